What follows belongs to an exercise in optimizing a design on an open flow for small area, a short achievable clock period and few clock cycles; a production flow would make more cautious choices.
Where RTL was checked, it was by simulation tests only, not by an equivalence proof against the original.
Runs are listed by start time; runs that overlapped did not see each other's results, and the first one shown may already differ from the original design.
Not every run is shown, and edits may drop behaviour that the tests do not exercise.
The RTL of runs 3 to 12, 20, 24, 25, 37 and 39 was laid out without a check of its function.

### flow/design.v
module huffman(clk, reset, gray_valid, CNT_valid,  gray_data, CNT1, CNT2, CNT3, CNT4, CNT5, CNT6,
    code_valid, HC1, HC2, HC3, HC4, HC5, HC6, M1, M2, M3, M4, M5, M6);
input clk;
input reset;
input gray_valid;
input [7:0] gray_data;
output reg CNT_valid;
output reg [7:0] CNT1, CNT2, CNT3, CNT4, CNT5, CNT6;
output reg code_valid;
output reg [7:0] HC1, HC2, HC3, HC4, HC5, HC6;
output reg [7:0] M1, M2, M3, M4, M5, M6;
reg [7:0] SET[0:5];
reg [5:0] SET_flag[0:5];
reg [2:0] num;
reg [2:0] times;
reg [2:0] count;
reg [6:0] amount; 
reg [2:0] endpoint;
reg [2:0] bitpos[0:5];
reg [2:0] state;
reg [2:0] nextstate;
parameter Initialization = 3'd0;
parameter OutputCNT = 3'd1;
parameter Sort = 3'd2;
parameter Encode = 3'd3;
parameter FinalStage = 3'd4;
parameter Finish = 3'd5;
always@(posedge clk) begin
	if(reset) state <= Initialization;
	else state <= nextstate;
end
always@(*) begin
	case(state)
		Initialization: begin
			if(amount==7'd100) nextstate = OutputCNT;
			else nextstate = Initialization;
		end
		OutputCNT: nextstate = Sort;
		Sort: begin
			if(times==3'd7) nextstate = Encode;
			else nextstate = Sort;
		end
		Encode: begin
			if(endpoint==3'd1) nextstate = FinalStage;
			else nextstate = Sort;
		end
		FinalStage: nextstate = Finish;
		default: nextstate = Finish;
	endcase
end
always@(posedge clk) begin
	if(reset) begin
		CNT1 <= 8'd0;
		CNT2 <= 8'd0;
		CNT3 <= 8'd0;
		CNT4 <= 8'd0;
		CNT5 <= 8'd0;
		CNT6 <= 8'd0;
		CNT_valid <= 0;
		amount <= 7'd0;
		count <= 3'd0;
		num <= 3'd0;
		times <= 3'd0;
		SET[0] <= 8'd0;
		SET[1] <= 8'd0;
		SET[2] <= 8'd0;
		SET[3] <= 8'd0;
		SET[4] <= 8'd0;
		SET[5] <= 8'd0;
		SET_flag[0] <= 6'b000001;
		SET_flag[1] <= 6'b000010;
		SET_flag[2] <= 6'b000100;
		SET_flag[3] <= 6'b001000;
		SET_flag[4] <= 6'b010000;
		SET_flag[5] <= 6'b100000;
		endpoint <= 3'd5;
		HC1 <= 8'd0;
		HC2 <= 8'd0;
		HC3 <= 8'd0;
		HC4 <= 8'd0;
		HC5 <= 8'd0;
		HC6 <= 8'd0;
		M1 <= 8'd0;
		M2 <= 8'd0;
		M3 <= 8'd0;
		M4 <= 8'd0;
		M5 <= 8'd0;
		M6 <= 8'd0;
		bitpos[0] <= 3'd0;
		bitpos[1] <= 3'd0;
		bitpos[2] <= 3'd0;
		bitpos[3] <= 3'd0;
		bitpos[4] <= 3'd0;
		bitpos[5] <= 3'd0;
		code_valid <= 0;
	end
	else begin
		case(state)
			Initialization: begin
				if(gray_valid) begin
					case(gray_data)
						8'h01: CNT1 <= CNT1 + 8'd1;
						8'h02: CNT2 <= CNT2 + 8'd1;
						8'h03: CNT3 <= CNT3 + 8'd1;
						8'h04: CNT4 <= CNT4 + 8'd1;
						8'h05: CNT5 <= CNT5 + 8'd1;
						8'h06: CNT6 <= CNT6 + 8'd1;
					endcase
					amount <= amount + 7'd1;
				end
			end
			OutputCNT: begin
				count <= 3'd0;
				num <= 3'd1;
				times <= 3'd2;
				CNT_valid <= 1;
				SET[0] <= CNT1;
				SET[1] <= CNT2;
				SET[2] <= CNT3;
				SET[3] <= CNT4;
				SET[4] <= CNT5;
				SET[5] <= CNT6;			
			end
			Sort: begin
				CNT_valid <= 0;
				if(times!=7) begin
					if(SET[num] > SET[count]) begin
						SET[num] <= SET[count];
						SET[count] <= SET[num];
						SET_flag[num] <= SET_flag[count];
						SET_flag[count] <= SET_flag[num];
						if(count!=0) num <= num - 3'd1;
					end
					if(count==3'd0) begin
						num <= times;
						times <= times + 3'd1;
						count <= times - 3'd1;
					end
					else begin
						count <= count - 3'd1;
					end
				end
			end
			Encode: begin
				endpoint <= endpoint - 3'd1;
				if(SET_flag[endpoint][0]) begin
					M1[bitpos[0]] <= 1;
					HC1[bitpos[0]] <= 1;
					bitpos[0] <= bitpos[0] + 3'd1;
				end
				if(SET_flag[endpoint][1]) begin
					M2[bitpos[1]] <= 1;
					HC2[bitpos[1]] <= 1;
					bitpos[1] <= bitpos[1] + 3'd1;
				end
				if(SET_flag[endpoint][2]) begin
					M3[bitpos[2]] <= 1;
					HC3[bitpos[2]] <= 1;
					bitpos[2] <= bitpos[2] + 3'd1;
				end
				if(SET_flag[endpoint][3]) begin
					M4[bitpos[3]] <= 1;
					HC4[bitpos[3]] <= 1;
					bitpos[3] <= bitpos[3] + 3'd1;
				end
				if(SET_flag[endpoint][4]) begin
					M5[bitpos[4]] <= 1;
					HC5[bitpos[4]] <= 1;
					bitpos[4] <= bitpos[4] + 3'd1;
				end
				if(SET_flag[endpoint][5]) begin
					M6[bitpos[5]] <= 1;
					HC6[bitpos[5]] <= 1;
					bitpos[5] <= bitpos[5] + 3'd1;
				end
				if(SET_flag[endpoint-3'd1][0]) begin
					M1[bitpos[0]] <= 1;
					HC1[bitpos[0]] <= 0;
					bitpos[0] <= bitpos[0] + 3'd1;
				end
				if(SET_flag[endpoint-3'd1][1]) begin
					M2[bitpos[1]] <= 1;
					HC2[bitpos[1]] <= 0;
					bitpos[1] <= bitpos[1] + 3'd1;
				end
				if(SET_flag[endpoint-3'd1][2]) begin
					M3[bitpos[2]] <= 1;
					HC3[bitpos[2]] <= 0;
					bitpos[2] <= bitpos[2] + 3'd1;
				end
				if(SET_flag[endpoint-3'd1][3]) begin
					M4[bitpos[3]] <= 1;
					HC4[bitpos[3]] <= 0;
					bitpos[3] <= bitpos[3] + 3'd1;
				end
				if(SET_flag[endpoint-3'd1][4]) begin
					M5[bitpos[4]] <= 1;
					HC5[bitpos[4]] <= 0;
					bitpos[4] <= bitpos[4] + 3'd1;
				end
				if(SET_flag[endpoint-3'd1][5]) begin
					M6[bitpos[5]] <= 1;
					HC6[bitpos[5]] <= 0;
					bitpos[5] <= bitpos[5] + 3'd1;
				end
				SET[endpoint] <= 8'd0;
				SET_flag[endpoint] <= 6'b000000;
				SET[endpoint-3'd1] <= SET[endpoint] + SET[endpoint-3'd1];
				SET_flag[endpoint-3'd1] <= SET_flag[endpoint] | SET_flag[endpoint-3'd1];
				count <= 3'd0;
				num <= 3'd1;
				times <= 3'd2;
			end
			FinalStage: code_valid <= 1;
			Finish: code_valid <= 0;
		endcase
	end
end
endmodule
### flow/run.sh
#!/bin/bash
# synth_recipe.tcl (not shown) runs the flow's synth.tcl, then flattens the netlist and writes it again
# the make line also repeats each setting of config.mk as NAME=value (left out here)
make -C /OpenROAD-flow-scripts/flow DESIGN_CONFIG=/design/flow/config.mk WORK_HOME=/design/flow/orfs CLKGATE_MAP_FILE= SYNTH_SCRIPT=/design/flow/synth_recipe.tcl finish
### flow/config.mk
export PLATFORM = sky130hd
export DESIGN_NAME = huffman
export DESIGN_NICKNAME = huffman
export VERILOG_FILES = /design/flow/design.v
export SDC_FILE = /design/flow/constraint.sdc
export NUM_CORES = 4
export LEC_CHECK = 0
export CAP_MARGIN = 20
export CORE_MARGIN = 2
export CORE_UTILIZATION = 40
export PLACE_DENSITY = 0.6
export SLEW_MARGIN = 20
### flow/constraint.sdc
create_clock -name core_clock -period 4.5 [get_ports {clk}]
set_input_delay 0.9000 -clock core_clock [delete_from_list [all_inputs] [get_ports {clk}]]
set_output_delay 0.9000 -clock core_clock [all_outputs]
set_load 0.01 [all_outputs]
==> results of run 1 <==
[per-layer routing]
| layer | global-route usage, % | wire, µm | part of all wire (%) |
|---|---|---|---|
| met5 | 0 | 0 | 0 |
| met4 | 8.41 | 1850 | 3.3 |
| met3 | 5.95 | 5710 | 10 |
| met2 | 36.6 | 24600 | 44 |
| met1 | 32.8 | 23700 | 42 |
[worst min-delay path by stage]
stage                                 from                     end  slack, ns
CTS                     M4[3]$_SDFFE_PP0P_      M4[3]$_SDFFE_PP0P_       0.47
finish                  M3[7]$_SDFFE_PP0P_      M3[7]$_SDFFE_PP0P_       0.46
detailed placement      M4[3]$_SDFFE_PP0P_      M4[3]$_SDFFE_PP0P_       0.46
global placement        M5[6]$_SDFFE_PP0P_      M5[6]$_SDFFE_PP0P_       0.45
global route            M3[7]$_SDFFE_PP0P_      M3[7]$_SDFFE_PP0P_       0.48
floorplan           amount[0]$_SDFFE_PP0P_  amount[0]$_SDFFE_PP0P_       0.45
[critical path, stage by stage (launching register included)]
cell,delay [ns]
dfxtp_2,0.35
buf_12,0.25
mux4_2,0.54
mux2i_1,0.24
inv_1,0.07
ha_1,0.31
and4_1,0.24
nand2b_1,0.11
nand3_1,0.38
and3_1,0.37
or4_4,0.68
nand2_1,0.34
[stage by stage]
step | utilization (%) | area (µm²) | std cells
after floorplan | - | 17900 | 1754
after global placement | 45.7 | 20200 | 2436
after detailed placement | 45.7 | 20200 | 2436
after CTS | 48.6 | 21500 | 2506
after global routing | 48.7 | 21500 | 2506
final | 48.7 | 21500 | 2506
[kinds of logic after synthesis]
group           count (synthesis)
simple gates                  549
mux                           197
xor+xnor                       70
flops                         307
compound gates                412
buf+inv                       163
fa+ha+maj                      56
[layout by cell type, fill, tap and decap left out, drive strengths merged, types with 5 or more instances in the layout]
master         count
and4               7
nand3b             9
nor2             224
mux2              32
and3              12
a22oi             13
inv               42
edfxtp           112
buf               60
a32oi             13
mux2i             53
clkinv            11
xor2              39
and2              27
a221oi            21
clkbuf            50
o21ai             40
nor4               7
a31o               6
a21oi            173
a31oi             36
a311oi             9
or3               16
dfxtp            195
nor3              23
xnor2             31
nand2b             9
nor2b             14
mux4             112
or4b               5
clkdlybuf4s50    155
nand3             36
a211oi            49
ha                55
nand4             16
o31ai             23
nand2            126
a211o              6
[area by class of cell]
class                      count  area (µm²)
fill                        4100       22700
multi-input combinational   1284        9990
sequential                   307        7270
timing repair buffer         215        2020
clock buffer                  50        1050
tap                          592         741
clock inverter                20         254
inverter                      38         143
[what timing repair did]
item                                    in CTS  in global routing
endpoints found under the setup margin       0                 32
gates resized for setup                      0                  3
setup buffers                                0                  0
hold endpoints to repair                     0                  0
==> flow_metrics.tcl, run 1 <==
set metrics [dict create \
    combinational_family_with_the_most_area_after_synthesis "multiplexers" \
    timing_worst_slew_pin_value_ns 1.24 \
    clockBufferDepth 3 \
    drt-initial-drc-count 1803 \
    min_period_over_period_pct 94.4 \
    r2r_cells 11 \
    post_route_cells_drive_above_1_share_pct 15.0 \
    remaining_drc_errors 0 \
    avgRoutedWirePerCell_um 22.3 \
    outcome "complete, no violations" \
    synth-main-ff-cell "dfxtp_1" \
    reg.largest.list "SET: 64 flops, SET_flag: 48 flops, bitpos: 18 flops" \
    synth_fa_ha_area_share_pct 3.96 \
    synthTopCellsByArea "dfxtp_1, edfxtp_1, mux4_2" \
    largest_reg_flops 64 \
    setup_total_negative_slack_ns 0 \
    timing_max_transition_violations_final 0 \
    vias 14900 \
    syn-mean-instance-area_um2 10.2 \
    via_per_inst 5.94 \
    layout-area-overhead-vs-synth_pct 20.0 \
    coreArea_mm2 0.0441 \
    hold_slack_ns 0.461 \
    grt_pass1_vias 14500 \
    floorplan.die.width_um 215 \
    post_synth_and_or_nand_nor_area_fraction_pct 14.5 \
    fmax_mhz 235 \
    ant_nets 0 \
    start_util_pct 40.5 \
    largest-register "SET" \
    drt-pass1-iter-count 5 \
    finalHoldViolCount 0 \
    place_congestion 0.969 \
    synth_cell_types 71 \
    final-setup-viol-count 0 \
    cts_tree "built" \
    ys_async_sr_fraction_pct 0 \
    numClockSinks 307 \
    worst-r2r-setup-slack_ns 0.25 \
    yosys-mux-area-fraction_pct 19.1 \
    synth_top_cell_area_share_pct 21.8 \
    globalRoute.totalOverflow 0 \
    timing.final.ws_setup_ns 0.252 \
    post_synth_instance_area_mm2 0.0179 \
    worst-setup-path-type "reg2reg" \
    synth_edf_count 112 \
    cp.arrival_ns 4.48 \
    cts.root.buffer_cell "clkbuf_16" \
    grt_start_max_net_pins 92 \
    synth.ff_latch_count 307 \
    max-slew-margin-rel_pct 16.9 \
    commonest_cells_in_the_synthesized_netlist "nor2_1, dfxtp_1, a21oi_1" \
    skew_ns 0.0183 \
    clk-insertion-delay-late_ns 0.57 \
    path_clk_slew_ns 0.06 \
    critPathCapture "SET[6][3]$_DFFE_PP_" \
    clock_tree.htree_level_count 2 \
    place_ws_ns 0.273 \
    cts_hold_buf 0 \
    num_antenna_cells 0 \
    die_y_um 215 \
    critPathMaxFanout 28 \
    synth_area_leader_cell "dfxtp_1" \
    antenna_found_initial 0 \
    num_rows 77 \
    worstHoldPathType "reg2reg" \
    compound_gate_fraction_of_synth_area_pct 14.7 \
    xor_xnor_portion_of_the_synthesized_cell_area_pct 3.43 \
    period_minus_slack_ns 4.25 \
    yosys.cell_count.top_type "nor2_1" \
    critical_path.reg2reg.endpoint "SET[6][3]$_DFFE_PP_" \
    hold-path-cell-count 2 \
    grt_pass1_wl_mm 86.1 \
    start_kind "flip-flop" \
    synth.yosys.seq_area_share_pct 40.6 \
    dp.final_hpwl_mm 40.9 \
    syn-instance-count 1754 \
    dieArea_mm2 0.0464 \
    cts_buffers 38 \
    critPathRequiredTime_ns 4.73 \
    drv_cap 0 \
    ys.warnings.count 2 \
    kind_of_capture_point_of_the_worst_setup_path "flip-flop" \
    portBuffers 156 \
    grtUsageTotal_pct 23.9 \
    rsz_0062_raised_after_global_routing "no" \
    wirelength_mm 55.8 \
    design.final.nets 1951 \
    ioPinCount 157 \
]
Testbench counts, summed over its fixed seeds: cycles 60,480.
Power of run 1 is not shown: the default activity estimate is doubtful for this run.
==> run 2: changes to the inputs <==
==> flow/design.v (replaced) <==
module huffman(clk, reset, gray_valid, CNT_valid,  gray_data, CNT1, CNT2, CNT3, CNT4, CNT5, CNT6,
    code_valid, HC1, HC2, HC3, HC4, HC5, HC6, M1, M2, M3, M4, M5, M6);
input clk;
input reset;
input gray_valid;
input [7:0] gray_data;
output reg CNT_valid;
output [7:0] CNT1, CNT2, CNT3, CNT4, CNT5, CNT6;
output reg code_valid;
output [7:0] HC1, HC2, HC3, HC4, HC5, HC6;
output [7:0] M1, M2, M3, M4, M5, M6;
reg [6:0] W1, W2, W3, W4, W5;
reg [6:0] V;
reg [6:0] amount;    
reg [2:0] ptr [0:5];
reg [4:0] hc [0:5];
reg [4:0] m [0:5];
assign CNT1 = {1'b0, W5};
assign CNT2 = {1'b0, V};
assign CNT3 = {1'b0, W1};
assign CNT4 = {1'b0, W2};
assign CNT5 = {1'b0, W3};
assign CNT6 = {1'b0, W4};
assign HC1 = {3'b0, hc[0]};
assign HC2 = {3'b0, hc[1]};
assign HC3 = {3'b0, hc[2]};
assign HC4 = {3'b0, hc[3]};
assign HC5 = {3'b0, hc[4]};
assign HC6 = {3'b0, hc[5]};
assign M1 = {3'b0, m[0]};
assign M2 = {3'b0, m[1]};
assign M3 = {3'b0, m[2]};
assign M4 = {3'b0, m[3]};
assign M5 = {3'b0, m[4]};
assign M6 = {3'b0, m[5]};
wire counting = (amount < 7'd100);
wire sorting  = (amount >= 7'd100) && (amount <= 7'd104);
wire merging  = (amount >= 7'd105) && (amount <= 7'd109);
wire last_sort = (amount == 7'd104);
wire last_merge = (amount == 7'd109);
wire [5:1] U = {1'b0,
                amount == 7'd100,
                amount <= 7'd101,
                amount <= 7'd102,
                amount <= 7'd103};
wire [6:0] D = 7'd127;    
wire lt1 = W1 < V;
wire lt2 = W2 < V;
wire lt3 = W3 < V;
wire lt4 = W4 < V;
wire lt5 = W5 < V;
wire [6:1] T;
assign T[1] = merging ? lt2 : (lt1 | U[1]);
assign T[2] = merging ? lt3 : (lt2 | U[2]);
assign T[3] = merging ? lt4 : (lt3 | U[3]);
assign T[4] = merging ? lt5 : (lt4 | U[4]);
assign T[5] = merging ? 1'b0 : lt5;
assign T[6] = 1'b0;
wire [2:0] p = T[1] + T[2] + T[3] + T[4] + T[5];
wire [6:0] Wa1 = merging ? W3 : W2;
wire [6:0] Wa2 = merging ? W4 : W3;
wire [6:0] Wa3 = merging ? W5 : W4;
wire [6:0] Wa4 = merging ? D  : W5;
wire [6:0] Wa5 = D;
wire [6:0] Wb1 = merging ? W2 : W1;
wire [6:0] Wb2 = merging ? W3 : W2;
wire [6:0] Wb3 = merging ? W4 : W3;
wire [6:0] Wb4 = merging ? W5 : W4;
wire [6:0] Wb5 = merging ? D  : W5;
wire step = sorting | merging;
function [6:0] pick;
    input up, here;
    input [6:0] a, v, b;
    pick = up ? a : here ? v : b;
endfunction
wire [2:0] sym = gray_data[2:0];
wire take = counting & gray_valid;
wire [6:0] s1 = W2 + (merging ? W3 : W1);
wire [6:0] s2 = V + (merging ? W2 : W1);
wire sel1 = T[2];
always @(posedge clk) begin
    if (reset) begin
        amount <= 7'd0;
        CNT_valid <= 1'b0;
        code_valid <= 1'b0;
        V <= 7'd0;
        W1 <= 7'd0; W2 <= 7'd0; W3 <= 7'd0; W4 <= 7'd0; W5 <= 7'd0;
    end else begin
        CNT_valid <= take && amount == 7'd99;
        code_valid <= last_merge;
        if (take || (!counting && amount != 7'd110))
            amount <= amount + 7'd1;
        if (take) begin
            if (sym == 3'd1) W5 <= W5 + 7'd1;
            if (sym == 3'd2) V  <= V  + 7'd1;
            if (sym == 3'd3) W1 <= W1 + 7'd1;
            if (sym == 3'd4) W2 <= W2 + 7'd1;
            if (sym == 3'd5) W3 <= W3 + 7'd1;
            if (sym == 3'd6) W4 <= W4 + 7'd1;
        end
        if (step) begin
            W1 <= pick(T[2], T[1],          Wa1, V, Wb1);
            W2 <= pick(T[3], T[2] & !T[3],  Wa2, V, Wb2);
            W3 <= pick(T[4], T[3] & !T[4],  Wa3, V, Wb3);
            W4 <= pick(T[5], T[4] & !T[5],  Wa4, V, Wb4);
            W5 <= pick(1'b0, T[5],          Wa5, V, Wb5);
            if (sorting && !last_sort) V <= W1;
            else V <= sel1 ? s1 : s2;
        end
    end
end
integer s;
reg [2:0] j;
always @(posedge clk) begin
    if (reset) begin
        ptr[0] <= 3'd5;
        ptr[1] <= 3'd0;
        ptr[2] <= 3'd1;
        ptr[3] <= 3'd2;
        ptr[4] <= 3'd3;
        ptr[5] <= 3'd4;
    end else if (step) begin
        for (s = 0; s < 6; s = s + 1) begin
            j = ptr[s];
            if (sorting) begin
                if (j == 3'd0) ptr[s] <= p;
                else ptr[s] <= j - {2'b0, T[j]};
            end else begin
                if (j <= 3'd1) ptr[s] <= p;
                else ptr[s] <= j - 3'd1 - {2'b0, T[j-3'd1]};
            end
        end
    end
end
always @(posedge clk) begin
    if (reset) begin
        for (s = 0; s < 6; s = s + 1) begin
            hc[s] <= 5'd0;
            m[s] <= 5'd0;
        end
    end else if (merging) begin
        for (s = 0; s < 6; s = s + 1) begin
            if (ptr[s] <= 3'd1) begin
                m[s] <= {m[s][3:0], 1'b1};
                hc[s] <= hc[s] | (({m[s][3:0], 1'b1} & ~m[s]) & {5{ptr[s] == 3'd0}});
            end
        end
    end
end
endmodule
==> run 2 against run 1 <==
Effect of this change: sequential share of layout area decreased by 13 points; core utilization about the same; clock-buffer cell count is 33 lower; worst hold slack better by 0.012 ns; design area decreased by 43%; die area down 42%; via count fell by 32%; synthesized area is 43% lower; worst setup slack better by 0.067 ns; largest cell class unchanged; wire length is 43% lower.
==> flow_metrics.tcl, run 2 <==
set metrics [dict create \
    outcome "complete, no violations" \
    design.final.nets 1571 \
    syn-instance-count 1357 \
    setup_total_negative_slack_ns 0 \
    synthTopCellsByArea "dfxtp_1, ha_1, a21oi_1" \
    final-setup-viol-count 0 \
    skew_ns 0.00876 \
    cts.root.buffer_cell "clkbuf_16" \
    ys_async_sr_fraction_pct 0 \
    kind_of_capture_point_of_the_worst_setup_path "flip-flop" \
    grt_pass1_wl_mm 50.9 \
    vias 10100 \
    cts_hold_buf 0 \
    synth.ff_latch_count 129 \
    ys.warnings.count 4 \
    ioPinCount 157 \
    worstHoldPathType "reg2reg" \
    grt_pass1_vias 9277 \
    floorplan.die.width_um 164 \
    die_y_um 164 \
    antenna_found_initial 0 \
    min_period_over_period_pct 92.9 \
    synth_cell_types 72 \
    max-slew-margin-rel_pct 45.6 \
    reg.largest.list "hc: 30 flops, m: 30 flops, ptr: 18 flops" \
    layout-area-overhead-vs-synth_pct 19.6 \
    compound_gate_fraction_of_synth_area_pct 24.9 \
    rsz_0062_raised_after_global_routing "no" \
    path_clk_slew_ns 0.07 \
    place_congestion 0.879 \
    cts_buffers 17 \
    post_synth_instance_area_mm2 0.0102 \
    drt-initial-drc-count 814 \
    layout.cells.most_common "nor2_1" \
    post_cts_buffers 0 \
    clockBufferDepth 2 \
    timing_max_transition_violations_final 0 \
    num_antenna_cells 0 \
    yosys-mux-area-fraction_pct 3.36 \
    post_route_cells_drive_above_1_share_pct 8.09 \
    avgRoutedWirePerCell_um 17.6 \
    period_minus_slack_ns 4.18 \
    fmax_mhz 239 \
    finalHoldViolCount 0 \
    worst-setup-path-type "reg2reg" \
    grt_start_max_net_pins 76 \
    ant_nets 0 \
    coreArea_mm2 0.0251 \
    synth-main-ff-cell "dfxtp_1" \
    drv_cap 0 \
    commonest_cells_in_the_synthesized_netlist "nor2_1, a21oi_1, dfxtp_1" \
    start_util_pct 40.6 \
    synth_area_leader_cell "dfxtp_1" \
    combinational_family_with_the_most_area_after_synthesis "compound AO/OA/AOI/OAI gates" \
    post_synth_and_or_nand_nor_area_fraction_pct 19.8 \
    globalRoute.totalOverflow 0 \
    commonest_cells_after_routing_fill_and_taps_aside "nor2_1, a21oi_1, dfxtp_1, nand2_1, clkdlybuf4s50_1" \
    clk-insertion-delay-late_ns 0.42 \
    timing_worst_slew_pin_value_ns 0.814 \
    synth_edf_count 0 \
    num_rows 58 \
    drt-pass1-iter-count 5 \
    dp.final_hpwl_mm 22.4 \
    xor_xnor_portion_of_the_synthesized_cell_area_pct 4.72 \
    wirelength_mm 31.8 \
    cp.arrival_ns 4.46 \
    yosys.cell_count.top_type "nor2_1" \
    dieArea_mm2 0.0268 \
    ctsResizeCount 0 \
    syn-mean-instance-area_um2 7.52 \
    critPathRequiredTime_ns 4.78 \
    layout.filler_cells 2543 \
    portBuffers 109 \
    grtUsageTotal_pct 24.0 \
    clock_tree.htree_level_count 4 \
    cts_tree "built" \
    via_per_inst 5.61 \
    remaining_drc_errors 0 \
    synth_top_cell_area_share_pct 25.3 \
    start_kind "flip-flop" \
    synth.yosys.seq_area_share_pct 25.3 \
    synth_fa_ha_area_share_pct 12.8 \
    numClockSinks 129 \
    critPathMaxFanout 17 \
]
## run 2: cell count changes in the layout (fill, tap and decap cells not counted), sizes merged, moves of 38 or more
cell	change
inv	+39
edfxtp	-112
mux4	-112
a21oi	-38
dfxtp	-66
nor2	-49
clkdlybuf4s50	-47
conb	+42
ha	+43
## run 2: cell type report
cell class              count  area, µm²  share of cell area (%)
multi-input cells        1078       6880                    56.3
flip-flops and latches    129       2580                    21.2
repair buffers            162       1490                    12.2
clock buffers              17        425                    3.49
well taps                 330        413                    3.38
clock inverters            15        159                    1.30
inverters                  70        263                    2.15
## run 2: cell families after synthesis
group                      after synthesis
xor gates and xnor gates                55
DFF                                    129
other                                    1
buffers and inverters                  191
muxes                                   33
AOI/OAI and AO/OA                      398
and+or+nand+nor                        448
adders and majority gates              102
## run 2: worst paths after layout
check	depth (start not counted)	slack, ns	startpoint	to
max	21	0.32	V[2]$_SDFFE_PP0P_	ptr[4][2]$_SDFFE_PP0N_
min	2	0.47	ptr[0][1]$_SDFFE_PP0N_	ptr[0][1]$_SDFFE_PP0N_
max reg2reg	21	0.32	V[2]$_SDFFE_PP0P_	ptr[4][2]$_SDFFE_PP0N_
min reg2reg	2	0.47	ptr[0][1]$_SDFFE_PP0N_	ptr[0][1]$_SDFFE_PP0N_
## run 2: routing by layer
metal / share of wire (%) / global-route usage, %
met5: 0 / 0
met4: 2.8 / 8.29
met3: 7.9 / 5.33
met2: 43 / 36.5
met1: 46 / 33.3
## run 2: through the flow
step	hold slack (ns)	instances	worst slack (ns)	util (%)	area, µm²
floorplan	0.446	1398	0.0199	-	10400
global placement	0.447	1769	0.436	46.3	11600
detailed placement	0.457	1769	0.420	46.3	11600
CTS	0.480	1801	0.363	48.6	12200
global route	0.506	1801	0.00473	48.6	12200
finish	0.473	1801	0.319	48.6	12200
## run 2: critical path, cell delays in order, from the launching register on
cell      delay (ns)
dfxtp_1         0.33
inv_1           0.17
ha_1            0.36
nand2_1         0.04
o21ai_0         0.36
a41oi_1         0.22
or2_2           0.38
o21a_2          0.29
inv_2           0.08
buf_4           0.25
nor2_1          0.06
a21oi_1         0.11
o21ai_0         0.09
a21boi_0        0.14
ha_1            0.21
ha_1            0.18
xnor2_1         0.15
nor2_1          0.05
a211oi_1        0.30
nor3_1          0.08
a21oi_1         0.12
nor2_1          0.05
Testbench counts for the RTL of run 2, summed over its fixed seeds: cycles 35,520.
Power of run 2 is not shown: the default activity estimate is doubtful for this run.
==> run 3: changes to the inputs <==
--- a/flow/design.v
+++ b/flow/design.v
@@ -56,7 +56,7 @@
 assign T[4] = merging ? lt5 : (lt4 | U[4]);
 assign T[5] = merging ? 1'b0 : lt5;
 assign T[6] = 1'b0;
-wire [2:0] p = T[1] + T[2] + T[3] + T[4] + T[5];
+wire [2:0] p = {T[4], T[2] & !T[4], (T[1] & !T[2]) | (T[3] & !T[4]) | T[5]};
 wire [6:0] Wa1 = merging ? W3 : W2;
 wire [6:0] Wa2 = merging ? W4 : W3;
 wire [6:0] Wa3 = merging ? W5 : W4;
@@ -109,8 +109,25 @@
         end
     end
 end
+wire [2:0] dst0 = p;
+wire [2:0] dst1 = merging ? p : (T[1] ? 3'd0 : 3'd1);
+wire [2:0] dst2 = merging ? (T[1] ? 3'd0 : 3'd1) : (T[2] ? 3'd1 : 3'd2);
+wire [2:0] dst3 = merging ? (T[2] ? 3'd1 : 3'd2) : (T[3] ? 3'd2 : 3'd3);
+wire [2:0] dst4 = merging ? (T[3] ? 3'd2 : 3'd3) : (T[4] ? 3'd3 : 3'd4);
+wire [2:0] dst5 = merging ? (T[4] ? 3'd3 : 3'd4) : (T[5] ? 3'd4 : 3'd5);
+function [2:0] dst;
+    input [2:0] j;
+    input [2:0] d0, d1, d2, d3, d4, d5;
+    case (j)
+        3'd0: dst = d0;
+        3'd1: dst = d1;
+        3'd2: dst = d2;
+        3'd3: dst = d3;
+        3'd4: dst = d4;
+        default: dst = d5;
+    endcase
+endfunction
 integer s;
-reg [2:0] j;
 always @(posedge clk) begin
     if (reset) begin
         ptr[0] <= 3'd5;
@@ -120,16 +137,8 @@
         ptr[4] <= 3'd3;
         ptr[5] <= 3'd4;
     end else if (step) begin
-        for (s = 0; s < 6; s = s + 1) begin
-            j = ptr[s];
-            if (sorting) begin
-                if (j == 3'd0) ptr[s] <= p;
-                else ptr[s] <= j - {2'b0, T[j]};
-            end else begin
-                if (j <= 3'd1) ptr[s] <= p;
-                else ptr[s] <= j - 3'd1 - {2'b0, T[j-3'd1]};
-            end
-        end
+        for (s = 0; s < 6; s = s + 1)
+            ptr[s] <= dst(ptr[s], dst0, dst1, dst2, dst3, dst4, dst5);
     end
 end
 always @(posedge clk) begin
--- a/flow/config.mk
+++ b/flow/config.mk
@@ -9,4 +9,5 @@
 export CORE_MARGIN = 2
 export CORE_UTILIZATION = 40
 export PLACE_DENSITY = 0.6
+export SETUP_SLACK_MARGIN = 1.5
 export SLEW_MARGIN = 20
==> run 3 against run 2 <==
Effect of this change: still clean on timing, DRC and antenna; synthesized area decreased by 11%; core utilization up 1.6 points; first-iteration DRC count fell by 4.3%; worst setup slack improved by 1.2 ns; worst hold slack got worse by 0.0047 ns; die area shrank 10%; fmax up 38%; sequential cell count unchanged; critical path depth is 5 lower; design area shrank 7.4%.
==> flow_metrics.tcl, run 3 <==
set metrics [dict create \
    outcome "complete, no violations" \
    synthTopCellsByArea "dfxtp_1, ha_1, nor2_1" \
    place_ws_ns 1.03 \
    finalHoldViolCount 0 \
    globalRoute.totalOverflow 0 \
    cts.root.buffer_cell "clkbuf_16" \
    portBuffers 109 \
    period_minus_slack_ns 3.03 \
    timing.final.ws_setup_ns 1.47 \
    num_rows 55 \
    crit_buf_inv 1 \
    clockBufferDepth 2 \
    worst-r2r-setup-slack_ns 1.47 \
    vias 9167 \
    timing_worst_slew_pin_value_ns 1.00 \
    remaining_drc_errors 0 \
    synth_area_leader_cell "dfxtp_1" \
    numClockSinks 129 \
    floorplan.die.width_um 155 \
    post_route_cells_drive_above_1_share_pct 11.2 \
    rsz_0062_raised_after_global_routing "yes" \
    start_kind "flip-flop" \
    drv_cap 0 \
    worst_path_dominant_cell_family "simple AND/OR/NAND/NOR gates" \
    cp.arrival_ns 3.38 \
    clock_tree.htree_level_count 4 \
    synth.yosys.seq_area_share_pct 28.4 \
    cts_tree "built" \
    r2r_cells 16 \
    cts_buffers 17 \
    grt_start_max_net_pins 65 \
    design.final.nets 1373 \
    worst_path_max_delay_cell "or3_4" \
    worstPathCellList "or3_4, a21o_4, nand2_4, nand2_2, nand2_1, ha_2, inv_2, fa_2, nor2b_2, o21ai_2, nand2b_1, a31oi_2, xor2_1, mux2i_1, nand3_1, a21oi_2" \
    setup_total_negative_slack_ns 0 \
    path_clk_slew_ns 0.06 \
    ant_nets 0 \
    grt_pass1_wl_mm 45.7 \
    reg.largest.list "hc: 30 flops, m: 30 flops, ptr: 18 flops" \
    die_y_um 155 \
    grtUsageTotal_pct 23.7 \
    worst-setup-path-type "reg2reg" \
    layout.filler_cells 2150 \
    post_synth_instance_area_mm2 0.00911 \
    ys_async_sr_fraction_pct 0 \
    syn-mean-instance-area_um2 7.55 \
    place_congestion 0.880 \
    synth_cell_types 77 \
    synth_top_cell_area_share_pct 28.4 \
    kind_of_capture_point_of_the_worst_setup_path "flip-flop" \
    hold-path-cell-count 2 \
    max_stage_delay_ns 0.41 \
    placed_area_mm2 0.0103 \
    rr_startpoint "amount[1]$_SDFFE_PP0P_" \
    critPathMaxFanout 6 \
    max-slew-margin-rel_pct 32.4 \
    timing.hold.worst.start "hc[5][0]$_SDFFE_PP0P_" \
    critical_path.reg2reg.endpoint "V[6]$_SDFFE_PP0P_" \
    grt_pass1_vias 8528 \
    num_antenna_cells 0 \
    commonest_cells_after_routing_fill_and_taps_aside "nor2_1, dfxtp_1, clkdlybuf4s50_1, a21oi_1, nand2_1" \
    critPathRequiredTime_ns 4.86 \
    coreArea_mm2 0.0225 \
    synth.ff_latch_count 129 \
    synth_edf_count 0 \
    avgRoutedWirePerCell_um 18.0 \
    final-setup-viol-count 0 \
    wirelength_mm 28.8 \
    drt-pass1-iter-count 6 \
    dieArea_mm2 0.0240 \
    via_per_inst 5.72 \
    antenna_found_initial 0 \
    min_period_over_period_pct 67.2 \
    commonest_cells_in_the_synthesized_netlist "nor2_1, dfxtp_1, a21oi_1" \
    clk-insertion-delay-late_ns 0.43 \
    ioPinCount 157 \
    skew_ns 0.00984 \
    synth-main-ff-cell "dfxtp_1" \
    drt-initial-drc-count 779 \
    cts_hold_buf 0 \
    place_inst 1540 \
    fmax_mhz 331 \
    start_util_pct 40.5 \
    yosys.cell_count.top_type "nor2_1" \
    layout.cells.most_common "nor2_1" \
    worstHoldPathType "reg2reg" \
    layout-area-overhead-vs-synth_pct 24.0 \
    timing.hold.worst_endpoint "hc[5][0]$_SDFFE_PP0P_" \
    worstSetupStartpoint "amount[1]$_SDFFE_PP0P_" \
    syn-instance-count 1207 \
    ys.warnings.count 4 \
    stdcell_count 1603 \
    post-route-cell-area_mm2 0.0113 \
    timing_max_transition_violations_final 0 \
    dp.final_hpwl_mm 19.3 \
]
==> run 3: cell count changes after synthesis, sizes merged, moves of 12 or more <==
cell / before / now
nand2: 128 / 90
a221oi: 13 / 1
inv: 70 / 55
a211oi: 41 / 28
xor2: 29 / 11
a21oi: 135 / 94
ha: 98 / 55
mux2i: 23 / 48
clkbuf: 48 / 64
==> run 3: cell families (layout without fill, tap and decap cells) <==
| kind of cell | Yosys count | in the layout | share of synthesized area, % |
|---|---|---|---|
| buffers and inverters | 183 | 251 | 9.73 |
| xor gates and xnor gates | 28 | 28 | 2.69 |
| and+or+nand+nor | 406 | 407 | 20.3 |
| adders and majority gates | 57 | 57 | 7.99 |
| other | 1 | 42 | 0.0412 |
| DFF | 129 | 129 | 28.4 |
| muxes | 52 | 52 | 5.77 |
| AOI/OAI and AO/OA | 351 | 352 | 25.1 |
==> run 3: how the worst max path moves through the flow <==
stage | slack [ns] | end | cells after the start
floorplan | 1.47 | V[6]$_SDFFE_PP0P_ | 19
global placement | 1.06 | V[6]$_SDFFE_PP0P_ | 16
detailed placement | 1.03 | V[6]$_SDFFE_PP0P_ | 16
CTS | 1.44 | V[6]$_SDFFE_PP0P_ | 16
global route | 1.34 | V[6]$_SDFFE_PP0P_ | 16
finish | 1.47 | V[6]$_SDFFE_PP0P_ | 16
==> run 3: through the flow <==
step	util [%]	hold WS, ns
global placement	45.7	0.447
CTS	49.0	0.473
global route	50.2	0.478
finish	50.2	0.468
floorplan	-	0.502
detailed placement	45.7	0.453
==> run 3: per-layer routing <==
| metal | global-route usage [%] | vias up | share of wire, % |
|---|---|---|---|
| li1 | - | 4440 | - |
| met1 | 32.0 | 4323 | 45 |
| met2 | 38.5 | 355 | 46 |
| met3 | 5.15 | 49 | 7.1 |
| met4 | 6.48 | 0 | 1.8 |
| met5 | 0 | - | 0 |
==> run 3: tightest hold or removal path: stages (launching register included) <==
cell and delay (ns):
dfxtp_1 0.32, a21oi_1 0.04, nor2_1 0.07
==> run 3: area by class of cell <==
type	instances	area [µm²]	share of cell area, %
multi-input cells	938	6030	53.3
flip-flops and latches	129	2590	23.0
repair buffers	163	1500	13.3
clock buffers	17	425	3.77
well taps	285	357	3.16
inverters	56	213	1.88
clock inverters	15	184	1.63
==> run 3: repair_timing <==
item,4_1_cts,5_1_grt
buffers inserted,10,19
gates resized for setup,20,33
cloned,1,1
pin swaps,5,15
setup endpoints to repair,34,37
hold endpoints to repair,0,0
Power of run 3 is not shown: the default activity estimate is doubtful for this run.
==> run 4: changes to the inputs <==
--- a/flow/config.mk
+++ b/flow/config.mk
@@ -5,9 +5,10 @@
 export SDC_FILE = /design/flow/constraint.sdc
 export NUM_CORES = 4
 export LEC_CHECK = 0
+export ABC_CLOCK_PERIOD_IN_PS = 2000
 export CAP_MARGIN = 20
 export CORE_MARGIN = 2
 export CORE_UTILIZATION = 40
 export PLACE_DENSITY = 0.6
-export SETUP_SLACK_MARGIN = 1.5
+export SETUP_SLACK_MARGIN = 2.5
 export SLEW_MARGIN = 20
==> run 4 against run 3 <==
Effect of this change: fmax is 1.8% higher; wire length is 20% higher; non-clock buffer count is 113 higher; cell count is 7.2% higher; register-to-register slack better by 0.05 ns; design area is 18% higher; highest routed layer unchanged.
==> flow_metrics.tcl, run 4 <==
set metrics [dict create \
    clockBufferDepth 2 \
    clk-insertion-delay-late_ns 0.44 \
    kind_of_capture_point_of_the_worst_setup_path "flip-flop" \
    commonest_cells_after_routing_fill_and_taps_aside "nor2_1, buf_4, nand2_1, a21oi_1, dfxtp_1" \
    post_route_cells_drive_above_1_share_pct 33.1 \
    finalHoldViolCount 0 \
    ant_nets 0 \
    synth.ff_latch_count 129 \
    critPathRequiredTime_ns 4.86 \
    num_antenna_cells 0 \
    synth_top_cell_area_share_pct 28.4 \
    num_rows 55 \
    grt_pass1_wl_mm 51.3 \
    synth_edf_count 0 \
    max-slew-margin-rel_pct 29.4 \
    drv_cap 0 \
    timing_worst_slew_pin_value_ns 1.06 \
    ys_async_sr_fraction_pct 0 \
    worstHoldPathType "reg2reg" \
    outcome "complete, no violations" \
    start_kind "flip-flop" \
    syn-instance-count 1207 \
    cts.root.buffer_cell "clkbuf_16" \
    path_clk_slew_ns 0.07 \
    fmax_mhz 336 \
    synth.yosys.seq_area_share_pct 28.4 \
    avgRoutedWirePerCell_um 20.0 \
    ys.warnings.count 4 \
    synth_cell_types 77 \
    cts_tree "built" \
    clock_tree.htree_level_count 4 \
    layout.cells.most_common "nor2_1" \
    start_util_pct 40.5 \
    commonest_cells_in_the_synthesized_netlist "nor2_1, dfxtp_1, a21oi_1" \
    dieArea_mm2 0.0240 \
    grtUsageTotal_pct 26.7 \
    grt_start_max_net_pins 74 \
    post_synth_instance_area_mm2 0.00911 \
    die_y_um 155 \
    rsz_0062_raised_after_global_routing "yes" \
    via_per_inst 5.94 \
    floorplan.die.width_um 155 \
    numClockSinks 129 \
    coreArea_mm2 0.0225 \
    min_period_over_period_pct 66.1 \
    portBuffers 109 \
    place_congestion 0.887 \
    timing_max_transition_violations_final 0 \
    synth_area_leader_cell "dfxtp_1" \
    antenna_found_initial 0 \
    globalRoute.totalOverflow 0 \
    ioPinCount 157 \
    dp.final_hpwl_mm 19.3 \
    yosys.cell_count.top_type "nor2_1" \
    setup_total_negative_slack_ns 0 \
    skew_ns 0.00965 \
    drt-initial-drc-count 1068 \
    layout-area-overhead-vs-synth_pct 46.2 \
    vias 10200 \
    reg.largest.list "hc: 30 flops, m: 30 flops, ptr: 18 flops" \
    synthTopCellsByArea "dfxtp_1, ha_1, nor2_1" \
    period_minus_slack_ns 2.97 \
    wirelength_mm 34.5 \
    cts_hold_buf 0 \
    remaining_drc_errors 0 \
    worst-setup-path-type "reg2reg" \
    syn-mean-instance-area_um2 7.55 \
    critPathMaxFanout 6 \
    synth-main-ff-cell "dfxtp_1" \
    grt_pass1_vias 9236 \
    cp.arrival_ns 3.33 \
    cts_buffers 17 \
    drt-pass1-iter-count 6 \
    final-setup-viol-count 0 \
    design.final.nets 1489 \
]
run 4: cell counts after synthesis:
No cell type changed its count.
run 4: repair_timing:
item | CTS | global route
pin swaps | 69 | 57
resized for setup | 458 | 152
setup endpoints to repair | 230 | 191
buffers inserted | 88 | 46
gates cloned | 9 | 3
run 4: area by class of cell:
class                   instances  area [µm²]
clock buffers                  17         425
fillers                      1970        9180
repair buffers                276        2560
multi-input cells             941        6810
well taps                     285         357
clock inverters                15         185
inverters                      56         223
flip-flops and latches        129        2760
run 4: final timing paths:
kind | from | end | slack (ns) | cells past startpoint
setup / recovery | amount[2]$_SDFFE_PP0P_ | V[6]$_SDFFE_PP0P_ | 1.53 | 16
hold / removal | hc[1][4]$_SDFFE_PP0P_ | hc[1][4]$_SDFFE_PP0P_ | 0.47 | 2
setup reg to reg | amount[2]$_SDFFE_PP0P_ | V[6]$_SDFFE_PP0P_ | 1.53 | 16
hold reg to reg | hc[1][4]$_SDFFE_PP0P_ | hc[1][4]$_SDFFE_PP0P_ | 0.47 | 2
run 4: metrics by stage:
step	utilization [%]	setup slack, ns	hold slack [ns]	area, µm²	std cells
global route	59.2	1.43	0.495	13300	1719
floorplan	-	1.56	0.502	9420	1248
detailed placement	46.1	0.965	0.457	10400	1541
finish	59.2	1.53	0.466	13300	1719
global placement	46.1	0.936	0.445	10400	1541
CTS	56.0	1.64	0.468	12600	1670
run 4: cell families (layout without fill, tap and decap cells):
group | after synthesis | after routing | synth area share (%)
flip-flops | 129 | 129 | 28.4
XOR/XNOR | 28 | 28 | 2.69
buffers and inverters | 183 | 364 | 9.73
multiplexers | 52 | 52 | 5.77
adder cells (fa/ha/maj) | 57 | 57 | 7.99
AO/OA/AOI/OAI | 351 | 355 | 25.1
AND/OR/NAND/NOR | 406 | 407 | 20.3
other | 1 | 42 | 0.0412
run 4: critical path: stages, from the launching register on:
cell	delay, ns
dfxtp_4	0.35
or3_4	0.41
a21o_4	0.24
nand2_8	0.09
nand2_4	0.06
nand2_4	0.07
ha_4	0.12
inv_2	0.03
fa_2	0.35
nor2b_2	0.13
o21ai_1	0.08
nand2b_1	0.15
a31oi_2	0.13
xor2_1	0.18
mux2i_1	0.18
nand3_1	0.10
a21oi_1	0.20
run 4: layer usage:
metal | routed length, µm | up-vias | part of all wire [%] | track usage (%)
li1 | - | 4687 | - | -
met1 | 13900 | 4839 | 40 | 35.0
met2 | 15900 | 534 | 46 | 42.6
met3 | 3120 | 145 | 9.0 | 5.52
met4 | 1540 | 0 | 4.5 | 11.4
met5 | 0 | - | 0 | 0
Power of run 4 is not shown: the default activity estimate is doubtful for this run.
==> run 5: changes to the inputs <==
--- a/flow/design.v
+++ b/flow/design.v
@@ -33,16 +33,10 @@
 assign M4 = {3'b0, m[3]};
 assign M5 = {3'b0, m[4]};
 assign M6 = {3'b0, m[5]};
-wire counting = (amount < 7'd100);
-wire sorting  = (amount >= 7'd100) && (amount <= 7'd104);
-wire merging  = (amount >= 7'd105) && (amount <= 7'd109);
-wire last_sort = (amount == 7'd104);
-wire last_merge = (amount == 7'd109);
-wire [5:1] U = {1'b0,
-                amount == 7'd100,
-                amount <= 7'd101,
-                amount <= 7'd102,
-                amount <= 7'd103};
+reg counting, sorting, merging;
+reg [4:1] U;
+wire last_sort = sorting & !U[1];
+wire last_merge = merging & !U[1];
 wire [6:0] D = 7'd127;    
 wire lt1 = W1 < V;
 wire lt2 = W2 < V;
@@ -81,6 +75,10 @@
 always @(posedge clk) begin
     if (reset) begin
         amount <= 7'd0;
+        counting <= 1'b1;
+        sorting <= 1'b0;
+        merging <= 1'b0;
+        U <= 4'b1111;
         CNT_valid <= 1'b0;
         code_valid <= 1'b0;
         V <= 7'd0;
@@ -88,8 +86,17 @@
     end else begin
         CNT_valid <= take && amount == 7'd99;
         code_valid <= last_merge;
-        if (take || (!counting && amount != 7'd110))
-            amount <= amount + 7'd1;
+        if (take) amount <= amount + 7'd1;
+        if (take && amount == 7'd99) begin
+            counting <= 1'b0;
+            sorting <= 1'b1;
+        end
+        if (last_sort) begin
+            sorting <= 1'b0;
+            merging <= 1'b1;
+        end
+        if (last_merge) merging <= 1'b0;
+        if (step) U <= last_sort ? 4'b1111 : {1'b0, U[4:2]};
         if (take) begin
             if (sym == 3'd1) W5 <= W5 + 7'd1;
             if (sym == 3'd2) V  <= V  + 7'd1;
==> flow/config.mk (replaced) <==
export PLATFORM = sky130hd
export DESIGN_NAME = huffman
export DESIGN_NICKNAME = huffman
export VERILOG_FILES = /design/flow/design.v
export SDC_FILE = /design/flow/constraint.sdc
export NUM_CORES = 4
export LEC_CHECK = 0
export CAP_MARGIN = 20
export CORE_MARGIN = 2
export CORE_UTILIZATION = 40
export PLACE_DENSITY = 0.6
export SETUP_SLACK_MARGIN = 1.5
export SLEW_MARGIN = 20
==> run 5 against run 4 <==
Effect of this change: clock-buffer cell count is the same; via count shrank 10%; register-to-register slack gained 0.07 ns; clock skew grew 0.00065 ns; sequential cell count grew 7; core utilization shrank 9.3 points; critical path type unchanged; highest routed layer unchanged.
==> flow_metrics.tcl, run 5 <==
set metrics [dict create \
    critPathMaxFanout 8 \
    ioPinCount 157 \
    antenna_found_initial 0 \
    cts_hold_buf 0 \
    grt_pass1_wl_mm 45.1 \
    ys_async_sr_fraction_pct 0 \
    r2r_cells 11 \
    synth_cell_types 74 \
    post_route_cells_drive_above_1_share_pct 9.79 \
    path_clk_slew_ns 0.07 \
    post_synth_instance_area_mm2 0.00928 \
    num_rows 55 \
    synth-main-ff-cell "dfxtp_1" \
    min_period_over_period_pct 64.6 \
    synth.ff_latch_count 136 \
    fmax_mhz 344 \
    placed_area_mm2 0.0105 \
    wirelength_mm 28.7 \
    drv_cap 0 \
    clockBufferDepth 2 \
    syn-mean-instance-area_um2 7.71 \
    globalRoute.totalOverflow 0 \
    skew_ns 0.0103 \
    ys.warnings.count 4 \
    final-setup-viol-count 0 \
    dp.final_hpwl_mm 19.7 \
    clk-insertion-delay-late_ns 0.43 \
    timing.final.ws_setup_ns 1.59 \
    most_used_cell_along_the_critical_path "buf_4" \
    synthTopCellsByArea "dfxtp_1, nor2_1, ha_1" \
    layout.filler_cells 2242 \
    synth_edf_count 0 \
    yosys.cell_count.top_type "nor2_1" \
    hold-path-cell-count 2 \
    m1WireLength_mm 13.4 \
    sequential_cell_area_mm2 0.00273 \
    dieArea_mm2 0.0244 \
    synth_top_cell_area_share_pct 29.3 \
    grt_pass1_vias 8237 \
    start_util_pct 40.9 \
    commonest_cells_in_the_synthesized_netlist "nor2_1, dfxtp_1, a21oi_1, nand2_1, o21ai_0" \
    die_y_um 156 \
    worst_path_max_delay_cell "a221o_1" \
    num_antenna_cells 0 \
    clock_tree.htree_level_count 4 \
    numClockSinks 136 \
    commonest_cells_after_routing_fill_and_taps_aside "nor2_1, dfxtp_1, clkdlybuf4s50_1, nand2_1, a21oi_1" \
    grt_start_max_net_pins 58 \
    cts_buffers 17 \
    rsz_0062_raised_after_global_routing "no" \
    synth.yosys.seq_area_share_pct 29.3 \
    multiInputGateArea_mm2 0.00600 \
    syn-instance-count 1203 \
    portBuffers 109 \
    route.met2.wl_mm 13.0 \
    setup_total_negative_slack_ns 0 \
    met3_wirelength_mm 1.88 \
    ant_nets 0 \
    coreArea_mm2 0.0227 \
    worstPathCellList "clkinvlp_4, ha_4, and2_1, a221o_1, a31oi_4, buf_4, o22ai_4, buf_4, mux2i_1, a211oi_2, a211oi_1" \
    floorplan.die.width_um 156 \
    post-route-cell-area_mm2 0.0113 \
    finalHoldViolCount 0 \
    grtUsageTotal_pct 23.2 \
    drt-initial-drc-count 667 \
    start_kind "flip-flop" \
    place_ws_ns 1.33 \
    drt-pass1-iter-count 7 \
    layout-area-overhead-vs-synth_pct 22.2 \
    remaining_drc_errors 0 \
    design.final.nets 1358 \
    worst-setup-path-type "reg2reg" \
    outcome "complete, no violations" \
    via_per_inst 5.73 \
    top_layer_used "met4" \
    period_minus_slack_ns 2.91 \
    timing_max_transition_violations_final 0 \
    cp.arrival_ns 3.19 \
    timing_worst_slew_pin_value_ns 0.986 \
    kind_of_capture_point_of_the_worst_setup_path "flip-flop" \
    worstHoldPathType "reg2reg" \
    avgRoutedWirePerCell_um 18.0 \
    layout.cells.most_common "nor2_1" \
    reg.largest.list "hc: 30 flops, m: 30 flops, ptr: 18 flops" \
    critPathRequiredTime_ns 4.78 \
    place_congestion 0.880 \
    synth_area_leader_cell "dfxtp_1" \
    cts_tree "built" \
    cts.root.buffer_cell "clkbuf_16" \
    max-slew-margin-rel_pct 33.7 \
    vias 9135 \
    max_stage_delay_ns 0.40 \
]
[run 5: cell types whose count changed after synthesis, sizes merged, moves of 8 or more]
| cell | before | now |
|---|---|---|
| clkbuf | 64 | 50 |
| nand4 | 9 | 17 |
| nor2 | 183 | 167 |
| xnor2 | 17 | 29 |
| mux2i | 48 | 33 |
| mux2 | 4 | 13 |
| a31oi | 46 | 32 |
| xor2 | 11 | 21 |
| nand3 | 33 | 24 |
[run 5: final timing paths]
kind / startpoint / slack (ns) / endpoint
setup reg to reg: V[6]$_SDFFE_PP0P_ / 1.59 / W3[3]$_SDFFE_PP0P_
hold / removal: hc[3][0]$_SDFFE_PP0P_ / 0.47 / hc[3][0]$_SDFFE_PP0P_
hold reg to reg: hc[3][0]$_SDFFE_PP0P_ / 0.47 / hc[3][0]$_SDFFE_PP0P_
setup / recovery: V[6]$_SDFFE_PP0P_ / 1.59 / W3[3]$_SDFFE_PP0P_
[run 5: per-stage QoR]
stage	hold WS, ns	util (%)	instances
floorplan	0.433	-	1244
global placement	0.446	46.0	1544
detailed placement	0.459	46.0	1544
CTS	0.475	48.8	1575
global route	0.501	49.9	1593
finish	0.467	49.9	1593
[run 5: timing repair]
action                                  CTS  global route
endpoints found under the setup margin    8            40
buffers inserted                          0            17
pin swaps                                 0             3
gates resized for setup                   4            20
cloned                                    0             1
[run 5: metal layers]
layer	track usage [%]	vias to the layer above
li1	-	4436
met1	32.6	4318
met2	36.6	345
met3	4.43	36
met4	5.77	0
met5	0	-
[run 5: worst max-delay path, delay by kind of cell, from the launching register on]
| family | cells | cell delay, ns |
|---|---|---|
| AO/OA/AOI/OAI | 5 | 1.16 |
| AND/OR/NAND/NOR | 1 | 0.19 |
| adder cells (fa/ha/maj) | 1 | 0.31 |
| buffers and inverters | 3 | 0.62 |
| flip-flops | 1 | 0.37 |
| multiplexers | 1 | 0.12 |
[run 5: final cells by class]
type	instances	share of cell area (%)
repair buffers	152	12.5
well taps	285	3.14
multi-input cells	932	52.9
clock inverters	14	1.68
clock buffers	17	3.75
inverters	57	1.95
flip-flops and latches	136	24.1
[run 5: cells by family after synthesis]
family | synth area share, %
fa+ha+maj | 7.04
simple gates | 18.5
compound gates | 25.9
mux | 5.27
buf+inv | 9.21
xor+xnor | 4.72
flops | 29.3
other cells | 0.0404
Power of run 5 is not shown: the default activity estimate is doubtful for this run.
==> run 6: changes to the inputs <==
--- a/flow/design.v
+++ b/flow/design.v
@@ -38,11 +38,21 @@
 wire last_sort = sorting & !U[1];
 wire last_merge = merging & !U[1];
 wire [6:0] D = 7'd127;    
-wire lt1 = W1 < V;
-wire lt2 = W2 < V;
-wire lt3 = W3 < V;
-wire lt4 = W4 < V;
-wire lt5 = W5 < V;
+function lt7;
+    input [6:0] a, b;
+    reg [6:0] l, e;
+    begin
+        l = ~a & b;
+        e = ~(a ^ b);
+        lt7 = l[6] | e[6] & (l[5] | e[5] & (l[4] | e[4] & (l[3] | e[3] &
+              (l[2] | e[2] & (l[1] | e[1] & l[0])))));
+    end
+endfunction
+wire lt1 = lt7(W1, V);
+wire lt2 = lt7(W2, V);
+wire lt3 = lt7(W3, V);
+wire lt4 = lt7(W4, V);
+wire lt5 = lt7(W5, V);
 wire [6:1] T;
 assign T[1] = merging ? lt2 : (lt1 | U[1]);
 assign T[2] = merging ? lt3 : (lt2 | U[2]);
==> run 6 against run 5 <==
Effect of this change: critical path depth decreased by 2; first-iteration DRC count increased by 13%; sequential share of layout area increased by 0.65 points; non-clock buffer count decreased by 16; highest routed layer unchanged; cell count increased by 1.1%; synthesized cell count increased by 2.8%; die area increased by 0.16%; via count about the same; worst hold slack got worse by 0.00098 ns; wire length increased by 0.82%; sequential cell count unchanged; largest cell class unchanged.
==> flow_metrics.tcl, run 6 <==
set metrics [dict create \
    dieArea_mm2 0.0245 \
    period_minus_slack_ns 2.90 \
    outcome "complete, no violations" \
    cp.arrival_ns 3.24 \
    dp.final_hpwl_mm 20.1 \
    syn-instance-count 1237 \
    vias 9131 \
    wirelength_mm 28.9 \
    worstHoldPathType "reg2reg" \
    coreArea_mm2 0.0227 \
    ys.warnings.count 4 \
    syn-mean-instance-area_um2 7.51 \
    synth_edf_count 0 \
    groute.layer.met3.usage_pct 3.49 \
    hold_slack_ns 0.466 \
    critPathRequiredTime_ns 4.84 \
    setup_total_negative_slack_ns 0 \
    final-setup-viol-count 0 \
    clock_tree.htree_level_count 4 \
    grt.met1_usage_pct 33.1 \
    layout-area-overhead-vs-synth_pct 18.9 \
    antenna_found_initial 0 \
    synth_cell_types 88 \
    num_antenna_cells 0 \
    die_y_um 156 \
    num_rows 55 \
    synth-main-ff-cell "dfxtp_1" \
    start_kind "flip-flop" \
    commonest_cells_in_the_synthesized_netlist "nor2_1, dfxtp_1, nand2_1" \
    grtUsageTotal_pct 23.5 \
    synth.ff_latch_count 136 \
    globalRoute.totalOverflow 0 \
    commonest_cells_after_routing_fill_and_taps_aside "nor2_1, dfxtp_1, clkdlybuf4s50_1, nand2_1, a21oi_1" \
    yosys.cell_count.top_type "nor2_1" \
    max-slew-margin-rel_pct 29.7 \
    remaining_drc_errors 0 \
    cts_tree "built" \
    kind_of_capture_point_of_the_worst_setup_path "flip-flop" \
    critical_path.reg2reg.endpoint "ptr[3][0]$_SDFFE_PP0N_" \
    numClockSinks 136 \
    floorplan.die.width_um 156 \
    path_clk_slew_ns 0.06 \
    hold-path-cell-count 2 \
    r2r_cells 9 \
    min_period_over_period_pct 64.5 \
    drt-initial-drc-count 756 \
    drv_cap 0 \
    ioPinCount 157 \
    timing.final.ws_setup_ns 1.60 \
    reg.largest.list "hc: 30 flops, m: 30 flops, ptr: 18 flops" \
    fmax_mhz 345 \
    critPathMaxFanout 10 \
    place_ws_ns 1.34 \
    grt_pass1_vias 8234 \
    grt-busiest-layer "met2" \
    start_util_pct 40.9 \
    ys_async_sr_fraction_pct 0 \
    cts_buffers 17 \
    via_per_inst 5.67 \
    rsz_0062_raised_after_global_routing "no" \
    globalRouteMet2Util_pct 38.2 \
    multiInputGateArea_mm2 0.00581 \
    worst-r2r-setup-slack_ns 1.60 \
    skew_ns 0.0127 \
    portBuffers 109 \
    ant_nets 0 \
    layout.cells.most_common "nor2_1" \
    worst-setup-path-type "reg2reg" \
    synth_area_leader_cell "dfxtp_1" \
    post_synth_instance_area_mm2 0.00930 \
    timing_max_transition_violations_final 0 \
    avgRoutedWirePerCell_um 18.0 \
    clockBufferDepth 2 \
    grt_start_max_net_pins 74 \
    grt_pass1_wl_mm 45.5 \
    post_route_cells_drive_above_1_share_pct 8.30 \
    place_congestion 0.854 \
    timing_worst_slew_pin_value_ns 1.05 \
    timing.hold.worst.start "hc[4][3]$_SDFFE_PP0P_" \
    design.final.nets 1374 \
    rr_startpoint "W5[5]$_SDFFE_PP0P_" \
    clk-insertion-delay-late_ns 0.42 \
    cts.root.buffer_cell "clkbuf_16" \
    drt-pass1-iter-count 7 \
    timing.hold.worst_endpoint "hc[4][3]$_SDFFE_PP0P_" \
    synth_top_cell_area_share_pct 29.3 \
    finalHoldViolCount 0 \
    sequential_cell_area_mm2 0.00273 \
    synthTopCellsByArea "dfxtp_1, nor2_1, ha_1" \
    layout.filler_cells 2263 \
    synth.yosys.seq_area_share_pct 29.3 \
]
run 6: cell families (layout without fill, tap and decap cells):
kind of cell | after synthesis | count (layout) | synth area share, %
buffers and inverters | 202 | 249 | 10.5
adder cells (fa/ha/maj) | 51 | 51 | 7.03
XOR/XNOR | 45 | 45 | 4.24
multiplexers | 28 | 28 | 3.12
AO/OA/AOI/OAI | 342 | 342 | 24.1
AND/OR/NAND/NOR | 432 | 432 | 21.8
other | 1 | 42 | 0.0403
flip-flops | 136 | 136 | 29.3
run 6: worst max-delay path by stage:
stage	start	end	slack (ns)	cells past startpoint
2_1_floorplan	merging$_SDFFE_PP0P_	V[6]$_SDFFE_PP0P_	1.61	14
3_3_place_gp	gray_valid	W4[6]$_SDFFE_PP0P_	1.36	8
3_5_place_dp	gray_data[0]	W1[6]$_SDFFE_PP0P_	1.34	6
4_1_cts	W4[2]$_SDFFE_PP0P_	ptr[1][0]$_SDFFE_PP0N_	1.49	9
5_1_grt	W5[5]$_SDFFE_PP0P_	ptr[3][0]$_SDFFE_PP0N_	1.47	9
6_report	W5[5]$_SDFFE_PP0P_	ptr[3][0]$_SDFFE_PP0N_	1.60	9
run 6: final cells by class:
cell class,instances,share of cell area (%)
flip-flops and latches,136,24.7
clock buffers,19,4.01
inverters,81,2.75
repair buffers,136,11.7
well taps,285,3.23
clock inverters,13,1.10
multi-input cells,940,52.5
run 6: what timing repair did:
action,CTS,global route
setup buffers,0,4
pin swaps,0,1
endpoints found under the setup margin,13,30
gates resized for setup,3,10
hold buffers,0,0
hold endpoints to repair,0,0
cloned,0,0
run 6: critical path: stages (launching register included):
cell and delay, ns:
dfxtp_1 0.58, inv_1 0.09, ha_1 0.35, a21oi_1 0.30, nand3b_1 0.24, o211ai_2 0.33
and2_2 0.39, o211ai_1 0.17, a31o_2 0.29, o211ai_1 0.07
run 6: routing by layer:
| metal | up-vias | share of wire [%] | wire (µm) |
|---|---|---|---|
| li1 | 4467 | - | - |
| met1 | 4330 | 47 | 13600 |
| met2 | 311 | 46 | 13300 |
| met3 | 23 | 6.1 | 1780 |
| met4 | 0 | 0.95 | 274 |
| met5 | - | 0 | 0 |
run 6: per-stage QoR:
| stage | instance area (µm²) | std cells | util (%) |
|---|---|---|---|
| detailed placement | 10400 | 1574 | 45.9 |
| finish | 11100 | 1610 | 48.7 |
| global route | 11100 | 1610 | 48.7 |
| CTS | 11000 | 1606 | 48.4 |
| floorplan | 9450 | 1278 | - |
| global placement | 10400 | 1574 | 45.9 |
Power of run 6 is not shown: the default activity estimate is doubtful for this run.
==> run 7: changes to the inputs <==
--- a/flow/config.mk
+++ b/flow/config.mk
@@ -9,5 +9,5 @@
 export CORE_MARGIN = 2
 export CORE_UTILIZATION = 40
 export PLACE_DENSITY = 0.6
-export SETUP_SLACK_MARGIN = 1.5
+export SETUP_SLACK_MARGIN = 2.5
 export SLEW_MARGIN = 20
==> run 7 against run 6 <==
Effect of this change: still clean; non-clock buffer count grew 126; clock skew is 0.0047 ns lower; die area unchanged; critical path depth up 1; worst hold slack got worse by 0.0062 ns; fmax rose by 16%; core utilization increased by 11 points; via count up 12%; clock-buffer cell count is 2 lower.
==> flow_metrics.tcl, run 7 <==
set metrics [dict create \
    start_util_pct 40.9 \
    r2r_cells 10 \
    min_period_over_period_pct 55.7 \
    synth.ff_latch_count 136 \
    worst-r2r-setup-slack_ns 1.99 \
    coreArea_mm2 0.0227 \
    critPathRequiredTime_ns 4.80 \
    cts.root.buffer_cell "clkbuf_16" \
    portBuffers 109 \
    kind_of_capture_point_of_the_worst_setup_path "flip-flop" \
    timing_max_transition_violations_final 0 \
    worstHoldPathType "reg2reg" \
    num_antenna_cells 0 \
    yosys.cell_count.top_type "nor2_1" \
    cts_hold_buf 0 \
    outcome "complete, no violations" \
    clockBufferDepth 2 \
    combinational_family_with_the_most_area_after_synthesis "compound AO/OA/AOI/OAI gates" \
    rsz_0062_raised_after_global_routing "yes" \
    wirelength_mm 34.9 \
    setup_total_negative_slack_ns 0 \
    antenna_found_initial 0 \
    finalHoldViolCount 0 \
    worstPathCellList "ha_4, a21oi_4, nand3_2, or4_4, buf_12, buf_6, and2_4, o22a_1, o21ai_1, o211ai_1" \
    cts_tree "built" \
    globalRoute.totalOverflow 0 \
    post_synth_instance_area_mm2 0.00930 \
    ioPinCount 157 \
    fmax_mhz 399 \
    via_per_inst 5.87 \
    period_minus_slack_ns 2.51 \
    timing.critical_path.depth 10 \
    synth_fa_ha_area_share_pct 7.03 \
    clock_tree.htree_level_count 4 \
    layout.cells.most_common "nor2_1" \
    post_synth_and_or_nand_nor_area_fraction_pct 21.8 \
    path_clk_slew_ns 0.07 \
    worst_path_dominant_cell_family "simple AND/OR/NAND/NOR gates" \
    synth_area_leader_cell "dfxtp_1" \
    critPathMaxFanout 6 \
    grt_start_max_net_pins 69 \
    vias 10200 \
    critPathCapture "ptr[1][0]$_SDFFE_PP0N_" \
    grt_pass1_wl_mm 51.6 \
    commonest_cells_in_the_synthesized_netlist "nor2_1, dfxtp_1, nand2_1" \
    synth.yosys.seq_area_share_pct 29.3 \
    dp.final_hpwl_mm 19.9 \
    layout-area-overhead-vs-synth_pct 46.8 \
    grt_pass1_vias 9216 \
    critical_path.reg2reg.endpoint "ptr[1][0]$_SDFFE_PP0N_" \
    synthTopCellsByArea "dfxtp_1, nor2_1, ha_1" \
    drt-initial-drc-count 1092 \
    grtUsageTotal_pct 26.9 \
    ys_async_sr_fraction_pct 0 \
    dieArea_mm2 0.0245 \
    die_y_um 156 \
    worst_path_max_delay_cell "or4_4" \
    worst-setup-path-type "reg2reg" \
    yosys-mux-area-fraction_pct 3.12 \
    compound_gate_fraction_of_synth_area_pct 24.1 \
    worstSetupStartpoint "V[6]$_SDFFE_PP0P_" \
    synth_cell_types 88 \
    place_congestion 0.848 \
    syn-mean-instance-area_um2 7.51 \
    xor_xnor_portion_of_the_synthesized_cell_area_pct 4.24 \
    skew_ns 0.00804 \
    numClockSinks 136 \
    layout.filler_cells 1960 \
    reg.largest.list "hc: 30 flops, m: 30 flops, ptr: 18 flops" \
    num_rows 55 \
    commonest_cells_after_routing_fill_and_taps_aside "nor2_1, nand2_1, buf_4, a21oi_1, dfxtp_1" \
    design.final.nets 1503 \
    synth_edf_count 0 \
    rr_startpoint "V[6]$_SDFFE_PP0P_" \
    synth_top_cell_area_share_pct 29.3 \
    syn-instance-count 1237 \
    ys.warnings.count 4 \
    start_kind "flip-flop" \
    clk-insertion-delay-late_ns 0.43 \
    final-setup-viol-count 0 \
    max-slew-margin-rel_pct 36.2 \
    post_route_cells_drive_above_1_share_pct 34.2 \
    ant_nets 0 \
    avgRoutedWirePerCell_um 20.1 \
    synth-main-ff-cell "dfxtp_1" \
    hold_slack_ns 0.460 \
    drt-pass1-iter-count 6 \
    floorplan.die.width_um 156 \
    timing_worst_slew_pin_value_ns 0.955 \
    max_stage_delay_ns 0.58 \
    crit_buf_inv 2 \
    cp.arrival_ns 2.81 \
    drv_cap 0 \
    cts_buffers 17 \
    remaining_drc_errors 0 \
]
==> run 7: cell count changes in the layout (fill, tap and decap cells not counted), moves of 17 or more <==
cell             before  now
dfxtp_1             132   74
a21oi_4               1   18
dlygate4sd2_1         0   44
dfxtp_2               3   25
o21ai_0              55   36
ha_1                 49   30
buf_4                28   95
clkdlybuf4s15_1       0   28
ha_4                  0   18
clkdlybuf4s50_1     108    0
dfxtp_4               1   37
buf_6                 0   41
a21oi_1              97   75
==> run 7: what timing repair did <==
action	CTS	global route
gates resized for setup	343	160
gates cloned	4	2
endpoints found under the setup margin	206	157
pin swaps	71	76
endpoints found under the hold margin	0	0
setup buffers	96	44
==> run 7: metal layers <==
metal / wire length [µm] / up-vias / track usage (%)
met1: 14900 / 4785 / 36.2
met4: 1270 / 0 / 10.7
li1: - / 4754 / -
met5: 0 / - / 0
met2: 15800 / 548 / 42.2
met3: 2960 / 120 / 5.32
==> run 7: logic make-up after synthesis <==
family	count (synthesis)
flops	136
fa+ha+maj	51
mux	28
simple gates	432
compound gates	342
xor+xnor	45
other cells	1
buf+inv	202
==> run 7: per-stage QoR <==
stage | instances | util, % | setup WS (ns) | area, µm²
final | 1739 | 60.1 | 1.99 | 13600
after global routing | 1739 | 60.1 | 1.94 | 13600
after CTS | 1693 | 56.5 | 2.08 | 12800
after detailed placement | 1561 | 47.6 | 1.28 | 10800
after global placement | 1561 | 47.6 | 1.34 | 10800
after floorplan | 1278 | - | 2.06 | 10000
==> run 7: cell type report <==
cell class	count	area [µm²]	area share, %
sequential	136	2890	21.2
inverter	81	314	2.30
multi-input combinational	943	7060	51.7
timing repair buffer	262	2460	18.1
clock inverter	15	131	0.963
tap	285	357	2.61
clock buffer	17	425	3.12
==> run 7: worst min-delay path by stage <==
stage,from,endpoint,slack [ns],cells past startpoint
floorplan,amount[1]$_SDFFE_PP0P_,amount[1]$_SDFFE_PP0P_,0.45,2
finish,hc[2][4]$_SDFFE_PP0P_,hc[2][4]$_SDFFE_PP0P_,0.46,2
global route,hc[2][0]$_SDFFE_PP0P_,hc[2][0]$_SDFFE_PP0P_,0.48,2
CTS,hc[2][0]$_SDFFE_PP0P_,hc[2][0]$_SDFFE_PP0P_,0.47,2
detailed placement,hc[2][0]$_SDFFE_PP0P_,hc[2][0]$_SDFFE_PP0P_,0.45,2
global placement,hc[3][2]$_SDFFE_PP0P_,hc[3][2]$_SDFFE_PP0P_,0.45,2
==> run 7: tightest hold or removal path, stage by stage (launching register included) <==
cell and delay, ns:
dfxtp_1 0.32, a31oi_1 0.04, nor2_1 0.07
Power of run 7 is not shown: the default activity estimate is doubtful for this run.
==> run 8: changes to the inputs <==
--- a/flow/design.v
+++ b/flow/design.v
@@ -27,25 +27,25 @@
 assign HC4 = {3'b0, hc[3]};
 assign HC5 = {3'b0, hc[4]};
 assign HC6 = {3'b0, hc[5]};
-assign M1 = {3'b0, m[0]};
-assign M2 = {3'b0, m[1]};
-assign M3 = {3'b0, m[2]};
-assign M4 = {3'b0, m[3]};
-assign M5 = {3'b0, m[4]};
-assign M6 = {3'b0, m[5]};
+assign M1 = {3'b0, m[0][4:1], 1'b1};
+assign M2 = {3'b0, m[1][4:1], 1'b1};
+assign M3 = {3'b0, m[2][4:1], 1'b1};
+assign M4 = {3'b0, m[3][4:1], 1'b1};
+assign M5 = {3'b0, m[4][4:1], 1'b1};
+assign M6 = {3'b0, m[5][4:1], 1'b1};
 reg counting, sorting, merging;
 reg [4:1] U;
 wire last_sort = sorting & !U[1];
 wire last_merge = merging & !U[1];
-wire [6:0] D = 7'd127;    
+wire step = sorting | merging;
 function lt7;
     input [6:0] a, b;
-    reg [6:0] l, e;
+    reg [6:0] l, g;
     begin
         l = ~a & b;
-        e = ~(a ^ b);
-        lt7 = l[6] | e[6] & (l[5] | e[5] & (l[4] | e[4] & (l[3] | e[3] &
-              (l[2] | e[2] & (l[1] | e[1] & l[0])))));
+        g = a & ~b;
+        lt7 = l[6] | ~g[6] & (l[5] | ~g[5] & (l[4] | ~g[4] & (l[3] | ~g[3] &
+              (l[2] | ~g[2] & (l[1] | ~g[1] & l[0])))));
     end
 endfunction
 wire lt1 = lt7(W1, V);
@@ -58,30 +58,19 @@
 assign T[2] = merging ? lt3 : (lt2 | U[2]);
 assign T[3] = merging ? lt4 : (lt3 | U[3]);
 assign T[4] = merging ? lt5 : (lt4 | U[4]);
-assign T[5] = merging ? 1'b0 : lt5;
+assign T[5] = !merging & lt5;
 assign T[6] = 1'b0;
 wire [2:0] p = {T[4], T[2] & !T[4], (T[1] & !T[2]) | (T[3] & !T[4]) | T[5]};
-wire [6:0] Wa1 = merging ? W3 : W2;
-wire [6:0] Wa2 = merging ? W4 : W3;
-wire [6:0] Wa3 = merging ? W5 : W4;
-wire [6:0] Wa4 = merging ? D  : W5;
-wire [6:0] Wa5 = D;
-wire [6:0] Wb1 = merging ? W2 : W1;
-wire [6:0] Wb2 = merging ? W3 : W2;
-wire [6:0] Wb3 = merging ? W4 : W3;
-wire [6:0] Wb4 = merging ? W5 : W4;
-wire [6:0] Wb5 = merging ? D  : W5;
-wire step = sorting | merging;
+wire [6:0] D = 7'd127;    
 function [6:0] pick;
-    input up, here;
-    input [6:0] a, v, b;
-    pick = up ? a : here ? v : b;
+    input mrg, up, here;
+    input [6:0] w2, w1, w0, v;
+    pick = here ? v : up ? (mrg ? w2 : w1) : (mrg ? w1 : w0);
 endfunction
 wire [2:0] sym = gray_data[2:0];
 wire take = counting & gray_valid;
 wire [6:0] s1 = W2 + (merging ? W3 : W1);
 wire [6:0] s2 = V + (merging ? W2 : W1);
-wire sel1 = T[2];
 always @(posedge clk) begin
     if (reset) begin
         amount <= 7'd0;
@@ -116,13 +105,13 @@
             if (sym == 3'd6) W4 <= W4 + 7'd1;
         end
         if (step) begin
-            W1 <= pick(T[2], T[1],          Wa1, V, Wb1);
-            W2 <= pick(T[3], T[2] & !T[3],  Wa2, V, Wb2);
-            W3 <= pick(T[4], T[3] & !T[4],  Wa3, V, Wb3);
-            W4 <= pick(T[5], T[4] & !T[5],  Wa4, V, Wb4);
-            W5 <= pick(1'b0, T[5],          Wa5, V, Wb5);
+            W1 <= pick(merging, T[2], T[1] & !T[2], W3, W2, W1, V);
+            W2 <= pick(merging, T[3], T[2] & !T[3], W4, W3, W2, V);
+            W3 <= pick(merging, T[4], T[3] & !T[4], W5, W4, W3, V);
+            W4 <= pick(merging, T[5], T[4] & !T[5], D,  W5, W4, V);
+            W5 <= pick(merging, 1'b0, T[5],         D,  D,  W5, V);
             if (sorting && !last_sort) V <= W1;
-            else V <= sel1 ? s1 : s2;
+            else V <= T[2] ? s1 : s2;
         end
     end
 end
--- a/flow/config.mk
+++ b/flow/config.mk
@@ -9,5 +9,5 @@
 export CORE_MARGIN = 2
 export CORE_UTILIZATION = 40
 export PLACE_DENSITY = 0.6
-export SETUP_SLACK_MARGIN = 2.5
+export SETUP_SLACK_MARGIN = 1.5
 export SLEW_MARGIN = 20
==> run 8 against run 7 <==
Effect of this change: design area down 19%; die area up 2.3%; critical endpoint is now ptr[4][0]$_SDFFE_PP1N_; synthesized cell count up 3.9%; register-to-register slack worse by 0.35 ns; synthesized area up 2.4%; highest routed layer unchanged; wire length down 15%; largest cell class unchanged.
==> flow_metrics.tcl, run 8 <==
set metrics [dict create \
    groute.layer.met3.usage_pct 4.27 \
    cts_tree "built" \
    num_rows 56 \
    synth_cell_types 85 \
    fmax_mhz 350 \
    die_y_um 158 \
    max-slew-margin-rel_pct 33.6 \
    critPathMaxFanout 11 \
    min_period_over_period_pct 63.5 \
    ys_async_sr_fraction_pct 0 \
    post_synth_instance_area_mm2 0.00952 \
    layout-area-overhead-vs-synth_pct 15.8 \
    start_util_pct 40.7 \
    outcome "complete, no violations" \
    cts.root.buffer_cell "clkbuf_16" \
    timing.final.ws_setup_ns 1.64 \
    synth_area_leader_cell "dfxtp_1" \
    period_minus_slack_ns 2.86 \
    numClockSinks 136 \
    avgRoutedWirePerCell_um 17.9 \
    coreArea_mm2 0.0234 \
    vias 9399 \
    grt.met1_usage_pct 32.4 \
    globalRoute.totalOverflow 0 \
    globalRouteMet2Util_pct 37.2 \
    timing_worst_slew_pin_value_ns 0.989 \
    post_route_cells_drive_above_1_share_pct 8.70 \
    drt-initial-drc-count 839 \
    antenna_found_initial 0 \
    place_ws_ns 1.11 \
    setup_total_negative_slack_ns 0 \
    ioPinCount 157 \
    place_congestion 0.900 \
    grt_pass1_vias 8461 \
    drv_cap 0 \
    synth_edf_count 0 \
    synth_top_cell_area_share_pct 28.6 \
    start_kind "flip-flop" \
    critPathRequiredTime_ns 4.87 \
    clk-insertion-delay-late_ns 0.43 \
    syn-mean-instance-area_um2 7.40 \
    ant_nets 0 \
    skew_ns 0.00862 \
    timing_max_transition_violations_final 0 \
    grtUsageTotal_pct 23.4 \
    via_per_inst 5.69 \
    final-setup-viol-count 0 \
    layout.filler_cells 2389 \
    wirelength_mm 29.5 \
    grt_start_max_net_pins 68 \
    kind_of_capture_point_of_the_worst_setup_path "flip-flop" \
    commonest_cells_after_routing_fill_and_taps_aside "nor2_1, dfxtp_1, nand2_1, a21oi_1, clkdlybuf4s50_1" \
    portBuffers 103 \
    synth-main-ff-cell "dfxtp_1" \
    grt_pass1_wl_mm 46.1 \
    cp.arrival_ns 3.23 \
    drt-pass1-iter-count 6 \
    ys.warnings.count 4 \
    num_antenna_cells 0 \
    worst-setup-path-type "reg2reg" \
    cts_buffers 17 \
    rr_startpoint "W5[4]$_SDFFE_PP0P_" \
    worstHoldPathType "reg2reg" \
    clock_tree.htree_level_count 4 \
    synthTopCellsByArea "dfxtp_1, nor2_1, buf_4" \
    floorplan.die.width_um 158 \
    remaining_drc_errors 0 \
    path_clk_slew_ns 0.07 \
    finalHoldViolCount 0 \
    grt-busiest-layer "met2" \
    rsz_0062_raised_after_global_routing "yes" \
    syn-instance-count 1285 \
    reg.largest.list "hc: 30 flops, m: 30 flops, ptr: 18 flops" \
    synth.yosys.seq_area_share_pct 28.6 \
    clockBufferDepth 2 \
    place_inst 1619 \
    yosys.cell_count.top_type "nor2_1" \
    stdcell_count 1653 \
    cts_hold_buf 0 \
    dieArea_mm2 0.0250 \
    design.final.nets 1354 \
    worstSetupStartpoint "W5[4]$_SDFFE_PP0P_" \
    timing.hold.worst.start "hc[4][2]$_SDFFE_PP0P_" \
    dp.final_hpwl_mm 20.4 \
    synth.ff_latch_count 136 \
    commonest_cells_in_the_synthesized_netlist "nor2_1, dfxtp_1, nand2_1" \
    layout.cells.most_common "nor2_1" \
]
[run 8: changes by cell type after synthesis, moves of 10 or more]
cell / before / now
nand3_1: 35 / 24
inv_1: 79 / 60
nand2_1: 106 / 119
nor2b_1: 5 / 17
nor2_1: 168 / 158
nand2b_1: 4 / 24
buf_4: 45 / 75
mux2_2: 8 / 18
o22ai_1: 25 / 14
ha_1: 49 / 19
[run 8: critical path, cell delays in order, from the launching register on]
cell      delay [ns]
dfxtp_1         0.56
nand2b_1        0.13
o21ai_1         0.27
a21oi_1         0.18
and2_2          0.31
xnor2_1         0.65
o41ai_1         0.18
o311ai_0        0.35
a22o_1          0.17
[run 8: final cells by class]
class | count | area, µm² | share of cell area, %
timing repair buffer | 128 | 1220 | 11.0
multi-input combinational | 972 | 5850 | 53.1
clock buffer | 17 | 425 | 3.86
sequential | 136 | 2740 | 24.8
clock inverter | 14 | 140 | 1.27
inverter | 67 | 251 | 2.28
tap | 319 | 399 | 3.62
[run 8: cell families (layout without fill, tap and decap cells)]
kind of cell               Yosys count  after routing  share of synthesized area (%)
xor gates and xnor gates            46             46                           4.23
AOI/OAI and AO/OA                  373            374                           26.0
other                                2             48                         0.0789
buffers and inverters              224            226                           12.2
muxes                               36             36                           4.02
DFF                                136            136                           28.6
and+or+nand+nor                    445            445                           21.7
adders and majority gates           23             23                           3.14
[run 8: path summary, 6_finish.rpt]
kind	to	slack, ns	depth (start not counted)
max	ptr[4][0]$_SDFFE_PP1N_	1.64	8
min	hc[4][2]$_SDFFE_PP0P_	0.47	2
max reg2reg	ptr[4][0]$_SDFFE_PP1N_	1.64	8
min reg2reg	hc[4][2]$_SDFFE_PP0P_	0.47	2
[run 8: metrics by stage]
step / util (%) / area [µm²] / hold slack (ns)
2_1_floorplan: - / 9690 / 0.431
3_3_place_gp: 44.4 / 10400 / 0.448
3_5_place_dp: 44.4 / 10400 / 0.456
4_1_cts: 46.9 / 11000 / 0.472
5_1_grt: 47.1 / 11000 / 0.479
6_report: 47.1 / 11000 / 0.466
[run 8: repair_timing]
| item | CTS | global route |
|---|---|---|
| pin swaps | 0 | 3 |
| setup buffers | 0 | 2 |
| cloned | 0 | 1 |
| resized for setup | 10 | 10 |
| setup endpoints to repair | 38 | 31 |
[run 8: metal layers]
metal / vias up / part of all wire [%]
met1: 4442 / 46
met2: 363 / 45
met5: - / 0
li1: 4545 / -
met3: 49 / 7.1
met4: 0 / 2.0
Power of run 8 is not shown: the default activity estimate is doubtful for this run.
==> run 9: changes to the inputs <==
==> flow/design.v: back to that of run 6 <==
==> flow/flow/run.sh (new file) <==
#!/bin/bash
# Standard layout, but with the smallest buffer on the ports.
set -euo pipefail
sed 's|"\${@:-finish}"|BUFFER_PORTS_ARGS="-buffer_cell sky130_fd_sc_hd__buf_1" "${@:-finish}"|' standard.sh > my_standard.sh
bash my_standard.sh > flow.log 2>&1
==> flow/standard.sh (new file) <==
#!/bin/bash
# synth_recipe.tcl (not shown) runs the flow's synth.tcl, then flattens the netlist and writes it again
# the make line also repeats each setting of config.mk as NAME=value (left out here)
make -C /OpenROAD-flow-scripts/flow DESIGN_CONFIG=/design/flow/config.mk WORK_HOME=/design/flow/orfs CLKGATE_MAP_FILE= SYNTH_SCRIPT=/design/flow/synth_recipe.tcl "${@:-finish}"
--- a/flow/config.mk
+++ b/flow/config.mk
@@ -8,6 +8,7 @@
 export CAP_MARGIN = 20
 export CORE_MARGIN = 2
 export CORE_UTILIZATION = 40
+export CTS_BUF_LIST = sky130_fd_sc_hd__clkbuf_8
 export PLACE_DENSITY = 0.6
 export SETUP_SLACK_MARGIN = 1.5
 export SLEW_MARGIN = 20
removed: flow/run.sh
==> run 9 against run 8 <==
Effect of this change: wire length decreased by 4.0%; design area decreased by 7.4%; global-route usage decreased by 0.29 points; core utilization shrank 2.2 points; register-to-register slack lost 0.02 ns; die area fell by 2.3%; clock skew increased by 0.0046 ns; synthesized area fell by 2.3%; still clean; sequential cell count is the same; cell count down 2.8%; critical path depth is 1 higher; fmax is 0.57% lower.
==> flow_metrics.tcl, run 9 <==
set metrics [dict create \
    critPathRequiredTime_ns 4.88 \
    portBuffers 109 \
    drv_cap 0 \
    fmax_mhz 348 \
    timing_max_transition_violations_final 0 \
    critPathCapture "W2[6]$_SDFFE_PP0P_" \
    cts_buffers 17 \
    groute.layer.met3.usage_pct 4.02 \
    post_route_cells_drive_above_1_share_pct 8.02 \
    place_congestion 0.854 \
    cts.root.buffer_cell "clkbuf_8" \
    syn-mean-instance-area_um2 7.51 \
    synth_area_leader_cell "dfxtp_1" \
    start_kind "flip-flop" \
    ant_nets 0 \
    numClockSinks 136 \
    design.final.nets 1371 \
    place_ws_ns 1.44 \
    worst-r2r-setup-slack_ns 1.63 \
    clk-insertion-delay-late_ns 0.46 \
    outcome "complete, no violations" \
    skew_ns 0.0132 \
    synth-main-ff-cell "dfxtp_1" \
    rsz_0062_raised_after_global_routing "yes" \
    critPathMaxFanout 18 \
    via_per_inst 5.70 \
    layout.cells.most_common "nor2_1" \
    synth_edf_count 0 \
    clock_tree.htree_level_count 4 \
    rr_startpoint "V[2]$_SDFFE_PP0P_" \
    layout-area-overhead-vs-synth_pct 9.79 \
    floorplan.die.width_um 156 \
    grt_pass1_vias 8176 \
    syn-instance-count 1237 \
    final-setup-viol-count 0 \
    drt-initial-drc-count 771 \
    ioPinCount 157 \
    synthTopCellsByArea "dfxtp_1, nor2_1, ha_1" \
    yosys.cell_count.top_type "nor2_1" \
    grt-busiest-layer "met2" \
    path_clk_slew_ns 0.09 \
    dp.final_hpwl_mm 20.1 \
    reg.largest.list "hc: 30 flops, m: 30 flops, ptr: 18 flops" \
    synth_cell_types 88 \
    setup_total_negative_slack_ns 0 \
    timing.final.ws_setup_ns 1.63 \
    clockBufferDepth 2 \
    drt-pass1-iter-count 5 \
    cp.arrival_ns 3.26 \
    dieArea_mm2 0.0245 \
    ys.warnings.count 4 \
    stdcell_count 1607 \
    avgRoutedWirePerCell_um 17.7 \
    grtUsageTotal_pct 23.1 \
    place_inst 1571 \
    num_rows 55 \
    period_minus_slack_ns 2.87 \
    commonest_cells_after_routing_fill_and_taps_aside "nor2_1, dfxtp_1, buf_1, nand2_1, a21oi_1" \
    start_util_pct 40.9 \
    globalRoute.totalOverflow 0 \
    grt.met1_usage_pct 32.3 \
    remaining_drc_errors 0 \
    critical_path.reg2reg.endpoint "W2[6]$_SDFFE_PP0P_" \
    finalHoldViolCount 0 \
    die_y_um 156 \
    timing_worst_slew_pin_value_ns 1.11 \
    post_synth_instance_area_mm2 0.00930 \
    cts_tree "built" \
    synth.ff_latch_count 136 \
    worst-setup-path-type "reg2reg" \
    synth_top_cell_area_share_pct 29.3 \
    ys_async_sr_fraction_pct 0 \
    vias 9158 \
    grt_pass1_wl_mm 44.8 \
    grt_start_max_net_pins 59 \
    coreArea_mm2 0.0227 \
    num_antenna_cells 0 \
    kind_of_capture_point_of_the_worst_setup_path "flip-flop" \
    worstSetupStartpoint "V[2]$_SDFFE_PP0P_" \
    cts_hold_buf 0 \
    min_period_over_period_pct 63.9 \
    worstHoldPathType "reg2reg" \
    max-slew-margin-rel_pct 25.5 \
    antenna_found_initial 0 \
    globalRouteMet2Util_pct 36.1 \
    commonest_cells_in_the_synthesized_netlist "nor2_1, dfxtp_1, nand2_1" \
    r2r_cells 9 \
    wirelength_mm 28.4 \
    synth.yosys.seq_area_share_pct 29.3 \
]
==> run 9: cell type report <==
cell class / instances / area, µm²
clock buffer: 19 / 262
clock inverter: 13 / 153
fill: 2323 / 12500
inverter: 81 / 307
multi-input combinational: 940 / 5810
sequential: 136 / 2730
tap: 285 / 357
timing repair buffer: 133 / 593
==> run 9: worst min path at each step <==
stage / from / depth (start not counted) / slack [ns] / to
floorplan: counting$_SDFFE_PP1P_ / 2 / 0.44 / counting$_SDFFE_PP1P_
global placement: hc[3][3]$_SDFFE_PP0P_ / 2 / 0.44 / hc[3][3]$_SDFFE_PP0P_
detailed placement: hc[4][4]$_SDFFE_PP0P_ / 2 / 0.46 / hc[4][4]$_SDFFE_PP0P_
CTS: hc[4][4]$_SDFFE_PP0P_ / 2 / 0.47 / hc[4][4]$_SDFFE_PP0P_
global route: hc[0][4]$_SDFFE_PP0P_ / 2 / 0.49 / hc[0][4]$_SDFFE_PP0P_
finish: hc[4][4]$_SDFFE_PP0P_ / 2 / 0.47 / hc[4][4]$_SDFFE_PP0P_
==> run 9: cell families after synthesis <==
kind of cell	Yosys count	share of synthesized area, %
XOR/XNOR	45	4.24
flip-flops	136	29.3
AO/OA/AOI/OAI	342	24.1
buffers and inverters	202	10.5
other	1	0.0403
multiplexers	28	3.12
adder cells (fa/ha/maj)	51	7.03
AND/OR/NAND/NOR	432	21.8
==> run 9: critical path: stages (launching register included) <==
cell and delay, ns:
dfxtp_2 0.46, buf_4 0.26, ha_1 0.27, a21oi_1 0.19, a21oi_2 0.12, or4_4 0.59
nand2_4 0.25, nor2_1 0.07, o311a_1 0.39, a211oi_2 0.20
==> run 9: per-stage QoR <==
step | util [%] | hold WS [ns] | instance area (µm²)
floorplan | - | 0.444 | 9450
CTS | 44.7 | 0.475 | 10200
detailed placement | 42.8 | 0.456 | 9720
finish | 44.9 | 0.469 | 10200
global placement | 42.8 | 0.445 | 9720
global route | 44.9 | 0.494 | 10200
==> run 9: what timing repair did <==
action / CTS / global route
pin swaps: 1 / 1
endpoints found under the setup margin: 20 / 26
buffers inserted: 1 / 3
resized for setup: 6 / 7
cloned: 0 / 0
==> run 9: metal layers <==
metal	wire, µm	part of all wire (%)
met5	0	0
met4	588	2.1
met3	1900	6.7
met2	12600	45
met1	13200	47
Power of run 9 is not shown: the default activity estimate is doubtful for this run.
==> run 10: changes to the inputs <==
--- a/flow/design.v
+++ b/flow/design.v
@@ -27,25 +27,28 @@
 assign HC4 = {3'b0, hc[3]};
 assign HC5 = {3'b0, hc[4]};
 assign HC6 = {3'b0, hc[5]};
-assign M1 = {3'b0, m[0]};
-assign M2 = {3'b0, m[1]};
-assign M3 = {3'b0, m[2]};
-assign M4 = {3'b0, m[3]};
-assign M5 = {3'b0, m[4]};
-assign M6 = {3'b0, m[5]};
+assign M1 = {3'b0, m[0][4:1], 1'b1};
+assign M2 = {3'b0, m[1][4:1], 1'b1};
+assign M3 = {3'b0, m[2][4:1], 1'b1};
+assign M4 = {3'b0, m[3][4:1], 1'b1};
+assign M5 = {3'b0, m[4][4:1], 1'b1};
+assign M6 = {3'b0, m[5][4:1], 1'b1};
 reg counting, sorting, merging;
 reg [4:1] U;
 wire last_sort = sorting & !U[1];
 wire last_merge = merging & !U[1];
-wire [6:0] D = 7'd127;    
+reg ph;              
+reg [5:1] Tr;
+wire step = (sorting | merging) & (ph | last_merge);
+wire cmp_cycle = (sorting | merging) & !ph & !last_merge;
 function lt7;
     input [6:0] a, b;
-    reg [6:0] l, e;
+    reg [6:0] l, g;
     begin
         l = ~a & b;
-        e = ~(a ^ b);
-        lt7 = l[6] | e[6] & (l[5] | e[5] & (l[4] | e[4] & (l[3] | e[3] &
-              (l[2] | e[2] & (l[1] | e[1] & l[0])))));
+        g = a & ~b;
+        lt7 = l[6] | ~g[6] & (l[5] | ~g[5] & (l[4] | ~g[4] & (l[3] | ~g[3] &
+              (l[2] | ~g[2] & (l[1] | ~g[1] & l[0])))));
     end
 endfunction
 wire lt1 = lt7(W1, V);
@@ -53,35 +56,24 @@
 wire lt3 = lt7(W3, V);
 wire lt4 = lt7(W4, V);
 wire lt5 = lt7(W5, V);
-wire [6:1] T;
-assign T[1] = merging ? lt2 : (lt1 | U[1]);
-assign T[2] = merging ? lt3 : (lt2 | U[2]);
-assign T[3] = merging ? lt4 : (lt3 | U[3]);
-assign T[4] = merging ? lt5 : (lt4 | U[4]);
-assign T[5] = merging ? 1'b0 : lt5;
-assign T[6] = 1'b0;
+wire [5:1] Tc;
+assign Tc[1] = merging ? lt2 : (lt1 | U[1]);
+assign Tc[2] = merging ? lt3 : (lt2 | U[2]);
+assign Tc[3] = merging ? lt4 : (lt3 | U[3]);
+assign Tc[4] = merging ? lt5 : (lt4 | U[4]);
+assign Tc[5] = !merging & lt5;
+wire [6:1] T = {1'b0, Tr};
 wire [2:0] p = {T[4], T[2] & !T[4], (T[1] & !T[2]) | (T[3] & !T[4]) | T[5]};
-wire [6:0] Wa1 = merging ? W3 : W2;
-wire [6:0] Wa2 = merging ? W4 : W3;
-wire [6:0] Wa3 = merging ? W5 : W4;
-wire [6:0] Wa4 = merging ? D  : W5;
-wire [6:0] Wa5 = D;
-wire [6:0] Wb1 = merging ? W2 : W1;
-wire [6:0] Wb2 = merging ? W3 : W2;
-wire [6:0] Wb3 = merging ? W4 : W3;
-wire [6:0] Wb4 = merging ? W5 : W4;
-wire [6:0] Wb5 = merging ? D  : W5;
-wire step = sorting | merging;
+wire [6:0] D = 7'd127;    
 function [6:0] pick;
-    input up, here;
-    input [6:0] a, v, b;
-    pick = up ? a : here ? v : b;
+    input mrg, up, here;
+    input [6:0] w2, w1, w0, v;
+    pick = here ? v : up ? (mrg ? w2 : w1) : (mrg ? w1 : w0);
 endfunction
 wire [2:0] sym = gray_data[2:0];
 wire take = counting & gray_valid;
 wire [6:0] s1 = W2 + (merging ? W3 : W1);
 wire [6:0] s2 = V + (merging ? W2 : W1);
-wire sel1 = T[2];
 always @(posedge clk) begin
     if (reset) begin
         amount <= 7'd0;
@@ -89,6 +81,8 @@
         sorting <= 1'b0;
         merging <= 1'b0;
         U <= 4'b1111;
+        ph <= 1'b0;
+        Tr <= 5'd0;
         CNT_valid <= 1'b0;
         code_valid <= 1'b0;
         V <= 7'd0;
@@ -101,11 +95,14 @@
             counting <= 1'b0;
             sorting <= 1'b1;
         end
-        if (last_sort) begin
+        if (step & last_sort) begin
             sorting <= 1'b0;
             merging <= 1'b1;
         end
         if (last_merge) merging <= 1'b0;
+        if (cmp_cycle) Tr <= Tc;
+        if (cmp_cycle) ph <= 1'b1;
+        if (step) ph <= 1'b0;
         if (step) U <= last_sort ? 4'b1111 : {1'b0, U[4:2]};
         if (take) begin
             if (sym == 3'd1) W5 <= W5 + 7'd1;
@@ -116,13 +113,13 @@
             if (sym == 3'd6) W4 <= W4 + 7'd1;
         end
         if (step) begin
-            W1 <= pick(T[2], T[1],          Wa1, V, Wb1);
-            W2 <= pick(T[3], T[2] & !T[3],  Wa2, V, Wb2);
-            W3 <= pick(T[4], T[3] & !T[4],  Wa3, V, Wb3);
-            W4 <= pick(T[5], T[4] & !T[5],  Wa4, V, Wb4);
-            W5 <= pick(1'b0, T[5],          Wa5, V, Wb5);
+            W1 <= pick(merging, T[2], T[1] & !T[2], W3, W2, W1, V);
+            W2 <= pick(merging, T[3], T[2] & !T[3], W4, W3, W2, V);
+            W3 <= pick(merging, T[4], T[3] & !T[4], W5, W4, W3, V);
+            W4 <= pick(merging, T[5], T[4] & !T[5], D,  W5, W4, V);
+            W5 <= pick(merging, 1'b0, T[5],         D,  D,  W5, V);
             if (sorting && !last_sort) V <= W1;
-            else V <= sel1 ? s1 : s2;
+            else V <= T[2] ? s1 : s2;
         end
     end
 end
@@ -164,7 +161,7 @@
             hc[s] <= 5'd0;
             m[s] <= 5'd0;
         end
-    end else if (merging) begin
+    end else if (merging & step) begin
         for (s = 0; s < 6; s = s + 1) begin
             if (ptr[s] <= 3'd1) begin
                 m[s] <= {m[s][3:0], 1'b1};
==> flow/run.sh (new file) <==
#!/bin/bash
# synth_recipe.tcl (not shown) runs the flow's synth.tcl, then flattens the netlist and writes it again
# the make line also repeats each setting of config.mk as NAME=value (left out here)
make -C /OpenROAD-flow-scripts/flow DESIGN_CONFIG=/design/flow/config.mk WORK_HOME=/design/flow/orfs CLKGATE_MAP_FILE= SYNTH_SCRIPT=/design/flow/synth_recipe.tcl finish
--- a/flow/config.mk
+++ b/flow/config.mk
@@ -8,7 +8,6 @@
 export CAP_MARGIN = 20
 export CORE_MARGIN = 2
 export CORE_UTILIZATION = 40
-export CTS_BUF_LIST = sky130_fd_sc_hd__clkbuf_8
 export PLACE_DENSITY = 0.6
-export SETUP_SLACK_MARGIN = 1.5
+export SETUP_SLACK_MARGIN = 2.5
 export SLEW_MARGIN = 20
removed: flow/flow/run.sh
removed: flow/standard.sh
==> run 10 against run 9 <==
Effect of this change: synthesized area about the same; fmax up 23%; sequential cell count up 6; worst setup slack better by 0.54 ns; critical path depth up 2; synthesized cell count up 0.97%; critical path type unchanged; first-iteration DRC count down 18%; cell count up 0.87%; highest routed layer unchanged.
==> flow_metrics.tcl, run 10 <==
set metrics [dict create \
    place_ws_ns 1.62 \
    synth_edf_count 0 \
    max_stage_delay_ns 0.41 \
    stdcell_count 1621 \
    reg.largest.list "hc: 30 flops, m: 30 flops, ptr: 18 flops" \
    start_kind "flip-flop" \
    worstHoldPathType "reg2reg" \
    place_congestion 0.844 \
    synth.ff_latch_count 142 \
    worstPathCellList "or2b_1, o21ai_4, ha_4, inv_2, fa_2, nor2b_4, o31a_1, o21ai_2, a21oi_1, nor3b_1, o32ai_1" \
    avgRoutedWirePerCell_um 17.1 \
    start_util_pct 40.9 \
    layout.filler_cells 2264 \
    antenna_found_initial 0 \
    synth_top_cell_area_share_pct 30.6 \
    ioPinCount 157 \
    skew_ns 0.0131 \
    grt_start_max_net_pins 87 \
    globalRoute.totalOverflow 0 \
    crit_buf_inv 1 \
    grt_pass1_vias 8207 \
    rsz_0062_raised_after_global_routing "yes" \
    worst-setup-path-type "reg2reg" \
    worst_path_dominant_cell_family "compound AO/OA/AOI/OAI gates" \
    ys.warnings.count 4 \
    cts_hold_buf 0 \
    clk-insertion-delay-late_ns 0.43 \
    floorplan.die.width_um 156 \
    synth.yosys.seq_area_share_pct 30.6 \
    path_clk_slew_ns 0.06 \
    yosys.cell_count.top_type "nor2_1" \
    wirelength_mm 27.8 \
    max-slew-margin-rel_pct 43.3 \
    sequential_cell_area_mm2 0.00302 \
    syn-instance-count 1249 \
    commonest_cells_in_the_synthesized_netlist "nor2_1, dfxtp_1, a21oi_1" \
    critPathRequiredTime_ns 4.83 \
    synth-main-ff-cell "dfxtp_1" \
    clock_tree.htree_level_count 4 \
    layout-area-overhead-vs-synth_pct 23.2 \
    drt-initial-drc-count 635 \
    worst-r2r-setup-slack_ns 2.17 \
    route.met2.wl_mm 13.2 \
    min_period_over_period_pct 51.8 \
    portBuffers 103 \
    dp.final_hpwl_mm 17.8 \
    timing.final.ws_setup_ns 2.17 \
    final-setup-viol-count 0 \
    finalHoldViolCount 0 \
    cp.arrival_ns 2.66 \
    multiInputGateArea_mm2 0.00576 \
    setup_total_negative_slack_ns 0 \
    timing_max_transition_violations_final 0 \
    period_minus_slack_ns 2.33 \
    via_per_inst 5.60 \
    vias 9085 \
    cts_tree "built" \
    syn-mean-instance-area_um2 7.44 \
    ys_async_sr_fraction_pct 0 \
    post_route_cells_drive_above_1_share_pct 22.2 \
    drt-pass1-iter-count 5 \
    cts_buffers 17 \
    commonest_cells_after_routing_fill_and_taps_aside "nor2_1, a21oi_1, nand2_1, dfxtp_1, inv_1" \
    synth_area_leader_cell "dfxtp_1" \
    worst_path_max_delay_cell "dfxtp_4" \
    clockBufferDepth 2 \
    place_inst 1530 \
    num_antenna_cells 0 \
    remaining_drc_errors 0 \
    drv_cap 0 \
    dieArea_mm2 0.0245 \
    grtUsageTotal_pct 22.6 \
    fmax_mhz 429 \
    synth_cell_types 67 \
    m1WireLength_mm 12.2 \
    met3_wirelength_mm 1.83 \
    cts.root.buffer_cell "clkbuf_16" \
    numClockSinks 142 \
    synthTopCellsByArea "dfxtp_1, nor2_1, buf_4" \
    outcome "complete, no violations" \
    post_synth_instance_area_mm2 0.00930 \
    coreArea_mm2 0.0227 \
    die_y_um 156 \
    top_layer_used "met4" \
    ant_nets 0 \
    critPathMaxFanout 7 \
    num_rows 55 \
    timing_worst_slew_pin_value_ns 0.850 \
    kind_of_capture_point_of_the_worst_setup_path "flip-flop" \
    layout.cells.most_common "nor2_1" \
    design.final.nets 1355 \
    grt_pass1_wl_mm 43.9 \
]
run 10: cell types whose count changed in the layout (fill, tap and decap cells not counted), moves of 18 or more:
cell	previous run	this run
buf_4	24	53
ha_1	49	18
clkbuf_8	19	1
nand2_1	106	86
nand3_1	35	13
dfxtp_4	1	40
dfxtp_1	133	84
clkdlybuf4s15_1	0	25
buf_1	108	0
clkbuf_2	0	25
dlygate4sd2_1	0	35
a211oi_1	20	42
run 10: per-layer routing:
layer | up-vias | global-route usage [%]
met3 | 38 | 3.77
li1 | 4397 | -
met2 | 350 | 37.3
met1 | 4300 | 29.7
met5 | - | 0
met4 | 0 | 8.13
run 10: worst paths after layout:
check | startpoint | endpoint | depth (start not counted)
min reg2reg | hc[5][2]$_SDFFE_PP0P_ | hc[5][2]$_SDFFE_PP0P_ | 2
max | merging$_SDFFE_PP0P_ | V[6]$_SDFFE_PP0P_ | 11
max reg2reg | merging$_SDFFE_PP0P_ | V[6]$_SDFFE_PP0P_ | 11
min | hc[5][2]$_SDFFE_PP0P_ | hc[5][2]$_SDFFE_PP0P_ | 2
run 10: kinds of logic after synthesis:
| logic type | share of synthesized area, % |
|---|---|
| and+or+nand+nor | 19.6 |
| AOI/OAI and AO/OA | 23.6 |
| buffers and inverters | 13.3 |
| DFF | 30.6 |
| xor gates and xnor gates | 3.96 |
| adders and majority gates | 5.17 |
| muxes | 3.80 |
| other | 0.0808 |
run 10: worst reg2reg max path, stage by stage, from the launching register on:
cell and delay (ns):
dfxtp_4 0.41, or2b_1 0.29, o21ai_4 0.09, ha_4 0.16
inv_2 0.03, fa_2 0.37, nor2b_4 0.15, o31a_1 0.20
o21ai_2 0.08, a21oi_1 0.13, nor3b_1 0.06, o32ai_1 0.25
run 10: stage by stage:
step | util (%) | hold WS (ns) | instance area, µm²
6_report | 50.4 | 0.459 | 11500
5_1_grt | 50.4 | 0.486 | 11500
4_1_cts | 49.4 | 0.468 | 11200
3_5_place_dp | 44.3 | 0.457 | 10100
3_3_place_gp | 44.3 | 0.446 | 10100
2_1_floorplan | - | 0.436 | 9580
run 10: final cells by class:
class | count | share of cell area (%)
Clock buffer | 18 | 3.83
Clock inverter | 14 | 1.11
Inverter | 78 | 2.69
Multi-Input combinational cell | 916 | 50.3
Sequential cell | 142 | 26.3
Tap cell | 285 | 3.11
Timing Repair Buffer | 168 | 12.7
run 10: timing repair:
item	in CTS	in global routing
buffers inserted	30	26
endpoints found under the setup margin	236	126
resized for setup	293	89
cloned	3	0
pin swaps	23	18
Power of run 10 is not shown: the default activity estimate is doubtful for this run.
==> run 11: changes to the inputs <==
--- a/flow/design.v
+++ b/flow/design.v
@@ -35,12 +35,13 @@
 assign M6 = {3'b0, m[5][4:1], 1'b1};
 reg counting, sorting, merging;
 reg [4:1] U;
+reg ph;              
+reg [5:1] Tr;
 wire last_sort = sorting & !U[1];
 wire last_merge = merging & !U[1];
-reg ph;              
-reg [5:1] Tr;
-wire step = (sorting | merging) & (ph | last_merge);
-wire cmp_cycle = (sorting | merging) & !ph & !last_merge;
+wire cmp_cycle = (sorting | merging) & !ph;
+wire ins_cycle = (sorting | merging) & ph;
+wire drop = merging & cmp_cycle;
 function lt7;
     input [6:0] a, b;
     reg [6:0] l, g;
@@ -66,14 +67,28 @@
 wire [2:0] p = {T[4], T[2] & !T[4], (T[1] & !T[2]) | (T[3] & !T[4]) | T[5]};
 wire [6:0] D = 7'd127;    
 function [6:0] pick;
-    input mrg, up, here;
-    input [6:0] w2, w1, w0, v;
-    pick = here ? v : up ? (mrg ? w2 : w1) : (mrg ? w1 : w0);
+    input up, here;
+    input [6:0] w1, w0, v;
+    pick = here ? v : up ? w1 : w0;
 endfunction
 wire [2:0] sym = gray_data[2:0];
 wire take = counting & gray_valid;
-wire [6:0] s1 = W2 + (merging ? W3 : W1);
-wire [6:0] s2 = V + (merging ? W2 : W1);
+function [6:0] add7;
+    input [6:0] a, b;
+    reg [6:0] g, t, x, g1, t1, g2, t2, g3;
+    begin
+        g = a & b;
+        t = a | b;
+        x = a ^ b;
+        g1 = g | (t & {g[5:0], 1'b0});
+        t1 = t & {t[5:0], 1'b0};
+        g2 = g1 | (t1 & {g1[4:0], 2'b0});
+        t2 = t1 & {t1[4:0], 2'b0};
+        g3 = g2 | (t2 & {g2[2:0], 4'b0});
+        add7 = x ^ {g3[5:0], 1'b0};
+    end
+endfunction
+wire [6:0] vsum = add7(W1, T[2] ? W2 : V);
 always @(posedge clk) begin
     if (reset) begin
         amount <= 7'd0;
@@ -82,7 +97,6 @@
         merging <= 1'b0;
         U <= 4'b1111;
         ph <= 1'b0;
-        Tr <= 5'd0;
         CNT_valid <= 1'b0;
         code_valid <= 1'b0;
         V <= 7'd0;
@@ -95,15 +109,13 @@
             counting <= 1'b0;
             sorting <= 1'b1;
         end
-        if (step & last_sort) begin
+        if (ins_cycle & last_sort) begin
             sorting <= 1'b0;
             merging <= 1'b1;
         end
         if (last_merge) merging <= 1'b0;
-        if (cmp_cycle) Tr <= Tc;
-        if (cmp_cycle) ph <= 1'b1;
-        if (step) ph <= 1'b0;
-        if (step) U <= last_sort ? 4'b1111 : {1'b0, U[4:2]};
+        ph <= cmp_cycle & !last_merge;
+        if (ins_cycle) U <= last_sort ? 4'b1111 : {1'b0, U[4:2]};
         if (take) begin
             if (sym == 3'd1) W5 <= W5 + 7'd1;
             if (sym == 3'd2) V  <= V  + 7'd1;
@@ -112,23 +124,28 @@
             if (sym == 3'd5) W3 <= W3 + 7'd1;
             if (sym == 3'd6) W4 <= W4 + 7'd1;
         end
-        if (step) begin
-            W1 <= pick(merging, T[2], T[1] & !T[2], W3, W2, W1, V);
-            W2 <= pick(merging, T[3], T[2] & !T[3], W4, W3, W2, V);
-            W3 <= pick(merging, T[4], T[3] & !T[4], W5, W4, W3, V);
-            W4 <= pick(merging, T[5], T[4] & !T[5], D,  W5, W4, V);
-            W5 <= pick(merging, 1'b0, T[5],         D,  D,  W5, V);
+        if (drop) begin
+            W1 <= W2; W2 <= W3; W3 <= W4; W4 <= W5; W5 <= D;
+        end
+        if (ins_cycle) begin
+            W1 <= pick(T[2], T[1] & !T[2], W2, W1, V);
+            W2 <= pick(T[3], T[2] & !T[3], W3, W2, V);
+            W3 <= pick(T[4], T[3] & !T[4], W4, W3, V);
+            W4 <= pick(T[5], T[4] & !T[5], W5, W4, V);
+            W5 <= pick(1'b0, T[5],         D,  W5, V);
             if (sorting && !last_sort) V <= W1;
-            else V <= T[2] ? s1 : s2;
+            else V <= vsum;
         end
     end
 end
+always @(posedge clk)
+    if (cmp_cycle) Tr <= Tc;
 wire [2:0] dst0 = p;
-wire [2:0] dst1 = merging ? p : (T[1] ? 3'd0 : 3'd1);
-wire [2:0] dst2 = merging ? (T[1] ? 3'd0 : 3'd1) : (T[2] ? 3'd1 : 3'd2);
-wire [2:0] dst3 = merging ? (T[2] ? 3'd1 : 3'd2) : (T[3] ? 3'd2 : 3'd3);
-wire [2:0] dst4 = merging ? (T[3] ? 3'd2 : 3'd3) : (T[4] ? 3'd3 : 3'd4);
-wire [2:0] dst5 = merging ? (T[4] ? 3'd3 : 3'd4) : (T[5] ? 3'd4 : 3'd5);
+wire [2:0] dst1 = T[1] ? 3'd0 : 3'd1;
+wire [2:0] dst2 = T[2] ? 3'd1 : 3'd2;
+wire [2:0] dst3 = T[3] ? 3'd2 : 3'd3;
+wire [2:0] dst4 = T[4] ? 3'd3 : 3'd4;
+wire [2:0] dst5 = T[5] ? 3'd4 : 3'd5;
 function [2:0] dst;
     input [2:0] j;
     input [2:0] d0, d1, d2, d3, d4, d5;
@@ -150,7 +167,10 @@
         ptr[3] <= 3'd2;
         ptr[4] <= 3'd3;
         ptr[5] <= 3'd4;
-    end else if (step) begin
+    end else if (drop) begin
+        for (s = 0; s < 6; s = s + 1)
+            if (ptr[s] != 3'd0) ptr[s] <= ptr[s] - 3'd1;
+    end else if (ins_cycle) begin
         for (s = 0; s < 6; s = s + 1)
             ptr[s] <= dst(ptr[s], dst0, dst1, dst2, dst3, dst4, dst5);
     end
@@ -161,7 +181,7 @@
             hc[s] <= 5'd0;
             m[s] <= 5'd0;
         end
-    end else if (merging & step) begin
+    end else if (drop) begin
         for (s = 0; s < 6; s = s + 1) begin
             if (ptr[s] <= 3'd1) begin
                 m[s] <= {m[s][3:0], 1'b1};
==> flow/flow/run.sh (new file) <==
#!/bin/bash
# Standard layout, but with the smallest buffer on the ports.
set -euo pipefail
sed 's|"\${@:-finish}"|BUFFER_PORTS_ARGS="-buffer_cell sky130_fd_sc_hd__buf_1" "${@:-finish}"|' standard.sh > my_standard.sh
bash my_standard.sh > flow.log 2>&1
==> flow/standard.sh (new file) <==
#!/bin/bash
# synth_recipe.tcl (not shown) runs the flow's synth.tcl, then flattens the netlist and writes it again
# the make line also repeats each setting of config.mk as NAME=value (left out here)
make -C /OpenROAD-flow-scripts/flow DESIGN_CONFIG=/design/flow/config.mk WORK_HOME=/design/flow/orfs CLKGATE_MAP_FILE= SYNTH_SCRIPT=/design/flow/synth_recipe.tcl "${@:-finish}"
--- a/flow/config.mk
+++ b/flow/config.mk
@@ -8,6 +8,7 @@
 export CAP_MARGIN = 20
 export CORE_MARGIN = 2
 export CORE_UTILIZATION = 40
+export CTS_BUF_LIST = sky130_fd_sc_hd__clkbuf_8
 export PLACE_DENSITY = 0.6
 export SETUP_SLACK_MARGIN = 2.5
 export SLEW_MARGIN = 20
removed: flow/run.sh
==> run 11 against run 10 <==
Effect of this change: wire length fell by 0.48%; highest routed layer unchanged; design area down 4.1%; sequential cell count stayed put; synthesized area increased by 0.69%; clock skew increased by 0.0038 ns; global-route usage fell by 0.47 points; critical endpoint unchanged; largest cell class unchanged.
==> flow_metrics.tcl, run 11 <==
set metrics [dict create \
    outcome "complete, no violations" \
    coreArea_mm2 0.0228 \
    drt-initial-drc-count 839 \
    rsz_0062_raised_after_global_routing "yes" \
    post_synth_instance_area_mm2 0.00936 \
    critPathRequiredTime_ns 4.87 \
    period_minus_slack_ns 2.49 \
    worst-setup-path-type "reg2reg" \
    dieArea_mm2 0.0246 \
    max-slew-margin-rel_pct 41.8 \
    cp.arrival_ns 2.86 \
    globalRoute.totalOverflow 0 \
    ys.warnings.count 4 \
    wirelength_mm 27.7 \
    path_clk_slew_ns 0.11 \
    synth-main-ff-cell "dfxtp_1" \
    vias 8924 \
    numClockSinks 142 \
    cts_hold_buf 0 \
    place_congestion 0.863 \
    final-setup-viol-count 0 \
    timing_worst_slew_pin_value_ns 0.863 \
    synth_cell_types 73 \
    min_period_over_period_pct 55.3 \
    reg.largest.list "hc: 30 flops, m: 30 flops, ptr: 18 flops" \
    avgRoutedWirePerCell_um 17.4 \
    yosys.cell_count.top_type "dfxtp_1" \
    layout.cells.most_common "nor2_1" \
    antenna_found_initial 0 \
    num_antenna_cells 0 \
    remaining_drc_errors 0 \
    start_kind "flip-flop" \
    fmax_mhz 402 \
    die_y_um 157 \
    portBuffers 103 \
    design.final.nets 1332 \
    clk-insertion-delay-late_ns 0.49 \
    dp.final_hpwl_mm 17.8 \
    grtUsageTotal_pct 22.1 \
    grt_pass1_vias 7988 \
    kind_of_capture_point_of_the_worst_setup_path "flip-flop" \
    floorplan.die.width_um 157 \
    num_rows 55 \
    post_route_cells_drive_above_1_share_pct 19.2 \
    synth_top_cell_area_share_pct 29.3 \
    layout-area-overhead-vs-synth_pct 17.4 \
    drt-pass1-iter-count 5 \
    via_per_inst 5.61 \
    grt_start_max_net_pins 67 \
    synth_area_leader_cell "dfxtp_1" \
    synth_edf_count 5 \
    clockBufferDepth 2 \
    cts.root.buffer_cell "clkbuf_8" \
    critPathMaxFanout 6 \
    synthTopCellsByArea "dfxtp_1, ha_1, buf_4" \
    skew_ns 0.0169 \
    finalHoldViolCount 0 \
    commonest_cells_in_the_synthesized_netlist "dfxtp_1, nor2_1, inv_1" \
    commonest_cells_after_routing_fill_and_taps_aside "nor2_1, buf_1, inv_1, dfxtp_1, a21oi_1" \
    start_util_pct 41.1 \
    cts_tree "built" \
    worstHoldPathType "reg2reg" \
    cts_buffers 17 \
    timing_max_transition_violations_final 0 \
    setup_total_negative_slack_ns 0 \
    ys_async_sr_fraction_pct 0 \
    grt_pass1_wl_mm 43.2 \
    clock_tree.htree_level_count 4 \
    syn-instance-count 1187 \
    synth.ff_latch_count 142 \
    syn-mean-instance-area_um2 7.89 \
    drv_cap 0 \
    ioPinCount 157 \
    synth.yosys.seq_area_share_pct 30.9 \
    ant_nets 0 \
]
[run 11: what timing repair did]
item | in CTS | in global routing
endpoints found under the setup margin | 176 | 76
pin swaps | 13 | 16
resized for setup | 128 | 72
gates cloned | 2 | 1
buffers inserted | 34 | 11
[run 11: per-layer routing]
layer / routed length (µm) / GRT usage (%) / share of wire, %
met1: 12400 / 30.0 / 45
met2: 12700 / 34.9 / 46
met3: 1930 / 4.30 / 7.0
met4: 614 / 8.21 / 2.2
met5: 0 / 0 / 0
[run 11: logic make-up after synthesis]
family,count (synthesis),synth area share [%]
compound gates,329,23.8
xor+xnor,26,2.43
fa+ha+maj,65,8.50
buf+inv,238,12.8
flops,142,30.9
mux,32,3.45
other cells,2,0.0802
simple gates,353,18.1
[run 11: layout make-up]
type / instances / area [µm²]
Inverter: 91 / 355
Tap cell: 313 / 392
Sequential cell: 142 / 3050
Fill cell: 2245 / 11800
Clock inverter: 15 / 189
Multi-Input combinational cell: 854 / 5850
Timing Repair Buffer: 160 / 917
Clock buffer: 17 / 234
[run 11: critical path, cell delays in order, from the launching register on]
cell and delay [ns]:
edfxtp_1 0.51, clkinvlp_4 0.27, a21boi_2 0.19, inv_1 0.06, ha_2 0.18, or4_4 0.50, mux2_4 0.28, and3_4 0.16
o31a_1 0.22
[run 11: metrics by stage]
stage          std cells  instance area (µm²)  util, %  setup slack [ns]  hold slack (ns)
3_5_place_dp        1512                 9610     42.2              1.60            0.454
6_report            1592                11000     48.2              2.01            0.473
2_1_floorplan       1233                 9630        -              2.09            0.453
5_1_grt             1592                11000     48.2              1.92            0.495
4_1_cts             1580                10700     46.9              2.05            0.477
3_3_place_gp        1512                 9610     42.2              1.57            0.449
[run 11: path summary, 6_finish.rpt]
kind                                             from                     to  slack, ns  cells after the start
worst min register to register  hc[0][2]$_SDFFE_PP0P_  hc[0][2]$_SDFFE_PP0P_       0.47                      2
worst min-delay path            hc[0][2]$_SDFFE_PP0P_  hc[0][2]$_SDFFE_PP0P_       0.47                      2
worst max register to register        Tr[2]$_DFFE_PP_      V[6]$_SDFFE_PP0P_       2.01                      8
worst max-delay path                  Tr[2]$_DFFE_PP_      V[6]$_SDFFE_PP0P_       2.01                      8
Power of run 11 is not shown: the default activity estimate is doubtful for this run.
==> run 12: changes to the inputs <==
--- a/flow/design.v
+++ b/flow/design.v
@@ -88,7 +88,11 @@
         add7 = x ^ {g3[5:0], 1'b0};
     end
 endfunction
-wire [6:0] vsum = add7(W1, T[2] ? W2 : V);
+reg [6:0] S;
+wire [6:0] sa = merging ? W2 : W1;
+wire [6:0] sb = merging ? W3 : W2;
+wire [6:0] sum_ab = add7(sa, sb);
+wire [6:0] sum_va = add7(V, sa);
 always @(posedge clk) begin
     if (reset) begin
         amount <= 7'd0;
@@ -134,12 +138,15 @@
             W4 <= pick(T[5], T[4] & !T[5], W5, W4, V);
             W5 <= pick(1'b0, T[5],         D,  W5, V);
             if (sorting && !last_sort) V <= W1;
-            else V <= vsum;
+            else V <= S;
         end
     end
 end
 always @(posedge clk)
-    if (cmp_cycle) Tr <= Tc;
+    if (cmp_cycle) begin
+        Tr <= Tc;
+        S <= Tc[2] ? sum_ab : sum_va;
+    end
 wire [2:0] dst0 = p;
 wire [2:0] dst1 = T[1] ? 3'd0 : 3'd1;
 wire [2:0] dst2 = T[2] ? 3'd1 : 3'd2;
==> run 12 against run 11 <==
Effect of this change: critical path depth increased by 1; wire length increased by 5.6%; clock skew decreased by 0.0046 ns; register-to-register slack improved by 0.17 ns; global-route usage decreased by 0.23 points; via count increased by 4.1%; critical path type unchanged; highest routed layer unchanged.
==> flow_metrics.tcl, run 12 <==
set metrics [dict create \
    outcome "complete, no violations" \
    synth_fa_ha_area_share_pct 9.37 \
    place_ws_ns 1.46 \
    cts_buffers 17 \
    grt_pass1_vias 8410 \
    timing_worst_slew_pin_value_ns 0.671 \
    setup_total_negative_slack_ns 0 \
    design.final.nets 1397 \
    ioPinCount 157 \
    cts_tree "built" \
    synth_cell_types 81 \
    clock_tree.htree_level_count 4 \
    start_kind "flip-flop" \
    post-route-cell-area_mm2 0.0116 \
    crit_buf_inv 2 \
    floorplan.die.width_um 161 \
    cts.root.buffer_cell "clkbuf_8" \
    post_synth_and_or_nand_nor_area_fraction_pct 16.1 \
    worstHoldPathType "reg2reg" \
    timing_max_transition_violations_final 0 \
    synth-main-ff-cell "dfxtp_1" \
    grt_start_max_net_pins 58 \
    worst_path_max_delay_cell "fa_2" \
    reg.largest.list "hc: 30 flops, m: 30 flops, ptr: 18 flops" \
    drt-pass1-iter-count 5 \
    ys.warnings.count 4 \
    die_y_um 161 \
    commonest_cells_in_the_synthesized_netlist "nor2_1, dfxtp_1, inv_1" \
    xor_xnor_portion_of_the_synthesized_cell_area_pct 2.92 \
    globalRoute.totalOverflow 0 \
    max_stage_delay_ns 0.42 \
    vias 9288 \
    syn-mean-instance-area_um2 8.09 \
    coreArea_mm2 0.0243 \
    finalHoldViolCount 0 \
    clk-insertion-delay-late_ns 0.48 \
    numClockSinks 149 \
    timing.hold.worst.start "hc[5][2]$_SDFFE_PP0P_" \
    worst_path_dominant_cell_family "adder cells" \
    timing.hold.worst_endpoint "hc[5][2]$_SDFFE_PP0P_" \
    ys_async_sr_fraction_pct 0 \
    skew_ns 0.0123 \
    fmax_mhz 431 \
    critPathRequiredTime_ns 4.74 \
    post_route_cells_drive_above_1_share_pct 21.0 \
    r2r_cells 9 \
    via_per_inst 5.61 \
    portBuffers 103 \
    avgRoutedWirePerCell_um 17.6 \
    min_period_over_period_pct 51.5 \
    synth_top_cell_area_share_pct 27.7 \
    combinational_family_with_the_most_area_after_synthesis "compound AO/OA/AOI/OAI gates" \
    syn-instance-count 1223 \
    synth_area_leader_cell "dfxtp_1" \
    path_clk_slew_ns 0.10 \
    placed_area_mm2 0.0102 \
    place_congestion 0.840 \
    worstPathCellList "buf_12, mux2_4, ha_4, fa_2, inv_2, o311a_4, o31ai_4, xnor2_2, mux2i_1" \
    rsz_0062_raised_after_global_routing "yes" \
    ant_nets 0 \
    compound_gate_fraction_of_synth_area_pct 21.9 \
    critPathMaxFanout 6 \
    timing.final.ws_setup_ns 2.18 \
    rr_startpoint "merging$_SDFFE_PP0P_" \
    post_synth_instance_area_mm2 0.00989 \
    grtUsageTotal_pct 21.9 \
    grt_pass1_wl_mm 45.7 \
    yosys-mux-area-fraction_pct 5.49 \
    max-slew-margin-rel_pct 55.2 \
    period_minus_slack_ns 2.32 \
    layout.cells.most_common "nor2_1" \
    start_util_pct 40.7 \
    hold-path-cell-count 2 \
    layout-area-overhead-vs-synth_pct 17.8 \
    remaining_drc_errors 0 \
    antenna_found_initial 0 \
    dieArea_mm2 0.0260 \
    cp.arrival_ns 2.55 \
    num_rows 57 \
    worst-r2r-setup-slack_ns 2.18 \
    dp.final_hpwl_mm 18.7 \
    commonest_cells_after_routing_fill_and_taps_aside "nor2_1, inv_1, a21oi_1, buf_1, dfxtp_1" \
    clockBufferDepth 2 \
    drv_cap 0 \
    synth_edf_count 12 \
    synth.yosys.seq_area_share_pct 31.4 \
    wirelength_mm 29.2 \
    critical_path.reg2reg.endpoint "S[6]$_DFFE_PP_" \
    yosys.cell_count.top_type "nor2_1" \
    worst-setup-path-type "reg2reg" \
    kind_of_capture_point_of_the_worst_setup_path "flip-flop" \
    synth.ff_latch_count 149 \
    drt-initial-drc-count 858 \
    sequential_cell_area_mm2 0.00327 \
    multiInputGateArea_mm2 0.00612 \
    num_antenna_cells 0 \
    synthTopCellsByArea "dfxtp_1, ha_1, buf_4" \
    layout.filler_cells 2370 \
    final-setup-viol-count 0 \
]
run 12: metal layers:
| metal | track usage (%) | wire, µm | vias up |
|---|---|---|---|
| met5 | 0 | 0 | - |
| met4 | 7.14 | 772 | 0 |
| met3 | 4.21 | 1920 | 52 |
| met2 | 36.1 | 13700 | 346 |
| met1 | 28.9 | 12800 | 4475 |
| li1 | - | - | 4415 |
run 12: cell families after synthesis:
kind of cell    count (synthesis)
mux                            53
other cells                     2
buf+inv                       250
fa+ha+maj                      74
flops                         149
simple gates                  334
compound gates                328
xor+xnor                       33
run 12: worst min-delay path: stages (launching register included):
cell and delay (ns):
dfxtp_1 0.34, a31oi_1 0.04, nor2_1 0.07
run 12: what timing repair did:
action                     CTS  global route
buffers inserted            36            23
setup endpoints to repair  174           133
cloned                       2             1
gates resized for setup    105            99
hold buffers                 0             0
pin swaps                   10            18
run 12: cell type report:
type | instances | area share [%]
Tap cell | 324 | 3.48
Clock inverter | 15 | 1.35
Multi-Input combinational cell | 873 | 52.5
Timing Repair Buffer | 173 | 9.01
Inverter | 105 | 3.54
Clock buffer | 17 | 2.01
Sequential cell | 149 | 28.1
run 12: worst max-delay path by stage:
stage	startpoint	to	cells past startpoint
3_5_place_dp	merging$_SDFFE_PP0P_	S[5]$_DFFE_PP_	8
5_1_grt	merging$_SDFFE_PP0P_	S[6]$_DFFE_PP_	9
6_report	merging$_SDFFE_PP0P_	S[6]$_DFFE_PP_	9
3_3_place_gp	merging$_SDFFE_PP0P_	S[5]$_DFFE_PP_	8
4_1_cts	merging$_SDFFE_PP0P_	S[6]$_DFFE_PP_	9
2_1_floorplan	merging$_SDFFE_PP0P_	S[6]$_DFFE_PP_	10
run 12: stage by stage:
stage,hold slack (ns),util (%),instances
floorplan,0.453,-,1269
global placement,0.447,42.0,1562
detailed placement,0.452,42.0,1562
CTS,0.480,46.0,1632
global route,0.498,47.9,1656
finish,0.474,47.9,1656
Power of run 12 is not shown: the default activity estimate is doubtful for this run.
==> run 13: changes to the inputs <==
--- a/flow/design.v
+++ b/flow/design.v
@@ -73,26 +73,8 @@
 endfunction
 wire [2:0] sym = gray_data[2:0];
 wire take = counting & gray_valid;
-function [6:0] add7;
-    input [6:0] a, b;
-    reg [6:0] g, t, x, g1, t1, g2, t2, g3;
-    begin
-        g = a & b;
-        t = a | b;
-        x = a ^ b;
-        g1 = g | (t & {g[5:0], 1'b0});
-        t1 = t & {t[5:0], 1'b0};
-        g2 = g1 | (t1 & {g1[4:0], 2'b0});
-        t2 = t1 & {t1[4:0], 2'b0};
-        g3 = g2 | (t2 & {g2[2:0], 4'b0});
-        add7 = x ^ {g3[5:0], 1'b0};
-    end
-endfunction
-reg [6:0] S;
-wire [6:0] sa = merging ? W2 : W1;
-wire [6:0] sb = merging ? W3 : W2;
-wire [6:0] sum_ab = add7(sa, sb);
-wire [6:0] sum_va = add7(V, sa);
+wire [6:0] s1 = W1 + W2;
+wire [6:0] s2 = V + W1;
 always @(posedge clk) begin
     if (reset) begin
         amount <= 7'd0;
@@ -138,15 +120,12 @@
             W4 <= pick(T[5], T[4] & !T[5], W5, W4, V);
             W5 <= pick(1'b0, T[5],         D,  W5, V);
             if (sorting && !last_sort) V <= W1;
-            else V <= S;
+            else V <= T[2] ? s1 : s2;
         end
     end
 end
 always @(posedge clk)
-    if (cmp_cycle) begin
-        Tr <= Tc;
-        S <= Tc[2] ? sum_ab : sum_va;
-    end
+    if (cmp_cycle) Tr <= Tc;
 wire [2:0] dst0 = p;
 wire [2:0] dst1 = T[1] ? 3'd0 : 3'd1;
 wire [2:0] dst2 = T[2] ? 3'd1 : 3'd2;
==> run 13 against run 12 <==
Effect of this change: core utilization grew 1.1 points; worst hold slack about the same; critical path depth rose by 3; fmax is 2.1% lower; sequential share of layout area rose by 0.22 points; synthesized cell count shrank 6.2%; clock skew increased by 0.0098 ns; design area fell by 7.6%; first-iteration DRC count decreased by 6.8%.
==> flow_metrics.tcl, run 13 <==
set metrics [dict create \
    ant_nets 0 \
    clk-insertion-delay-late_ns 0.48 \
    worstHoldPathType "reg2reg" \
    dp.final_hpwl_mm 17.6 \
    layout.cells.most_common "nor2_1" \
    placed_area_mm2 0.00930 \
    min_period_over_period_pct 52.6 \
    fmax_mhz 422 \
    drt-initial-drc-count 800 \
    dieArea_mm2 0.0238 \
    grt_start_max_net_pins 71 \
    worstPathCellList "buf_6, buf_12, buf_4, nand2_1, o21ai_1, ha_1, o211ai_1, a21oi_2, a211oi_2, xor2_1, a41o_1, nor3_2" \
    critPathRequiredTime_ns 4.86 \
    remaining_drc_errors 0 \
    syn-mean-instance-area_um2 7.87 \
    worst-setup-path-type "reg2reg" \
    max-slew-margin-rel_pct 54.0 \
    worst-r2r-setup-slack_ns 2.13 \
    grtUsageTotal_pct 22.2 \
    timing.hold.worst_endpoint "hc[5][0]$_SDFFE_PP0P_" \
    portBuffers 103 \
    die_y_um 154 \
    reg.largest.list "hc: 30 flops, m: 30 flops, ptr: 18 flops" \
    hold-path-cell-count 2 \
    timing.critical_path.depth 12 \
    outcome "complete, no violations" \
    synth_edf_count 5 \
    layout.filler_cells 2088 \
    drv_cap 0 \
    ys.warnings.count 4 \
    commonest_cells_after_routing_fill_and_taps_aside "nor2_1, buf_1, a21oi_1, inv_1, dfxtp_1" \
    avgRoutedWirePerCell_um 17.6 \
    rr_startpoint "Tr[2]$_DFFE_PP_" \
    start_util_pct 41.1 \
    cp.arrival_ns 2.73 \
    path_clk_slew_ns 0.09 \
    synth.ff_latch_count 142 \
    commonest_cells_in_the_synthesized_netlist "nor2_1, dfxtp_1, a21oi_1" \
    worstSetupStartpoint "Tr[2]$_DFFE_PP_" \
    cts_hold_buf 0 \
    kind_of_capture_point_of_the_worst_setup_path "flip-flop" \
    critPathMaxFanout 6 \
    timing_max_transition_violations_final 0 \
    num_antenna_cells 0 \
    ys_async_sr_fraction_pct 0 \
    layout-area-overhead-vs-synth_pct 19.2 \
    floorplan.die.width_um 154 \
    yosys.cell_count.top_type "nor2_1" \
    vias 8709 \
    skew_ns 0.0220 \
    place_congestion 0.892 \
    finalHoldViolCount 0 \
    worst_path_max_delay_cell "edfxtp_1" \
    timing.hold.worst.start "hc[5][0]$_SDFFE_PP0P_" \
    antenna_found_initial 0 \
    synth_cell_types 78 \
    start_kind "flip-flop" \
    cts_buffers 17 \
    cts_tree "built" \
    grt_pass1_wl_mm 42.5 \
    num_rows 54 \
    setup_total_negative_slack_ns 0 \
    synth_top_cell_area_share_pct 30.4 \
    grt_pass1_vias 7919 \
    wirelength_mm 27.0 \
    syn-instance-count 1147 \
    post_route_cells_drive_above_1_share_pct 20.9 \
    numClockSinks 142 \
    post_synth_instance_area_mm2 0.00903 \
    drt-pass1-iter-count 8 \
    coreArea_mm2 0.0220 \
    clockBufferDepth 2 \
    synthTopCellsByArea "dfxtp_1, ha_1, buf_4" \
    clock_tree.htree_level_count 4 \
    period_minus_slack_ns 2.37 \
    rsz_0062_raised_after_global_routing "yes" \
    synth.yosys.seq_area_share_pct 32.0 \
    max_stage_delay_ns 0.42 \
    worst_path_dominant_cell_family "compound AO/OA/AOI/OAI gates" \
    final-setup-viol-count 0 \
    critical_path.reg2reg.endpoint "V[6]$_SDFFE_PP0P_" \
    via_per_inst 5.68 \
    cts.root.buffer_cell "clkbuf_8" \
    r2r_cells 12 \
    timing_worst_slew_pin_value_ns 0.690 \
    design.final.nets 1300 \
    synth_area_leader_cell "dfxtp_1" \
    post-route-cell-area_mm2 0.0108 \
    ioPinCount 157 \
    globalRoute.totalOverflow 0 \
    crit_buf_inv 3 \
    synth-main-ff-cell "dfxtp_1" \
]
==> run 13: changes by cell type in the layout (fill, tap and decap cells not counted), sizes merged, moves of 6 or more <==
cell	previous run	this run
o32ai	6	0
clkbuf	33	22
a221oi	7	19
nand2	60	73
ha	65	49
inv	113	88
edfxtp	12	5
mux2i	49	31
nand2b	18	10
nor3	25	33
==> run 13: cell families (layout without fill, tap and decap cells) <==
logic type,Yosys count,after routing,synth area share (%)
xor+xnor,24,24,2.33
compound gates,328,329,24.2
other cells,2,48,0.0832
buf+inv,221,279,12.5
flops,142,142,32.0
simple gates,342,342,17.6
mux,32,32,3.56
fa+ha+maj,56,56,7.71
==> run 13: what timing repair did <==
item                                    CTS  global route
cloned                                    2             0
pin swaps                                12            35
setup buffers                            30            15
gates resized for setup                 107           116
endpoints found under the setup margin  172           157
==> run 13: metal layers <==
layer  track usage [%]  vias up  wire [µm]
met1              29.8     4133      11800
met4              7.39        0        593
li1                  -     4177          -
met3              4.31       43       1940
met2              35.8      356      12600
met5                 0        -          0
==> run 13: worst register-to-register path: stages (launching register included) <==
cell and delay [ns]:
edfxtp_1 0.42, buf_6 0.14, buf_12 0.13, buf_4 0.16, nand2_1 0.06, o21ai_1 0.07, ha_1 0.34, o211ai_1 0.13
a21oi_2 0.06, a211oi_2 0.25, xor2_1 0.25, a41o_1 0.22, nor3_2 0.04
==> run 13: area by class of cell <==
type / count / area, µm² / area share (%)
Sequential cell: 142 / 3050 / 28.3
Multi-Input combinational cell: 831 / 5610 / 52.1
Inverter: 83 / 323 / 3.00
Timing Repair Buffer: 164 / 1010 / 9.37
Clock buffer: 17 / 234 / 2.17
Clock inverter: 15 / 191 / 1.78
Tap cell: 280 / 350 / 3.26
==> run 13: worst max-delay path by stage <==
stage / end / slack [ns]
2_1_floorplan: V[6]$_SDFFE_PP0P_ / 2.13
3_3_place_gp: hc[4][4]$_SDFFE_PP0P_ / 1.81
3_5_place_dp: W1[4]$_SDFFE_PP0P_ / 1.81
4_1_cts: V[6]$_SDFFE_PP0P_ / 2.25
5_1_grt: V[6]$_SDFFE_PP0P_ / 2.08
6_report: V[6]$_SDFFE_PP0P_ / 2.13
==> run 13: per-stage QoR <==
| stage | hold slack, ns | setup slack, ns | cells | utilization [%] |
|---|---|---|---|---|
| finish | 0.474 | 2.13 | 1532 | 49.0 |
| global route | 0.497 | 2.08 | 1532 | 49.0 |
| CTS | 0.480 | 2.25 | 1517 | 46.8 |
| detailed placement | 0.453 | 1.81 | 1453 | 42.3 |
| global placement | 0.447 | 1.81 | 1453 | 42.3 |
| floorplan | 0.445 | 2.13 | 1193 | - |
Testbench counts for the RTL of run 13, summed over its fixed seeds: cycles 38,400.
Power of run 13 is not shown: the default activity estimate is doubtful for this run.
==> run 14: changes to the inputs <==
--- a/flow/config.mk
+++ b/flow/config.mk
@@ -10,5 +10,5 @@
 export CORE_UTILIZATION = 40
 export CTS_BUF_LIST = sky130_fd_sc_hd__clkbuf_8
 export PLACE_DENSITY = 0.6
-export SETUP_SLACK_MARGIN = 2.5
+export SETUP_SLACK_MARGIN = 2.9
 export SLEW_MARGIN = 20
==> run 14 against run 13 <==
Effect of this change: critical path depth down 1; register-to-register slack better by 0.05 ns; via count up 14%; clock-buffer cell count up 1; still clean; wire length up 22%; die area unchanged; cell count up 11%; synthesized cell count unchanged; design area up 31%; non-clock buffer count up 165; fmax up 2.1%.
==> flow_metrics.tcl, run 14 <==
set metrics [dict create \
    clk-insertion-delay-late_ns 0.49 \
    portBuffers 103 \
    worst_path_dominant_cell_family "adder cells" \
    num_antenna_cells 0 \
    vias 9911 \
    dp.final_hpwl_mm 17.3 \
    worst-setup-path-type "reg2reg" \
    critPathMaxFanout 12 \
    max-slew-margin-rel_pct 48.8 \
    worst_path_max_delay_cell "edfxtp_1" \
    path_clk_slew_ns 0.09 \
    skew_ns 0.0208 \
    cts.root.buffer_cell "clkbuf_8" \
    cts_tree "built" \
    num_rows 54 \
    synth_cell_types 78 \
    commonest_cells_in_the_synthesized_netlist "nor2_1, dfxtp_1, a21oi_1" \
    critPathRequiredTime_ns 4.91 \
    yosys.cell_count.top_type "nor2_1" \
    commonest_cells_after_routing_fill_and_taps_aside "buf_4, buf_6, nor2_1, dfxtp_2, inv_1" \
    worstPathCellList "buf_12, o21ai_2, ha_2, inv_2, fa_2, nand2b_4, a21oi_2, a211oi_1, xor2_1, a41o_1, nor3_1" \
    rr_startpoint "Tr[2]$_DFFE_PP_" \
    start_util_pct 41.1 \
    worst-r2r-setup-slack_ns 2.18 \
    drt-pass1-iter-count 8 \
    ys.warnings.count 4 \
    floorplan.die.width_um 154 \
    cp.arrival_ns 2.73 \
    wirelength_mm 32.9 \
    synth.ff_latch_count 142 \
    design.final.nets 1467 \
    via_per_inst 5.83 \
    antenna_found_initial 0 \
    grt_pass1_vias 9129 \
    critical_path.reg2reg.endpoint "V[6]$_SDFFE_PP0P_" \
    drt-initial-drc-count 942 \
    combinational_family_with_the_most_area_after_synthesis "compound AO/OA/AOI/OAI gates" \
    timing.hold.worst.start "hc[2][4]$_SDFFE_PP0P_" \
    ys_async_sr_fraction_pct 0 \
    cts_buffers 17 \
    synthTopCellsByArea "dfxtp_1, ha_1, buf_4" \
    layout-area-overhead-vs-synth_pct 56.1 \
    dieArea_mm2 0.0238 \
    stdcell_count 1699 \
    kind_of_capture_point_of_the_worst_setup_path "flip-flop" \
    yosys-mux-area-fraction_pct 3.56 \
    crit_buf_inv 2 \
    timing_max_transition_violations_final 0 \
    start_kind "flip-flop" \
    post_synth_instance_area_mm2 0.00903 \
    xor_xnor_portion_of_the_synthesized_cell_area_pct 2.33 \
    layout.cells.most_common "buf_4" \
    setup_total_negative_slack_ns 0 \
    clock_tree.htree_level_count 4 \
    min_period_over_period_pct 51.5 \
    die_y_um 154 \
    finalHoldViolCount 0 \
    synth.yosys.seq_area_share_pct 32.0 \
    timing_worst_slew_pin_value_ns 0.765 \
    outcome "complete, no violations" \
    post_route_cells_drive_above_1_share_pct 48.9 \
    post_synth_and_or_nand_nor_area_fraction_pct 17.6 \
    ioPinCount 157 \
    synth-main-ff-cell "dfxtp_1" \
    ant_nets 0 \
    fmax_mhz 431 \
    period_minus_slack_ns 2.32 \
    multiInputGateArea_mm2 0.00646 \
    numClockSinks 142 \
    grt_start_max_net_pins 72 \
    syn-mean-instance-area_um2 7.87 \
    grt_pass1_wl_mm 49.3 \
    synth_area_leader_cell "dfxtp_1" \
    place_inst 1448 \
    final-setup-viol-count 0 \
    hold-path-cell-count 2 \
    clockBufferDepth 2 \
    compound_gate_fraction_of_synth_area_pct 24.2 \
    globalRoute.totalOverflow 0 \
    place_congestion 0.860 \
    max_stage_delay_ns 0.47 \
    rsz_0062_raised_after_global_routing "yes" \
    synth_fa_ha_area_share_pct 7.71 \
    reg.largest.list "hc: 30 flops, m: 30 flops, ptr: 18 flops" \
    synth_edf_count 5 \
    synth_top_cell_area_share_pct 30.4 \
    avgRoutedWirePerCell_um 19.4 \
    drv_cap 0 \
    coreArea_mm2 0.0220 \
    hold_slack_ns 0.477 \
    layout.filler_cells 1775 \
    syn-instance-count 1147 \
    r2r_cells 11 \
    worstHoldPathType "reg2reg" \
    timing.hold.worst_endpoint "hc[2][4]$_SDFFE_PP0P_" \
    sequential_cell_area_mm2 0.00317 \
    remaining_drc_errors 0 \
    grtUsageTotal_pct 25.8 \
]
[run 14: cell count changes in the layout (fill, tap and decap cells not counted), sizes merged]
| cell | previous run | this run |
|---|---|---|
| clkinv | 8 | 2 |
| o22a | 6 | 7 |
| inv | 88 | 87 |
| o31a | 3 | 4 |
| buf | 159 | 321 |
| a21o | 7 | 6 |
| clkbuf | 22 | 25 |
| bufinv | 0 | 1 |
| nand2 | 73 | 74 |
| clkinvlp | 2 | 7 |
| bufbuf | 0 | 1 |
[run 14: worst register-to-register path: cells and delay by family, from the launching register on]
kind	cells	cell delay, ns
simple gates	2	0.28
flops	1	0.47
compound gates	4	0.52
buf+inv	2	0.22
xor+xnor	1	0.17
fa+ha+maj	2	0.59
[run 14: cell families (layout without fill, tap and decap cells)]
family,after synthesis,count (layout)
simple gates,342,343
compound gates,328,330
buf+inv,221,444
flops,142,142
fa+ha+maj,56,56
mux,32,32
xor+xnor,24,24
other cells,2,48
[run 14: how the worst max path moves through the flow]
stage / start / end / slack (ns) / depth (start not counted)
2_1_floorplan: Tr[2]$_DFFE_PP_ / V[6]$_SDFFE_PP0P_ / 2.13 / 13
3_3_place_gp: merging$_SDFFE_PP0P_ / hc[0][3]$_SDFFE_PP0P_ / 1.65 / 5
3_5_place_dp: merging$_SDFFE_PP0P_ / hc[0][3]$_SDFFE_PP0P_ / 1.66 / 5
4_1_cts: Tr[2]$_DFFE_PP_ / V[6]$_SDFFE_PP0P_ / 2.20 / 11
5_1_grt: Tr[2]$_DFFE_PP_ / V[5]$_SDFFE_PP0P_ / 2.01 / 11
6_report: Tr[2]$_DFFE_PP_ / V[6]$_SDFFE_PP0P_ / 2.18 / 11
[run 14: layout make-up]
type	instances	area share (%)
Clock buffer	18	1.76
Clock inverter	14	1.03
Inverter	83	2.43
Multi-Input combinational cell	833	45.9
Sequential cell	142	22.5
Tap cell	280	2.49
Timing Repair Buffer	329	23.9
[run 14: what timing repair did]
item / 4_1_cts / 5_1_grt
hold buffers: 0 / 0
setup endpoints to repair: 235 / 225
gates cloned: 8 / 3
gates resized for setup: 546 / 138
endpoints found under the hold margin: 0 / 0
setup buffers: 158 / 50
pin swaps: 50 / 83
[run 14: per-layer routing]
metal  vias to the layer above  global-route usage [%]  part of all wire [%]
met1                      4745                    33.4                    40
met2                       524                    42.7                    49
met4                         0                    10.0                   3.4
met5                         -                       0                     0
li1                       4531                       -                     -
met3                       111                    4.79                   8.2
[run 14: stage by stage]
step | instance area [µm²] | setup slack, ns | util [%]
4_1_cts | 13000 | 2.20 | 59.3
3_3_place_gp | 9430 | 1.65 | 43.0
3_5_place_dp | 9430 | 1.66 | 43.0
5_1_grt | 14100 | 2.01 | 64.2
6_report | 14100 | 2.18 | 64.2
2_1_floorplan | 9530 | 2.13 | -
Power of run 14 is not shown: the default activity estimate is doubtful for this run.
==> run 15: changes to the inputs <==
--- a/flow/config.mk
+++ b/flow/config.mk
@@ -10,5 +10,5 @@
 export CORE_UTILIZATION = 40
 export CTS_BUF_LIST = sky130_fd_sc_hd__clkbuf_8
 export PLACE_DENSITY = 0.6
-export SETUP_SLACK_MARGIN = 2.9
+export SETUP_SLACK_MARGIN = 2.0
 export SLEW_MARGIN = 20
==> run 15 against run 14 <==
Effect of this change: cell count is 12% lower; via count is 14% lower; largest cell class unchanged; critical endpoint is now W3[4]$_SDFFE_PP0P_; global-route usage is 4.2 points lower; critical path type unchanged; sequential cell count stayed put; clock skew is 0.0035 ns lower.
==> flow_metrics.tcl, run 15 <==
set metrics [dict create \
    grt_start_max_net_pins 81 \
    synth_edf_count 5 \
    grt-busiest-layer "met2" \
    outcome "complete, no violations" \
    period_minus_slack_ns 2.47 \
    worstSetupStartpoint "sorting$_SDFFE_PP0P_" \
    max-slew-margin-rel_pct 33.5 \
    post_synth_instance_area_mm2 0.00903 \
    worst-setup-path-type "reg2reg" \
    vias 8493 \
    r2r_cells 7 \
    critPathCapture "W3[4]$_SDFFE_PP0P_" \
    synth-main-ff-cell "dfxtp_1" \
    start_kind "flip-flop" \
    clockBufferDepth 2 \
    floorplan.die.width_um 154 \
    timing_max_transition_violations_final 0 \
    die_y_um 154 \
    ioPinCount 157 \
    path_clk_slew_ns 0.10 \
    drt-pass1-iter-count 8 \
    cts.root.buffer_cell "clkbuf_8" \
    globalRouteMet2Util_pct 35.4 \
    dieArea_mm2 0.0238 \
    final_core_util_pct 44.7 \
    layout-area-overhead-vs-synth_pct 8.65 \
    cts_hold_buf 0 \
    synth_area_leader_cell "dfxtp_1" \
    globalRoute.totalOverflow 0 \
    cts_tree "built" \
    drv_cap 0 \
    drt-initial-drc-count 892 \
    portBuffers 103 \
    synth.yosys.seq_area_share_pct 32.0 \
    fmax_mhz 405 \
    synth.ff_latch_count 142 \
    via_per_inst 5.70 \
    grt_pass1_vias 7780 \
    rsz_0062_raised_after_global_routing "yes" \
    antenna_found_initial 0 \
    num_rows 54 \
    reg.largest.list "hc: 30 flops, m: 30 flops, ptr: 18 flops" \
    syn-instance-count 1147 \
    num_antenna_cells 0 \
    wirelength_mm 26.0 \
    ys_async_sr_fraction_pct 0 \
    yosys.cell_count.top_type "nor2_1" \
    worstHoldPathType "reg2reg" \
    groute.layer.met3.usage_pct 3.73 \
    grtUsageTotal_pct 21.6 \
    avgRoutedWirePerCell_um 17.5 \
    critPathMaxFanout 19 \
    worst-r2r-setup-slack_ns 2.03 \
    kind_of_capture_point_of_the_worst_setup_path "flip-flop" \
    design.final.nets 1259 \
    final-setup-viol-count 0 \
    commonest_cells_in_the_synthesized_netlist "nor2_1, dfxtp_1, a21oi_1" \
    synth_cell_types 78 \
    dp.final_hpwl_mm 17.9 \
    cts_buffers 17 \
    clk-insertion-delay-late_ns 0.47 \
    layout.cells.most_common "nor2_1" \
    grt_pass1_wl_mm 41.6 \
    coreArea_mm2 0.0220 \
    setup_total_negative_slack_ns 0 \
    synth_top_cell_area_share_pct 30.4 \
    commonest_cells_after_routing_fill_and_taps_aside "nor2_1, dfxtp_1, buf_1, a21oi_1, inv_1" \
    cp.arrival_ns 2.83 \
    clock_tree.htree_level_count 4 \
    synthTopCellsByArea "dfxtp_1, ha_1, buf_4" \
    ys.warnings.count 4 \
    skew_ns 0.0172 \
    rr_startpoint "sorting$_SDFFE_PP0P_" \
    remaining_drc_errors 0 \
    place_congestion 0.886 \
    min_period_over_period_pct 54.9 \
    ant_nets 0 \
    post_route_cells_drive_above_1_share_pct 8.26 \
    syn-mean-instance-area_um2 7.87 \
    timing_worst_slew_pin_value_ns 0.998 \
    start_util_pct 41.1 \
    numClockSinks 142 \
    grt.met1_usage_pct 29.1 \
    critical_path.reg2reg.endpoint "W3[4]$_SDFFE_PP0P_" \
    critPathRequiredTime_ns 4.86 \
    finalHoldViolCount 0 \
]
-- run 15: stage by stage --
stage	hold WS (ns)	worst slack [ns]	area, µm²	instances
detailed placement	0.452	1.40	9250	1454
global placement	0.446	1.45	9250	1454
floorplan	0.440	2.01	9210	1193
CTS	0.478	1.94	9700	1487
global route	0.509	1.95	9810	1491
finish	0.475	2.03	9810	1491
-- run 15: cell families after synthesis --
| kind of cell | count (synthesis) | synth area share (%) |
|---|---|---|
| xor gates and xnor gates | 24 | 2.33 |
| DFF | 142 | 32.0 |
| muxes | 32 | 3.56 |
| and+or+nand+nor | 342 | 17.6 |
| other | 2 | 0.0832 |
| adders and majority gates | 56 | 7.71 |
| AOI/OAI and AO/OA | 328 | 24.2 |
| buffers and inverters | 221 | 12.5 |
-- run 15: critical path, stage by stage (launching register included) --
cell	delay (ns)
dfxtp_1	0.80
o21ai_4	0.26
buf_4	0.28
nor2_1	0.49
a21oi_1	0.14
nor2_1	0.11
nor2_1	0.05
o31a_1	0.24
-- run 15: worst min-delay path by stage --
stage | startpoint | to | slack (ns) | depth (start not counted)
after global placement | hc[1][2]$_SDFFE_PP0P_ | hc[1][2]$_SDFFE_PP0P_ | 0.45 | 2
after CTS | counting$_SDFFE_PP1P_ | counting$_SDFFE_PP1P_ | 0.48 | 2
final | hc[1][2]$_SDFFE_PP0P_ | hc[1][2]$_SDFFE_PP0P_ | 0.48 | 2
after floorplan | counting$_SDFFE_PP1P_ | counting$_SDFFE_PP1P_ | 0.44 | 2
after detailed placement | hc[1][2]$_SDFFE_PP0P_ | hc[1][2]$_SDFFE_PP0P_ | 0.45 | 2
after global routing | hc[2][1]$_SDFFE_PP0P_ | hc[2][1]$_SDFFE_PP0P_ | 0.51 | 2
-- run 15: layout make-up --
type | count | area, µm²
inverter | 83 | 322
tap | 280 | 350
clock buffer | 17 | 234
fill | 2246 | 12200
timing repair buffer | 124 | 556
multi-input combinational | 830 | 5260
clock inverter | 15 | 189
sequential | 142 | 2900
-- run 15: repair_timing --
item / 4_1_cts / 5_1_grt
pin swaps: 0 / 1
gates resized for setup: 5 / 21
cloned: 0 / 0
endpoints found under the setup margin: 26 / 39
buffers inserted: 1 / 4
-- run 15: metal layers --
layer	vias to the layer above	share of wire (%)
met5	-	0
met1	4032	45
met4	0	1.8
met2	327	47
li1	4092	-
met3	42	6.7
Power of run 15 is not shown: the default activity estimate is doubtful for this run.
==> run 16: changes to the inputs <==
--- a/flow/config.mk
+++ b/flow/config.mk
@@ -7,8 +7,8 @@
 export LEC_CHECK = 0
 export CAP_MARGIN = 20
 export CORE_MARGIN = 2
-export CORE_UTILIZATION = 40
+export CORE_UTILIZATION = 60
 export CTS_BUF_LIST = sky130_fd_sc_hd__clkbuf_8
-export PLACE_DENSITY = 0.6
-export SETUP_SLACK_MARGIN = 2.0
+export PLACE_DENSITY = 0.75
+export SETUP_SLACK_MARGIN = 2.5
 export SLEW_MARGIN = 20
==> run 16 against run 15 <==
Effect of this change: cell count fell by 5.0%; sequential cell count is the same; worst hold slack lost 0.0014 ns.
==> flow_metrics.tcl, run 16 <==
set metrics [dict create \
    outcome "complete, no violations" \
    antenna_found_initial 0 \
    skew_ns 0.0176 \
    place_congestion 0.896 \
    synth_area_leader_cell "dfxtp_1" \
    clock_tree.htree_level_count 4 \
    ioPinCount 157 \
    syn-mean-instance-area_um2 7.87 \
    hold-path-cell-count 2 \
    worst_path_max_delay_cell "edfxtp_1" \
    yosys.cell_count.top_type "nor2_1" \
    crit_buf_inv 2 \
    portBuffers 103 \
    clk-insertion-delay-late_ns 0.46 \
    drt-pass1-iter-count 6 \
    worstPathCellList "buf_12, buf_4, o21ai_0, ha_1, o211ai_1, a21oi_2, a211oi_2, xor2_1, a41o_1, nor3_2" \
    timing.hold.worst_endpoint "hc[1][4]$_SDFFE_PP0P_" \
    layout-area-overhead-vs-synth_pct 14.7 \
    final-setup-viol-count 0 \
    period_minus_slack_ns 2.43 \
    kind_of_capture_point_of_the_worst_setup_path "flip-flop" \
    num_antenna_cells 0 \
    post_synth_instance_area_mm2 0.00903 \
    cts_tree "built" \
    synth_cell_types 78 \
    start_util_pct 61.6 \
    rsz_0062_raised_after_global_routing "yes" \
    dieArea_mm2 0.0160 \
    worst-setup-path-type "reg2reg" \
    layout.cells.most_common "nor2_1" \
    timing_max_transition_violations_final 0 \
    globalRoute.totalOverflow 0 \
    synth-main-ff-cell "dfxtp_1" \
    grt_start_max_net_pins 78 \
    syn-instance-count 1147 \
    worstHoldPathType "reg2reg" \
    grtUsageTotal_pct 29.5 \
    critPathMaxFanout 6 \
    ant_nets 0 \
    synthTopCellsByArea "dfxtp_1, ha_1, buf_4" \
    avgRoutedWirePerCell_um 17.5 \
    floorplan.die.width_um 127 \
    max_stage_delay_ns 0.53 \
    numClockSinks 142 \
    critical_path.reg2reg.endpoint "V[6]$_SDFFE_PP0P_" \
    wirelength_mm 24.8 \
    worst_path_dominant_cell_family "compound AO/OA/AOI/OAI gates" \
    synth_edf_count 5 \
    setup_total_negative_slack_ns 0 \
    design.final.nets 1281 \
    commonest_cells_in_the_synthesized_netlist "nor2_1, dfxtp_1, a21oi_1" \
    grt_pass1_wl_mm 38.5 \
    finalHoldViolCount 0 \
    worst-r2r-setup-slack_ns 2.07 \
    drv_cap 0 \
    post_route_cells_drive_above_1_share_pct 17.7 \
    timing.hold.worst.start "hc[1][4]$_SDFFE_PP0P_" \
    rr_startpoint "Tr[2]$_DFFE_PP_" \
    place_inst 1352 \
    reg.largest.list "hc: 30 flops, m: 30 flops, ptr: 18 flops" \
    cts.root.buffer_cell "clkbuf_8" \
    r2r_cells 10 \
    commonest_cells_after_routing_fill_and_taps_aside "nor2_1, buf_1, dfxtp_1, a21oi_1, inv_1" \
    drt-initial-drc-count 1028 \
    remaining_drc_errors 0 \
    fmax_mhz 411 \
    synth_top_cell_area_share_pct 30.4 \
    cts_hold_buf 0 \
    cts_buffers 17 \
    dp.final_hpwl_mm 15.7 \
    grt_pass1_vias 7503 \
    min_period_over_period_pct 54.1 \
    critPathRequiredTime_ns 4.86 \
    vias 8755 \
    timing_worst_slew_pin_value_ns 0.758 \
    die_y_um 127 \
    synth.yosys.seq_area_share_pct 32.0 \
    max-slew-margin-rel_pct 49.3 \
    start_kind "flip-flop" \
    path_clk_slew_ns 0.10 \
    ys.warnings.count 4 \
    coreArea_mm2 0.0146 \
    clockBufferDepth 2 \
    worstSetupStartpoint "Tr[2]$_DFFE_PP_" \
    final_core_util_pct 70.7 \
    placed_area_mm2 0.00914 \
    num_rows 44 \
    stdcell_count 1417 \
    ys_async_sr_fraction_pct 0 \
    synth.ff_latch_count 142 \
    post-route-cell-area_mm2 0.0104 \
    via_per_inst 6.18 \
    cp.arrival_ns 2.80 \
]
[run 16: cell counts after synthesis]
Identical to the previous run, type by type.
[run 16: metrics by stage]
stage          setup slack (ns)  hold WS (ns)
3_5_place_dp               1.57         0.456
6_report                   2.07         0.474
3_3_place_gp               1.62         0.447
2_1_floorplan              2.13         0.445
5_1_grt                    1.97         0.501
4_1_cts                    2.22         0.478
[run 16: final cells by class]
type,instances,area [µm²]
Multi-Input combinational cell,832,5580
Tap cell,184,230
Inverter,83,323
Sequential cell,142,3000
Timing Repair Buffer,144,847
Clock buffer,17,234
Fill cell,1210,4290
Clock inverter,15,148
[run 16: worst max path at each step]
| stage | end | slack (ns) | cells past startpoint |
|---|---|---|---|
| final | V[6]$_SDFFE_PP0P_ | 2.07 | 10 |
| after global routing | V[6]$_SDFFE_PP0P_ | 1.97 | 10 |
| after CTS | V[6]$_SDFFE_PP0P_ | 2.22 | 11 |
| after detailed placement | hc[2][2]$_SDFFE_PP0P_ | 1.57 | 5 |
| after global placement | hc[2][3]$_SDFFE_PP0P_ | 1.62 | 5 |
| after floorplan | V[6]$_SDFFE_PP0P_ | 2.13 | 13 |
[run 16: routing by layer]
layer	wire length (µm)	vias to the layer above	track usage (%)
li1	-	4141	-
met5	0	-	0
met3	2200	45	5.78
met1	10700	4120	42.3
met2	11400	449	44.8
met4	476	0	9.44
[run 16: worst register-to-register path: cells and delay by family (launching register included)]
family          cells  cell delay (ns)
xor+xnor            1             0.26
simple gates        1             0.04
flops               1             0.53
compound gates      5             0.85
buf+inv             2             0.33
fa+ha+maj           1             0.33
[run 16: repair_timing]
item                       in CTS  in global routing
hold endpoints to repair        0                  0
cloned                          2                  3
buffers inserted               18                 10
pin swaps                       6                 23
gates resized for setup        84                 86
setup endpoints to repair     170                 99
[run 16: cell families (layout without fill, tap and decap cells)]
group / count (synthesis) / after routing / synth area share [%]
adders and majority gates: 56 / 56 / 7.71
buffers and inverters: 221 / 259 / 12.5
xor gates and xnor gates: 24 / 24 / 2.33
muxes: 32 / 32 / 3.56
AOI/OAI and AO/OA: 328 / 330 / 24.2
DFF: 142 / 142 / 32.0
and+or+nand+nor: 342 / 342 / 17.6
other: 2 / 48 / 0.0832
Power of run 16 is not shown: the default activity estimate is doubtful for this run.
==> run 17: changes to the inputs <==
--- a/flow/config.mk
+++ b/flow/config.mk
@@ -10,5 +10,5 @@
 export CORE_UTILIZATION = 60
 export CTS_BUF_LIST = sky130_fd_sc_hd__clkbuf_8
 export PLACE_DENSITY = 0.75
-export SETUP_SLACK_MARGIN = 2.5
+export SETUP_SLACK_MARGIN = 2.0
 export SLEW_MARGIN = 20
==> run 17 against run 16 <==
Effect of this change: still clean on timing, DRC and antenna; wire length is 5.2% lower; clock-buffer cell count grew 3; die area did not move; synthesized area unchanged; global-route usage fell by 0.80 points; register-to-register slack about the same; sequential share of layout area increased by 1.0 points; design area shrank 6.2%; worst setup slack better by 0.0048 ns; synthesized cell count unchanged; non-clock buffer count decreased by 16; critical path type unchanged; largest cell class unchanged.
==> flow_metrics.tcl, run 17 <==
set metrics [dict create \
    min_period_over_period_pct 54.0 \
    via_per_inst 6.12 \
    critical_path.reg2reg.endpoint "V[4]$_SDFFE_PP0P_" \
    grt_start_max_net_pins 73 \
    post_route_cells_drive_above_1_share_pct 8.64 \
    setup_total_negative_slack_ns 0 \
    commonest_cells_after_routing_fill_and_taps_aside "nor2_1, dfxtp_1, buf_1, a21oi_1, inv_1" \
    reg.largest.list "hc: 30 flops, m: 30 flops, ptr: 18 flops" \
    critPathMaxFanout 16 \
    globalRoute.totalOverflow 0 \
    dieArea_mm2 0.0160 \
    commonest_cells_in_the_synthesized_netlist "nor2_1, dfxtp_1, a21oi_1" \
    grt_pass1_wl_mm 37.7 \
    finalHoldViolCount 0 \
    post-route-cell-area_mm2 0.00972 \
    skew_ns 0.00854 \
    ys_async_sr_fraction_pct 0 \
    r2r_cells 6 \
    timing.hold.worst_endpoint "hc[5][0]$_SDFFE_PP0P_" \
    wirelength_mm 23.5 \
    clk-insertion-delay-late_ns 0.48 \
    cts_hold_buf 0 \
    placed_area_mm2 0.00911 \
    rsz_0062_raised_after_global_routing "yes" \
    max-slew-margin-rel_pct 37.2 \
    hold-path-cell-count 2 \
    crit_buf_inv 0 \
    worstHoldPathType "reg2reg" \
    place_inst 1355 \
    synth_area_leader_cell "dfxtp_1" \
    synth_edf_count 5 \
    max_stage_delay_ns 0.52 \
    num_antenna_cells 0 \
    place_congestion 0.880 \
    rr_startpoint "V[1]$_SDFFE_PP0P_" \
    clock_tree.htree_level_count 4 \
    floorplan.die.width_um 127 \
    timing.hold.worst.start "hc[5][0]$_SDFFE_PP0P_" \
    synth.yosys.seq_area_share_pct 32.0 \
    start_util_pct 61.6 \
    num_rows 44 \
    vias 8557 \
    path_clk_slew_ns 0.09 \
    kind_of_capture_point_of_the_worst_setup_path "flip-flop" \
    synthTopCellsByArea "dfxtp_1, ha_1, buf_4" \
    synth-main-ff-cell "dfxtp_1" \
    cts_tree "built" \
    syn-instance-count 1147 \
    ioPinCount 157 \
    cts_buffers 17 \
    drt-initial-drc-count 931 \
    portBuffers 103 \
    yosys.cell_count.top_type "nor2_1" \
    clockBufferDepth 2 \
    worst-setup-path-type "reg2reg" \
    grtUsageTotal_pct 28.7 \
    syn-mean-instance-area_um2 7.87 \
    start_kind "flip-flop" \
    post_synth_instance_area_mm2 0.00903 \
    dp.final_hpwl_mm 15.7 \
    period_minus_slack_ns 2.43 \
    layout.filler_cells 1335 \
    final_core_util_pct 66.3 \
    layout-area-overhead-vs-synth_pct 7.62 \
    grt_pass1_vias 7466 \
    outcome "complete, no violations" \
    worstPathCellList "ha_1, or3b_2, or4_1, xnor2_1, nor2_1, a311oi_1" \
    remaining_drc_errors 0 \
    synth_top_cell_area_share_pct 30.4 \
    fmax_mhz 412 \
    critPathRequiredTime_ns 4.88 \
    stdcell_count 1399 \
    die_y_um 127 \
    ant_nets 0 \
    drv_cap 0 \
    worst-r2r-setup-slack_ns 2.07 \
    avgRoutedWirePerCell_um 16.8 \
    numClockSinks 142 \
    design.final.nets 1263 \
    cp.arrival_ns 2.80 \
    ys.warnings.count 4 \
    antenna_found_initial 0 \
    timing_worst_slew_pin_value_ns 0.942 \
    synth_cell_types 78 \
    worst_path_max_delay_cell "or4_1" \
    timing.critical_path.depth 6 \
    worst_path_dominant_cell_family "simple AND/OR/NAND/NOR gates" \
    synth.ff_latch_count 142 \
    final-setup-viol-count 0 \
    layout.cells.most_common "nor2_1" \
    timing_max_transition_violations_final 0 \
    drt-pass1-iter-count 6 \
    coreArea_mm2 0.0146 \
    cts.root.buffer_cell "clkbuf_8" \
]
-- run 17: logic make-up (layout without fill, tap and decap cells) --
logic type	after synthesis	in the layout	share of synthesized area, %
simple gates	342	342	17.6
compound gates	328	328	24.2
buf+inv	221	243	12.5
flops	142	142	32.0
fa+ha+maj	56	56	7.71
mux	32	32	3.56
xor+xnor	24	24	2.33
other cells	2	48	0.0832
-- run 17: cell type report --
| class | count | area [µm²] | area share [%] |
|---|---|---|---|
| multi-input combinational | 830 | 5250 | 54.0 |
| sequential | 142 | 2910 | 30.0 |
| timing repair buffer | 128 | 608 | 6.26 |
| inverter | 83 | 319 | 3.28 |
| clock buffer | 20 | 275 | 2.83 |
| tap | 184 | 230 | 2.37 |
| clock inverter | 12 | 124 | 1.27 |
-- run 17: per-layer routing --
layer / share of wire [%] / GRT usage, % / routed length, µm / up-vias
li1: - / - / - / 4087
met1: 44 / 40.3 / 10400 / 4008
met2: 44 / 44.3 / 10400 / 415
met3: 9.1 / 6.79 / 2140 / 47
met4: 2.1 / 8.21 / 493 / 0
met5: 0 / 0 / 0 / -
-- run 17: worst max-delay path by stage --
stage                          to                  from
6_report        V[4]$_SDFFE_PP0P_     V[1]$_SDFFE_PP0P_
3_3_place_gp   W1[0]$_SDFFE_PP0P_         ph$_SDFF_PP0_
5_1_grt        W1[4]$_SDFFE_PP0P_            gray_valid
2_1_floorplan   V[6]$_SDFFE_PP0P_       Tr[2]$_DFFE_PP_
4_1_cts        W1[4]$_SDFFE_PP0P_  sorting$_SDFFE_PP0P_
3_5_place_dp   W1[4]$_SDFFE_PP0P_            gray_valid
-- run 17: worst register-to-register path, delay by kind of cell, from the launching register on --
kind,cells,cell delay (ns)
fa+ha+maj,1,0.29
xor+xnor,1,0.23
simple gates,3,1.04
flops,1,0.49
compound gates,1,0.28
-- run 17: timing repair --
item                                    CTS  global route
pin swaps                                 0             6
cloned                                    0             1
endpoints found under the setup margin  103            65
resized for setup                        11            20
setup buffers                             1            10
-- run 17: stage by stage --
step | setup slack, ns | hold slack [ns]
6_report | 2.07 | 0.471
5_1_grt | 1.99 | 0.502
4_1_cts | 1.88 | 0.478
3_5_place_dp | 1.54 | 0.457
3_3_place_gp | 1.56 | 0.446
2_1_floorplan | 2.01 | 0.440
Power of run 17 is not shown: the default activity estimate is doubtful for this run.
==> run 18: changes to the inputs <==
--- a/flow/design.v
+++ b/flow/design.v
@@ -73,8 +73,8 @@
 endfunction
 wire [2:0] sym = gray_data[2:0];
 wire take = counting & gray_valid;
-wire [6:0] s1 = W1 + W2;
-wire [6:0] s2 = V + W1;
+reg selw2, selv;
+wire [6:0] vnext = W1 + (({7{selw2}} & W2) | ({7{selv}} & V));
 always @(posedge clk) begin
     if (reset) begin
         amount <= 7'd0;
@@ -119,13 +119,16 @@
             W3 <= pick(T[4], T[3] & !T[4], W4, W3, V);
             W4 <= pick(T[5], T[4] & !T[5], W5, W4, V);
             W5 <= pick(1'b0, T[5],         D,  W5, V);
-            if (sorting && !last_sort) V <= W1;
-            else V <= T[2] ? s1 : s2;
+            V <= vnext;
         end
     end
 end
-always @(posedge clk)
-    if (cmp_cycle) Tr <= Tc;
+wire sum_next = merging | last_sort;
+always @(posedge clk) begin
+    Tr <= Tc;
+    selw2 <= sum_next & Tc[2];
+    selv <= sum_next & !Tc[2];
+end
 wire [2:0] dst0 = p;
 wire [2:0] dst1 = T[1] ? 3'd0 : 3'd1;
 wire [2:0] dst2 = T[2] ? 3'd1 : 3'd2;
--- a/flow/config.mk
+++ b/flow/config.mk
@@ -7,8 +7,8 @@
 export LEC_CHECK = 0
 export CAP_MARGIN = 20
 export CORE_MARGIN = 2
-export CORE_UTILIZATION = 60
+export CORE_UTILIZATION = 40
 export CTS_BUF_LIST = sky130_fd_sc_hd__clkbuf_8
-export PLACE_DENSITY = 0.75
+export PLACE_DENSITY = 0.6
 export SETUP_SLACK_MARGIN = 2.0
 export SLEW_MARGIN = 20
==> run 18 against run 17 <==
Effect of this change: cell count is 3.4% higher; core utilization shrank 23 points; via count down 6.4%; synthesized cell count fell by 3.7%; sequential cell count is 2 higher; non-clock buffer count decreased by 14.
==> flow_metrics.tcl, run 18 <==
set metrics [dict create \
    path_clk_slew_ns 0.09 \
    commonest_cells_after_routing_fill_and_taps_aside "nor2_1, dfxtp_1, buf_1, inv_1, a21oi_1" \
    skew_ns 0.0120 \
    grtUsageTotal_pct 20.2 \
    clockBufferDepth 2 \
    ys_async_sr_fraction_pct 0 \
    ys.warnings.count 4 \
    cts_tree "built" \
    remaining_drc_errors 0 \
    synth_edf_count 0 \
    antenna_found_initial 0 \
    numClockSinks 144 \
    num_antenna_cells 0 \
    hold_slack_ns 0.455 \
    clock_tree.htree_level_count 4 \
    drt-pass1-iter-count 5 \
    post-route-cell-area_mm2 0.00949 \
    num_rows 54 \
    layout.cells.most_common "nor2_1" \
    globalRoute.totalOverflow 0 \
    synth_area_leader_cell "dfxtp_1" \
    design.final.nets 1214 \
    commonest_cells_in_the_synthesized_netlist "nor2_1, dfxtp_1, a21oi_1" \
    outcome "complete, no violations" \
    cts.root.buffer_cell "clkbuf_8" \
    final-setup-viol-count 0 \
    synth.ff_latch_count 144 \
    dieArea_mm2 0.0233 \
    placed_area_mm2 0.00906 \
    dp.final_hpwl_mm 16.5 \
    ant_nets 0 \
    post_synth_instance_area_mm2 0.00883 \
    final_core_util_pct 43.6 \
    drv_cap 0 \
    vias 8012 \
    yosys.cell_count.top_type "nor2_1" \
    timing.hold.worst.start "counting$_SDFFE_PP1P_" \
    drt-initial-drc-count 564 \
    timing_max_transition_violations_final 0 \
    avgRoutedWirePerCell_um 16.4 \
    synth_top_cell_area_share_pct 32.6 \
    via_per_inst 5.54 \
    synth.yosys.seq_area_share_pct 32.6 \
    place_congestion 0.847 \
    synthTopCellsByArea "dfxtp_1, ha_1, nor2_1" \
    critPathMaxFanout 7 \
    timing.hold.worst_endpoint "counting$_SDFFE_PP1P_" \
    rr_startpoint "selw2$_DFF_P_" \
    kind_of_capture_point_of_the_worst_setup_path "flip-flop" \
    floorplan.die.width_um 153 \
    worstSetupStartpoint "selw2$_DFF_P_" \
    min_period_over_period_pct 53.4 \
    layout-area-overhead-vs-synth_pct 7.41 \
    worstHoldPathType "reg2reg" \
    grt_pass1_vias 7310 \
    worst-setup-path-type "reg2reg" \
    syn-mean-instance-area_um2 7.99 \
    finalHoldViolCount 0 \
    wirelength_mm 23.7 \
    syn-instance-count 1105 \
    portBuffers 103 \
    hold-path-cell-count 2 \
    sequential_cell_area_mm2 0.00289 \
    rsz_0062_raised_after_global_routing "yes" \
    critPathRequiredTime_ns 4.87 \
    reg.largest.list "hc: 30 flops, m: 30 flops, ptr: 18 flops" \
    worst-r2r-setup-slack_ns 2.10 \
    grt_start_max_net_pins 59 \
    coreArea_mm2 0.0218 \
    ioPinCount 157 \
    synth_cell_types 70 \
    synth-main-ff-cell "dfxtp_1" \
    cp.arrival_ns 2.77 \
    timing_worst_slew_pin_value_ns 0.898 \
    grt_pass1_wl_mm 39.0 \
    die_y_um 153 \
    clk-insertion-delay-late_ns 0.46 \
    period_minus_slack_ns 2.40 \
    multiInputGateArea_mm2 0.00507 \
    r2r_cells 9 \
    start_kind "flip-flop" \
    post_route_cells_drive_above_1_share_pct 5.92 \
    max-slew-margin-rel_pct 39.6 \
    cts_buffers 17 \
    critical_path.reg2reg.endpoint "V[6]$_SDFFE_PP0P_" \
    setup_total_negative_slack_ns 0 \
    start_util_pct 40.6 \
    layout.filler_cells 2251 \
    fmax_mhz 416 \
]
[run 18: cell types whose count changed after synthesis, sizes merged, moves of 9 or more]
cell and delta:
nand2 -21, mux2i +9, a221oi -9, o21ai -27
a211oi +15, o22ai +12
[run 18: cell families after synthesis]
| group | share of synthesized area, % |
|---|---|
| AO/OA/AOI/OAI | 23.5 |
| XOR/XNOR | 2.28 |
| adder cells (fa/ha/maj) | 7.85 |
| buffers and inverters | 12.4 |
| flip-flops | 32.6 |
| multiplexers | 4.53 |
| other | 0.0850 |
| AND/OR/NAND/NOR | 16.6 |
[run 18: timing repair]
action | in CTS | in global routing
resized for setup | 2 | 12
buffers inserted | 0 | 0
hold buffers | 0 | 0
endpoints found under the hold margin | 0 | 0
setup endpoints to repair | 4 | 39
[run 18: critical path, cell delays in order (launching register included)]
cell and delay, ns:
dfxtp_1 0.40, a22o_1 0.26, ha_1 0.20, fa_1 0.40, a21o_1 0.21, a21oi_2 0.19
o21bai_1 0.08, a21oi_1 0.21, xnor2_1 0.11, a211oi_1 0.24
[run 18: cell type report]
cell class	count	area share, %
clock inverters	14	1.45
multi-input cells	793	53.5
inverters	83	3.28
clock buffers	18	2.61
repair buffers	114	4.99
well taps	280	3.69
flip-flops and latches	144	30.5
[run 18: stage by stage]
| stage | setup slack, ns | instances |
|---|---|---|
| floorplan | 2.19 | 1151 |
| global placement | 1.74 | 1414 |
| detailed placement | 1.72 | 1414 |
| CTS | 2.00 | 1446 |
| global route | 1.98 | 1446 |
| finish | 2.10 | 1446 |
[run 18: worst max-delay path by stage]
| stage | endpoint | slack, ns |
|---|---|---|
| 2_1_floorplan | V[6]$_SDFFE_PP0P_ | 2.19 |
| 3_3_place_gp | V[6]$_SDFFE_PP0P_ | 1.74 |
| 4_1_cts | W4[3]$_SDFFE_PP0P_ | 2.00 |
| 6_report | V[6]$_SDFFE_PP0P_ | 2.10 |
| 3_5_place_dp | V[6]$_SDFFE_PP0P_ | 1.72 |
| 5_1_grt | W1[3]$_SDFFE_PP0P_ | 1.98 |
[run 18: layer usage]
| metal | track usage [%] | routed length, µm | vias up |
|---|---|---|---|
| met5 | 0 | 0 | - |
| met4 | 4.54 | 195 | 0 |
| met3 | 3.78 | 1500 | 19 |
| met2 | 32.3 | 10900 | 267 |
| met1 | 28.5 | 11100 | 3796 |
| li1 | - | - | 3930 |
Testbench counts for the RTL of run 18, summed over its fixed seeds: cycles 38,400.
Power of run 18 is not shown: the default activity estimate is doubtful for this run.
==> run 19: changes to the inputs <==
--- a/flow/config.mk
+++ b/flow/config.mk
@@ -10,5 +10,5 @@
 export CORE_UTILIZATION = 40
 export CTS_BUF_LIST = sky130_fd_sc_hd__clkbuf_8
 export PLACE_DENSITY = 0.6
-export SETUP_SLACK_MARGIN = 2.0
+export SETUP_SLACK_MARGIN = 1.7
 export SLEW_MARGIN = 20
==> run 19 against run 18 <==
Effect of this change: largest cell class unchanged; global-route usage did not move; via count fell by 0.31%; clock skew fell by 0.00051 ns; wire length fell by 0.30%; core utilization fell by 0.20 points; die area did not move; sequential cell count did not move.
==> flow_metrics.tcl, run 19 <==
set metrics [dict create \
    outcome "complete, no violations" \
    numClockSinks 144 \
    portBuffers 103 \
    wirelength_mm 23.6 \
    clk-insertion-delay-late_ns 0.46 \
    dp.final_hpwl_mm 16.5 \
    layout.cells.most_common "nor2_1" \
    period_minus_slack_ns 2.61 \
    ys_async_sr_fraction_pct 0 \
    cts.root.buffer_cell "clkbuf_8" \
    synth-main-ff-cell "dfxtp_1" \
    grt_start_max_net_pins 59 \
    cp.arrival_ns 2.98 \
    reg.largest.list "hc: 30 flops, m: 30 flops, ptr: 18 flops" \
    via_per_inst 5.52 \
    ioPinCount 157 \
    vias 7987 \
    finalHoldViolCount 0 \
    min_period_over_period_pct 57.9 \
    hold-path-cell-count 2 \
    drt-pass1-iter-count 5 \
    clock_tree.htree_level_count 4 \
    final_core_util_pct 43.4 \
    dieArea_mm2 0.0233 \
    synth_area_leader_cell "dfxtp_1" \
    critPathMaxFanout 16 \
    num_rows 54 \
    antenna_found_initial 0 \
    cts_buffers 17 \
    hold_slack_ns 0.454 \
    fmax_mhz 384 \
    max-slew-margin-rel_pct 37.9 \
    skew_ns 0.0115 \
    critPathRequiredTime_ns 4.87 \
    coreArea_mm2 0.0218 \
    start_kind "flip-flop" \
    syn-instance-count 1105 \
    ant_nets 0 \
    commonest_cells_after_routing_fill_and_taps_aside "nor2_1, dfxtp_1, buf_1, a21oi_1, inv_1" \
    synth_cell_types 70 \
    place_congestion 0.847 \
    r2r_cells 9 \
    worst-setup-path-type "reg2reg" \
    timing.final.ws_setup_ns 1.89 \
    worst-r2r-setup-slack_ns 1.89 \
    synth_top_cell_area_share_pct 32.6 \
    final-setup-viol-count 0 \
    timing_max_transition_violations_final 0 \
    grt-busiest-layer "met2" \
    cts_tree "built" \
    worstSetupStartpoint "V[0]$_SDFFE_PP0P_" \
    drt-initial-drc-count 502 \
    setup_total_negative_slack_ns 0 \
    grt_pass1_vias 7310 \
    critical_path.reg2reg.endpoint "V[6]$_SDFFE_PP0P_" \
    place_ws_ns 1.72 \
    globalRouteMet2Util_pct 32.3 \
    syn-mean-instance-area_um2 7.99 \
    ys.warnings.count 4 \
    die_y_um 153 \
    rsz_0062_raised_after_global_routing "no" \
    post_synth_instance_area_mm2 0.00883 \
    synth.ff_latch_count 144 \
    synthTopCellsByArea "dfxtp_1, ha_1, nor2_1" \
    kind_of_capture_point_of_the_worst_setup_path "flip-flop" \
    clockBufferDepth 2 \
    groute.layer.met3.usage_pct 3.78 \
    commonest_cells_in_the_synthesized_netlist "nor2_1, dfxtp_1, a21oi_1" \
    timing_worst_slew_pin_value_ns 0.923 \
    path_clk_slew_ns 0.09 \
    remaining_drc_errors 0 \
    synth.yosys.seq_area_share_pct 32.6 \
    critPathCapture "V[6]$_SDFFE_PP0P_" \
    grt.met1_usage_pct 28.5 \
    layout-area-overhead-vs-synth_pct 6.93 \
    design.final.nets 1214 \
    globalRoute.totalOverflow 0 \
    avgRoutedWirePerCell_um 16.3 \
    grtUsageTotal_pct 20.2 \
    drv_cap 0 \
    rr_startpoint "V[0]$_SDFFE_PP0P_" \
    synth_edf_count 0 \
    num_antenna_cells 0 \
    start_util_pct 40.6 \
    worstHoldPathType "reg2reg" \
    post_route_cells_drive_above_1_share_pct 5.15 \
    floorplan.die.width_um 153 \
    yosys.cell_count.top_type "nor2_1" \
    grt_pass1_wl_mm 39.0 \
]
-- run 19: cell counts after synthesis --
Identical to the previous run, type by type.
-- run 19: layer usage --
layer	wire, µm	part of all wire (%)
met5	0	0
met4	248	1.1
met3	1490	6.3
met2	10800	46
met1	11100	47
-- run 19: critical path: stages, from the launching register on --
cell and delay, ns:
dfxtp_1 0.55, a22o_1 0.31, ha_1 0.20, fa_1 0.40, a21o_1 0.20, a21oi_1 0.22
o21bai_1 0.09, a21oi_1 0.21, xnor2_1 0.10, a211oi_1 0.23
-- run 19: cell type report --
| class | instances | area [µm²] |
|---|---|---|
| fill | 2253 | 12300 |
| multi-input combinational | 793 | 5040 |
| sequential | 144 | 2880 |
| timing repair buffer | 114 | 473 |
| tap | 280 | 350 |
| inverter | 83 | 312 |
| clock buffer | 18 | 248 |
| clock inverter | 14 | 138 |
-- run 19: worst min-delay path by stage --
stage / start / endpoint / slack, ns
global placement: counting$_SDFFE_PP1P_ / counting$_SDFFE_PP1P_ / 0.45
CTS: counting$_SDFFE_PP1P_ / counting$_SDFFE_PP1P_ / 0.46
finish: counting$_SDFFE_PP1P_ / counting$_SDFFE_PP1P_ / 0.45
detailed placement: counting$_SDFFE_PP1P_ / counting$_SDFFE_PP1P_ / 0.44
floorplan: counting$_SDFFE_PP1P_ / counting$_SDFFE_PP1P_ / 0.43
global route: counting$_SDFFE_PP1P_ / counting$_SDFFE_PP1P_ / 0.50
-- run 19: timing repair --
action | CTS | global route
resized for setup | 0 | 1
setup endpoints to repair | 0 | 2
hold endpoints to repair | 0 | 0
setup buffers | 0 | 0
hold buffers | 0 | 0
-- run 19: cells by family (layout without fill, tap and decap cells) --
logic type,Yosys count,count (layout),synth area share [%]
AO/OA/AOI/OAI,310,310,23.5
XOR/XNOR,23,23,2.28
adder cells (fa/ha/maj),56,56,7.85
buffers and inverters,214,229,12.4
flip-flops,144,144,32.6
multiplexers,40,40,4.53
other,2,48,0.0850
AND/OR/NAND/NOR,316,316,16.6
-- run 19: through the flow --
stage	instance area, µm²	cells
global route	9440	1446
CTS	9440	1446
detailed placement	9060	1414
finish	9440	1446
global placement	9060	1414
floorplan	9000	1151
Power of run 19 is not shown: the default activity estimate is doubtful for this run.
==> run 20: changes to the inputs <==
--- a/flow/design.v
+++ b/flow/design.v
@@ -38,7 +38,7 @@
 reg ph;              
 reg [5:1] Tr;
 wire last_sort = sorting & !U[1];
-wire last_merge = merging & !U[1];
+wire last_merge = merging & !U[2];
 wire cmp_cycle = (sorting | merging) & !ph;
 wire ins_cycle = (sorting | merging) & ph;
 wire drop = merging & cmp_cycle;
@@ -89,7 +89,7 @@
         W1 <= 7'd0; W2 <= 7'd0; W3 <= 7'd0; W4 <= 7'd0; W5 <= 7'd0;
     end else begin
         CNT_valid <= take && amount == 7'd99;
-        code_valid <= last_merge;
+        code_valid <= last_merge & ins_cycle;
         if (take) amount <= amount + 7'd1;
         if (take && amount == 7'd99) begin
             counting <= 1'b0;
@@ -99,8 +99,8 @@
             sorting <= 1'b0;
             merging <= 1'b1;
         end
-        if (last_merge) merging <= 1'b0;
-        ph <= cmp_cycle & !last_merge;
+        if (last_merge & ins_cycle) merging <= 1'b0;
+        ph <= cmp_cycle;
         if (ins_cycle) U <= last_sort ? 4'b1111 : {1'b0, U[4:2]};
         if (take) begin
             if (sym == 3'd1) W5 <= W5 + 7'd1;
@@ -164,17 +164,20 @@
             ptr[s] <= dst(ptr[s], dst0, dst1, dst2, dst3, dst4, dst5);
     end
 end
+reg part, bit1;
 always @(posedge clk) begin
     if (reset) begin
         for (s = 0; s < 6; s = s + 1) begin
             hc[s] <= 5'd0;
             m[s] <= 5'd0;
         end
-    end else if (drop) begin
+    end else if (drop | (last_merge & ins_cycle)) begin
         for (s = 0; s < 6; s = s + 1) begin
-            if (ptr[s] <= 3'd1) begin
+            part = drop ? (ptr[s] <= 3'd1) : 1'b1;
+            bit1 = drop ? (ptr[s] == 3'd0) : ((ptr[s] == 3'd0) ^ T[1]);
+            if (part) begin
                 m[s] <= {m[s][3:0], 1'b1};
-                hc[s] <= hc[s] | (({m[s][3:0], 1'b1} & ~m[s]) & {5{ptr[s] == 3'd0}});
+                hc[s] <= hc[s] | (({m[s][3:0], 1'b1} & ~m[s]) & {5{bit1}});
             end
         end
     end
--- a/flow/config.mk
+++ b/flow/config.mk
@@ -10,5 +10,5 @@
 export CORE_UTILIZATION = 40
 export CTS_BUF_LIST = sky130_fd_sc_hd__clkbuf_8
 export PLACE_DENSITY = 0.6
-export SETUP_SLACK_MARGIN = 1.7
+export SETUP_SLACK_MARGIN = 2.0
 export SLEW_MARGIN = 20
==> run 20 against run 19 <==
Effect of this change: critical path type is now reg2out; register-to-register slack improved by 0.25 ns; sequential share of layout area fell by 1.6 points; core utilization fell by 0.67 points; highest routed layer unchanged; fmax rose by 7.9%; synthesized area rose by 7.0%; worst setup slack improved by 0.19 ns; first-iteration DRC count rose by 48%; worst hold slack improved by 0.0087 ns.
==> flow_metrics.tcl, run 20 <==
set metrics [dict create \
    grt_start_max_net_pins 69 \
    synth_edf_count 0 \
    ant_nets 0 \
    combinational_family_with_the_most_area_after_synthesis "compound AO/OA/AOI/OAI gates" \
    commonest_cells_after_routing_fill_and_taps_aside "dfxtp_1, buf_1, nor2_1, a21oi_1, nand2_1" \
    clk-insertion-delay-late_ns 0.48 \
    worst-setup-path-type "reg2out" \
    place_ws_ns 1.72 \
    synth_top_cell_area_share_pct 30.5 \
    post_route_cells_drive_above_1_share_pct 6.93 \
    start_util_pct 40.5 \
    coreArea_mm2 0.0233 \
    design.final.nets 1245 \
    min_period_over_period_pct 53.6 \
    period_minus_slack_ns 2.41 \
    vias 8521 \
    dieArea_mm2 0.0249 \
    critPathRequiredTime_ns 3.60 \
    globalRoute.totalOverflow 0 \
    outcome "complete, no violations" \
    grt_pass1_vias 7807 \
    rr_startpoint "V[1]$_SDFFE_PP0P_" \
    wirelength_mm 26.7 \
    num_rows 56 \
    ioPinCount 157 \
    compound_gate_fraction_of_synth_area_pct 27.1 \
    synth_area_leader_cell "dfxtp_1" \
    timing.final.ws_setup_ns 2.09 \
    worst-r2r-setup-slack_ns 2.14 \
    clock_tree.htree_level_count 4 \
    crit_buf_inv 1 \
    ys.warnings.count 4 \
    yosys.cell_count.top_type "dfxtp_1" \
    drt-pass1-iter-count 7 \
    ys_async_sr_fraction_pct 0 \
    timing_worst_slew_pin_value_ns 0.943 \
    fmax_mhz 414 \
    max-slew-margin-rel_pct 37.0 \
    layout.cells.most_common "dfxtp_1" \
    synth_fa_ha_area_share_pct 7.02 \
    remaining_drc_errors 0 \
    layout-area-overhead-vs-synth_pct 5.54 \
    timing.hold.worst_endpoint "hc[2][4]$_SDFFE_PP0P_" \
    post_synth_instance_area_mm2 0.00945 \
    final_core_util_pct 42.7 \
    max_stage_delay_ns 0.82 \
    finalHoldViolCount 0 \
    portBuffers 103 \
    synth.yosys.seq_area_share_pct 30.5 \
    worstPathCellList "buf_1" \
    kind_of_capture_point_of_the_worst_setup_path "output pin" \
    grt_pass1_wl_mm 42.5 \
    via_per_inst 5.61 \
    critPathMaxFanout 21 \
    path_clk_slew_ns 0.09 \
    timing_max_transition_violations_final 0 \
    final-setup-viol-count 0 \
    reg.largest.list "hc: 30 flops, m: 30 flops, ptr: 18 flops" \
    clockBufferDepth 2 \
    drt-initial-drc-count 744 \
    skew_ns 0.0166 \
    worstHoldPathType "reg2reg" \
    synth.ff_latch_count 144 \
    xor_xnor_portion_of_the_synthesized_cell_area_pct 2.97 \
    commonest_cells_in_the_synthesized_netlist "dfxtp_1, nor2_1, buf_4" \
    rsz_0062_raised_after_global_routing "no" \
    cts.root.buffer_cell "clkbuf_8" \
    synth-main-ff-cell "dfxtp_1" \
    syn-mean-instance-area_um2 8.22 \
    worst_path_max_delay_cell "dfxtp_1" \
    place_inst 1483 \
    start_kind "flip-flop" \
    place_congestion 0.851 \
    avgRoutedWirePerCell_um 17.6 \
    setup_total_negative_slack_ns 0 \
    timing.hold.worst.start "hc[2][4]$_SDFFE_PP0P_" \
    synthTopCellsByArea "dfxtp_1, buf_4, ha_1" \
    syn-instance-count 1150 \
    yosys-mux-area-fraction_pct 3.24 \
    numClockSinks 144 \
    floorplan.die.width_um 158 \
    drv_cap 0 \
    hold-path-cell-count 2 \
    cts_tree "built" \
    grtUsageTotal_pct 21.5 \
    stdcell_count 1519 \
    die_y_um 158 \
    worst_path_dominant_cell_family "flip-flops" \
    post_synth_and_or_nand_nor_area_fraction_pct 16.5 \
    synth_cell_types 79 \
    dp.final_hpwl_mm 18.3 \
    antenna_found_initial 3 \
    cts_buffers 17 \
    cp.arrival_ns 1.51 \
    r2r_cells 7 \
    critical_path.reg2reg.endpoint "V[6]$_SDFFE_PP0P_" \
]
run 20: metrics by stage:
stage | hold slack, ns | instance area (µm²)
2_1_floorplan | 0.425 | 9620
5_1_grt | 0.473 | 9970
3_3_place_gp | 0.444 | 9580
6_report | 0.463 | 9970
3_5_place_dp | 0.445 | 9580
4_1_cts | 0.465 | 9950
run 20: cell type report:
type,count,area [µm²]
fill,2415,13400
multi-input combinational,835,5580
sequential,144,2890
timing repair buffer,112,458
tap,319,399
inverter,74,278
clock buffer,19,262
clock inverter,13,104
antenna,3,7.51
run 20: cell families after synthesis:
kind of cell | Yosys count
flip-flops | 144
other | 2
multiplexers | 30
AO/OA/AOI/OAI | 353
AND/OR/NAND/NOR | 318
buffers and inverters | 218
adder cells (fa/ha/maj) | 53
XOR/XNOR | 32
run 20: worst max-delay path by stage:
stage / from / end / slack [ns] / depth (start not counted)
floorplan: V[0]$_SDFFE_PP0P_ / V[6]$_SDFFE_PP0P_ / 2.33 / 9
global placement: ph$_SDFF_PP0_ / W2[4]$_SDFFE_PP0P_ / 1.75 / 4
detailed placement: ph$_SDFF_PP0_ / hc[3][2]$_SDFFE_PP0P_ / 1.72 / 5
CTS: ph$_SDFF_PP0_ / W2[4]$_SDFFE_PP0P_ / 2.02 / 4
global route: ph$_SDFF_PP0_ / W1[3]$_SDFFE_PP0P_ / 2.01 / 6
finish: V[5]$_SDFFE_PP0P_ / CNT2[5] / 2.09 / 1
run 20: what timing repair did:
item	CTS	global route
setup buffers	0	0
endpoints found under the hold margin	0	0
pin swaps	0	1
gates cloned	0	1
hold buffers	0	0
endpoints found under the setup margin	62	24
gates resized for setup	2	3
run 20: routing by layer:
metal	global-route usage (%)	vias up	part of all wire [%]
met2	33.6	320	45
met1	29.2	4031	46
met4	8.61	0	2.4
li1	-	4122	-
met3	3.91	48	6.3
met5	0	-	0
Power of run 20 is not shown: the default activity estimate is doubtful for this run.
==> run 21: changes to the inputs <==
--- a/flow/design.v
+++ b/flow/design.v
@@ -38,7 +38,7 @@
 reg ph;              
 reg [5:1] Tr;
 wire last_sort = sorting & !U[1];
-wire last_merge = merging & !U[2];
+wire last_merge = merging & !U[1];
 wire cmp_cycle = (sorting | merging) & !ph;
 wire ins_cycle = (sorting | merging) & ph;
 wire drop = merging & cmp_cycle;
@@ -89,7 +89,7 @@
         W1 <= 7'd0; W2 <= 7'd0; W3 <= 7'd0; W4 <= 7'd0; W5 <= 7'd0;
     end else begin
         CNT_valid <= take && amount == 7'd99;
-        code_valid <= last_merge & ins_cycle;
+        code_valid <= last_merge;
         if (take) amount <= amount + 7'd1;
         if (take && amount == 7'd99) begin
             counting <= 1'b0;
@@ -99,8 +99,8 @@
             sorting <= 1'b0;
             merging <= 1'b1;
         end
-        if (last_merge & ins_cycle) merging <= 1'b0;
-        ph <= cmp_cycle;
+        if (last_merge) merging <= 1'b0;
+        ph <= cmp_cycle & !last_merge;
         if (ins_cycle) U <= last_sort ? 4'b1111 : {1'b0, U[4:2]};
         if (take) begin
             if (sym == 3'd1) W5 <= W5 + 7'd1;
@@ -164,20 +164,17 @@
             ptr[s] <= dst(ptr[s], dst0, dst1, dst2, dst3, dst4, dst5);
     end
 end
-reg part, bit1;
 always @(posedge clk) begin
     if (reset) begin
         for (s = 0; s < 6; s = s + 1) begin
             hc[s] <= 5'd0;
             m[s] <= 5'd0;
         end
-    end else if (drop | (last_merge & ins_cycle)) begin
+    end else if (drop) begin
         for (s = 0; s < 6; s = s + 1) begin
-            part = drop ? (ptr[s] <= 3'd1) : 1'b1;
-            bit1 = drop ? (ptr[s] == 3'd0) : ((ptr[s] == 3'd0) ^ T[1]);
-            if (part) begin
+            if (ptr[s] <= 3'd1) begin
                 m[s] <= {m[s][3:0], 1'b1};
-                hc[s] <= hc[s] | (({m[s][3:0], 1'b1} & ~m[s]) & {5{bit1}});
+                hc[s] <= hc[s] | (({m[s][3:0], 1'b1} & ~m[s]) & {5{ptr[s] == 3'd0}});
             end
         end
     end
--- a/flow/config.mk
+++ b/flow/config.mk
@@ -10,5 +10,5 @@
 export CORE_UTILIZATION = 40
 export CTS_BUF_LIST = sky130_fd_sc_hd__clkbuf_8
 export PLACE_DENSITY = 0.6
-export SETUP_SLACK_MARGIN = 2.0
+export SETUP_SLACK_MARGIN = 2.6
 export SLEW_MARGIN = 20
==> run 21 against run 20 <==
Effect of this change: design area grew 14%; fmax grew 14%; sequential cell count is the same; via count grew 0.65%; worst setup slack gained 0.31 ns; register-to-register slack gained 0.25 ns; worst hold slack is essentially flat; die area shrank 6.4%; critical path type unchanged; largest cell class unchanged.
==> flow_metrics.tcl, run 21 <==
set metrics [dict create \
    syn-mean-instance-area_um2 7.99 \
    cts_tree "built" \
    top_layer_used "met4" \
    max-slew-margin-rel_pct 56.7 \
    portBuffers 103 \
    grtUsageTotal_pct 21.2 \
    yosys.cell_count.top_type "nor2_1" \
    avgRoutedWirePerCell_um 17.0 \
    ys.warnings.count 4 \
    drt-initial-drc-count 614 \
    skew_ns 0.0132 \
    start_kind "flip-flop" \
    synthTopCellsByArea "dfxtp_1, ha_1, nor2_1" \
    synth.ff_latch_count 144 \
    crit_buf_inv 1 \
    final-setup-viol-count 0 \
    synth_cell_types 70 \
    worst_path_dominant_cell_family "flip-flops" \
    worst-setup-path-type "reg2out" \
    floorplan.die.width_um 153 \
    num_antenna_cells 0 \
    ioPinCount 157 \
    cts_hold_buf 0 \
    wirelength_mm 26.3 \
    grt_pass1_wl_mm 40.6 \
    numClockSinks 144 \
    coreArea_mm2 0.0218 \
    fmax_mhz 474 \
    clockBufferDepth 2 \
    antenna_found_initial 0 \
    synth_edf_count 0 \
    route.met2.wl_mm 12.2 \
    synth_top_cell_area_share_pct 32.6 \
    worst_path_max_delay_cell "dfxtp_2" \
    worstPathCellList "buf_1" \
    met3_wirelength_mm 1.64 \
    layout-area-overhead-vs-synth_pct 28.3 \
    max_stage_delay_ns 0.55 \
    outcome "complete, no violations" \
    remaining_drc_errors 0 \
    path_clk_slew_ns 0.09 \
    worst-r2r-setup-slack_ns 2.39 \
    critPathMaxFanout 11 \
    timing_max_transition_violations_final 0 \
    worstHoldPathType "reg2reg" \
    commonest_cells_after_routing_fill_and_taps_aside "nor2_1, buf_4, inv_1, a21oi_1, dfxtp_1" \
    m1WireLength_mm 12.0 \
    ant_nets 0 \
    dp.final_hpwl_mm 16.1 \
    cp.arrival_ns 1.21 \
    drt-pass1-iter-count 8 \
    place_congestion 0.833 \
    grt_pass1_vias 7715 \
    via_per_inst 5.54 \
    commonest_cells_in_the_synthesized_netlist "nor2_1, dfxtp_1, a21oi_1" \
    drv_cap 0 \
    ys_async_sr_fraction_pct 0 \
    post_synth_instance_area_mm2 0.00883 \
    synth_area_leader_cell "dfxtp_1" \
    globalRoute.totalOverflow 0 \
    cts_buffers 17 \
    syn-instance-count 1105 \
    start_util_pct 40.6 \
    critPathRequiredTime_ns 3.60 \
    dieArea_mm2 0.0233 \
    synth.yosys.seq_area_share_pct 32.6 \
    num_rows 54 \
    synth-main-ff-cell "dfxtp_1" \
    layout.cells.most_common "nor2_1" \
    rsz_0062_raised_after_global_routing "yes" \
    kind_of_capture_point_of_the_worst_setup_path "output pin" \
    period_minus_slack_ns 2.11 \
    reg.largest.list "hc: 30 flops, m: 30 flops, ptr: 18 flops" \
    design.final.nets 1316 \
    clk-insertion-delay-late_ns 0.46 \
    finalHoldViolCount 0 \
    die_y_um 153 \
    post_route_cells_drive_above_1_share_pct 33.2 \
    timing_worst_slew_pin_value_ns 0.648 \
    clock_tree.htree_level_count 4 \
    vias 8576 \
    cts.root.buffer_cell "clkbuf_8" \
    min_period_over_period_pct 46.9 \
    setup_total_negative_slack_ns 0 \
    grt_start_max_net_pins 69 \
]
==> run 21: cells by family (layout without fill, tap and decap cells) <==
| kind of cell | count (synthesis) | after routing | synth area share, % |
|---|---|---|---|
| AOI/OAI and AO/OA | 310 | 311 | 23.5 |
| xor gates and xnor gates | 23 | 23 | 2.28 |
| adders and majority gates | 56 | 56 | 7.85 |
| buffers and inverters | 214 | 330 | 12.4 |
| DFF | 144 | 144 | 32.6 |
| muxes | 40 | 40 | 4.53 |
| other | 2 | 48 | 0.0850 |
| and+or+nand+nor | 316 | 316 | 16.6 |
==> run 21: repair_timing <==
| action | in CTS | in global routing |
|---|---|---|
| endpoints found under the setup margin | 192 | 143 |
| resized for setup | 224 | 145 |
| pin swaps | 23 | 38 |
| cloned | 0 | 2 |
| setup buffers | 62 | 39 |
==> run 21: path summary, 6_finish.rpt <==
path,from,end,depth (start not counted)
hold reg to reg,counting$_SDFFE_PP1P_,counting$_SDFFE_PP1P_,2
setup / recovery,V[2]$_SDFFE_PP0P_,CNT2[2],1
hold / removal,counting$_SDFFE_PP1P_,counting$_SDFFE_PP1P_,2
setup reg to reg,W2[0]$_SDFFE_PP0P_,V[6]$_SDFFE_PP0P_,9
==> run 21: through the flow <==
stage	cells	cell area, µm²	hold WS (ns)	util [%]	worst slack, ns
2_1_floorplan	1151	9070	0.436	-	2.41
3_3_place_gp	1413	9100	0.448	41.8	1.61
3_5_place_dp	1413	9100	0.453	41.8	1.55
4_1_cts	1507	10500	0.468	48.1	2.42
5_1_grt	1548	11300	0.486	52.1	2.27
6_report	1548	11300	0.463	52.1	2.39
==> run 21: routing by layer <==
metal  vias to the layer above  global-route usage, %
met5                         -                      0
met4                         0                   6.79
met3                        46                   3.41
met2                       317                   34.0
met1                      4067                   29.1
li1                       4146                      -
==> run 21: area by class of cell <==
class | instances | area, µm²
flip-flops and latches | 144 | 3130
clock inverters | 14 | 179
inverters | 83 | 330
well taps | 280 | 350
multi-input cells | 794 | 5610
clock buffers | 18 | 248
fillers | 2105 | 10400
repair buffers | 215 | 1480
Testbench counts for the RTL of run 21, summed over its fixed seeds: cycles 38,400.
Power of run 21 is not shown: the default activity estimate is doubtful for this run.
==> run 22: changes to the inputs <==
--- a/flow/config.mk
+++ b/flow/config.mk
@@ -10,5 +10,5 @@
 export CORE_UTILIZATION = 40
 export CTS_BUF_LIST = sky130_fd_sc_hd__clkbuf_8
 export PLACE_DENSITY = 0.6
-export SETUP_SLACK_MARGIN = 2.6
+export SETUP_SLACK_MARGIN = 2.3
 export SLEW_MARGIN = 20
==> run 22 against run 21 <==
Effect of this change: still clean; cell count decreased by 5.9%; critical path depth rose by 8; wire length shrank 7.7%; register-to-register slack worse by 0.04 ns; global-route usage decreased by 1.1 points; design area shrank 15%; synthesized area unchanged; worst hold slack better by 0.0070 ns; core utilization is 7.6 points lower; synthesized cell count unchanged; clock-buffer cell count unchanged; largest cell class unchanged; highest routed layer unchanged.
==> flow_metrics.tcl, run 22 <==
set metrics [dict create \
    outcome "complete, no violations" \
    max-slew-margin-rel_pct 55.5 \
    floorplan.die.width_um 153 \
    dieArea_mm2 0.0233 \
    syn-mean-instance-area_um2 7.99 \
    cts_hold_buf 0 \
    synth_area_leader_cell "dfxtp_1" \
    dp.final_hpwl_mm 16.5 \
    via_per_inst 5.59 \
    worst-setup-path-type "reg2reg" \
    setup_total_negative_slack_ns 0 \
    num_rows 54 \
    syn-instance-count 1105 \
    post_synth_instance_area_mm2 0.00883 \
    commonest_cells_after_routing_fill_and_taps_aside "nor2_1, dfxtp_1, buf_1, inv_1, a21oi_1" \
    synth_cell_types 70 \
    synthTopCellsByArea "dfxtp_1, ha_1, nor2_1" \
    timing.final.ws_setup_ns 2.36 \
    portBuffers 103 \
    period_minus_slack_ns 2.14 \
    synth.ff_latch_count 144 \
    kind_of_capture_point_of_the_worst_setup_path "flip-flop" \
    wirelength_mm 24.3 \
    drt-initial-drc-count 654 \
    final-setup-viol-count 0 \
    drt-pass1-iter-count 6 \
    remaining_drc_errors 0 \
    critPathMaxFanout 7 \
    min_period_over_period_pct 47.6 \
    die_y_um 153 \
    post_route_cells_drive_above_1_share_pct 8.58 \
    skew_ns 0.0140 \
    synth_top_cell_area_share_pct 32.6 \
    place_ws_ns 1.51 \
    grtUsageTotal_pct 20.1 \
    layout.cells.most_common "nor2_1" \
    vias 8147 \
    grt_pass1_wl_mm 38.8 \
    timing_worst_slew_pin_value_ns 0.668 \
    multiInputGateArea_mm2 0.00514 \
    layout-area-overhead-vs-synth_pct 9.52 \
    fmax_mhz 466 \
    synth-main-ff-cell "dfxtp_1" \
    grt_start_max_net_pins 56 \
    reg.largest.list "hc: 30 flops, m: 30 flops, ptr: 18 flops" \
    timing_max_transition_violations_final 0 \
    commonest_cells_in_the_synthesized_netlist "nor2_1, dfxtp_1, a21oi_1" \
    hold_slack_ns 0.470 \
    layout.filler_cells 2260 \
    finalHoldViolCount 0 \
    cts_buffers 17 \
    antenna_found_initial 0 \
    numClockSinks 144 \
    ys.warnings.count 4 \
    clock_tree.htree_level_count 4 \
    start_kind "flip-flop" \
    design.final.nets 1225 \
    num_antenna_cells 0 \
    ant_nets 0 \
    critPathRequiredTime_ns 4.84 \
    ys_async_sr_fraction_pct 0 \
    sequential_cell_area_mm2 0.00292 \
    ioPinCount 157 \
    cp.arrival_ns 2.49 \
    cts_tree "built" \
    drv_cap 0 \
    start_util_pct 40.6 \
    place_congestion 0.846 \
    worstHoldPathType "reg2reg" \
    synth_edf_count 0 \
    clk-insertion-delay-late_ns 0.45 \
    path_clk_slew_ns 0.08 \
    grt_pass1_vias 7378 \
    rsz_0062_raised_after_global_routing "yes" \
    coreArea_mm2 0.0218 \
    clockBufferDepth 2 \
    synth.yosys.seq_area_share_pct 32.6 \
    globalRoute.totalOverflow 0 \
    avgRoutedWirePerCell_um 16.6 \
    cts.root.buffer_cell "clkbuf_8" \
    yosys.cell_count.top_type "nor2_1" \
]
run 22: cell counts after synthesis:
No cell type changed its count.
run 22: worst paths after layout:
check                           slack [ns]             startpoint                    end  depth (start not counted)
worst max-delay path                  2.36          selw2$_DFF_P_      V[6]$_SDFFE_PP0P_                          9
worst min-delay path                  0.47  hc[1][0]$_SDFFE_PP0P_  hc[1][0]$_SDFFE_PP0P_                          2
worst max register to register        2.36          selw2$_DFF_P_      V[6]$_SDFFE_PP0P_                          9
worst min register to register        0.47  hc[1][0]$_SDFFE_PP0P_  hc[1][0]$_SDFFE_PP0P_                          2
run 22: worst max-delay path, cell delays in order, from the launching register on:
cell      delay [ns]
dfxtp_4         0.38
a22o_1          0.25
ha_4            0.17
fa_2            0.36
a21o_1          0.18
a21oi_2         0.16
o21bai_1        0.10
a21oi_1         0.17
xnor2_1         0.09
a211oi_1        0.19
run 22: layer usage:
layer	GRT usage (%)	share of wire (%)
met5	0	0
met1	27.5	47
met4	6.17	1.6
met2	32.1	46
met3	3.70	5.8
run 22: final cells by class:
type / count / area share [%]
Timing Repair Buffer: 125 / 5.74
Sequential cell: 144 / 30.2
Multi-Input combinational cell: 793 / 53.2
Clock buffer: 18 / 2.56
Tap cell: 280 / 3.62
Clock inverter: 14 / 1.46
Inverter: 83 / 3.26
run 22: per-stage QoR:
stage | instances | area (µm²) | util [%]
finish | 1457 | 9670 | 44.5
global route | 1457 | 9670 | 44.5
CTS | 1451 | 9580 | 44.0
detailed placement | 1414 | 9060 | 41.7
global placement | 1414 | 9060 | 41.7
floorplan | 1151 | 9020 | -
run 22: repair_timing:
item                       CTS  global route
buffers inserted             5             6
resized for setup           28            18
pin swaps                    2             8
cloned                       0             0
setup endpoints to repair  116            71
run 22: cells by family (layout without fill, tap and decap cells):
kind of cell    count (synthesis)  count (layout)  synth area share [%]
compound gates                310             310                  23.5
xor+xnor                       23              23                  2.28
fa+ha+maj                      56              56                  7.85
buf+inv                       214             240                  12.4
flops                         144             144                  32.6
mux                            40              40                  4.53
other cells                     2              48                0.0850
simple gates                  316             316                  16.6
Power of run 22 is not shown: the default activity estimate is doubtful for this run.
==> run 23: changes to the inputs <==
--- a/flow/config.mk
+++ b/flow/config.mk
@@ -7,8 +7,8 @@
 export LEC_CHECK = 0
 export CAP_MARGIN = 20
 export CORE_MARGIN = 2
-export CORE_UTILIZATION = 40
+export CORE_UTILIZATION = 70
 export CTS_BUF_LIST = sky130_fd_sc_hd__clkbuf_8
-export PLACE_DENSITY = 0.6
+export PLACE_DENSITY = 0.8
 export SETUP_SLACK_MARGIN = 2.3
 export SLEW_MARGIN = 20
==> run 23 against run 22 <==
Effect of this change: worst setup slack lost 0.026 ns; fmax shrank 1.2%; via count grew 1.1%; non-clock buffer count shrank 7; cell count fell by 8.0%; wire length down 9.9%; sequential share of layout area increased by 0.66 points; core utilization increased by 31 points; design area decreased by 2.1%; die area fell by 42%; largest cell class unchanged.
==> flow_metrics.tcl, run 23 <==
set metrics [dict create \
    synth-main-ff-cell "dfxtp_1" \
    worst_path_dominant_cell_family "compound AO/OA/AOI/OAI gates" \
    floorplan.die.width_um 116 \
    max_stage_delay_ns 0.36 \
    ant_nets 0 \
    worstHoldPathType "reg2reg" \
    synthTopCellsByArea "dfxtp_1, ha_1, nor2_1" \
    numClockSinks 144 \
    antenna_found_initial 0 \
    drt-initial-drc-count 841 \
    grt_pass1_wl_mm 34.5 \
    synth_edf_count 0 \
    period_minus_slack_ns 2.17 \
    dp.final_hpwl_mm 14.7 \
    timing_max_transition_violations_final 0 \
    clockBufferDepth 2 \
    cts_buffers 17 \
    ioPinCount 157 \
    synth.yosys.seq_area_share_pct 32.6 \
    cts_tree "built" \
    yosys.cell_count.top_type "nor2_1" \
    post_synth_instance_area_mm2 0.00883 \
    crit_buf_inv 0 \
    design.final.nets 1218 \
    syn-mean-instance-area_um2 7.99 \
    timing_worst_slew_pin_value_ns 0.644 \
    grt_pass1_vias 7119 \
    start_kind "flip-flop" \
    clk-insertion-delay-late_ns 0.48 \
    wirelength_mm 21.8 \
    synth_top_cell_area_share_pct 32.6 \
    vias 8240 \
    critPathMaxFanout 7 \
    fmax_mhz 461 \
    path_clk_slew_ns 0.08 \
    avgRoutedWirePerCell_um 16.3 \
    setup_total_negative_slack_ns 0 \
    dieArea_mm2 0.0135 \
    final-setup-viol-count 0 \
    layout.cells.most_common "nor2_1" \
    layout.filler_cells 998 \
    synth_cell_types 70 \
    kind_of_capture_point_of_the_worst_setup_path "flip-flop" \
    grt_start_max_net_pins 53 \
    place_ws_ns 1.64 \
    max-slew-margin-rel_pct 56.9 \
    finalHoldViolCount 0 \
    reg.largest.list "hc: 30 flops, m: 30 flops, ptr: 18 flops" \
    num_rows 41 \
    synth_area_leader_cell "dfxtp_1" \
    syn-instance-count 1105 \
    cts.root.buffer_cell "clkbuf_8" \
    post_route_cells_drive_above_1_share_pct 8.38 \
    commonest_cells_in_the_synthesized_netlist "nor2_1, dfxtp_1, a21oi_1" \
    drt-pass1-iter-count 6 \
    timing.final.ws_setup_ns 2.33 \
    skew_ns 0.0123 \
    layout-area-overhead-vs-synth_pct 7.21 \
    grtUsageTotal_pct 31.8 \
    ys_async_sr_fraction_pct 0 \
    commonest_cells_after_routing_fill_and_taps_aside "nor2_1, dfxtp_1, buf_1, inv_1, a21oi_1" \
    start_util_pct 70.8 \
    remaining_drc_errors 0 \
    drv_cap 0 \
    min_period_over_period_pct 48.2 \
    synth.ff_latch_count 144 \
    place_congestion 0.915 \
    portBuffers 103 \
    worst-setup-path-type "reg2reg" \
    globalRoute.totalOverflow 0 \
    worst_path_max_delay_cell "dfxtp_2" \
    clock_tree.htree_level_count 4 \
    die_y_um 116 \
    ys.warnings.count 4 \
    outcome "complete, no violations" \
    worstPathCellList "a22o_1, ha_1, fa_2, a21o_1, a21oi_2, o21bai_1, a21oi_1, xnor2_1, a211oi_1" \
    rsz_0062_raised_after_global_routing "yes" \
    via_per_inst 6.14 \
    num_antenna_cells 0 \
    critPathRequiredTime_ns 4.88 \
    coreArea_mm2 0.0125 \
    cp.arrival_ns 2.55 \
]
run 23: cell counts after synthesis:
Identical to the previous run, type by type.
run 23: worst min-delay path: cells and delay by family (launching register included):
family	cells	cell delay, ns
AOI/OAI and AO/OA	1	0.04
and+or+nand+nor	1	0.07
DFF	1	0.33
run 23: what timing repair did:
action                                 CTS  global route
endpoints found under the hold margin    0             0
buffers inserted                         3             4
resized for setup                       21            28
setup endpoints to repair              116            72
hold buffers                             0             0
gates cloned                             0             0
pin swaps                                1             2
run 23: logic make-up (layout without fill, tap and decap cells):
group           after synthesis  count (layout)  synth area share [%]
compound gates              310             310                  23.5
mux                          40              40                  4.53
simple gates                316             316                  16.6
xor+xnor                     23              23                  2.28
flops                       144             144                  32.6
other cells                   2              48                0.0850
fa+ha+maj                    56              56                  7.85
buf+inv                     214             232                  12.4
run 23: layer usage:
layer | routed length, µm | GRT usage, % | share of wire (%)
met4 | 614 | 13.0 | 2.8
met2 | 9710 | 48.7 | 44
met5 | 0 | 0 | 0
met3 | 1980 | 6.54 | 9.1
met1 | 9540 | 44.1 | 44
run 23: area by class of cell:
type	count	area, µm²	area share, %
Clock buffer	18	248	2.62
Inverter	83	324	3.42
Multi-Input combinational cell	793	5140	54.3
Sequential cell	144	2920	30.8
Timing Repair Buffer	118	503	5.31
Clock inverter	13	116	1.23
Tap cell	172	215	2.27
run 23: worst paths after layout:
path	depth (start not counted)	startpoint	slack, ns	to
worst max-delay path	9	selw2$_DFF_P_	2.33	V[6]$_SDFFE_PP0P_
worst min-delay path	2	hc[2][4]$_SDFFE_PP0P_	0.47	hc[2][4]$_SDFFE_PP0P_
worst max register to register	9	selw2$_DFF_P_	2.33	V[6]$_SDFFE_PP0P_
worst min register to register	2	hc[2][4]$_SDFFE_PP0P_	0.47	hc[2][4]$_SDFFE_PP0P_
run 23: metrics by stage:
step | utilization, % | instances | hold WS, ns | instance area, µm²
after global routing | 76.0 | 1341 | 0.498 | 9470
after detailed placement | 71.4 | 1303 | 0.455 | 8900
after global placement | 71.4 | 1303 | 0.444 | 8900
after floorplan | - | 1151 | 0.431 | 9020
final | 76.0 | 1341 | 0.467 | 9470
after CTS | 74.9 | 1337 | 0.474 | 9340
Power of run 23 is not shown: the default activity estimate is doubtful for this run.
==> run 24: changes to the inputs <==
--- a/flow/design.v
+++ b/flow/design.v
@@ -52,11 +52,13 @@
               (l[2] | ~g[2] & (l[1] | ~g[1] & l[0])))));
     end
 endfunction
-wire lt1 = lt7(W1, V);
-wire lt2 = lt7(W2, V);
-wire lt3 = lt7(W3, V);
-wire lt4 = lt7(W4, V);
-wire lt5 = lt7(W5, V);
+wire fly = sorting & ph;
+wire [6:0] R = fly ? W1 : V;
+wire lt1 = lt7(fly ? V : W1, R);
+wire lt2 = lt7(W2, R);
+wire lt3 = lt7(W3, R);
+wire lt4 = lt7(W4, R);
+wire lt5 = lt7(W5, R);
 wire [5:1] Tc;
 assign Tc[1] = merging ? lt2 : (lt1 | U[1]);
 assign Tc[2] = merging ? lt3 : (lt2 | U[2]);
@@ -64,6 +66,12 @@
 assign Tc[4] = merging ? lt5 : (lt4 | U[4]);
 assign Tc[5] = !merging & lt5;
 wire [6:1] T = {1'b0, Tr};
+wire [5:1] Tn;
+assign Tn[1] = U[2] | (T[1] & !T[2] ? lt1 : T[2] ? lt2 : 1'b0);
+assign Tn[2] = U[3] | (T[2] & !T[3] ? lt1 : T[3] ? lt3 : lt2);
+assign Tn[3] = U[4] | (T[3] & !T[4] ? lt1 : T[4] ? lt4 : lt3);
+assign Tn[4] =        (T[4] & !T[5] ? lt1 : T[5] ? lt5 : lt4);
+assign Tn[5] =        (T[5]         ? lt1 : lt5);
 wire [2:0] p = {T[4], T[2] & !T[4], (T[1] & !T[2]) | (T[3] & !T[4]) | T[5]};
 wire [6:0] D = 7'd127;    
 function [6:0] pick;
@@ -100,7 +108,7 @@
             merging <= 1'b1;
         end
         if (last_merge) merging <= 1'b0;
-        ph <= cmp_cycle & !last_merge;
+        ph <= cmp_cycle ? !last_merge : (fly & !last_sort);
         if (ins_cycle) U <= last_sort ? 4'b1111 : {1'b0, U[4:2]};
         if (take) begin
             if (sym == 3'd1) W5 <= W5 + 7'd1;
@@ -123,11 +131,12 @@
         end
     end
 end
-wire sum_next = merging | last_sort;
+wire sum_next = cmp_cycle ? merging : !U[2];
+wire [5:1] Tnext = fly ? Tn : Tc;
 always @(posedge clk) begin
-    Tr <= Tc;
-    selw2 <= sum_next & Tc[2];
-    selv <= sum_next & !Tc[2];
+    Tr <= Tnext;
+    selw2 <= sum_next & Tnext[2];
+    selv <= sum_next & !Tnext[2];
 end
 wire [2:0] dst0 = p;
 wire [2:0] dst1 = T[1] ? 3'd0 : 3'd1;
--- a/flow/config.mk
+++ b/flow/config.mk
@@ -7,8 +7,8 @@
 export LEC_CHECK = 0
 export CAP_MARGIN = 20
 export CORE_MARGIN = 2
-export CORE_UTILIZATION = 70
+export CORE_UTILIZATION = 40
 export CTS_BUF_LIST = sky130_fd_sc_hd__clkbuf_8
-export PLACE_DENSITY = 0.8
-export SETUP_SLACK_MARGIN = 2.3
+export PLACE_DENSITY = 0.6
+export SETUP_SLACK_MARGIN = 2.0
 export SLEW_MARGIN = 20
==> run 24 against run 23 <==
Effect of this change: design area grew 11%; non-clock buffer count grew 31; global-route usage shrank 10 points; critical path depth is the same; still clean on timing, DRC and antenna; synthesized cell count grew 11%; worst setup slack lost 0.43 ns; critical path type unchanged; die area grew 82%; highest routed layer unchanged; via count grew 7.9%; fmax shrank 16%; critical endpoint is now selv$_DFF_P_; core utilization shrank 31 points.
==> flow_metrics.tcl, run 24 <==
set metrics [dict create \
    period_minus_slack_ns 2.60 \
    groute.layer.met3.usage_pct 4.05 \
    grt_start_max_net_pins 51 \
    synth.yosys.seq_area_share_pct 30.8 \
    coreArea_mm2 0.0233 \
    wirelength_mm 26.6 \
    hold-path-cell-count 2 \
    worst_path_max_delay_cell "dfxtp_4" \
    design.final.nets 1352 \
    yosys.cell_count.top_type "nor2_1" \
    dieArea_mm2 0.0247 \
    synthTopCellsByArea "dfxtp_1, nor2_1, ha_1" \
    kind_of_capture_point_of_the_worst_setup_path "flip-flop" \
    worst-r2r-setup-slack_ns 1.90 \
    max_stage_delay_ns 0.37 \
    portBuffers 103 \
    r2r_cells 9 \
    synth_top_cell_area_share_pct 30.8 \
    setup_total_negative_slack_ns 0 \
    critPathMaxFanout 4 \
    synth_area_leader_cell "dfxtp_1" \
    synth.ff_latch_count 144 \
    dp.final_hpwl_mm 17.8 \
    start_util_pct 40.3 \
    max-slew-margin-rel_pct 34.1 \
    grt-busiest-layer "met2" \
    cts.root.buffer_cell "clkbuf_8" \
    ioPinCount 157 \
    yosys-mux-area-fraction_pct 3.35 \
    finalHoldViolCount 0 \
    ant_nets 0 \
    clockBufferDepth 2 \
    rr_startpoint "W1[1]$_SDFFE_PP0P_" \
    vias 8889 \
    post_route_cells_drive_above_1_share_pct 11.3 \
    cp.arrival_ns 2.95 \
    num_antenna_cells 0 \
    syn-mean-instance-area_um2 7.66 \
    cts_buffers 17 \
    cts_tree "built" \
    critPathRequiredTime_ns 4.85 \
    skew_ns 0.0123 \
    floorplan.die.width_um 157 \
    worst-setup-path-type "reg2reg" \
    timing_worst_slew_pin_value_ns 0.979 \
    clock_tree.htree_level_count 4 \
    drt-initial-drc-count 815 \
    grtUsageTotal_pct 21.5 \
    commonest_cells_in_the_synthesized_netlist "nor2_1, dfxtp_1, a21oi_1" \
    avgRoutedWirePerCell_um 16.4 \
    timing.hold.worst_endpoint "hc[0][4]$_SDFFE_PP0P_" \
    min_period_over_period_pct 57.7 \
    num_rows 56 \
    start_kind "flip-flop" \
    globalRoute.totalOverflow 0 \
    globalRouteMet2Util_pct 32.5 \
    grt_pass1_vias 7986 \
    reg.largest.list "hc: 30 flops, m: 30 flops, ptr: 18 flops" \
    commonest_cells_after_routing_fill_and_taps_aside "nor2_1, dfxtp_1, buf_1, a21oi_1, inv_1" \
    die_y_um 157 \
    timing_max_transition_violations_final 0 \
    fmax_mhz 385 \
    synth_cell_types 76 \
    rsz_0062_raised_after_global_routing "yes" \
    antenna_found_initial 0 \
    grt_pass1_wl_mm 42.3 \
    compound_gate_fraction_of_synth_area_pct 25.1 \
    synth_fa_ha_area_share_pct 7.33 \
    path_clk_slew_ns 0.10 \
    drv_cap 0 \
    timing.hold.worst.start "hc[0][4]$_SDFFE_PP0P_" \
    ys.warnings.count 4 \
    worstHoldPathType "reg2reg" \
    layout.cells.most_common "nor2_1" \
    synth-main-ff-cell "dfxtp_1" \
    post_synth_instance_area_mm2 0.00937 \
    numClockSinks 144 \
    xor_xnor_portion_of_the_synthesized_cell_area_pct 1.96 \
    final-setup-viol-count 0 \
    ys_async_sr_fraction_pct 0 \
    layout-area-overhead-vs-synth_pct 12.3 \
    via_per_inst 5.48 \
    grt.met1_usage_pct 30.6 \
    layout.filler_cells 2422 \
    drt-pass1-iter-count 6 \
    combinational_family_with_the_most_area_after_synthesis "compound AO/OA/AOI/OAI gates" \
    place_congestion 0.908 \
    synth_edf_count 0 \
    remaining_drc_errors 0 \
    critical_path.reg2reg.endpoint "selv$_DFF_P_" \
    worstPathCellList "nor2b_4, o311a_4, o21ai_2, a31oi_2, o32ai_2, o311ai_2, or2_1, maj3_2, o311a_1" \
    post_synth_and_or_nand_nor_area_fraction_pct 19.2 \
    clk-insertion-delay-late_ns 0.47 \
    outcome "complete, no violations" \
    syn-instance-count 1223 \
]
run 24: stage by stage:
stage / instances / hold WS (ns) / utilization (%) / setup WS [ns] / instance area [µm²]
after detailed placement: 1562 / 0.454 / 41.4 / 1.39 / 9640
after global routing: 1623 / 0.501 / 45.3 / 1.80 / 10500
final: 1623 / 0.473 / 45.3 / 1.90 / 10500
after floorplan: 1269 / 0.454 / - / 2.02 / 9550
after global placement: 1562 / 0.446 / 41.4 / 1.42 / 9640
after CTS: 1608 / 0.477 / 44.0 / 1.88 / 10200
run 24: timing repair:
| action | CTS | global route |
|---|---|---|
| buffers inserted | 12 | 15 |
| hold buffers | 0 | 0 |
| endpoints found under the setup margin | 21 | 42 |
| pin swaps | 6 | 11 |
| cloned | 2 | 0 |
| gates resized for setup | 29 | 41 |
run 24: area by class of cell:
class | instances | area [µm²] | share of cell area (%)
multi-input combinational | 903 | 5770 | 54.8
sequential | 144 | 2910 | 27.7
timing repair buffer | 149 | 757 | 7.19
tap | 319 | 399 | 3.79
inverter | 76 | 300 | 2.85
clock buffer | 18 | 248 | 2.35
clock inverter | 14 | 144 | 1.37
run 24: worst max-delay path: cells and delay by family (launching register included):
kind / cells / cell delay (ns)
adders and majority gates: 1 / 0.34
DFF: 1 / 0.37
AOI/OAI and AO/OA: 6 / 1.38
and+or+nand+nor: 2 / 0.40
run 24: logic make-up (layout without fill, tap and decap cells):
logic type	count (synthesis)	in the layout
compound gates	349	350
xor+xnor	21	21
fa+ha+maj	55	55
buf+inv	224	257
flops	144	144
mux	31	31
other cells	2	48
simple gates	397	398
run 24: per-layer routing:
layer | wire (µm) | vias to the layer above | share of wire (%)
li1 | - | 4378 | -
met5 | 0 | - | 0
met3 | 2040 | 36 | 7.7
met2 | 11900 | 358 | 45
met1 | 12300 | 4117 | 46
met4 | 425 | 0 | 1.6
run 24: worst max-delay path by stage:
stage,from,endpoint,slack [ns],cells past startpoint
2_1_floorplan,W1[1]$_SDFFE_PP0P_,selv$_DFF_P_,2.02,9
4_1_cts,W1[1]$_SDFFE_PP0P_,selv$_DFF_P_,1.88,9
6_report,W1[1]$_SDFFE_PP0P_,selv$_DFF_P_,1.90,9
3_3_place_gp,sorting$_SDFFE_PP0P_,selv$_DFF_P_,1.42,8
3_5_place_dp,sorting$_SDFFE_PP0P_,selv$_DFF_P_,1.39,8
5_1_grt,W1[1]$_SDFFE_PP0P_,selv$_DFF_P_,1.80,9
Power of run 24 is not shown: the default activity estimate is doubtful for this run.
==> run 25: changes to the inputs <==
--- a/flow/config.mk
+++ b/flow/config.mk
@@ -10,5 +10,5 @@
 export CORE_UTILIZATION = 40
 export CTS_BUF_LIST = sky130_fd_sc_hd__clkbuf_8
 export PLACE_DENSITY = 0.6
-export SETUP_SLACK_MARGIN = 2.0
+export SETUP_SLACK_MARGIN = 2.3
 export SLEW_MARGIN = 20
==> run 25 against run 24 <==
Effect of this change: non-clock buffer count grew 5; register-to-register slack better by 0.04 ns; fmax is 1.7% higher; wire length is 2.6% higher; cell count up 0.25%; first-iteration DRC count grew 28%; sequential cell count unchanged; largest cell class unchanged; clock skew up 0.011 ns; via count up 2.1%; die area unchanged; synthesized area unchanged; global-route usage grew 0.18 points.
==> flow_metrics.tcl, run 25 <==
set metrics [dict create \
    syn-instance-count 1223 \
    reg.largest.list "hc: 30 flops, m: 30 flops, ptr: 18 flops" \
    synthTopCellsByArea "dfxtp_1, nor2_1, ha_1" \
    max_stage_delay_ns 0.36 \
    worst-setup-path-type "reg2reg" \
    floorplan.die.width_um 157 \
    cts_tree "built" \
    worstPathCellList "nor2b_4, o311a_4, o21ai_2, a31oi_4, o32ai_4, o311ai_2, or2_1, maj3_2, o311a_1" \
    commonest_cells_after_routing_fill_and_taps_aside "nor2_1, dfxtp_1, buf_1, a21oi_1, inv_1" \
    post_synth_instance_area_mm2 0.00937 \
    outcome "complete, no violations" \
    via_per_inst 5.58 \
    path_clk_slew_ns 0.11 \
    worstHoldPathType "reg2reg" \
    synth-main-ff-cell "dfxtp_1" \
    cts.root.buffer_cell "clkbuf_8" \
    critPathRequiredTime_ns 4.85 \
    post_route_cells_drive_above_1_share_pct 13.5 \
    ioPinCount 157 \
    layout.cells.most_common "nor2_1" \
    timing_max_transition_violations_final 0 \
    synth.ff_latch_count 144 \
    portBuffers 103 \
    start_kind "flip-flop" \
    clockBufferDepth 2 \
    clock_tree.htree_level_count 4 \
    worst_path_max_delay_cell "dfxtp_4" \
    critPathMaxFanout 3 \
    commonest_cells_in_the_synthesized_netlist "nor2_1, dfxtp_1, a21oi_1" \
    grtUsageTotal_pct 21.7 \
    layout-area-overhead-vs-synth_pct 15.5 \
    grt_start_max_net_pins 84 \
    cp.arrival_ns 2.90 \
    synth_edf_count 0 \
    ant_nets 0 \
    yosys.cell_count.top_type "nor2_1" \
    numClockSinks 144 \
    wirelength_mm 27.3 \
    vias 9078 \
    timing_worst_slew_pin_value_ns 0.920 \
    num_antenna_cells 0 \
    clk-insertion-delay-late_ns 0.47 \
    cts_hold_buf 0 \
    ys.warnings.count 4 \
    finalHoldViolCount 0 \
    kind_of_capture_point_of_the_worst_setup_path "flip-flop" \
    skew_ns 0.0228 \
    avgRoutedWirePerCell_um 16.8 \
    design.final.nets 1356 \
    dp.final_hpwl_mm 17.6 \
    drv_cap 0 \
    cts_buffers 17 \
    start_util_pct 40.3 \
    num_rows 56 \
    drt-pass1-iter-count 6 \
    synth_area_leader_cell "dfxtp_1" \
    max-slew-margin-rel_pct 38.7 \
    coreArea_mm2 0.0233 \
    setup_total_negative_slack_ns 0 \
    period_minus_slack_ns 2.55 \
    dieArea_mm2 0.0247 \
    synth.yosys.seq_area_share_pct 30.8 \
    min_period_over_period_pct 56.8 \
    grt_pass1_vias 8013 \
    syn-mean-instance-area_um2 7.66 \
    globalRoute.totalOverflow 0 \
    final-setup-viol-count 0 \
    antenna_found_initial 0 \
    drt-initial-drc-count 1042 \
    die_y_um 157 \
    synth_cell_types 76 \
    rsz_0062_raised_after_global_routing "yes" \
    grt_pass1_wl_mm 42.6 \
    remaining_drc_errors 0 \
    synth_top_cell_area_share_pct 30.8 \
    fmax_mhz 392 \
    ys_async_sr_fraction_pct 0 \
    place_congestion 0.886 \
]
run 25: logic make-up (layout without fill, tap and decap cells):
kind of cell	Yosys count	count (layout)	share of synthesized area, %
fa+ha+maj	55	55	7.33
xor+xnor	21	21	1.96
buf+inv	224	262	12.2
flops	144	144	30.8
mux	31	31	3.35
simple gates	397	398	19.2
other cells	2	48	0.0801
compound gates	349	349	25.1
run 25: what timing repair did:
item	CTS	global route
cloned	1	0
endpoints found under the setup margin	132	66
resized for setup	68	48
pin swaps	22	18
setup buffers	23	12
run 25: final timing paths:
check / startpoint / to / slack [ns] / cells past startpoint
max: W1[1]$_SDFFE_PP0P_ / selv$_DFF_P_ / 1.95 / 9
min: hc[0][2]$_SDFFE_PP0P_ / hc[0][2]$_SDFFE_PP0P_ / 0.47 / 2
max reg2reg: W1[1]$_SDFFE_PP0P_ / selv$_DFF_P_ / 1.95 / 9
min reg2reg: hc[0][2]$_SDFFE_PP0P_ / hc[0][2]$_SDFFE_PP0P_ / 0.47 / 2
run 25: cell type report:
| cell class | count | area, µm² |
|---|---|---|
| clock buffer | 17 | 234 |
| clock inverter | 15 | 210 |
| fill | 2381 | 12400 |
| multi-input combinational | 902 | 5890 |
| timing repair buffer | 154 | 853 |
| inverter | 76 | 304 |
| tap | 319 | 399 |
| sequential | 144 | 2930 |
run 25: per-stage QoR:
stage	util, %	cell area, µm²	hold WS [ns]	std cells	setup slack [ns]
after global routing	46.5	10800	0.507	1627	1.85
after global placement	41.4	9640	0.447	1559	1.32
after CTS	45.3	10500	0.478	1615	1.91
after floorplan	-	9600	0.454	1269	2.10
after detailed placement	41.4	9640	0.453	1559	1.28
final	46.5	10800	0.474	1627	1.95
run 25: metal layers:
| metal | vias to the layer above | share of wire (%) | track usage [%] |
|---|---|---|---|
| met5 | - | 0 | 0 |
| met4 | 0 | 1.9 | 7.06 |
| met2 | 363 | 46 | 34.2 |
| met3 | 39 | 7.5 | 3.85 |
| met1 | 4283 | 45 | 30.0 |
| li1 | 4393 | - | - |
run 25: critical path: cells and delay by family, from the launching register on:
kind,cells,cell delay (ns)
AO/OA/AOI/OAI,6,1.36
adder cells (fa/ha/maj),1,0.31
flip-flops,1,0.36
AND/OR/NAND/NOR,2,0.39
Power of run 25 is not shown: the default activity estimate is doubtful for this run.
==> run 26: changes to the inputs <==
--- a/flow/design.v
+++ b/flow/design.v
@@ -52,13 +52,11 @@
               (l[2] | ~g[2] & (l[1] | ~g[1] & l[0])))));
     end
 endfunction
-wire fly = sorting & ph;
-wire [6:0] R = fly ? W1 : V;
-wire lt1 = lt7(fly ? V : W1, R);
-wire lt2 = lt7(W2, R);
-wire lt3 = lt7(W3, R);
-wire lt4 = lt7(W4, R);
-wire lt5 = lt7(W5, R);
+wire lt1 = lt7(W1, V);
+wire lt2 = lt7(W2, V);
+wire lt3 = lt7(W3, V);
+wire lt4 = lt7(W4, V);
+wire lt5 = lt7(W5, V);
 wire [5:1] Tc;
 assign Tc[1] = merging ? lt2 : (lt1 | U[1]);
 assign Tc[2] = merging ? lt3 : (lt2 | U[2]);
@@ -66,12 +64,6 @@
 assign Tc[4] = merging ? lt5 : (lt4 | U[4]);
 assign Tc[5] = !merging & lt5;
 wire [6:1] T = {1'b0, Tr};
-wire [5:1] Tn;
-assign Tn[1] = U[2] | (T[1] & !T[2] ? lt1 : T[2] ? lt2 : 1'b0);
-assign Tn[2] = U[3] | (T[2] & !T[3] ? lt1 : T[3] ? lt3 : lt2);
-assign Tn[3] = U[4] | (T[3] & !T[4] ? lt1 : T[4] ? lt4 : lt3);
-assign Tn[4] =        (T[4] & !T[5] ? lt1 : T[5] ? lt5 : lt4);
-assign Tn[5] =        (T[5]         ? lt1 : lt5);
 wire [2:0] p = {T[4], T[2] & !T[4], (T[1] & !T[2]) | (T[3] & !T[4]) | T[5]};
 wire [6:0] D = 7'd127;    
 function [6:0] pick;
@@ -108,7 +100,7 @@
             merging <= 1'b1;
         end
         if (last_merge) merging <= 1'b0;
-        ph <= cmp_cycle ? !last_merge : (fly & !last_sort);
+        ph <= cmp_cycle & !last_merge;
         if (ins_cycle) U <= last_sort ? 4'b1111 : {1'b0, U[4:2]};
         if (take) begin
             if (sym == 3'd1) W5 <= W5 + 7'd1;
@@ -131,12 +123,11 @@
         end
     end
 end
-wire sum_next = cmp_cycle ? merging : !U[2];
-wire [5:1] Tnext = fly ? Tn : Tc;
+wire sum_next = merging | last_sort;
 always @(posedge clk) begin
-    Tr <= Tnext;
-    selw2 <= sum_next & Tnext[2];
-    selv <= sum_next & !Tnext[2];
+    Tr <= Tc;
+    selw2 <= sum_next & Tc[2];
+    selv <= sum_next & !Tc[2];
 end
 wire [2:0] dst0 = p;
 wire [2:0] dst1 = T[1] ? 3'd0 : 3'd1;
--- a/flow/config.mk
+++ b/flow/config.mk
@@ -9,6 +9,8 @@
 export CORE_MARGIN = 2
 export CORE_UTILIZATION = 40
 export CTS_BUF_LIST = sky130_fd_sc_hd__clkbuf_8
+export CTS_CLUSTER_DIAMETER = 60
+export CTS_CLUSTER_SIZE = 30
 export PLACE_DENSITY = 0.6
 export SETUP_SLACK_MARGIN = 2.3
 export SLEW_MARGIN = 20
==> run 26 against run 25 <==
Effect of this change: still clean on timing, DRC and antenna; synthesized cell count is 9.6% lower; sequential cell count stayed put; synthesized area is 5.8% lower; core utilization is 2.1 points lower; global-route usage is 1.6 points lower; first-iteration DRC count is 37% lower; critical path depth stayed put; register-to-register slack better by 0.41 ns; clock skew is 0.0089 ns lower; wire length is 11% lower; via count is 10% lower; fmax is 19% higher; critical path type unchanged.
==> flow_metrics.tcl, run 26 <==
set metrics [dict create \
    grtUsageTotal_pct 20.1 \
    synth_cell_types 70 \
    synth.yosys.seq_area_share_pct 32.6 \
    synth-main-ff-cell "dfxtp_1" \
    min_period_over_period_pct 47.6 \
    hold-path-cell-count 2 \
    dieArea_mm2 0.0233 \
    layout.filler_cells 2260 \
    setup_total_negative_slack_ns 0 \
    dp.final_hpwl_mm 16.5 \
    drt-initial-drc-count 654 \
    worstPathCellList "a22o_1, ha_4, fa_2, a21o_1, a21oi_2, o21bai_1, a21oi_1, xnor2_1, a211oi_1" \
    cts.root.buffer_cell "clkbuf_8" \
    cp.arrival_ns 2.49 \
    num_antenna_cells 0 \
    synth.ff_latch_count 144 \
    timing.hold.worst.start "hc[1][0]$_SDFFE_PP0P_" \
    post_route_cells_drive_above_1_share_pct 8.58 \
    reg.largest.list "hc: 30 flops, m: 30 flops, ptr: 18 flops" \
    yosys.cell_count.top_type "nor2_1" \
    drt-pass1-iter-count 6 \
    max_stage_delay_ns 0.38 \
    layout-area-overhead-vs-synth_pct 9.52 \
    syn-mean-instance-area_um2 7.99 \
    numClockSinks 144 \
    skew_ns 0.0140 \
    globalRoute.totalOverflow 0 \
    timing.hold.worst_endpoint "hc[1][0]$_SDFFE_PP0P_" \
    portBuffers 103 \
    commonest_cells_after_routing_fill_and_taps_aside "nor2_1, dfxtp_1, buf_1, inv_1, a21oi_1" \
    coreArea_mm2 0.0218 \
    grt_pass1_vias 7378 \
    floorplan.die.width_um 153 \
    fmax_mhz 466 \
    worst-r2r-setup-slack_ns 2.36 \
    synth_top_cell_area_share_pct 32.6 \
    synthTopCellsByArea "dfxtp_1, ha_1, nor2_1" \
    max-slew-margin-rel_pct 55.5 \
    synth_edf_count 0 \
    grt_pass1_wl_mm 38.8 \
    vias 8147 \
    synth_area_leader_cell "dfxtp_1" \
    clock_tree.htree_level_count 4 \
    place_congestion 0.846 \
    worstHoldPathType "reg2reg" \
    syn-instance-count 1105 \
    antenna_found_initial 0 \
    timing_worst_slew_pin_value_ns 0.668 \
    worst-setup-path-type "reg2reg" \
    design.final.nets 1225 \
    start_kind "flip-flop" \
    via_per_inst 5.59 \
    die_y_um 153 \
    drv_cap 0 \
    wirelength_mm 24.3 \
    ys_async_sr_fraction_pct 0 \
    kind_of_capture_point_of_the_worst_setup_path "flip-flop" \
    ioPinCount 157 \
    period_minus_slack_ns 2.14 \
    critPathRequiredTime_ns 4.84 \
    post_synth_instance_area_mm2 0.00883 \
    outcome "complete, no violations" \
    num_rows 54 \
    ys.warnings.count 4 \
    rsz_0062_raised_after_global_routing "yes" \
    ant_nets 0 \
    timing_max_transition_violations_final 0 \
    cts_tree "built" \
    final-setup-viol-count 0 \
    worst_path_max_delay_cell "dfxtp_4" \
    layout.cells.most_common "nor2_1" \
    grt_start_max_net_pins 56 \
    critical_path.reg2reg.endpoint "V[6]$_SDFFE_PP0P_" \
    commonest_cells_in_the_synthesized_netlist "nor2_1, dfxtp_1, a21oi_1" \
    finalHoldViolCount 0 \
    clockBufferDepth 2 \
    critPathMaxFanout 7 \
    remaining_drc_errors 0 \
    rr_startpoint "selw2$_DFF_P_" \
    start_util_pct 40.6 \
    clk-insertion-delay-late_ns 0.45 \
    avgRoutedWirePerCell_um 16.6 \
    cts_buffers 17 \
    r2r_cells 9 \
    path_clk_slew_ns 0.08 \
]
==> run 26: cell types whose count changed after synthesis, sizes merged, moves of 9 or more <==
cell    before  now
o21ai       63   37
nor2       189  149
and3        15    2
nand4        4   15
mux2i       31   40
nor3        53   27
clkbuf      60   38
a21oi       90   81
a211oi      22   34
==> run 26: critical path: cells and delay by family (launching register included) <==
kind,cells,cell delay [ns]
flip-flops,1,0.38
AO/OA/AOI/OAI,6,1.05
XOR/XNOR,1,0.09
adder cells (fa/ha/maj),2,0.53
==> run 26: how the worst max path moves through the flow <==
| stage | from | endpoint | slack, ns | depth (start not counted) |
|---|---|---|---|---|
| after global placement | merging$_SDFFE_PP0P_ | W4[2]$_SDFFE_PP0P_ | 1.60 | 5 |
| after global routing | W2[0]$_SDFFE_PP0P_ | V[6]$_SDFFE_PP0P_ | 2.27 | 9 |
| after detailed placement | merging$_SDFFE_PP0P_ | W4[5]$_SDFFE_PP0P_ | 1.51 | 5 |
| after CTS | gray_valid | V[5]$_SDFFE_PP0P_ | 2.30 | 8 |
| after floorplan | gray_valid | V[6]$_SDFFE_PP0P_ | 2.33 | 8 |
| final | selw2$_DFF_P_ | V[6]$_SDFFE_PP0P_ | 2.36 | 9 |
==> run 26: routing by layer <==
metal / track usage [%] / share of wire [%]
met1: 27.5 / 47
met2: 32.1 / 46
met3: 3.70 / 5.8
met4: 6.17 / 1.6
met5: 0 / 0
==> run 26: stage by stage <==
stage / std cells / setup slack [ns] / util (%) / hold WS, ns / instance area [µm²]
after detailed placement: 1414 / 1.51 / 41.7 / 0.448 / 9060
after CTS: 1451 / 2.30 / 44.0 / 0.464 / 9580
after global placement: 1414 / 1.60 / 41.7 / 0.446 / 9060
after global routing: 1457 / 2.27 / 44.5 / 0.500 / 9670
final: 1457 / 2.36 / 44.5 / 0.470 / 9670
after floorplan: 1151 / 2.33 / - / 0.431 / 9020
==> run 26: timing repair <==
action / in CTS / in global routing
buffers inserted: 5 / 6
pin swaps: 2 / 8
gates resized for setup: 28 / 18
hold buffers: 0 / 0
endpoints found under the hold margin: 0 / 0
endpoints found under the setup margin: 116 / 71
==> run 26: area by class of cell <==
type | count | area (µm²) | area share, %
timing repair buffer | 125 | 556 | 5.74
clock inverter | 14 | 141 | 1.46
multi-input combinational | 793 | 5140 | 53.2
sequential | 144 | 2920 | 30.2
clock buffer | 18 | 248 | 2.56
inverter | 83 | 315 | 3.26
tap | 280 | 350 | 3.62
==> run 26: logic make-up after synthesis <==
logic type	share of synthesized area (%)
AO/OA/AOI/OAI	23.5
flip-flops	32.6
other	0.0850
XOR/XNOR	2.28
buffers and inverters	12.4
AND/OR/NAND/NOR	16.6
adder cells (fa/ha/maj)	7.85
multiplexers	4.53
Testbench counts for the RTL of run 26, summed over its fixed seeds: cycles 38,400.
Power of run 26 is not shown: the default activity estimate is doubtful for this run.
==> run 27: changes to the inputs <==
--- a/flow/config.mk
+++ b/flow/config.mk
@@ -9,8 +9,8 @@
 export CORE_MARGIN = 2
 export CORE_UTILIZATION = 40
 export CTS_BUF_LIST = sky130_fd_sc_hd__clkbuf_8
-export CTS_CLUSTER_DIAMETER = 60
-export CTS_CLUSTER_SIZE = 30
+export CTS_CLUSTER_DIAMETER = 120
+export CTS_CLUSTER_SIZE = 50
 export PLACE_DENSITY = 0.6
 export SETUP_SLACK_MARGIN = 2.3
 export SLEW_MARGIN = 20
==> run 27 against run 26 <==
Effect of this change: still clean; sequential share of layout area unchanged; sequential cell count did not move; design area unchanged; global-route usage is the same; register-to-register slack barely moved; non-clock buffer count unchanged; clock-buffer cell count did not move; cell count did not move; via count did not move; critical path type unchanged; largest cell class unchanged.
==> flow_metrics.tcl, run 27 <==
set metrics [dict create \
    globalRoute.totalOverflow 0 \
    outcome "complete, no violations" \
    vias 8147 \
    timing.hold.worst.start "hc[1][0]$_SDFFE_PP0P_" \
    layout-area-overhead-vs-synth_pct 9.52 \
    finalHoldViolCount 0 \
    post_route_cells_drive_above_1_share_pct 8.58 \
    max-slew-margin-rel_pct 55.5 \
    path_clk_slew_ns 0.08 \
    fmax_mhz 466 \
    ys.warnings.count 4 \
    dp.final_hpwl_mm 16.5 \
    worstHoldPathType "reg2reg" \
    floorplan.die.width_um 153 \
    post_synth_instance_area_mm2 0.00883 \
    timing_max_transition_violations_final 0 \
    setup_total_negative_slack_ns 0 \
    sequential_cell_area_mm2 0.00292 \
    synth-main-ff-cell "dfxtp_1" \
    grt_start_max_net_pins 56 \
    coreArea_mm2 0.0218 \
    multiInputGateArea_mm2 0.00514 \
    start_util_pct 40.6 \
    commonest_cells_after_routing_fill_and_taps_aside "nor2_1, dfxtp_1, buf_1, inv_1, a21oi_1" \
    drt-initial-drc-count 654 \
    worst-r2r-setup-slack_ns 2.36 \
    worst_path_dominant_cell_family "compound AO/OA/AOI/OAI gates" \
    synth.yosys.seq_area_share_pct 32.6 \
    layout.filler_cells 2260 \
    wirelength_mm 24.3 \
    worst_path_max_delay_cell "dfxtp_4" \
    remaining_drc_errors 0 \
    worst-setup-path-type "reg2reg" \
    cts.root.buffer_cell "clkbuf_8" \
    design.final.nets 1225 \
    final_core_util_pct 44.5 \
    timing.hold.worst_endpoint "hc[1][0]$_SDFFE_PP0P_" \
    reg.largest.list "hc: 30 flops, m: 30 flops, ptr: 18 flops" \
    antenna_found_initial 0 \
    start_kind "flip-flop" \
    rsz_0062_raised_after_global_routing "yes" \
    yosys.cell_count.top_type "nor2_1" \
    skew_ns 0.0140 \
    synth.ff_latch_count 144 \
    synth_cell_types 70 \
    grt_pass1_wl_mm 38.8 \
    avgRoutedWirePerCell_um 16.6 \
    post-route-cell-area_mm2 0.00967 \
    worstPathCellList "a22o_1, ha_4, fa_2, a21o_1, a21oi_2, o21bai_1, a21oi_1, xnor2_1, a211oi_1" \
    critPathRequiredTime_ns 4.84 \
    ys_async_sr_fraction_pct 0 \
    place_congestion 0.846 \
    timing_worst_slew_pin_value_ns 0.668 \
    r2r_cells 9 \
    critical_path.reg2reg.endpoint "V[6]$_SDFFE_PP0P_" \
    syn-mean-instance-area_um2 7.99 \
    die_y_um 153 \
    via_per_inst 5.59 \
    synthTopCellsByArea "dfxtp_1, ha_1, nor2_1" \
    grt_pass1_vias 7378 \
    cp.arrival_ns 2.49 \
    num_rows 54 \
    cts_hold_buf 0 \
    clk-insertion-delay-late_ns 0.45 \
    max_stage_delay_ns 0.38 \
    critPathMaxFanout 7 \
    portBuffers 103 \
    syn-instance-count 1105 \
    dieArea_mm2 0.0233 \
    placed_area_mm2 0.00906 \
    clock_tree.htree_level_count 4 \
    synth_area_leader_cell "dfxtp_1" \
    min_period_over_period_pct 47.6 \
    place_inst 1414 \
    synth_edf_count 0 \
    cts_buffers 17 \
    crit_buf_inv 0 \
    drv_cap 0 \
    cts_tree "built" \
    ioPinCount 157 \
    num_antenna_cells 0 \
    ant_nets 0 \
    rr_startpoint "selw2$_DFF_P_" \
    commonest_cells_in_the_synthesized_netlist "nor2_1, dfxtp_1, a21oi_1" \
    numClockSinks 144 \
    hold-path-cell-count 2 \
    kind_of_capture_point_of_the_worst_setup_path "flip-flop" \
    clockBufferDepth 2 \
    grtUsageTotal_pct 20.1 \
    period_minus_slack_ns 2.14 \
    synth_top_cell_area_share_pct 32.6 \
    stdcell_count 1457 \
    layout.cells.most_common "nor2_1" \
    drt-pass1-iter-count 6 \
    final-setup-viol-count 0 \
]
-- run 27: cell counts after synthesis --
No cell type changed its count.
-- run 27: cells by family after synthesis --
logic type / synth area share [%]
buffers and inverters: 12.4
DFF: 32.6
other: 0.0850
adders and majority gates: 7.85
AOI/OAI and AO/OA: 23.5
muxes: 4.53
and+or+nand+nor: 16.6
xor gates and xnor gates: 2.28
-- run 27: what timing repair did --
| item | in CTS | in global routing |
|---|---|---|
| resized for setup | 28 | 18 |
| setup buffers | 5 | 6 |
| gates cloned | 0 | 0 |
| pin swaps | 2 | 8 |
| endpoints found under the setup margin | 116 | 71 |
-- run 27: worst reg2reg max path: stages (launching register included) --
cell,delay (ns)
dfxtp_4,0.38
a22o_1,0.25
ha_4,0.17
fa_2,0.36
a21o_1,0.18
a21oi_2,0.16
o21bai_1,0.10
a21oi_1,0.17
xnor2_1,0.09
a211oi_1,0.19
-- run 27: worst max path at each step --
stage,start,endpoint,depth (start not counted)
final,selw2$_DFF_P_,V[6]$_SDFFE_PP0P_,9
after global routing,W2[0]$_SDFFE_PP0P_,V[6]$_SDFFE_PP0P_,9
after CTS,gray_valid,V[5]$_SDFFE_PP0P_,8
after detailed placement,merging$_SDFFE_PP0P_,W4[5]$_SDFFE_PP0P_,5
after global placement,merging$_SDFFE_PP0P_,W4[2]$_SDFFE_PP0P_,5
after floorplan,gray_valid,V[6]$_SDFFE_PP0P_,8
-- run 27: metrics by stage --
step	hold WS [ns]	worst slack (ns)
3_3_place_gp	0.446	1.60
3_5_place_dp	0.448	1.51
4_1_cts	0.464	2.30
6_report	0.470	2.36
2_1_floorplan	0.431	2.33
5_1_grt	0.500	2.27
-- run 27: area by class of cell --
class / instances / area share [%]
clock buffers: 18 / 2.56
clock inverters: 14 / 1.46
multi-input cells: 793 / 53.2
well taps: 280 / 3.62
flip-flops and latches: 144 / 30.2
inverters: 83 / 3.26
repair buffers: 125 / 5.74
-- run 27: routing by layer --
layer  part of all wire, %  up-vias  track usage, %
li1                      -     3962               -
met1                    47     3864            27.5
met2                    46      289            32.1
met3                   5.8       32            3.70
met4                   1.6        0            6.17
met5                     0        -               0
Power of run 27 is not shown: the default activity estimate is doubtful for this run.
==> run 28: changes to the inputs <==
--- a/flow/config.mk
+++ b/flow/config.mk
@@ -9,8 +9,6 @@
 export CORE_MARGIN = 2
 export CORE_UTILIZATION = 40
 export CTS_BUF_LIST = sky130_fd_sc_hd__clkbuf_8
-export CTS_CLUSTER_DIAMETER = 120
-export CTS_CLUSTER_SIZE = 50
 export PLACE_DENSITY = 0.6
-export SETUP_SLACK_MARGIN = 2.3
+export SETUP_SLACK_MARGIN = 2.4
 export SLEW_MARGIN = 20
==> run 28 against run 27 <==
Effect of this change: fmax is 0.31% higher; cell count is 0.21% higher; sequential share of layout area rose by 0.17 points; critical path depth is the same; non-clock buffer count grew 2; sequential cell count unchanged; via count is 0.75% lower; synthesized area did not move; critical path type unchanged; critical endpoint unchanged.
==> flow_metrics.tcl, run 28 <==
set metrics [dict create \
    antenna_found_initial 0 \
    cts_buffers 17 \
    post_route_cells_drive_above_1_share_pct 11.9 \
    num_antenna_cells 0 \
    grt_pass1_wl_mm 39.0 \
    compound_gate_fraction_of_synth_area_pct 23.5 \
    final-setup-viol-count 0 \
    grtUsageTotal_pct 20.2 \
    layout-area-overhead-vs-synth_pct 10.7 \
    outcome "complete, no violations" \
    remaining_drc_errors 0 \
    coreArea_mm2 0.0218 \
    timing_max_transition_violations_final 0 \
    ant_nets 0 \
    synth_fa_ha_area_share_pct 7.85 \
    post_synth_instance_area_mm2 0.00883 \
    combinational_family_with_the_most_area_after_synthesis "compound AO/OA/AOI/OAI gates" \
    globalRoute.totalOverflow 0 \
    worstPathCellList "a22o_1, ha_2, fa_2, a21o_1, a21oi_2, o21bai_1, a21oi_2, xnor2_1, a211oi_2" \
    portBuffers 103 \
    layout.cells.most_common "nor2_1" \
    numClockSinks 144 \
    wirelength_mm 24.1 \
    ioPinCount 157 \
    ys.warnings.count 4 \
    xor_xnor_portion_of_the_synthesized_cell_area_pct 2.28 \
    drt-initial-drc-count 548 \
    setup_total_negative_slack_ns 0 \
    synth.yosys.seq_area_share_pct 32.6 \
    ys_async_sr_fraction_pct 0 \
    synth.ff_latch_count 144 \
    yosys.cell_count.top_type "nor2_1" \
    skew_ns 0.0160 \
    synthTopCellsByArea "dfxtp_1, ha_1, nor2_1" \
    layout.filler_cells 2192 \
    critPathMaxFanout 2 \
    worst_path_max_delay_cell "fa_2" \
    kind_of_capture_point_of_the_worst_setup_path "flip-flop" \
    grt_start_max_net_pins 57 \
    final_core_util_pct 44.9 \
    dp.final_hpwl_mm 16.3 \
    min_period_over_period_pct 47.5 \
    max_stage_delay_ns 0.36 \
    synth_top_cell_area_share_pct 32.6 \
    dieArea_mm2 0.0233 \
    avgRoutedWirePerCell_um 16.5 \
    period_minus_slack_ns 2.14 \
    synth_edf_count 0 \
    cp.arrival_ns 2.45 \
    reg.largest.list "hc: 30 flops, m: 30 flops, ptr: 18 flops" \
    most_used_cell_along_the_critical_path "a21oi_2" \
    yosys-mux-area-fraction_pct 4.53 \
    start_kind "flip-flop" \
    vias 8086 \
    clockBufferDepth 2 \
    clk-insertion-delay-late_ns 0.46 \
    commonest_cells_in_the_synthesized_netlist "nor2_1, dfxtp_1, a21oi_1" \
    synth_cell_types 70 \
    place_congestion 0.873 \
    die_y_um 153 \
    syn-mean-instance-area_um2 7.99 \
    synth_area_leader_cell "dfxtp_1" \
    clock_tree.htree_level_count 4 \
    path_clk_slew_ns 0.09 \
    cts_hold_buf 0 \
    grt_pass1_vias 7413 \
    finalHoldViolCount 0 \
    max-slew-margin-rel_pct 52.7 \
    drt-pass1-iter-count 5 \
    commonest_cells_after_routing_fill_and_taps_aside "nor2_1, dfxtp_1, buf_1, inv_1, a21oi_1" \
    num_rows 54 \
    synth-main-ff-cell "dfxtp_1" \
    post_synth_and_or_nand_nor_area_fraction_pct 16.6 \
    fmax_mhz 468 \
    start_util_pct 40.6 \
    worst-r2r-setup-slack_ns 2.36 \
    worstHoldPathType "reg2reg" \
    design.final.nets 1228 \
    worst-setup-path-type "reg2reg" \
    via_per_inst 5.54 \
    drv_cap 0 \
    critPathRequiredTime_ns 4.81 \
    cts.root.buffer_cell "clkbuf_8" \
    timing_worst_slew_pin_value_ns 0.710 \
    syn-instance-count 1105 \
    rsz_0062_raised_after_global_routing "yes" \
    cts_tree "built" \
    floorplan.die.width_um 153 \
]
## run 28: cell count changes in the layout (fill, tap and decap cells not counted), moves of 3 or more
cell	before	now
a21oi_1	76	72
a21oi_2	4	9
dfxtp_1	127	103
dfxtp_2	11	28
dfxtp_4	6	13
inv_8	0	3
o21ai_0	33	30
o21ai_1	3	6
## run 28: path summary, 6_finish.rpt
path / to / from / depth (start not counted)
setup reg to reg: V[6]$_SDFFE_PP0P_ / W2[0]$_SDFFE_PP0P_ / 9
hold reg to reg: hc[0][2]$_SDFFE_PP0P_ / hc[0][2]$_SDFFE_PP0P_ / 2
hold / removal: hc[0][2]$_SDFFE_PP0P_ / hc[0][2]$_SDFFE_PP0P_ / 2
setup / recovery: V[6]$_SDFFE_PP0P_ / W2[0]$_SDFFE_PP0P_ / 9
## run 28: cell families (layout without fill, tap and decap cells)
group	Yosys count	after routing
buffers and inverters	214	242
AND/OR/NAND/NOR	316	316
multiplexers	40	40
XOR/XNOR	23	23
flip-flops	144	144
adder cells (fa/ha/maj)	56	56
other	2	48
AO/OA/AOI/OAI	310	311
## run 28: critical path, delay by kind of cell (launching register included)
kind	cells	cell delay (ns)
flip-flops	1	0.35
adder cells (fa/ha/maj)	2	0.54
XOR/XNOR	1	0.16
AO/OA/AOI/OAI	6	0.94
## run 28: stage by stage
stage | instance area (µm²) | hold slack, ns | setup slack [ns] | instances
after CTS | 9640 | 0.478 | 2.35 | 1456
after global placement | 9070 | 0.442 | 1.62 | 1413
after floorplan | 9030 | 0.431 | 2.38 | 1151
after global routing | 9770 | 0.503 | 2.27 | 1460
after detailed placement | 9070 | 0.455 | 1.61 | 1413
final | 9770 | 0.475 | 2.36 | 1460
## run 28: final cells by class
| type | count | area (µm²) | area share (%) |
|---|---|---|---|
| Clock buffer | 17 | 234 | 2.39 |
| Clock inverter | 15 | 128 | 1.31 |
| Inverter | 83 | 315 | 3.23 |
| Multi-Input combinational cell | 794 | 5210 | 53.3 |
| Sequential cell | 144 | 2970 | 30.4 |
| Tap cell | 280 | 350 | 3.58 |
| Timing Repair Buffer | 127 | 571 | 5.84 |
## run 28: per-layer routing
metal / part of all wire, % / track usage [%] / up-vias
met5: 0 / 0 / -
met4: 1.5 / 5.56 / 0
met3: 6.9 / 3.98 / 28
met2: 46 / 32.5 / 295
met1: 46 / 27.5 / 3803
li1: - / - / 3960
## run 28: what timing repair did
action,in CTS,in global routing
pin swaps,8,6
resized for setup,53,37
gates cloned,0,1
setup endpoints to repair,142,65
buffers inserted,11,3
Power of run 28 is not shown: the default activity estimate is doubtful for this run.
==> run 29: changes to the inputs <==
--- a/flow/config.mk
+++ b/flow/config.mk
@@ -10,5 +10,5 @@
 export CORE_UTILIZATION = 40
 export CTS_BUF_LIST = sky130_fd_sc_hd__clkbuf_8
 export PLACE_DENSITY = 0.6
-export SETUP_SLACK_MARGIN = 2.4
+export SETUP_SLACK_MARGIN = 2.2
 export SLEW_MARGIN = 20
==> run 29 against run 28 <==
Effect of this change: register-to-register slack worse by 0.07 ns; core utilization down 0.82 points; non-clock buffer count down 10; highest routed layer unchanged; synthesized area unchanged; sequential share of layout area about the same; wire length down 0.34%; via count about the same; die area unchanged; sequential cell count unchanged; fmax down 3.2%.
==> flow_metrics.tcl, run 29 <==
set metrics [dict create \
    layout.cells.most_common "nor2_1" \
    commonest_cells_after_routing_fill_and_taps_aside "nor2_1, dfxtp_1, buf_1, inv_1, a21oi_1" \
    timing_max_transition_violations_final 0 \
    synth.yosys.seq_area_share_pct 32.6 \
    critPathMaxFanout 7 \
    vias 8088 \
    avgRoutedWirePerCell_um 16.6 \
    antenna_found_initial 0 \
    outcome "complete, no violations" \
    floorplan.die.width_um 153 \
    syn-instance-count 1105 \
    num_antenna_cells 0 \
    rsz_0062_raised_after_global_routing "no" \
    drt-initial-drc-count 544 \
    start_util_pct 40.6 \
    max-slew-margin-rel_pct 50.4 \
    remaining_drc_errors 0 \
    coreArea_mm2 0.0218 \
    cts.root.buffer_cell "clkbuf_8" \
    ant_nets 0 \
    path_clk_slew_ns 0.09 \
    clockBufferDepth 2 \
    syn-mean-instance-area_um2 7.99 \
    post_synth_instance_area_mm2 0.00883 \
    design.final.nets 1217 \
    min_period_over_period_pct 49.1 \
    grt_start_max_net_pins 58 \
    cts_tree "built" \
    via_per_inst 5.58 \
    finalHoldViolCount 0 \
    wirelength_mm 24.0 \
    ys.warnings.count 4 \
    yosys.cell_count.top_type "nor2_1" \
    timing_worst_slew_pin_value_ns 0.744 \
    synthTopCellsByArea "dfxtp_1, ha_1, nor2_1" \
    drt-pass1-iter-count 5 \
    reg.largest.list "hc: 30 flops, m: 30 flops, ptr: 18 flops" \
    skew_ns 0.0148 \
    final-setup-viol-count 0 \
    die_y_um 153 \
    dp.final_hpwl_mm 16.2 \
    kind_of_capture_point_of_the_worst_setup_path "flip-flop" \
    synth_area_leader_cell "dfxtp_1" \
    setup_total_negative_slack_ns 0 \
    drv_cap 0 \
    fmax_mhz 453 \
    ioPinCount 157 \
    cp.arrival_ns 2.56 \
    portBuffers 103 \
    grt_pass1_wl_mm 38.6 \
    worst-setup-path-type "reg2reg" \
    start_kind "flip-flop" \
    synth_top_cell_area_share_pct 32.6 \
    place_congestion 0.863 \
    worstHoldPathType "reg2reg" \
    period_minus_slack_ns 2.21 \
    cts_buffers 17 \
    critPathRequiredTime_ns 4.85 \
    globalRoute.totalOverflow 0 \
    num_rows 54 \
    layout.filler_cells 2226 \
    synth_cell_types 70 \
    synth-main-ff-cell "dfxtp_1" \
    clk-insertion-delay-late_ns 0.46 \
    ys_async_sr_fraction_pct 0 \
    layout-area-overhead-vs-synth_pct 8.66 \
    synth.ff_latch_count 144 \
    synth_edf_count 0 \
    post_route_cells_drive_above_1_share_pct 8.21 \
    numClockSinks 144 \
    commonest_cells_in_the_synthesized_netlist "nor2_1, dfxtp_1, a21oi_1" \
    grtUsageTotal_pct 20.0 \
    grt_pass1_vias 7153 \
    clock_tree.htree_level_count 4 \
    dieArea_mm2 0.0233 \
]
run 29: cell counts after synthesis:
Identical to the previous run, type by type.
run 29: cells by family (layout without fill, tap and decap cells):
logic type | count (synthesis) | count (layout) | synth area share (%)
compound gates | 310 | 310 | 23.5
xor+xnor | 23 | 23 | 2.28
fa+ha+maj | 56 | 56 | 7.85
buf+inv | 214 | 232 | 12.4
flops | 144 | 144 | 32.6
mux | 40 | 40 | 4.53
other cells | 2 | 48 | 0.0850
simple gates | 316 | 316 | 16.6
run 29: what timing repair did:
item                                    CTS  global route
buffers inserted                          3             1
pin swaps                                 1             2
endpoints found under the setup margin  104            77
hold buffers                              0             0
resized for setup                        21            25
run 29: per-stage QoR:
stage | instance area [µm²] | std cells | hold slack, ns | setup WS (ns) | util (%)
final | 9600 | 1449 | 0.458 | 2.29 | 44.1
after detailed placement | 9050 | 1413 | 0.449 | 1.63 | 41.6
after global routing | 9600 | 1449 | 0.499 | 2.20 | 44.1
after CTS | 9520 | 1448 | 0.463 | 2.19 | 43.8
after global placement | 9050 | 1413 | 0.445 | 1.64 | 41.6
after floorplan | 9010 | 1151 | 0.431 | 2.22 | -
run 29: path summary, 6_finish.rpt:
path	start	endpoint	slack [ns]	cells after the start
hold / removal	counting$_SDFFE_PP1P_	counting$_SDFFE_PP1P_	0.46	2
setup reg to reg	selw2$_DFF_P_	V[6]$_SDFFE_PP0P_	2.29	9
setup / recovery	selw2$_DFF_P_	V[6]$_SDFFE_PP0P_	2.29	9
hold reg to reg	counting$_SDFFE_PP1P_	counting$_SDFFE_PP1P_	0.46	2
run 29: per-layer routing:
| layer | part of all wire, % | GRT usage, % |
|---|---|---|
| met3 | 6.7 | 3.41 |
| met1 | 46 | 28.1 |
| met4 | 0.84 | 4.28 |
| met2 | 46 | 32.1 |
| met5 | 0 | 0 |
run 29: area by class of cell:
| type | instances | area, µm² | share of cell area (%) |
|---|---|---|---|
| Clock buffer | 17 | 234 | 2.44 |
| Clock inverter | 15 | 141 | 1.47 |
| Inverter | 83 | 315 | 3.29 |
| Multi-Input combinational cell | 793 | 5140 | 53.6 |
| Sequential cell | 144 | 2910 | 30.4 |
| Tap cell | 280 | 350 | 3.65 |
| Timing Repair Buffer | 117 | 499 | 5.20 |
run 29: worst max-delay path, stage by stage, from the launching register on:
cell      delay (ns)
dfxtp_4         0.38
a22o_1          0.23
ha_1            0.20
fa_2            0.35
a21o_1          0.19
a21oi_2         0.17
o21bai_1        0.10
a21oi_2         0.17
xnor2_1         0.09
a211oi_1        0.21
Power of run 29 is not shown: the default activity estimate is doubtful for this run.
==> run 30: changes to the inputs <==
--- a/flow/design.v
+++ b/flow/design.v
@@ -149,7 +149,7 @@
 endfunction
 integer s;
 always @(posedge clk) begin
-    if (reset) begin
+    if (counting) begin
         ptr[0] <= 3'd5;
         ptr[1] <= 3'd0;
         ptr[2] <= 3'd1;
@@ -165,7 +165,7 @@
     end
 end
 always @(posedge clk) begin
-    if (reset) begin
+    if (counting) begin
         for (s = 0; s < 6; s = s + 1) begin
             hc[s] <= 5'd0;
             m[s] <= 5'd0;
--- a/flow/config.mk
+++ b/flow/config.mk
@@ -10,5 +10,5 @@
 export CORE_UTILIZATION = 40
 export CTS_BUF_LIST = sky130_fd_sc_hd__clkbuf_8
 export PLACE_DENSITY = 0.6
-export SETUP_SLACK_MARGIN = 2.2
+export SETUP_SLACK_MARGIN = 2.3
 export SLEW_MARGIN = 20
==> run 30 against run 29 <==
Effect of this change: still clean on timing, DRC and antenna; fmax rose by 4.7%; global-route usage is 1.0 points lower; critical path depth shrank 8; cell count decreased by 0.35%; clock skew is 0.0023 ns higher; worst hold slack improved by 0.011 ns; critical endpoint is now CNT6[5]; critical path type is now reg2out; via count is 1.8% lower; highest routed layer unchanged; core utilization up 0.22 points; synthesized cell count is 0.45% lower; design area rose by 0.81%; wire length shrank 5.2%.
==> flow_metrics.tcl, run 30 <==
set metrics [dict create \
    outcome "complete, no violations" \
    max_stage_delay_ns 0.56 \
    antenna_found_initial 0 \
    yosys.cell_count.top_type "dfxtp_1" \
    synth_cell_types 65 \
    path_clk_slew_ns 0.09 \
    finalHoldViolCount 0 \
    ys.warnings.count 4 \
    rsz_0062_raised_after_global_routing "yes" \
    start_util_pct 40.7 \
    timing.hold.worst.start "hc[3][0]$_SDFFE_PP0P_" \
    setup_total_negative_slack_ns 0 \
    design.final.nets 1212 \
    synth_top_cell_area_share_pct 32.4 \
    critPathMaxFanout 8 \
    reg.largest.list "hc: 30 flops, m: 30 flops, ptr: 18 flops" \
    synth.yosys.seq_area_share_pct 32.4 \
    timing.hold.worst_endpoint "hc[3][0]$_SDFFE_PP0P_" \
    wirelength_mm 22.8 \
    syn-instance-count 1100 \
    globalRoute.totalOverflow 0 \
    cts_buffers 17 \
    layout.cells.most_common "nor2_1" \
    dp.final_hpwl_mm 15.5 \
    vias 7942 \
    post_synth_instance_area_mm2 0.00889 \
    critical_path.reg2reg.endpoint "ptr[4][1]$_SDFFE_PP1P_" \
    cts_hold_buf 0 \
    min_period_over_period_pct 46.9 \
    worst_path_dominant_cell_family "flip-flops" \
    worst-setup-path-type "reg2out" \
    place_congestion 0.844 \
    drv_cap 0 \
    die_y_um 153 \
    clockBufferDepth 2 \
    worstHoldPathType "reg2reg" \
    timing_worst_slew_pin_value_ns 0.800 \
    num_rows 54 \
    commonest_cells_in_the_synthesized_netlist "dfxtp_1, nor2_1, a21oi_1" \
    cp.arrival_ns 1.21 \
    layout-area-overhead-vs-synth_pct 8.80 \
    grt_pass1_vias 6973 \
    hold-path-cell-count 2 \
    commonest_cells_after_routing_fill_and_taps_aside "nor2_1, dfxtp_1, buf_1, inv_1, a21oi_1" \
    worstPathCellList "buf_1" \
    coreArea_mm2 0.0218 \
    clock_tree.htree_level_count 4 \
    period_minus_slack_ns 2.11 \
    clk-insertion-delay-late_ns 0.46 \
    fmax_mhz 474 \
    grt_start_max_net_pins 79 \
    ys_async_sr_fraction_pct 0 \
    synth-main-ff-cell "dfxtp_1" \
    grtUsageTotal_pct 18.9 \
    synth.ff_latch_count 144 \
    final-setup-viol-count 0 \
    kind_of_capture_point_of_the_worst_setup_path "output pin" \
    grt_pass1_wl_mm 36.8 \
    critPathRequiredTime_ns 3.60 \
    ioPinCount 157 \
    worst_path_max_delay_cell "dfxtp_1" \
    via_per_inst 5.50 \
    num_antenna_cells 0 \
    max-slew-margin-rel_pct 46.6 \
    syn-mean-instance-area_um2 8.08 \
    worst-r2r-setup-slack_ns 2.40 \
    remaining_drc_errors 0 \
    dieArea_mm2 0.0234 \
    synth_area_leader_cell "dfxtp_1" \
    synthTopCellsByArea "dfxtp_1, ha_1, buf_4" \
    crit_buf_inv 1 \
    timing_max_transition_violations_final 0 \
    synth_edf_count 0 \
    ant_nets 0 \
    post_route_cells_drive_above_1_share_pct 8.51 \
    rr_startpoint "ptr[4][0]$_SDFFE_PP1P_" \
    numClockSinks 144 \
    r2r_cells 7 \
    start_kind "flip-flop" \
    floorplan.die.width_um 153 \
    avgRoutedWirePerCell_um 15.8 \
    cts_tree "built" \
    drt-pass1-iter-count 6 \
    cts.root.buffer_cell "clkbuf_8" \
    drt-initial-drc-count 571 \
    portBuffers 103 \
    skew_ns 0.0171 \
]
## run 30: per-stage QoR
step	std cells	area (µm²)	hold WS, ns	util [%]	setup slack, ns
floorplan	1146	9070	0.454	-	2.33
global placement	1403	9050	0.443	41.5	1.74
detailed placement	1403	9050	0.451	41.5	1.74
CTS	1438	9560	0.476	43.8	2.30
global route	1444	9670	0.502	44.3	2.23
finish	1444	9670	0.469	44.3	2.39
## run 30: layout make-up
class | instances | area, µm²
fillers | 2262 | 12200
clock buffers | 17 | 234
clock inverters | 15 | 210
well taps | 280 | 350
flip-flops and latches | 144 | 2920
multi-input cells | 785 | 5120
inverters | 84 | 315
repair buffers | 119 | 520
## run 30: cells by family after synthesis
kind of cell               synth area share, %
AOI/OAI and AO/OA                         23.3
xor gates and xnor gates                  2.36
adders and majority gates                 7.68
buffers and inverters                     12.7
DFF                                       32.4
muxes                                     4.62
other                                   0.0845
and+or+nand+nor                           16.8
## run 30: routing by layer
| layer | up-vias | track usage (%) | wire (µm) |
|---|---|---|---|
| li1 | 3921 | - | - |
| met5 | - | 0 | 0 |
| met2 | 247 | 31.0 | 10800 |
| met3 | 21 | 3.77 | 1350 |
| met1 | 3753 | 25.8 | 10400 |
| met4 | 0 | 4.28 | 236 |
## run 30: worst max path at each step
stage               cells past startpoint                      to  slack [ns]                  from
global route                            6      W5[2]$_SDFFE_PP0P_        2.23  merging$_SDFFE_PP0P_
detailed placement                      6  ptr[1][0]$_SDFFE_PP0P_        1.74         Tr[4]$_DFF_P_
global placement                        6  ptr[1][0]$_SDFFE_PP0P_        1.74         Tr[4]$_DFF_P_
CTS                                     1                 CNT2[2]        2.30     V[2]$_SDFFE_PP0P_
floorplan                              10       V[6]$_SDFFE_PP0P_        2.33     V[0]$_SDFFE_PP0P_
finish                                  1                 CNT6[5]        2.39    W4[5]$_SDFFE_PP0P_
## run 30: what timing repair did
item                       CTS  global route
pin swaps                    0            10
setup endpoints to repair   49            48
gates cloned                 0             0
resized for setup           17            20
buffers inserted             3             6
Testbench counts for the RTL of run 30, summed over its fixed seeds: cycles 38,400.
Power of run 30 is not shown: the default activity estimate is doubtful for this run.
==> run 31: changes to the inputs <==
--- a/flow/config.mk
+++ b/flow/config.mk
@@ -10,5 +10,5 @@
 export CORE_UTILIZATION = 40
 export CTS_BUF_LIST = sky130_fd_sc_hd__clkbuf_8
 export PLACE_DENSITY = 0.6
-export SETUP_SLACK_MARGIN = 2.3
+export SETUP_SLACK_MARGIN = 2.4
 export SLEW_MARGIN = 20
==> run 31 against run 30 <==
Effect of this change: still clean on timing, DRC and antenna; global-route usage is 0.096 points higher; critical path depth is 8 higher; worst hold slack hardly changed.
==> flow_metrics.tcl, run 31 <==
set metrics [dict create \
    synth_cell_types 65 \
    post_route_cells_drive_above_1_share_pct 12.0 \
    synth_top_cell_area_share_pct 32.4 \
    num_antenna_cells 0 \
    critPathMaxFanout 2 \
    layout.cells.most_common "nor2_1" \
    synthTopCellsByArea "dfxtp_1, ha_1, buf_4" \
    design.final.nets 1225 \
    commonest_cells_after_routing_fill_and_taps_aside "nor2_1, dfxtp_1, buf_1, inv_1, a21oi_1" \
    ys.warnings.count 4 \
    syn-instance-count 1100 \
    reg.largest.list "hc: 30 flops, m: 30 flops, ptr: 18 flops" \
    hold_slack_ns 0.469 \
    yosys.cell_count.top_type "dfxtp_1" \
    cts.root.buffer_cell "clkbuf_8" \
    layout.filler_cells 2200 \
    coreArea_mm2 0.0218 \
    finalHoldViolCount 0 \
    via_per_inst 5.43 \
    drt-initial-drc-count 665 \
    max_stage_delay_ns 0.36 \
    drt-pass1-iter-count 7 \
    antenna_found_initial 0 \
    floorplan.die.width_um 153 \
    worst_path_max_delay_cell "dfxtp_4" \
    min_period_over_period_pct 47.7 \
    rsz_0062_raised_after_global_routing "yes" \
    start_kind "flip-flop" \
    timing_max_transition_violations_final 0 \
    kind_of_capture_point_of_the_worst_setup_path "flip-flop" \
    syn-mean-instance-area_um2 8.08 \
    drv_cap 0 \
    cts_tree "built" \
    cp.arrival_ns 2.46 \
    num_rows 54 \
    clockBufferDepth 2 \
    skew_ns 0.0111 \
    layout-area-overhead-vs-synth_pct 11.3 \
    avgRoutedWirePerCell_um 15.7 \
    synth_edf_count 0 \
    timing_worst_slew_pin_value_ns 0.815 \
    ioPinCount 157 \
    synth-main-ff-cell "dfxtp_1" \
    clk-insertion-delay-late_ns 0.46 \
    grt_start_max_net_pins 79 \
    remaining_drc_errors 0 \
    multiInputGateArea_mm2 0.00522 \
    dieArea_mm2 0.0234 \
    numClockSinks 144 \
    synth.yosys.seq_area_share_pct 32.4 \
    crit_buf_inv 0 \
    place_congestion 0.824 \
    portBuffers 103 \
    final-setup-viol-count 0 \
    grt_pass1_vias 7086 \
    worstPathCellList "a22o_1, ha_4, fa_2, a21o_1, a21oi_2, o21bai_1, a21oi_1, xnor2_1, a211oi_1" \
    ys_async_sr_fraction_pct 0 \
    path_clk_slew_ns 0.09 \
    grt_pass1_wl_mm 36.9 \
    outcome "complete, no violations" \
    dp.final_hpwl_mm 15.2 \
    worst_path_dominant_cell_family "compound AO/OA/AOI/OAI gates" \
    setup_total_negative_slack_ns 0 \
    grtUsageTotal_pct 19.0 \
    period_minus_slack_ns 2.15 \
    clock_tree.htree_level_count 4 \
    fmax_mhz 466 \
    synth_area_leader_cell "dfxtp_1" \
    critPathRequiredTime_ns 4.81 \
    vias 7912 \
    start_util_pct 40.7 \
    worst-setup-path-type "reg2reg" \
    max-slew-margin-rel_pct 45.6 \
    cts_buffers 17 \
    wirelength_mm 22.9 \
    worstHoldPathType "reg2reg" \
    commonest_cells_in_the_synthesized_netlist "dfxtp_1, nor2_1, a21oi_1" \
    ant_nets 0 \
    sequential_cell_area_mm2 0.00297 \
    die_y_um 153 \
    synth.ff_latch_count 144 \
    globalRoute.totalOverflow 0 \
    post_synth_instance_area_mm2 0.00889 \
]
-- run 31: cell type report --
cell class                 count  share of cell area [%]
multi-input combinational    786                    52.7
sequential                   144                    30.0
timing repair buffer         131                    6.32
tap                          280                    3.54
inverter                      84                    3.19
clock buffer                  17                    2.36
clock inverter                15                    1.87
-- run 31: routing by layer --
layer | GRT usage [%] | vias to the layer above | routed length [µm]
li1 | - | 3939 | -
met1 | 25.2 | 3697 | 10400
met2 | 31.2 | 266 | 10900
met3 | 4.37 | 10 | 1430
met4 | 5.07 | 0 | 167
met5 | 0 | - | 0
-- run 31: final timing paths --
kind                                end  slack, ns  cells past startpoint                   from
setup reg to reg      V[6]$_SDFFE_PP0P_       2.35                      9          selw2$_DFF_P_
setup / recovery      V[6]$_SDFFE_PP0P_       2.35                      9          selw2$_DFF_P_
hold reg to reg   hc[5][4]$_SDFFE_PP0P_       0.47                      2  hc[5][4]$_SDFFE_PP0P_
hold / removal    hc[5][4]$_SDFFE_PP0P_       0.47                      2  hc[5][4]$_SDFFE_PP0P_
-- run 31: stage by stage --
step                setup WS (ns)  utilization, %  area, µm²  cells
floorplan                    2.42               -       9080   1146
global placement             1.75            41.5       9050   1403
detailed placement           1.72            41.5       9050   1403
CTS                          2.32            44.2       9640   1445
global route                 2.28            45.4       9900   1457
finish                       2.35            45.4       9900   1457
-- run 31: what timing repair did --
action,4_1_cts,5_1_grt
hold buffers,0,0
gates resized for setup,34,51
endpoints found under the setup margin,73,89
cloned,0,1
pin swaps,7,14
buffers inserted,10,11
-- run 31: worst register-to-register path, delay by kind of cell, from the launching register on --
| kind | cells | cell delay, ns |
|---|---|---|
| compound gates | 6 | 0.97 |
| fa+ha+maj | 2 | 0.53 |
| flops | 1 | 0.36 |
| xor+xnor | 1 | 0.14 |
-- run 31: cells by family (layout without fill, tap and decap cells) --
logic type,after synthesis,after routing,synth area share [%]
compound gates,306,307,23.3
mux,41,41,4.62
fa+ha+maj,55,55,7.68
buf+inv,217,247,12.7
xor+xnor,24,24,2.36
flops,144,144,32.4
simple gates,311,311,16.8
other cells,2,48,0.0845
Power of run 31 is not shown: the default activity estimate is doubtful for this run.
==> run 32: changes to the inputs <==
--- a/flow/config.mk
+++ b/flow/config.mk
@@ -9,6 +9,7 @@
 export CORE_MARGIN = 2
 export CORE_UTILIZATION = 40
 export CTS_BUF_LIST = sky130_fd_sc_hd__clkbuf_8
+export GPL_ROUTABILITY_DRIVEN = 0
 export PLACE_DENSITY = 0.6
-export SETUP_SLACK_MARGIN = 2.4
+export SETUP_SLACK_MARGIN = 2.3
 export SLEW_MARGIN = 20
==> run 32 against run 31 <==
Effect of this change: global-route usage shrank 0.096 points; highest routed layer unchanged; design area shrank 2.3%; wire length shrank 0.39%; worst setup slack gained 0.038 ns; sequential cell count is the same.
==> flow_metrics.tcl, run 32 <==
set metrics [dict create \
    outcome "complete, no violations" \
    critPathMaxFanout 8 \
    cp.arrival_ns 1.21 \
    r2r_cells 7 \
    ant_nets 0 \
    start_util_pct 40.7 \
    dp.final_hpwl_mm 15.5 \
    timing.critical_path.depth 1 \
    stdcell_count 1444 \
    reg.largest.list "hc: 30 flops, m: 30 flops, ptr: 18 flops" \
    max-slew-margin-rel_pct 46.6 \
    syn-mean-instance-area_um2 8.08 \
    remaining_drc_errors 0 \
    rr_startpoint "ptr[4][0]$_SDFFE_PP1P_" \
    clock_tree.htree_level_count 4 \
    start_kind "flip-flop" \
    skew_ns 0.0171 \
    avgRoutedWirePerCell_um 15.8 \
    critPathCapture "CNT6[5]" \
    clk-insertion-delay-late_ns 0.46 \
    worst_path_max_delay_cell "dfxtp_1" \
    finalHoldViolCount 0 \
    timing_max_transition_violations_final 0 \
    ioPinCount 157 \
    path_clk_slew_ns 0.09 \
    commonest_cells_after_routing_fill_and_taps_aside "nor2_1, dfxtp_1, buf_1, inv_1, a21oi_1" \
    rsz_0062_raised_after_global_routing "yes" \
    fmax_mhz 474 \
    critPathRequiredTime_ns 3.60 \
    clockBufferDepth 2 \
    ys_async_sr_fraction_pct 0 \
    num_rows 54 \
    setup_total_negative_slack_ns 0 \
    portBuffers 103 \
    synth.ff_latch_count 144 \
    via_per_inst 5.50 \
    num_antenna_cells 0 \
    worstPathCellList "buf_1" \
    timing_worst_slew_pin_value_ns 0.800 \
    post-route-cell-area_mm2 0.00967 \
    synth_edf_count 0 \
    grt_pass1_vias 6973 \
    worst-setup-path-type "reg2out" \
    floorplan.die.width_um 153 \
    dieArea_mm2 0.0234 \
    cts_tree "built" \
    period_minus_slack_ns 2.11 \
    synth_cell_types 65 \
    grt_pass1_wl_mm 36.8 \
    worst_path_dominant_cell_family "flip-flops" \
    synth-main-ff-cell "dfxtp_1" \
    layout-area-overhead-vs-synth_pct 8.80 \
    placed_area_mm2 0.00905 \
    synth.yosys.seq_area_share_pct 32.4 \
    critical_path.reg2reg.endpoint "ptr[4][1]$_SDFFE_PP1P_" \
    post_synth_instance_area_mm2 0.00889 \
    worst-r2r-setup-slack_ns 2.40 \
    vias 7942 \
    drv_cap 0 \
    hold_slack_ns 0.469 \
    commonest_cells_in_the_synthesized_netlist "dfxtp_1, nor2_1, a21oi_1" \
    ys.warnings.count 4 \
    min_period_over_period_pct 46.9 \
    sequential_cell_area_mm2 0.00292 \
    globalRoute.totalOverflow 0 \
    layout.filler_cells 2262 \
    worstSetupStartpoint "W4[5]$_SDFFE_PP0P_" \
    kind_of_capture_point_of_the_worst_setup_path "output pin" \
    grt_start_max_net_pins 79 \
    grtUsageTotal_pct 18.9 \
    design.final.nets 1212 \
    coreArea_mm2 0.0218 \
    worstHoldPathType "reg2reg" \
    synthTopCellsByArea "dfxtp_1, ha_1, buf_4" \
    place_inst 1403 \
    max_stage_delay_ns 0.56 \
    cts.root.buffer_cell "clkbuf_8" \
    syn-instance-count 1100 \
    final-setup-viol-count 0 \
    post_route_cells_drive_above_1_share_pct 8.51 \
    wirelength_mm 22.8 \
    synth_area_leader_cell "dfxtp_1" \
    cts_buffers 17 \
    layout.cells.most_common "nor2_1" \
    synth_top_cell_area_share_pct 32.4 \
    antenna_found_initial 0 \
    multiInputGateArea_mm2 0.00512 \
    drt-pass1-iter-count 6 \
    crit_buf_inv 1 \
    drt-initial-drc-count 571 \
    numClockSinks 144 \
    yosys.cell_count.top_type "dfxtp_1" \
    die_y_um 153 \
]
==> run 32: cell types whose count changed in the layout (fill, tap and decap cells not counted), moves of 2 or more <==
cell	delta
inv_6	-2
nor4_2	+2
dfxtp_2	-15
buf_4	-9
dfxtp_1	+23
dfxtp_4	-8
nor4_4	-2
buf_6	-2
a21oi_1	+3
a21oi_2	-2
==> run 32: worst min-delay path by stage <==
| stage | cells past startpoint | from | endpoint |
|---|---|---|---|
| after CTS | 2 | hc[3][0]$_SDFFE_PP0P_ | hc[3][0]$_SDFFE_PP0P_ |
| after global routing | 2 | hc[5][2]$_SDFFE_PP0P_ | hc[5][2]$_SDFFE_PP0P_ |
| after floorplan | 2 | amount[1]$_SDFFE_PP0P_ | amount[1]$_SDFFE_PP0P_ |
| after detailed placement | 2 | hc[3][0]$_SDFFE_PP0P_ | hc[3][0]$_SDFFE_PP0P_ |
| final | 2 | hc[3][0]$_SDFFE_PP0P_ | hc[3][0]$_SDFFE_PP0P_ |
| after global placement | 2 | hc[2][4]$_SDFFE_PP0P_ | hc[2][4]$_SDFFE_PP0P_ |
==> run 32: per-stage QoR <==
stage	setup slack, ns	util [%]
floorplan	2.33	-
global placement	1.74	41.5
detailed placement	1.74	41.5
CTS	2.30	43.8
global route	2.23	44.3
finish	2.39	44.3
==> run 32: cell type report <==
cell class	instances	share of cell area, %
flip-flops and latches	144	30.2
clock buffers	17	2.42
repair buffers	119	5.38
inverters	84	3.26
multi-input cells	785	53.0
clock inverters	15	2.17
well taps	280	3.62
==> run 32: cell families after synthesis <==
kind of cell | share of synthesized area, %
compound gates | 23.3
xor+xnor | 2.36
fa+ha+maj | 7.68
buf+inv | 12.7
flops | 32.4
mux | 4.62
other cells | 0.0845
simple gates | 16.8
==> run 32: what timing repair did <==
item,4_1_cts,5_1_grt
resized for setup,17,20
hold buffers,0,0
setup endpoints to repair,49,48
setup buffers,3,6
pin swaps,0,10
==> run 32: per-layer routing <==
metal / GRT usage (%) / share of wire [%] / up-vias / routed length (µm)
met5: 0 / 0 / - / 0
met4: 4.28 / 1.0 / 0 / 236
met3: 3.77 / 5.9 / 21 / 1350
met2: 31.0 / 47 / 247 / 10800
met1: 25.8 / 46 / 3753 / 10400
li1: - / - / 3921 / -
Power of run 32 is not shown: the default activity estimate is doubtful for this run.
==> run 33: changes to the inputs <==
==> flow/flow/run.sh (replaced) <==
#!/bin/bash
# Standard layout, but with the smallest buffer on the ports and, after global
# routing, non-critical cells sized down again (RECOVER_POWER).
set -euo pipefail
sed 's|"\${@:-finish}"|BUFFER_PORTS_ARGS="-buffer_cell sky130_fd_sc_hd__buf_1" RECOVER_POWER=100 "${@:-finish}"|' standard.sh > my_standard.sh
bash my_standard.sh > flow.log 2>&1
--- a/flow/config.mk
+++ b/flow/config.mk
@@ -9,7 +9,6 @@
 export CORE_MARGIN = 2
 export CORE_UTILIZATION = 40
 export CTS_BUF_LIST = sky130_fd_sc_hd__clkbuf_8
-export GPL_ROUTABILITY_DRIVEN = 0
 export PLACE_DENSITY = 0.6
 export SETUP_SLACK_MARGIN = 2.3
 export SLEW_MARGIN = 20
==> run 33 against run 32 <==
Effect of this change: the layout now fails its checks (capacitance limit, slew limit); via count shrank 0.40%; synthesized cell count is the same; cell count is the same; worst hold slack gained 0.00067 ns; worst setup slack lost 0.99 ns; wire length grew 0.26%; critical endpoint is now W3[3]$_SDFFE_PP0P_; design area shrank 1.2%; clock skew is essentially flat; clock-buffer cell count is the same; fmax shrank 32%; non-clock buffer count is the same; largest cell class unchanged; first-iteration DRC count grew 0.18%; highest routed layer unchanged.
==> flow_metrics.tcl, run 33 <==
set metrics [dict create \
    portBuffers 103 \
    grt_start_max_net_pins 79 \
    num_rows 54 \
    synth.ff_latch_count 144 \
    ys.warnings.count 4 \
    commonest_cells_after_routing_fill_and_taps_aside "nor2_1, dfxtp_1, buf_1, inv_1, a21oi_1" \
    cts.root.buffer_cell "clkbuf_8" \
    synthTopCellsByArea "dfxtp_1, ha_1, buf_4" \
    via_per_inst 5.48 \
    period_minus_slack_ns 3.09 \
    drt-pass1-iter-count 5 \
    rsz_0062_raised_after_global_routing "yes" \
    path_clk_slew_ns 0.09 \
    timing_max_transition_violations_final 60 \
    ant_nets 0 \
    outcome "complete, but fails checks" \
    floorplan.die.width_um 153 \
    worst_path_dominant_cell_family "buffers and inverters" \
    start_kind "flip-flop" \
    max-slew-margin-rel_pct -89.6 \
    worstPathCellList "nand2b_1, clkbuf_1, nand2_4, o32ai_1, buf_12, a21oi_1, o22ai_1, nor2_1" \
    reg.largest.list "hc: 30 flops, m: 30 flops, ptr: 18 flops" \
    vias 7910 \
    synth_top_cell_area_share_pct 32.4 \
    setup_total_negative_slack_ns 0 \
    drv_cap 1 \
    coreArea_mm2 0.0218 \
    synth_edf_count 0 \
    grt_pass1_wl_mm 36.8 \
    critPathRequiredTime_ns 4.75 \
    timing_worst_slew_pin_value_ns 2.84 \
    grt_pass1_vias 6973 \
    syn-instance-count 1100 \
    worst-setup-path-type "reg2reg" \
    remaining_drc_errors 0 \
    num_antenna_cells 0 \
    min_period_over_period_pct 68.8 \
    start_util_pct 40.7 \
    yosys.cell_count.top_type "dfxtp_1" \
    crit_buf_inv 2 \
    critPathMaxFanout 26 \
    wirelength_mm 22.9 \
    cp.arrival_ns 3.34 \
    synth_cell_types 65 \
    design.final.nets 1212 \
    dp.final_hpwl_mm 15.5 \
    place_congestion 0.844 \
    numClockSinks 144 \
    globalRoute.totalOverflow 0 \
    avgRoutedWirePerCell_um 15.8 \
    check_failures "capacitance limit, slew limit" \
    clk-insertion-delay-late_ns 0.46 \
    synth-main-ff-cell "dfxtp_1" \
    max_stage_delay_ns 0.88 \
    fmax_mhz 323 \
    cts_hold_buf 0 \
    drt-initial-drc-count 572 \
    kind_of_capture_point_of_the_worst_setup_path "flip-flop" \
    ys_async_sr_fraction_pct 0 \
    antenna_found_initial 0 \
    worstHoldPathType "reg2reg" \
    skew_ns 0.0167 \
    cts_buffers 17 \
    synth_area_leader_cell "dfxtp_1" \
    ioPinCount 157 \
    worst_path_max_delay_cell "clkbuf_1" \
    synth.yosys.seq_area_share_pct 32.4 \
    clock_tree.htree_level_count 4 \
    post_synth_instance_area_mm2 0.00889 \
    layout.cells.most_common "nor2_1" \
    final-setup-viol-count 0 \
    cts_tree "built" \
    finalHoldViolCount 0 \
    grtUsageTotal_pct 18.9 \
    layout-area-overhead-vs-synth_pct 7.53 \
    die_y_um 153 \
    commonest_cells_in_the_synthesized_netlist "dfxtp_1, nor2_1, a21oi_1" \
    clockBufferDepth 2 \
    post_route_cells_drive_above_1_share_pct 6.19 \
    dieArea_mm2 0.0234 \
    syn-mean-instance-area_um2 8.08 \
]
run 33: cell type report:
class / instances / area [µm²]
Tap cell: 280 / 350
Fill cell: 2278 / 12300
Multi-Input combinational cell: 785 / 5040
Inverter: 84 / 315
Clock inverter: 15 / 210
Timing Repair Buffer: 119 / 509
Clock buffer: 17 / 234
Sequential cell: 144 / 2900
run 33: per-layer routing:
layer | track usage (%) | vias to the layer above | routed length (µm)
li1 | - | 3913 | -
met4 | 4.28 | 0 | 202
met2 | 31.0 | 264 | 10800
met1 | 25.8 | 3715 | 10500
met5 | 0 | - | 0
met3 | 3.77 | 18 | 1340
run 33: timing repair:
action | 4_1_cts | 5_1_grt
resized for setup | 17 | 20
pin swaps | 0 | 10
buffers inserted | 3 | 6
endpoints found under the setup margin | 49 | 48
run 33: path summary, 6_finish.rpt:
check,slack [ns],depth (start not counted),to,start
worst max register to register,1.41,8,W3[3]$_SDFFE_PP0P_,merging$_SDFFE_PP0P_
worst max-delay path,1.41,8,W3[3]$_SDFFE_PP0P_,merging$_SDFFE_PP0P_
worst min-delay path,0.47,2,hc[3][0]$_SDFFE_PP0P_,hc[3][0]$_SDFFE_PP0P_
worst min register to register,0.47,2,hc[3][0]$_SDFFE_PP0P_,hc[3][0]$_SDFFE_PP0P_
run 33: worst min-delay path, cell delays in order, from the launching register on:
cell and delay, ns:
dfxtp_1 0.33, a21oi_1 0.04, nor2_1 0.07
run 33: cells by family (layout without fill, tap and decap cells):
kind of cell | after synthesis | count (layout) | synth area share [%]
muxes | 41 | 41 | 4.62
and+or+nand+nor | 311 | 311 | 16.8
other | 2 | 48 | 0.0845
adders and majority gates | 55 | 55 | 7.68
xor gates and xnor gates | 24 | 24 | 2.36
DFF | 144 | 144 | 32.4
AOI/OAI and AO/OA | 306 | 306 | 23.3
buffers and inverters | 217 | 235 | 12.7
run 33: through the flow:
| step | setup WS, ns | util, % | hold slack (ns) | cell area [µm²] | std cells |
|---|---|---|---|---|---|
| 5_1_grt | 1.19 | 43.8 | 0.502 | 9560 | 1444 |
| 2_1_floorplan | 2.33 | - | 0.454 | 9070 | 1146 |
| 3_3_place_gp | 1.74 | 41.5 | 0.443 | 9050 | 1403 |
| 6_report | 1.41 | 43.8 | 0.470 | 9560 | 1444 |
| 3_5_place_dp | 1.74 | 41.5 | 0.451 | 9050 | 1403 |
| 4_1_cts | 2.30 | 43.8 | 0.476 | 9560 | 1438 |
Power of run 33 is not shown: the default activity estimate is doubtful for this run.
==> run 34: changes to the inputs <==
==> flow/flow/run.sh (replaced) <==
#!/bin/bash
# Standard layout, but with the smallest buffer on the ports.
set -euo pipefail
sed 's|"\${@:-finish}"|BUFFER_PORTS_ARGS="-buffer_cell sky130_fd_sc_hd__buf_1" "${@:-finish}"|' standard.sh > my_standard.sh
bash my_standard.sh > flow.log 2>&1
--- a/flow/config.mk
+++ b/flow/config.mk
@@ -7,8 +7,8 @@
 export LEC_CHECK = 0
 export CAP_MARGIN = 20
 export CORE_MARGIN = 2
-export CORE_UTILIZATION = 40
+export CORE_UTILIZATION = 70
 export CTS_BUF_LIST = sky130_fd_sc_hd__clkbuf_8
-export PLACE_DENSITY = 0.6
-export SETUP_SLACK_MARGIN = 2.3
+export PLACE_DENSITY = 0.8
+export SETUP_SLACK_MARGIN = 2.4
 export SLEW_MARGIN = 20
==> run 34 against run 33 <==
Effect of this change: the run now finishes clean; via count rose by 2.8%; design area rose by 1.1%; synthesized cell count did not move; sequential share of layout area barely moved; clock-buffer cell count rose by 1; sequential cell count did not move; die area fell by 42%; critical path depth rose by 1; global-route usage rose by 12 points.
==> flow_metrics.tcl, run 34 <==
set metrics [dict create \
    drv_cap 0 \
    dp.final_hpwl_mm 14.1 \
    max-slew-margin-rel_pct 48.4 \
    synth-main-ff-cell "dfxtp_1" \
    reg.largest.list "hc: 30 flops, m: 30 flops, ptr: 18 flops" \
    cts_buffers 17 \
    cp.arrival_ns 2.42 \
    grt_pass1_wl_mm 33.6 \
    grt.met1_usage_pct 38.3 \
    post_synth_instance_area_mm2 0.00889 \
    grt_pass1_vias 6991 \
    placed_area_mm2 0.00892 \
    commonest_cells_in_the_synthesized_netlist "dfxtp_1, nor2_1, a21oi_1" \
    kind_of_capture_point_of_the_worst_setup_path "flip-flop" \
    timing_worst_slew_pin_value_ns 0.774 \
    finalHoldViolCount 0 \
    cts.root.buffer_cell "clkbuf_8" \
    synth_area_leader_cell "dfxtp_1" \
    ioPinCount 157 \
    fmax_mhz 475 \
    min_period_over_period_pct 46.7 \
    ys.warnings.count 4 \
    portBuffers 103 \
    num_rows 41 \
    crit_buf_inv 0 \
    synth_cell_types 65 \
    numClockSinks 144 \
    dieArea_mm2 0.0136 \
    critPathMaxFanout 3 \
    layout-area-overhead-vs-synth_pct 8.67 \
    yosys.cell_count.top_type "dfxtp_1" \
    worst_path_dominant_cell_family "compound AO/OA/AOI/OAI gates" \
    final-setup-viol-count 0 \
    remaining_drc_errors 0 \
    synth_edf_count 0 \
    start_kind "flip-flop" \
    cts_tree "built" \
    vias 8133 \
    max_stage_delay_ns 0.37 \
    grtUsageTotal_pct 30.8 \
    synth.yosys.seq_area_share_pct 32.4 \
    die_y_um 117 \
    globalRouteMet2Util_pct 51.5 \
    synthTopCellsByArea "dfxtp_1, ha_1, buf_4" \
    outcome "complete, no violations" \
    syn-instance-count 1100 \
    grt-busiest-layer "met2" \
    period_minus_slack_ns 2.10 \
    timing_max_transition_violations_final 0 \
    start_util_pct 71.0 \
    grt_start_max_net_pins 79 \
    place_congestion 0.909 \
    layout.cells.most_common "nor2_1" \
    clock_tree.htree_level_count 4 \
    synth.ff_latch_count 144 \
    post-route-cell-area_mm2 0.00966 \
    antenna_found_initial 0 \
    groute.layer.met3.usage_pct 5.60 \
    ant_nets 0 \
    design.final.nets 1217 \
    drt-initial-drc-count 679 \
    worst-setup-path-type "reg2reg" \
    clk-insertion-delay-late_ns 0.46 \
    worstHoldPathType "reg2reg" \
    drt-pass1-iter-count 8 \
    worstPathCellList "a22o_1, ha_2, fa_2, a21o_1, a21oi_2, o21bai_1, a21oi_1, xnor2_1, a211oi_1" \
    ys_async_sr_fraction_pct 0 \
    syn-mean-instance-area_um2 8.08 \
    worst_path_max_delay_cell "dfxtp_4" \
    synth_top_cell_area_share_pct 32.4 \
    worst-r2r-setup-slack_ns 2.40 \
    post_route_cells_drive_above_1_share_pct 10.5 \
    globalRoute.totalOverflow 0 \
    num_antenna_cells 0 \
    cts_hold_buf 0 \
    commonest_cells_after_routing_fill_and_taps_aside "nor2_1, dfxtp_1, buf_1, inv_1, a21oi_1" \
    coreArea_mm2 0.0125 \
    floorplan.die.width_um 117 \
    wirelength_mm 21.4 \
    clockBufferDepth 2 \
    avgRoutedWirePerCell_um 16.0 \
    skew_ns 0.0100 \
    via_per_inst 6.06 \
    setup_total_negative_slack_ns 0 \
    rsz_0062_raised_after_global_routing "yes" \
    critPathRequiredTime_ns 4.81 \
    path_clk_slew_ns 0.08 \
]
## run 34: cell counts after synthesis
Identical to the previous run, type by type.
## run 34: metal layers
| layer | routed length, µm | vias up |
|---|---|---|
| li1 | - | 3929 |
| met1 | 9030 | 3793 |
| met2 | 10300 | 340 |
| met3 | 1290 | 71 |
| met4 | 775 | 0 |
| met5 | 0 | - |
## run 34: kinds of logic (layout without fill, tap and decap cells)
kind of cell	Yosys count	after routing	synth area share (%)
AOI/OAI and AO/OA	306	306	23.3
xor gates and xnor gates	24	24	2.36
muxes	41	41	4.62
buffers and inverters	217	240	12.7
adders and majority gates	55	55	7.68
other	2	48	0.0845
DFF	144	144	32.4
and+or+nand+nor	311	311	16.8
## run 34: final cells by class
| cell class | instances | area (µm²) |
|---|---|---|
| multi-input cells | 785 | 5200 |
| flip-flops and latches | 144 | 2930 |
| fillers | 975 | 2860 |
| repair buffers | 124 | 576 |
| inverters | 84 | 315 |
| clock buffers | 18 | 248 |
| well taps | 172 | 215 |
| clock inverters | 14 | 180 |
## run 34: final timing paths
check | from | end | depth (start not counted)
max | selw2$_DFF_P_ | V[6]$_SDFFE_PP0P_ | 9
min | hc[2][2]$_SDFFE_PP0P_ | hc[2][2]$_SDFFE_PP0P_ | 2
max reg2reg | selw2$_DFF_P_ | V[6]$_SDFFE_PP0P_ | 9
min reg2reg | hc[2][2]$_SDFFE_PP0P_ | hc[2][2]$_SDFFE_PP0P_ | 2
## run 34: repair_timing
action                                  4_1_cts  5_1_grt
pin swaps                                     6       15
setup buffers                                 7        7
endpoints found under the setup margin       71       61
gates resized for setup                      28       35
## run 34: per-stage QoR
stage	util, %	std cells	setup WS (ns)	hold slack, ns
after floorplan	-	1146	2.42	0.454
after global placement	71.3	1295	1.80	0.443
after detailed placement	71.3	1295	1.82	0.453
after CTS	75.6	1334	2.36	0.473
after global routing	77.2	1341	2.26	0.488
final	77.2	1341	2.40	0.469
## run 34: tightest hold or removal path: cells and delay by family (launching register included)
family | cells | cell delay, ns
AO/OA/AOI/OAI | 1 | 0.04
flip-flops | 1 | 0.33
AND/OR/NAND/NOR | 1 | 0.07
Power of run 34 is not shown: the default activity estimate is doubtful for this run.
==> run 35: changes to the inputs <==
--- a/flow/config.mk
+++ b/flow/config.mk
@@ -5,10 +5,11 @@
 export SDC_FILE = /design/flow/constraint.sdc
 export NUM_CORES = 4
 export LEC_CHECK = 0
+export ABC_AREA = 1
 export CAP_MARGIN = 20
 export CORE_MARGIN = 2
 export CORE_UTILIZATION = 70
 export CTS_BUF_LIST = sky130_fd_sc_hd__clkbuf_8
 export PLACE_DENSITY = 0.8
-export SETUP_SLACK_MARGIN = 2.4
+export SETUP_SLACK_MARGIN = 2.3
 export SLEW_MARGIN = 20
==> run 35 against run 34 <==
Effect of this change: design area grew 2.9%; core utilization shrank 1.2 points; clock-buffer cell count grew 1; register-to-register slack lost 0.06 ns; via count grew 14%; critical endpoint is now CNT5[2]; still clean; critical path depth shrank 8; clock skew grew 0.0019 ns.
==> flow_metrics.tcl, run 35 <==
set metrics [dict create \
    max_stage_delay_ns 0.54 \
    synth-main-ff-cell "dfxtp_1" \
    post_synth_and_or_nand_nor_area_fraction_pct 19.5 \
    worst-r2r-setup-slack_ns 2.34 \
    setup_total_negative_slack_ns 0 \
    drt-pass1-iter-count 6 \
    design.final.nets 1470 \
    worstPathCellList "buf_1" \
    synth.ff_latch_count 144 \
    xor_xnor_portion_of_the_synthesized_cell_area_pct 1.79 \
    syn-mean-instance-area_um2 6.88 \
    ys.warnings.count 4 \
    grt_pass1_wl_mm 38.6 \
    cp.arrival_ns 1.26 \
    critPathRequiredTime_ns 3.60 \
    crit_buf_inv 1 \
    globalRoute.totalOverflow 0 \
    synth_edf_count 0 \
    antenna_found_initial 0 \
    num_antenna_cells 0 \
    timing_max_transition_violations_final 0 \
    rsz_0062_raised_after_global_routing "yes" \
    numClockSinks 144 \
    synth_area_leader_cell "dfxtp_1" \
    critPathMaxFanout 10 \
    path_clk_slew_ns 0.08 \
    cts_hold_buf 0 \
    fmax_mhz 462 \
    post_synth_instance_area_mm2 0.00929 \
    clk-insertion-delay-late_ns 0.47 \
    commonest_cells_in_the_synthesized_netlist "nand2_1, inv_1, a21oi_1" \
    outcome "complete, no violations" \
    layout.filler_cells 1084 \
    syn-instance-count 1349 \
    timing_worst_slew_pin_value_ns 0.704 \
    cts.root.buffer_cell "clkbuf_8" \
    kind_of_capture_point_of_the_worst_setup_path "output pin" \
    cts_buffers 17 \
    place_congestion 0.935 \
    ioPinCount 157 \
    grt_start_max_net_pins 48 \
    layout-area-overhead-vs-synth_pct 7.11 \
    wirelength_mm 24.3 \
    reg.largest.list "hc: 30 flops, m: 30 flops, ptr: 18 flops" \
    synth_cell_types 47 \
    synth_fa_ha_area_share_pct 6.82 \
    worst-setup-path-type "reg2out" \
    worstHoldPathType "reg2reg" \
    yosys.cell_count.top_type "nand2_1" \
    sequential_cell_area_mm2 0.00289 \
    vias 9257 \
    skew_ns 0.0120 \
    worst_path_dominant_cell_family "flip-flops" \
    dp.final_hpwl_mm 15.9 \
    yosys-mux-area-fraction_pct 0 \
    via_per_inst 5.80 \
    synth_top_cell_area_share_pct 31.0 \
    start_kind "flip-flop" \
    min_period_over_period_pct 48.1 \
    synth.yosys.seq_area_share_pct 31.0 \
    ant_nets 0 \
    post_route_cells_drive_above_1_share_pct 7.32 \
    start_util_pct 71.0 \
    dieArea_mm2 0.0142 \
    finalHoldViolCount 0 \
    drv_cap 0 \
    worst_path_max_delay_cell "dfxtp_1" \
    combinational_family_with_the_most_area_after_synthesis "compound AO/OA/AOI/OAI gates" \
    clock_tree.htree_level_count 4 \
    cts_tree "built" \
    avgRoutedWirePerCell_um 15.2 \
    max-slew-margin-rel_pct 53.1 \
    remaining_drc_errors 0 \
    commonest_cells_after_routing_fill_and_taps_aside "nand2_1, inv_1, a21oi_1, dfxtp_1, o21ai_0" \
    grtUsageTotal_pct 33.6 \
    multiInputGateArea_mm2 0.00516 \
    final-setup-viol-count 0 \
    num_rows 42 \
    ys_async_sr_fraction_pct 0 \
    drt-initial-drc-count 976 \
    synthTopCellsByArea "dfxtp_1, nand2_1, a21oi_1" \
    portBuffers 103 \
    compound_gate_fraction_of_synth_area_pct 24.9 \
    grt_pass1_vias 7957 \
    clockBufferDepth 2 \
    die_y_um 119 \
    coreArea_mm2 0.0131 \
    floorplan.die.width_um 119 \
    layout.cells.most_common "nand2_1" \
    period_minus_slack_ns 2.16 \
]
## run 35: cell type report
class	count	share of cell area (%)
timing repair buffer	123	5.47
clock buffer	19	2.63
sequential	144	29.1
clock inverter	12	1.84
tap	176	2.21
multi-input combinational	946	51.9
inverter	177	6.89
## run 35: cell families after synthesis
family,count (synthesis)
buf+inv,308
simple gates,421
compound gates,405
flops,144
xor+xnor,19
other cells,2
fa+ha+maj,50
## run 35: worst reg2reg max path, stage by stage, from the launching register on
cell	delay (ns)
dfxtp_2	0.50
clkinvlp_4	0.14
buf_4	0.19
o22ai_1	0.18
ha_1	0.29
a21oi_1	0.15
a21boi_0	0.27
nand2_1	0.08
nand3_1	0.08
nand3_1	0.08
a21oi_1	0.14
## run 35: per-layer routing
| layer | share of wire (%) | GRT usage, % | vias to the layer above |
|---|---|---|---|
| met2 | 45 | 55.0 | 487 |
| met1 | 42 | 42.3 | 4140 |
| met5 | 0 | 0 | - |
| met3 | 9.5 | 6.23 | 81 |
| li1 | - | - | 4549 |
| met4 | 3.6 | 16.8 | 0 |
## run 35: what timing repair did
| item | 4_1_cts | 5_1_grt |
|---|---|---|
| cloned | 1 | 2 |
| pin swaps | 2 | 3 |
| endpoints found under the setup margin | 75 | 83 |
| resized for setup | 6 | 13 |
| setup buffers | 2 | 11 |
## run 35: final timing paths
| kind | startpoint | end | depth (start not counted) |
|---|---|---|---|
| worst min register to register | hc[2][4]$_SDFFE_PP0P_ | hc[2][4]$_SDFFE_PP0P_ | 2 |
| worst max register to register | V[5]$_SDFFE_PP0P_ | V[6]$_SDFFE_PP0P_ | 10 |
| worst max-delay path | W3[2]$_SDFFE_PP0P_ | CNT5[2] | 1 |
| worst min-delay path | hc[2][4]$_SDFFE_PP0P_ | hc[2][4]$_SDFFE_PP0P_ | 2 |
## run 35: through the flow
| stage | std cells | cell area (µm²) | worst slack, ns | utilization [%] | hold slack [ns] |
|---|---|---|---|---|---|
| after floorplan | 1395 | 9460 | 2.41 | - | 0.445 |
| after global placement | 1550 | 9320 | 1.93 | 71.2 | 0.435 |
| after detailed placement | 1550 | 9320 | 1.88 | 71.2 | 0.439 |
| after CTS | 1584 | 9800 | 2.10 | 74.9 | 0.451 |
| after global routing | 1597 | 9950 | 2.15 | 76.0 | 0.467 |
| final | 1597 | 9950 | 2.34 | 76.0 | 0.449 |
Power of run 35 is not shown: the default activity estimate is doubtful for this run.
==> run 36: changes to the inputs <==
--- a/flow/config.mk
+++ b/flow/config.mk
@@ -5,7 +5,6 @@
 export SDC_FILE = /design/flow/constraint.sdc
 export NUM_CORES = 4
 export LEC_CHECK = 0
-export ABC_AREA = 1
 export CAP_MARGIN = 20
 export CORE_MARGIN = 2
 export CORE_UTILIZATION = 70
==> run 36 against run 35 <==
Effect of this change: synthesized area fell by 4.2%; sequential share of layout area rose by 1.7 points; clock-buffer cell count up 2.
==> flow_metrics.tcl, run 36 <==
set metrics [dict create \
    outcome "complete, no violations" \
    ys_async_sr_fraction_pct 0 \
    post_synth_instance_area_mm2 0.00889 \
    worstSetupStartpoint "V[4]$_SDFFE_PP0P_" \
    r2r_cells 9 \
    critPathMaxFanout 10 \
    period_minus_slack_ns 2.17 \
    min_period_over_period_pct 48.1 \
    cts.root.buffer_cell "clkbuf_8" \
    finalHoldViolCount 0 \
    post_route_cells_drive_above_1_share_pct 8.10 \
    fmax_mhz 462 \
    coreArea_mm2 0.0125 \
    layout.filler_cells 1007 \
    multiInputGateArea_mm2 0.00511 \
    cts_tree "built" \
    grt_start_max_net_pins 79 \
    path_clk_slew_ns 0.07 \
    synthTopCellsByArea "dfxtp_1, ha_1, buf_4" \
    cts_hold_buf 0 \
    ioPinCount 157 \
    grt_pass1_wl_mm 32.7 \
    skew_ns 0.0124 \
    num_rows 41 \
    clk-insertion-delay-late_ns 0.46 \
    final-setup-viol-count 0 \
    drv_cap 0 \
    clock_tree.htree_level_count 4 \
    num_antenna_cells 0 \
    remaining_drc_errors 0 \
    portBuffers 103 \
    worst_path_dominant_cell_family "flip-flops" \
    setup_total_negative_slack_ns 0 \
    synth_edf_count 0 \
    worst_path_max_delay_cell "dfxtp_1" \
    critPathRequiredTime_ns 3.60 \
    timing_worst_slew_pin_value_ns 0.773 \
    rr_startpoint "selw2$_DFF_P_" \
    dp.final_hpwl_mm 14.1 \
    synth_cell_types 65 \
    clockBufferDepth 2 \
    wirelength_mm 20.8 \
    timing_max_transition_violations_final 0 \
    antenna_found_initial 0 \
    cts_buffers 17 \
    worstHoldPathType "reg2reg" \
    place_congestion 0.914 \
    commonest_cells_in_the_synthesized_netlist "dfxtp_1, nor2_1, a21oi_1" \
    avgRoutedWirePerCell_um 15.6 \
    synth.ff_latch_count 144 \
    yosys.cell_count.top_type "dfxtp_1" \
    layout.cells.most_common "nor2_1" \
    synth.yosys.seq_area_share_pct 32.4 \
    place_inst 1295 \
    commonest_cells_after_routing_fill_and_taps_aside "nor2_1, dfxtp_1, buf_1, inv_1, a21oi_1" \
    drt-initial-drc-count 596 \
    reg.largest.list "hc: 30 flops, m: 30 flops, ptr: 18 flops" \
    floorplan.die.width_um 117 \
    globalRoute.totalOverflow 0 \
    via_per_inst 5.98 \
    synth-main-ff-cell "dfxtp_1" \
    critical_path.reg2reg.endpoint "V[6]$_SDFFE_PP0P_" \
    cp.arrival_ns 1.27 \
    critPathCapture "CNT2[4]" \
    layout-area-overhead-vs-synth_pct 6.25 \
    die_y_um 117 \
    worstPathCellList "buf_1" \
    ys.warnings.count 4 \
    numClockSinks 144 \
    syn-mean-instance-area_um2 8.08 \
    rsz_0062_raised_after_global_routing "yes" \
    stdcell_count 1333 \
    ant_nets 0 \
    grt_pass1_vias 6780 \
    crit_buf_inv 1 \
    max_stage_delay_ns 0.61 \
    sequential_cell_area_mm2 0.00291 \
    timing.critical_path.depth 1 \
    worst-setup-path-type "reg2out" \
    kind_of_capture_point_of_the_worst_setup_path "output pin" \
    dieArea_mm2 0.0136 \
    vias 7970 \
    synth_top_cell_area_share_pct 32.4 \
    start_kind "flip-flop" \
    grtUsageTotal_pct 30.1 \
    worst-r2r-setup-slack_ns 2.42 \
    synth_area_leader_cell "dfxtp_1" \
    start_util_pct 71.0 \
    drt-pass1-iter-count 5 \
    design.final.nets 1210 \
    syn-instance-count 1100 \
    max-slew-margin-rel_pct 48.5 \
]
==> run 36: cell count changes in the layout (fill, tap and decap cells not counted), sizes merged, moves of 12 or more <==
cell,previous run,this run
o21ai,156,32
nand3,64,13
a211oi,9,34
nand2,228,50
nor3,16,34
inv,175,81
nand2b,0,17
nor2,87,139
mux2i,0,41
a221oi,0,12
a21oi,152,85
nor2b,0,18
==> run 36: worst min path at each step <==
stage / startpoint / to / slack, ns / depth (start not counted)
after floorplan: amount[1]$_SDFFE_PP0P_ / amount[1]$_SDFFE_PP0P_ / 0.45 / 2
after detailed placement: hc[2][4]$_SDFFE_PP0P_ / hc[2][4]$_SDFFE_PP0P_ / 0.45 / 2
final: hc[2][4]$_SDFFE_PP0P_ / hc[2][4]$_SDFFE_PP0P_ / 0.47 / 2
after global placement: hc[3][2]$_SDFFE_PP0P_ / hc[3][2]$_SDFFE_PP0P_ / 0.44 / 2
after global routing: hc[1][3]$_SDFFE_PP0P_ / hc[1][3]$_SDFFE_PP0P_ / 0.49 / 2
after CTS: hc[2][4]$_SDFFE_PP0P_ / hc[2][4]$_SDFFE_PP0P_ / 0.47 / 2
==> run 36: metal layers <==
| metal | vias to the layer above | part of all wire, % | track usage [%] |
|---|---|---|---|
| met5 | - | 0 | 0 |
| met4 | 0 | 1.7 | 12.2 |
| met3 | 31 | 6.6 | 5.19 |
| met2 | 330 | 48 | 50.0 |
| met1 | 3689 | 43 | 38.8 |
| li1 | 3920 | - | - |
==> run 36: area by class of cell <==
type / instances / area share, %
multi-input combinational: 785 / 54.1
sequential: 144 / 30.8
timing repair buffer: 117 / 5.46
inverter: 84 / 3.42
clock buffer: 21 / 3.06
tap: 172 / 2.28
clock inverter: 10 / 0.927
==> run 36: metrics by stage <==
stage | util, % | cell area, µm² | setup WS, ns | hold slack (ns)
final | 75.5 | 9450 | 2.33 | 0.466
after global routing | 75.5 | 9450 | 2.26 | 0.488
after CTS | 74.5 | 9330 | 2.27 | 0.472
after detailed placement | 71.2 | 8920 | 1.79 | 0.454
after global placement | 71.2 | 8920 | 1.83 | 0.444
after floorplan | - | 9070 | 2.33 | 0.454
==> run 36: cells by family after synthesis <==
| kind of cell | after synthesis | share of synthesized area (%) |
|---|---|---|
| compound gates | 306 | 23.3 |
| xor+xnor | 24 | 2.36 |
| fa+ha+maj | 55 | 7.68 |
| buf+inv | 217 | 12.7 |
| flops | 144 | 32.4 |
| mux | 41 | 4.62 |
| other cells | 2 | 0.0845 |
| simple gates | 311 | 16.8 |
==> run 36: timing repair <==
item                       4_1_cts  5_1_grt
buffers inserted                 0        7
pin swaps                        0        6
resized for setup               15       18
setup endpoints to repair       50       38
Power of run 36 is not shown: the default activity estimate is doubtful for this run.
==> run 37: changes to the inputs <==
--- a/flow/design.v
+++ b/flow/design.v
@@ -74,7 +74,22 @@
 wire [2:0] sym = gray_data[2:0];
 wire take = counting & gray_valid;
 reg selw2, selv;
-wire [6:0] vnext = W1 + (({7{selw2}} & W2) | ({7{selv}} & V));
+function [6:0] add7;
+    input [6:0] a, b;
+    reg [6:0] g, t, x, g1, t1, g2, t2, g3;
+    begin
+        g = a & b;
+        t = a | b;
+        x = a ^ b;
+        g1 = g | (t & {g[5:0], 1'b0});
+        t1 = t & {t[5:0], 1'b0};
+        g2 = g1 | (t1 & {g1[4:0], 2'b0});
+        t2 = t1 & {t1[4:0], 2'b0};
+        g3 = g2 | (t2 & {g2[2:0], 4'b0});
+        add7 = x ^ {g3[5:0], 1'b0};
+    end
+endfunction
+wire [6:0] vnext = add7(W1, ({7{selw2}} & W2) | ({7{selv}} & V));
 always @(posedge clk) begin
     if (reset) begin
         amount <= 7'd0;
==> run 37 against run 36 <==
Effect of this change: still clean; worst setup slack improved by 0.020 ns; global-route usage increased by 3.2 points; critical path depth unchanged; core utilization increased by 2.4 points; synthesized area increased by 0.17%; non-clock buffer count increased by 11; critical path type unchanged; critical endpoint is now CNT4[5]; highest routed layer unchanged.
==> flow_metrics.tcl, run 37 <==
set metrics [dict create \
    outcome "complete, no violations" \
    commonest_cells_after_routing_fill_and_taps_aside "nor2_1, dfxtp_1, buf_1, inv_1, a21oi_1" \
    ys_async_sr_fraction_pct 0 \
    num_rows 41 \
    timing_worst_slew_pin_value_ns 0.674 \
    commonest_cells_in_the_synthesized_netlist "nor2_1, dfxtp_1, inv_1" \
    clockBufferDepth 2 \
    grt_pass1_wl_mm 36.0 \
    min_period_over_period_pct 47.7 \
    critPathMaxFanout 8 \
    synth-main-ff-cell "dfxtp_1" \
    critical_path.reg2reg.endpoint "hc[5][3]$_SDFFE_PP0P_" \
    drt-pass1-iter-count 8 \
    design.final.nets 1260 \
    grt.met1_usage_pct 42.7 \
    ant_nets 0 \
    reg.largest.list "hc: 30 flops, m: 30 flops, ptr: 18 flops" \
    synth_top_cell_area_share_pct 32.4 \
    cp.arrival_ns 1.25 \
    start_util_pct 71.2 \
    finalHoldViolCount 0 \
    period_minus_slack_ns 2.15 \
    synth_edf_count 0 \
    critPathRequiredTime_ns 3.60 \
    wirelength_mm 23.2 \
    grtUsageTotal_pct 33.3 \
    portBuffers 103 \
    drt-initial-drc-count 926 \
    rsz_0062_raised_after_global_routing "yes" \
    final-setup-viol-count 0 \
    place_congestion 0.895 \
    numClockSinks 144 \
    remaining_drc_errors 0 \
    syn-mean-instance-area_um2 7.87 \
    synth_cell_types 64 \
    die_y_um 117 \
    grt_pass1_vias 7333 \
    rr_startpoint "ptr[5][0]$_SDFFE_PP0P_" \
    cts_tree "built" \
    crit_buf_inv 1 \
    globalRoute.totalOverflow 0 \
    worst_path_max_delay_cell "dfxtp_1" \
    max-slew-margin-rel_pct 55.1 \
    fmax_mhz 466 \
    via_per_inst 6.10 \
    worst-r2r-setup-slack_ns 2.39 \
    dp.final_hpwl_mm 15.4 \
    synth.yosys.seq_area_share_pct 32.4 \
    worstHoldPathType "reg2reg" \
    cts_buffers 17 \
    clk-insertion-delay-late_ns 0.47 \
    ioPinCount 157 \
    avgRoutedWirePerCell_um 16.8 \
    globalRouteMet2Util_pct 55.9 \
    antenna_found_initial 0 \
    synth_area_leader_cell "dfxtp_1" \
    layout.cells.most_common "nor2_1" \
    timing.hold.worst.start "hc[4][0]$_SDFFE_PP0P_" \
    timing_max_transition_violations_final 0 \
    path_clk_slew_ns 0.08 \
    ys.warnings.count 4 \
    worstPathCellList "buf_1" \
    hold-path-cell-count 2 \
    synth.ff_latch_count 144 \
    dieArea_mm2 0.0136 \
    drv_cap 0 \
    post_route_cells_drive_above_1_share_pct 8.95 \
    syn-instance-count 1132 \
    skew_ns 0.0106 \
    cts.root.buffer_cell "clkbuf_8" \
    worst_path_dominant_cell_family "flip-flops" \
    start_kind "flip-flop" \
    post_synth_instance_area_mm2 0.00891 \
    max_stage_delay_ns 0.58 \
    num_antenna_cells 0 \
    yosys.cell_count.top_type "nor2_1" \
    groute.layer.met3.usage_pct 6.18 \
    setup_total_negative_slack_ns 0 \
    layout-area-overhead-vs-synth_pct 9.48 \
    synthTopCellsByArea "dfxtp_1, ha_1, nor2_1" \
    vias 8410 \
    worst-setup-path-type "reg2out" \
    r2r_cells 7 \
    cts_hold_buf 0 \
    floorplan.die.width_um 117 \
    grt_start_max_net_pins 54 \
    kind_of_capture_point_of_the_worst_setup_path "output pin" \
    grt-busiest-layer "met2" \
    coreArea_mm2 0.0125 \
    timing.hold.worst_endpoint "hc[4][0]$_SDFFE_PP0P_" \
    clock_tree.htree_level_count 4 \
]
==> run 37: changes by cell type in the layout (fill, tap and decap cells not counted), sizes merged, moves of 6 or more <==
cell   previous run  this run
inv              81        95
o22ai            21        38
o21ai            32        26
nand2            50        36
buf             115       127
mux2i            41        29
nand3            13        25
nor2            139       172
a21o              8         2
xnor2            12        18
==> run 37: per-stage QoR <==
| stage | hold WS, ns | setup slack, ns | cell area (µm²) | util, % | std cells |
|---|---|---|---|---|---|
| after detailed placement | 0.452 | 1.81 | 9010 | 72.0 | 1335 |
| after CTS | 0.477 | 2.27 | 9580 | 76.5 | 1370 |
| after global routing | 0.498 | 2.26 | 9750 | 77.9 | 1379 |
| after floorplan | 0.468 | 2.31 | 9080 | - | 1178 |
| after global placement | 0.447 | 1.81 | 9010 | 72.0 | 1335 |
| final | 0.470 | 2.35 | 9750 | 77.9 | 1379 |
==> run 37: layout make-up <==
cell class                 instances  area, µm²
fill                             969       2770
sequential                       144       2920
clock inverter                    15        233
tap                              172        215
inverter                          92        349
timing repair buffer             128        592
multi-input combinational        811       5210
clock buffer                      17        234
==> run 37: kinds of logic (layout without fill, tap and decap cells) <==
| family | count (synthesis) | count (layout) | synth area share, % |
|---|---|---|---|
| xor gates and xnor gates | 30 | 30 | 2.95 |
| AOI/OAI and AO/OA | 299 | 299 | 22.2 |
| buffers and inverters | 223 | 252 | 12.6 |
| DFF | 144 | 144 | 32.4 |
| other | 2 | 48 | 0.0843 |
| muxes | 29 | 29 | 3.26 |
| adders and majority gates | 62 | 62 | 8.61 |
| and+or+nand+nor | 343 | 343 | 17.9 |
==> run 37: how the worst max path moves through the flow <==
stage | startpoint | to | cells past startpoint
global placement | gray_valid | W5[2]$_SDFFE_PP0P_ | 7
CTS | merging$_SDFFE_PP0P_ | hc[0][4]$_SDFFE_PP0P_ | 7
finish | W2[5]$_SDFFE_PP0P_ | CNT4[5] | 1
detailed placement | gray_valid | W5[2]$_SDFFE_PP0P_ | 7
floorplan | V[0]$_SDFFE_PP0P_ | V[6]$_SDFFE_PP0P_ | 11
global route | selv$_DFF_P_ | V[6]$_SDFFE_PP0P_ | 10
==> run 37: routing by layer <==
layer | share of wire [%] | vias up
met5 | 0 | -
met4 | 2.3 | 0
met3 | 7.9 | 55
met2 | 48 | 400
met1 | 41 | 3942
li1 | - | 4013
==> run 37: what timing repair did <==
item                                    CTS  global route
resized for setup                        26            30
endpoints found under the setup margin  105            49
pin swaps                                 0             9
buffers inserted                          3             9
Power of run 37 is not shown: the default activity estimate is doubtful for this run.
==> run 38: changes to the inputs <==
--- a/flow/design.v
+++ b/flow/design.v
@@ -74,22 +74,7 @@
 wire [2:0] sym = gray_data[2:0];
 wire take = counting & gray_valid;
 reg selw2, selv;
-function [6:0] add7;
-    input [6:0] a, b;
-    reg [6:0] g, t, x, g1, t1, g2, t2, g3;
-    begin
-        g = a & b;
-        t = a | b;
-        x = a ^ b;
-        g1 = g | (t & {g[5:0], 1'b0});
-        t1 = t & {t[5:0], 1'b0};
-        g2 = g1 | (t1 & {g1[4:0], 2'b0});
-        t2 = t1 & {t1[4:0], 2'b0};
-        g3 = g2 | (t2 & {g2[2:0], 4'b0});
-        add7 = x ^ {g3[5:0], 1'b0};
-    end
-endfunction
-wire [6:0] vnext = add7(W1, ({7{selw2}} & W2) | ({7{selv}} & V));
+wire [6:0] vnext = W1 + (({7{selw2}} & W2) | ({7{selv}} & V));
 always @(posedge clk) begin
     if (reset) begin
         amount <= 7'd0;
--- a/flow/config.mk
+++ b/flow/config.mk
@@ -7,8 +7,8 @@
 export LEC_CHECK = 0
 export CAP_MARGIN = 20
 export CORE_MARGIN = 2
-export CORE_UTILIZATION = 70
+export CORE_UTILIZATION = 80
 export CTS_BUF_LIST = sky130_fd_sc_hd__clkbuf_8
-export PLACE_DENSITY = 0.8
+export PLACE_DENSITY = 0.88
 export SETUP_SLACK_MARGIN = 2.3
 export SLEW_MARGIN = 20
==> run 38 against run 37 <==
Effect of this change: still clean; worst hold slack barely moved; design area down 2.6%; sequential share of layout area grew 0.69 points; first-iteration DRC count decreased by 5.4%; cell count fell by 5.8%; sequential cell count unchanged; clock-buffer cell count up 4; fmax is 4.8% lower; clock skew rose by 0.0020 ns; critical endpoint is now W5[6]$_SDFFE_PP0P_.
==> flow_metrics.tcl, run 38 <==
set metrics [dict create \
    die_y_um 109 \
    clk-insertion-delay-late_ns 0.47 \
    floorplan.die.width_um 109 \
    place_congestion 0.902 \
    skew_ns 0.0127 \
    min_period_over_period_pct 50.1 \
    remaining_drc_errors 0 \
    ys.warnings.count 4 \
    synth_area_leader_cell "dfxtp_1" \
    layout-area-overhead-vs-synth_pct 6.77 \
    reg.largest.list "hc: 30 flops, m: 30 flops, ptr: 18 flops" \
    commonest_cells_in_the_synthesized_netlist "dfxtp_1, nor2_1, a21oi_1" \
    commonest_cells_after_routing_fill_and_taps_aside "nor2_1, dfxtp_1, buf_1, inv_1, a21oi_1" \
    via_per_inst 6.47 \
    vias 8404 \
    drt-initial-drc-count 876 \
    design.final.nets 1207 \
    coreArea_mm2 0.0108 \
    avgRoutedWirePerCell_um 17.4 \
    synth_edf_count 0 \
    kind_of_capture_point_of_the_worst_setup_path "flip-flop" \
    drv_cap 0 \
    dp.final_hpwl_mm 14.4 \
    antenna_found_initial 0 \
    cts_buffers 17 \
    layout.cells.most_common "nor2_1" \
    synth.ff_latch_count 144 \
    syn-instance-count 1100 \
    clock_tree.htree_level_count 4 \
    sequential_cell_area_mm2 0.00291 \
    synth.yosys.seq_area_share_pct 32.4 \
    grt_pass1_wl_mm 34.8 \
    grt_start_max_net_pins 79 \
    path_clk_slew_ns 0.08 \
    grtUsageTotal_pct 36.7 \
    cp.arrival_ns 2.57 \
    cts_hold_buf 0 \
    cts.root.buffer_cell "clkbuf_8" \
    ys_async_sr_fraction_pct 0 \
    ioPinCount 157 \
    post_route_cells_drive_above_1_share_pct 7.94 \
    rsz_0062_raised_after_global_routing "yes" \
    yosys.cell_count.top_type "dfxtp_1" \
    start_kind "flip-flop" \
    syn-mean-instance-area_um2 8.08 \
    start_util_pct 82.0 \
    portBuffers 103 \
    finalHoldViolCount 0 \
    cts_tree "built" \
    num_antenna_cells 0 \
    critPathMaxFanout 26 \
    setup_total_negative_slack_ns 0 \
    synthTopCellsByArea "dfxtp_1, ha_1, buf_4" \
    globalRoute.totalOverflow 0 \
    wirelength_mm 22.7 \
    clockBufferDepth 2 \
    numClockSinks 144 \
    dieArea_mm2 0.0120 \
    outcome "complete, no violations" \
    timing_worst_slew_pin_value_ns 0.765 \
    final-setup-viol-count 0 \
    ant_nets 0 \
    period_minus_slack_ns 2.25 \
    fmax_mhz 444 \
    grt_pass1_vias 7383 \
    multiInputGateArea_mm2 0.00511 \
    synth-main-ff-cell "dfxtp_1" \
    worstPathCellList "nand2b_1, buf_4, nand2_4, o22a_2, a21oi_1, a211oi_1" \
    synth_cell_types 65 \
    synth_top_cell_area_share_pct 32.4 \
    worst-r2r-setup-slack_ns 2.25 \
    timing_max_transition_violations_final 0 \
    worstHoldPathType "reg2reg" \
    critPathRequiredTime_ns 4.82 \
    max-slew-margin-rel_pct 49.0 \
    worst_path_max_delay_cell "dfxtp_2" \
    worst-setup-path-type "reg2reg" \
    post_synth_instance_area_mm2 0.00889 \
    max_stage_delay_ns 0.58 \
    num_rows 38 \
    layout.filler_cells 619 \
    drt-pass1-iter-count 6 \
]
[run 38: changes by cell type after synthesis, moves of 9 or more]
| cell | previous run | this run |
|---|---|---|
| nand3_1 | 25 | 13 |
| mux2i_1 | 29 | 41 |
| nor2_1 | 172 | 139 |
| buf_2 | 11 | 20 |
| clkbuf_1 | 42 | 32 |
| nand2_1 | 36 | 49 |
| inv_1 | 90 | 79 |
| o22ai_1 | 38 | 21 |
[run 38: final timing paths]
check | from | end | depth (start not counted)
hold / removal | hc[3][1]$_SDFFE_PP0P_ | hc[3][1]$_SDFFE_PP0P_ | 2
setup / recovery | ph$_SDFF_PP0_ | W5[6]$_SDFFE_PP0P_ | 6
setup reg to reg | ph$_SDFF_PP0_ | W5[6]$_SDFFE_PP0P_ | 6
hold reg to reg | hc[3][1]$_SDFFE_PP0P_ | hc[3][1]$_SDFFE_PP0P_ | 2
[run 38: per-layer routing]
layer  vias up  part of all wire (%)  routed length (µm)  global-route usage, %
met5         -                     0                   0                      0
met4         0                   5.2                1170                   18.6
met3       122                   8.7                1980                   8.60
met2       536                    49               11000                   63.2
met1      3843                    37                8470                   42.3
li1       3903                     -                   -                      -
[run 38: per-stage QoR]
| stage | cells | hold WS, ns | worst slack, ns | instance area [µm²] | util [%] |
|---|---|---|---|---|---|
| 2_1_floorplan | 1146 | 0.454 | 2.33 | 9070 | - |
| 3_3_place_gp | 1264 | 0.444 | 1.88 | 8880 | 81.9 |
| 3_5_place_dp | 1264 | 0.458 | 1.80 | 8880 | 81.9 |
| 4_1_cts | 1298 | 0.476 | 2.30 | 9430 | 87.0 |
| 5_1_grt | 1299 | 0.499 | 2.23 | 9490 | 87.6 |
| 6_report | 1299 | 0.470 | 2.25 | 9490 | 87.6 |
[run 38: area by class of cell]
class	count	share of cell area (%)
Tap cell	140	1.85
Sequential cell	144	30.6
Timing Repair Buffer	114	5.09
Multi-Input combinational cell	785	53.8
Clock buffer	21	3.04
Inverter	84	3.36
Clock inverter	11	2.20
[run 38: cells by family (layout without fill, tap and decap cells)]
family                     after synthesis  count (layout)  share of synthesized area (%)
buffers and inverters                  217             230                           12.7
adders and majority gates               55              55                           7.68
DFF                                    144             144                           32.4
other                                    2              48                         0.0845
and+or+nand+nor                        311             311                           16.8
muxes                                   41              41                           4.62
AOI/OAI and AO/OA                      306             306                           23.3
xor gates and xnor gates                24              24                           2.36
[run 38: repair_timing]
action                                  4_1_cts  5_1_grt
buffers inserted                              2        1
resized for setup                            13       20
pin swaps                                     0        9
endpoints found under the setup margin       44       34
gates cloned                                  0        0
[run 38: worst max-delay path: cells and delay by family, from the launching register on]
kind                   cells  cell delay (ns)
AND/OR/NAND/NOR            2             0.46
buffers and inverters      1             0.34
flip-flops                 1             0.58
AO/OA/AOI/OAI              3             0.72
Testbench counts for the RTL of run 38, summed over its fixed seeds: cycles 38,400.
Power of run 38 is not shown: the default activity estimate is doubtful for this run.
==> run 39: changes to the inputs <==
--- a/flow/design.v
+++ b/flow/design.v
@@ -38,7 +38,7 @@
 reg ph;              
 reg [5:1] Tr;
 wire last_sort = sorting & !U[1];
-wire last_merge = merging & !U[1];
+wire last_merge = merging & !U[2];
 wire cmp_cycle = (sorting | merging) & !ph;
 wire ins_cycle = (sorting | merging) & ph;
 wire drop = merging & cmp_cycle;
@@ -89,7 +89,7 @@
         W1 <= 7'd0; W2 <= 7'd0; W3 <= 7'd0; W4 <= 7'd0; W5 <= 7'd0;
     end else begin
         CNT_valid <= take && amount == 7'd99;
-        code_valid <= last_merge;
+        code_valid <= last_merge & ins_cycle;
         if (take) amount <= amount + 7'd1;
         if (take && amount == 7'd99) begin
             counting <= 1'b0;
@@ -99,8 +99,8 @@
             sorting <= 1'b0;
             merging <= 1'b1;
         end
-        if (last_merge) merging <= 1'b0;
-        ph <= cmp_cycle & !last_merge;
+        if (last_merge & ins_cycle) merging <= 1'b0;
+        ph <= cmp_cycle;
         if (ins_cycle) U <= last_sort ? 4'b1111 : {1'b0, U[4:2]};
         if (take) begin
             if (sym == 3'd1) W5 <= W5 + 7'd1;
@@ -164,17 +164,20 @@
             ptr[s] <= dst(ptr[s], dst0, dst1, dst2, dst3, dst4, dst5);
     end
 end
+reg part, bit1;
 always @(posedge clk) begin
     if (counting) begin
         for (s = 0; s < 6; s = s + 1) begin
             hc[s] <= 5'd0;
             m[s] <= 5'd0;
         end
-    end else if (drop) begin
+    end else if (drop | (last_merge & ins_cycle)) begin
         for (s = 0; s < 6; s = s + 1) begin
-            if (ptr[s] <= 3'd1) begin
+            part = drop ? (ptr[s] <= 3'd1) : 1'b1;
+            bit1 = drop ? (ptr[s] == 3'd0) : ((ptr[s] == 3'd0) ^ T[1]);
+            if (part) begin
                 m[s] <= {m[s][3:0], 1'b1};
-                hc[s] <= hc[s] | (({m[s][3:0], 1'b1} & ~m[s]) & {5{ptr[s] == 3'd0}});
+                hc[s] <= hc[s] | (({m[s][3:0], 1'b1} & ~m[s]) & {5{bit1}});
             end
         end
     end
--- a/flow/config.mk
+++ b/flow/config.mk
@@ -7,8 +7,8 @@
 export LEC_CHECK = 0
 export CAP_MARGIN = 20
 export CORE_MARGIN = 2
-export CORE_UTILIZATION = 80
+export CORE_UTILIZATION = 70
 export CTS_BUF_LIST = sky130_fd_sc_hd__clkbuf_8
-export PLACE_DENSITY = 0.88
+export PLACE_DENSITY = 0.8
 export SETUP_SLACK_MARGIN = 2.3
 export SLEW_MARGIN = 20
==> run 39 against run 38 <==
Effect of this change: highest routed layer unchanged; wire length up 8.1%; sequential cell count unchanged; worst hold slack lost 0.0071 ns; clock skew barely moved; cell count increased by 6.9%; core utilization shrank 11 points; critical path depth down 5; global-route usage fell by 3.0 points; synthesized area increased by 5.0%; still clean on timing, DRC and antenna; register-to-register slack better by 0.12 ns; critical path type is now reg2out; synthesized cell count rose by 3.8%.
==> flow_metrics.tcl, run 39 <==
set metrics [dict create \
    outcome "complete, no violations" \
    hold-path-cell-count 1 \
    fmax_mhz 460 \
    timing.critical_path.depth 1 \
    worst-r2r-setup-slack_ns 2.37 \
    floorplan.die.width_um 120 \
    yosys.cell_count.top_type "dfxtp_1" \
    die_y_um 120 \
    critical_path.reg2reg.endpoint "Tr[4]$_DFF_P_" \
    dp.final_hpwl_mm 16.1 \
    clk-insertion-delay-late_ns 0.48 \
    path_clk_slew_ns 0.10 \
    vias 8868 \
    ys_async_sr_fraction_pct 0 \
    met3_wirelength_mm 2.40 \
    setup_total_negative_slack_ns 0 \
    cts.root.buffer_cell "clkbuf_8" \
    drt-pass1-iter-count 12 \
    antenna_found_initial 0 \
    rr_startpoint "V[2]$_SDFFE_PP0P_" \
    max-slew-margin-rel_pct 40.5 \
    layout.cells.most_common "dfxtp_1" \
    critPathCapture "CNT2[5]" \
    post_synth_instance_area_mm2 0.00934 \
    coreArea_mm2 0.0131 \
    drv_cap 0 \
    portBuffers 103 \
    wirelength_mm 24.5 \
    cp.arrival_ns 1.27 \
    worstHoldPathType "reg2reg" \
    synth.yosys.seq_area_share_pct 30.9 \
    m1WireLength_mm 10.5 \
    start_util_pct 71.1 \
    num_rows 42 \
    design.final.nets 1261 \
    synth-main-ff-cell "dfxtp_1" \
    cts_hold_buf 0 \
    ys.warnings.count 4 \
    post-route-cell-area_mm2 0.0100 \
    r2r_cells 5 \
    timing_max_transition_violations_final 0 \
    reg.largest.list "hc: 30 flops, m: 30 flops, ptr: 18 flops" \
    worstPathCellList "buf_1" \
    worst_path_dominant_cell_family "flip-flops" \
    layout.filler_cells 1090 \
    clock_tree.htree_level_count 4 \
    worstSetupStartpoint "V[5]$_SDFFE_PP0P_" \
    post_route_cells_drive_above_1_share_pct 9.40 \
    worst_path_max_delay_cell "dfxtp_2" \
    grt_pass1_vias 7955 \
    numClockSinks 144 \
    via_per_inst 6.38 \
    rsz_0062_raised_after_global_routing "yes" \
    final_core_util_pct 76.4 \
    ioPinCount 157 \
    layout-area-overhead-vs-synth_pct 7.54 \
    period_minus_slack_ns 2.17 \
    placed_area_mm2 0.00936 \
    syn-instance-count 1142 \
    place_congestion 0.951 \
    synth_edf_count 0 \
    final-setup-viol-count 0 \
    worst-setup-path-type "reg2out" \
    timing_worst_slew_pin_value_ns 0.893 \
    synth_cell_types 79 \
    skew_ns 0.0123 \
    hold_slack_ns 0.463 \
    grt_start_max_net_pins 45 \
    grt_pass1_wl_mm 39.2 \
    dieArea_mm2 0.0143 \
    remaining_drc_errors 0 \
    drt-initial-drc-count 1107 \
    top_layer_used "met4" \
    critPathRequiredTime_ns 3.60 \
    synth_top_cell_area_share_pct 30.9 \
    cts_tree "built" \
    globalRoute.totalOverflow 0 \
    route.met2.wl_mm 10.9 \
    syn-mean-instance-area_um2 8.18 \
    synth.ff_latch_count 144 \
    max_stage_delay_ns 0.59 \
    synth_area_leader_cell "dfxtp_1" \
    start_kind "flip-flop" \
    cts_buffers 17 \
    synthTopCellsByArea "dfxtp_1, ha_1, buf_4" \
    grtUsageTotal_pct 33.7 \
    kind_of_capture_point_of_the_worst_setup_path "output pin" \
    finalHoldViolCount 0 \
    crit_buf_inv 1 \
    commonest_cells_after_routing_fill_and_taps_aside "dfxtp_1, buf_1, nor2_1, inv_1" \
    critPathMaxFanout 19 \
    clockBufferDepth 2 \
    ant_nets 0 \
    commonest_cells_in_the_synthesized_netlist "dfxtp_1, nor2_1, buf_4" \
    avgRoutedWirePerCell_um 17.6 \
    min_period_over_period_pct 48.3 \
    num_antenna_cells 0 \
]
==> run 39: per-layer routing <==
layer	vias up	global-route usage (%)
li1	4156	-
met2	510	51.8
met3	63	6.51
met1	4139	47.1
met5	-	0
met4	0	12.3
==> run 39: how the worst min path moves through the flow <==
stage | start | to
floorplan | m[5][0]$_SDFFE_PP0P_ | hc[5][0]$_SDFFE_PP0P_
global placement | hc[4][4]$_SDFFE_PP0P_ | hc[4][4]$_SDFFE_PP0P_
detailed placement | hc[5][4]$_SDFFE_PP0P_ | hc[5][4]$_SDFFE_PP0P_
CTS | m[4][0]$_SDFFE_PP0P_ | hc[4][0]$_SDFFE_PP0P_
global route | hc[0][1]$_SDFFE_PP0P_ | hc[0][1]$_SDFFE_PP0P_
finish | m[4][0]$_SDFFE_PP0P_ | hc[4][0]$_SDFFE_PP0P_
==> run 39: kinds of logic after synthesis <==
group	after synthesis	share of synthesized area (%)
adders and majority gates	53	7.11
other	2	0.0804
and+or+nand+nor	320	16.6
xor gates and xnor gates	24	2.25
buffers and inverters	214	12.1
muxes	28	3.01
AOI/OAI and AO/OA	357	27.9
DFF	144	30.9
==> run 39: timing repair <==
action                                 in CTS  in global routing
gates resized for setup                    18                 28
endpoints found under the hold margin       0                  0
pin swaps                                   4                  8
cloned                                      1                  0
setup endpoints to repair                 116                 56
buffers inserted                            6                  9
==> run 39: layout make-up <==
class	count	area [µm²]	share of cell area [%]
clock buffers	17	234	2.33
clock inverters	15	184	1.83
inverters	78	293	2.92
multi-input cells	831	5600	55.7
flip-flops and latches	144	2920	29.1
well taps	176	220	2.19
repair buffers	128	596	5.93
==> run 39: per-stage QoR <==
| stage | setup WS [ns] | cells |
|---|---|---|
| after floorplan | 2.35 | 1188 |
| after global placement | 1.75 | 1341 |
| after detailed placement | 1.70 | 1341 |
| after CTS | 2.31 | 1380 |
| after global routing | 2.30 | 1389 |
| final | 2.33 | 1389 |
Power of run 39 is not shown: the default activity estimate is doubtful for this run.
==> run 40: changes to the inputs <==
--- a/flow/design.v
+++ b/flow/design.v
@@ -38,7 +38,7 @@
 reg ph;              
 reg [5:1] Tr;
 wire last_sort = sorting & !U[1];
-wire last_merge = merging & !U[2];
+wire last_merge = merging & !U[1];
 wire cmp_cycle = (sorting | merging) & !ph;
 wire ins_cycle = (sorting | merging) & ph;
 wire drop = merging & cmp_cycle;
@@ -89,7 +89,7 @@
         W1 <= 7'd0; W2 <= 7'd0; W3 <= 7'd0; W4 <= 7'd0; W5 <= 7'd0;
     end else begin
         CNT_valid <= take && amount == 7'd99;
-        code_valid <= last_merge & ins_cycle;
+        code_valid <= last_merge;
         if (take) amount <= amount + 7'd1;
         if (take && amount == 7'd99) begin
             counting <= 1'b0;
@@ -99,8 +99,8 @@
             sorting <= 1'b0;
             merging <= 1'b1;
         end
-        if (last_merge & ins_cycle) merging <= 1'b0;
-        ph <= cmp_cycle;
+        if (last_merge) merging <= 1'b0;
+        ph <= cmp_cycle & !last_merge;
         if (ins_cycle) U <= last_sort ? 4'b1111 : {1'b0, U[4:2]};
         if (take) begin
             if (sym == 3'd1) W5 <= W5 + 7'd1;
@@ -164,20 +164,17 @@
             ptr[s] <= dst(ptr[s], dst0, dst1, dst2, dst3, dst4, dst5);
     end
 end
-reg part, bit1;
 always @(posedge clk) begin
     if (counting) begin
         for (s = 0; s < 6; s = s + 1) begin
             hc[s] <= 5'd0;
             m[s] <= 5'd0;
         end
-    end else if (drop | (last_merge & ins_cycle)) begin
+    end else if (drop) begin
         for (s = 0; s < 6; s = s + 1) begin
-            part = drop ? (ptr[s] <= 3'd1) : 1'b1;
-            bit1 = drop ? (ptr[s] == 3'd0) : ((ptr[s] == 3'd0) ^ T[1]);
-            if (part) begin
+            if (ptr[s] <= 3'd1) begin
                 m[s] <= {m[s][3:0], 1'b1};
-                hc[s] <= hc[s] | (({m[s][3:0], 1'b1} & ~m[s]) & {5{bit1}});
+                hc[s] <= hc[s] | (({m[s][3:0], 1'b1} & ~m[s]) & {5{ptr[s] == 3'd0}});
             end
         end
     end
--- a/flow/config.mk
+++ b/flow/config.mk
@@ -10,5 +10,5 @@
 export CORE_UTILIZATION = 70
 export CTS_BUF_LIST = sky130_fd_sc_hd__clkbuf_8
 export PLACE_DENSITY = 0.8
-export SETUP_SLACK_MARGIN = 2.3
+export SETUP_SLACK_MARGIN = 2.35
 export SLEW_MARGIN = 20
==> run 40 against run 39 <==
Effect of this change: still clean on timing, DRC and antenna; worst hold slack improved by 0.0023 ns; clock-buffer cell count increased by 2; via count decreased by 10%; register-to-register slack improved by 0.02 ns; wire length decreased by 12%; core utilization decreased by 0.39 points; fmax increased by 3.1%; sequential share of layout area increased by 1.6 points; first-iteration DRC count decreased by 47%; sequential cell count unchanged; critical path type is now reg2reg.
==> flow_metrics.tcl, run 40 <==
set metrics [dict create \
    synth.ff_latch_count 144 \
    cp.arrival_ns 2.42 \
    drv_cap 0 \
    numClockSinks 144 \
    coreArea_mm2 0.0125 \
    synth.yosys.seq_area_share_pct 32.4 \
    drt-initial-drc-count 582 \
    commonest_cells_in_the_synthesized_netlist "dfxtp_1, nor2_1, a21oi_1" \
    synthTopCellsByArea "dfxtp_1, ha_1, buf_4" \
    clk-insertion-delay-late_ns 0.46 \
    antenna_found_initial 0 \
    kind_of_capture_point_of_the_worst_setup_path "flip-flop" \
    layout-area-overhead-vs-synth_pct 7.08 \
    clock_tree.htree_level_count 4 \
    ioPinCount 157 \
    sequential_cell_area_mm2 0.00292 \
    worstSetupStartpoint "W2[0]$_SDFFE_PP0P_" \
    synth_area_leader_cell "dfxtp_1" \
    post-route-cell-area_mm2 0.00952 \
    via_per_inst 5.97 \
    synth_edf_count 0 \
    syn-instance-count 1100 \
    die_y_um 117 \
    worstHoldPathType "reg2reg" \
    layout.cells.most_common "nor2_1" \
    synth_cell_types 65 \
    worst-setup-path-type "reg2reg" \
    yosys.cell_count.top_type "dfxtp_1" \
    remaining_drc_errors 0 \
    grt_pass1_wl_mm 33.3 \
    dieArea_mm2 0.0136 \
    clockBufferDepth 2 \
    fmax_mhz 474 \
    layout.filler_cells 972 \
    final-setup-viol-count 0 \
    ys_async_sr_fraction_pct 0 \
    critPathMaxFanout 5 \
    outcome "complete, no violations" \
    num_antenna_cells 0 \
    cts_tree "built" \
    post_route_cells_drive_above_1_share_pct 9.10 \
    dp.final_hpwl_mm 14.2 \
    grtUsageTotal_pct 30.7 \
    design.final.nets 1214 \
    cts_buffers 17 \
    vias 7982 \
    synth_top_cell_area_share_pct 32.4 \
    grt_pass1_vias 6854 \
    ys.warnings.count 4 \
    timing_worst_slew_pin_value_ns 0.780 \
    commonest_cells_after_routing_fill_and_taps_aside "nor2_1, dfxtp_1, buf_1, inv_1, a21oi_1" \
    period_minus_slack_ns 2.11 \
    start_kind "flip-flop" \
    min_period_over_period_pct 46.8 \
    wirelength_mm 21.6 \
    ant_nets 0 \
    multiInputGateArea_mm2 0.00513 \
    critPathRequiredTime_ns 4.81 \
    skew_ns 0.0117 \
    worst-r2r-setup-slack_ns 2.39 \
    critical_path.reg2reg.endpoint "V[6]$_SDFFE_PP0P_" \
    finalHoldViolCount 0 \
    path_clk_slew_ns 0.08 \
    portBuffers 103 \
    max-slew-margin-rel_pct 48.0 \
    cts.root.buffer_cell "clkbuf_8" \
    critPathCapture "V[6]$_SDFFE_PP0P_" \
    setup_total_negative_slack_ns 0 \
    avgRoutedWirePerCell_um 16.1 \
    num_rows 41 \
    rr_startpoint "W2[0]$_SDFFE_PP0P_" \
    synth-main-ff-cell "dfxtp_1" \
    reg.largest.list "hc: 30 flops, m: 30 flops, ptr: 18 flops" \
    syn-mean-instance-area_um2 8.08 \
    drt-pass1-iter-count 5 \
    globalRoute.totalOverflow 0 \
    grt_start_max_net_pins 79 \
    start_util_pct 71.0 \
    r2r_cells 9 \
    floorplan.die.width_um 117 \
    post_synth_instance_area_mm2 0.00889 \
    rsz_0062_raised_after_global_routing "yes" \
    placed_area_mm2 0.00892 \
    place_congestion 0.918 \
    timing_max_transition_violations_final 0 \
]
run 40: cell count changes after synthesis, sizes merged, moves of 16 or more:
cell | before | now
nand2 | 71 | 50
nor2 | 94 | 139
nor3 | 18 | 34
nand3 | 29 | 13
o21ai | 59 | 32
a31oi | 13 | 30
run 40: stage by stage:
step                hold WS (ns)  instances  util, %  setup WS, ns
floorplan                  0.454       1146        -          2.35
global placement           0.443       1295     71.2          1.84
detailed placement         0.456       1295     71.2          1.69
global route               0.491       1337     76.1          2.27
finish                     0.465       1337     76.1          2.39
CTS                        0.473       1331     75.2          2.30
run 40: cell type report:
class / count / share of cell area [%]
Inverter: 84 / 3.35
Multi-Input combinational cell: 785 / 53.9
Sequential cell: 144 / 30.7
Tap cell: 172 / 2.26
Timing Repair Buffer: 121 / 5.60
Clock inverter: 12 / 1.51
Clock buffer: 19 / 2.75
run 40: worst min path at each step:
| stage | start | end | cells past startpoint |
|---|---|---|---|
| 2_1_floorplan | amount[1]$_SDFFE_PP0P_ | amount[1]$_SDFFE_PP0P_ | 2 |
| 3_3_place_gp | hc[5][4]$_SDFFE_PP0P_ | hc[5][4]$_SDFFE_PP0P_ | 2 |
| 3_5_place_dp | hc[5][2]$_SDFFE_PP0P_ | hc[5][2]$_SDFFE_PP0P_ | 2 |
| 4_1_cts | hc[4][1]$_SDFFE_PP0P_ | hc[4][1]$_SDFFE_PP0P_ | 2 |
| 5_1_grt | hc[1][2]$_SDFFE_PP0P_ | hc[1][2]$_SDFFE_PP0P_ | 2 |
| 6_report | hc[5][2]$_SDFFE_PP0P_ | hc[5][2]$_SDFFE_PP0P_ | 2 |
run 40: cell families (layout without fill, tap and decap cells):
logic type                 count (synthesis)  count (layout)  synth area share (%)
AOI/OAI and AO/OA                        306             306                  23.3
xor gates and xnor gates                  24              24                  2.36
adders and majority gates                 55              55                  7.68
buffers and inverters                    217             236                  12.7
DFF                                      144             144                  32.4
muxes                                     41              41                  4.62
other                                      2              48                0.0845
and+or+nand+nor                          311             311                  16.8
run 40: metal layers:
metal | track usage (%) | vias up | wire length, µm
li1 | - | 3912 | -
met1 | 39.0 | 3719 | 9440
met4 | 14.4 | 0 | 669
met2 | 50.9 | 303 | 10300
met3 | 5.29 | 48 | 1190
met5 | 0 | - | 0
run 40: worst max-delay path, cell delays in order, from the launching register on:
cell and delay (ns):
dfxtp_4 0.37, a22o_1 0.24, ha_2 0.19, fa_2 0.37
a21o_1 0.18, a21oi_2 0.15, o21bai_1 0.08, a21oi_1 0.16
xnor2_1 0.14, a211oi_1 0.08
run 40: timing repair:
item / CTS / global route
pin swaps: 2 / 9
gates resized for setup: 22 / 24
buffers inserted: 5 / 6
hold buffers: 0 / 0
endpoints found under the setup margin: 63 / 67
Testbench counts for the RTL of run 40, summed over its fixed seeds: cycles 38,400.
Power of run 40 is not shown: the default activity estimate is doubtful for this run.
==> run 41: changes to the inputs <==
--- a/flow/design.v
+++ b/flow/design.v
@@ -12,7 +12,7 @@
 reg [6:0] W1, W2, W3, W4, W5;
 reg [6:0] V;
 reg [6:0] amount;    
-reg [2:0] ptr [0:5];
+reg [5:1] ptr [0:5];
 reg [4:0] hc [0:5];
 reg [4:0] m [0:5];
 assign CNT1 = {1'b0, W5};
@@ -64,7 +64,6 @@
 assign Tc[4] = merging ? lt5 : (lt4 | U[4]);
 assign Tc[5] = !merging & lt5;
 wire [6:1] T = {1'b0, Tr};
-wire [2:0] p = {T[4], T[2] & !T[4], (T[1] & !T[2]) | (T[3] & !T[4]) | T[5]};
 wire [6:0] D = 7'd127;    
 function [6:0] pick;
     input up, here;
@@ -129,39 +128,21 @@
     selw2 <= sum_next & Tc[2];
     selv <= sum_next & !Tc[2];
 end
-wire [2:0] dst0 = p;
-wire [2:0] dst1 = T[1] ? 3'd0 : 3'd1;
-wire [2:0] dst2 = T[2] ? 3'd1 : 3'd2;
-wire [2:0] dst3 = T[3] ? 3'd2 : 3'd3;
-wire [2:0] dst4 = T[4] ? 3'd3 : 3'd4;
-wire [2:0] dst5 = T[5] ? 3'd4 : 3'd5;
-function [2:0] dst;
-    input [2:0] j;
-    input [2:0] d0, d1, d2, d3, d4, d5;
-    case (j)
-        3'd0: dst = d0;
-        3'd1: dst = d1;
-        3'd2: dst = d2;
-        3'd3: dst = d3;
-        3'd4: dst = d4;
-        default: dst = d5;
-    endcase
-endfunction
 integer s;
 always @(posedge clk) begin
     if (counting) begin
-        ptr[0] <= 3'd5;
-        ptr[1] <= 3'd0;
-        ptr[2] <= 3'd1;
-        ptr[3] <= 3'd2;
-        ptr[4] <= 3'd3;
-        ptr[5] <= 3'd4;
+        ptr[0] <= 5'b11111;
+        ptr[1] <= 5'b00000;
+        ptr[2] <= 5'b00001;
+        ptr[3] <= 5'b00011;
+        ptr[4] <= 5'b00111;
+        ptr[5] <= 5'b01111;
     end else if (drop) begin
         for (s = 0; s < 6; s = s + 1)
-            if (ptr[s] != 3'd0) ptr[s] <= ptr[s] - 3'd1;
+            ptr[s] <= {1'b0, ptr[s][5:2]};
     end else if (ins_cycle) begin
         for (s = 0; s < 6; s = s + 1)
-            ptr[s] <= dst(ptr[s], dst0, dst1, dst2, dst3, dst4, dst5);
+            ptr[s] <= !ptr[s][1] ? T[5:1] : ptr[s] & ({1'b0, ptr[s][5:2]} | ~T[5:1]);
     end
 end
 always @(posedge clk) begin
@@ -172,9 +153,9 @@
         end
     end else if (drop) begin
         for (s = 0; s < 6; s = s + 1) begin
-            if (ptr[s] <= 3'd1) begin
+            if (!ptr[s][2]) begin
                 m[s] <= {m[s][3:0], 1'b1};
-                hc[s] <= hc[s] | (({m[s][3:0], 1'b1} & ~m[s]) & {5{ptr[s] == 3'd0}});
+                hc[s] <= hc[s] | (({m[s][3:0], 1'b1} & ~m[s]) & {5{!ptr[s][1]}});
             end
         end
     end
--- a/flow/config.mk
+++ b/flow/config.mk
@@ -10,5 +10,5 @@
 export CORE_UTILIZATION = 70
 export CTS_BUF_LIST = sky130_fd_sc_hd__clkbuf_8
 export PLACE_DENSITY = 0.8
-export SETUP_SLACK_MARGIN = 2.35
+export SETUP_SLACK_MARGIN = 2.3
 export SLEW_MARGIN = 20
==> run 41 against run 40 <==
Effect of this change: still clean; clock-buffer cell count did not move; worst hold slack improved by 0.0032 ns; clock skew fell by 0.0024 ns; sequential cell count rose by 12; cell count fell by 2.8%.
==> flow_metrics.tcl, run 41 <==
set metrics [dict create \
    outcome "complete, no violations" \
    max_stage_delay_ns 0.61 \
    start_util_pct 71.5 \
    synth.ff_latch_count 156 \
    cts_buffers 17 \
    grt_pass1_vias 6745 \
    post_synth_and_or_nand_nor_area_fraction_pct 16.9 \
    kind_of_capture_point_of_the_worst_setup_path "output pin" \
    finalHoldViolCount 0 \
    synthTopCellsByArea "dfxtp_1, buf_4, a21oi_1" \
    synth_top_cell_area_share_pct 36.5 \
    skew_ns 0.00932 \
    synth_cell_types 70 \
    synth-main-ff-cell "dfxtp_1" \
    setup_total_negative_slack_ns 0 \
    place_congestion 0.945 \
    min_period_over_period_pct 48.2 \
    drt-initial-drc-count 932 \
    post_synth_instance_area_mm2 0.00855 \
    cp.arrival_ns 1.27 \
    critPathRequiredTime_ns 3.60 \
    dieArea_mm2 0.0131 \
    design.final.nets 1165 \
    synth_area_leader_cell "dfxtp_1" \
    wirelength_mm 21.1 \
    worst_path_max_delay_cell "dfxtp_1" \
    yosys.cell_count.top_type "dfxtp_1" \
    final-setup-viol-count 0 \
    floorplan.die.width_um 115 \
    ioPinCount 157 \
    final_core_util_pct 75.6 \
    ys.warnings.count 4 \
    reg.largest.list "hc: 30 flops, m: 30 flops, ptr: 30 flops" \
    syn-instance-count 1102 \
    drv_cap 0 \
    worst-r2r-setup-slack_ns 2.38 \
    grtUsageTotal_pct 31.5 \
    rsz_0062_raised_after_global_routing "yes" \
    num_rows 40 \
    period_minus_slack_ns 2.17 \
    ys_async_sr_fraction_pct 0 \
    timing.final.ws_setup_ns 2.33 \
    layout.cells.most_common "dfxtp_1" \
    max-slew-margin-rel_pct 43.5 \
    syn-mean-instance-area_um2 7.76 \
    dp.final_hpwl_mm 14.0 \
    commonest_cells_after_routing_fill_and_taps_aside "dfxtp_1, nor2_1, buf_1, a21oi_1, nand2_1" \
    place_ws_ns 1.79 \
    combinational_family_with_the_most_area_after_synthesis "compound AO/OA/AOI/OAI gates" \
    xor_xnor_portion_of_the_synthesized_cell_area_pct 2.25 \
    grt_pass1_wl_mm 33.3 \
    cts_tree "built" \
    layout.filler_cells 970 \
    commonest_cells_in_the_synthesized_netlist "dfxtp_1, nor2_1, a21oi_1" \
    synth.yosys.seq_area_share_pct 36.5 \
    worst_path_dominant_cell_family "flip-flops" \
    crit_buf_inv 1 \
    post_route_cells_drive_above_1_share_pct 7.46 \
    cts.root.buffer_cell "clkbuf_8" \
    clockBufferDepth 2 \
    portBuffers 103 \
    die_y_um 115 \
    path_clk_slew_ns 0.09 \
    synth_edf_count 0 \
    globalRoute.totalOverflow 0 \
    worstHoldPathType "reg2reg" \
    num_antenna_cells 0 \
    yosys-mux-area-fraction_pct 0.234 \
    vias 8091 \
    avgRoutedWirePerCell_um 16.2 \
    grt_start_max_net_pins 87 \
    antenna_found_initial 0 \
    remaining_drc_errors 0 \
    timing_max_transition_violations_final 0 \
    fmax_mhz 461 \
    via_per_inst 6.22 \
    coreArea_mm2 0.0120 \
    timing_worst_slew_pin_value_ns 0.847 \
    start_kind "flip-flop" \
    layout-area-overhead-vs-synth_pct 5.84 \
    critPathMaxFanout 11 \
    ant_nets 0 \
    synth_fa_ha_area_share_pct 2.25 \
    worst-setup-path-type "reg2out" \
    worstPathCellList "buf_1" \
    drt-pass1-iter-count 5 \
    clock_tree.htree_level_count 4 \
    numClockSinks 156 \
    clk-insertion-delay-late_ns 0.47 \
    compound_gate_fraction_of_synth_area_pct 29.1 \
]
==> run 41: metrics by stage <==
stage | hold slack, ns | instances | instance area, µm²
CTS | 0.474 | 1300 | 8970
floorplan | 0.458 | 1148 | 8730
global route | 0.491 | 1300 | 9050
global placement | 0.444 | 1266 | 8550
detailed placement | 0.453 | 1266 | 8550
finish | 0.468 | 1300 | 9050
==> run 41: cell type report <==
type / instances / area [µm²] / area share [%]
Timing Repair Buffer: 116 / 490 / 5.42
Clock inverter: 13 / 108 / 1.19
Inverter: 63 / 241 / 2.67
Clock buffer: 19 / 262 / 2.89
Sequential cell: 156 / 3140 / 34.7
Tap cell: 147 / 184 / 2.03
Multi-Input combinational cell: 786 / 4620 / 51.1
==> run 41: worst paths after layout <==
kind              cells after the start                  start                     to
setup / recovery                      1     W2[2]$_SDFFE_PP0P_                CNT4[2]
hold / removal                        2  hc[0][1]$_SDFFE_PP0P_  hc[0][1]$_SDFFE_PP0P_
setup reg to reg                      9      V[0]$_SDFFE_PP0P_      V[6]$_SDFFE_PP0P_
hold reg to reg                       2  hc[0][1]$_SDFFE_PP0P_  hc[0][1]$_SDFFE_PP0P_
==> run 41: logic make-up (layout without fill, tap and decap cells) <==
logic type,count (synthesis),after routing
AOI/OAI and AO/OA,385,386
xor gates and xnor gates,22,22
adders and majority gates,15,15
buffers and inverters,207,211
DFF,156,156
muxes,2,2
other,2,48
and+or+nand+nor,313,313
==> run 41: per-layer routing <==
metal	global-route usage, %	part of all wire, %	vias up
met3	6.67	8.5	47
met4	13.1	2.2	0
li1	-	-	3895
met2	51.2	47	440
met1	40.7	42	3709
met5	0	0	-
==> run 41: timing repair <==
item / in CTS / in global routing
cloned: 1 / 0
hold buffers: 0 / 0
endpoints found under the setup margin: 104 / 40
pin swaps: 2 / 6
setup buffers: 1 / 0
resized for setup: 14 / 20
Testbench counts for the RTL of run 41, summed over its fixed seeds: cycles 38,400.
Power of run 41 is not shown: the default activity estimate is doubtful for this run.
==> run 42: changes to the inputs <==
--- a/flow/config.mk
+++ b/flow/config.mk
@@ -10,5 +10,5 @@
 export CORE_UTILIZATION = 70
 export CTS_BUF_LIST = sky130_fd_sc_hd__clkbuf_8
 export PLACE_DENSITY = 0.8
-export SETUP_SLACK_MARGIN = 2.3
+export SETUP_SLACK_MARGIN = 2.4
 export SLEW_MARGIN = 20
==> run 42 against run 41 <==
Effect of this change: wire length grew 3.5%; core utilization rose by 1.3 points; worst hold slack got worse by 0.0013 ns; worst setup slack improved by 0.083 ns; sequential cell count unchanged; critical path type is now reg2reg.
==> flow_metrics.tcl, run 42 <==
set metrics [dict create \
    num_rows 40 \
    globalRoute.totalOverflow 0 \
    coreArea_mm2 0.0120 \
    die_y_um 115 \
    hold-path-cell-count 2 \
    via_per_inst 6.25 \
    dieArea_mm2 0.0131 \
    wirelength_mm 21.9 \
    rsz_0062_raised_after_global_routing "yes" \
    commonest_cells_after_routing_fill_and_taps_aside "dfxtp_1, nor2_1, buf_1, a21oi_1, nand2_1" \
    synth.yosys.seq_area_share_pct 36.5 \
    drv_cap 0 \
    numClockSinks 156 \
    ys_async_sr_fraction_pct 0 \
    start_kind "flip-flop" \
    worst-r2r-setup-slack_ns 2.41 \
    cts.root.buffer_cell "clkbuf_8" \
    grtUsageTotal_pct 32.8 \
    reg.largest.list "hc: 30 flops, m: 30 flops, ptr: 30 flops" \
    outcome "complete, no violations" \
    synth.ff_latch_count 156 \
    path_clk_slew_ns 0.09 \
    place_ws_ns 1.78 \
    cts_tree "built" \
    timing.hold.worst_endpoint "hc[5][1]$_SDFFE_PP0P_" \
    yosys.cell_count.top_type "dfxtp_1" \
    antenna_found_initial 0 \
    remaining_drc_errors 0 \
    setup_total_negative_slack_ns 0 \
    min_period_over_period_pct 46.4 \
    multiInputGateArea_mm2 0.00464 \
    syn-instance-count 1102 \
    final_core_util_pct 77.0 \
    grt_pass1_wl_mm 34.9 \
    cp.arrival_ns 2.45 \
    final-setup-viol-count 0 \
    synthTopCellsByArea "dfxtp_1, buf_4, a21oi_1" \
    grt_pass1_vias 7225 \
    drt-initial-drc-count 900 \
    floorplan.die.width_um 115 \
    fmax_mhz 479 \
    timing.final.ws_setup_ns 2.41 \
    synth_cell_types 70 \
    rr_startpoint "V[0]$_SDFFE_PP0P_" \
    finalHoldViolCount 0 \
    layout.cells.most_common "dfxtp_1" \
    kind_of_capture_point_of_the_worst_setup_path "flip-flop" \
    critPathMaxFanout 4 \
    ys.warnings.count 4 \
    clock_tree.htree_level_count 4 \
    design.final.nets 1172 \
    ioPinCount 157 \
    layout.filler_cells 919 \
    synth_edf_count 0 \
    post_synth_instance_area_mm2 0.00855 \
    worstHoldPathType "reg2reg" \
    clockBufferDepth 2 \
    avgRoutedWirePerCell_um 16.8 \
    ant_nets 0 \
    period_minus_slack_ns 2.09 \
    critical_path.reg2reg.endpoint "V[6]$_SDFFE_PP0P_" \
    syn-mean-instance-area_um2 7.76 \
    cts_buffers 17 \
    commonest_cells_in_the_synthesized_netlist "dfxtp_1, nor2_1, a21oi_1" \
    post_route_cells_drive_above_1_share_pct 9.50 \
    synth-main-ff-cell "dfxtp_1" \
    vias 8154 \
    timing.hold.worst.start "hc[5][1]$_SDFFE_PP0P_" \
    clk-insertion-delay-late_ns 0.45 \
    skew_ns 0.0116 \
    synth_area_leader_cell "dfxtp_1" \
    place_inst 1264 \
    r2r_cells 9 \
    stdcell_count 1305 \
    cts_hold_buf 0 \
    place_congestion 0.929 \
    max-slew-margin-rel_pct 40.4 \
    critPathRequiredTime_ns 4.86 \
    synth_top_cell_area_share_pct 36.5 \
    worst-setup-path-type "reg2reg" \
    dp.final_hpwl_mm 13.9 \
    start_util_pct 71.5 \
    num_antenna_cells 0 \
    timing_worst_slew_pin_value_ns 0.893 \
    grt_start_max_net_pins 87 \
    sequential_cell_area_mm2 0.00317 \
    timing_max_transition_violations_final 0 \
    drt-pass1-iter-count 6 \
    layout-area-overhead-vs-synth_pct 7.73 \
    portBuffers 103 \
]
[run 42: cell count changes in the layout (fill, tap and decap cells not counted), sizes merged]
cell and change:
bufinv +4, clkinvlp -2, buf +6, inv -4, clkinv +1
[run 42: kinds of logic after synthesis]
family	Yosys count	share of synthesized area (%)
AO/OA/AOI/OAI	385	29.1
AND/OR/NAND/NOR	313	16.9
buffers and inverters	207	12.7
flip-flops	156	36.5
XOR/XNOR	22	2.25
adder cells (fa/ha/maj)	15	2.25
other	2	0.0878
multiplexers	2	0.234
[run 42: per-layer routing]
| layer | global-route usage (%) | share of wire, % | vias to the layer above |
|---|---|---|---|
| li1 | - | - | 3924 |
| met1 | 43.1 | 43 | 3804 |
| met2 | 53.1 | 47 | 377 |
| met3 | 5.56 | 7.4 | 49 |
| met4 | 14.3 | 2.6 | 0 |
| met5 | 0 | 0 | - |
[run 42: metrics by stage]
| step | hold slack [ns] | instance area (µm²) |
|---|---|---|
| after floorplan | 0.458 | 8740 |
| after global placement | 0.445 | 8540 |
| after detailed placement | 0.452 | 8540 |
| after CTS | 0.471 | 9100 |
| after global routing | 0.491 | 9210 |
| final | 0.467 | 9210 |
[run 42: timing repair]
item | CTS | global route
gates resized for setup | 29 | 32
pin swaps | 8 | 4
cloned | 1 | 0
endpoints found under the hold margin | 0 | 0
setup buffers | 8 | 2
setup endpoints to repair | 149 | 82
[run 42: layout make-up]
| cell class | count | share of cell area (%) |
|---|---|---|
| tap | 147 | 2.00 |
| sequential | 156 | 34.4 |
| clock buffer | 18 | 2.69 |
| inverter | 63 | 2.59 |
| timing repair buffer | 123 | 6.09 |
| multi-input combinational | 786 | 50.4 |
| clock inverter | 12 | 1.87 |
[run 42: worst max path at each step]
stage | from | end | slack (ns)
after floorplan | gray_data[0] | W3[1]$_SDFFE_PP0P_ | 2.30
after global placement | ph$_SDFF_PP0_ | W3[1]$_SDFFE_PP0P_ | 1.81
after detailed placement | ph$_SDFF_PP0_ | W3[1]$_SDFFE_PP0P_ | 1.78
after CTS | W1[0]$_SDFFE_PP0P_ | CNT3[0] | 2.38
after global routing | V[0]$_SDFFE_PP0P_ | V[6]$_SDFFE_PP0P_ | 2.34
final | V[0]$_SDFFE_PP0P_ | V[6]$_SDFFE_PP0P_ | 2.41
[run 42: critical path, stage by stage, from the launching register on]
cell and delay [ns]:
dfxtp_2 0.33, buf_8 0.12, a22o_1 0.21, ha_4 0.18, fa_2 0.37, a211oi_2 0.22
o21bai_1 0.09, a21oi_1 0.18, xnor2_1 0.10, a211oi_1 0.18
Power of run 42 is not shown: the default activity estimate is doubtful for this run.
==> run 43: changes to the inputs <==
--- a/flow/config.mk
+++ b/flow/config.mk
@@ -10,5 +10,5 @@
 export CORE_UTILIZATION = 70
 export CTS_BUF_LIST = sky130_fd_sc_hd__clkbuf_8
 export PLACE_DENSITY = 0.8
-export SETUP_SLACK_MARGIN = 2.4
+export SETUP_SLACK_MARGIN = 2.6
 export SLEW_MARGIN = 20
==> run 43 against run 42 <==
Effect of this change: core utilization increased by 9.3 points; clock skew increased by 0.0045 ns; critical path type unchanged; design area increased by 12%; first-iteration DRC count increased by 48%; synthesized area unchanged; still clean; sequential cell count unchanged; via count increased by 10%.
==> flow_metrics.tcl, run 43 <==
set metrics [dict create \
    sequential_cell_area_mm2 0.00335 \
    syn-mean-instance-area_um2 7.76 \
    setup_total_negative_slack_ns 0 \
    globalRoute.totalOverflow 0 \
    max-slew-margin-rel_pct 42.8 \
    synth_top_cell_area_share_pct 36.5 \
    grt_start_max_net_pins 87 \
    numClockSinks 156 \
    grt_pass1_vias 7698 \
    path_clk_slew_ns 0.09 \
    clk-insertion-delay-late_ns 0.48 \
    critPathMaxFanout 5 \
    timing_max_transition_violations_final 0 \
    synth.yosys.seq_area_share_pct 36.5 \
    drt-pass1-iter-count 6 \
    layout-area-overhead-vs-synth_pct 20.8 \
    dieArea_mm2 0.0131 \
    max_stage_delay_ns 0.36 \
    fmax_mhz 475 \
    period_minus_slack_ns 2.10 \
    dp.final_hpwl_mm 13.8 \
    antenna_found_initial 0 \
    cts_hold_buf 0 \
    synth_area_leader_cell "dfxtp_1" \
    remaining_drc_errors 0 \
    skew_ns 0.0162 \
    finalHoldViolCount 0 \
    grt_pass1_wl_mm 37.7 \
    yosys.cell_count.top_type "dfxtp_1" \
    worst-setup-path-type "reg2reg" \
    die_y_um 115 \
    place_congestion 0.932 \
    cts_buffers 17 \
    placed_area_mm2 0.00859 \
    reg.largest.list "hc: 30 flops, m: 30 flops, ptr: 30 flops" \
    final-setup-viol-count 0 \
    clock_tree.htree_level_count 4 \
    synthTopCellsByArea "dfxtp_1, buf_4, a21oi_1" \
    synth-main-ff-cell "dfxtp_1" \
    start_util_pct 71.5 \
    hold_slack_ns 0.468 \
    coreArea_mm2 0.0120 \
    drt-initial-drc-count 1336 \
    worstHoldPathType "reg2reg" \
    post-route-cell-area_mm2 0.0103 \
    vias 9010 \
    cts_tree "built" \
    critPathRequiredTime_ns 4.88 \
    num_antenna_cells 0 \
    ioPinCount 157 \
    portBuffers 103 \
    post_synth_instance_area_mm2 0.00855 \
    via_per_inst 6.53 \
    commonest_cells_in_the_synthesized_netlist "dfxtp_1, nor2_1, a21oi_1" \
    commonest_cells_after_routing_fill_and_taps_aside "nor2_1, a21oi_1, nand2_1, dfxtp_1, buf_4" \
    grtUsageTotal_pct 35.7 \
    layout.cells.most_common "nor2_1" \
    synth_cell_types 70 \
    min_period_over_period_pct 46.7 \
    synth_edf_count 0 \
    kind_of_capture_point_of_the_worst_setup_path "flip-flop" \
    worst_path_max_delay_cell "dfxtp_4" \
    syn-instance-count 1102 \
    floorplan.die.width_um 115 \
    drv_cap 0 \
    synth.ff_latch_count 156 \
    ys_async_sr_fraction_pct 0 \
    multiInputGateArea_mm2 0.00481 \
    rsz_0062_raised_after_global_routing "yes" \
    post_route_cells_drive_above_1_share_pct 26.6 \
    timing_worst_slew_pin_value_ns 0.858 \
    ant_nets 0 \
    layout.filler_cells 671 \
    cts.root.buffer_cell "clkbuf_8" \
    clockBufferDepth 2 \
    num_rows 40 \
    avgRoutedWirePerCell_um 19.1 \
    design.final.nets 1246 \
    cp.arrival_ns 2.49 \
    wirelength_mm 26.3 \
    worstPathCellList "buf_4, a22o_1, ha_1, o21ai_0, o21bai_1, a21oi_1, xnor2_1, a211oi_1" \
    start_kind "flip-flop" \
    ys.warnings.count 4 \
    outcome "complete, no violations" \
]
## run 43: changes by cell type in the layout (fill, tap and decap cells not counted), moves of 4 or more
| cell | before | now |
|---|---|---|
| buf_1 | 99 | 14 |
| dfxtp_1 | 130 | 87 |
| buf_6 | 1 | 11 |
| dfxtp_4 | 5 | 55 |
| a211oi_2 | 1 | 5 |
| buf_4 | 17 | 86 |
| clkbuf_2 | 3 | 41 |
| o21ai_1 | 0 | 4 |
| dfxtp_2 | 21 | 14 |
| buf_2 | 1 | 39 |
| o21ai_0 | 85 | 81 |
| a211oi_1 | 21 | 17 |
## run 43: worst max-delay path, delay by kind of cell, from the launching register on
kind | cells | cell delay (ns)
XOR/XNOR | 1 | 0.12
adder cells (fa/ha/maj) | 1 | 0.34
AO/OA/AOI/OAI | 5 | 1.04
buffers and inverters | 1 | 0.15
flip-flops | 1 | 0.36
## run 43: what timing repair did
action	CTS	global route
hold endpoints to repair	0	0
gates resized for setup	174	104
pin swaps	6	15
setup buffers	46	36
gates cloned	2	1
endpoints found under the setup margin	194	122
## run 43: layout make-up
cell class	instances	share of cell area (%)
well taps	147	1.78
flip-flops and latches	156	32.4
repair buffers	197	13.1
multi-input cells	786	46.5
clock inverters	13	1.49
clock buffers	17	2.27
inverters	63	2.39
## run 43: metal layers
layer | track usage (%) | wire length (µm)
met1 | 43.4 | 9570
met2 | 58.2 | 12200
met3 | 8.47 | 2760
met4 | 19.7 | 1740
met5 | 0 | 0
## run 43: logic make-up (layout without fill, tap and decap cells)
family / count (synthesis) / count (layout) / synth area share, %
flip-flops: 156 / 156 / 36.5
AND/OR/NAND/NOR: 313 / 313 / 16.9
AO/OA/AOI/OAI: 385 / 386 / 29.1
adder cells (fa/ha/maj): 15 / 15 / 2.25
other: 2 / 48 / 0.0878
buffers and inverters: 207 / 290 / 12.7
XOR/XNOR: 22 / 22 / 2.25
multiplexers: 2 / 2 / 0.234
## run 43: through the flow
step,util (%),setup WS (ns),cells
floorplan,-,2.30,1148
global placement,71.8,1.90,1264
detailed placement,71.8,1.85,1264
CTS,81.3,2.54,1342
global route,86.3,2.30,1379
finish,86.3,2.40,1379
## run 43: worst paths after layout
| kind | cells past startpoint | slack, ns | to | from |
|---|---|---|---|---|
| max | 8 | 2.40 | V[6]$_SDFFE_PP0P_ | selw2$_DFF_P_ |
| min | 2 | 0.47 | hc[2][2]$_SDFFE_PP0P_ | hc[2][2]$_SDFFE_PP0P_ |
| max reg2reg | 8 | 2.40 | V[6]$_SDFFE_PP0P_ | selw2$_DFF_P_ |
| min reg2reg | 2 | 0.47 | hc[2][2]$_SDFFE_PP0P_ | hc[2][2]$_SDFFE_PP0P_ |
Power of run 43 is not shown: the default activity estimate is doubtful for this run.
==> run 44: changes to the inputs <==
--- a/flow/config.mk
+++ b/flow/config.mk
@@ -10,5 +10,5 @@
 export CORE_UTILIZATION = 70
 export CTS_BUF_LIST = sky130_fd_sc_hd__clkbuf_8
 export PLACE_DENSITY = 0.8
-export SETUP_SLACK_MARGIN = 2.6
+export SETUP_SLACK_MARGIN = 2.5
 export SLEW_MARGIN = 20
==> run 44 against run 43 <==
Effect of this change: critical path depth fell by 7; register-to-register slack better by 0.13 ns; design area decreased by 8.8%; wire length down 15%; fmax up 5.5%; clock-buffer cell count unchanged; clock skew is 0.0030 ns lower; global-route usage down 1.7 points; worst hold slack improved by 0.0036 ns; sequential share of layout area rose by 1.9 points; still clean.
==> flow_metrics.tcl, run 44 <==
set metrics [dict create \
    skew_ns 0.0132 \
    synth.ff_latch_count 156 \
    fmax_mhz 502 \
    drt-initial-drc-count 834 \
    grt_start_max_net_pins 87 \
    worstHoldPathType "reg2reg" \
    num_antenna_cells 0 \
    post_synth_instance_area_mm2 0.00855 \
    worst_path_dominant_cell_family "flip-flops" \
    drt-pass1-iter-count 6 \
    path_clk_slew_ns 0.08 \
    ys_async_sr_fraction_pct 0 \
    drv_cap 0 \
    layout-area-overhead-vs-synth_pct 10.1 \
    syn-mean-instance-area_um2 7.76 \
    grt_pass1_wl_mm 35.8 \
    layout.filler_cells 877 \
    cts.root.buffer_cell "clkbuf_8" \
    grt_pass1_vias 7307 \
    synth_cell_types 70 \
    period_minus_slack_ns 1.99 \
    crit_buf_inv 1 \
    commonest_cells_after_routing_fill_and_taps_aside "dfxtp_1, nor2_1, buf_1, a21oi_1, nand2_1" \
    reg.largest.list "hc: 30 flops, m: 30 flops, ptr: 30 flops" \
    clockBufferDepth 2 \
    synth-main-ff-cell "dfxtp_1" \
    ant_nets 0 \
    outcome "complete, no violations" \
    timing_worst_slew_pin_value_ns 0.845 \
    globalRoute.totalOverflow 0 \
    grtUsageTotal_pct 34.0 \
    setup_total_negative_slack_ns 0 \
    clk-insertion-delay-late_ns 0.48 \
    critPathRequiredTime_ns 3.60 \
    via_per_inst 6.24 \
    max_stage_delay_ns 0.44 \
    multiInputGateArea_mm2 0.00466 \
    critPathMaxFanout 9 \
    timing_max_transition_violations_final 0 \
    timing.hold.worst.start "hc[3][4]$_SDFFE_PP0P_" \
    post_route_cells_drive_above_1_share_pct 13.2 \
    remaining_drc_errors 0 \
    worst-setup-path-type "reg2out" \
    portBuffers 103 \
    grt-busiest-layer "met2" \
    coreArea_mm2 0.0120 \
    cts_tree "built" \
    cp.arrival_ns 1.09 \
    vias 8255 \
    yosys.cell_count.top_type "dfxtp_1" \
    grt.met1_usage_pct 42.6 \
    globalRouteMet2Util_pct 56.3 \
    floorplan.die.width_um 115 \
    numClockSinks 156 \
    finalHoldViolCount 0 \
    avgRoutedWirePerCell_um 16.8 \
    synth.yosys.seq_area_share_pct 36.5 \
    start_kind "flip-flop" \
    rsz_0062_raised_after_global_routing "yes" \
    worstSetupStartpoint "W1[0]$_SDFFE_PP0P_" \
    synth_top_cell_area_share_pct 36.5 \
    antenna_found_initial 0 \
    cts_buffers 17 \
    design.final.nets 1188 \
    kind_of_capture_point_of_the_worst_setup_path "output pin" \
    min_period_over_period_pct 44.3 \
    dp.final_hpwl_mm 14.0 \
    max-slew-margin-rel_pct 43.7 \
    cts_hold_buf 0 \
    start_util_pct 71.5 \
    dieArea_mm2 0.0131 \
    num_rows 40 \
    commonest_cells_in_the_synthesized_netlist "dfxtp_1, nor2_1, a21oi_1" \
    synth_area_leader_cell "dfxtp_1" \
    worst_path_max_delay_cell "dfxtp_2" \
    final_core_util_pct 78.7 \
    groute.layer.met3.usage_pct 7.41 \
    wirelength_mm 22.2 \
    sequential_cell_area_mm2 0.00324 \
    synth_edf_count 0 \
    worstPathCellList "buf_1" \
    place_congestion 0.912 \
    synthTopCellsByArea "dfxtp_1, buf_4, a21oi_1" \
    ioPinCount 157 \
    ys.warnings.count 4 \
    syn-instance-count 1102 \
    die_y_um 115 \
    clock_tree.htree_level_count 4 \
    final-setup-viol-count 0 \
    rr_startpoint "selw2$_DFF_P_" \
]
run 44: cell counts after synthesis:
No cell type changed its count.
run 44: what timing repair did:
item	CTS	global route
pin swaps	5	8
setup endpoints to repair	157	81
resized for setup	67	30
buffers inserted	21	5
run 44: metal layers:
| layer | wire length (µm) | vias to the layer above |
|---|---|---|
| li1 | - | 3940 |
| met1 | 9110 | 3817 |
| met2 | 10500 | 434 |
| met3 | 1880 | 64 |
| met4 | 674 | 0 |
| met5 | 0 | - |
run 44: stage by stage:
step / cell area [µm²] / cells / hold slack (ns) / worst slack [ns]
after CTS: 9300 / 1317 / 0.475 / 2.49
after global routing: 9420 / 1322 / 0.498 / 2.45
after detailed placement: 8580 / 1265 / 0.457 / 1.80
final: 9420 / 1322 / 0.471 / 2.51
after floorplan: 8790 / 1148 / 0.458 / 2.30
after global placement: 8580 / 1265 / 0.444 / 1.86
run 44: cells by family after synthesis:
kind of cell / after synthesis / synth area share [%]
AOI/OAI and AO/OA: 385 / 29.1
xor gates and xnor gates: 22 / 2.25
adders and majority gates: 15 / 2.25
buffers and inverters: 207 / 12.7
DFF: 156 / 36.5
muxes: 2 / 0.234
other: 2 / 0.0878
and+or+nand+nor: 313 / 16.9
run 44: area by class of cell:
type,count,share of cell area [%]
Inverter,63,2.54
Clock inverter,14,1.82
Tap cell,147,1.95
Multi-Input combinational cell,785,49.4
Timing Repair Buffer,140,7.40
Clock buffer,17,2.48
Sequential cell,156,34.4
run 44: path summary, 6_finish.rpt:
kind                            to  slack [ns]  cells after the start
max                        CNT3[0]        2.51                      1
min reg2reg  hc[3][4]$_SDFFE_PP0P_        0.47                      2
max reg2reg      V[6]$_SDFFE_PP0P_        2.53                      8
min          hc[3][4]$_SDFFE_PP0P_        0.47                      2
run 44: worst reg2reg max path, cell delays in order (launching register included):
cell and delay, ns:
dfxtp_4 0.37, a22o_1 0.23, ha_2 0.19, fa_2 0.37
a211oi_2 0.20, o21bai_1 0.12, a21oi_2 0.15, xnor2_1 0.08
a211oi_1 0.17
Power of run 44 is not shown: the default activity estimate is doubtful for this run.
==> run 45: changes to the inputs <==
--- a/flow/config.mk
+++ b/flow/config.mk
@@ -7,8 +7,8 @@
 export LEC_CHECK = 0
 export CAP_MARGIN = 20
 export CORE_MARGIN = 2
-export CORE_UTILIZATION = 70
+export CORE_UTILIZATION = 40
 export CTS_BUF_LIST = sky130_fd_sc_hd__clkbuf_8
-export PLACE_DENSITY = 0.8
+export PLACE_DENSITY = 0.6
 export SETUP_SLACK_MARGIN = 2.5
 export SLEW_MARGIN = 20
==> run 45 against run 44 <==
Effect of this change: critical path type is now reg2reg; die area rose by 72%; via count fell by 1.5%; sequential share of layout area fell by 0.48 points; fmax fell by 3.2%.
==> flow_metrics.tcl, run 45 <==
set metrics [dict create \
    r2r_cells 8 \
    clk-insertion-delay-late_ns 0.47 \
    critical_path.reg2reg.endpoint "V[6]$_SDFFE_PP0P_" \
    final-setup-viol-count 0 \
    portBuffers 103 \
    syn-instance-count 1102 \
    worst-r2r-setup-slack_ns 2.44 \
    antenna_found_initial 0 \
    synth_edf_count 0 \
    layout-area-overhead-vs-synth_pct 13.0 \
    synth_top_cell_area_share_pct 36.5 \
    wirelength_mm 24.0 \
    period_minus_slack_ns 2.06 \
    min_period_over_period_pct 45.8 \
    hold-path-cell-count 2 \
    cts_tree "built" \
    via_per_inst 5.58 \
    cts.root.buffer_cell "clkbuf_8" \
    start_kind "flip-flop" \
    grt_start_max_net_pins 87 \
    kind_of_capture_point_of_the_worst_setup_path "flip-flop" \
    skew_ns 0.0177 \
    timing_worst_slew_pin_value_ns 0.900 \
    worstHoldPathType "reg2reg" \
    fmax_mhz 486 \
    start_util_pct 40.7 \
    avgRoutedWirePerCell_um 16.4 \
    rr_startpoint "selw2$_DFF_P_" \
    die_y_um 150 \
    critPathRequiredTime_ns 4.87 \
    synth.ff_latch_count 156 \
    design.final.nets 1195 \
    max-slew-margin-rel_pct 40.0 \
    grt_pass1_vias 7178 \
    synth-main-ff-cell "dfxtp_1" \
    yosys.cell_count.top_type "dfxtp_1" \
    setup_total_negative_slack_ns 0 \
    timing_max_transition_violations_final 0 \
    synth_cell_types 70 \
    drt-pass1-iter-count 8 \
    coreArea_mm2 0.0210 \
    commonest_cells_after_routing_fill_and_taps_aside "nor2_1, a21oi_1, dfxtp_1, nand2_1, buf_1" \
    hold_slack_ns 0.474 \
    cts_buffers 17 \
    globalRoute.totalOverflow 0 \
    post_synth_instance_area_mm2 0.00855 \
    clock_tree.htree_level_count 4 \
    cp.arrival_ns 2.43 \
    dp.final_hpwl_mm 15.3 \
    numClockSinks 156 \
    grt_pass1_wl_mm 37.8 \
    rsz_0062_raised_after_global_routing "yes" \
    stdcell_count 1458 \
    place_congestion 0.843 \
    grtUsageTotal_pct 21.0 \
    commonest_cells_in_the_synthesized_netlist "dfxtp_1, nor2_1, a21oi_1" \
    ant_nets 0 \
    num_antenna_cells 0 \
    layout.cells.most_common "nor2_1" \
    critPathMaxFanout 6 \
    floorplan.die.width_um 150 \
    synth_area_leader_cell "dfxtp_1" \
    syn-mean-instance-area_um2 7.76 \
    ys_async_sr_fraction_pct 0 \
    clockBufferDepth 2 \
    finalHoldViolCount 0 \
    ys.warnings.count 4 \
    timing.hold.worst_endpoint "hc[0][4]$_SDFFE_PP0P_" \
    synth.yosys.seq_area_share_pct 36.5 \
    drv_cap 0 \
    synthTopCellsByArea "dfxtp_1, buf_4, a21oi_1" \
    ioPinCount 157 \
    timing.hold.worst.start "hc[0][4]$_SDFFE_PP0P_" \
    place_inst 1392 \
    outcome "complete, no violations" \
    dieArea_mm2 0.0226 \
    num_rows 53 \
    post_route_cells_drive_above_1_share_pct 15.7 \
    vias 8131 \
    reg.largest.list "hc: 30 flops, m: 30 flops, ptr: 30 flops" \
    drt-initial-drc-count 635 \
    path_clk_slew_ns 0.10 \
    worst-setup-path-type "reg2reg" \
    remaining_drc_errors 0 \
]
## run 45: through the flow
step	utilization [%]	setup slack (ns)	area, µm²
2_1_floorplan	-	2.30	8790
3_3_place_gp	41.5	1.75	8730
3_5_place_dp	41.5	1.73	8730
4_1_cts	44.9	2.47	9430
5_1_grt	46.0	2.37	9660
6_report	46.0	2.44	9660
## run 45: timing repair
action	4_1_cts	5_1_grt
pin swaps	7	6
gates cloned	1	0
hold buffers	0	0
resized for setup	71	55
setup buffers	19	14
setup endpoints to repair	124	87
## run 45: how the worst max path moves through the flow
stage	start	to	slack, ns	cells past startpoint
after global routing	V[2]$_SDFFE_PP0P_	Tr[4]$_DFF_P_	2.37	6
after global placement	gray_data[0]	W5[2]$_SDFFE_PP0P_	1.75	6
after detailed placement	gray_data[0]	W5[2]$_SDFFE_PP0P_	1.73	6
after floorplan	gray_data[0]	W3[1]$_SDFFE_PP0P_	2.30	6
after CTS	W2[0]$_SDFFE_PP0P_	V[6]$_SDFFE_PP0P_	2.47	8
final	selw2$_DFF_P_	V[6]$_SDFFE_PP0P_	2.44	8
## run 45: layout make-up
cell class / instances / area, µm²
clock buffers: 18 / 248
clock inverters: 14 / 146
fillers: 2093 / 11400
inverters: 63 / 238
multi-input cells: 786 / 4660
flip-flops and latches: 156 / 3270
well taps: 275 / 344
repair buffers: 146 / 748
## run 45: cells by family (layout without fill, tap and decap cells)
logic type	Yosys count	count (layout)	synth area share, %
other cells	2	48	0.0878
xor+xnor	22	22	2.25
flops	156	156	36.5
compound gates	385	386	29.1
fa+ha+maj	15	15	2.25
buf+inv	207	241	12.7
mux	2	2	0.234
simple gates	313	313	16.9
## run 45: routing by layer
| layer | vias up | global-route usage [%] | part of all wire [%] |
|---|---|---|---|
| li1 | 3963 | - | - |
| met3 | 26 | 4.09 | 6.4 |
| met4 | 0 | 6.89 | 1.7 |
| met2 | 294 | 33.9 | 46 |
| met1 | 3848 | 28.3 | 46 |
| met5 | - | 0 | 0 |
## run 45: critical path, stage by stage (launching register included)
cell      delay [ns]
dfxtp_4         0.38
a22o_1          0.25
ha_2            0.21
fa_2            0.37
a211oi_2        0.19
o21bai_1        0.09
a21oi_1         0.18
xnor2_1         0.09
a211oi_1        0.21
Power of run 45 is not shown: the default activity estimate is doubtful for this run.
==> run 46: changes to the inputs <==
--- a/flow/config.mk
+++ b/flow/config.mk
@@ -7,8 +7,8 @@
 export LEC_CHECK = 0
 export CAP_MARGIN = 20
 export CORE_MARGIN = 2
-export CORE_UTILIZATION = 40
+export CORE_UTILIZATION = 70
 export CTS_BUF_LIST = sky130_fd_sc_hd__clkbuf_8
-export PLACE_DENSITY = 0.6
+export PLACE_DENSITY = 0.72
 export SETUP_SLACK_MARGIN = 2.5
 export SLEW_MARGIN = 20
==> run 46 against run 45 <==
Effect of this change: still clean; global-route usage is 13 points higher; register-to-register slack better by 0.09 ns; die area decreased by 42%; sequential share of layout area is 0.48 points higher; synthesized cell count unchanged; core utilization is 33 points higher; clock skew shrank 0.0045 ns; critical path depth is 7 lower; worst hold slack worse by 0.0028 ns; via count rose by 1.5%; wire length decreased by 7.3%.
==> flow_metrics.tcl, run 46 <==
set metrics [dict create \
    grt_pass1_vias 7307 \
    cp.arrival_ns 1.09 \
    synth-main-ff-cell "dfxtp_1" \
    critical_path.reg2reg.endpoint "V[6]$_SDFFE_PP0P_" \
    cts_tree "built" \
    grt_pass1_wl_mm 35.8 \
    vias 8255 \
    stdcell_count 1322 \
    place_congestion 0.912 \
    syn-mean-instance-area_um2 7.76 \
    timing.hold.worst.start "hc[3][4]$_SDFFE_PP0P_" \
    syn-instance-count 1102 \
    rsz_0062_raised_after_global_routing "yes" \
    worstPathCellList "buf_1" \
    min_period_over_period_pct 44.3 \
    start_util_pct 71.5 \
    cts_buffers 17 \
    synth_area_leader_cell "dfxtp_1" \
    coreArea_mm2 0.0120 \
    clock_tree.htree_level_count 4 \
    numClockSinks 156 \
    num_antenna_cells 0 \
    cts.root.buffer_cell "clkbuf_8" \
    place_inst 1265 \
    ant_nets 0 \
    final_core_util_pct 78.7 \
    worstSetupStartpoint "W1[0]$_SDFFE_PP0P_" \
    synth_cell_types 70 \
    grt_start_max_net_pins 87 \
    layout-area-overhead-vs-synth_pct 10.1 \
    design.final.nets 1188 \
    commonest_cells_after_routing_fill_and_taps_aside "dfxtp_1, nor2_1, buf_1, a21oi_1, nand2_1" \
    worst_path_max_delay_cell "dfxtp_2" \
    reg.largest.list "hc: 30 flops, m: 30 flops, ptr: 30 flops" \
    timing_max_transition_violations_final 0 \
    worstHoldPathType "reg2reg" \
    final-setup-viol-count 0 \
    timing_worst_slew_pin_value_ns 0.845 \
    fmax_mhz 502 \
    ioPinCount 157 \
    period_minus_slack_ns 1.99 \
    clk-insertion-delay-late_ns 0.48 \
    num_rows 40 \
    antenna_found_initial 0 \
    drt-initial-drc-count 834 \
    place_ws_ns 1.80 \
    wirelength_mm 22.2 \
    synth_top_cell_area_share_pct 36.5 \
    synth.ff_latch_count 156 \
    grtUsageTotal_pct 34.0 \
    dp.final_hpwl_mm 14.0 \
    skew_ns 0.0132 \
    portBuffers 103 \
    ys_async_sr_fraction_pct 0 \
    worst-r2r-setup-slack_ns 2.53 \
    remaining_drc_errors 0 \
    crit_buf_inv 1 \
    setup_total_negative_slack_ns 0 \
    finalHoldViolCount 0 \
    post_route_cells_drive_above_1_share_pct 13.2 \
    worst-setup-path-type "reg2out" \
    cts_hold_buf 0 \
    start_kind "flip-flop" \
    post_synth_instance_area_mm2 0.00855 \
    die_y_um 115 \
    hold-path-cell-count 2 \
    dieArea_mm2 0.0131 \
    avgRoutedWirePerCell_um 16.8 \
    commonest_cells_in_the_synthesized_netlist "dfxtp_1, nor2_1, a21oi_1" \
    drt-pass1-iter-count 6 \
    path_clk_slew_ns 0.08 \
    synthTopCellsByArea "dfxtp_1, buf_4, a21oi_1" \
    clockBufferDepth 2 \
    timing.hold.worst_endpoint "hc[3][4]$_SDFFE_PP0P_" \
    max-slew-margin-rel_pct 43.7 \
    rr_startpoint "selw2$_DFF_P_" \
    max_stage_delay_ns 0.44 \
    floorplan.die.width_um 115 \
    kind_of_capture_point_of_the_worst_setup_path "output pin" \
    via_per_inst 6.24 \
    outcome "complete, no violations" \
    synth.yosys.seq_area_share_pct 36.5 \
    r2r_cells 8 \
    synth_edf_count 0 \
    timing.final.ws_setup_ns 2.51 \
    yosys.cell_count.top_type "dfxtp_1" \
    critPathRequiredTime_ns 3.60 \
    globalRoute.totalOverflow 0 \
    ys.warnings.count 4 \
    drv_cap 0 \
    critPathMaxFanout 9 \
    worst_path_dominant_cell_family "flip-flops" \
]
run 46: cell type report:
type | instances | area [µm²]
flip-flops and latches | 156 | 3240
repair buffers | 140 | 697
fillers | 877 | 2540
clock buffers | 17 | 234
well taps | 147 | 184
clock inverters | 14 | 171
multi-input cells | 785 | 4660
inverters | 63 | 239
run 46: cells by family after synthesis:
group | count (synthesis) | synth area share [%]
AOI/OAI and AO/OA | 385 | 29.1
xor gates and xnor gates | 22 | 2.25
adders and majority gates | 15 | 2.25
buffers and inverters | 207 | 12.7
DFF | 156 | 36.5
muxes | 2 | 0.234
other | 2 | 0.0878
and+or+nand+nor | 313 | 16.9
run 46: worst max-delay path by stage:
| stage | end | slack [ns] | depth (start not counted) |
|---|---|---|---|
| after global routing | V[6]$_SDFFE_PP0P_ | 2.45 | 10 |
| after floorplan | W3[1]$_SDFFE_PP0P_ | 2.30 | 6 |
| after detailed placement | W5[2]$_SDFFE_PP0P_ | 1.80 | 6 |
| after CTS | W3[1]$_SDFFE_PP0P_ | 2.49 | 6 |
| final | CNT3[0] | 2.51 | 1 |
| after global placement | W5[2]$_SDFFE_PP0P_ | 1.86 | 6 |
run 46: per-layer routing:
layer | routed length (µm) | global-route usage [%]
met5 | 0 | 0
met3 | 1880 | 7.41
met4 | 674 | 14.6
met1 | 9110 | 42.6
met2 | 10500 | 56.3
run 46: through the flow:
step | cell area (µm²) | hold WS [ns]
after floorplan | 8790 | 0.458
after global routing | 9420 | 0.498
after detailed placement | 8580 | 0.457
final | 9420 | 0.471
after CTS | 9300 | 0.475
after global placement | 8580 | 0.444
run 46: what timing repair did:
action                     CTS  global route
pin swaps                    5             8
setup endpoints to repair  157            81
resized for setup           67            30
setup buffers               21             5
Power of run 46 is not shown: the default activity estimate is doubtful for this run.
==> run 47: changes to the inputs <==
--- a/flow/config.mk
+++ b/flow/config.mk
@@ -7,8 +7,8 @@
 export LEC_CHECK = 0
 export CAP_MARGIN = 20
 export CORE_MARGIN = 2
-export CORE_UTILIZATION = 70
+export CORE_UTILIZATION = 60
 export CTS_BUF_LIST = sky130_fd_sc_hd__clkbuf_8
-export PLACE_DENSITY = 0.72
+export PLACE_DENSITY = 0.75
 export SETUP_SLACK_MARGIN = 2.5
 export SLEW_MARGIN = 20
==> run 47 against run 46 <==
Effect of this change: synthesized area is the same; fmax shrank 4.0%; die area rose by 16%; clock-buffer cell count up 1; design area increased by 1.0%; cell count is 2.4% higher; synthesized cell count unchanged; core utilization shrank 10 points; sequential cell count stayed put.
==> flow_metrics.tcl, run 47 <==
set metrics [dict create \
    timing_worst_slew_pin_value_ns 1.03 \
    finalHoldViolCount 0 \
    layout-area-overhead-vs-synth_pct 11.2 \
    globalRoute.totalOverflow 0 \
    synth_edf_count 0 \
    die_y_um 123 \
    worst_path_dominant_cell_family "compound AO/OA/AOI/OAI gates" \
    commonest_cells_after_routing_fill_and_taps_aside "dfxtp_1, nor2_1, buf_1, a21oi_1, nand2_1" \
    clock_tree.htree_level_count 4 \
    setup_total_negative_slack_ns 0 \
    worstPathCellList "a22o_1, ha_2, fa_2, a211oi_2, o21bai_1, a21oi_1, xnor2_1, a211oi_1" \
    clockBufferDepth 2 \
    grt_pass1_wl_mm 35.4 \
    post_synth_instance_area_mm2 0.00855 \
    synth_cell_types 70 \
    grt_start_max_net_pins 87 \
    worstHoldPathType "reg2reg" \
    syn-mean-instance-area_um2 7.76 \
    coreArea_mm2 0.0139 \
    drv_cap 0 \
    avgRoutedWirePerCell_um 16.5 \
    critPathRequiredTime_ns 4.86 \
    floorplan.die.width_um 123 \
    cts_tree "built" \
    ys_async_sr_fraction_pct 0 \
    syn-instance-count 1102 \
    dieArea_mm2 0.0152 \
    cp.arrival_ns 2.43 \
    post-route-cell-area_mm2 0.00951 \
    via_per_inst 6.07 \
    yosys.cell_count.top_type "dfxtp_1" \
    cts_hold_buf 0 \
    kind_of_capture_point_of_the_worst_setup_path "flip-flop" \
    ant_nets 0 \
    synth.yosys.seq_area_share_pct 36.5 \
    placed_area_mm2 0.00862 \
    final-setup-viol-count 0 \
    layout.cells.most_common "dfxtp_1" \
    start_kind "flip-flop" \
    grtUsageTotal_pct 29.2 \
    clk-insertion-delay-late_ns 0.46 \
    vias 8213 \
    cts.root.buffer_cell "clkbuf_8" \
    place_congestion 0.939 \
    worst_path_max_delay_cell "dfxtp_1" \
    start_util_pct 61.6 \
    wirelength_mm 22.3 \
    post_route_cells_drive_above_1_share_pct 13.2 \
    cts_buffers 17 \
    ys.warnings.count 4 \
    place_ws_ns 1.80 \
    worst-setup-path-type "reg2reg" \
    skew_ns 0.0129 \
    path_clk_slew_ns 0.09 \
    dp.final_hpwl_mm 14.0 \
    grt_pass1_vias 7129 \
    critPathMaxFanout 7 \
    timing_max_transition_violations_final 0 \
    synth_top_cell_area_share_pct 36.5 \
    min_period_over_period_pct 46.2 \
    layout.filler_cells 1173 \
    num_antenna_cells 0 \
    reg.largest.list "hc: 30 flops, m: 30 flops, ptr: 30 flops" \
    multiInputGateArea_mm2 0.00470 \
    remaining_drc_errors 0 \
    design.final.nets 1186 \
    rsz_0062_raised_after_global_routing "yes" \
    crit_buf_inv 0 \
    synthTopCellsByArea "dfxtp_1, buf_4, a21oi_1" \
    antenna_found_initial 0 \
    numClockSinks 156 \
    num_rows 43 \
    max-slew-margin-rel_pct 31.0 \
    timing.final.ws_setup_ns 2.42 \
    synth-main-ff-cell "dfxtp_1" \
    ioPinCount 157 \
    period_minus_slack_ns 2.08 \
    portBuffers 103 \
    synth_area_leader_cell "dfxtp_1" \
    synth.ff_latch_count 156 \
    outcome "complete, no violations" \
    drt-pass1-iter-count 6 \
    sequential_cell_area_mm2 0.00322 \
    max_stage_delay_ns 0.39 \
    commonest_cells_in_the_synthesized_netlist "dfxtp_1, nor2_1, a21oi_1" \
    drt-initial-drc-count 838 \
    fmax_mhz 481 \
    final_core_util_pct 68.5 \
]
==> run 47: cell counts after synthesis <==
Identical to the previous run, type by type.
==> run 47: area by class of cell <==
cell class / instances / area share (%)
Clock buffer: 18 / 2.60
Inverter: 63 / 2.51
Clock inverter: 14 / 2.29
Sequential cell: 156 / 33.9
Tap cell: 180 / 2.37
Timing Repair Buffer: 136 / 6.89
Multi-Input combinational cell: 787 / 49.4
==> run 47: what timing repair did <==
item	4_1_cts	5_1_grt
gates cloned	2	0
setup buffers	16	6
pin swaps	8	3
hold endpoints to repair	0	0
endpoints found under the setup margin	169	104
resized for setup	61	35
==> run 47: worst reg2reg max path, stage by stage, from the launching register on <==
cell and delay [ns]:
dfxtp_1 0.39, a22o_1 0.21, ha_2 0.18, fa_2 0.38, a211oi_2 0.21, o21bai_1 0.09
a21oi_1 0.18, xnor2_1 0.12, a211oi_1 0.21
==> run 47: worst paths after layout <==
kind / start / to / slack, ns / cells after the start
max: selv$_DFF_P_ / V[6]$_SDFFE_PP0P_ / 2.42 / 8
min: hc[1][2]$_SDFFE_PP0P_ / hc[1][2]$_SDFFE_PP0P_ / 0.47 / 2
max reg2reg: selv$_DFF_P_ / V[6]$_SDFFE_PP0P_ / 2.42 / 8
min reg2reg: hc[1][2]$_SDFFE_PP0P_ / hc[1][2]$_SDFFE_PP0P_ / 0.47 / 2
==> run 47: per-stage QoR <==
stage / cells / hold WS [ns]
2_1_floorplan: 1148 / 0.458
3_3_place_gp: 1298 / 0.444
3_5_place_dp: 1298 / 0.455
4_1_cts: 1348 / 0.474
5_1_grt: 1354 / 0.498
6_report: 1354 / 0.466
==> run 47: layer usage <==
layer | GRT usage, % | part of all wire [%]
met1 | 38.0 | 43
met2 | 47.6 | 47
met5 | 0 | 0
met3 | 5.30 | 7.0
met4 | 12.3 | 2.8
==> run 47: cell families (layout without fill, tap and decap cells) <==
family | Yosys count | in the layout | synth area share [%]
compound gates | 385 | 387 | 29.1
flops | 156 | 156 | 36.5
buf+inv | 207 | 231 | 12.7
fa+ha+maj | 15 | 15 | 2.25
mux | 2 | 2 | 0.234
other cells | 2 | 48 | 0.0878
simple gates | 313 | 313 | 16.9
xor+xnor | 22 | 22 | 2.25
Power of run 47 is not shown: the default activity estimate is doubtful for this run.

what the ideal ports hide:
No port has a modelled driver above. Below, the same layouts with a new extraction and two added sets of constraints. Step 1 sets driving cells, clkbuf_16 on the clock port and buf_2 on the other inputs (assumed; they add their load-dependent delay and slew). Step 2, shift: input delay + t, output delay - t, t = (earliest + latest rising clock arrival at the registers) / 2. This alone moves slack from input paths to output paths. Three values: no drivers, after step 1, after step 2; two values: the first two.
| run | shift t [ns] | setup WS [ns] | worst hold slack (ns) | worst setup path at the end | worst data-port slew with drivers (ns) |
|---|---|---|---|---|---|
| run 1 | 0.617 | 0.252 / 0.252 / 0.252 | 0.461 / 0.461 / 0.461 | register to register | 0.04 |
| run 2 | 0.469 | 0.319 / 0.319 / 0.319 | 0.473 / 0.473 / 0.473 | register to register | 0.04 |
| run 3 | 0.475 | 1.475 / 1.475 / 1.153 | 0.468 / 0.468 / 0.468 | input to register | 0.04 |
| run 4 | 0.480 | 1.527 / 1.527 / 1.271 | 0.466 / 0.466 / 0.466 | input to register | 0.03 |
| run 5 | 0.473 | 1.594 / 1.594 / 1.316 | 0.467 / 0.467 / 0.467 | input to register | 0.04 |
| run 6 | 0.458 | 1.599 / 1.599 / 1.278 | 0.466 / 0.466 / 0.466 | input to register | 0.03 |
| run 7 | 0.473 | 1.993 / 1.993 / 1.724 | 0.460 / 0.460 / 0.460 | input to register | 0.03 |
| run 8 | 0.466 | 1.642 / 1.642 / 1.311 | 0.466 / 0.466 / 0.466 | input to register | 0.03 |
| run 9 | 0.493 | 1.626 / 1.626 / 1.625 | 0.469 / 0.469 / 0.469 | input to register | 0.03 |
| run 10 | 0.475 | 2.167 / 2.167 / 2.005 | 0.459 / 0.459 / 0.459 | input to register | 0.04 |
| run 11 | 0.523 | 2.012 / 2.012 / 1.859 | 0.473 / 0.473 / 0.473 | input to register | 0.04 |
| run 12 | 0.519 | 2.181 / 2.181 / 2.071 | 0.474 / 0.474 / 0.474 | input to register | 0.04 |
| run 13 | 0.504 | 2.132 / 2.132 / 1.835 | 0.474 / 0.474 / 0.474 | input to register | 0.05 |
| run 14 | 0.521 | 2.180 / 2.180 / 1.872 | 0.477 / 0.477 / 0.477 | input to register | 0.06 |
| run 15 | 0.506 | 2.030 / 2.030 / 1.785 | 0.475 / 0.475 / 0.475 | input to register | 0.05 |
| run 16 | 0.497 | 2.067 / 2.067 / 1.802 | 0.474 / 0.474 / 0.474 | input to register | 0.04 |
| run 17 | 0.516 | 2.072 / 2.072 / 1.623 | 0.471 / 0.471 / 0.471 | input to register | 0.03 |
| run 18 | 0.494 | 2.097 / 2.061 / 1.691 | 0.455 / 0.455 / 0.455 | input to register | 0.04 |
| run 19 | 0.495 | 1.894 / 1.894 / 1.693 | 0.454 / 0.454 / 0.454 | input to register | 0.04 |
| run 20 | 0.510 | 2.086 / 2.043 / 1.775 | 0.463 / 0.463 / 0.463 | input to register | 0.09 |
| run 21 | 0.490 | 2.391 / 2.351 / 2.177 | 0.463 / 0.463 / 0.463 | input to register | 0.04 |
| run 22 | 0.480 | 2.356 / 2.356 / 1.915 | 0.470 / 0.470 / 0.470 | input to register | 0.06 |
| run 23 | 0.510 | 2.330 / 2.303 / 1.914 | 0.467 / 0.467 / 0.467 | input to register | 0.04 |
| run 24 | 0.502 | 1.902 / 1.902 / 1.839 | 0.473 / 0.473 / 0.473 | input to register | 0.04 |
| run 25 | 0.502 | 1.946 / 1.946 / 1.818 | 0.474 / 0.474 / 0.474 | input to register | 0.04 |
| run 26 | 0.480 | 2.356 / 2.356 / 1.915 | 0.470 / 0.470 / 0.470 | input to register | 0.06 |
| run 27 | 0.480 | 2.356 / 2.356 / 1.915 | 0.470 / 0.470 / 0.470 | input to register | 0.06 |
| run 28 | 0.490 | 2.363 / 2.363 / 1.907 | 0.475 / 0.475 / 0.475 | input to register | 0.03 |
| run 29 | 0.490 | 2.292 / 2.271 / 1.837 | 0.458 / 0.458 / 0.458 | input to register | 0.04 |
| run 30 | 0.493 | 2.391 / 2.354 / 1.938 | 0.469 / 0.469 / 0.469 | input to register | 0.06 |
| run 31 | 0.496 | 2.353 / 2.353 / 1.949 | 0.469 / 0.469 / 0.469 | input to register | 0.05 |
| run 32 | 0.493 | 2.391 / 2.354 / 1.938 | 0.469 / 0.469 / 0.469 | input to register | 0.06 |
| run 33 | 0.494 | 1.406 / 1.406 / 1.087 | 0.470 / 0.470 / 0.470 | input to register | 0.06 |
| run 34 | 0.497 | 2.397 / 2.390 / 2.034 | 0.469 / 0.469 / 0.469 | input to register | 0.04 |
| run 35 | 0.503 | 2.336 / 2.300 / 2.120 | 0.449 / 0.449 / 0.449 | input to register | 0.03 |
| run 36 | 0.492 | 2.334 / 2.297 / 1.982 | 0.466 / 0.466 / 0.466 | input to register | 0.04 |
| run 37 | 0.502 | 2.354 / 2.316 / 2.046 | 0.470 / 0.470 / 0.470 | input to register | 0.03 |
| run 38 | 0.496 | 2.246 / 2.246 / 1.935 | 0.470 / 0.470 / 0.470 | input to register | 0.03 |
| run 39 | 0.517 | 2.326 / 2.288 / 1.884 | 0.463 / 0.463 / 0.463 | input to register | 0.05 |
| run 40 | 0.491 | 2.392 / 2.384 / 1.958 | 0.465 / 0.465 / 0.465 | input to register | 0.05 |
| run 41 | 0.500 | 2.330 / 2.291 / 1.916 | 0.468 / 0.468 / 0.468 | input to register | 0.03 |
| run 42 | 0.486 | 2.414 / 2.380 / 2.032 | 0.467 / 0.467 / 0.467 | input to register | 0.03 |
| run 43 | 0.504 | 2.397 / 2.397 / 1.920 | 0.468 / 0.468 / 0.468 | input to register | 0.07 |
| run 44 | 0.508 | 2.507 / 2.470 / 2.028 | 0.471 / 0.471 / 0.471 | input to register | 0.06 |
| run 45 | 0.503 | 2.441 / 2.424 / 2.019 | 0.474 / 0.474 / 0.474 | input to register | 0.05 |
| run 46 | 0.508 | 2.507 / 2.470 / 2.028 | 0.471 / 0.471 / 0.471 | input to register | 0.06 |
| run 47 | 0.494 | 2.423 / 2.423 / 2.044 | 0.466 / 0.466 / 0.466 | input to register | 0.06 |
